This is an optimization exercise on Yosys and OpenROAD, whose aim is small area, a short achievable clock period and few clock cycles, not a production implementation. Function was checked by simulation only, so behaviour that the tests miss may differ from the original. Order is by start time. A run may have started before the one above it ended, and the first run may already hold edits. Some runs may be left out. An edit can pass the tests and still lose a function that they never use. Power figures rest on the tool's default switching activity, not on a simulated workload.

$ cat design/flow/design.v
module cpu (input clk, input rst,
            output [31:0] imem_addr, input [31:0] imem_rdata,
            output [31:0] dmem_addr, output [31:0] dmem_wdata,
            output dmem_we, output dmem_re, input [31:0] dmem_rdata);
    reg [31:2] pc;
    reg        x_wr, x_lw, x_sw, x_beq, x_imm, x_sub, x_fa, x_fb;
    reg [4:0]  x_rd;
    reg [31:0] x_a, x_b;
    reg [15:0] x_i;
    reg [31:2] x_tgt;
    reg        m_wr, m_lw, m_sw;
    reg [4:0]  m_rd;
    reg [31:0] m_r, m_sd;
    assign dmem_addr  = m_r;
    assign dmem_wdata = m_sd;
    assign dmem_we    = m_sw;
    assign dmem_re    = m_lw;
    wire [31:0] m_res = m_lw ? dmem_rdata : m_r;
    wire [31:0] a   = x_fa ? m_res : x_a;
    wire [31:0] b   = x_fb ? m_res : x_b;
    wire [31:0] op2 = x_imm ? {{16{x_i[15]}}, x_i} : b;
    wire [31:0] alu = a + (op2 ^ {32{x_sub}}) + {31'd0, x_sub};
    wire taken = x_beq & (a == b);
    wire [31:0] inst = imem_rdata;
    wire [5:0] op = inst[31:26];
    wire [4:0] rs = inst[25:21];
    wire [4:0] rt = inst[20:16];
    wire [4:0] rdf = inst[15:11];
    wire d_R    = (op == 6'h00);
    wire d_addi = (op == 6'h08) | (op == 6'h09);
    wire d_lw   = (op == 6'h23);
    wire d_sw   = (op == 6'h2B);
    wire d_beq  = (op == 6'h04);
    wire d_j    = (op == 6'h02);
    wire d_ubeq = d_beq & (rs == rt);
    wire [4:0] d_rd = d_R ? rdf : (d_addi | d_lw) ? rt : 5'd0;
    wire d_wr = (d_R | d_addi | d_lw) & (d_rd != 5'd0);
    wire [31:2] pc4  = pc + 30'd1;
    wire [31:2] btgt = pc4 + {{14{inst[15]}}, inst[15:0]};
    wire [31:2] jtgt = {4'b0000, inst[25:0]};
    wire [31:0] rsv, rtv;
    regfile rf (.clk(clk), .rst(rst), .ra(rs), .rb(rt), .qa(rsv), .qb(rtv),
                .we(m_wr), .wa(m_rd), .wd(m_res));
    always @(posedge clk or posedge rst) begin
        if (rst) begin
            pc <= 30'd0;
            x_wr <= 1'b0; x_lw <= 1'b0; x_sw <= 1'b0; x_beq <= 1'b0;
            m_wr <= 1'b0; m_lw <= 1'b0; m_sw <= 1'b0;
        end else begin
            if (taken)             pc <= x_tgt;
            else if (d_j)          pc <= jtgt;
            else if (d_ubeq)       pc <= btgt;
            else                   pc <= pc4;
            x_wr  <= ~taken & d_wr;
            x_lw  <= ~taken & d_lw;
            x_sw  <= ~taken & d_sw;
            x_beq <= ~taken & d_beq & ~d_ubeq;
            m_wr  <= x_wr;
            m_lw  <= x_lw;
            m_sw  <= x_sw;
        end
    end
    always @(posedge clk) begin
        x_rd  <= d_rd;
        x_imm <= ~d_R;
        x_sub <= d_R & inst[1];
        x_fa  <= x_wr & (x_rd == rs);
        x_fb  <= x_wr & (x_rd == rt);
        x_a   <= rsv;
        x_b   <= rtv;
        x_i   <= inst[15:0];
        x_tgt <= btgt;
        m_rd  <= x_rd;
        m_r   <= alu;
        m_sd  <= b;
    end
    assign imem_addr = {pc, 2'b00};
endmodule
module regfile (input clk, input rst,
                input [4:0] ra, input [4:0] rb, output [31:0] qa, output [31:0] qb,
                input we, input [4:0] wa, input [31:0] wd);
    reg [31:0] r [1:31];
    reg [31:1] v;
    integer i;
    always @(posedge clk)
        for (i = 1; i < 32; i = i + 1)
            if (we && wa == i) r[i] <= wd;
    always @(posedge clk or posedge rst)
        if (rst) v <= 31'd0;
        else
            for (i = 1; i < 32; i = i + 1)
                if (we && wa == i) v[i] <= 1'b1;
    reg [31:0] oa, ob;
    always @* begin
        oa = 32'd0;
        ob = 32'd0;
        for (i = 1; i < 32; i = i + 1) begin
            oa = oa | ({32{v[i] && ra == i}} & r[i]);
            ob = ob | ({32{v[i] && rb == i}} & r[i]);
        end
    end
    wire hita = we && wa == ra;    
    wire hitb = we && wa == rb;
    assign qa = hita ? wd : oa;
    assign qb = hitb ? wd : ob;
endmodule
$ cat design/flow/run.sh
#!/bin/bash
# synth_recipe.tcl (not shown) runs the flow's synth.tcl, then flattens the netlist and writes it again
# the make line also repeats each setting of config.mk as NAME=value (left out here)
make -C /OpenROAD-flow-scripts/flow DESIGN_CONFIG=/design/flow/config.mk WORK_HOME=/design/flow/orfs CLKGATE_MAP_FILE= SYNTH_SCRIPT=/design/flow/synth_recipe.tcl finish
$ cat design/flow/config.mk
export PLATFORM = sky130hd
export DESIGN_NAME = cpu
export DESIGN_NICKNAME = cpu
export VERILOG_FILES = /design/flow/design.v
export SDC_FILE = /design/flow/constraint.sdc
export NUM_CORES = 4
export LEC_CHECK = 0
export CAP_MARGIN = 20
export CELL_PAD_IN_SITES_DETAIL_PLACEMENT = 2
export CELL_PAD_IN_SITES_GLOBAL_PLACEMENT = 2
export CORE_MARGIN = 2
export CORE_UTILIZATION = 35
export PLACE_DENSITY = 0.6
export SLEW_MARGIN = 20
$ cat design/flow/constraint.sdc
create_clock -name core_clock -period 8.0 [get_ports {clk}]
set_input_delay 1.6000 -clock core_clock [delete_from_list [all_inputs] [get_ports {clk}]]
set_output_delay 1.6000 -clock core_clock [all_outputs]
set_load 0.01 [all_outputs]
==> flow_summary.json, run 1 <==
{
  "post_layout_instance_count_excluding_filler_cells": 6464,
  "port_buffers": 161,
  "placedInstanceArea_um2": 59500,
  "synth_async_sr_flop_share": 0.0545,
  "die_width_um": 399,
  "ctsLongestPathBuffers": 3,
  "leak_nw": 22.2,
  "critical_path_class": "in -> reg",
  "cts_tree": "built",
  "grt_use_total": 0.367,
  "clkSlewWorstSetupHoldPaths_ns": 0.06,
  "cp.required_ns": 8.67,
  "post-dp-hpwl_um": 176000,
  "setup_tns_ns": 0,
  "worst_clock_skew_ns": 0.0405,
  "timing.max_cap.violations": 0,
  "vias": 46300,
  "ir_worst_vdd_mv": 0.231,
  "cts_resized": 0,
  "synth_simple_gate_area_frac": 0.0765,
  "htree_num_levels": 4,
  "tcrit_tclk_final": 0.731,
  "final_core_utilization": 0.413,
  "post_synth_instance_area_um2": 54700,
  "synth.mux.area_fraction": 0.0166,
  "critPathArrivalTime_ns": 6.52,
  "synth_compound_area_frac": 0.191,
  "die-height_um": 399,
  "outcome": "finished clean",
  "layout.cells.most_common": "sky130_fd_sc_hd__edfxtp_1",
  "hold_viol_final": 0,
  "drive_above_1_share": 0.131,
  "total_core_area_um2": 156000,
  "startpoint_type": "primary input",
  "top_library_cells_by_usage_in_the_layout_fill_and_taps_aside": "sky130_fd_sc_hd__edfxtp_1 (992), sky130_fd_sc_hd__a22oi_1 (306), sky130_fd_sc_hd__a22o_1 (300)",
  "setup_repair_after_global_routing_missed_its_margin": "no",
  "synthesis.instances": 4115,
  "achievable-frequency_ghz": 0.171,
  "crit_path_slowest_cell": "sky130_fd_sc_hd__clkinv_1",
  "timing.final.setup_violations": 0,
  "design_area_um2": 64300,
  "synth-seq-area-share": 0.645,
  "die_area_um2": 159000,
  "timing.critical_path.slowest_cell_delay_ns": 0.92,
  "synth.yosys.warnings": 3,
  "design.portCount": 164,
  "globalRouteOverflowTotal": 0,
  "first_iter_violations": 8165,
  "cts.root.buffer_cell": "sky130_fd_sc_hd__clkbuf_16",
  "combinational_family_with_the_most_area_after_synthesis": "compound AO/OA/AOI/OAI gates",
  "drtPass1Iterations": 9,
  "crit_fanout": 33,
  "final_critical_path_time_including_i_o_delays_and_setup_ns": 5.85,
  "place_inst": 6181,
  "grt_antenna_before_repair": 13,
  "fp-row-count": 145,
  "synth_cell_types": 80,
  "ctsHoldBuffers": 0,
  "wirelength_routed_um": 299000,
  "synthFlopType": "sky130_fd_sc_hd__edfxtp_1",
  "count_of_fill_cells_added_during_filler_insertion": 15400,
  "post-cts-setup-buffers": 0,
  "worstSetupEndpointType": "flip-flop",
  "first_pass_grt_wire_length_um": 399000,
  "first_global_vias": 45900,
  "post_drt_via_cell_ratio": 7.17,
  "insertion_delay_ns": 0.81,
  "cp_common_cell": "sky130_fd_sc_hd__mux2i_1",
  "start_util": 0.351,
  "power.density_nw_per_um2": 243,
  "relSlewSlack": 0.145,
  "tritoncts.num_buffers": 145,
  "synthAdderAreaFrac": 0.0145,
  "place.gp.congestion": 0.903,
  "cts.sinks": 1248,
  "final_max_slew_viol_count": 0,
  "hold_path_class": "reg -> reg",
  "routedWlPerCell_um": 46.2,
  "post_synth_xor_area_fraction": 0.0279,
  "synth_enable_flop_cells": 992,
  "slew_worst_pin_ns": 1.27,
  "postRouteAntennaNets": 0,
  "path_cells": "clkdlybuf4s50_1 -> mux2i_1 -> clkinv_1 -> mux2i_1 -> xor2_1 -> nand4_1 -> nor4b_2 -> and3_1 -> buf_4 -> nor2_1 -> a22o_1",
  "drc_errors": 0,
  "design.final.nets": 4405,
  "number_of_register_bits_inferred_by_synthesis": 1248,
  "syn_area_per_cell_um2": 13.3,
  "grt_start_max_net_pins": 63,
  "flow.area_growth_from_synthesis_pct": 17.7
}
==> cell families after synthesis <==
kind of cell / count (synthesis)
AO/OA/AOI/OAI: 1332
flip-flops: 1248
AND/OR/NAND/NOR: 810
buffers and inverters: 401
XOR/XNOR: 174
multiplexers: 87
adder cells (fa/ha/maj): 62
other: 1
==> flip-flops by register name, indices dropped and copies added (netlist names), 5 cells and up <==
name,flops
x_rd,5
x_i,16
rf.v,31
x_a,32
m_rd,5
rf.r,992
pc,30
x_b,32
m_sd,32
m_r,32
x_tgt,30
==> stage by stage <==
step                worst slack (ns)  power (mW)  hold WS (ns)
finish                          2.15        15.7         0.363
global route                    1.86        16.1         0.380
CTS                             2.52        15.7         0.372
detailed placement              1.73        9.06         0.358
global placement                1.75        9.02         0.361
floorplan                       3.32        8.41         0.331
==> where the power goes <==
group | switching, mW | total [mW] | internal, mW
clock | 2.92 | 6.72 | 3.80
sequential | 0.157 | 7.37 | 7.21
combinational | 0.922 | 1.56 | 0.641
total | 4.00 | 15.7 | 11.6
==> area by class of cell <==
class,count,area [µm²],area share
Multi-Input combinational cell,2467,18300,0.284
Clock inverter,75,783,0.0122
Inverter,70,264,0.00410
Antenna cell,7,17.5,0.000272
Tap cell,2058,2570,0.0400
Clock buffer,194,3910,0.0608
Timing Repair Buffer,345,3230,0.0502
Sequential cell,1248,35300,0.548
==> cells in the mapped netlist (all sizes together), types with 60 or more instances <==
library cell,instances,area (µm²)
clkbuf,292,1100
nor2,190,713
mux2i,65,651
a22o,300,2630
dfrtp,68,1700
and3,75,469
a222oi,64,641
a21oi,153,766
nand3,96,485
xnor2,118,1030
a22oi,306,2300
edfxtp,992,29800
nand4,131,820
a221oi,298,2610
inv,70,263
nand2,107,402
ha,60,751
dfxtp,188,3760
==> path summary, 6_finish.rpt <==
path                                start       to  slack [ns]  cells past startpoint
setup / recovery           dmem_rdata[21]   pc[13]        2.15                     11
min in group asynchronous             rst  rf.v[9]        1.16                      2
hold reg to reg                      x_lw     m_lw        0.36                      0
hold / removal                       x_lw     m_lw        0.36                      0
max in group asynchronous             rst     m_lw        5.72                      3
setup reg to reg                     m_lw   pc[13]        2.18                     11
==> worst max-delay path, delay by kind of cell <==
kind	cells	cell delay, ns
XOR/XNOR	1	0.32
AND/OR/NAND/NOR	4	1.67
buffers and inverters	3	1.66
multiplexers	2	1.06
AO/OA/AOI/OAI	1	0.20
==> routing by layer <==
layer,up-vias,part of all wire,track usage
met3,984,0.12,0.103
met2,3876,0.43,0.539
li1,17100,-,-
met1,24300,0.38,0.485
met4,10,0.066,0.209
met5,-,0.00033,0
Testbench counts, summed over its fixed seeds: cycles 46,573.
==> run 2, diff against run 1 <==
--- a/design/flow/config.mk
+++ b/design/flow/config.mk
@@ -5,10 +5,12 @@
 export SDC_FILE = /design/flow/constraint.sdc
 export NUM_CORES = 4
 export LEC_CHECK = 0
+export ABC_CLOCK_PERIOD_IN_PS = 3000
 export CAP_MARGIN = 20
 export CELL_PAD_IN_SITES_DETAIL_PLACEMENT = 2
 export CELL_PAD_IN_SITES_GLOBAL_PLACEMENT = 2
 export CORE_MARGIN = 2
 export CORE_UTILIZATION = 35
 export PLACE_DENSITY = 0.6
+export SETUP_SLACK_MARGIN = 4.8
 export SLEW_MARGIN = 20
==> flow_summary.json, run 2 <==
{
  "total_core_area_um2": 156000,
  "leak_nw": 26.5,
  "number_of_register_bits_inferred_by_synthesis": 1248,
  "timing.final.setup_violations": 0,
  "synth-seq-area-share": 0.645,
  "synthesis.instances": 4115,
  "worstSetupEndpointType": "flip-flop",
  "drc_errors": 0,
  "setup_repair_after_global_routing_missed_its_margin": "yes",
  "pre_cts_slack_ns": 2.15,
  "cts.sinks": 1248,
  "cts_tree": "built",
  "power.density_nw_per_um2": 227,
  "critPathArrivalTime_ns": 4.61,
  "final_max_slew_viol_count": 0,
  "wirelength_routed_um": 338000,
  "layout.cells.most_common": "sky130_fd_sc_hd__edfxtp_1",
  "timing.final.ws_setup_ns": 4.09,
  "final_core_utilization": 0.472,
  "grt_antenna_before_repair": 20,
  "cp.required_ns": 8.70,
  "grt_start_max_net_pins": 54,
  "die-height_um": 399,
  "most_area_consuming_cells_after_synthesis": "sky130_fd_sc_hd__edfxtp_1 (54%), sky130_fd_sc_hd__dfxtp_1 (6.9%), sky130_fd_sc_hd__a22o_1 (4.8%)",
  "design_area_um2": 73500,
  "relSlewSlack": 0.157,
  "outcome": "finished clean",
  "die_width_um": 399,
  "ctsLongestPathBuffers": 3,
  "cts.root.buffer_cell": "sky130_fd_sc_hd__clkbuf_16",
  "clkSlewWorstSetupHoldPaths_ns": 0.06,
  "placedInstanceArea_um2": 60700,
  "fp-row-count": 145,
  "synth.yosys.warnings": 3,
  "port_buffers": 161,
  "insertion_delay_ns": 0.83,
  "worst_clock_skew_ns": 0.0383,
  "routedWlPerCell_um": 48.4,
  "crit_fanout": 4,
  "sequential_cell_area_um2": 35300,
  "vias": 50000,
  "startpoint_type": "primary input",
  "first_global_vias": 49500,
  "synth.top_cells.by_count": "sky130_fd_sc_hd__edfxtp_1 (992), sky130_fd_sc_hd__a22oi_1 (306), sky130_fd_sc_hd__a22o_1 (300)",
  "tritoncts.num_buffers": 147,
  "postRouteAntennaNets": 0,
  "first_pass_grt_wire_length_um": 437000,
  "post_synth_instance_area_um2": 54700,
  "multi_input_area_um2": 22400,
  "synth_enable_flop_cells": 992,
  "design.final.nets": 4909,
  "syn_area_per_cell_um2": 13.3,
  "regMostFlops": "rf.r",
  "top_library_cells_by_usage_in_the_layout_fill_and_taps_aside": "sky130_fd_sc_hd__edfxtp_1 (992), sky130_fd_sc_hd__buf_4 (502), sky130_fd_sc_hd__a22o_1 (300)",
  "drtPass1Iterations": 9,
  "synth_cell_types": 80,
  "synth_async_sr_flop_share": 0.0545,
  "achievable-frequency_ghz": 0.256,
  "p_total_mw": 16.7,
  "tcrit_tclk_final": 0.488,
  "ir_worst_vdd_mv": 0.243,
  "setup_tns_ns": 0,
  "post-dp-hpwl_um": 184000,
  "globalRouteOverflowTotal": 0,
  "flow.area_growth_from_synthesis_pct": 34.5,
  "synth.most_common_cell": "sky130_fd_sc_hd__edfxtp_1",
  "count_of_fill_cells_added_during_filler_insertion": 14700,
  "design.portCount": 164,
  "synthFlopType": "sky130_fd_sc_hd__edfxtp_1",
  "hold_path_class": "reg -> reg",
  "place.gp.congestion": 0.913,
  "timing.max_cap.violations": 0,
  "largest_register_ff_count": 992,
  "critical_path_class": "in -> reg",
  "hold_viol_final": 0,
  "slew_worst_pin_ns": 1.27,
  "drive_above_1_share": 0.325,
  "first_iter_violations": 9556,
  "grt_use_total": 0.404,
  "post_drt_via_cell_ratio": 7.17,
  "synth_area_leader_cell": "sky130_fd_sc_hd__edfxtp_1",
  "start_util": 0.351,
  "die_area_um2": 159000,
  "synth_top_cell_area_share": 0.545,
  "final_critical_path_time_including_i_o_delays_and_setup_ns": 3.91,
  "htree_num_levels": 4
}
[run 2: cell counts after synthesis]
No cell type changed its count.
[run 2: per-stage QoR]
stage | hold WS [ns] | instances
2_1_floorplan | 0.331 | 4116
3_5_place_dp | 0.342 | 6194
6_report | 0.352 | 6975
3_3_place_gp | 0.348 | 6193
5_1_grt | 0.356 | 6964
4_1_cts | 0.355 | 6828
[run 2: layer usage]
layer / track usage / part of all wire / wire length (µm) / up-vias
met5: 0 / 0.00057 / 194 / -
met4: 0.259 / 0.079 / 26600 / 20
met3: 0.140 / 0.13 / 45000 / 1318
met2: 0.584 / 0.42 / 143000 / 4610
met1: 0.514 / 0.37 / 123000 / 25900
li1: - / - / - / 18200
[run 2: final timing paths]
check / startpoint / end / slack [ns] / depth (start not counted)
hold reg to reg: x_lw / m_lw / 0.35 / 0
max in group asynchronous: rst / m_lw / 5.58 / 3
setup reg to reg: m_lw / m_r[29] / 4.16 / 17
setup / recovery: dmem_rdata[9] / m_r[21] / 4.09 / 17
hold / removal: x_lw / m_lw / 0.35 / 0
min in group asynchronous: rst / rf.v[5] / 1.12 / 2
[run 2: worst max-delay path, cell delays in order]
cell	delay [ns]
sky130_fd_sc_hd__buf_2	0.12
sky130_fd_sc_hd__mux2i_4	0.26
sky130_fd_sc_hd__a21oi_4	0.13
sky130_fd_sc_hd__mux2i_1	0.21
sky130_fd_sc_hd__xnor2_1	0.22
sky130_fd_sc_hd__ha_2	0.37
sky130_fd_sc_hd__nand2_2	0.09
sky130_fd_sc_hd__o21ai_2	0.08
sky130_fd_sc_hd__a221oi_2	0.32
sky130_fd_sc_hd__nor2_1	0.10
sky130_fd_sc_hd__a211oi_2	0.26
sky130_fd_sc_hd__o41ai_4	0.14
sky130_fd_sc_hd__buf_6	0.17
sky130_fd_sc_hd__a31oi_4	0.24
sky130_fd_sc_hd__buf_4	0.15
sky130_fd_sc_hd__buf_6	0.08
sky130_fd_sc_hd__xnor2_2	0.05
[run 2: final cells by class]
cell class	instances	share of cell area
diodes	12	0.000408
flip-flops and latches	1248	0.480
inverters	70	0.00458
repair buffers	831	0.110
multi-input cells	2475	0.304
clock inverters	71	0.00888
clock buffers	202	0.0559
repair inverters	8	0.000749
well taps	2058	0.0350
[run 2: cell families after synthesis]
kind of cell,after synthesis,synth area share
buf+inv,401,0.0282
simple gates,810,0.0765
flops,1248,0.645
other cells,1,0.0000686
fa+ha+maj,62,0.0145
xor+xnor,174,0.0279
mux,87,0.0166
compound gates,1332,0.191
[run 2: what timing repair did]
item | in CTS | in global routing
setup buffers | 342 | 125
endpoints found under the hold margin | 0 | 0
hold buffers | 0 | 0
pin swaps | 189 | 166
cloned | 19 | 8
endpoints found under the setup margin | 238 | 212
resized for setup | 717 | 297
[run 2: power breakdown]
part	total (mW)	switching [mW]	internal, mW
combinational	2.45	1.34	1.11
sequential	7.37	0.146	7.22
clock	6.90	2.97	3.93
==> run 3, diff against run 2 <==
--- a/design/flow/design.v
+++ b/design/flow/design.v
@@ -3,10 +3,10 @@
             output [31:0] dmem_addr, output [31:0] dmem_wdata,
             output dmem_we, output dmem_re, input [31:0] dmem_rdata);
     reg [31:2] pc;
-    reg        x_wr, x_lw, x_sw, x_beq, x_imm, x_sub, x_fa, x_fb;
+    reg        x_wr, x_lw, x_sw, x_beq, x_sub;
+    reg        x_fam, x_fal, x_fbm, x_fbl, x_fom;    
     reg [4:0]  x_rd;
-    reg [31:0] x_a, x_b;
-    reg [15:0] x_i;
+    reg [31:0] x_a, x_b, x_o;
     reg [31:2] x_tgt;
     reg        m_wr, m_lw, m_sw;
     reg [4:0]  m_rd;
@@ -16,10 +16,11 @@
     assign dmem_we    = m_sw;
     assign dmem_re    = m_lw;
     wire [31:0] m_res = m_lw ? dmem_rdata : m_r;
-    wire [31:0] a   = x_fa ? m_res : x_a;
-    wire [31:0] b   = x_fb ? m_res : x_b;
-    wire [31:0] op2 = x_imm ? {{16{x_i[15]}}, x_i} : b;
-    wire [31:0] alu = a + (op2 ^ {32{x_sub}}) + {31'd0, x_sub};
+    wire [31:0] a   = x_fam ? m_r : x_fal ? dmem_rdata : x_a;
+    wire [31:0] b   = x_fbm ? m_r : x_fbl ? dmem_rdata : x_b;
+    wire [31:0] aa  = x_fam ? m_r : x_a;
+    wire [31:0] op2 = x_fom ? m_r : x_o;
+    wire [31:0] alu = aa + (op2 ^ {32{x_sub}}) + {31'd0, x_sub};
     wire taken = x_beq & (a == b);
     wire [31:0] inst = imem_rdata;
     wire [5:0] op = inst[31:26];
@@ -36,11 +37,16 @@
     wire [4:0] d_rd = d_R ? rdf : (d_addi | d_lw) ? rt : 5'd0;
     wire d_wr = (d_R | d_addi | d_lw) & (d_rd != 5'd0);
     wire [31:2] pc4  = pc + 30'd1;
-    wire [31:2] btgt = pc4 + {{14{inst[15]}}, inst[15:0]};
+    wire [31:1] btgt_c = {pc, 1'b1} + {{14{inst[15]}}, inst[15:0], 1'b1};
+    wire [31:2] btgt = btgt_c[31:2];    
     wire [31:2] jtgt = {4'b0000, inst[25:0]};
     wire [31:0] rsv, rtv;
     regfile rf (.clk(clk), .rst(rst), .ra(rs), .rb(rt), .qa(rsv), .qb(rtv),
                 .we(m_wr), .wa(m_rd), .wd(m_res));
+    wire hs = x_wr & (x_rd == rs);
+    wire ht = x_wr & (x_rd == rt);
+    wire stall = x_lw & ((hs & (d_R | d_addi | d_lw | d_sw)) | (ht & d_R));
+    wire go = ~taken & ~stall;
     always @(posedge clk or posedge rst) begin
         if (rst) begin
             pc <= 30'd0;
@@ -48,13 +54,14 @@
             m_wr <= 1'b0; m_lw <= 1'b0; m_sw <= 1'b0;
         end else begin
             if (taken)             pc <= x_tgt;
+            else if (stall)        pc <= pc;
             else if (d_j)          pc <= jtgt;
             else if (d_ubeq)       pc <= btgt;
             else                   pc <= pc4;
-            x_wr  <= ~taken & d_wr;
-            x_lw  <= ~taken & d_lw;
-            x_sw  <= ~taken & d_sw;
-            x_beq <= ~taken & d_beq & ~d_ubeq;
+            x_wr  <= go & d_wr;
+            x_lw  <= go & d_lw;
+            x_sw  <= go & d_sw;
+            x_beq <= go & d_beq & ~d_ubeq;
             m_wr  <= x_wr;
             m_lw  <= x_lw;
             m_sw  <= x_sw;
@@ -62,13 +69,15 @@
     end
     always @(posedge clk) begin
         x_rd  <= d_rd;
-        x_imm <= ~d_R;
         x_sub <= d_R & inst[1];
-        x_fa  <= x_wr & (x_rd == rs);
-        x_fb  <= x_wr & (x_rd == rt);
+        x_fam <= hs & ~x_lw;
+        x_fal <= hs & x_lw;
+        x_fbm <= ht & ~x_lw;
+        x_fbl <= ht & x_lw;
+        x_fom <= ht & ~x_lw & d_R;
         x_a   <= rsv;
         x_b   <= rtv;
-        x_i   <= inst[15:0];
+        x_o   <= d_R ? rtv : {{16{inst[15]}}, inst[15:0]};
         x_tgt <= btgt;
         m_rd  <= x_rd;
         m_r   <= alu;
--- a/design/flow/config.mk
+++ b/design/flow/config.mk
@@ -5,12 +5,13 @@
 export SDC_FILE = /design/flow/constraint.sdc
 export NUM_CORES = 4
 export LEC_CHECK = 0
-export ABC_CLOCK_PERIOD_IN_PS = 3000
 export CAP_MARGIN = 20
 export CELL_PAD_IN_SITES_DETAIL_PLACEMENT = 2
 export CELL_PAD_IN_SITES_GLOBAL_PLACEMENT = 2
 export CORE_MARGIN = 2
 export CORE_UTILIZATION = 35
+export CTS_BUF_LIST = sky130_fd_sc_hd__clkbuf_8
+export CTS_CLUSTER_SIZE = 20
 export PLACE_DENSITY = 0.6
 export SETUP_SLACK_MARGIN = 4.8
 export SLEW_MARGIN = 20
==> flow_summary.json, run 3 <==
{
  "outcome": "finished clean",
  "synthFlopType": "sky130_fd_sc_hd__edfxtp_1",
  "routedWlPerCell_um": 47.0,
  "pre_cts_slack_ns": 2.06,
  "htree_num_levels": 4,
  "place.gp.congestion": 0.917,
  "number_of_register_bits_inferred_by_synthesis": 1266,
  "cts_tree": "built",
  "worst_clock_skew_ns": 0.0766,
  "synth-seq-area-share": 0.631,
  "fp-row-count": 147,
  "design.portCount": 164,
  "hold_viol_final": 0,
  "critPathArrivalTime_ns": 4.51,
  "synth.top_cells.by_count": "sky130_fd_sc_hd__edfxtp_1 (992), sky130_fd_sc_hd__a221oi_1 (441), sky130_fd_sc_hd__a22o_1 (438)",
  "ctsLongestPathBuffers": 3,
  "die_area_um2": 164000,
  "synth_cell_types": 90,
  "cp.required_ns": 8.83,
  "timing.final.ws_setup_ns": 4.32,
  "critical_path_class": "reg -> reg",
  "cts.root.buffer_cell": "sky130_fd_sc_hd__clkbuf_8",
  "synth_async_sr_flop_share": 0.0537,
  "drc_errors": 0,
  "synth_area_leader_cell": "sky130_fd_sc_hd__edfxtp_1",
  "grt_antenna_before_repair": 21,
  "grt_use_total": 0.397,
  "postRouteAntennaNets": 0,
  "most_area_consuming_cells_after_synthesis": "sky130_fd_sc_hd__edfxtp_1 (53%), sky130_fd_sc_hd__dfxtp_1 (7.3%), sky130_fd_sc_hd__a221oi_1 (6.8%)",
  "top_library_cells_by_usage_in_the_layout_fill_and_taps_aside": "sky130_fd_sc_hd__edfxtp_1 (992), sky130_fd_sc_hd__a22o_1 (438), sky130_fd_sc_hd__buf_4 (403)",
  "synth_enable_flop_cells": 992,
  "cts.sinks": 1266,
  "count_of_fill_cells_added_during_filler_insertion": 15600,
  "insertion_delay_ns": 1.00,
  "synth.most_common_cell": "sky130_fd_sc_hd__edfxtp_1",
  "final_max_slew_viol_count": 0,
  "syn_area_per_cell_um2": 13.1,
  "first_global_vias": 49100,
  "relSlewSlack": 0.138,
  "final_critical_path_time_including_i_o_delays_and_setup_ns": 3.68,
  "post_synth_instance_area_um2": 56400,
  "die_width_um": 406,
  "drive_above_1_share": 0.301,
  "synth_top_cell_area_share": 0.528,
  "synth.yosys.warnings": 3,
  "crit_fanout": 4,
  "post_drt_via_cell_ratio": 7.07,
  "largest_register_ff_count": 992,
  "setup_repair_after_global_routing_missed_its_margin": "yes",
  "flow.area_growth_from_synthesis_pct": 26.5,
  "worstSetupEndpointType": "flip-flop",
  "slew_worst_pin_ns": 1.29,
  "layout.cells.most_common": "sky130_fd_sc_hd__edfxtp_1",
  "port_buffers": 161,
  "ir_worst_vdd_mv": 0.159,
  "power.density_nw_per_um2": 224,
  "vias": 50700,
  "timing.final.setup_violations": 0,
  "setup_tns_ns": 0,
  "drtPass1Iterations": 13,
  "tcrit_tclk_final": 0.460,
  "startpoint_type": "flip-flop",
  "hold_path_class": "reg -> reg",
  "tritoncts.num_buffers": 220,
  "globalRouteOverflowTotal": 0,
  "first_iter_violations": 8927,
  "die-height_um": 406,
  "total_core_area_um2": 160000,
  "achievable-frequency_ghz": 0.272,
  "design.final.nets": 4943,
  "post-dp-hpwl_um": 195000,
  "timing.max_cap.violations": 0,
  "wirelength_routed_um": 337000,
  "grt_start_max_net_pins": 58,
  "ctsHoldBuffers": 0,
  "synthesis.instances": 4300,
  "regMostFlops": "rf.r",
  "start_util": 0.352,
  "first_pass_grt_wire_length_um": 443000,
  "clkSlewWorstSetupHoldPaths_ns": 0.06,
  "leak_nw": 25.1
}
==> run 3: cell types whose count changed after synthesis, sizes merged, moves of 29 or more <==
cell    change
nor4       -40
buf        +29
a221oi    +144
a22oi     -283
nand2     +124
mux2i      +58
nand3      -51
a22o      +138
nor3       +29
o21ai      +80
nor2       -76
==> run 3: layout make-up <==
type | instances | area, µm² | area share
clock inverters | 162 | 996 | 0.0140
diodes | 16 | 40.0 | 0.000561
well taps | 2160 | 2700 | 0.0379
multi-input cells | 2589 | 22200 | 0.311
inverters | 94 | 377 | 0.00528
clock buffers | 250 | 3440 | 0.0482
repair buffers | 642 | 5820 | 0.0815
repair inverters | 2 | 10.0 | 0.000140
flip-flops and latches | 1266 | 35800 | 0.501
==> run 3: cell families (layout without fill, tap and decap cells) <==
logic type / count (synthesis) / after routing / synth area share
AOI/OAI and AO/OA: 1400 / 1401 / 0.199
DFF: 1266 / 1266 / 0.631
and+or+nand+nor: 815 / 819 / 0.0733
buffers and inverters: 451 / 1150 / 0.0313
xor gates and xnor gates: 167 / 167 / 0.0259
muxes: 138 / 138 / 0.0249
adders and majority gates: 62 / 62 / 0.0140
other: 1 / 18 / 0.0000665
==> run 3: critical path: stages, from the launching register on <==
cell	delay, ns
sky130_fd_sc_hd__dfxtp_4	0.38
sky130_fd_sc_hd__buf_12	0.13
sky130_fd_sc_hd__mux2_4	0.33
sky130_fd_sc_hd__nor3b_4	0.17
sky130_fd_sc_hd__nor3_2	0.23
sky130_fd_sc_hd__fa_2	0.28
sky130_fd_sc_hd__a21o_1	0.15
sky130_fd_sc_hd__and4_4	0.26
sky130_fd_sc_hd__o41ai_4	0.06
sky130_fd_sc_hd__buf_4	0.18
sky130_fd_sc_hd__a2111oi_4	0.45
sky130_fd_sc_hd__o21ai_2	0.11
sky130_fd_sc_hd__nand4_1	0.14
sky130_fd_sc_hd__a211oi_2	0.11
sky130_fd_sc_hd__o2111ai_1	0.20
sky130_fd_sc_hd__or3b_1	0.37
==> run 3: layer usage <==
metal  part of all wire  up-vias  track usage
li1                   -    18600            -
met1               0.37    26200        0.513
met2               0.42     4570        0.578
met3               0.13     1298        0.139
met4              0.067       18        0.223
met5            0.00042        -      0.00178
==> run 3: path summary, 6_finish.rpt <==
| check | depth (start not counted) | from | slack, ns | to |
|---|---|---|---|---|
| worst max-delay path | 15 | x_fom | 4.32 | m_r[30] |
| worst min-delay path | 0 | x_sw | 0.36 | m_sw |
| worst max register to register | 15 | x_fom | 4.32 | m_r[30] |
| worst min register to register | 0 | x_sw | 0.36 | m_sw |
| max in group asynchronous | 3 | rst | 5.71 | m_lw |
| min in group asynchronous | 2 | rst | 1.06 | x_sw |
==> run 3: power breakdown <==
| group | switching [mW] | leakage, nW | total (mW) | internal, mW |
|---|---|---|---|---|
| registers | 0.150 | 11.5 | 7.47 | 7.32 |
| clock network | 3.01 | 2.50 | 6.17 | 3.16 |
| logic | 1.31 | 11.1 | 2.31 | 1.00 |
| total | 4.47 | 25.1 | 16.0 | 11.5 |
==> run 3: timing repair <==
action | in CTS | in global routing
pin swaps | 73 | 117
endpoints found under the hold margin | 0 | 0
endpoints found under the setup margin | 316 | 201
gates resized for setup | 838 | 213
setup buffers | 174 | 108
gates cloned | 7 | 6
==> run 3: per-stage QoR <==
step	utilization	hold WS, ns	std cells	cell area [µm²]	power (mW)
finish	0.445	0.360	7181	71400	16.0
floorplan	-	0.331	4301	58500	8.63
detailed placement	0.389	0.341	6458	62400	9.35
global route	0.445	0.357	7166	71300	16.4
CTS	0.435	0.361	7051	69700	15.8
global placement	0.389	0.336	6458	62400	9.32
Testbench counts for the RTL of run 3, summed over its fixed seeds: cycles 47,174.
==> run 4, diff against run 3 <==
--- a/design/flow/design.v
+++ b/design/flow/design.v
@@ -20,7 +20,8 @@
     wire [31:0] b   = x_fbm ? m_r : x_fbl ? dmem_rdata : x_b;
     wire [31:0] aa  = x_fam ? m_r : x_a;
     wire [31:0] op2 = x_fom ? m_r : x_o;
-    wire [31:0] alu = aa + (op2 ^ {32{x_sub}}) + {31'd0, x_sub};
+    wire [31:0] alu;
+    sk_add #(32) alu_add (.a(aa), .b(op2 ^ {32{x_sub}}), .ci(x_sub), .s(alu));
     wire taken = x_beq & (a == b);
     wire [31:0] inst = imem_rdata;
     wire [5:0] op = inst[31:26];
@@ -36,9 +37,9 @@
     wire d_ubeq = d_beq & (rs == rt);
     wire [4:0] d_rd = d_R ? rdf : (d_addi | d_lw) ? rt : 5'd0;
     wire d_wr = (d_R | d_addi | d_lw) & (d_rd != 5'd0);
-    wire [31:2] pc4  = pc + 30'd1;
-    wire [31:1] btgt_c = {pc, 1'b1} + {{14{inst[15]}}, inst[15:0], 1'b1};
-    wire [31:2] btgt = btgt_c[31:2];    
+    wire [31:2] pc4, btgt;
+    sk_add #(30) pc_inc (.a(pc), .b(30'd0), .ci(1'b1), .s(pc4));
+    sk_add #(30) br_add (.a(pc), .b({{14{inst[15]}}, inst[15:0]}), .ci(1'b1), .s(btgt));
     wire [31:2] jtgt = {4'b0000, inst[25:0]};
     wire [31:0] rsv, rtv;
     regfile rf (.clk(clk), .rst(rst), .ra(rs), .rb(rt), .qa(rsv), .qb(rtv),
@@ -113,3 +114,27 @@
     assign qa = hita ? wd : oa;
     assign qb = hitb ? wd : ob;
 endmodule
+module sk_add #(parameter N = 32) (input [N-1:0] a, input [N-1:0] b, input ci,
+                                   output [N-1:0] s);
+    wire [N-1:0] g0 = a & b;
+    wire [N-1:0] p0 = a ^ b;
+    reg  [N-1:0] g, p, gn, pn;
+    integer i, l;
+    always @* begin
+        g = g0;
+        p = p0;
+        for (l = 0; (1 << l) < N; l = l + 1) begin
+            gn = g;
+            pn = p;
+            for (i = 0; i < N; i = i + 1)
+                if ((i >> l) & 1) begin
+                    gn[i] = g[i] | (p[i] & g[((i >> l) << l) - 1]);
+                    pn[i] = p[i] & p[((i >> l) << l) - 1];
+                end
+            g = gn;
+            p = pn;
+        end
+    end
+    wire [N-1:0] c = {g[N-2:0] | (p[N-2:0] & {(N-1){ci}}), ci};
+    assign s = p0 ^ c;
+endmodule
==> flow_summary.json, run 4 <==
{
  "cp-endpoint": "x_o[0]",
  "regMostFlops": "rf.r",
  "pre_cts_slack_ns": 2.20,
  "design.portCount": 164,
  "path_cells": "buf_4 -> nor2b_4 -> buf_4 -> buf_4 -> buf_4 -> and3_4 -> a221oi_1 -> nand4_1 -> nor3_4 -> a21oi_1 -> nand2_1 -> o21ai_1",
  "synthFlopType": "sky130_fd_sc_hd__edfxtp_1",
  "crit_path_slowest_cell": "sky130_fd_sc_hd__nor3_4",
  "seqPwrFrac": 0.488,
  "ctsLongestPathBuffers": 3,
  "first_pass_grt_wire_length_um": 445000,
  "clockPowerShare": 0.387,
  "die_width_um": 404,
  "drtPass1Iterations": 9,
  "die-height_um": 404,
  "critical_path_class": "in -> reg",
  "grt_use_total": 0.402,
  "reg2reg_path_depth": 4,
  "postRouteAntennaNets": 0,
  "final_critical_path_time_including_i_o_delays_and_setup_ns": 3.44,
  "tcrit_tclk_final": 0.430,
  "leak_nw": 25.1,
  "grt_start_max_net_pins": 49,
  "worstSetupEndpointType": "flip-flop",
  "synth_area_leader_cell": "sky130_fd_sc_hd__edfxtp_1",
  "clkSlewWorstSetupHoldPaths_ns": 0.06,
  "routedWlPerCell_um": 48.6,
  "drive_above_1_share": 0.310,
  "number_of_register_bits_inferred_by_synthesis": 1266,
  "synth.top_cells.by_count": "sky130_fd_sc_hd__edfxtp_1 (992), sky130_fd_sc_hd__a221oi_1 (448), sky130_fd_sc_hd__a22o_1 (446)",
  "crit_family": "simple AND/OR/NAND/NOR gates",
  "cts.sinks": 1266,
  "synth_async_sr_flop_share": 0.0537,
  "synth_cell_types": 93,
  "ir_worst_vdd_mv": 0.172,
  "design.final.nets": 4849,
  "slew_worst_pin_ns": 1.29,
  "syn_area_per_cell_um2": 13.4,
  "first_iter_violations": 9175,
  "drc_errors": 0,
  "worst_clock_skew_ns": 0.0740,
  "cts_tree": "built",
  "synth.most_common_cell": "sky130_fd_sc_hd__edfxtp_1",
  "top_library_cells_by_usage_in_the_layout_fill_and_taps_aside": "sky130_fd_sc_hd__edfxtp_1 (992), sky130_fd_sc_hd__a22o_1 (446), sky130_fd_sc_hd__buf_4 (381)",
  "start_util": 0.352,
  "vias": 50100,
  "power.density_nw_per_um2": 215,
  "tritoncts.num_buffers": 219,
  "final_hold_slack_ns": 0.358,
  "fp-row-count": 146,
  "timing.max_cap.violations": 0,
  "total_buffers_and_inverters_traversed_by_the_critical_path": 4,
  "hold_path_class": "reg -> reg",
  "placedInstanceArea_um2": 61600,
  "achievable-frequency_ghz": 0.291,
  "grt_antenna_before_repair": 31,
  "post_drt_via_cell_ratio": 7.16,
  "cell_internal_pwr_mw": 11.1,
  "outcome": "finished clean",
  "worst_r2r_startpoint": "m_lw",
  "die_area_um2": 163000,
  "timing.final.setup_violations": 0,
  "largest_register_ff_count": 992,
  "synthesis.instances": 4169,
  "final_max_slew_viol_count": 0,
  "post_synth_instance_area_um2": 55900,
  "timing.critical_path.slowest_cell_delay_ns": 0.46,
  "place.gp.congestion": 0.898,
  "cp.required_ns": 8.81,
  "worstSetupStartpoint": "imem_rdata[19]",
  "globalRouteOverflowTotal": 0,
  "synth-seq-area-share": 0.637,
  "crit_fanout": 10,
  "insertion_delay_ns": 1.00,
  "hold_viol_final": 0,
  "setup_repair_after_global_routing_missed_its_margin": "yes",
  "cts.root.buffer_cell": "sky130_fd_sc_hd__clkbuf_8",
  "net-switching-power_mw": 4.19,
  "switching_share": 0.274,
  "layout.cells.most_common": "sky130_fd_sc_hd__edfxtp_1",
  "startpoint_type": "primary input",
  "synth_enable_flop_cells": 992,
  "setup_tns_ns": 0,
  "design_area_um2": 71100,
  "cp_common_cell": "sky130_fd_sc_hd__buf_4",
  "most_area_consuming_cells_after_synthesis": "sky130_fd_sc_hd__edfxtp_1 (53%), sky130_fd_sc_hd__dfxtp_1 (7.4%), sky130_fd_sc_hd__a221oi_1 (7.0%)",
  "post-dp-hpwl_um": 185000,
  "first_global_vias": 48900,
  "crit-reg2reg-capture": "rf.r[2][20]",
  "relSlewSlack": 0.143,
  "total_core_area_um2": 159000,
  "critPathArrivalTime_ns": 4.25,
  "htree_num_levels": 4,
  "port_buffers": 161,
  "flow.area_growth_from_synthesis_pct": 27.2,
  "cp.depth": 12,
  "synth_top_cell_area_share": 0.533,
  "wirelength_routed_um": 340000,
  "reg2reg_setup_slack_ns": 4.63,
  "timing.final.ws_setup_ns": 4.56,
  "p_comb_frac": 0.125,
  "synth.yosys.warnings": 5
}
==> run 4: cell types whose count changed after synthesis, sizes merged, moves of 9 or more <==
| cell | change |
|---|---|
| buf | +61 |
| a22oi | -17 |
| clkbuf | -71 |
| nand3 | -16 |
| inv | -9 |
| nand2 | -15 |
| mux2i | +11 |
| a21o | -26 |
==> run 4: worst min-delay path by stage <==
stage | startpoint | endpoint | slack, ns | cells after the start
2_1_floorplan | x_sw | m_sw | 0.33 | 0
3_3_place_gp | x_sw | m_sw | 0.34 | 0
3_5_place_dp | x_sw | m_sw | 0.35 | 0
4_1_cts | x_sw | m_sw | 0.36 | 0
5_1_grt | x_sw | m_sw | 0.38 | 0
6_report | x_sw | m_sw | 0.36 | 0
==> run 4: cell type report <==
cell class	count	area (µm²)
fill	15300	87500
sequential	1266	35800
multi-input combinational	2486	21900
timing repair buffer	656	6230
clock buffer	241	3320
tap	2072	2590
clock inverter	174	912
inverter	85	347
antenna	17	42.5
timing repair inverter	3	22.5
==> run 4: metrics by stage <==
step / power (mW) / util / std cells
6_report: 15.3 / 0.448 / 7000
5_1_grt: 15.7 / 0.448 / 6988
4_1_cts: 15.2 / 0.438 / 6873
3_5_place_dp: 9.13 / 0.389 / 6220
3_3_place_gp: 9.09 / 0.388 / 6217
2_1_floorplan: 8.51 / - / 4170
==> run 4: power groups by stage <==
stage               combinational [mW]  sequential (mW)  clock [mW]
floorplan                        0.911             7.60           0
global placement                  1.44             7.66           0
detailed placement                1.47             7.66           0
CTS                               1.80             7.44        5.93
global route                      2.05             7.46        6.21
finish                            1.91             7.44        5.91
==> run 4: kinds of logic after synthesis <==
family	after synthesis	share of synthesized area
AO/OA/AOI/OAI	1333	0.193
multiplexers	144	0.0264
XOR/XNOR	159	0.0251
adder cells (fa/ha/maj)	66	0.0148
flip-flops	1266	0.637
other	1	0.0000671
buffers and inverters	432	0.0326
AND/OR/NAND/NOR	768	0.0706
==> run 4: worst reg2reg max path, stage by stage (launching register included) <==
cell and delay, ns:
sky130_fd_sc_hd__dfrtp_2 0.41, sky130_fd_sc_hd__buf_4 0.17, sky130_fd_sc_hd__buf_4 0.62, sky130_fd_sc_hd__mux2i_1 0.94, sky130_fd_sc_hd__inv_1 0.74
==> run 4: metal layers <==
layer,GRT usage,share of wire,up-vias
met5,0.00773,0.0013,-
met3,0.144,0.14,1431
met4,0.260,0.078,24
li1,-,-,18200
met1,0.504,0.37,25800
met2,0.586,0.42,4679
==> run 4: timing repair <==
item / in CTS / in global routing
gates resized for setup: 838 / 197
pin swaps: 125 / 102
setup endpoints to repair: 325 / 433
gates cloned: 13 / 9
hold buffers: 0 / 0
buffers inserted: 225 / 101
Testbench counts for the RTL of run 4, summed over its fixed seeds: cycles 47,174.
==> run 5, diff against run 4 <==
--- a/design/flow/design.v
+++ b/design/flow/design.v
@@ -4,7 +4,7 @@
             output dmem_we, output dmem_re, input [31:0] dmem_rdata);
     reg [31:2] pc;
     reg        x_wr, x_lw, x_sw, x_beq, x_sub;
-    reg        x_fam, x_fal, x_fbm, x_fbl, x_fom;    
+    reg        x_fam, x_fbm, x_fom;    
     reg [4:0]  x_rd;
     reg [31:0] x_a, x_b, x_o;
     reg [31:2] x_tgt;
@@ -16,12 +16,11 @@
     assign dmem_we    = m_sw;
     assign dmem_re    = m_lw;
     wire [31:0] m_res = m_lw ? dmem_rdata : m_r;
-    wire [31:0] a   = x_fam ? m_r : x_fal ? dmem_rdata : x_a;
-    wire [31:0] b   = x_fbm ? m_r : x_fbl ? dmem_rdata : x_b;
-    wire [31:0] aa  = x_fam ? m_r : x_a;
+    wire [31:0] a   = x_fam ? m_r : x_a;
+    wire [31:0] b   = x_fbm ? m_r : x_b;
     wire [31:0] op2 = x_fom ? m_r : x_o;
     wire [31:0] alu;
-    sk_add #(32) alu_add (.a(aa), .b(op2 ^ {32{x_sub}}), .ci(x_sub), .s(alu));
+    sk_add #(32) alu_add (.a(a), .b(op2 ^ {32{x_sub}}), .ci(x_sub), .s(alu));
     wire taken = x_beq & (a == b);
     wire [31:0] inst = imem_rdata;
     wire [5:0] op = inst[31:26];
@@ -38,15 +37,48 @@
     wire [4:0] d_rd = d_R ? rdf : (d_addi | d_lw) ? rt : 5'd0;
     wire d_wr = (d_R | d_addi | d_lw) & (d_rd != 5'd0);
     wire [31:2] pc4, btgt;
-    sk_add #(30) pc_inc (.a(pc), .b(30'd0), .ci(1'b1), .s(pc4));
+    assign pc4 = pc + 30'd1;
     sk_add #(30) br_add (.a(pc), .b({{14{inst[15]}}, inst[15:0]}), .ci(1'b1), .s(btgt));
     wire [31:2] jtgt = {4'b0000, inst[25:0]};
+    reg [31:0] rf_r [1:31];
+    reg [31:1] rf_v;
+    integer i;
+    always @(posedge clk)
+        for (i = 1; i < 32; i = i + 1)
+            if (m_wr && m_rd == i) rf_r[i] <= m_res;
+    always @(posedge clk or posedge rst)
+        if (rst) rf_v <= 31'd0;
+        else
+            for (i = 1; i < 32; i = i + 1)
+                if (m_wr && m_rd == i) rf_v[i] <= 1'b1;
+    wire [31:0] sa, sb;
+    assign sa[0] = m_wr && m_rd == rs;    
+    assign sb[0] = m_wr && m_rd == rt;
+    genvar k, n;
+    generate for (k = 1; k < 32; k = k + 1) begin : sel
+        assign sa[k] = rf_v[k] && !(m_wr && m_rd == k) && rs == k;
+        assign sb[k] = rf_v[k] && !(m_wr && m_rd == k) && rt == k;
+    end endgenerate
     wire [31:0] rsv, rtv;
-    regfile rf (.clk(clk), .rst(rst), .ra(rs), .rb(rt), .qa(rsv), .qb(rtv),
-                .we(m_wr), .wa(m_rd), .wd(m_res));
+    generate for (n = 0; n < 32; n = n + 1) begin : col
+        wire [31:0] d;
+        assign d[0] = m_res[n];
+        for (k = 1; k < 32; k = k + 1) begin : rb
+            assign d[k] = rf_r[k][n];
+        end
+        wire [3:0] pa, pb;
+        for (k = 0; k < 4; k = k + 1) begin : grp
+            ao8 ua (.s(sa[8*k+7:8*k]), .d(d[8*k+7:8*k]), .y(pa[k]));
+            ao8 ub (.s(sb[8*k+7:8*k]), .d(d[8*k+7:8*k]), .y(pb[k]));
+        end
+        assign rsv[n] = |pa;
+        assign rtv[n] = |pb;
+    end endgenerate
     wire hs = x_wr & (x_rd == rs);
     wire ht = x_wr & (x_rd == rt);
-    wire stall = x_lw & ((hs & (d_R | d_addi | d_lw | d_sw)) | (ht & d_R));
+    wire use_rs = d_R | d_addi | d_lw | d_sw | (d_beq & ~d_ubeq);
+    wire use_rt = d_R | d_sw | (d_beq & ~d_ubeq);
+    wire stall = x_lw & ((hs & use_rs) | (ht & use_rt));
     wire go = ~taken & ~stall;
     always @(posedge clk or posedge rst) begin
         if (rst) begin
@@ -71,11 +103,9 @@
     always @(posedge clk) begin
         x_rd  <= d_rd;
         x_sub <= d_R & inst[1];
-        x_fam <= hs & ~x_lw;
-        x_fal <= hs & x_lw;
-        x_fbm <= ht & ~x_lw;
-        x_fbl <= ht & x_lw;
-        x_fom <= ht & ~x_lw & d_R;
+        x_fam <= hs;
+        x_fbm <= ht;
+        x_fom <= ht & d_R;
         x_a   <= rsv;
         x_b   <= rtv;
         x_o   <= d_R ? rtv : {{16{inst[15]}}, inst[15:0]};
@@ -86,33 +116,8 @@
     end
     assign imem_addr = {pc, 2'b00};
 endmodule
-module regfile (input clk, input rst,
-                input [4:0] ra, input [4:0] rb, output [31:0] qa, output [31:0] qb,
-                input we, input [4:0] wa, input [31:0] wd);
-    reg [31:0] r [1:31];
-    reg [31:1] v;
-    integer i;
-    always @(posedge clk)
-        for (i = 1; i < 32; i = i + 1)
-            if (we && wa == i) r[i] <= wd;
-    always @(posedge clk or posedge rst)
-        if (rst) v <= 31'd0;
-        else
-            for (i = 1; i < 32; i = i + 1)
-                if (we && wa == i) v[i] <= 1'b1;
-    reg [31:0] oa, ob;
-    always @* begin
-        oa = 32'd0;
-        ob = 32'd0;
-        for (i = 1; i < 32; i = i + 1) begin
-            oa = oa | ({32{v[i] && ra == i}} & r[i]);
-            ob = ob | ({32{v[i] && rb == i}} & r[i]);
-        end
-    end
-    wire hita = we && wa == ra;    
-    wire hitb = we && wa == rb;
-    assign qa = hita ? wd : oa;
-    assign qb = hitb ? wd : ob;
+module ao8 (input [7:0] s, input [7:0] d, output y);
+    assign y = |(s & d);
 endmodule
 module sk_add #(parameter N = 32) (input [N-1:0] a, input [N-1:0] b, input ci,
                                    output [N-1:0] s);
--- a/design/flow/config.mk
+++ b/design/flow/config.mk
@@ -10,8 +10,10 @@
 export CELL_PAD_IN_SITES_GLOBAL_PLACEMENT = 2
 export CORE_MARGIN = 2
 export CORE_UTILIZATION = 35
-export CTS_BUF_LIST = sky130_fd_sc_hd__clkbuf_8
-export CTS_CLUSTER_SIZE = 20
+export CTS_CLUSTER_DIAMETER = 80
+export CTS_CLUSTER_SIZE = 18
 export PLACE_DENSITY = 0.6
 export SETUP_SLACK_MARGIN = 4.8
 export SLEW_MARGIN = 20
+export SYNTH_HIERARCHICAL = 1
+export SYNTH_MINIMUM_KEEP_SIZE = 0
==> flow_summary.json, run 5 <==
{
  "first_iter_violations": 4915,
  "cp.required_ns": 8.65,
  "post_layout_instance_count_excluding_filler_cells": 6705,
  "first_global_vias": 45400,
  "grt_antenna_before_repair": 15,
  "synthesis.instances": 3975,
  "drc_errors": 0,
  "setup_repair_after_global_routing_missed_its_margin": "yes",
  "grt_use_total": 0.344,
  "synth_enable_flop_cells": 992,
  "tritoncts.num_buffers": 92,
  "start_util": 0.353,
  "cts.sinks": 1264,
  "critPathArrivalTime_ns": 4.14,
  "design.final.nets": 4717,
  "pre_cts_slack_ns": 2.16,
  "final_critical_path_time_including_i_o_delays_and_setup_ns": 3.49,
  "place.gp.congestion": 0.846,
  "synth_cell_types": 82,
  "synth.most_common_cell": "sky130_fd_sc_hd__a22oi_1",
  "ctsLongestPathBuffers": 3,
  "timing.final.setup_violations": 0,
  "die_area_um2": 159000,
  "leak_nw": 23.8,
  "synth_top_cell_area_share": 0.546,
  "hold_viol_final": 0,
  "largest_register_ff_count": 992,
  "timing.final.ws_setup_ns": 4.51,
  "hold_path_class": "reg -> reg",
  "final_max_slew_viol_count": 0,
  "wirelength_routed_um": 280000,
  "cts.root.buffer_cell": "sky130_fd_sc_hd__clkbuf_16",
  "top_library_cells_by_usage_in_the_layout_fill_and_taps_aside": "sky130_fd_sc_hd__edfxtp_1 (992), sky130_fd_sc_hd__a22oi_1 (886), sky130_fd_sc_hd__nand4_1 (275)",
  "die-height_um": 399,
  "synthFlopType": "sky130_fd_sc_hd__edfxtp_1",
  "outcome": "finished clean",
  "slew_worst_pin_ns": 1.00,
  "startpoint_type": "primary input",
  "synth-seq-area-share": 0.652,
  "total_core_area_um2": 154000,
  "synth.yosys.warnings": 10,
  "p_total_mw": 14.5,
  "vias": 44600,
  "crit_fanout": 8,
  "routedWlPerCell_um": 41.7,
  "cts_tree": "built",
  "power.density_nw_per_um2": 206,
  "setup_tns_ns": 0,
  "timing.max_cap.violations": 0,
  "grt_start_max_net_pins": 39,
  "drtPass1Iterations": 6,
  "fp-row-count": 144,
  "synth.top_cells.by_count": "sky130_fd_sc_hd__a22oi_1 (1028), sky130_fd_sc_hd__edfxtp_1 (992), sky130_fd_sc_hd__nand4_1 (275)",
  "layout.cells.most_common": "sky130_fd_sc_hd__edfxtp_1",
  "postRouteAntennaNets": 0,
  "worst_clock_skew_ns": 0.0866,
  "critical_path_class": "in -> reg",
  "synth_async_sr_flop_share": 0.0538,
  "design.portCount": 164,
  "ctsHoldBuffers": 0,
  "relSlewSlack": 0.331,
  "syn_area_per_cell_um2": 13.7,
  "ir_worst_vdd_mv": 0.206,
  "clkSlewWorstSetupHoldPaths_ns": 0.08,
  "most_area_consuming_cells_after_synthesis": "sky130_fd_sc_hd__edfxtp_1 (55%), sky130_fd_sc_hd__a22oi_1 (14%), sky130_fd_sc_hd__dfxtp_1 (7.5%)",
  "count_of_fill_cells_added_during_filler_insertion": 14600,
  "place_inst": 6235,
  "htree_num_levels": 3,
  "post-dp-hpwl_um": 155000,
  "insertion_delay_ns": 0.77,
  "synth_area_leader_cell": "sky130_fd_sc_hd__edfxtp_1",
  "achievable-frequency_ghz": 0.286,
  "post_synth_instance_area_um2": 54500,
  "post_drt_via_cell_ratio": 6.65,
  "regMostFlops": "rf_r",
  "die_width_um": 399,
  "port_buffers": 161,
  "globalRouteOverflowTotal": 0,
  "worstSetupEndpointType": "flip-flop",
  "tcrit_tclk_final": 0.436,
  "number_of_register_bits_inferred_by_synthesis": 1264,
  "drive_above_1_share": 0.281,
  "flow.area_growth_from_synthesis_pct": 29.5,
  "first_pass_grt_wire_length_um": 380000
}
## run 5: cell count changes in the layout (fill, tap and decap cells not counted), sizes merged, moves of 118 or more
cell	delta
clkbuf	-127
buf	-130
inv	-120
a22oi	+1022
a22o	-437
nand2	-118
a221oi	-445
nand4	+133
## run 5: layout make-up
cell class                 instances  area (µm²)  share of cell area
clock buffer                     119        2430              0.0345
timing repair buffer             590        7360               0.104
antenna                            6        15.0            0.000213
tap                             2044        2560              0.0362
sequential                      1264       35700               0.506
multi-input combinational       2578       21900               0.310
inverter                          62         236             0.00335
clock inverter                    42         403             0.00571
## run 5: report_power, final
| group | total (mW) | switching (mW) | internal [mW] |
|---|---|---|---|
| combinational | 2.29 | 1.26 | 1.03 |
| sequential | 7.45 | 0.144 | 7.30 |
| clock | 4.79 | 2.55 | 2.24 |
| total | 14.5 | 3.95 | 10.6 |
## run 5: metrics by stage
stage | area, µm² | utilization | hold WS (ns)
floorplan | 56000 | - | 0.331
global placement | 60700 | 0.393 | 0.342
detailed placement | 60700 | 0.393 | 0.346
CTS | 69300 | 0.449 | 0.362
global route | 70600 | 0.457 | 0.368
finish | 70600 | 0.457 | 0.367
## run 5: worst paths after layout
path	startpoint	endpoint	slack, ns	depth (start not counted)
worst min-delay path	x_sw	m_sw	0.37	0
max in group asynchronous	rst	pc[15]	5.37	3
min in group asynchronous	rst	rf_v[9]	1.39	2
worst max-delay path	imem_rdata[16]	x_o[19]	4.51	13
worst min register to register	x_sw	m_sw	0.37	0
worst max register to register	x_fom	m_r[31]	4.60	12
## run 5: logic make-up (layout without fill, tap and decap cells)
| logic type | count (synthesis) | after routing | synth area share |
|---|---|---|---|
| xor+xnor | 161 | 161 | 0.0259 |
| compound gates | 1282 | 1282 | 0.173 |
| buf+inv | 138 | 813 | 0.0102 |
| flops | 1264 | 1264 | 0.652 |
| other cells | 2 | 10 | 0.000138 |
| mux | 156 | 156 | 0.0307 |
| simple gates | 909 | 912 | 0.0929 |
| fa+ha+maj | 63 | 63 | 0.0147 |
## run 5: worst max-delay path, stage by stage
cell and delay [ns]:
sky130_fd_sc_hd__buf_6 0.07, sky130_fd_sc_hd__buf_12 0.12, sky130_fd_sc_hd__nand2b_4 0.16, sky130_fd_sc_hd__or2_4 0.18, sky130_fd_sc_hd__buf_6 0.12, sky130_fd_sc_hd__nor3_4 0.04, sky130_fd_sc_hd__buf_12 0.16, sky130_fd_sc_hd__buf_16 0.17
sky130_fd_sc_hd__a22oi_2 0.16, sky130_fd_sc_hd__nand4_1 0.41, sky130_fd_sc_hd__or4_4 0.74, sky130_fd_sc_hd__nor2_2 0.11, sky130_fd_sc_hd__nor2_1 0.05
## run 5: metal layers
| metal | wire (µm) | vias up | global-route usage |
|---|---|---|---|
| met5 | 110 | - | 0 |
| met4 | 17200 | 12 | 0.187 |
| met3 | 21100 | 562 | 0.0546 |
| met2 | 130000 | 2303 | 0.546 |
| met1 | 112000 | 23900 | 0.452 |
| li1 | - | 17900 | - |
## run 5: modules after synthesis (local to each module, per instance), a selection
module | cell area (µm²) | flops+latches | cells | times used
cpu | 42700 | 1264 | 2374 | 1
ao8 | 36.3 | 0 | 5 | 256
## run 5: what timing repair did
item | 4_1_cts | 5_1_grt
endpoints found under the setup margin | 264 | 121
pin swaps | 260 | 169
resized for setup | 934 | 163
gates cloned | 57 | 4
setup buffers | 192 | 50
Testbench counts for the RTL of run 5, summed over its fixed seeds: cycles 47,352.
==> run 6, diff against run 5 <==
--- a/design/flow/design.v
+++ b/design/flow/design.v
@@ -3,6 +3,9 @@
             output [31:0] dmem_addr, output [31:0] dmem_wdata,
             output dmem_we, output dmem_re, input [31:0] dmem_rdata);
     reg [31:2] pc;
+    reg        d_v;
+    reg [31:0] ir;
+    reg [31:2] d_tgt;
     reg        x_wr, x_lw, x_sw, x_beq, x_sub;
     reg        x_fam, x_fbm, x_fom;    
     reg [4:0]  x_rd;
@@ -23,23 +26,24 @@
     sk_add #(32) alu_add (.a(a), .b(op2 ^ {32{x_sub}}), .ci(x_sub), .s(alu));
     wire taken = x_beq & (a == b);
     wire [31:0] inst = imem_rdata;
-    wire [5:0] op = inst[31:26];
-    wire [4:0] rs = inst[25:21];
-    wire [4:0] rt = inst[20:16];
-    wire [4:0] rdf = inst[15:11];
-    wire d_R    = (op == 6'h00);
-    wire d_addi = (op == 6'h08) | (op == 6'h09);
-    wire d_lw   = (op == 6'h23);
-    wire d_sw   = (op == 6'h2B);
-    wire d_beq  = (op == 6'h04);
-    wire d_j    = (op == 6'h02);
-    wire d_ubeq = d_beq & (rs == rt);
-    wire [4:0] d_rd = d_R ? rdf : (d_addi | d_lw) ? rt : 5'd0;
-    wire d_wr = (d_R | d_addi | d_lw) & (d_rd != 5'd0);
+    wire f_j    = (inst[31:26] == 6'h02);
+    wire f_ubeq = (inst[31:26] == 6'h04) & (inst[25:21] == inst[20:16]);
     wire [31:2] pc4, btgt;
     assign pc4 = pc + 30'd1;
     sk_add #(30) br_add (.a(pc), .b({{14{inst[15]}}, inst[15:0]}), .ci(1'b1), .s(btgt));
     wire [31:2] jtgt = {4'b0000, inst[25:0]};
+    wire [5:0] op = ir[31:26];
+    wire [4:0] rs = ir[25:21];
+    wire [4:0] rt = ir[20:16];
+    wire [4:0] rdf = ir[15:11];
+    wire d_R    = d_v & (op == 6'h00);
+    wire d_addi = d_v & ((op == 6'h08) | (op == 6'h09));
+    wire d_lw   = d_v & (op == 6'h23);
+    wire d_sw   = d_v & (op == 6'h2B);
+    wire d_beq  = d_v & (op == 6'h04);
+    wire d_ubeq = d_beq & (rs == rt);
+    wire [4:0] d_rd = d_R ? rdf : (d_addi | d_lw) ? rt : 5'd0;
+    wire d_wr = (d_R | d_addi | d_lw) & (d_rd != 5'd0);
     reg [31:0] rf_r [1:31];
     reg [31:1] rf_v;
     integer i;
@@ -83,14 +87,17 @@
     always @(posedge clk or posedge rst) begin
         if (rst) begin
             pc <= 30'd0;
+            d_v <= 1'b0;
             x_wr <= 1'b0; x_lw <= 1'b0; x_sw <= 1'b0; x_beq <= 1'b0;
             m_wr <= 1'b0; m_lw <= 1'b0; m_sw <= 1'b0;
         end else begin
             if (taken)             pc <= x_tgt;
             else if (stall)        pc <= pc;
-            else if (d_j)          pc <= jtgt;
-            else if (d_ubeq)       pc <= btgt;
+            else if (f_j)          pc <= jtgt;
+            else if (f_ubeq)       pc <= btgt;
             else                   pc <= pc4;
+            if (taken)             d_v <= 1'b0;
+            else if (!stall)       d_v <= 1'b1;
             x_wr  <= go & d_wr;
             x_lw  <= go & d_lw;
             x_sw  <= go & d_sw;
@@ -101,15 +108,19 @@
         end
     end
     always @(posedge clk) begin
+        if (!stall) begin
+            ir    <= inst;
+            d_tgt <= btgt;
+        end
         x_rd  <= d_rd;
-        x_sub <= d_R & inst[1];
+        x_sub <= d_R & ir[1];
         x_fam <= hs;
         x_fbm <= ht;
         x_fom <= ht & d_R;
         x_a   <= rsv;
         x_b   <= rtv;
-        x_o   <= d_R ? rtv : {{16{inst[15]}}, inst[15:0]};
-        x_tgt <= btgt;
+        x_o   <= d_R ? rtv : {{16{ir[15]}}, ir[15:0]};
+        x_tgt <= d_tgt;
         m_rd  <= x_rd;
         m_r   <= alu;
         m_sd  <= b;
==> flow_summary.json, run 6 <==
{
  "worstSetupEndpointType": "flip-flop",
  "grt_use_total": 0.286,
  "drive_above_1_share": 0.218,
  "die-height_um": 406,
  "crit_path_slowest_cell": "sky130_fd_sc_hd__a22o_4",
  "final_max_slew_viol_count": 0,
  "total_buffers_and_inverters_traversed_by_the_critical_path": 4,
  "htree_num_levels": 3,
  "post_synth_instance_area_um2": 56500,
  "post-dp-hpwl_um": 149000,
  "grt_start_max_net_pins": 48,
  "routedWlPerCell_um": 36.9,
  "slew_worst_pin_ns": 1.16,
  "port_buffers": 161,
  "critPathArrivalTime_ns": 4.15,
  "final_hold_slack_ns": 0.339,
  "insertion_delay_ns": 0.77,
  "fp-row-count": 147,
  "ctsLongestPathBuffers": 3,
  "hold_viol_final": 0,
  "most_area_consuming_cells_after_synthesis": "sky130_fd_sc_hd__edfxtp_1 (56%), sky130_fd_sc_hd__a22oi_1 (14%), sky130_fd_sc_hd__dfxtp_1 (7.2%)",
  "synth_cell_types": 91,
  "leak_nw": 23.2,
  "synth.yosys.warnings": 10,
  "worst_clock_skew_ns": 0.0415,
  "synth_top_cell_area_share": 0.560,
  "timing.critical_path.slowest_cell_delay_ns": 0.28,
  "setup_repair_after_global_routing_missed_its_margin": "yes",
  "largest_register_ff_count": 992,
  "tritoncts.num_buffers": 96,
  "synth-seq-area-share": 0.663,
  "die_area_um2": 165000,
  "first_pass_grt_wire_length_um": 337000,
  "pre_cts_slack_ns": 2.53,
  "postRouteAntennaNets": 0,
  "hold_path_class": "reg -> reg",
  "cp.required_ns": 8.64,
  "drc_errors": 0,
  "synthesis.instances": 3989,
  "crit_fanout": 6,
  "die_width_um": 406,
  "timing.final.setup_violations": 0,
  "synth_async_sr_flop_share": 0.0520,
  "path_cells": "buf_6 -> ha_4 -> buf_6 -> and4_4 -> nor2b_4 -> buf_4 -> a22o_4 -> nor2_8 -> buf_4 -> o21ai_4 -> a21oi_2 -> xnor2_2 -> nor2_1 -> a211oi_1 -> a221oi_1 -> o31ai_1",
  "first_global_vias": 44100,
  "start_util": 0.352,
  "tcrit_tclk_final": 0.438,
  "worst_r2r_startpoint": "x_fom",
  "relSlewSlack": 0.229,
  "grt_antenna_before_repair": 3,
  "first_iter_violations": 4212,
  "timing.max_cap.violations": 0,
  "number_of_register_bits_inferred_by_synthesis": 1327,
  "outcome": "finished clean",
  "vias": 42300,
  "synth.top_cells.by_count": "sky130_fd_sc_hd__edfxtp_1 (1054), sky130_fd_sc_hd__a22oi_1 (1027), sky130_fd_sc_hd__nand4_1 (279)",
  "cp.depth": 16,
  "synth.most_common_cell": "sky130_fd_sc_hd__edfxtp_1",
  "setup_tns_ns": 0,
  "crit-reg2reg-capture": "m_r[31]",
  "flow.area_growth_from_synthesis_pct": 22.0,
  "final_core_utilization": 0.430,
  "cts.sinks": 1327,
  "power.density_nw_per_um2": 221,
  "globalRouteOverflowTotal": 0,
  "cts_tree": "built",
  "synth_area_leader_cell": "sky130_fd_sc_hd__edfxtp_1",
  "design.final.nets": 4606,
  "startpoint_type": "primary input",
  "crit_family": "compound AO/OA/AOI/OAI gates",
  "synthFlopType": "sky130_fd_sc_hd__edfxtp_1",
  "regMostFlops": "rf_r",
  "timing.final.ws_setup_ns": 4.49,
  "critical_path_class": "in -> reg",
  "total_core_area_um2": 160000,
  "final_critical_path_time_including_i_o_delays_and_setup_ns": 3.51,
  "worstSetupStartpoint": "imem_rdata[9]",
  "reg2reg_path_depth": 16,
  "drtPass1Iterations": 8,
  "p_total_mw": 15.2,
  "clkSlewWorstSetupHoldPaths_ns": 0.08,
  "design.portCount": 164,
  "cts.root.buffer_cell": "sky130_fd_sc_hd__clkbuf_16",
  "ctsHoldBuffers": 0,
  "top_library_cells_by_usage_in_the_layout_fill_and_taps_aside": "sky130_fd_sc_hd__edfxtp_1 (1054), sky130_fd_sc_hd__a22oi_1 (1023), sky130_fd_sc_hd__nand4_1 (279)",
  "syn_area_per_cell_um2": 14.2,
  "layout.cells.most_common": "sky130_fd_sc_hd__edfxtp_1",
  "wirelength_routed_um": 248000,
  "cp-endpoint": "pc[23]",
  "ir_worst_vdd_mv": 0.172,
  "post_drt_via_cell_ratio": 6.30,
  "reg2reg_setup_slack_ns": 4.63,
  "achievable-frequency_ghz": 0.285,
  "synth_enable_flop_cells": 1054,
  "place.gp.congestion": 0.904
}
==> run 6: cell types whose count changed in the layout (fill, tap and decap cells not counted), sizes merged, moves of 14 or more <==
cell,previous run,this run
nand3,33,53
mux2,83,120
buf,433,294
o31ai,4,25
o21ai,82,42
a211oi,7,28
bufbuf,16,2
nor2,160,109
mux2i,73,52
a21oi,56,37
edfxtp,992,1054
nor4,59,29
==> run 6: how the worst min path moves through the flow <==
stage	end	from	slack (ns)	cells after the start
after global placement	x_tgt[28]	d_tgt[28]	0.32	0
after floorplan	x_tgt[10]	d_tgt[10]	0.32	0
after CTS	x_tgt[4]	d_tgt[4]	0.34	0
after global routing	x_tgt[2]	d_tgt[2]	0.35	0
after detailed placement	x_tgt[24]	d_tgt[24]	0.33	0
final	x_tgt[4]	d_tgt[4]	0.34	0
==> run 6: per-layer routing <==
layer | GRT usage | vias to the layer above | routed length, µm
li1 | - | 17700 | -
met4 | 0.128 | 2 | 14400
met2 | 0.479 | 1461 | 120000
met5 | 0 | - | 13
met1 | 0.379 | 22700 | 102000
met3 | 0.0242 | 389 | 11100
==> run 6: report_power, final <==
| part | internal (mW) | leakage [nW] | switching (mW) |
|---|---|---|---|
| clock | 2.55 | 1.54 | 2.71 |
| combinational | 0.893 | 9.53 | 1.12 |
| sequential | 7.77 | 12.1 | 0.176 |
| total | 11.2 | 23.2 | 4.00 |
==> run 6: logic make-up after synthesis <==
logic type / Yosys count / synth area share
mux: 162 / 0.0318
xor+xnor: 166 / 0.0257
buf+inv: 141 / 0.0108
compound gates: 1272 / 0.168
flops: 1327 / 0.663
fa+ha+maj: 63 / 0.0142
other cells: 2 / 0.000133
simple gates: 856 / 0.0862
==> run 6: through the flow <==
stage                     instances  cell area, µm²
after floorplan                3991           57100
after global placement         6359           62500
after detailed placement       6359           62500
after CTS                      6635           67700
after global routing           6708           69000
final                          6710           69000
==> run 6: layout make-up <==
cell class	count	area (µm²)
Sequential cell	1327	37600
Multi-Input combinational cell	2537	21000
Clock buffer	119	2590
Inverter	67	262
Fill cell	15600	91400
Timing Repair Buffer	448	4220
Tap cell	2160	2700
Antenna cell	2	5.00
Clock inverter	50	608
==> run 6: repair_timing <==
item / CTS / global route
gates resized for setup: 481 / 155
setup endpoints to repair: 328 / 115
pin swaps: 79 / 69
cloned: 9 / 10
setup buffers: 98 / 63
==> run 6: Yosys stat by module, one instance, submodules excluded, excerpt <==
| module | cells | flops+latches |
|---|---|---|
| ao8 | 5 | 0 |
| cpu | 2388 | 1327 |
==> run 6: worst reg2reg max path, cell delays in order (launching register included) <==
cell                      delay (ns)
sky130_fd_sc_hd__dfxtp_4        0.38
sky130_fd_sc_hd__buf_12         0.13
sky130_fd_sc_hd__buf_12         0.13
sky130_fd_sc_hd__buf_16         0.16
sky130_fd_sc_hd__buf_8          0.12
sky130_fd_sc_hd__buf_4          0.16
sky130_fd_sc_hd__mux2i_1        0.31
sky130_fd_sc_hd__xnor2_1        0.18
sky130_fd_sc_hd__ha_1           0.32
sky130_fd_sc_hd__a21o_1         0.20
sky130_fd_sc_hd__a21oi_1        0.30
sky130_fd_sc_hd__nor2_1         0.13
sky130_fd_sc_hd__a21oi_2        0.17
sky130_fd_sc_hd__o31ai_4        0.09
sky130_fd_sc_hd__buf_6          0.14
sky130_fd_sc_hd__o41ai_4        0.24
sky130_fd_sc_hd__xnor2_1        0.15
Testbench counts for the RTL of run 6, summed over its fixed seeds: cycles 48,361.
==> run 7, diff against run 6 <==
--- a/design/flow/design.v
+++ b/design/flow/design.v
@@ -3,13 +3,12 @@
             output [31:0] dmem_addr, output [31:0] dmem_wdata,
             output dmem_we, output dmem_re, input [31:0] dmem_rdata);
     reg [31:2] pc;
-    reg        d_v;
-    reg [31:0] ir;
-    reg [31:2] d_tgt;
     reg        x_wr, x_lw, x_sw, x_beq, x_sub;
-    reg        x_fam, x_fbm, x_fom;    
+    reg        x_fam, x_fbm;    
+    reg        x_imm;           
     reg [4:0]  x_rd;
-    reg [31:0] x_a, x_b, x_o;
+    reg [31:0] x_a, x_b;
+    reg [15:0] x_i;
     reg [31:2] x_tgt;
     reg        m_wr, m_lw, m_sw;
     reg [4:0]  m_rd;
@@ -21,29 +20,35 @@
     wire [31:0] m_res = m_lw ? dmem_rdata : m_r;
     wire [31:0] a   = x_fam ? m_r : x_a;
     wire [31:0] b   = x_fbm ? m_r : x_b;
-    wire [31:0] op2 = x_fom ? m_r : x_o;
+    wire [31:0] op2 = x_imm ? {{16{x_i[15]}}, x_i} : b;
     wire [31:0] alu;
     sk_add #(32) alu_add (.a(a), .b(op2 ^ {32{x_sub}}), .ci(x_sub), .s(alu));
     wire taken = x_beq & (a == b);
     wire [31:0] inst = imem_rdata;
-    wire f_j    = (inst[31:26] == 6'h02);
-    wire f_ubeq = (inst[31:26] == 6'h04) & (inst[25:21] == inst[20:16]);
-    wire [31:2] pc4, btgt;
-    assign pc4 = pc + 30'd1;
-    sk_add #(30) br_add (.a(pc), .b({{14{inst[15]}}, inst[15:0]}), .ci(1'b1), .s(btgt));
-    wire [31:2] jtgt = {4'b0000, inst[25:0]};
-    wire [5:0] op = ir[31:26];
-    wire [4:0] rs = ir[25:21];
-    wire [4:0] rt = ir[20:16];
-    wire [4:0] rdf = ir[15:11];
-    wire d_R    = d_v & (op == 6'h00);
-    wire d_addi = d_v & ((op == 6'h08) | (op == 6'h09));
-    wire d_lw   = d_v & (op == 6'h23);
-    wire d_sw   = d_v & (op == 6'h2B);
-    wire d_beq  = d_v & (op == 6'h04);
+    wire [5:0] op = inst[31:26];
+    wire [4:0] rs = inst[25:21];
+    wire [4:0] rt = inst[20:16];
+    wire [4:0] rdf = inst[15:11];
+    wire d_R    = (op == 6'h00);
+    wire d_addi = (op == 6'h08) | (op == 6'h09);
+    wire d_lw   = (op == 6'h23);
+    wire d_sw   = (op == 6'h2B);
+    wire d_beq  = (op == 6'h04);
+    wire d_j    = (op == 6'h02);
     wire d_ubeq = d_beq & (rs == rt);
     wire [4:0] d_rd = d_R ? rdf : (d_addi | d_lw) ? rt : 5'd0;
     wire d_wr = (d_R | d_addi | d_lw) & (d_rd != 5'd0);
+    wire [31:2] pc4, btgt;
+    assign pc4 = pc + 30'd1;
+    wire [16:0] bt_lo;
+    sk_add #(17) br_add (.a({1'b0, pc[17:2]}), .b({1'b0, inst[15:0]}), .ci(1'b1), .s(bt_lo));
+    wire [31:18] pc_hi = pc[31:18];
+    wire [31:18] pc_hi_p1 = pc_hi + 14'd1;
+    wire [31:18] pc_hi_m1 = pc_hi - 14'd1;
+    wire [31:18] bt_hi = inst[15] ? (bt_lo[16] ? pc_hi : pc_hi_m1)
+                                  : (bt_lo[16] ? pc_hi_p1 : pc_hi);
+    assign btgt = {bt_hi, bt_lo[15:0]};
+    wire [31:2] jtgt = {4'b0000, inst[25:0]};
     reg [31:0] rf_r [1:31];
     reg [31:1] rf_v;
     integer i;
@@ -84,20 +89,20 @@
     wire use_rt = d_R | d_sw | (d_beq & ~d_ubeq);
     wire stall = x_lw & ((hs & use_rs) | (ht & use_rt));
     wire go = ~taken & ~stall;
+    wire p_tgt  = taken;
+    wire p_hold = ~taken & stall;
+    wire p_j    = ~taken & ~stall & d_j;
+    wire p_b    = ~taken & ~stall & d_ubeq;
+    wire p_inc  = ~taken & ~stall & ~d_j & ~d_ubeq;
+    wire [31:2] pc_next = ({30{p_tgt}} & x_tgt) | ({30{p_hold}} & pc) | ({30{p_j}} & jtgt) |
+                          ({30{p_b}} & btgt) | ({30{p_inc}} & pc4);
     always @(posedge clk or posedge rst) begin
         if (rst) begin
             pc <= 30'd0;
-            d_v <= 1'b0;
             x_wr <= 1'b0; x_lw <= 1'b0; x_sw <= 1'b0; x_beq <= 1'b0;
             m_wr <= 1'b0; m_lw <= 1'b0; m_sw <= 1'b0;
         end else begin
-            if (taken)             pc <= x_tgt;
-            else if (stall)        pc <= pc;
-            else if (f_j)          pc <= jtgt;
-            else if (f_ubeq)       pc <= btgt;
-            else                   pc <= pc4;
-            if (taken)             d_v <= 1'b0;
-            else if (!stall)       d_v <= 1'b1;
+            pc <= pc_next;
             x_wr  <= go & d_wr;
             x_lw  <= go & d_lw;
             x_sw  <= go & d_sw;
@@ -108,19 +113,15 @@
         end
     end
     always @(posedge clk) begin
-        if (!stall) begin
-            ir    <= inst;
-            d_tgt <= btgt;
-        end
         x_rd  <= d_rd;
-        x_sub <= d_R & ir[1];
+        x_sub <= d_R & inst[1];
         x_fam <= hs;
         x_fbm <= ht;
-        x_fom <= ht & d_R;
+        x_imm <= ~d_R;
         x_a   <= rsv;
         x_b   <= rtv;
-        x_o   <= d_R ? rtv : {{16{ir[15]}}, ir[15:0]};
-        x_tgt <= d_tgt;
+        x_i   <= inst[15:0];
+        x_tgt <= btgt;
         m_rd  <= x_rd;
         m_r   <= alu;
         m_sd  <= b;
==> flow_summary.json, run 7 <==
{
  "cp.depth": 17,
  "worst_r2r_startpoint": "x_fbm",
  "synth_enable_flop_cells": 992,
  "routedWlPerCell_um": 38.3,
  "synth_top_cell_area_share": 0.554,
  "critical_path_class": "in -> reg",
  "worstSetupEndpointType": "flip-flop",
  "power.density_nw_per_um2": 213,
  "placedInstanceArea_um2": 59800,
  "startpoint_type": "primary input",
  "wirelength_routed_um": 252000,
  "port_buffers": 161,
  "cts_tree": "built",
  "flow.area_growth_from_synthesis_pct": 26.4,
  "die_width_um": 396,
  "synthesis.instances": 3871,
  "hold_viol_final": 0,
  "insertion_delay_ns": 0.75,
  "globalRouteOverflowTotal": 0,
  "synth.most_common_cell": "sky130_fd_sc_hd__a22oi_1",
  "design_area_um2": 68000,
  "tcrit_tclk_final": 0.498,
  "layout.cells.most_common": "sky130_fd_sc_hd__edfxtp_1",
  "drc_errors": 0,
  "crit_family": "compound AO/OA/AOI/OAI gates",
  "die-height_um": 396,
  "grt_start_max_net_pins": 47,
  "cp.required_ns": 8.65,
  "final_max_slew_viol_count": 0,
  "place.gp.congestion": 0.862,
  "final_critical_path_time_including_i_o_delays_and_setup_ns": 3.98,
  "die_area_um2": 157000,
  "largest_register_ff_count": 992,
  "slew_worst_pin_ns": 1.03,
  "crit_fanout": 7,
  "synthFlopType": "sky130_fd_sc_hd__edfxtp_1",
  "postRouteAntennaNets": 0,
  "total_core_area_um2": 152000,
  "critPathArrivalTime_ns": 4.63,
  "crit-reg2reg-capture": "m_r[31]",
  "first_global_vias": 43300,
  "outcome": "finished clean",
  "cp_common_cell": "sky130_fd_sc_hd__buf_6",
  "drtPass1Iterations": 6,
  "first_pass_grt_wire_length_um": 341000,
  "timing.max_cap.violations": 0,
  "achievable-frequency_ghz": 0.251,
  "worstSetupStartpoint": "imem_rdata[9]",
  "worst_clock_skew_ns": 0.0545,
  "ir_worst_vdd_mv": 0.166,
  "grt_antenna_before_repair": 25,
  "cp-endpoint": "pc[26]",
  "count_of_fill_cells_added_during_filler_insertion": 14700,
  "post_synth_instance_area_um2": 53800,
  "number_of_register_bits_inferred_by_synthesis": 1248,
  "setup_repair_after_global_routing_missed_its_margin": "yes",
  "reg2reg_setup_slack_ns": 4.44,
  "regMostFlops": "rf_r",
  "post_drt_via_cell_ratio": 6.54,
  "htree_num_levels": 3,
  "relSlewSlack": 0.313,
  "drive_above_1_share": 0.262,
  "ctsLongestPathBuffers": 3,
  "synth.top_cells.by_count": "sky130_fd_sc_hd__a22oi_1 (1039), sky130_fd_sc_hd__edfxtp_1 (992), sky130_fd_sc_hd__nand4_1 (284)",
  "timing.critical_path.slowest_cell_delay_ns": 0.38,
  "start_util": 0.353,
  "most_area_consuming_cells_after_synthesis": "sky130_fd_sc_hd__edfxtp_1 (55%), sky130_fd_sc_hd__a22oi_1 (14%), sky130_fd_sc_hd__dfxtp_1 (7.0%)",
  "crit_path_slowest_cell": "sky130_fd_sc_hd__or3_1",
  "first_iter_violations": 4914,
  "setup_tns_ns": 0,
  "leak_nw": 23.2,
  "synth.yosys.warnings": 10,
  "timing.final.setup_violations": 0,
  "clkSlewWorstSetupHoldPaths_ns": 0.08,
  "reg2reg_path_depth": 14,
  "synth_area_leader_cell": "sky130_fd_sc_hd__edfxtp_1",
  "synth_async_sr_flop_share": 0.0545,
  "top_library_cells_by_usage_in_the_layout_fill_and_taps_aside": "sky130_fd_sc_hd__edfxtp_1 (992), sky130_fd_sc_hd__a22oi_1 (987), sky130_fd_sc_hd__nand4_1 (284)",
  "cts.root.buffer_cell": "sky130_fd_sc_hd__clkbuf_16",
  "vias": 42900,
  "design.final.nets": 4576,
  "design.portCount": 164,
  "final_core_utilization": 0.447,
  "grt_use_total": 0.304,
  "tritoncts.num_buffers": 90,
  "hold_path_class": "reg -> reg",
  "fp-row-count": 143,
  "path_cells": "buf_8 -> ha_4 -> nand4_1 -> buf_4 -> buf_6 -> buf_6 -> nor2_2 -> a32oi_2 -> o211a_1 -> a211oi_4 -> buf_12 -> and3b_2 -> o2bb2a_4 -> or3_1 -> a32oi_1 -> a211o_1 -> mux2_4",
  "syn_area_per_cell_um2": 13.9,
  "synth-seq-area-share": 0.655,
  "synth_cell_types": 99,
  "cts.sinks": 1248,
  "total_buffers_and_inverters_traversed_by_the_critical_path": 5,
  "post-dp-hpwl_um": 149000
}
[run 7: cell count changes after synthesis, moves of 12 or more]
| cell | previous run | this run |
|---|---|---|
| sky130_fd_sc_hd__edfxtp_1 | 1054 | 992 |
| sky130_fd_sc_hd__mux2i_1 | 51 | 24 |
| sky130_fd_sc_hd__o21ai_0 | 34 | 73 |
| sky130_fd_sc_hd__o31ai_1 | 23 | 2 |
| sky130_fd_sc_hd__mux2_2 | 101 | 89 |
| sky130_fd_sc_hd__a221o_1 | 2 | 15 |
| sky130_fd_sc_hd__a211oi_1 | 28 | 5 |
| sky130_fd_sc_hd__dfxtp_1 | 204 | 188 |
| sky130_fd_sc_hd__clkbuf_1 | 45 | 57 |
| sky130_fd_sc_hd__xnor2_1 | 106 | 90 |
| sky130_fd_sc_hd__nor2_1 | 106 | 91 |
| sky130_fd_sc_hd__a22oi_1 | 1027 | 1039 |
| sky130_fd_sc_hd__a21oi_1 | 32 | 48 |
[run 7: worst reg2reg max path, delay by kind of cell (launching register included)]
| family | cells | cell delay (ns) |
|---|---|---|
| flops | 1 | 0.45 |
| compound gates | 5 | 0.95 |
| mux | 2 | 0.51 |
| fa+ha+maj | 1 | 0.34 |
| buf+inv | 2 | 0.33 |
| xor+xnor | 2 | 0.27 |
| simple gates | 2 | 0.63 |
[run 7: layer usage]
layer	global-route usage	routed length (µm)
met1	0.429	107000
met5	0	44
met3	0.0437	20200
met2	0.483	116000
met4	0.0908	8610
[run 7: per-stage QoR]
step                      hold slack [ns]  total power [mW]  setup slack, ns  instances
after floorplan                     0.331              8.50             3.82       3875
after global placement              0.336              9.22             2.56       6106
after detailed placement            0.350              9.26             2.57       6106
after CTS                           0.380              14.4             4.24       6472
after global routing                0.379              14.9             3.96       6554
final                               0.386              14.5             4.02       6562
[run 7: modules after synthesis (local to each module, per instance), a selection]
module,cells inside,area (µm²),times used,flip-flops and latches
ao8,5,36.3,256,0
cpu,2313,42400,1,1248
[run 7: report_power, final]
part           leakage, nW  total, mW  switching (mW)  internal [mW]
Sequential            11.3       7.44           0.202           7.24
Clock                 1.42       4.89            2.53           2.36
Combinational         10.5       2.15            1.26          0.891
[run 7: final cells by class]
cell class / count / area (µm²) / share of cell area
Antenna cell: 9 / 22.5 / 0.000331
Clock buffer: 119 / 2460 / 0.0362
Timing Repair Buffer: 575 / 6120 / 0.0900
Clock inverter: 38 / 468 / 0.00688
Multi-Input combinational cell: 2486 / 20800 / 0.306
Inverter: 57 / 218 / 0.00320
Tap cell: 2030 / 2540 / 0.0373
Sequential cell: 1248 / 35400 / 0.520
[run 7: logic make-up after synthesis]
family	after synthesis	synth area share
XOR/XNOR	145	0.0236
adder cells (fa/ha/maj)	52	0.0124
flip-flops	1248	0.655
other	2	0.000140
AO/OA/AOI/OAI	1330	0.183
multiplexers	120	0.0250
AND/OR/NAND/NOR	829	0.0882
buffers and inverters	145	0.0118
[run 7: what timing repair did]
item,CTS,global route
endpoints found under the setup margin,236,134
pin swaps,140,147
buffers inserted,186,69
gates resized for setup,706,216
hold buffers,0,0
gates cloned,23,12
[run 7: worst min path at each step]
stage | from | endpoint | slack [ns] | cells after the start
floorplan | x_sw | m_sw | 0.33 | 0
CTS | x_sw | m_sw | 0.38 | 0
detailed placement | x_sw | m_sw | 0.35 | 0
global placement | x_sw | m_sw | 0.34 | 0
global route | x_sw | m_sw | 0.38 | 0
finish | x_sw | m_sw | 0.39 | 0
Testbench counts for the RTL of run 7, summed over its fixed seeds: cycles 47,352.
==> run 8, diff against run 7 <==
--- a/design/flow/config.mk
+++ b/design/flow/config.mk
@@ -13,7 +13,7 @@
 export CTS_CLUSTER_DIAMETER = 80
 export CTS_CLUSTER_SIZE = 18
 export PLACE_DENSITY = 0.6
-export SETUP_SLACK_MARGIN = 4.8
+export SETUP_SLACK_MARGIN = 4.4
 export SLEW_MARGIN = 20
 export SYNTH_HIERARCHICAL = 1
 export SYNTH_MINIMUM_KEEP_SIZE = 0
==> flow_summary.json, run 8 <==
{
  "critical_path_class": "in -> reg",
  "clkSlewWorstSetupHoldPaths_ns": 0.07,
  "wirelength_routed_um": 238000,
  "number_of_register_bits_inferred_by_synthesis": 1248,
  "ctsHoldBuffers": 0,
  "routed-wl-met3_um": 17500,
  "wl_met1_um": 105000,
  "largest_register_ff_count": 992,
  "p_comb_frac": 0.127,
  "post_synth_instance_area_um2": 53800,
  "cts.sinks": 1248,
  "reg2reg_path_depth": 15,
  "syn_area_per_cell_um2": 13.9,
  "crit-reg2reg-capture": "m_r[30]",
  "first_iter_violations": 4475,
  "critical_hold_path_startpoint": "x_sw",
  "synth_async_sr_flop_share": 0.0545,
  "design.portCount": 164,
  "slew_worst_pin_ns": 0.933,
  "final_critical_path_time_including_i_o_delays_and_setup_ns": 3.78,
  "synth.most_common_cell": "sky130_fd_sc_hd__a22oi_1",
  "hold_path_class": "reg -> reg",
  "setup_tns_ns": 0,
  "htree_num_levels": 3,
  "design_area_um2": 65200,
  "crit_path_slowest_cell": "sky130_fd_sc_hd__or3_1",
  "synth-seq-area-share": 0.655,
  "worst_clock_skew_ns": 0.0307,
  "cts.root.buffer_cell": "sky130_fd_sc_hd__clkbuf_16",
  "grt_start_max_net_pins": 53,
  "setup_repair_after_global_routing_missed_its_margin": "yes",
  "ir_worst_vdd_mv": 0.176,
  "fp-row-count": 143,
  "top_library_cells_by_usage_in_the_layout_fill_and_taps_aside": "sky130_fd_sc_hd__a22oi_1 (1015), sky130_fd_sc_hd__edfxtp_1 (992), sky130_fd_sc_hd__nand4_1 (284)",
  "post-dp-hpwl_um": 151000,
  "final_hold_slack_ns": 0.353,
  "die-height_um": 396,
  "place.gp.congestion": 0.854,
  "flow.area_growth_from_synthesis_pct": 21.2,
  "most_area_consuming_cells_after_synthesis": "sky130_fd_sc_hd__edfxtp_1 (55%), sky130_fd_sc_hd__a22oi_1 (14%), sky130_fd_sc_hd__dfxtp_1 (7.0%)",
  "synth_enable_flop_cells": 992,
  "synth.top_cells.by_count": "sky130_fd_sc_hd__a22oi_1 (1039), sky130_fd_sc_hd__edfxtp_1 (992), sky130_fd_sc_hd__nand4_1 (284)",
  "final_max_slew_viol_count": 0,
  "grt_use_total": 0.293,
  "worstSetupEndpointType": "flip-flop",
  "total_core_area_um2": 152000,
  "cell_internal_pwr_mw": 10.3,
  "post_drt_via_cell_ratio": 6.48,
  "synth_area_leader_cell": "sky130_fd_sc_hd__edfxtp_1",
  "power.density_nw_per_um2": 218,
  "critPathArrivalTime_ns": 4.43,
  "min_delay_path_depth": 0,
  "clockPowerShare": 0.341,
  "reg2reg_setup_slack_ns": 4.34,
  "drc_errors": 0,
  "switching_share": 0.274,
  "die_width_um": 396,
  "hold_viol_final": 0,
  "relSlewSlack": 0.378,
  "drtPass1Iterations": 5,
  "crit_fanout": 6,
  "startpoint_type": "primary input",
  "worst_r2r_startpoint": "x_fbm",
  "first_pass_grt_wire_length_um": 330000,
  "path_cells": "buf_2 -> ha_4 -> nand3_1 -> or2_4 -> a21o_1 -> o211a_1 -> a211oi_4 -> buf_6 -> and3b_2 -> o2bb2a_4 -> or3_1 -> a32oi_1 -> a211o_1 -> mux2_4",
  "net-switching-power_mw": 3.89,
  "synthesis.instances": 3871,
  "tcrit_tclk_final": 0.473,
  "cts_tree": "built",
  "regMostFlops": "rf_r",
  "tritoncts.num_buffers": 93,
  "start_util": 0.353,
  "drive_above_1_share": 0.195,
  "design.final.nets": 4428,
  "die_area_um2": 157000,
  "postRouteAntennaNets": 0,
  "cp.required_ns": 8.65,
  "layout.cells.most_common": "sky130_fd_sc_hd__a22oi_1",
  "synth_top_cell_area_share": 0.554,
  "ctsLongestPathBuffers": 3,
  "placedInstanceArea_um2": 59700,
  "first_global_vias": 42600,
  "leak_nw": 21.7,
  "achievable-frequency_ghz": 0.265,
  "maxUsedRoutingLayer": "met5",
  "grt_antenna_before_repair": 28,
  "routedWlPerCell_um": 37.0,
  "synth.yosys.warnings": 10,
  "port_buffers": 161,
  "worstHoldEndpoint": "m_sw",
  "synthFlopType": "sky130_fd_sc_hd__edfxtp_1",
  "outcome": "finished clean",
  "globalRouteOverflowTotal": 0,
  "timing.final.setup_violations": 0,
  "dr_wl_met2_um": 109000,
  "timing.max_cap.violations": 0,
  "seqPwrFrac": 0.532,
  "timing.critical_path.slowest_cell_delay_ns": 0.31,
  "insertion_delay_ns": 0.74,
  "vias": 41600,
  "synth_cell_types": 99
}
run 8: how the worst max path moves through the flow:
stage,startpoint,end,cells past startpoint,slack (ns)
4_1_cts,x_fbm,m_r[31],13,4.27
3_3_place_gp,imem_rdata[24],pc[14],9,2.59
3_5_place_dp,imem_rdata[11],pc[24],14,2.55
6_report,imem_rdata[3],pc[26],14,4.22
2_1_floorplan,imem_rdata[6],pc[26],13,3.82
5_1_grt,imem_rdata[9],pc[26],14,4.17
run 8: final cells by class:
type	count	area, µm²
clock buffer	119	2460
antenna	5	12.5
fill	14900	87100
sequential	1248	35300
clock inverter	45	469
timing repair buffer	426	4260
multi-input combinational	2484	20000
inverter	57	215
tap	2030	2540
run 8: logic make-up (layout without fill, tap and decap cells):
logic type | after synthesis | after routing | share of synthesized area
buffers and inverters | 145 | 647 | 0.0118
other | 2 | 11 | 0.000140
xor gates and xnor gates | 145 | 145 | 0.0236
adders and majority gates | 52 | 52 | 0.0124
AOI/OAI and AO/OA | 1330 | 1331 | 0.183
muxes | 120 | 120 | 0.0250
and+or+nand+nor | 829 | 830 | 0.0882
DFF | 1248 | 1248 | 0.655
run 8: modules after synthesis, one instance, submodules excluded, excerpt:
module,flops+latches,cell area [µm²],copies in the design,cells
cpu,1248,42400,1,2313
ao8,0,36.3,256,5
run 8: power by group through the flow:
stage | registers, mW | logic [mW] | clock network, mW
finish | 7.55 | 1.80 | 4.84
global route | 7.58 | 1.94 | 5.16
CTS | 7.54 | 1.72 | 4.94
detailed placement | 7.68 | 1.56 | 0
global placement | 7.67 | 1.53 | 0
floorplan | 7.54 | 0.947 | 0
run 8: critical path: cells and delay by family:
| family | cells | cell delay (ns) |
|---|---|---|
| compound gates | 6 | 1.10 |
| fa+ha+maj | 1 | 0.30 |
| buf+inv | 2 | 0.32 |
| mux | 1 | 0.14 |
| simple gates | 4 | 0.95 |
run 8: what timing repair did:
action	in CTS	in global routing
endpoints found under the setup margin	147	102
setup buffers	85	38
resized for setup	361	138
gates cloned	7	4
pin swaps	101	89
run 8: through the flow:
stage	setup slack (ns)	util	power, mW	std cells
3_5_place_dp	2.55	0.392	9.24	6111
5_1_grt	4.17	0.428	14.7	6409
6_report	4.22	0.428	14.2	6414
3_3_place_gp	2.59	0.392	9.21	6109
4_1_cts	4.27	0.422	14.2	6367
2_1_floorplan	3.82	-	8.49	3875
run 8: layer usage:
layer  vias up  GRT usage
li1      17200          -
met1     22300      0.426
met2      1694      0.459
met3       341     0.0404
met4         4     0.0786
met5         -          0
==> run 9, diff against run 8 <==
--- a/design/flow/design.v
+++ b/design/flow/design.v
@@ -40,14 +40,7 @@
     wire d_wr = (d_R | d_addi | d_lw) & (d_rd != 5'd0);
     wire [31:2] pc4, btgt;
     assign pc4 = pc + 30'd1;
-    wire [16:0] bt_lo;
-    sk_add #(17) br_add (.a({1'b0, pc[17:2]}), .b({1'b0, inst[15:0]}), .ci(1'b1), .s(bt_lo));
-    wire [31:18] pc_hi = pc[31:18];
-    wire [31:18] pc_hi_p1 = pc_hi + 14'd1;
-    wire [31:18] pc_hi_m1 = pc_hi - 14'd1;
-    wire [31:18] bt_hi = inst[15] ? (bt_lo[16] ? pc_hi : pc_hi_m1)
-                                  : (bt_lo[16] ? pc_hi_p1 : pc_hi);
-    assign btgt = {bt_hi, bt_lo[15:0]};
+    sk_add #(30) br_add (.a(pc), .b({{14{inst[15]}}, inst[15:0]}), .ci(1'b1), .s(btgt));
     wire [31:2] jtgt = {4'b0000, inst[25:0]};
     reg [31:0] rf_r [1:31];
     reg [31:1] rf_v;
@@ -75,13 +68,13 @@
         for (k = 1; k < 32; k = k + 1) begin : rb
             assign d[k] = rf_r[k][n];
         end
-        wire [3:0] pa, pb;
+        wire [3:0] pa_n, pb_n;
         for (k = 0; k < 4; k = k + 1) begin : grp
-            ao8 ua (.s(sa[8*k+7:8*k]), .d(d[8*k+7:8*k]), .y(pa[k]));
-            ao8 ub (.s(sb[8*k+7:8*k]), .d(d[8*k+7:8*k]), .y(pb[k]));
+            aoi8 ua (.s(sa[8*k+7:8*k]), .d(d[8*k+7:8*k]), .y_n(pa_n[k]));
+            aoi8 ub (.s(sb[8*k+7:8*k]), .d(d[8*k+7:8*k]), .y_n(pb_n[k]));
         end
-        assign rsv[n] = |pa;
-        assign rtv[n] = |pb;
+        assign rsv[n] = ~&pa_n;
+        assign rtv[n] = ~&pb_n;
     end endgenerate
     wire hs = x_wr & (x_rd == rs);
     wire ht = x_wr & (x_rd == rt);
@@ -89,20 +82,17 @@
     wire use_rt = d_R | d_sw | (d_beq & ~d_ubeq);
     wire stall = x_lw & ((hs & use_rs) | (ht & use_rt));
     wire go = ~taken & ~stall;
-    wire p_tgt  = taken;
-    wire p_hold = ~taken & stall;
-    wire p_j    = ~taken & ~stall & d_j;
-    wire p_b    = ~taken & ~stall & d_ubeq;
-    wire p_inc  = ~taken & ~stall & ~d_j & ~d_ubeq;
-    wire [31:2] pc_next = ({30{p_tgt}} & x_tgt) | ({30{p_hold}} & pc) | ({30{p_j}} & jtgt) |
-                          ({30{p_b}} & btgt) | ({30{p_inc}} & pc4);
     always @(posedge clk or posedge rst) begin
         if (rst) begin
             pc <= 30'd0;
             x_wr <= 1'b0; x_lw <= 1'b0; x_sw <= 1'b0; x_beq <= 1'b0;
             m_wr <= 1'b0; m_lw <= 1'b0; m_sw <= 1'b0;
         end else begin
-            pc <= pc_next;
+            if (taken)             pc <= x_tgt;
+            else if (stall)        pc <= pc;
+            else if (d_j)          pc <= jtgt;
+            else if (d_ubeq)       pc <= btgt;
+            else                   pc <= pc4;
             x_wr  <= go & d_wr;
             x_lw  <= go & d_lw;
             x_sw  <= go & d_sw;
@@ -128,8 +118,8 @@
     end
     assign imem_addr = {pc, 2'b00};
 endmodule
-module ao8 (input [7:0] s, input [7:0] d, output y);
-    assign y = |(s & d);
+module aoi8 (input [7:0] s, input [7:0] d, output y_n);
+    assign y_n = ~|(s & d);
 endmodule
 module sk_add #(parameter N = 32) (input [N-1:0] a, input [N-1:0] b, input ci,
                                    output [N-1:0] s);
--- a/design/flow/config.mk
+++ b/design/flow/config.mk
@@ -13,7 +13,7 @@
 export CTS_CLUSTER_DIAMETER = 80
 export CTS_CLUSTER_SIZE = 18
 export PLACE_DENSITY = 0.6
-export SETUP_SLACK_MARGIN = 4.4
+export SETUP_SLACK_MARGIN = 4.8
 export SLEW_MARGIN = 20
 export SYNTH_HIERARCHICAL = 1
 export SYNTH_MINIMUM_KEEP_SIZE = 0
==> flow_summary.json, run 9 <==
{
  "outcome": "finished clean",
  "ir_worst_vdd_mv": 0.185,
  "first_pass_grt_wire_length_um": 331000,
  "synth.top_cells.by_count": "sky130_fd_sc_hd__a22oi_1 (1028), sky130_fd_sc_hd__edfxtp_1 (992), sky130_fd_sc_hd__and4_1 (262)",
  "clockPowerShare": 0.329,
  "path_cells": "buf_12 -> ha_4 -> a21o_1 -> a21oi_4 -> o21ai_4 -> a31o_1 -> buf_4 -> and2_4 -> o311a_1 -> nor2_1 -> xnor2_1 -> o21ai_1 -> o21ai_1 -> mux2_2 -> mux2_4",
  "tcrit_tclk_final": 0.448,
  "grt_use_total": 0.292,
  "cell_internal_pwr_mw": 10.8,
  "synth.yosys.warnings": 10,
  "ctsHoldBuffers": 0,
  "start_util": 0.353,
  "leak_nw": 21.4,
  "crit_path_slowest_cell": "sky130_fd_sc_hd__o311a_1",
  "regMostFlops": "rf_r",
  "cts_tree": "built",
  "crit_family": "compound AO/OA/AOI/OAI gates",
  "cp_common_cell": "sky130_fd_sc_hd__o21ai_1",
  "synth_area_leader_cell": "sky130_fd_sc_hd__edfxtp_1",
  "crit_fanout": 4,
  "post_drt_via_cell_ratio": 6.46,
  "cts.sinks": 1248,
  "critical_path_class": "in -> reg",
  "synth_enable_flop_cells": 992,
  "top_library_cells_by_usage_in_the_layout_fill_and_taps_aside": "sky130_fd_sc_hd__a22oi_1 (1026), sky130_fd_sc_hd__edfxtp_1 (992), sky130_fd_sc_hd__and4_1 (260)",
  "timing.final.setup_violations": 0,
  "post_synth_instance_area_um2": 54500,
  "largest_register_ff_count": 992,
  "drtPass1Iterations": 7,
  "worst_clock_skew_ns": 0.0320,
  "p_comb_frac": 0.176,
  "synth.most_common_cell": "sky130_fd_sc_hd__a22oi_1",
  "htree_num_levels": 3,
  "flow.area_growth_from_synthesis_pct": 22.6,
  "cp.required_ns": 8.62,
  "number_of_register_bits_inferred_by_synthesis": 1248,
  "die_width_um": 398,
  "design.portCount": 164,
  "vias": 41600,
  "setup_repair_after_global_routing_missed_its_margin": "yes",
  "port_buffers": 161,
  "synthesis.instances": 3829,
  "final_critical_path_time_including_i_o_delays_and_setup_ns": 3.58,
  "drc_errors": 0,
  "synth_async_sr_flop_share": 0.0545,
  "total_core_area_um2": 154000,
  "setup_tns_ns": 0,
  "synth-seq-area-share": 0.647,
  "layout.cells.most_common": "sky130_fd_sc_hd__a22oi_1",
  "synth_cell_types": 95,
  "ctsLongestPathBuffers": 3,
  "syn_area_per_cell_um2": 14.2,
  "first_iter_violations": 4288,
  "insertion_delay_ns": 0.74,
  "postRouteAntennaNets": 0,
  "startpoint_type": "primary input",
  "net-switching-power_mw": 4.13,
  "wirelength_routed_um": 240000,
  "post-dp-hpwl_um": 150000,
  "worstSetupEndpointType": "flip-flop",
  "synthFlopType": "sky130_fd_sc_hd__edfxtp_1",
  "seqPwrFrac": 0.495,
  "power.density_nw_per_um2": 224,
  "relSlewSlack": 0.319,
  "timing.max_cap.violations": 0,
  "tritoncts.num_buffers": 91,
  "hold_path_class": "reg -> reg",
  "drive_above_1_share": 0.226,
  "grt_start_max_net_pins": 52,
  "slew_worst_pin_ns": 1.01,
  "switching_share": 0.276,
  "final_max_slew_viol_count": 0,
  "routedWlPerCell_um": 37.2,
  "final_core_utilization": 0.433,
  "hold_viol_final": 0,
  "die-height_um": 398,
  "grt_antenna_before_repair": 15,
  "achievable-frequency_ghz": 0.279,
  "critPathArrivalTime_ns": 4.20,
  "fp-row-count": 144,
  "first_global_vias": 41600,
  "timing.critical_path.slowest_cell_delay_ns": 0.29,
  "die_area_um2": 159000,
  "total_buffers_and_inverters_traversed_by_the_critical_path": 2,
  "globalRouteOverflowTotal": 0,
  "synth_top_cell_area_share": 0.547,
  "clkSlewWorstSetupHoldPaths_ns": 0.08,
  "place.gp.congestion": 0.874,
  "most_area_consuming_cells_after_synthesis": "sky130_fd_sc_hd__edfxtp_1 (55%), sky130_fd_sc_hd__a22oi_1 (14%), sky130_fd_sc_hd__dfxtp_1 (6.9%)",
  "cts.root.buffer_cell": "sky130_fd_sc_hd__clkbuf_16",
  "design.final.nets": 4451
}
==> run 9: path summary, 6_finish.rpt <==
kind	end	from	cells after the start	slack, ns
worst min-delay path	m_sw	x_sw	0	0.35
max in group asynchronous	pc[23]	rst	3	5.43
worst min register to register	m_sw	x_sw	0	0.35
worst max register to register	m_r[31]	x_fbm	14	4.46
worst max-delay path	pc[13]	imem_rdata[0]	15	4.42
min in group asynchronous	rf_v[7]	rst	2	1.24
==> run 9: power by group through the flow <==
stage / logic, mW / registers, mW / clock network, mW
2_1_floorplan: 1.13 / 7.58 / 0
3_3_place_gp: 1.74 / 7.67 / 0
3_5_place_dp: 1.78 / 7.67 / 0
4_1_cts: 2.32 / 7.40 / 5.01
5_1_grt: 2.79 / 7.43 / 5.23
6_report: 2.63 / 7.41 / 4.93
==> run 9: layout make-up <==
type                            count  area, µm²
Timing Repair Buffer              458       4340
Tap cell                         2044       2560
Clock buffer                      121       2420
Sequential cell                  1248      35400
Clock inverter                     40        549
Fill cell                       15000      87500
Multi-Input combinational cell   2469      21300
Antenna cell                        3       7.51
Inverter                           54        206
==> run 9: logic make-up (layout without fill, tap and decap cells) <==
logic type	after synthesis	in the layout	synth area share
adders and majority gates	63	63	0.0148
buffers and inverters	115	673	0.00921
other	2	7	0.000138
muxes	154	154	0.0337
AOI/OAI and AO/OA	1276	1276	0.173
DFF	1248	1248	0.647
and+or+nand+nor	808	809	0.0954
xor gates and xnor gates	163	163	0.0262
==> run 9: timing repair <==
action                     4_1_cts  5_1_grt
setup endpoints to repair      242      107
resized for setup              536      166
hold endpoints to repair         0        0
cloned                           5        5
pin swaps                      117       94
setup buffers                  128       42
==> run 9: per-module statistics from Yosys, one instance, submodules excluded, a selection <==
module  flip-flops and latches  cell area, µm²
cpu                       1248           42000
aoi8                         0            38.8
==> run 9: per-layer routing <==
metal  track usage  wire (µm)  part of all wire  up-vias
met2         0.457     110000              0.46     1914
li1              -          -                 -    17100
met3        0.0350      18100             0.076      303
met4        0.0646       5980             0.025        4
met5             0         21          0.000088        -
met1         0.433     105000              0.44    22300
==> run 9: through the flow <==
stage | instance area, µm² | worst slack [ns] | total power [mW] | hold slack, ns | std cells
floorplan | 55800 | 4.10 | 8.72 | 0.331 | 3831
global placement | 60600 | 2.30 | 9.41 | 0.335 | 6093
detailed placement | 60600 | 2.13 | 9.46 | 0.337 | 6093
CTS | 65700 | 4.46 | 14.7 | 0.355 | 6387
global route | 66700 | 4.36 | 15.5 | 0.357 | 6435
finish | 66700 | 4.42 | 15.0 | 0.351 | 6437
==> run 9: worst reg2reg max path: cells and delay by family (launching register included) <==
kind                       cells  cell delay, ns
muxes                          1            0.35
adders and majority gates      1            0.40
DFF                            1            0.37
AOI/OAI and AO/OA              5            1.29
buffers and inverters          3            0.40
xor gates and xnor gates       2            0.27
and+or+nand+nor                2            0.41
Testbench counts for the RTL of run 9, summed over its fixed seeds: cycles 47,352.
==> run 10, diff against run 9 <==
--- a/design/flow/config.mk
+++ b/design/flow/config.mk
@@ -17,3 +17,4 @@
 export SLEW_MARGIN = 20
 export SYNTH_HIERARCHICAL = 1
 export SYNTH_MINIMUM_KEEP_SIZE = 0
+export TNS_END_PERCENT = 5
==> flow_summary.json, run 10 <==
{
  "grt_use_total": 0.285,
  "total_buffers_and_inverters_traversed_by_the_critical_path": 2,
  "post_synth_instance_area_um2": 54500,
  "clkSlewWorstSetupHoldPaths_ns": 0.08,
  "synthesis.instances": 3829,
  "design.portCount": 164,
  "number_of_register_bits_inferred_by_synthesis": 1248,
  "routedWlPerCell_um": 36.6,
  "crit_fanout": 6,
  "drtPass1Iterations": 5,
  "ctsLongestPathBuffers": 3,
  "total_core_area_um2": 154000,
  "p_total_mw": 14.4,
  "start_util": 0.353,
  "cts.sinks": 1248,
  "die_width_um": 398,
  "synthFlopType": "sky130_fd_sc_hd__edfxtp_1",
  "grt_antenna_before_repair": 11,
  "timing.max_cap.violations": 0,
  "drive_above_1_share": 0.180,
  "worst_clock_skew_ns": 0.0431,
  "htree_num_levels": 3,
  "crit_path_slowest_cell": "sky130_fd_sc_hd__o41ai_4",
  "final_core_utilization": 0.423,
  "ir_worst_vdd_mv": 0.156,
  "post-dp-hpwl_um": 148000,
  "leak_nw": 20.4,
  "slew_worst_pin_ns": 1.15,
  "synth_top_cell_area_share": 0.547,
  "first_iter_violations": 4096,
  "final_max_slew_viol_count": 0,
  "sequential_cell_area_um2": 35300,
  "worstSetupEndpointType": "flip-flop",
  "syn_area_per_cell_um2": 14.2,
  "most_area_consuming_cells_after_synthesis": "sky130_fd_sc_hd__edfxtp_1 (55%), sky130_fd_sc_hd__a22oi_1 (14%), sky130_fd_sc_hd__dfxtp_1 (6.9%)",
  "critical_path_class": "in -> reg",
  "regMostFlops": "rf_r",
  "cp.required_ns": 8.60,
  "setup_tns_ns": 0,
  "fp-row-count": 144,
  "place.gp.congestion": 0.831,
  "timing.final.setup_violations": 0,
  "multi_input_area_um2": 20600,
  "first_pass_grt_wire_length_um": 324000,
  "synth_area_leader_cell": "sky130_fd_sc_hd__edfxtp_1",
  "port_buffers": 161,
  "drc_errors": 0,
  "final_critical_path_time_including_i_o_delays_and_setup_ns": 3.62,
  "synth.most_common_cell": "sky130_fd_sc_hd__a22oi_1",
  "synth_enable_flop_cells": 992,
  "hold_viol_final": 0,
  "postRouteAntennaNets": 0,
  "wirelength_routed_um": 232000,
  "tcrit_tclk_final": 0.452,
  "timing.critical_path.slowest_cell_delay_ns": 0.31,
  "synth_async_sr_flop_share": 0.0545,
  "insertion_delay_ns": 0.73,
  "crit_family": "compound AO/OA/AOI/OAI gates",
  "path_cells": "clkbuf_4 -> ha_4 -> and4_4 -> nor2b_4 -> and3_4 -> a22o_4 -> nor2_8 -> buf_4 -> o41ai_4 -> a41o_1 -> a22oi_2 -> nand2_1 -> a21oi_1 -> a22o_1 -> mux2_4",
  "achievable-frequency_ghz": 0.276,
  "largest_register_ff_count": 992,
  "layout.cells.most_common": "sky130_fd_sc_hd__a22oi_1",
  "outcome": "finished clean",
  "synth.yosys.warnings": 10,
  "die-height_um": 398,
  "hold_path_class": "reg -> reg",
  "synth.top_cells.by_count": "sky130_fd_sc_hd__a22oi_1 (1028), sky130_fd_sc_hd__edfxtp_1 (992), sky130_fd_sc_hd__and4_1 (262)",
  "grt_start_max_net_pins": 51,
  "critPathArrivalTime_ns": 4.22,
  "first_global_vias": 41800,
  "vias": 40600,
  "cts.root.buffer_cell": "sky130_fd_sc_hd__clkbuf_16",
  "synth_cell_types": 95,
  "relSlewSlack": 0.230,
  "design.final.nets": 4371,
  "post_drt_via_cell_ratio": 6.40,
  "startpoint_type": "primary input",
  "die_area_um2": 159000,
  "synth-seq-area-share": 0.647,
  "cts_tree": "built",
  "count_of_fill_cells_added_during_filler_insertion": 15100,
  "globalRouteOverflowTotal": 0,
  "flow.area_growth_from_synthesis_pct": 19.7,
  "tritoncts.num_buffers": 90,
  "power.density_nw_per_um2": 220,
  "top_library_cells_by_usage_in_the_layout_fill_and_taps_aside": "sky130_fd_sc_hd__a22oi_1 (1027), sky130_fd_sc_hd__edfxtp_1 (992), sky130_fd_sc_hd__and4_1 (259)",
  "setup_repair_after_global_routing_missed_its_margin": "yes"
}
==> run 10: changes by cell type in the layout (fill, tap and decap cells not counted), moves of 9 or more <==
cell / before / now
sky130_fd_sc_hd__a21oi_1: 8 / 18
sky130_fd_sc_hd__buf_12: 23 / 11
sky130_fd_sc_hd__buf_4: 220 / 174
sky130_fd_sc_hd__buf_6: 54 / 32
sky130_fd_sc_hd__clkdlybuf4s50_1: 33 / 130
sky130_fd_sc_hd__dfrtp_1: 37 / 65
sky130_fd_sc_hd__dfrtp_2: 31 / 3
sky130_fd_sc_hd__dfxtp_1: 154 / 180
sky130_fd_sc_hd__dfxtp_4: 19 / 1
sky130_fd_sc_hd__dlygate4sd2_1: 95 / 8
sky130_fd_sc_hd__xor2_1: 51 / 60
==> run 10: cells by family (layout without fill, tap and decap cells) <==
| group | count (synthesis) | after routing | share of synthesized area |
|---|---|---|---|
| buffers and inverters | 115 | 587 | 0.00921 |
| AOI/OAI and AO/OA | 1276 | 1276 | 0.173 |
| xor gates and xnor gates | 163 | 163 | 0.0262 |
| other | 2 | 6 | 0.000138 |
| DFF | 1248 | 1248 | 0.647 |
| and+or+nand+nor | 808 | 808 | 0.0954 |
| muxes | 154 | 154 | 0.0337 |
| adders and majority gates | 63 | 63 | 0.0148 |
==> run 10: where the power goes <==
part	switching (mW)	internal, mW
clock	2.48	2.35
sequential	0.280	7.23
combinational	1.07	0.947
==> run 10: area by class of cell <==
type	count	share of cell area
clock buffer	117	0.0372
sequential	1248	0.541
tap	2044	0.0392
antenna	2	0.0000768
clock inverter	36	0.00672
timing repair buffer	380	0.0558
multi-input combinational	2468	0.317
inverter	54	0.00313
==> run 10: timing repair <==
item	in CTS	in global routing
resized for setup	276	147
hold buffers	0	0
setup buffers	49	39
gates cloned	5	2
pin swaps	62	62
setup endpoints to repair	242	217
==> run 10: per-layer routing <==
metal	vias up	wire length, µm	GRT usage
met1	21800	103000	0.407
met2	1609	106000	0.449
met5	-	0	0
met4	0	6020	0.0768
li1	16900	-	-
met3	307	17000	0.0487
==> run 10: worst paths after layout <==
kind / from / to / slack (ns) / cells after the start
min in group asynchronous: rst / rf_v[9] / 1.26 / 2
max in group asynchronous: rst / pc[2] / 5.58 / 3
min reg2reg: x_sw / m_sw / 0.38 / 0
max reg2reg: x_fbm / m_r[31] / 4.39 / 15
max: imem_rdata[8] / pc[31] / 4.38 / 15
min: x_sw / m_sw / 0.38 / 0
==> run 10: per-stage QoR <==
step	instance area (µm²)	worst slack, ns	std cells	hold WS [ns]
after global placement	60400	2.45	6099	0.334
after CTS	64400	4.38	6306	0.380
after global routing	65200	4.31	6347	0.388
after detailed placement	60400	2.37	6099	0.363
final	65200	4.38	6349	0.384
after floorplan	55500	4.10	3831	0.331
==> run 10: modules after synthesis, one instance, submodules excluded, excerpt <==
| module | times used | cells inside | area [µm²] | flops+latches |
|---|---|---|---|---|
| cpu | 1 | 2228 | 42000 | 1248 |
| aoi8 | 256 | 5 | 38.8 | 0 |
==> run 11, diff against run 10 <==
--- a/design/flow/design.v
+++ b/design/flow/design.v
@@ -82,17 +82,17 @@
     wire use_rt = d_R | d_sw | (d_beq & ~d_ubeq);
     wire stall = x_lw & ((hs & use_rs) | (ht & use_rt));
     wire go = ~taken & ~stall;
+    wire [31:2] pc_oth = taken ? x_tgt : stall ? pc : d_j ? jtgt : pc4;
+    wire sel_b = ~taken & ~stall & ~d_j & d_ubeq;
+    wire [31:2] pc_next;
+    mux2w #(30) pc_mux (.s(sel_b), .a(pc_oth), .b(btgt), .y(pc_next));
     always @(posedge clk or posedge rst) begin
         if (rst) begin
             pc <= 30'd0;
             x_wr <= 1'b0; x_lw <= 1'b0; x_sw <= 1'b0; x_beq <= 1'b0;
             m_wr <= 1'b0; m_lw <= 1'b0; m_sw <= 1'b0;
         end else begin
-            if (taken)             pc <= x_tgt;
-            else if (stall)        pc <= pc;
-            else if (d_j)          pc <= jtgt;
-            else if (d_ubeq)       pc <= btgt;
-            else                   pc <= pc4;
+            pc <= pc_next;
             x_wr  <= go & d_wr;
             x_lw  <= go & d_lw;
             x_sw  <= go & d_sw;
@@ -145,3 +145,6 @@
     wire [N-1:0] c = {g[N-2:0] | (p[N-2:0] & {(N-1){ci}}), ci};
     assign s = p0 ^ c;
 endmodule
+module mux2w #(parameter N = 32) (input s, input [N-1:0] a, input [N-1:0] b, output [N-1:0] y);
+    assign y = s ? b : a;
+endmodule
==> flow_summary.json, run 11 <==
{
  "final_max_slew_viol_count": 0,
  "relSlewSlack": 0.339,
  "place.gp.congestion": 0.853,
  "ctsLongestPathBuffers": 3,
  "tcrit_tclk_final": 0.447,
  "post_synth_instance_area_um2": 54500,
  "first_iter_violations": 4405,
  "place_inst": 6073,
  "leak_nw": 20.6,
  "worstSetupEndpointType": "flip-flop",
  "setup_repair_after_global_routing_missed_its_margin": "yes",
  "design.portCount": 164,
  "post-dp-hpwl_um": 148000,
  "die_width_um": 399,
  "synth_async_sr_flop_share": 0.0545,
  "total_core_area_um2": 154000,
  "globalRouteOverflowTotal": 0,
  "design.final.nets": 4361,
  "regMostFlops": "rf_r",
  "synthFlopType": "sky130_fd_sc_hd__edfxtp_1",
  "final_hold_slack_ns": 0.361,
  "die-height_um": 399,
  "syn_area_per_cell_um2": 14.3,
  "wirelength_routed_um": 232000,
  "first_pass_grt_wire_length_um": 323000,
  "hold_path_class": "reg -> reg",
  "grt_start_max_net_pins": 49,
  "ctsHoldBuffers": 0,
  "cts.root.buffer_cell": "sky130_fd_sc_hd__clkbuf_16",
  "htree_num_levels": 3,
  "outcome": "finished clean",
  "synth-seq-area-share": 0.647,
  "port_buffers": 161,
  "drc_errors": 0,
  "synthesis.instances": 3806,
  "grt_use_total": 0.285,
  "critPathArrivalTime_ns": 4.18,
  "ir_worst_vdd_mv": 0.171,
  "achievable-frequency_ghz": 0.280,
  "start_util": 0.353,
  "postRouteAntennaNets": 0,
  "critical_path_class": "reg -> reg",
  "drive_above_1_share": 0.181,
  "slew_worst_pin_ns": 0.992,
  "synth_top_cell_area_share": 0.547,
  "grt_antenna_before_repair": 10,
  "power.density_nw_per_um2": 218,
  "final_critical_path_time_including_i_o_delays_and_setup_ns": 3.57,
  "drtPass1Iterations": 6,
  "most_area_consuming_cells_after_synthesis": "sky130_fd_sc_hd__edfxtp_1 (55%), sky130_fd_sc_hd__a22oi_1 (14%), sky130_fd_sc_hd__dfxtp_1 (6.9%)",
  "startpoint_type": "flip-flop",
  "synth.yosys.warnings": 10,
  "routedWlPerCell_um": 36.6,
  "synth_area_leader_cell": "sky130_fd_sc_hd__edfxtp_1",
  "layout.cells.most_common": "sky130_fd_sc_hd__a22oi_1",
  "insertion_delay_ns": 0.74,
  "setup_tns_ns": 0,
  "cts_tree": "built",
  "die_area_um2": 159000,
  "synth_cell_types": 92,
  "tritoncts.num_buffers": 93,
  "clkSlewWorstSetupHoldPaths_ns": 0.08,
  "first_global_vias": 41300,
  "hold_viol_final": 0,
  "synth_enable_flop_cells": 992,
  "cp.required_ns": 8.61,
  "post_layout_instance_count_excluding_filler_cells": 6345,
  "cts.sinks": 1248,
  "timing.max_cap.violations": 0,
  "largest_register_ff_count": 992,
  "synth.most_common_cell": "sky130_fd_sc_hd__a22oi_1",
  "vias": 40600,
  "flow.area_growth_from_synthesis_pct": 20.4,
  "fp-row-count": 144,
  "top_library_cells_by_usage_in_the_layout_fill_and_taps_aside": "sky130_fd_sc_hd__a22oi_1 (1023), sky130_fd_sc_hd__edfxtp_1 (992), sky130_fd_sc_hd__and4_1 (256)",
  "synth.top_cells.by_count": "sky130_fd_sc_hd__a22oi_1 (1025), sky130_fd_sc_hd__edfxtp_1 (992), sky130_fd_sc_hd__and4_1 (260)",
  "worst_clock_skew_ns": 0.0407,
  "post_drt_via_cell_ratio": 6.40,
  "number_of_register_bits_inferred_by_synthesis": 1248,
  "timing.final.setup_violations": 0,
  "crit_fanout": 6
}
-- run 11: worst max-delay path: stages (launching register included) --
cell,delay [ns]
sky130_fd_sc_hd__dfxtp_4,0.48
sky130_fd_sc_hd__buf_16,0.17
sky130_fd_sc_hd__buf_12,0.10
sky130_fd_sc_hd__mux2_4,0.30
sky130_fd_sc_hd__mux2i_2,0.17
sky130_fd_sc_hd__xnor2_1,0.09
sky130_fd_sc_hd__ha_1,0.36
sky130_fd_sc_hd__nand4b_1,0.30
sky130_fd_sc_hd__a2111oi_2,0.44
sky130_fd_sc_hd__nand3b_4,0.25
sky130_fd_sc_hd__a32oi_4,0.15
sky130_fd_sc_hd__o31ai_4,0.32
sky130_fd_sc_hd__o41ai_4,0.13
sky130_fd_sc_hd__xnor2_1,0.14
-- run 11: layout make-up --
class,instances,area [µm²]
repair buffers,391,3960
inverters,56,219
diodes,1,2.50
flip-flops and latches,1248,35300
fillers,14800,88800
clock inverters,47,643
clock buffers,116,2530
well taps,2044,2560
multi-input cells,2442,20400
-- run 11: path summary, 6_finish.rpt --
path,slack [ns],from,cells past startpoint,end
worst max-delay path,4.43,x_fbm,13,m_r[31]
max in group asynchronous,5.64,rst,3,pc[10]
min in group asynchronous,1.19,rst,2,rf_v[24]
worst min-delay path,0.36,x_sw,0,m_sw
worst max register to register,4.43,x_fbm,13,m_r[31]
worst min register to register,0.36,x_sw,0,m_sw
-- run 11: timing repair --
action,in CTS,in global routing
endpoints found under the setup margin,247,223
cloned,9,2
buffers inserted,77,20
pin swaps,67,8
resized for setup,260,114
-- run 11: logic make-up after synthesis --
group	synth area share
DFF	0.647
xor gates and xnor gates	0.0254
AOI/OAI and AO/OA	0.174
and+or+nand+nor	0.0931
adders and majority gates	0.0147
buffers and inverters	0.0102
muxes	0.0354
other	0.000138
-- run 11: Yosys stat by module (local to each module, per instance), excerpt --
module	cells inside	flops+latches	area [µm²]
cpu	2172	1248	41500
aoi8	5	0	38.8
-- run 11: power breakdown --
group / total, mW / switching [mW] / internal, mW
Sequential: 7.45 / 0.242 / 7.21
Clock: 5.14 / 2.55 / 2.59
Combinational: 1.73 / 0.933 / 0.801
Total: 14.3 / 3.72 / 10.6
-- run 11: metrics by stage --
| stage | utilization | worst slack, ns | power [mW] | cell area, µm² |
|---|---|---|---|---|
| after floorplan | - | 4.27 | 8.50 | 55400 |
| after global placement | 0.390 | 2.41 | 9.14 | 60300 |
| after detailed placement | 0.390 | 2.32 | 9.17 | 60300 |
| after CTS | 0.421 | 4.41 | 14.4 | 65000 |
| after global routing | 0.425 | 4.30 | 14.8 | 65600 |
| final | 0.425 | 4.43 | 14.3 | 65600 |
-- run 11: layer usage --
layer / vias to the layer above / share of wire / wire [µm] / global-route usage
li1: 16900 / - / - / -
met4: 2 / 0.025 / 5890 / 0.0703
met1: 21800 / 0.45 / 105000 / 0.420
met2: 1624 / 0.45 / 106000 / 0.443
met3: 288 / 0.070 / 16300 / 0.0366
met5: - / 0.000047 / 11 / 0
Testbench counts for the RTL of run 11, summed over its fixed seeds: cycles 47,352.
==> run 12, diff against run 11 <==
--- a/design/flow/config.mk
+++ b/design/flow/config.mk
@@ -17,4 +17,4 @@
 export SLEW_MARGIN = 20
 export SYNTH_HIERARCHICAL = 1
 export SYNTH_MINIMUM_KEEP_SIZE = 0
-export TNS_END_PERCENT = 5
+export TNS_END_PERCENT = 0
==> flow_summary.json, run 12 <==
{
  "sequential_cell_area_um2": 35300,
  "outcome": "finished clean",
  "place.gp.congestion": 0.829,
  "total_buffers_and_inverters_traversed_by_the_critical_path": 2,
  "flow.area_growth_from_synthesis_pct": 18.2,
  "port_buffers": 161,
  "startpoint_type": "primary input",
  "timing.final.setup_violations": 0,
  "synth.top_cells.by_count": "sky130_fd_sc_hd__a22oi_1 (1025), sky130_fd_sc_hd__edfxtp_1 (992), sky130_fd_sc_hd__and4_1 (260)",
  "highest_utilization_routing_layer_at_the_global_route_stage": "met2",
  "crit-reg2reg-capture": "m_r[30]",
  "timing.final.ws_setup_ns": 4.38,
  "htree_num_levels": 3,
  "synth_top_cell_area_share": 0.547,
  "fp-row-count": 144,
  "synth_cell_types": 92,
  "ctsLongestPathBuffers": 3,
  "count_of_fill_cells_added_during_filler_insertion": 15000,
  "synth_simple_gate_area_frac": 0.0931,
  "ir_worst_vdd_mv": 0.167,
  "multi_input_area_um2": 20200,
  "critPathArrivalTime_ns": 4.22,
  "met2_usage": 0.449,
  "leak_nw": 20.1,
  "number_of_register_bits_inferred_by_synthesis": 1248,
  "synthAdderAreaFrac": 0.0147,
  "postRouteAntennaNets": 0,
  "tritoncts.num_buffers": 90,
  "synth_async_sr_flop_share": 0.0545,
  "tcrit_tclk_final": 0.452,
  "first_global_vias": 41200,
  "post-dp-hpwl_um": 148000,
  "grt_use_met3": 0.0459,
  "timing.critical_path.slowest_cell_delay_ns": 0.52,
  "synth_area_leader_cell": "sky130_fd_sc_hd__edfxtp_1",
  "grt_start_max_net_pins": 59,
  "top_library_cells_by_usage_in_the_layout_fill_and_taps_aside": "sky130_fd_sc_hd__a22oi_1 (1024), sky130_fd_sc_hd__edfxtp_1 (992), sky130_fd_sc_hd__and4_1 (260)",
  "final_max_slew_viol_count": 0,
  "combinational_family_with_the_most_area_after_synthesis": "compound AO/OA/AOI/OAI gates",
  "die_width_um": 399,
  "grt_antenna_before_repair": 14,
  "synth.yosys.warnings": 10,
  "pre_cts_slack_ns": 2.52,
  "routedWlPerCell_um": 36.4,
  "critical_hold_path_startpoint": "x_sw",
  "die-height_um": 399,
  "relSlewSlack": 0.354,
  "ctsHoldBuffers": 0,
  "syn_area_per_cell_um2": 14.3,
  "drtPass1Iterations": 5,
  "synth_compound_area_frac": 0.174,
  "regMostFlops": "rf_r",
  "p_total_mw": 14.0,
  "first_iter_violations": 4816,
  "total_core_area_um2": 154000,
  "globalRouteOverflowTotal": 0,
  "most_area_consuming_cells_after_synthesis": "sky130_fd_sc_hd__edfxtp_1 (55%), sky130_fd_sc_hd__a22oi_1 (14%), sky130_fd_sc_hd__dfxtp_1 (6.9%)",
  "wirelength_routed_um": 229000,
  "synth.most_common_cell": "sky130_fd_sc_hd__a22oi_1",
  "drc_errors": 0,
  "cp.depth": 8,
  "worst_clock_skew_ns": 0.0189,
  "design.portCount": 164,
  "hold_viol_final": 0,
  "cp.required_ns": 8.61,
  "path_cells": "buf_2 -> nand2b_4 -> or2_4 -> nor4_4 -> buf_4 -> a22oi_1 -> and4_1 -> nand4_1",
  "synth-seq-area-share": 0.647,
  "min_delay_path_depth": 0,
  "post_synth_instance_area_um2": 54500,
  "final_critical_path_time_including_i_o_delays_and_setup_ns": 3.62,
  "critical_path_class": "in -> reg",
  "insertion_delay_ns": 0.73,
  "setup_tns_ns": 0,
  "synthFlopType": "sky130_fd_sc_hd__edfxtp_1",
  "crit_family": "simple AND/OR/NAND/NOR gates",
  "achievable-frequency_ghz": 0.276,
  "worstHoldEndpoint": "m_sw",
  "crit_fanout": 32,
  "grt_use_total": 0.284,
  "clkSlewWorstSetupHoldPaths_ns": 0.08,
  "synth.mux.area_fraction": 0.0354,
  "post_drt_via_cell_ratio": 6.42,
  "die_area_um2": 159000,
  "final_hold_slack_ns": 0.345,
  "cts.root.buffer_cell": "sky130_fd_sc_hd__clkbuf_16",
  "grtUsageMet1": 0.411,
  "crit_path_slowest_cell": "sky130_fd_sc_hd__buf_4",
  "synthesis.instances": 3806,
  "power.density_nw_per_um2": 217,
  "worstSetupEndpointType": "flip-flop",
  "start_util": 0.353,
  "timing.max_cap.violations": 0,
  "design.final.nets": 4318,
  "slew_worst_pin_ns": 0.969,
  "worst_r2r_startpoint": "x_fbm",
  "post_synth_xor_area_fraction": 0.0254,
  "vias": 40500,
  "synth_enable_flop_cells": 992,
  "largest_register_ff_count": 992,
  "setup_repair_after_global_routing_missed_its_margin": "yes",
  "layout.cells.most_common": "sky130_fd_sc_hd__a22oi_1",
  "cts.sinks": 1248,
  "reg2reg_setup_slack_ns": 4.46,
  "cts_tree": "built",
  "hold_path_class": "reg -> reg",
  "first_pass_grt_wire_length_um": 323000,
  "reg2reg_path_depth": 14,
  "drive_above_1_share": 0.167
}
-- run 12: modules after synthesis (local to each module, per instance), excerpt --
module / area [µm²] / flip-flops and latches
aoi8: 38.8 / 0
cpu: 41500 / 1248
-- run 12: stage by stage --
| stage | area (µm²) | std cells | util |
|---|---|---|---|
| after floorplan | 55400 | 3808 | - |
| after global placement | 60300 | 6079 | 0.391 |
| after detailed placement | 60300 | 6079 | 0.391 |
| after CTS | 64300 | 6288 | 0.416 |
| after global routing | 64400 | 6297 | 0.417 |
| final | 64400 | 6299 | 0.417 |
-- run 12: cell families (layout without fill, tap and decap cells) --
logic type | Yosys count | in the layout
mux | 157 | 157
xor+xnor | 158 | 158
simple gates | 782 | 783
other cells | 2 | 6
buf+inv | 121 | 565
flops | 1248 | 1248
compound gates | 1275 | 1275
fa+ha+maj | 63 | 63
-- run 12: cell type report --
class	count	area share
sequential	1248	0.548
multi-input combinational	2440	0.314
timing repair buffer	353	0.0500
tap	2044	0.0397
clock buffer	116	0.0378
clock inverter	40	0.00734
inverter	56	0.00334
antenna	2	0.0000777
-- run 12: timing repair --
action | in CTS | in global routing
resized for setup | 232 | 14
cloned | 4 | 0
pin swaps | 39 | 20
setup buffers | 49 | 9
setup endpoints to repair | 245 | 231
-- run 12: worst max-delay path by stage --
stage	startpoint	to	slack, ns
4_1_cts	x_fbm	m_r[31]	4.48
5_1_grt	x_fbm	m_r[30]	4.33
3_3_place_gp	imem_rdata[22]	pc[11]	2.58
2_1_floorplan	imem_rdata[16]	x_b[0]	4.27
3_5_place_dp	imem_rdata[22]	pc[24]	2.52
6_report	imem_rdata[17]	x_b[16]	4.38
-- run 12: power breakdown --
group	internal (mW)	switching, mW	total [mW]
clock	2.34	2.50	4.84
sequential	7.21	0.242	7.45
combinational	0.792	0.920	1.71
-- run 12: per-layer routing --
| layer | share of wire | vias to the layer above | routed length, µm |
|---|---|---|---|
| met5 | 0.000035 | - | 8 |
| met4 | 0.021 | 2 | 4880 |
| met3 | 0.077 | 289 | 17600 |
| met2 | 0.46 | 1638 | 105000 |
| met1 | 0.44 | 21700 | 102000 |
| li1 | - | 16800 | - |
==> run 13, diff against run 12 <==
--- a/design/flow/design.v
+++ b/design/flow/design.v
@@ -11,13 +11,15 @@
     reg [15:0] x_i;
     reg [31:2] x_tgt;
     reg        m_wr, m_lw, m_sw;
+    reg        m_ld;           
     reg [4:0]  m_rd;
     reg [31:0] m_r, m_sd;
-    assign dmem_addr  = m_r;
+    reg [31:0] m_a;            
+    assign dmem_addr  = m_a;
     assign dmem_wdata = m_sd;
     assign dmem_we    = m_sw;
     assign dmem_re    = m_lw;
-    wire [31:0] m_res = m_lw ? dmem_rdata : m_r;
+    wire [31:0] m_res = m_ld ? dmem_rdata : m_r;
     wire [31:0] a   = x_fam ? m_r : x_a;
     wire [31:0] b   = x_fbm ? m_r : x_b;
     wire [31:0] op2 = x_imm ? {{16{x_i[15]}}, x_i} : b;
@@ -90,7 +92,7 @@
         if (rst) begin
             pc <= 30'd0;
             x_wr <= 1'b0; x_lw <= 1'b0; x_sw <= 1'b0; x_beq <= 1'b0;
-            m_wr <= 1'b0; m_lw <= 1'b0; m_sw <= 1'b0;
+            m_wr <= 1'b0; m_lw <= 1'b0; m_sw <= 1'b0; m_ld <= 1'b0;
         end else begin
             pc <= pc_next;
             x_wr  <= go & d_wr;
@@ -99,6 +101,7 @@
             x_beq <= go & d_beq & ~d_ubeq;
             m_wr  <= x_wr;
             m_lw  <= x_lw;
+            m_ld  <= x_lw & x_wr;
             m_sw  <= x_sw;
         end
     end
@@ -114,6 +117,7 @@
         x_tgt <= btgt;
         m_rd  <= x_rd;
         m_r   <= alu;
+        m_a   <= (x_lw | x_sw) ? alu : 32'd0;
         m_sd  <= b;
     end
     assign imem_addr = {pc, 2'b00};
--- a/design/flow/config.mk
+++ b/design/flow/config.mk
@@ -17,4 +17,4 @@
 export SLEW_MARGIN = 20
 export SYNTH_HIERARCHICAL = 1
 export SYNTH_MINIMUM_KEEP_SIZE = 0
-export TNS_END_PERCENT = 0
+export TNS_END_PERCENT = 5
==> flow_summary.json, run 13 <==
{
  "outcome": "finished clean",
  "vias": 40600,
  "drtPass1Iterations": 5,
  "total_core_area_um2": 156000,
  "leak_nw": 20.6,
  "synth_async_sr_flop_share": 0.0539,
  "path_cells": "buf_6 -> clkbuf_16 -> buf_12 -> mux2_4 -> o21ai_2 -> xnor2_1 -> ha_1 -> a21o_1 -> a21o_1 -> a221o_1 -> a32oi_4 -> buf_6 -> buf_6 -> o21ai_2 -> a211oi_2 -> nor2_2 -> nor2b_2",
  "synth_cell_types": 81,
  "grt_antenna_before_repair": 9,
  "power.density_nw_per_um2": 220,
  "count_of_fill_cells_added_during_filler_insertion": 15200,
  "post_synth_instance_area_um2": 55100,
  "first_global_vias": 41700,
  "tcrit_tclk_final": 0.465,
  "synthAdderAreaFrac": 0.0146,
  "crit_fanout": 6,
  "combinational_family_with_the_most_area_after_synthesis": "compound AO/OA/AOI/OAI gates",
  "synth_top_cell_area_share": 0.541,
  "clkSlewWorstSetupHoldPaths_ns": 0.08,
  "achievable-frequency_ghz": 0.269,
  "ctsLongestPathBuffers": 3,
  "place.gp.congestion": 0.845,
  "start_util": 0.353,
  "multi_input_area_um2": 20300,
  "hold_viol_final": 0,
  "die_width_um": 401,
  "cts.root.buffer_cell": "sky130_fd_sc_hd__clkbuf_16",
  "hold_path_class": "reg -> reg",
  "critPathArrivalTime_ns": 4.32,
  "tritoncts.num_buffers": 94,
  "sequential_cell_area_um2": 35900,
  "synth_area_leader_cell": "sky130_fd_sc_hd__edfxtp_1",
  "first_iter_violations": 3992,
  "design.portCount": 164,
  "design.final.nets": 4413,
  "htree_num_levels": 3,
  "grt_use_total": 0.278,
  "worstSetupEndpointType": "flip-flop",
  "synth.most_common_cell": "sky130_fd_sc_hd__a22oi_1",
  "synth_compound_area_frac": 0.174,
  "synth.mux.area_fraction": 0.0292,
  "routedWlPerCell_um": 35.9,
  "timing.final.setup_violations": 0,
  "timing.max_cap.violations": 0,
  "crit_path_slowest_cell": "sky130_fd_sc_hd__a221o_1",
  "wirelength_routed_um": 230000,
  "final_hold_slack_ns": 0.401,
  "regMostFlops": "rf_r",
  "ctsHoldBuffers": 0,
  "insertion_delay_ns": 0.74,
  "post-dp-hpwl_um": 148000,
  "drc_errors": 0,
  "final_critical_path_time_including_i_o_delays_and_setup_ns": 3.72,
  "cts_tree": "built",
  "top_library_cells_by_usage_in_the_layout_fill_and_taps_aside": "sky130_fd_sc_hd__a22oi_1 (1026), sky130_fd_sc_hd__edfxtp_1 (992), sky130_fd_sc_hd__and4_1 (260)",
  "synthesis.instances": 3883,
  "relSlewSlack": 0.401,
  "timing.critical_path.slowest_cell_delay_ns": 0.41,
  "largest_register_ff_count": 992,
  "slew_worst_pin_ns": 0.899,
  "die-height_um": 401,
  "synth_enable_flop_cells": 992,
  "synth-seq-area-share": 0.652,
  "die_area_um2": 161000,
  "startpoint_type": "flip-flop",
  "synth.yosys.warnings": 10,
  "setup_tns_ns": 0,
  "number_of_register_bits_inferred_by_synthesis": 1281,
  "ir_worst_vdd_mv": 0.157,
  "worst_clock_skew_ns": 0.0356,
  "synth.top_cells.by_count": "sky130_fd_sc_hd__a22oi_1 (1026), sky130_fd_sc_hd__edfxtp_1 (992), sky130_fd_sc_hd__and4_1 (261)",
  "critical_path_class": "reg -> reg",
  "synthFlopType": "sky130_fd_sc_hd__edfxtp_1",
  "port_buffers": 161,
  "syn_area_per_cell_um2": 14.2,
  "post_synth_xor_area_fraction": 0.0264,
  "design_area_um2": 65600,
  "first_pass_grt_wire_length_um": 323000,
  "layout.cells.most_common": "sky130_fd_sc_hd__a22oi_1",
  "cts.sinks": 1281,
  "setup_repair_after_global_routing_missed_its_margin": "yes",
  "synth_simple_gate_area_frac": 0.0953,
  "drive_above_1_share": 0.166,
  "final_max_slew_viol_count": 0,
  "fp-row-count": 145,
  "placedInstanceArea_um2": 60900,
  "flow.area_growth_from_synthesis_pct": 19.2,
  "postRouteAntennaNets": 0,
  "cp.required_ns": 8.60,
  "grt_start_max_net_pins": 60,
  "globalRouteOverflowTotal": 0,
  "most_area_consuming_cells_after_synthesis": "sky130_fd_sc_hd__edfxtp_1 (54%), sky130_fd_sc_hd__a22oi_1 (14%), sky130_fd_sc_hd__dfxtp_1 (8.0%)",
  "p_total_mw": 14.5,
  "cp_common_cell": "sky130_fd_sc_hd__buf_6",
  "post_drt_via_cell_ratio": 6.33
}
run 13: final timing paths:
path	cells past startpoint	startpoint	to	slack (ns)
hold reg to reg	0	x_rd[2]	m_rd[2]	0.40
setup / recovery	17	x_fbm	m_a[28]	4.28
max in group asynchronous	3	rst	m_ld	5.59
min in group asynchronous	2	rst	rf_v[1]	1.17
setup reg to reg	17	x_fbm	m_a[28]	4.28
hold / removal	0	x_rd[2]	m_rd[2]	0.40
run 13: critical path: cells and delay by family, from the launching register on:
family | cells | cell delay, ns
fa+ha+maj | 1 | 0.36
simple gates | 2 | 0.23
xor+xnor | 1 | 0.08
buf+inv | 5 | 0.70
compound gates | 7 | 1.50
mux | 1 | 0.32
flops | 1 | 0.38
run 13: through the flow:
stage / util / setup WS, ns / std cells
CTS: 0.415 / 4.24 / 6365
detailed placement: 0.390 / 2.59 / 6159
finish: 0.420 / 4.28 / 6412
floorplan: - / 4.23 / 3885
global route: 0.420 / 4.15 / 6411
global placement: 0.390 / 2.56 / 6159
run 13: layout make-up:
cell class                 instances  area share
tap                             2058      0.0392
clock buffer                     120      0.0383
sequential                      1281       0.547
inverter                          43     0.00248
timing repair buffer             369      0.0548
multi-input combinational       2495       0.309
clock inverter                    44     0.00848
antenna                            2   0.0000762
run 13: Yosys stat by module (local to each module, per instance), a selection:
module / cells inside / copies in the design / flops+latches / area, µm²
aoi8: 5 / 256 / 0 / 38.8
cpu: 2249 / 1 / 1281 / 42200
run 13: repair_timing:
| action | 4_1_cts | 5_1_grt |
|---|---|---|
| setup buffers | 31 | 44 |
| gates resized for setup | 192 | 126 |
| endpoints found under the hold margin | 0 | 0 |
| gates cloned | 11 | 1 |
| pin swaps | 19 | 31 |
| setup endpoints to repair | 266 | 245 |
run 13: kinds of logic (layout without fill, tap and decap cells):
kind of cell / Yosys count / in the layout
buffers and inverters: 113 / 576
other: 2 / 6
AOI/OAI and AO/OA: 1306 / 1306
xor gates and xnor gates: 166 / 166
DFF: 1281 / 1281
muxes: 135 / 135
adders and majority gates: 63 / 63
and+or+nand+nor: 817 / 821
run 13: routing by layer:
metal / vias up / track usage / share of wire
met4: 0 / 0.0568 / 0.020
li1: 17100 / - / -
met1: 21700 / 0.395 / 0.44
met3: 256 / 0.0376 / 0.066
met2: 1514 / 0.454 / 0.47
met5: - / 0 / 0
run 13: power breakdown:
part           internal [mW]  switching, mW  total, mW
registers               7.40          0.252       7.65
clock network           2.48           2.57       5.06
logic                  0.767          0.984       1.75
total                   10.6           3.81       14.5
Testbench counts for the RTL of run 13, summed over its fixed seeds: cycles 47,352.
==> run 14, diff against run 13 <==
--- a/design/flow/design.v
+++ b/design/flow/design.v
@@ -42,7 +42,12 @@
     wire d_wr = (d_R | d_addi | d_lw) & (d_rd != 5'd0);
     wire [31:2] pc4, btgt;
     assign pc4 = pc + 30'd1;
-    sk_add #(30) br_add (.a(pc), .b({{14{inst[15]}}, inst[15:0]}), .ci(1'b1), .s(btgt));
+    wire [16:0] bt_lo;
+    sk_add #(17) br_add (.a({1'b0, pc[17:2]}), .b({1'b0, inst[15:0]}), .ci(1'b1), .s(bt_lo));
+    wire [31:18] bt_v0, bt_v1, bt_hi;
+    hi_adj br_hi (.x(pc[31:18]), .neg(inst[15]), .c0(bt_v0), .c1(bt_v1));
+    mux2w #(14) br_sel (.s(bt_lo[16]), .a(bt_v0), .b(bt_v1), .y(bt_hi));
+    assign btgt = {bt_hi, bt_lo[15:0]};
     wire [31:2] jtgt = {4'b0000, inst[25:0]};
     reg [31:0] rf_r [1:31];
     reg [31:1] rf_v;
@@ -152,3 +157,9 @@
 module mux2w #(parameter N = 32) (input s, input [N-1:0] a, input [N-1:0] b, output [N-1:0] y);
     assign y = s ? b : a;
 endmodule
+module hi_adj (input [13:0] x, input neg, output [13:0] c0, output [13:0] c1);
+    wire [13:0] xp = x + 14'd1;
+    wire [13:0] xm = x - 14'd1;
+    assign c0 = neg ? xm : x;
+    assign c1 = neg ? x : xp;
+endmodule
==> flow_summary.json, run 14 <==
{
  "post-dp-hpwl_um": 150000,
  "achievable-frequency_ghz": 0.264,
  "top_library_cells_by_usage_in_the_layout_fill_and_taps_aside": "sky130_fd_sc_hd__a22oi_1 (1025), sky130_fd_sc_hd__edfxtp_1 (992), sky130_fd_sc_hd__and4_1 (260)",
  "postRouteAntennaNets": 0,
  "net-switching-power_mw": 3.63,
  "grt_start_max_net_pins": 49,
  "ctsLongestPathBuffers": 3,
  "switching_share": 0.257,
  "final_core_utilization": 0.421,
  "leak_nw": 21.0,
  "htree_num_levels": 3,
  "crit_fanout": 8,
  "synth_cell_types": 94,
  "regMostFlops": "rf_r",
  "power.density_nw_per_um2": 212,
  "synthesis.instances": 3923,
  "largest_register_ff_count": 992,
  "slew_worst_pin_ns": 1.09,
  "port_buffers": 161,
  "die_area_um2": 162000,
  "die-height_um": 403,
  "grt_use_total": 0.281,
  "drive_above_1_share": 0.179,
  "post_synth_instance_area_um2": 55700,
  "globalRouteOverflowTotal": 0,
  "ctsHoldBuffers": 0,
  "post_drt_via_cell_ratio": 6.39,
  "first_iter_violations": 4566,
  "cell_internal_pwr_mw": 10.5,
  "clockPowerShare": 0.345,
  "critPathArrivalTime_ns": 4.37,
  "drc_errors": 0,
  "synthFlopType": "sky130_fd_sc_hd__edfxtp_1",
  "path_cells": "buf_6 -> buf_16 -> mux2_4 -> buf_4 -> xor2_1 -> nor3_1 -> a31oi_1 -> nor3_2 -> buf_4 -> and2_4 -> buf_12 -> nor4b_4 -> buf_4 -> buf_4 -> buf_12 -> mux2_4",
  "synth_area_leader_cell": "sky130_fd_sc_hd__edfxtp_1",
  "design.final.nets": 4468,
  "flow.area_growth_from_synthesis_pct": 19.5,
  "final_critical_path_time_including_i_o_delays_and_setup_ns": 3.78,
  "tritoncts.num_buffers": 91,
  "vias": 41500,
  "total_core_area_um2": 158000,
  "start_util": 0.352,
  "place.gp.congestion": 0.843,
  "cp_common_cell": "sky130_fd_sc_hd__buf_4",
  "first_global_vias": 41800,
  "tcrit_tclk_final": 0.473,
  "crit_path_slowest_cell": "sky130_fd_sc_hd__nor3_1",
  "final_max_slew_viol_count": 0,
  "timing.max_cap.violations": 0,
  "synth.yosys.warnings": 10,
  "cts.root.buffer_cell": "sky130_fd_sc_hd__clkbuf_16",
  "worstSetupEndpointType": "flip-flop",
  "ir_worst_vdd_mv": 0.143,
  "synth_top_cell_area_share": 0.535,
  "synth_enable_flop_cells": 992,
  "seqPwrFrac": 0.540,
  "grt_antenna_before_repair": 15,
  "layout.cells.most_common": "sky130_fd_sc_hd__a22oi_1",
  "total_buffers_and_inverters_traversed_by_the_critical_path": 8,
  "clkSlewWorstSetupHoldPaths_ns": 0.08,
  "crit_family": "buffers and inverters",
  "cts_tree": "built",
  "count_of_fill_cells_added_during_filler_insertion": 15500,
  "syn_area_per_cell_um2": 14.2,
  "hold_path_class": "reg -> reg",
  "startpoint_type": "flip-flop",
  "synth-seq-area-share": 0.645,
  "synth_async_sr_flop_share": 0.0539,
  "insertion_delay_ns": 0.73,
  "first_pass_grt_wire_length_um": 328000,
  "wirelength_routed_um": 238000,
  "timing.critical_path.slowest_cell_delay_ns": 0.49,
  "number_of_register_bits_inferred_by_synthesis": 1281,
  "drtPass1Iterations": 6,
  "outcome": "finished clean",
  "hold_viol_final": 0,
  "routedWlPerCell_um": 36.7,
  "worst_clock_skew_ns": 0.0308,
  "design.portCount": 164,
  "fp-row-count": 146,
  "critical_path_class": "reg -> reg",
  "p_comb_frac": 0.115,
  "most_area_consuming_cells_after_synthesis": "sky130_fd_sc_hd__edfxtp_1 (53%), sky130_fd_sc_hd__a22oi_1 (14%), sky130_fd_sc_hd__dfxtp_1 (7.9%)",
  "p_total_mw": 14.1,
  "setup_tns_ns": 0,
  "relSlewSlack": 0.269,
  "synth.most_common_cell": "sky130_fd_sc_hd__a22oi_1",
  "cts.sinks": 1281,
  "synth.top_cells.by_count": "sky130_fd_sc_hd__a22oi_1 (1025), sky130_fd_sc_hd__edfxtp_1 (992), sky130_fd_sc_hd__and4_1 (262)",
  "cp.required_ns": 8.59,
  "setup_repair_after_global_routing_missed_its_margin": "yes",
  "timing.final.setup_violations": 0,
  "die_width_um": 403
}
==> run 14: timing repair <==
action,in CTS,in global routing
pin swaps,45,34
gates cloned,7,6
endpoints found under the setup margin,266,256
setup buffers,57,47
gates resized for setup,150,205
==> run 14: area by class of cell <==
type	count	area (µm²)	share of cell area
clock buffer	121	2480	0.0373
sequential	1281	35900	0.540
antenna	4	10.0	0.000150
multi-input combinational	2512	20800	0.312
inverter	56	211	0.00318
clock inverter	35	393	0.00590
timing repair buffer	408	4200	0.0630
tap	2072	2590	0.0389
==> run 14: worst paths after layout <==
kind	start	slack (ns)	end	cells past startpoint
worst max register to register	x_fbm	4.22	pc[25]	16
worst min-delay path	x_rd[2]	0.41	m_rd[2]	0
worst max-delay path	x_fbm	4.22	pc[25]	16
max in group asynchronous	rst	5.54	m_ld	3
worst min register to register	x_rd[2]	0.41	m_rd[2]	0
min in group asynchronous	rst	1.23	rf_v[20]	2
==> run 14: Yosys stat by module (local to each module, per instance), excerpt <==
module	area, µm²	cells inside
cpu	42500	2239
hi_adj	532	77
aoi8	38.8	5
==> run 14: per-stage QoR <==
stage	instances	worst slack (ns)	instance area (µm²)	hold slack [ns]
4_1_cts	6432	4.27	65500	0.401
5_1_grt	6485	4.11	66600	0.414
6_report	6489	4.22	66600	0.405
3_5_place_dp	6212	2.29	61500	0.388
3_3_place_gp	6212	2.39	61500	0.381
2_1_floorplan	3927	4.31	56800	0.355
==> run 14: power by group through the flow <==
stage               clock network, mW  logic (mW)  registers, mW
global placement                    0        1.47           7.76
finish                           4.87        1.62           7.63
detailed placement                  0        1.52           7.76
CTS                              4.96        1.60           7.62
floorplan                           0        1.00           7.66
global route                     5.16        1.75           7.66
==> run 14: kinds of logic (layout without fill, tap and decap cells) <==
group,Yosys count,count (layout),share of synthesized area
AOI/OAI and AO/OA,1286,1286,0.170
DFF,1281,1281,0.645
and+or+nand+nor,822,823,0.0961
muxes,181,181,0.0399
xor gates and xnor gates,164,164,0.0258
buffers and inverters,135,620,0.0118
adders and majority gates,52,52,0.0119
other,2,10,0.000135
==> run 14: routing by layer <==
layer,share of wire,track usage,up-vias,routed length (µm)
met4,0.030,0.0725,0,7120
met1,0.44,0.412,22100,105000
met3,0.073,0.0371,343,17400
li1,-,-,17200,-
met5,0,0,-,0
met2,0.46,0.438,1754,108000
==> run 14: worst register-to-register path, cell delays in order (launching register included) <==
cell and delay (ns):
sky130_fd_sc_hd__dfxtp_4 0.48, sky130_fd_sc_hd__buf_6 0.17, sky130_fd_sc_hd__buf_16 0.15, sky130_fd_sc_hd__mux2_4 0.34
sky130_fd_sc_hd__buf_4 0.15, sky130_fd_sc_hd__xor2_1 0.13, sky130_fd_sc_hd__nor3_1 0.49, sky130_fd_sc_hd__a31oi_1 0.19
sky130_fd_sc_hd__nor3_2 0.15, sky130_fd_sc_hd__buf_4 0.24, sky130_fd_sc_hd__and2_4 0.24, sky130_fd_sc_hd__buf_12 0.13
sky130_fd_sc_hd__nor4b_4 0.05, sky130_fd_sc_hd__buf_4 0.15, sky130_fd_sc_hd__buf_4 0.14, sky130_fd_sc_hd__buf_12 0.14
sky130_fd_sc_hd__mux2_4 0.30
Testbench counts for the RTL of run 14, summed over its fixed seeds: cycles 47,352.
==> run 15, diff against run 14 <==
--- a/design/flow/design.v
+++ b/design/flow/design.v
@@ -11,15 +11,13 @@
     reg [15:0] x_i;
     reg [31:2] x_tgt;
     reg        m_wr, m_lw, m_sw;
-    reg        m_ld;           
     reg [4:0]  m_rd;
     reg [31:0] m_r, m_sd;
-    reg [31:0] m_a;            
-    assign dmem_addr  = m_a;
+    assign dmem_addr  = m_r;
     assign dmem_wdata = m_sd;
     assign dmem_we    = m_sw;
     assign dmem_re    = m_lw;
-    wire [31:0] m_res = m_ld ? dmem_rdata : m_r;
+    wire [31:0] m_res = m_lw ? dmem_rdata : m_r;
     wire [31:0] a   = x_fam ? m_r : x_a;
     wire [31:0] b   = x_fbm ? m_r : x_b;
     wire [31:0] op2 = x_imm ? {{16{x_i[15]}}, x_i} : b;
@@ -42,12 +40,7 @@
     wire d_wr = (d_R | d_addi | d_lw) & (d_rd != 5'd0);
     wire [31:2] pc4, btgt;
     assign pc4 = pc + 30'd1;
-    wire [16:0] bt_lo;
-    sk_add #(17) br_add (.a({1'b0, pc[17:2]}), .b({1'b0, inst[15:0]}), .ci(1'b1), .s(bt_lo));
-    wire [31:18] bt_v0, bt_v1, bt_hi;
-    hi_adj br_hi (.x(pc[31:18]), .neg(inst[15]), .c0(bt_v0), .c1(bt_v1));
-    mux2w #(14) br_sel (.s(bt_lo[16]), .a(bt_v0), .b(bt_v1), .y(bt_hi));
-    assign btgt = {bt_hi, bt_lo[15:0]};
+    sk_add #(30) br_add (.a(pc), .b({{14{inst[15]}}, inst[15:0]}), .ci(1'b1), .s(btgt));
     wire [31:2] jtgt = {4'b0000, inst[25:0]};
     reg [31:0] rf_r [1:31];
     reg [31:1] rf_v;
@@ -97,7 +90,7 @@
         if (rst) begin
             pc <= 30'd0;
             x_wr <= 1'b0; x_lw <= 1'b0; x_sw <= 1'b0; x_beq <= 1'b0;
-            m_wr <= 1'b0; m_lw <= 1'b0; m_sw <= 1'b0; m_ld <= 1'b0;
+            m_wr <= 1'b0; m_lw <= 1'b0; m_sw <= 1'b0;
         end else begin
             pc <= pc_next;
             x_wr  <= go & d_wr;
@@ -106,7 +99,6 @@
             x_beq <= go & d_beq & ~d_ubeq;
             m_wr  <= x_wr;
             m_lw  <= x_lw;
-            m_ld  <= x_lw & x_wr;
             m_sw  <= x_sw;
         end
     end
@@ -122,7 +114,6 @@
         x_tgt <= btgt;
         m_rd  <= x_rd;
         m_r   <= alu;
-        m_a   <= (x_lw | x_sw) ? alu : 32'd0;
         m_sd  <= b;
     end
     assign imem_addr = {pc, 2'b00};
@@ -157,9 +148,3 @@
 module mux2w #(parameter N = 32) (input s, input [N-1:0] a, input [N-1:0] b, output [N-1:0] y);
     assign y = s ? b : a;
 endmodule
-module hi_adj (input [13:0] x, input neg, output [13:0] c0, output [13:0] c1);
-    wire [13:0] xp = x + 14'd1;
-    wire [13:0] xm = x - 14'd1;
-    assign c0 = neg ? xm : x;
-    assign c1 = neg ? x : xp;
-endmodule
==> design/flow/config.mk (replaced) <==
export PLATFORM = sky130hd
export DESIGN_NAME = cpu
export DESIGN_NICKNAME = cpu
export VERILOG_FILES = /design/flow/design.v
export SDC_FILE = /design/flow/constraint.sdc
export NUM_CORES = 4
export LEC_CHECK = 0
export CAP_MARGIN = 20
export CELL_PAD_IN_SITES_DETAIL_PLACEMENT = 1
export CELL_PAD_IN_SITES_GLOBAL_PLACEMENT = 1
export CORE_MARGIN = 2
export CORE_UTILIZATION = 50
export CTS_CLUSTER_DIAMETER = 80
export CTS_CLUSTER_SIZE = 18
export PLACE_DENSITY = 0.8
export SETUP_SLACK_MARGIN = 4.8
export SLEW_MARGIN = 20
export SYNTH_HIERARCHICAL = 1
export SYNTH_MINIMUM_KEEP_SIZE = 0
export TNS_END_PERCENT = 5
==> flow_summary.json, run 15 <==
{
  "cts_tree": "built",
  "globalRouteOverflowTotal": 0,
  "worst_clock_skew_ns": 0.0461,
  "startpoint_type": "primary input",
  "design.final.nets": 4324,
  "start_util": 0.503,
  "worstSetupEndpointType": "flip-flop",
  "synthFlopType": "sky130_fd_sc_hd__edfxtp_1",
  "post_drt_via_cell_ratio": 7.48,
  "synth.most_common_cell": "sky130_fd_sc_hd__a22oi_1",
  "design.portCount": 164,
  "largest_register_ff_count": 992,
  "synth.top_cells.by_count": "sky130_fd_sc_hd__a22oi_1 (1025), sky130_fd_sc_hd__edfxtp_1 (992), sky130_fd_sc_hd__and4_1 (260)",
  "worst_r2r_startpoint": "x_fbm",
  "regMostFlops": "rf_r",
  "synth-seq-area-share": 0.647,
  "grt_antenna_before_repair": 23,
  "design_area_um2": 63800,
  "crit_fanout": 6,
  "vias": 42400,
  "power.density_nw_per_um2": 213,
  "setup_repair_after_global_routing_missed_its_margin": "yes",
  "grt_use_total": 0.365,
  "setup_tns_ns": 0,
  "cts.root.buffer_cell": "sky130_fd_sc_hd__clkbuf_16",
  "flow.area_growth_from_synthesis_pct": 17.1,
  "synth_cell_types": 92,
  "slew_worst_pin_ns": 0.839,
  "drtPass1Iterations": 6,
  "postRouteAntennaNets": 0,
  "synth_async_sr_flop_share": 0.0545,
  "drc_errors": 0,
  "first_global_vias": 42900,
  "syn_area_per_cell_um2": 14.3,
  "tritoncts.num_buffers": 80,
  "hold_viol_final": 0,
  "htree_num_levels": 3,
  "wirelength_routed_um": 210000,
  "total_core_area_um2": 108000,
  "timing.max_cap.violations": 0,
  "die_width_um": 334,
  "drive_above_1_share": 0.175,
  "most_area_consuming_cells_after_synthesis": "sky130_fd_sc_hd__edfxtp_1 (55%), sky130_fd_sc_hd__a22oi_1 (14%), sky130_fd_sc_hd__dfxtp_1 (6.9%)",
  "grt_start_max_net_pins": 69,
  "placedInstanceArea_um2": 59400,
  "place.gp.congestion": 0.920,
  "ir_worst_vdd_mv": 0.153,
  "synth_area_leader_cell": "sky130_fd_sc_hd__edfxtp_1",
  "number_of_register_bits_inferred_by_synthesis": 1248,
  "final_max_slew_viol_count": 0,
  "top_library_cells_by_usage_in_the_layout_fill_and_taps_aside": "sky130_fd_sc_hd__a22oi_1 (1024), sky130_fd_sc_hd__edfxtp_1 (992), sky130_fd_sc_hd__and4_1 (259)",
  "synth.yosys.warnings": 10,
  "synth_enable_flop_cells": 992,
  "count_of_fill_cells_added_during_filler_insertion": 10100,
  "hold_path_class": "reg -> reg",
  "clkSlewWorstSetupHoldPaths_ns": 0.09,
  "cp.required_ns": 8.57,
  "relSlewSlack": 0.437,
  "routedWlPerCell_um": 37.0,
  "die-height_um": 334,
  "insertion_delay_ns": 0.71,
  "critical_hold_path_startpoint": "x_sw",
  "ctsHoldBuffers": 0,
  "critPathArrivalTime_ns": 4.09,
  "final_critical_path_time_including_i_o_delays_and_setup_ns": 3.53,
  "worstSetupStartpoint": "imem_rdata[0]",
  "die_area_um2": 112000,
  "leak_nw": 20.1,
  "synth_top_cell_area_share": 0.547,
  "ctsLongestPathBuffers": 3,
  "layout.cells.most_common": "sky130_fd_sc_hd__a22oi_1",
  "first_pass_grt_wire_length_um": 300000,
  "outcome": "finished clean",
  "critical_path_class": "in -> reg",
  "first_iter_violations": 6717,
  "post-dp-hpwl_um": 130000,
  "achievable-frequency_ghz": 0.283,
  "synthesis.instances": 3806,
  "cts.sinks": 1248,
  "fp-row-count": 121,
  "tcrit_tclk_final": 0.441,
  "post_synth_instance_area_um2": 54500,
  "port_buffers": 161,
  "timing.final.setup_violations": 0
}
## run 15: cell count changes in the layout (fill, tap and decap cells not counted), moves of 16 or more
cell,delta
sky130_fd_sc_hd__clkbuf_16,-19
sky130_fd_sc_hd__buf_4,+20
sky130_fd_sc_hd__dfrtp_1,-17
sky130_fd_sc_hd__a21oi_1,-36
sky130_fd_sc_hd__nand2_1,-18
sky130_fd_sc_hd__clkbuf_1,+22
sky130_fd_sc_hd__nor2b_1,-32
sky130_fd_sc_hd__dfxtp_1,-42
sky130_fd_sc_hd__clkinv_1,-16
sky130_fd_sc_hd__dfrtp_2,+16
sky130_fd_sc_hd__buf_6,-24
sky130_fd_sc_hd__xor2_1,-18
## run 15: worst max-delay path: stages
cell and delay, ns:
sky130_fd_sc_hd__clkdlybuf4s15_2 0.26, sky130_fd_sc_hd__ha_1 0.33, sky130_fd_sc_hd__a21o_1 0.22, sky130_fd_sc_hd__a21oi_4 0.21, sky130_fd_sc_hd__o21ai_4 0.11, sky130_fd_sc_hd__a22o_4 0.27, sky130_fd_sc_hd__nor2_8 0.20, sky130_fd_sc_hd__nor3_2 0.09
sky130_fd_sc_hd__a2111oi_4 0.38, sky130_fd_sc_hd__xnor2_2 0.14, sky130_fd_sc_hd__mux2_4 0.27
## run 15: report_power, final
group / switching [mW] / internal, mW / total, mW
combinational: 1.02 / 0.857 / 1.87
clock: 2.26 / 1.95 / 4.21
sequential: 0.266 / 7.21 / 7.48
total: 3.55 / 10.0 / 13.6
## run 15: cell type report
| type | instances | area, µm² | area share |
|---|---|---|---|
| antenna | 7 | 17.5 | 0.000275 |
| clock buffer | 128 | 2190 | 0.0344 |
| clock inverter | 10 | 180 | 0.00282 |
| inverter | 56 | 211 | 0.00331 |
| multi-input combinational | 2441 | 20600 | 0.323 |
| sequential | 1248 | 35300 | 0.553 |
| tap | 1414 | 1770 | 0.0277 |
| timing repair buffer | 368 | 3500 | 0.0548 |
## run 15: worst paths after layout
kind | to | slack [ns] | depth (start not counted)
setup / recovery | pc[24] | 4.47 | 11
hold / removal | m_sw | 0.37 | 0
setup reg to reg | m_r[31] | 4.50 | 13
hold reg to reg | m_sw | 0.37 | 0
max in group asynchronous | pc[11] | 5.97 | 4
min in group asynchronous | rf_v[15] | 1.35 | 3
## run 15: per-stage QoR
step | power, mW | cells | setup WS, ns | hold slack [ns] | utilization
floorplan | 8.50 | 3808 | 4.27 | 0.331 | -
CTS | 13.4 | 5637 | 4.59 | 0.360 | 0.582
detailed placement | 9.11 | 5431 | 2.55 | 0.340 | 0.548
global route | 13.9 | 5670 | 4.38 | 0.373 | 0.589
finish | 13.6 | 5672 | 4.47 | 0.374 | 0.589
global placement | 9.04 | 5431 | 2.43 | 0.338 | 0.548
## run 15: per-module statistics from Yosys, one instance, submodules excluded, a selection
module	copies in the design	cells inside	area [µm²]	flops+latches
cpu	1	2172	41500	1248
aoi8	256	5	38.8	0
## run 15: routing by layer
metal | GRT usage | up-vias | share of wire
met5 | 0 | - | 0.00068
met4 | 0.137 | 20 | 0.038
met3 | 0.0979 | 620 | 0.14
met2 | 0.579 | 3511 | 0.47
met1 | 0.481 | 21500 | 0.36
li1 | - | 16800 | -
## run 15: what timing repair did
item | CTS | global route
cloned | 6 | 2
setup buffers | 62 | 25
setup endpoints to repair | 220 | 198
pin swaps | 56 | 38
gates resized for setup | 302 | 108
## run 15: cell families after synthesis
kind of cell,share of synthesized area
simple gates,0.0931
xor+xnor,0.0254
other cells,0.000138
compound gates,0.174
buf+inv,0.0102
mux,0.0354
fa+ha+maj,0.0147
flops,0.647
Testbench counts for the RTL of run 15, summed over its fixed seeds: cycles 47,352.
==> run 16, diff against run 15 <==
--- a/design/flow/design.v
+++ b/design/flow/design.v
@@ -5,7 +5,7 @@
     reg [31:2] pc;
     reg        x_wr, x_lw, x_sw, x_beq, x_sub;
     reg        x_fam, x_fbm;    
-    reg        x_imm;           
+    reg        x_oi, x_om, x_ob;    
     reg [4:0]  x_rd;
     reg [31:0] x_a, x_b;
     reg [15:0] x_i;
@@ -20,10 +20,14 @@
     wire [31:0] m_res = m_lw ? dmem_rdata : m_r;
     wire [31:0] a   = x_fam ? m_r : x_a;
     wire [31:0] b   = x_fbm ? m_r : x_b;
-    wire [31:0] op2 = x_imm ? {{16{x_i[15]}}, x_i} : b;
+    wire [31:0] op2 = ({32{x_oi}} & {{16{x_i[15]}}, x_i}) | ({32{x_om}} & m_r) |
+                      ({32{x_ob}} & x_b);
     wire [31:0] alu;
     sk_add #(32) alu_add (.a(a), .b(op2 ^ {32{x_sub}}), .ci(x_sub), .s(alu));
-    wire taken = x_beq & (a == b);
+    wire eq_ab = (x_a == x_b);
+    wire eq_mb = (m_r == x_b);
+    wire eq_am = (x_a == m_r);
+    wire taken = x_beq & (x_fam ? (x_fbm | eq_mb) : (x_fbm ? eq_am : eq_ab));
     wire [31:0] inst = imem_rdata;
     wire [5:0] op = inst[31:26];
     wire [4:0] rs = inst[25:21];
@@ -53,14 +57,16 @@
         else
             for (i = 1; i < 32; i = i + 1)
                 if (m_wr && m_rd == i) rf_v[i] <= 1'b1;
-    wire [31:0] sa, sb;
-    assign sa[0] = m_wr && m_rd == rs;    
-    assign sb[0] = m_wr && m_rd == rt;
+    wire [31:1] rf_en;
     genvar k, n;
     generate for (k = 1; k < 32; k = k + 1) begin : sel
-        assign sa[k] = rf_v[k] && !(m_wr && m_rd == k) && rs == k;
-        assign sb[k] = rf_v[k] && !(m_wr && m_rd == k) && rt == k;
+        assign rf_en[k] = rf_v[k] && !(m_wr && m_rd == k);
     end endgenerate
+    wire [31:0] sa0, sa1, sb0, sb1;
+    rdec dec_a0 (.r(rs), .en(rf_en), .we(m_wr), .wa(m_rd), .sel(sa0));
+    rdec dec_a1 (.r(rs), .en(rf_en), .we(m_wr), .wa(m_rd), .sel(sa1));
+    rdec dec_b0 (.r(rt), .en(rf_en), .we(m_wr), .wa(m_rd), .sel(sb0));
+    rdec dec_b1 (.r(rt), .en(rf_en), .we(m_wr), .wa(m_rd), .sel(sb1));
     wire [31:0] rsv, rtv;
     generate for (n = 0; n < 32; n = n + 1) begin : col
         wire [31:0] d;
@@ -70,6 +76,8 @@
         end
         wire [3:0] pa_n, pb_n;
         for (k = 0; k < 4; k = k + 1) begin : grp
+            wire [31:0] sa = (n < 16) ? sa0 : sa1;
+            wire [31:0] sb = (n < 16) ? sb0 : sb1;
             aoi8 ua (.s(sa[8*k+7:8*k]), .d(d[8*k+7:8*k]), .y_n(pa_n[k]));
             aoi8 ub (.s(sb[8*k+7:8*k]), .d(d[8*k+7:8*k]), .y_n(pb_n[k]));
         end
@@ -107,7 +115,9 @@
         x_sub <= d_R & inst[1];
         x_fam <= hs;
         x_fbm <= ht;
-        x_imm <= ~d_R;
+        x_oi  <= ~d_R;
+        x_om  <= d_R & ht;
+        x_ob  <= d_R & ~ht;
         x_a   <= rsv;
         x_b   <= rtv;
         x_i   <= inst[15:0];
@@ -148,3 +158,10 @@
 module mux2w #(parameter N = 32) (input s, input [N-1:0] a, input [N-1:0] b, output [N-1:0] y);
     assign y = s ? b : a;
 endmodule
+module rdec (input [4:0] r, input [31:1] en, input we, input [4:0] wa, output [31:0] sel);
+    assign sel[0] = we && wa == r;
+    genvar k;
+    generate for (k = 1; k < 32; k = k + 1) begin : d
+        assign sel[k] = en[k] && r == k;
+    end endgenerate
+endmodule
==> design/flow/config.mk (replaced) <==
export PLATFORM = sky130hd
export DESIGN_NAME = cpu
export DESIGN_NICKNAME = cpu
export VERILOG_FILES = /design/flow/design.v
export SDC_FILE = /design/flow/constraint.sdc
export NUM_CORES = 4
export LEC_CHECK = 0
export CAP_MARGIN = 20
export CELL_PAD_IN_SITES_DETAIL_PLACEMENT = 2
export CELL_PAD_IN_SITES_GLOBAL_PLACEMENT = 2
export CORE_MARGIN = 2
export CORE_UTILIZATION = 35
export CTS_CLUSTER_DIAMETER = 80
export CTS_CLUSTER_SIZE = 18
export PLACE_DENSITY = 0.6
export SETUP_SLACK_MARGIN = 4.8
export SLEW_MARGIN = 20
export SYNTH_HIERARCHICAL = 1
export SYNTH_MINIMUM_KEEP_SIZE = 0
export TNS_END_PERCENT = 5
==> flow_summary.json, run 16 <==
{
  "grt_use_total": 0.298,
  "synth.most_common_cell": "sky130_fd_sc_hd__a22oi_1",
  "die_area_um2": 161000,
  "die_width_um": 401,
  "path_cells": "buf_12 -> a222oi_1 -> xnor2_1 -> ha_1 -> a21oi_2 -> o21ai_2 -> a221oi_2 -> nand3b_4 -> a32oi_4 -> o31ai_4 -> buf_6 -> o41ai_4 -> xnor2_1",
  "most_area_consuming_cells_after_synthesis": "sky130_fd_sc_hd__edfxtp_1 (54%), sky130_fd_sc_hd__a22oi_1 (14%), sky130_fd_sc_hd__dfxtp_1 (6.9%)",
  "total_core_area_um2": 157000,
  "synth_cell_types": 83,
  "ctsLongestPathBuffers": 3,
  "p_total_mw": 14.1,
  "power.density_nw_per_um2": 217,
  "post-dp-hpwl_um": 163000,
  "post_layout_instance_count_excluding_filler_cells": 6342,
  "clkSlewWorstSetupHoldPaths_ns": 0.09,
  "timing.critical_path.slowest_cell_delay_ns": 0.41,
  "first_iter_violations": 4232,
  "crit_fanout": 16,
  "cp.required_ns": 8.63,
  "syn_area_per_cell_um2": 14.3,
  "insertion_delay_ns": 0.73,
  "layout.cells.most_common": "sky130_fd_sc_hd__a22oi_1",
  "synth-seq-area-share": 0.639,
  "globalRouteOverflowTotal": 0,
  "outcome": "finished clean",
  "port_buffers": 161,
  "drtPass1Iterations": 5,
  "synth_async_sr_flop_share": 0.0544,
  "timing.final.setup_violations": 0,
  "setup_repair_after_global_routing_missed_its_margin": "yes",
  "num_antenna_cells": 0,
  "largest_register_ff_count": 992,
  "postRouteAntennaNets": 0,
  "die-height_um": 401,
  "total_buffers_and_inverters_traversed_by_the_critical_path": 2,
  "hold_viol_final": 0,
  "htree_num_levels": 3,
  "design.final.nets": 4342,
  "timing.final.ws_setup_ns": 4.40,
  "place_inst": 6082,
  "final_max_slew_viol_count": 0,
  "final_core_utilization": 0.416,
  "critPathArrivalTime_ns": 4.24,
  "final_critical_path_time_including_i_o_delays_and_setup_ns": 3.60,
  "ir_worst_vdd_mv": 0.188,
  "routedWlPerCell_um": 38.9,
  "cts.sinks": 1250,
  "flow.area_growth_from_synthesis_pct": 17.8,
  "number_of_register_bits_inferred_by_synthesis": 1250,
  "leak_nw": 20.4,
  "synthAdderAreaFrac": 0.0145,
  "tcrit_tclk_final": 0.450,
  "grt_start_max_net_pins": 55,
  "drc_errors": 0,
  "place.gp.congestion": 0.859,
  "design.portCount": 164,
  "post_drt_via_cell_ratio": 6.48,
  "timing.max_cap.violations": 0,
  "cts.root.buffer_cell": "sky130_fd_sc_hd__clkbuf_16",
  "top_library_cells_by_usage_in_the_layout_fill_and_taps_aside": "sky130_fd_sc_hd__a22oi_1 (1025), sky130_fd_sc_hd__edfxtp_1 (992), sky130_fd_sc_hd__and4_1 (260)",
  "synthFlopType": "sky130_fd_sc_hd__edfxtp_1",
  "synth.mux.area_fraction": 0.0352,
  "first_pass_grt_wire_length_um": 341000,
  "synth.yosys.warnings": 10,
  "grt_antenna_before_repair": 8,
  "start_util": 0.353,
  "slew_worst_pin_ns": 1.14,
  "critical_path_class": "reg -> reg",
  "crit_path_slowest_cell": "sky130_fd_sc_hd__a32oi_4",
  "pre_cts_slack_ns": 2.33,
  "crit_family": "compound AO/OA/AOI/OAI gates",
  "achievable-frequency_ghz": 0.278,
  "combinational_family_with_the_most_area_after_synthesis": "compound AO/OA/AOI/OAI gates",
  "wirelength_routed_um": 247000,
  "fp-row-count": 145,
  "drive_above_1_share": 0.176,
  "startpoint_type": "flip-flop",
  "setup_tns_ns": 0,
  "relSlewSlack": 0.239,
  "tritoncts.num_buffers": 88,
  "cp_common_cell": "sky130_fd_sc_hd__xnor2_1",
  "worst_clock_skew_ns": 0.0384,
  "regMostFlops": "rf_r",
  "synth_enable_flop_cells": 992,
  "vias": 41100,
  "post_synth_instance_area_um2": 55200,
  "synthesis.instances": 3862,
  "synth_simple_gate_area_frac": 0.107,
  "first_global_vias": 42100,
  "synth.top_cells.by_count": "sky130_fd_sc_hd__a22oi_1 (1025), sky130_fd_sc_hd__edfxtp_1 (992), sky130_fd_sc_hd__and4_1 (261)",
  "hold_path_class": "reg -> reg",
  "synth_compound_area_frac": 0.168,
  "synth_top_cell_area_share": 0.539,
  "worstSetupEndpointType": "flip-flop",
  "synth_area_leader_cell": "sky130_fd_sc_hd__edfxtp_1",
  "cts_tree": "built",
  "post_synth_xor_area_fraction": 0.0287
}
run 16: what timing repair did:
action / in CTS / in global routing
setup endpoints to repair: 239 / 224
resized for setup: 379 / 83
hold buffers: 0 / 0
hold endpoints to repair: 0 / 0
buffers inserted: 66 / 19
pin swaps: 47 / 43
cloned: 13 / 1
run 16: per-layer routing:
metal,vias up,wire length (µm),track usage
met2,1536,116000,0.486
li1,17000,-,-
met4,2,13300,0.137
met5,-,9,0
met1,22200,104000,0.397
met3,385,13000,0.0355
run 16: worst register-to-register path, cell delays in order, from the launching register on:
cell,delay [ns]
sky130_fd_sc_hd__dfxtp_4,0.38
sky130_fd_sc_hd__buf_12,0.16
sky130_fd_sc_hd__a222oi_1,0.42
sky130_fd_sc_hd__xnor2_1,0.14
sky130_fd_sc_hd__ha_1,0.37
sky130_fd_sc_hd__a21oi_2,0.17
sky130_fd_sc_hd__o21ai_2,0.10
sky130_fd_sc_hd__a221oi_2,0.33
sky130_fd_sc_hd__nand3b_4,0.23
sky130_fd_sc_hd__a32oi_4,0.42
sky130_fd_sc_hd__o31ai_4,0.09
sky130_fd_sc_hd__buf_6,0.14
sky130_fd_sc_hd__o41ai_4,0.41
sky130_fd_sc_hd__xnor2_1,0.18
run 16: layout make-up:
| cell class | count | area [µm²] |
|---|---|---|
| fillers | 15300 | 91500 |
| flip-flops and latches | 1250 | 35300 |
| multi-input cells | 2526 | 20900 |
| repair buffers | 309 | 3280 |
| well taps | 2058 | 2570 |
| clock buffers | 130 | 2410 |
| clock inverters | 31 | 397 |
| inverters | 38 | 145 |
run 16: per-stage QoR:
step,hold WS [ns],instance area [µm²]
2_1_floorplan,0.331,55400
3_3_place_gp,0.336,59800
3_5_place_dp,0.339,59800
4_1_cts,0.357,64600
5_1_grt,0.361,65100
6_report,0.356,65100
run 16: path summary, 6_finish.rpt:
| check | startpoint | to | slack (ns) | depth (start not counted) |
|---|---|---|---|---|
| min | x_sw | m_sw | 0.36 | 0 |
| max in group asynchronous | rst | m_lw | 5.52 | 3 |
| min reg2reg | x_sw | m_sw | 0.36 | 0 |
| max reg2reg | x_om | m_r[31] | 4.40 | 13 |
| min in group asynchronous | rst | pc[8] | 1.18 | 2 |
| max | x_om | m_r[31] | 4.40 | 13 |
run 16: Yosys stat by module (local to each module, per instance), excerpt:
module  area [µm²]  cells inside  flops+latches  times used
rdec           380            54              0           4
aoi8          38.8             5              0         256
cpu          40800          2012           1250           1
run 16: power breakdown:
part | internal, mW | leakage (nW) | switching (mW)
Sequential | 7.21 | 11.4 | 0.285
Combinational | 0.853 | 7.68 | 0.990
Clock | 2.33 | 1.34 | 2.45
Total | 10.4 | 20.4 | 3.73
run 16: cell families (layout without fill, tap and decap cells):
kind of cell,Yosys count,count (layout)
flip-flops,1250,1250
AO/OA/AOI/OAI,1246,1247
AND/OR/NAND/NOR,877,877
XOR/XNOR,181,181
multiplexers,154,154
buffers and inverters,89,508
adder cells (fa/ha/maj),63,63
other,2,4
Testbench counts for the RTL of run 16, summed over its fixed seeds: cycles 47,352.
==> run 17, diff against run 16 <==
--- a/design/flow/design.v
+++ b/design/flow/design.v
@@ -23,7 +23,7 @@
     wire [31:0] op2 = ({32{x_oi}} & {{16{x_i[15]}}, x_i}) | ({32{x_om}} & m_r) |
                       ({32{x_ob}} & x_b);
     wire [31:0] alu;
-    sk_add #(32) alu_add (.a(a), .b(op2 ^ {32{x_sub}}), .ci(x_sub), .s(alu));
+    cs_add alu_add (.a(a), .b(op2 ^ {32{x_sub}}), .ci(x_sub), .s(alu));
     wire eq_ab = (x_a == x_b);
     wire eq_mb = (m_r == x_b);
     wire eq_am = (x_a == m_r);
@@ -47,21 +47,18 @@
     sk_add #(30) br_add (.a(pc), .b({{14{inst[15]}}, inst[15:0]}), .ci(1'b1), .s(btgt));
     wire [31:2] jtgt = {4'b0000, inst[25:0]};
     reg [31:0] rf_r [1:31];
-    reg [31:1] rf_v;
+    reg [31:1] rf_e;
     integer i;
     always @(posedge clk)
         for (i = 1; i < 32; i = i + 1)
             if (m_wr && m_rd == i) rf_r[i] <= m_res;
     always @(posedge clk or posedge rst)
-        if (rst) rf_v <= 31'd0;
+        if (rst) rf_e <= 31'd0;
         else
             for (i = 1; i < 32; i = i + 1)
-                if (m_wr && m_rd == i) rf_v[i] <= 1'b1;
-    wire [31:1] rf_en;
+                rf_e[i] <= (rf_e[i] | (m_wr && m_rd == i)) & !(x_wr && x_rd == i);
+    wire [31:1] rf_en = rf_e;
     genvar k, n;
-    generate for (k = 1; k < 32; k = k + 1) begin : sel
-        assign rf_en[k] = rf_v[k] && !(m_wr && m_rd == k);
-    end endgenerate
     wire [31:0] sa0, sa1, sb0, sb1;
     rdec dec_a0 (.r(rs), .en(rf_en), .we(m_wr), .wa(m_rd), .sel(sa0));
     rdec dec_a1 (.r(rs), .en(rf_en), .we(m_wr), .wa(m_rd), .sel(sa1));
@@ -165,3 +162,12 @@
         assign sel[k] = en[k] && r == k;
     end endgenerate
 endmodule
+module cs_add (input [31:0] a, input [31:0] b, input ci, output [31:0] s);
+    wire [16:0] lo;
+    wire [15:0] hi0, hi1, hi;
+    sk_add #(17) add_lo (.a({1'b0, a[15:0]}), .b({1'b0, b[15:0]}), .ci(ci), .s(lo));
+    sk_add #(16) add_h0 (.a(a[31:16]), .b(b[31:16]), .ci(1'b0), .s(hi0));
+    sk_add #(16) add_h1 (.a(a[31:16]), .b(b[31:16]), .ci(1'b1), .s(hi1));
+    mux2w #(16) hi_sel (.s(lo[16]), .a(hi0), .b(hi1), .y(hi));
+    assign s = {hi, lo[15:0]};
+endmodule
==> design/flow/config.mk (replaced) <==
export PLATFORM = sky130hd
export DESIGN_NAME = cpu
export DESIGN_NICKNAME = cpu
export VERILOG_FILES = /design/flow/design.v
export SDC_FILE = /design/flow/constraint.sdc
export NUM_CORES = 4
export LEC_CHECK = 0
export CAP_MARGIN = 20
export CELL_PAD_IN_SITES_DETAIL_PLACEMENT = 1
export CELL_PAD_IN_SITES_GLOBAL_PLACEMENT = 1
export CORE_MARGIN = 2
export CORE_UTILIZATION = 50
export CTS_CLUSTER_DIAMETER = 80
export CTS_CLUSTER_SIZE = 18
export PLACE_DENSITY = 0.8
export SETUP_SLACK_MARGIN = 4.8
export SLEW_MARGIN = 20
export SYNTH_HIERARCHICAL = 1
export SYNTH_MINIMUM_KEEP_SIZE = 0
export TNS_END_PERCENT = 5
==> flow_summary.json, run 17 <==
{
  "die_area_um2": 116000,
  "total_core_area_um2": 113000,
  "synth.most_common_cell": "sky130_fd_sc_hd__a22oi_1",
  "largest_register_ff_count": 992,
  "post_synth_instance_area_um2": 56800,
  "design.final.nets": 4561,
  "pre_cts_slack_ns": 2.42,
  "synth_top_cell_area_share": 0.524,
  "routedWlPerCell_um": 38.3,
  "cts.sinks": 1250,
  "setup_repair_after_global_routing_missed_its_margin": "yes",
  "drtPass1Iterations": 9,
  "post_synth_xor_area_fraction": 0.0278,
  "hold_path_class": "reg -> reg",
  "post_drt_via_cell_ratio": 7.56,
  "design.portCount": 164,
  "critical_path_class": "in -> reg",
  "worst_clock_skew_ns": 0.0307,
  "hold_viol_final": 0,
  "multi_input_area_um2": 22200,
  "port_buffers": 161,
  "number_of_register_bits_inferred_by_synthesis": 1250,
  "synth.mux.area_fraction": 0.0395,
  "p_total_mw": 14.1,
  "cts_tree": "built",
  "ctsLongestPathBuffers": 3,
  "synth_cell_types": 96,
  "count_of_fill_cells_added_during_filler_insertion": 10700,
  "ir_worst_vdd_mv": 0.152,
  "synth_compound_area_frac": 0.176,
  "leak_nw": 20.4,
  "worstSetupEndpointType": "flip-flop",
  "synth_simple_gate_area_frac": 0.109,
  "synthFlopType": "sky130_fd_sc_hd__edfxtp_1",
  "path_cells": "buf_6 -> buf_12 -> buf_4 -> nor2b_4 -> and2_1 -> and3_2 -> a22oi_1 -> and4_1 -> nand4_1",
  "power.density_nw_per_um2": 217,
  "setup_tns_ns": 0,
  "fp-row-count": 123,
  "sequential_cell_area_um2": 35400,
  "clkSlewWorstSetupHoldPaths_ns": 0.08,
  "grt_antenna_before_repair": 20,
  "first_iter_violations": 7196,
  "tritoncts.num_buffers": 80,
  "outcome": "finished clean",
  "htree_num_levels": 3,
  "cts.root.buffer_cell": "sky130_fd_sc_hd__clkbuf_16",
  "synth.top_cells.by_count": "sky130_fd_sc_hd__a22oi_1 (1028), sky130_fd_sc_hd__edfxtp_1 (992), sky130_fd_sc_hd__and4_1 (262)",
  "vias": 45300,
  "total_buffers_and_inverters_traversed_by_the_critical_path": 3,
  "crit_path_slowest_cell": "sky130_fd_sc_hd__and3_2",
  "synth_async_sr_flop_share": 0.0544,
  "first_pass_grt_wire_length_um": 322000,
  "regMostFlops": "rf_r",
  "syn_area_per_cell_um2": 14.0,
  "synthesis.instances": 4072,
  "timing.critical_path.slowest_cell_delay_ns": 0.43,
  "final_critical_path_time_including_i_o_delays_and_setup_ns": 3.46,
  "ctsHoldBuffers": 0,
  "timing.final.setup_violations": 0,
  "drive_above_1_share": 0.172,
  "first_global_vias": 45200,
  "die-height_um": 341,
  "slew_worst_pin_ns": 1.15,
  "flow.area_growth_from_synthesis_pct": 14.5,
  "cp.required_ns": 8.41,
  "place.gp.congestion": 0.960,
  "timing.max_cap.violations": 0,
  "drc_errors": 0,
  "final_max_slew_viol_count": 0,
  "die_width_um": 341,
  "achievable-frequency_ghz": 0.289,
  "combinational_family_with_the_most_area_after_synthesis": "compound AO/OA/AOI/OAI gates",
  "relSlewSlack": 0.232,
  "synth_enable_flop_cells": 992,
  "grt_use_total": 0.381,
  "final_core_utilization": 0.578,
  "synth_area_leader_cell": "sky130_fd_sc_hd__edfxtp_1",
  "synth.yosys.warnings": 11,
  "synthAdderAreaFrac": 0.0181,
  "timing.final.ws_setup_ns": 4.54,
  "layout.cells.most_common": "sky130_fd_sc_hd__a22oi_1",
  "wirelength_routed_um": 229000,
  "top_library_cells_by_usage_in_the_layout_fill_and_taps_aside": "sky130_fd_sc_hd__a22oi_1 (1027), sky130_fd_sc_hd__edfxtp_1 (992), sky130_fd_sc_hd__and4_1 (261)",
  "crit_fanout": 16,
  "most_area_consuming_cells_after_synthesis": "sky130_fd_sc_hd__edfxtp_1 (52%), sky130_fd_sc_hd__a22oi_1 (14%), sky130_fd_sc_hd__dfxtp_1 (6.7%)",
  "tcrit_tclk_final": 0.432,
  "postRouteAntennaNets": 0,
  "start_util": 0.504,
  "insertion_delay_ns": 0.70,
  "startpoint_type": "primary input",
  "post-dp-hpwl_um": 144000,
  "crit_family": "simple AND/OR/NAND/NOR gates",
  "synth-seq-area-share": 0.621,
  "grt_start_max_net_pins": 39,
  "globalRouteOverflowTotal": 0,
  "critPathArrivalTime_ns": 3.87
}
[run 17: worst paths after layout]
| kind | startpoint | end | slack (ns) | cells past startpoint |
|---|---|---|---|---|
| worst min register to register | x_sw | m_sw | 0.38 | 0 |
| worst max register to register | x_b[9] | pc[26] | 4.66 | 10 |
| max in group asynchronous | rst | m_lw | 5.63 | 3 |
| worst max-delay path | imem_rdata[25] | x_a[20] | 4.54 | 9 |
| min in group asynchronous | rst | x_sw | 1.31 | 2 |
| worst min-delay path | x_sw | m_sw | 0.38 | 0 |
[run 17: power breakdown]
group | internal, mW | total [mW] | switching [mW] | leakage (nW)
Combinational | 1.04 | 2.33 | 1.29 | 7.98
Clock | 1.96 | 4.23 | 2.27 | 1.13
Sequential | 7.33 | 7.58 | 0.251 | 11.3
Total | 10.3 | 14.1 | 3.82 | 20.4
[run 17: cell families after synthesis]
group,Yosys count
AOI/OAI and AO/OA,1349
adders and majority gates,80
other,4
and+or+nand+nor,933
DFF,1250
xor gates and xnor gates,180
buffers and inverters,101
muxes,175
[run 17: layer usage]
layer  track usage  wire [µm]
met5       0.00123         97
met4         0.185      13700
met3         0.134      34900
met2         0.584     101000
met1         0.481      79200
[run 17: Yosys stat by module (local to each module, per instance), excerpt]
| module | times used | flip-flops and latches | cells |
|---|---|---|---|
| cpu | 1 | 1250 | 2023 |
| rdec | 4 | 0 | 54 |
| aoi8 | 256 | 0 | 5 |
| cs_add | 1 | 0 | 2 |
[run 17: per-stage QoR]
stage / area [µm²] / cells / hold WS (ns)
after floorplan: 56900 / 4078 / 0.326
final: 65100 / 5987 / 0.384
after global placement: 60800 / 5749 / 0.343
after CTS: 64400 / 5940 / 0.383
after detailed placement: 60800 / 5749 / 0.350
after global routing: 65000 / 5980 / 0.394
[run 17: final cells by class]
type / count / share of cell area
Inverter: 41 / 0.00238
Timing Repair Buffer: 313 / 0.0470
Clock inverter: 11 / 0.00208
Clock buffer: 135 / 0.0342
Multi-Input combinational cell: 2729 / 0.341
Antenna cell: 8 / 0.000308
Sequential cell: 1250 / 0.544
Tap cell: 1500 / 0.0288
[run 17: repair_timing]
action,in CTS,in global routing
buffers inserted,38,37
resized for setup,396,83
endpoints found under the setup margin,209,172
pin swaps,32,49
hold endpoints to repair,0,0
cloned,7,2
Testbench counts for the RTL of run 17, summed over its fixed seeds: cycles 47,352.
==> run 18, diff against run 17 <==
--- a/design/flow/config.mk
+++ b/design/flow/config.mk
@@ -17,4 +17,4 @@
 export SLEW_MARGIN = 20
 export SYNTH_HIERARCHICAL = 1
 export SYNTH_MINIMUM_KEEP_SIZE = 0
-export TNS_END_PERCENT = 5
+export TNS_END_PERCENT = 100
==> flow_summary.json, run 18 <==
{
  "flow.area_growth_from_synthesis_pct": 16.8,
  "critPathArrivalTime_ns": 4.11,
  "die_width_um": 341,
  "most_area_consuming_cells_after_synthesis": "sky130_fd_sc_hd__edfxtp_1 (52%), sky130_fd_sc_hd__a22oi_1 (14%), sky130_fd_sc_hd__dfxtp_1 (6.7%)",
  "timing.max_cap.violations": 0,
  "net-switching-power_mw": 3.98,
  "synth_top_cell_area_share": 0.524,
  "largest_register_ff_count": 992,
  "cts.sinks": 1250,
  "design_area_um2": 66400,
  "hold_viol_final": 0,
  "cp.required_ns": 8.57,
  "grt_start_max_net_pins": 59,
  "synth.most_common_cell": "sky130_fd_sc_hd__a22oi_1",
  "final_critical_path_time_including_i_o_delays_and_setup_ns": 3.53,
  "synth_async_sr_flop_share": 0.0544,
  "tcrit_tclk_final": 0.442,
  "port_buffers": 161,
  "ir_worst_vdd_mv": 0.149,
  "setup_repair_after_global_routing_missed_its_margin": "yes",
  "start_util": 0.504,
  "clkSlewWorstSetupHoldPaths_ns": 0.10,
  "placedInstanceArea_um2": 60900,
  "fp-row-count": 123,
  "synth_area_leader_cell": "sky130_fd_sc_hd__edfxtp_1",
  "place.gp.congestion": 0.967,
  "clockPowerShare": 0.297,
  "cts.root.buffer_cell": "sky130_fd_sc_hd__clkbuf_16",
  "postRouteAntennaNets": 0,
  "worstSetupEndpointType": "flip-flop",
  "crit_fanout": 11,
  "seqPwrFrac": 0.528,
  "tritoncts.num_buffers": 81,
  "cell_internal_pwr_mw": 10.3,
  "globalRouteOverflowTotal": 0,
  "wirelength_routed_um": 237000,
  "number_of_register_bits_inferred_by_synthesis": 1250,
  "setup_tns_ns": 0,
  "design.final.nets": 4633,
  "achievable-frequency_ghz": 0.283,
  "critical_path_class": "in -> reg",
  "top_library_cells_by_usage_in_the_layout_fill_and_taps_aside": "sky130_fd_sc_hd__a22oi_1 (1022), sky130_fd_sc_hd__edfxtp_1 (992), sky130_fd_sc_hd__and4_1 (249)",
  "count_of_fill_cells_added_during_filler_insertion": 10700,
  "first_pass_grt_wire_length_um": 329000,
  "crit-reg2reg-capture": "pc[12]",
  "grt_use_total": 0.389,
  "slew_worst_pin_ns": 1.09,
  "drc_errors": 0,
  "p_total_mw": 14.3,
  "worstSetupStartpoint": "imem_rdata[17]",
  "die_area_um2": 116000,
  "design.portCount": 164,
  "reg2reg_setup_slack_ns": 4.59,
  "power.density_nw_per_um2": 215,
  "layout.cells.most_common": "sky130_fd_sc_hd__a22oi_1",
  "synth_enable_flop_cells": 992,
  "ctsLongestPathBuffers": 3,
  "post_drt_via_cell_ratio": 7.65,
  "synthesis.instances": 4072,
  "multi_input_area_um2": 22600,
  "synthFlopType": "sky130_fd_sc_hd__edfxtp_1",
  "syn_area_per_cell_um2": 14.0,
  "leak_nw": 21.1,
  "drive_above_1_share": 0.201,
  "synth.yosys.warnings": 11,
  "reg2reg_path_depth": 12,
  "routedWlPerCell_um": 39.1,
  "synth-seq-area-share": 0.621,
  "insertion_delay_ns": 0.71,
  "hold_path_class": "reg -> reg",
  "startpoint_type": "primary input",
  "synth.top_cells.by_count": "sky130_fd_sc_hd__a22oi_1 (1028), sky130_fd_sc_hd__edfxtp_1 (992), sky130_fd_sc_hd__and4_1 (262)",
  "cts_tree": "built",
  "cp-endpoint": "pc[12]",
  "first_iter_violations": 7920,
  "first_global_vias": 45900,
  "vias": 46400,
  "die-height_um": 341,
  "regMostFlops": "rf_r",
  "post_synth_instance_area_um2": 56800,
  "outcome": "finished clean",
  "total_core_area_um2": 113000,
  "drtPass1Iterations": 7,
  "htree_num_levels": 3,
  "worst_clock_skew_ns": 0.0505,
  "grt_antenna_before_repair": 15,
  "post-dp-hpwl_um": 144000,
  "relSlewSlack": 0.275,
  "sequential_cell_area_um2": 35400,
  "worst_r2r_startpoint": "m_r[9]",
  "timing.final.setup_violations": 0,
  "final_max_slew_viol_count": 0,
  "p_comb_frac": 0.176,
  "switching_share": 0.278,
  "synth_cell_types": 96
}
-- run 18: what timing repair did --
| item | in CTS | in global routing |
|---|---|---|
| endpoints found under the setup margin | 200 | 113 |
| pin swaps | 61 | 61 |
| gates resized for setup | 523 | 161 |
| gates cloned | 15 | 4 |
| setup buffers | 97 | 45 |
| hold buffers | 0 | 0 |
-- run 18: routing by layer --
layer,vias to the layer above,global-route usage,routed length (µm)
met5,-,0.00368,447
met4,24,0.205,15000
met3,941,0.129,36000
met2,4227,0.593,105000
met1,23200,0.493,80700
li1,18000,-,-
-- run 18: metrics by stage --
stage                util  std cells  setup slack (ns)  hold WS (ns)
CTS                 0.579       6005              4.76         0.454
detailed placement  0.541       5743              2.64         0.427
finish              0.589       6059              4.47         0.476
floorplan               -       4078              4.32         0.326
global route        0.589       6056              4.44         0.481
global placement    0.541       5743              2.72         0.418
-- run 18: modules after synthesis (local to each module, per instance), a selection --
module	flip-flops and latches	cells	area, µm²
aoi8	0	5	38.8
rdec	0	54	380
cs_add	0	2	7.51
cpu	1250	2023	40900
-- run 18: power groups by stage --
stage	combinational (mW)	clock (mW)	sequential [mW]
finish	2.51	4.24	7.54
global route	2.61	4.43	7.54
CTS	2.27	4.21	7.50
detailed placement	1.88	0	7.75
global placement	1.80	0	7.74
floorplan	1.18	0	7.66
-- run 18: kinds of logic (layout without fill, tap and decap cells) --
logic type,Yosys count,in the layout,share of synthesized area
buffers and inverters,101,575,0.00894
adder cells (fa/ha/maj),80,80,0.0181
other,4,15,0.000264
flip-flops,1250,1250,0.621
XOR/XNOR,180,180,0.0278
AND/OR/NAND/NOR,933,934,0.109
multiplexers,175,175,0.0395
AO/OA/AOI/OAI,1349,1350,0.176
-- run 18: worst min path at each step --
stage               slack, ns      end  depth (start not counted)    start
detailed placement       0.43     m_lw                          0     x_lw
floorplan                0.33  m_rd[0]                          0  x_rd[0]
global route             0.48     m_lw                          0     x_lw
global placement         0.42     m_lw                          0     x_lw
finish                   0.48     m_lw                          0     x_lw
CTS                      0.45     m_lw                          0     x_lw
-- run 18: critical path, cell delays in order --
cell	delay [ns]
sky130_fd_sc_hd__clkbuf_4	0.19
sky130_fd_sc_hd__buf_12	0.18
sky130_fd_sc_hd__xor2_1	0.15
sky130_fd_sc_hd__nor2_1	0.19
sky130_fd_sc_hd__a311oi_2	0.15
sky130_fd_sc_hd__o31a_4	0.43
sky130_fd_sc_hd__buf_12	0.18
sky130_fd_sc_hd__nor4b_4	0.27
sky130_fd_sc_hd__buf_4	0.19
sky130_fd_sc_hd__buf_12	0.11
sky130_fd_sc_hd__buf_16	0.14
sky130_fd_sc_hd__mux2_4	0.31
-- run 18: final cells by class --
type	instances	share of cell area
clock inverter	15	0.00213
sequential	1250	0.534
antenna	5	0.000189
tap	1500	0.0283
multi-input combinational	2729	0.340
timing repair buffer	384	0.0587
clock buffer	135	0.0339
inverter	41	0.00238
==> run 19, diff against run 18 <==
--- a/design/flow/design.v
+++ b/design/flow/design.v
@@ -4,8 +4,10 @@
             output dmem_we, output dmem_re, input [31:0] dmem_rdata);
     reg [31:2] pc;
     reg        x_wr, x_lw, x_sw, x_beq, x_sub;
-    reg        x_fam, x_fbm;    
-    reg        x_oi, x_om, x_ob;    
+    reg        x_fam, x_fbm;              
+    reg        x_fal, x_fbl;              
+    reg        x_as, x_bs;                
+    reg        x_oi, x_om, x_ol, x_ob;    
     reg [4:0]  x_rd;
     reg [31:0] x_a, x_b;
     reg [15:0] x_i;
@@ -18,10 +20,10 @@
     assign dmem_we    = m_sw;
     assign dmem_re    = m_lw;
     wire [31:0] m_res = m_lw ? dmem_rdata : m_r;
-    wire [31:0] a   = x_fam ? m_r : x_a;
-    wire [31:0] b   = x_fbm ? m_r : x_b;
+    wire [31:0] a   = ({32{x_fam}} & m_r) | ({32{x_fal}} & dmem_rdata) | ({32{x_as}} & x_a);
+    wire [31:0] b   = ({32{x_fbm}} & m_r) | ({32{x_fbl}} & dmem_rdata) | ({32{x_bs}} & x_b);
     wire [31:0] op2 = ({32{x_oi}} & {{16{x_i[15]}}, x_i}) | ({32{x_om}} & m_r) |
-                      ({32{x_ob}} & x_b);
+                      ({32{x_ol}} & dmem_rdata) | ({32{x_ob}} & x_b);
     wire [31:0] alu;
     cs_add alu_add (.a(a), .b(op2 ^ {32{x_sub}}), .ci(x_sub), .s(alu));
     wire eq_ab = (x_a == x_b);
@@ -83,9 +85,7 @@
     end endgenerate
     wire hs = x_wr & (x_rd == rs);
     wire ht = x_wr & (x_rd == rt);
-    wire use_rs = d_R | d_addi | d_lw | d_sw | (d_beq & ~d_ubeq);
-    wire use_rt = d_R | d_sw | (d_beq & ~d_ubeq);
-    wire stall = x_lw & ((hs & use_rs) | (ht & use_rt));
+    wire stall = x_lw & d_beq & ~d_ubeq & (hs | ht);
     wire go = ~taken & ~stall;
     wire [31:2] pc_oth = taken ? x_tgt : stall ? pc : d_j ? jtgt : pc4;
     wire sel_b = ~taken & ~stall & ~d_j & d_ubeq;
@@ -110,10 +110,15 @@
     always @(posedge clk) begin
         x_rd  <= d_rd;
         x_sub <= d_R & inst[1];
-        x_fam <= hs;
-        x_fbm <= ht;
+        x_fam <= hs & ~x_lw;
+        x_fal <= hs & x_lw;
+        x_as  <= ~hs;
+        x_fbm <= ht & ~x_lw;
+        x_fbl <= ht & x_lw;
+        x_bs  <= ~ht;
         x_oi  <= ~d_R;
-        x_om  <= d_R & ht;
+        x_om  <= d_R & ht & ~x_lw;
+        x_ol  <= d_R & ht & x_lw;
         x_ob  <= d_R & ~ht;
         x_a   <= rsv;
         x_b   <= rtv;
--- a/design/flow/config.mk
+++ b/design/flow/config.mk
@@ -17,4 +17,4 @@
 export SLEW_MARGIN = 20
 export SYNTH_HIERARCHICAL = 1
 export SYNTH_MINIMUM_KEEP_SIZE = 0
-export TNS_END_PERCENT = 100
+export TNS_END_PERCENT = 5
==> flow_summary.json, run 19 <==
{
  "worstSetupStartpoint": "imem_rdata[17]",
  "post_synth_instance_area_um2": 57500,
  "fp-row-count": 124,
  "crit_path_slowest_cell": "sky130_fd_sc_hd__and3_2",
  "regMostFlops": "rf_r",
  "leak_nw": 21.1,
  "tcrit_tclk_final": 0.473,
  "largest_register_ff_count": 992,
  "first_pass_grt_wire_length_um": 328000,
  "start_util": 0.503,
  "clkSlewWorstSetupHoldPaths_ns": 0.09,
  "synth-seq-area-share": 0.616,
  "drc_errors": 0,
  "ctsLongestPathBuffers": 3,
  "hold_viol_final": 0,
  "worst_clock_skew_ns": 0.0355,
  "worstSetupEndpointType": "flip-flop",
  "worst_r2r_startpoint": "x_b[25]",
  "die-height_um": 343,
  "placedInstanceArea_um2": 61300,
  "grt_antenna_before_repair": 14,
  "final_hold_slack_ns": 0.361,
  "relSlewSlack": 0.213,
  "grt_start_max_net_pins": 64,
  "final_max_slew_viol_count": 0,
  "cts_tree": "built",
  "critical_path_class": "in -> reg",
  "design.portCount": 164,
  "synth.most_common_cell": "sky130_fd_sc_hd__a22oi_1",
  "path_cells": "buf_4 -> bufbuf_16 -> nor3_1 -> and3_2 -> a22oi_1 -> and4_1 -> nand4_1",
  "synth_top_cell_area_share": 0.518,
  "post_layout_instance_count_excluding_filler_cells": 6146,
  "cp.required_ns": 8.54,
  "synth_enable_flop_cells": 992,
  "drtPass1Iterations": 9,
  "total_core_area_um2": 114000,
  "insertion_delay_ns": 0.71,
  "drive_above_1_share": 0.160,
  "worstHoldEndpoint": "m_sw",
  "setup_tns_ns": 0,
  "synth_cell_types": 93,
  "synth.yosys.warnings": 11,
  "post_drt_via_cell_ratio": 7.60,
  "routedWlPerCell_um": 37.4,
  "slew_worst_pin_ns": 1.18,
  "vias": 46700,
  "place_inst": 5883,
  "crit_fanout": 16,
  "crit-reg2reg-capture": "pc[24]",
  "design_area_um2": 66100,
  "startpoint_type": "primary input",
  "port_buffers": 161,
  "design.final.nets": 4699,
  "cp.depth": 7,
  "final_critical_path_time_including_i_o_delays_and_setup_ns": 3.79,
  "reg2reg_path_depth": 9,
  "synth_async_sr_flop_share": 0.0542,
  "synthesis.instances": 4224,
  "tritoncts.num_buffers": 82,
  "cts.root.buffer_cell": "sky130_fd_sc_hd__clkbuf_16",
  "wirelength_routed_um": 230000,
  "die_width_um": 343,
  "setup_repair_after_global_routing_missed_its_margin": "yes",
  "synth.top_cells.by_count": "sky130_fd_sc_hd__a22oi_1 (1043), sky130_fd_sc_hd__edfxtp_1 (992), sky130_fd_sc_hd__and4_1 (262)",
  "first_iter_violations": 8017,
  "synthFlopType": "sky130_fd_sc_hd__edfxtp_1",
  "crit_family": "simple AND/OR/NAND/NOR gates",
  "achievable-frequency_ghz": 0.264,
  "min_delay_path_depth": 0,
  "grt_use_total": 0.380,
  "layout.cells.most_common": "sky130_fd_sc_hd__a22oi_1",
  "power.density_nw_per_um2": 212,
  "reg2reg_setup_slack_ns": 4.59,
  "critical_hold_path_startpoint": "x_sw",
  "critPathArrivalTime_ns": 4.33,
  "timing.final.setup_violations": 0,
  "place.gp.congestion": 0.998,
  "flow.area_growth_from_synthesis_pct": 14.9,
  "timing.max_cap.violations": 0,
  "first_global_vias": 47000,
  "cts.sinks": 1255,
  "number_of_register_bits_inferred_by_synthesis": 1255,
  "outcome": "finished clean",
  "ir_worst_vdd_mv": 0.157,
  "top_library_cells_by_usage_in_the_layout_fill_and_taps_aside": "sky130_fd_sc_hd__a22oi_1 (1041), sky130_fd_sc_hd__edfxtp_1 (992), sky130_fd_sc_hd__and4_1 (262)",
  "synth_area_leader_cell": "sky130_fd_sc_hd__edfxtp_1",
  "syn_area_per_cell_um2": 13.6,
  "globalRouteOverflowTotal": 0,
  "die_area_um2": 118000,
  "most_area_consuming_cells_after_synthesis": "sky130_fd_sc_hd__edfxtp_1 (52%), sky130_fd_sc_hd__a22oi_1 (14%), sky130_fd_sc_hd__dfxtp_1 (6.8%)",
  "hold_path_class": "reg -> reg",
  "total_buffers_and_inverters_traversed_by_the_critical_path": 2,
  "timing.critical_path.slowest_cell_delay_ns": 0.67,
  "htree_num_levels": 3,
  "postRouteAntennaNets": 0,
  "post-dp-hpwl_um": 146000
}
## run 19: cell count changes in the layout (fill, tap and decap cells not counted), moves of 23 or more
cell / before / now
sky130_fd_sc_hd__buf_4: 175 / 131
sky130_fd_sc_hd__clkdlybuf4s50_1: 59 / 100
sky130_fd_sc_hd__dlygate4sd2_1: 73 / 18
sky130_fd_sc_hd__and3_4: 51 / 4
sky130_fd_sc_hd__mux2i_1: 5 / 40
sky130_fd_sc_hd__a222oi_1: 15 / 64
sky130_fd_sc_hd__and3_1: 24 / 64
sky130_fd_sc_hd__inv_1: 38 / 110
sky130_fd_sc_hd__dfxtp_4: 24 / 1
sky130_fd_sc_hd__nand3_1: 31 / 55
sky130_fd_sc_hd__mux2_2: 91 / 36
## run 19: worst max-delay path by stage
stage                     endpoint
after floorplan            m_r[20]
after global placement      pc[24]
after detailed placement    pc[24]
after CTS                  m_r[21]
after global routing       m_r[31]
final                      x_b[14]
## run 19: repair_timing
item / in CTS / in global routing
gates resized for setup: 547 / 3
setup buffers: 82 / 5
pin swaps: 117 / 13
hold buffers: 0 / 0
endpoints found under the setup margin: 218 / 196
endpoints found under the hold margin: 0 / 0
gates cloned: 11 / 0
## run 19: kinds of logic after synthesis
| logic type | count (synthesis) | synth area share |
|---|---|---|
| AO/OA/AOI/OAI | 1419 | 0.185 |
| AND/OR/NAND/NOR | 954 | 0.108 |
| XOR/XNOR | 182 | 0.0277 |
| buffers and inverters | 185 | 0.0139 |
| multiplexers | 145 | 0.0313 |
| adder cells (fa/ha/maj) | 80 | 0.0179 |
| flip-flops | 1255 | 0.616 |
| other | 4 | 0.000261 |
## run 19: layout make-up
cell class                      instances  area, µm²
Fill cell                           11000      48100
Sequential cell                      1255      35400
Multi-Input combinational cell       2792      22700
Timing Repair Buffer                  312       3040
Clock buffer                          142       2380
Tap cell                             1512       1890
Inverter                              110        414
Clock inverter                         11        115
Antenna cell                           12       30.0
## run 19: modules after synthesis (local to each module, per instance), a selection
module,area [µm²],copies in the design,flops+latches,cells inside
aoi8,38.8,256,0,5
cpu,41600,1,1255,2175
cs_add,7.51,1,0,2
rdec,380,4,0,54
## run 19: routing by layer
| layer | vias to the layer above | part of all wire | global-route usage |
|---|---|---|---|
| met2 | 3857 | 0.44 | 0.574 |
| met5 | - | 0.00060 | 0.00481 |
| met3 | 779 | 0.14 | 0.124 |
| li1 | 18400 | - | - |
| met1 | 23700 | 0.36 | 0.493 |
| met4 | 10 | 0.056 | 0.190 |
## run 19: through the flow
| step | total power [mW] | utilization | worst slack, ns |
|---|---|---|---|
| floorplan | 8.69 | - | 4.11 |
| global placement | 9.30 | 0.537 | 2.59 |
| detailed placement | 9.39 | 0.537 | 2.51 |
| CTS | 13.9 | 0.578 | 4.57 |
| global route | 14.3 | 0.578 | 4.32 |
| finish | 14.0 | 0.578 | 4.21 |
## run 19: where the power goes
part | internal, mW | total (mW) | switching [mW]
clock network | 2.08 | 4.37 | 2.29
registers | 7.31 | 7.59 | 0.282
logic | 0.923 | 2.03 | 1.11
total | 10.3 | 14.0 | 3.68
Testbench counts for the RTL of run 19, summed over its fixed seeds: cycles 46,614.
==> run 20, diff against run 19 <==
--- a/design/flow/design.v
+++ b/design/flow/design.v
@@ -4,10 +4,8 @@
             output dmem_we, output dmem_re, input [31:0] dmem_rdata);
     reg [31:2] pc;
     reg        x_wr, x_lw, x_sw, x_beq, x_sub;
-    reg        x_fam, x_fbm;              
-    reg        x_fal, x_fbl;              
-    reg        x_as, x_bs;                
-    reg        x_oi, x_om, x_ol, x_ob;    
+    reg        x_fam, x_fbm;    
+    reg        x_oi, x_om, x_ob;    
     reg [4:0]  x_rd;
     reg [31:0] x_a, x_b;
     reg [15:0] x_i;
@@ -20,10 +18,10 @@
     assign dmem_we    = m_sw;
     assign dmem_re    = m_lw;
     wire [31:0] m_res = m_lw ? dmem_rdata : m_r;
-    wire [31:0] a   = ({32{x_fam}} & m_r) | ({32{x_fal}} & dmem_rdata) | ({32{x_as}} & x_a);
-    wire [31:0] b   = ({32{x_fbm}} & m_r) | ({32{x_fbl}} & dmem_rdata) | ({32{x_bs}} & x_b);
+    wire [31:0] a   = x_fam ? m_r : x_a;
+    wire [31:0] b   = x_fbm ? m_r : x_b;
     wire [31:0] op2 = ({32{x_oi}} & {{16{x_i[15]}}, x_i}) | ({32{x_om}} & m_r) |
-                      ({32{x_ol}} & dmem_rdata) | ({32{x_ob}} & x_b);
+                      ({32{x_ob}} & x_b);
     wire [31:0] alu;
     cs_add alu_add (.a(a), .b(op2 ^ {32{x_sub}}), .ci(x_sub), .s(alu));
     wire eq_ab = (x_a == x_b);
@@ -85,7 +83,9 @@
     end endgenerate
     wire hs = x_wr & (x_rd == rs);
     wire ht = x_wr & (x_rd == rt);
-    wire stall = x_lw & d_beq & ~d_ubeq & (hs | ht);
+    wire use_rs = d_R | d_addi | d_lw | d_sw | (d_beq & ~d_ubeq);
+    wire use_rt = d_R | d_sw | (d_beq & ~d_ubeq);
+    wire stall = x_lw & ((hs & use_rs) | (ht & use_rt));
     wire go = ~taken & ~stall;
     wire [31:2] pc_oth = taken ? x_tgt : stall ? pc : d_j ? jtgt : pc4;
     wire sel_b = ~taken & ~stall & ~d_j & d_ubeq;
@@ -110,15 +110,10 @@
     always @(posedge clk) begin
         x_rd  <= d_rd;
         x_sub <= d_R & inst[1];
-        x_fam <= hs & ~x_lw;
-        x_fal <= hs & x_lw;
-        x_as  <= ~hs;
-        x_fbm <= ht & ~x_lw;
-        x_fbl <= ht & x_lw;
-        x_bs  <= ~ht;
+        x_fam <= hs;
+        x_fbm <= ht;
         x_oi  <= ~d_R;
-        x_om  <= d_R & ht & ~x_lw;
-        x_ol  <= d_R & ht & x_lw;
+        x_om  <= d_R & ht;
         x_ob  <= d_R & ~ht;
         x_a   <= rsv;
         x_b   <= rtv;
--- a/design/flow/config.mk
+++ b/design/flow/config.mk
@@ -13,7 +13,7 @@
 export CTS_CLUSTER_DIAMETER = 80
 export CTS_CLUSTER_SIZE = 18
 export PLACE_DENSITY = 0.8
-export SETUP_SLACK_MARGIN = 4.8
+export SETUP_SLACK_MARGIN = 5.0
 export SLEW_MARGIN = 20
 export SYNTH_HIERARCHICAL = 1
 export SYNTH_MINIMUM_KEEP_SIZE = 0
==> flow_summary.json, run 20 <==
{
  "crit-reg2reg-capture": "pc[3]",
  "place.gp.congestion": 0.960,
  "drtPass1Iterations": 7,
  "hold_viol_final": 0,
  "fp-row-count": 123,
  "worst_r2r_startpoint": "x_b[9]",
  "leak_nw": 20.7,
  "design_area_um2": 65500,
  "syn_area_per_cell_um2": 14.0,
  "most_area_consuming_cells_after_synthesis": "sky130_fd_sc_hd__edfxtp_1 (52%), sky130_fd_sc_hd__a22oi_1 (14%), sky130_fd_sc_hd__dfxtp_1 (6.7%)",
  "critical_path_class": "in -> reg",
  "slew_worst_pin_ns": 1.18,
  "grt_use_total": 0.383,
  "die-height_um": 341,
  "insertion_delay_ns": 0.70,
  "wirelength_routed_um": 233000,
  "final_core_utilization": 0.581,
  "post_drt_via_cell_ratio": 7.59,
  "relSlewSlack": 0.215,
  "final_critical_path_time_including_i_o_delays_and_setup_ns": 3.54,
  "dr_wl_met2_um": 103000,
  "synth_area_leader_cell": "sky130_fd_sc_hd__edfxtp_1",
  "first_global_vias": 45600,
  "min_delay_path_depth": 0,
  "critical_hold_path_startpoint": "x_sw",
  "cts.sinks": 1250,
  "setup_tns_ns": 0,
  "synth-seq-area-share": 0.621,
  "first_pass_grt_wire_length_um": 324000,
  "maxUsedRoutingLayer": "met5",
  "worstSetupEndpointType": "flip-flop",
  "synthFlopType": "sky130_fd_sc_hd__edfxtp_1",
  "setup_repair_after_global_routing_missed_its_margin": "yes",
  "synth_top_cell_area_share": 0.524,
  "number_of_register_bits_inferred_by_synthesis": 1250,
  "drive_above_1_share": 0.180,
  "grt_antenna_before_repair": 15,
  "routedWlPerCell_um": 38.7,
  "achievable-frequency_ghz": 0.282,
  "ctsLongestPathBuffers": 3,
  "synth_enable_flop_cells": 992,
  "critPathArrivalTime_ns": 4.10,
  "worst_clock_skew_ns": 0.0277,
  "outcome": "finished clean",
  "globalRouteOverflowTotal": 0,
  "synth_cell_types": 96,
  "synth.top_cells.by_count": "sky130_fd_sc_hd__a22oi_1 (1028), sky130_fd_sc_hd__edfxtp_1 (992), sky130_fd_sc_hd__and4_1 (262)",
  "hold_path_class": "reg -> reg",
  "synthesis.instances": 4072,
  "startpoint_type": "primary input",
  "largest_register_ff_count": 992,
  "wl_met1_um": 79800,
  "clockPowerShare": 0.298,
  "ir_worst_vdd_mv": 0.151,
  "grt_start_max_net_pins": 39,
  "switching_share": 0.273,
  "synth.yosys.warnings": 11,
  "routed-wl-met3_um": 35000,
  "timing.final.setup_violations": 0,
  "flow.area_growth_from_synthesis_pct": 15.3,
  "clkSlewWorstSetupHoldPaths_ns": 0.08,
  "final_max_slew_viol_count": 0,
  "layout.cells.most_common": "sky130_fd_sc_hd__a22oi_1",
  "cts.root.buffer_cell": "sky130_fd_sc_hd__clkbuf_16",
  "placedInstanceArea_um2": 60800,
  "regMostFlops": "rf_r",
  "tcrit_tclk_final": 0.443,
  "crit_fanout": 16,
  "htree_num_levels": 3,
  "synth.most_common_cell": "sky130_fd_sc_hd__a22oi_1",
  "reg2reg_setup_slack_ns": 4.58,
  "design.final.nets": 4588,
  "start_util": 0.504,
  "tritoncts.num_buffers": 80,
  "power.density_nw_per_um2": 217,
  "drc_errors": 0,
  "synth_async_sr_flop_share": 0.0544,
  "reg2reg_path_depth": 10,
  "die_area_um2": 116000,
  "seqPwrFrac": 0.529,
  "cp.required_ns": 8.55,
  "ctsHoldBuffers": 0,
  "net-switching-power_mw": 3.88,
  "cell_internal_pwr_mw": 10.3,
  "p_total_mw": 14.2,
  "worstHoldEndpoint": "m_sw",
  "count_of_fill_cells_added_during_filler_insertion": 10700,
  "p_comb_frac": 0.173,
  "post-dp-hpwl_um": 144000,
  "first_iter_violations": 7394,
  "post_synth_instance_area_um2": 56800,
  "port_buffers": 161,
  "die_width_um": 341,
  "timing.max_cap.violations": 0,
  "cts_tree": "built",
  "vias": 45600,
  "top_library_cells_by_usage_in_the_layout_fill_and_taps_aside": "sky130_fd_sc_hd__a22oi_1 (1028), sky130_fd_sc_hd__edfxtp_1 (992), sky130_fd_sc_hd__and4_1 (261)",
  "design.portCount": 164,
  "postRouteAntennaNets": 0,
  "total_core_area_um2": 113000
}
-- run 20: through the flow --
stage | std cells | setup slack (ns) | hold slack (ns)
3_5_place_dp | 5749 | 2.42 | 0.350
2_1_floorplan | 4078 | 4.32 | 0.326
6_report | 6013 | 4.46 | 0.384
4_1_cts | 5966 | 4.70 | 0.383
5_1_grt | 6008 | 4.52 | 0.394
3_3_place_gp | 5749 | 2.43 | 0.343
-- run 20: final cells by class --
type,count,area (µm²),area share
Sequential cell,1250,35400,0.541
Multi-Input combinational cell,2729,22300,0.341
Timing Repair Buffer,340,3340,0.0510
Clock buffer,135,2230,0.0340
Tap cell,1500,1880,0.0287
Inverter,41,155,0.00237
Clock inverter,11,135,0.00206
Antenna cell,7,17.5,0.000267
-- run 20: how the worst max path moves through the flow --
stage	start	end	slack, ns	cells after the start
after floorplan	imem_rdata[24]	pc[10]	4.32	9
after global placement	imem_rdata[24]	pc[13]	2.43	10
after detailed placement	imem_rdata[24]	pc[8]	2.42	10
after CTS	x_om	m_r[31]	4.70	11
after global routing	imem_rdata[3]	pc[13]	4.52	10
final	imem_rdata[22]	x_a[16]	4.46	8
-- run 20: Yosys stat by module, one instance, submodules excluded, excerpt --
module / cells inside / flip-flops and latches / copies in the design / cell area, µm²
rdec: 54 / 0 / 4 / 380
cs_add: 2 / 0 / 1 / 7.51
cpu: 2023 / 1250 / 1 / 40900
aoi8: 5 / 0 / 256 / 38.8
-- run 20: what timing repair did --
item,4_1_cts,5_1_grt
endpoints found under the setup margin,235,221
gates cloned,7,4
pin swaps,38,53
gates resized for setup,424,101
setup buffers,64,36
-- run 20: worst max-delay path, stage by stage --
cell and delay, ns:
sky130_fd_sc_hd__buf_6 0.12, sky130_fd_sc_hd__buf_12 0.15, sky130_fd_sc_hd__buf_12 0.14, sky130_fd_sc_hd__nor3_1 0.53
sky130_fd_sc_hd__and3_2 0.66, sky130_fd_sc_hd__a22oi_1 0.18, sky130_fd_sc_hd__and4_1 0.35, sky130_fd_sc_hd__nand4_1 0.34
-- run 20: power by group through the flow --
stage / Combinational, mW / Sequential, mW / Clock [mW]
floorplan: 1.13 / 7.65 / 0
global placement: 1.74 / 7.74 / 0
detailed placement: 1.81 / 7.74 / 0
CTS: 2.21 / 7.50 / 4.23
global route: 2.56 / 7.53 / 4.44
finish: 2.45 / 7.53 / 4.24
-- run 20: cells by family after synthesis --
kind of cell	Yosys count	share of synthesized area
xor+xnor	180	0.0278
other cells	4	0.000264
buf+inv	101	0.00894
mux	175	0.0395
flops	1250	0.621
compound gates	1349	0.176
simple gates	933	0.109
fa+ha+maj	80	0.0181
-- run 20: layer usage --
layer / vias to the layer above / track usage
li1: 17900 / -
met1: 22800 / 0.482
met2: 3981 / 0.589
met3: 922 / 0.134
met4: 8 / 0.191
met5: - / 0.00613
Testbench counts for the RTL of run 20, summed over its fixed seeds: cycles 47,352.
==> run 21, diff against run 20 <==
--- a/design/flow/config.mk
+++ b/design/flow/config.mk
@@ -13,7 +13,7 @@
 export CTS_CLUSTER_DIAMETER = 80
 export CTS_CLUSTER_SIZE = 18
 export PLACE_DENSITY = 0.8
-export SETUP_SLACK_MARGIN = 5.0
+export SETUP_SLACK_MARGIN = 4.6
 export SLEW_MARGIN = 20
 export SYNTH_HIERARCHICAL = 1
 export SYNTH_MINIMUM_KEEP_SIZE = 0
==> flow_summary.json, run 21 <==
{
  "timing.final.setup_violations": 0,
  "synth_area_leader_cell": "sky130_fd_sc_hd__edfxtp_1",
  "largest_register_ff_count": 992,
  "clkSlewWorstSetupHoldPaths_ns": 0.08,
  "final_max_slew_viol_count": 0,
  "place.gp.congestion": 0.960,
  "insertion_delay_ns": 0.72,
  "ir_worst_vdd_mv": 0.154,
  "grt_antenna_before_repair": 20,
  "slew_worst_pin_ns": 1.13,
  "htree_num_levels": 3,
  "globalRouteOverflowTotal": 0,
  "first_pass_grt_wire_length_um": 318000,
  "ctsLongestPathBuffers": 3,
  "cp.required_ns": 6.40,
  "syn_area_per_cell_um2": 14.0,
  "total_buffers_and_inverters_traversed_by_the_critical_path": 1,
  "setup_tns_ns": 0,
  "achievable-frequency_ghz": 0.278,
  "synth_cell_types": 96,
  "first_global_vias": 44800,
  "wirelength_routed_um": 226000,
  "regMostFlops": "rf_r",
  "hold_path_class": "reg -> reg",
  "placedInstanceArea_um2": 60800,
  "most_area_consuming_cells_after_synthesis": "sky130_fd_sc_hd__edfxtp_1 (52%), sky130_fd_sc_hd__a22oi_1 (14%), sky130_fd_sc_hd__dfxtp_1 (6.7%)",
  "worst_clock_skew_ns": 0.0390,
  "relSlewSlack": 0.249,
  "worstSetupEndpointType": "output port",
  "drive_above_1_share": 0.141,
  "grt_start_max_net_pins": 39,
  "design_area_um2": 64300,
  "drtPass1Iterations": 9,
  "final_critical_path_time_including_i_o_delays_and_setup_ns": 3.60,
  "post_synth_instance_area_um2": 56800,
  "drc_errors": 0,
  "tcrit_tclk_final": 0.450,
  "post-dp-hpwl_um": 144000,
  "die_width_um": 341,
  "synth_async_sr_flop_share": 0.0544,
  "die-height_um": 341,
  "total_core_area_um2": 113000,
  "timing.max_cap.violations": 0,
  "synth_enable_flop_cells": 992,
  "power.density_nw_per_um2": 216,
  "die_area_um2": 116000,
  "critical_path_class": "reg -> out",
  "first_iter_violations": 6973,
  "synth.most_common_cell": "sky130_fd_sc_hd__a22oi_1",
  "post_drt_via_cell_ratio": 7.55,
  "critPathArrivalTime_ns": 2.00,
  "hold_viol_final": 0,
  "cts_tree": "built",
  "cts.sinks": 1250,
  "design.portCount": 164,
  "path_cells": "clkdlybuf4s50_1",
  "timing.critical_path.slowest_cell_delay_ns": 0.65,
  "tritoncts.num_buffers": 80,
  "layout.cells.most_common": "sky130_fd_sc_hd__a22oi_1",
  "design.final.nets": 4519,
  "synth.yosys.warnings": 11,
  "synthesis.instances": 4072,
  "routedWlPerCell_um": 38.1,
  "synth-seq-area-share": 0.621,
  "port_buffers": 161,
  "number_of_register_bits_inferred_by_synthesis": 1250,
  "vias": 44900,
  "startpoint_type": "flip-flop",
  "postRouteAntennaNets": 0,
  "grt_use_total": 0.376,
  "setup_repair_after_global_routing_missed_its_margin": "yes",
  "flow.area_growth_from_synthesis_pct": 13.1,
  "leak_nw": 20.2,
  "cts.root.buffer_cell": "sky130_fd_sc_hd__clkbuf_16",
  "crit_fanout": 6,
  "crit_family": "flip-flops",
  "start_util": 0.504,
  "outcome": "finished clean",
  "top_library_cells_by_usage_in_the_layout_fill_and_taps_aside": "sky130_fd_sc_hd__a22oi_1 (1027), sky130_fd_sc_hd__edfxtp_1 (992), sky130_fd_sc_hd__and4_1 (261)",
  "crit_path_slowest_cell": "sky130_fd_sc_hd__dfxtp_1",
  "synthFlopType": "sky130_fd_sc_hd__edfxtp_1",
  "synth.top_cells.by_count": "sky130_fd_sc_hd__a22oi_1 (1028), sky130_fd_sc_hd__edfxtp_1 (992), sky130_fd_sc_hd__and4_1 (262)",
  "synth_top_cell_area_share": 0.524,
  "fp-row-count": 123
}
-- run 21: area by class of cell --
cell class	instances	area (µm²)
Inverter	41	155
Timing Repair Buffer	273	2740
Tap cell	1500	1880
Multi-Input combinational cell	2727	21800
Antenna cell	6	15.0
Sequential cell	1250	35300
Clock inverter	11	135
Clock buffer	135	2230
Fill cell	10800	48400
-- run 21: final timing paths --
check | startpoint | endpoint | slack, ns | depth (start not counted)
min in group asynchronous | rst | x_sw | 1.30 | 2
min | x_sw | m_sw | 0.38 | 0
max | m_r[6] | dmem_addr[6] | 4.40 | 1
min reg2reg | x_sw | m_sw | 0.38 | 0
max in group asynchronous | rst | rf_e[22] | 5.63 | 3
max reg2reg | x_b[3] | pc[10] | 4.60 | 11
-- run 21: cells by family (layout without fill, tap and decap cells) --
| logic type | after synthesis | count (layout) | synth area share |
|---|---|---|---|
| XOR/XNOR | 180 | 180 | 0.0278 |
| adder cells (fa/ha/maj) | 80 | 80 | 0.0181 |
| AO/OA/AOI/OAI | 1349 | 1349 | 0.176 |
| other | 4 | 16 | 0.000264 |
| buffers and inverters | 101 | 460 | 0.00894 |
| flip-flops | 1250 | 1250 | 0.621 |
| AND/OR/NAND/NOR | 933 | 933 | 0.109 |
| multiplexers | 175 | 175 | 0.0395 |
-- run 21: per-layer routing --
layer  routed length [µm]  track usage  vias up  share of wire
met2               100000        0.578     3724           0.44
li1                     -            -    17700              -
met4                13000        0.180       18          0.058
met5                  195      0.00123        -        0.00086
met3                34000        0.135      801           0.15
met1                78500        0.475    22600           0.35
-- run 21: worst register-to-register path, stage by stage, from the launching register on --
cell                        delay (ns)
sky130_fd_sc_hd__dfxtp_1          0.67
sky130_fd_sc_hd__mux2_2           0.38
sky130_fd_sc_hd__xor2_1           0.37
sky130_fd_sc_hd__nor4_1           0.10
sky130_fd_sc_hd__nand4_1          0.13
sky130_fd_sc_hd__nor2_2           0.06
sky130_fd_sc_hd__a31oi_4          0.19
sky130_fd_sc_hd__buf_8            0.34
sky130_fd_sc_hd__nor4b_4          0.35
sky130_fd_sc_hd__buf_6            0.20
sky130_fd_sc_hd__clkbuf_16        0.20
sky130_fd_sc_hd__mux2_4           0.31
-- run 21: what timing repair did --
| item | CTS | global route |
|---|---|---|
| gates resized for setup | 233 | 72 |
| setup buffers | 15 | 19 |
| hold buffers | 0 | 0 |
| setup endpoints to repair | 174 | 103 |
| cloned | 5 | 3 |
| pin swaps | 10 | 17 |
-- run 21: modules after synthesis (local to each module, per instance), excerpt --
module	area (µm²)	cells inside	times used	flip-flops and latches
aoi8	38.8	5	256	0
cs_add	7.51	2	1	0
cpu	40900	2023	1	1250
rdec	380	54	4	0
-- run 21: power by group --
part,switching [mW],internal [mW],total [mW]
Sequential,0.307,7.31,7.62
Clock,2.27,1.96,4.23
Combinational,1.12,0.906,2.02
Total,3.70,10.2,13.9
-- run 21: metrics by stage --
step / utilization / hold WS (ns) / instances / total power [mW] / setup WS [ns]
final: 0.570 / 0.383 / 5943 / 13.9 / 4.40
after global routing: 0.570 / 0.394 / 5938 / 14.2 / 4.40
after CTS: 0.566 / 0.383 / 5915 / 13.7 / 4.43
after detailed placement: 0.540 / 0.350 / 5749 / 9.55 / 2.42
after global placement: 0.540 / 0.343 / 5749 / 9.48 / 2.43
after floorplan: - / 0.326 / 4078 / 8.78 / 4.32
==> run 22, diff against run 21 <==
--- a/design/flow/config.mk
+++ b/design/flow/config.mk
@@ -9,11 +9,11 @@
 export CELL_PAD_IN_SITES_DETAIL_PLACEMENT = 1
 export CELL_PAD_IN_SITES_GLOBAL_PLACEMENT = 1
 export CORE_MARGIN = 2
-export CORE_UTILIZATION = 50
+export CORE_UTILIZATION = 55
 export CTS_CLUSTER_DIAMETER = 80
 export CTS_CLUSTER_SIZE = 18
-export PLACE_DENSITY = 0.8
-export SETUP_SLACK_MARGIN = 4.6
+export PLACE_DENSITY = 0.85
+export SETUP_SLACK_MARGIN = 4.8
 export SLEW_MARGIN = 20
 export SYNTH_HIERARCHICAL = 1
 export SYNTH_MINIMUM_KEEP_SIZE = 0
==> flow_summary.json, run 22 <==
{
  "outcome": "finished clean",
  "die_width_um": 325,
  "relSlewSlack": 0.156,
  "top_library_cells_by_usage_in_the_layout_fill_and_taps_aside": "sky130_fd_sc_hd__a22oi_1 (1028), sky130_fd_sc_hd__edfxtp_1 (992), sky130_fd_sc_hd__and4_1 (261)",
  "final_critical_path_time_including_i_o_delays_and_setup_ns": 3.86,
  "post_layout_instance_count_excluding_filler_cells": 5830,
  "critical_path_class": "reg -> reg",
  "die-height_um": 325,
  "setup_repair_after_global_routing_missed_its_margin": "yes",
  "synth_async_sr_flop_share": 0.0544,
  "setup_tns_ns": 0,
  "timing.max_cap.violations": 0,
  "regMostFlops": "rf_r",
  "layout.cells.most_common": "sky130_fd_sc_hd__a22oi_1",
  "crit_fanout": 18,
  "synthesis.instances": 4072,
  "synth_area_leader_cell": "sky130_fd_sc_hd__edfxtp_1",
  "most_area_consuming_cells_after_synthesis": "sky130_fd_sc_hd__edfxtp_1 (52%), sky130_fd_sc_hd__a22oi_1 (14%), sky130_fd_sc_hd__dfxtp_1 (6.7%)",
  "globalRouteOverflowTotal": 0,
  "synth-seq-area-share": 0.621,
  "achievable-frequency_ghz": 0.259,
  "fp-row-count": 117,
  "worstSetupEndpointType": "flip-flop",
  "first_iter_violations": 8589,
  "design_area_um2": 64500,
  "synth.most_common_cell": "sky130_fd_sc_hd__a22oi_1",
  "drc_errors": 0,
  "pre_cts_slack_ns": 2.63,
  "ctsHoldBuffers": 0,
  "ctsLongestPathBuffers": 3,
  "synthFlopType": "sky130_fd_sc_hd__edfxtp_1",
  "htree_num_levels": 3,
  "routedWlPerCell_um": 41.8,
  "final_max_slew_viol_count": 0,
  "critPathArrivalTime_ns": 4.44,
  "cp.required_ns": 8.58,
  "hold_viol_final": 0,
  "cp_common_cell": "sky130_fd_sc_hd__buf_12",
  "crit_path_slowest_cell": "sky130_fd_sc_hd__nor4b_4",
  "count_of_fill_cells_added_during_filler_insertion": 9542,
  "total_core_area_um2": 102000,
  "synth_enable_flop_cells": 992,
  "flow.area_growth_from_synthesis_pct": 13.5,
  "path_cells": "buf_12 -> mux2_4 -> xor2_1 -> nor4_1 -> nand4_1 -> nor2_2 -> a31oi_4 -> buf_12 -> nor4b_4 -> buf_6 -> buf_12 -> buf_16 -> mux2_4",
  "die_area_um2": 106000,
  "drive_above_1_share": 0.153,
  "power.density_nw_per_um2": 222,
  "design.portCount": 164,
  "synth_cell_types": 96,
  "drtPass1Iterations": 7,
  "worst_clock_skew_ns": 0.0415,
  "synth.top_cells.by_count": "sky130_fd_sc_hd__a22oi_1 (1028), sky130_fd_sc_hd__edfxtp_1 (992), sky130_fd_sc_hd__and4_1 (262)",
  "cts.sinks": 1250,
  "first_global_vias": 46800,
  "ir_worst_vdd_mv": 0.235,
  "post_synth_instance_area_um2": 56800,
  "cts_tree": "built",
  "timing.final.setup_violations": 0,
  "first_pass_grt_wire_length_um": 333000,
  "startpoint_type": "flip-flop",
  "wirelength_routed_um": 244000,
  "place.gp.congestion": 0.984,
  "clkSlewWorstSetupHoldPaths_ns": 0.09,
  "place_inst": 5602,
  "timing.final.ws_setup_ns": 4.14,
  "synth_top_cell_area_share": 0.524,
  "design.final.nets": 4527,
  "tcrit_tclk_final": 0.483,
  "syn_area_per_cell_um2": 14.0,
  "port_buffers": 161,
  "postRouteAntennaNets": 0,
  "slew_worst_pin_ns": 1.27,
  "cts.root.buffer_cell": "sky130_fd_sc_hd__clkbuf_16",
  "hold_path_class": "reg -> reg",
  "final_core_utilization": 0.631,
  "post_drt_via_cell_ratio": 8.14,
  "tritoncts.num_buffers": 80,
  "grt_use_total": 0.429,
  "insertion_delay_ns": 0.71,
  "post-dp-hpwl_um": 150000,
  "leak_nw": 20.3,
  "largest_register_ff_count": 992,
  "vias": 47400,
  "grt_antenna_before_repair": 25,
  "placedInstanceArea_um2": 60500,
  "number_of_register_bits_inferred_by_synthesis": 1250,
  "timing.critical_path.slowest_cell_delay_ns": 0.51,
  "synth.yosys.warnings": 11,
  "grt_start_max_net_pins": 46,
  "start_util": 0.556
}
[run 22: power breakdown]
group | total [mW] | leakage [nW] | internal, mW | switching [mW]
logic | 2.36 | 7.78 | 0.963 | 1.40
clock network | 4.31 | 1.14 | 1.99 | 2.32
registers | 7.62 | 11.3 | 7.33 | 0.293
[run 22: worst max-delay path: cells and delay by family, from the launching register on]
family,cells,cell delay [ns]
mux,2,0.66
flops,1,0.44
simple gates,4,0.93
buf+inv,5,0.94
compound gates,1,0.25
xor+xnor,1,0.46
[run 22: through the flow]
| step | total power, mW | hold slack [ns] |
|---|---|---|
| 3_5_place_dp | 9.57 | 0.437 |
| 2_1_floorplan | 8.78 | 0.326 |
| 3_3_place_gp | 9.45 | 0.429 |
| 6_report | 14.3 | 0.495 |
| 4_1_cts | 13.9 | 0.461 |
| 5_1_grt | 14.5 | 0.501 |
[run 22: worst paths after layout]
kind,start,end,slack (ns),depth (start not counted)
max in group asynchronous,rst,rf_e[20],5.58,3
worst min-delay path,x_lw,m_lw,0.50,0
worst min register to register,x_lw,m_lw,0.50,0
worst max register to register,x_fbm,pc[7],4.14,13
worst max-delay path,x_fbm,pc[7],4.14,13
min in group asynchronous,rst,pc[13],1.26,2
[run 22: area by class of cell]
type	instances	area [µm²]	share of cell area
tap	1368	1710	0.0265
sequential	1250	35400	0.549
clock inverter	11	144	0.00223
multi-input combinational	2727	21900	0.340
inverter	41	155	0.00241
timing repair buffer	281	2820	0.0438
clock buffer	137	2270	0.0352
antenna	15	37.5	0.000582
[run 22: repair_timing]
| item | 4_1_cts | 5_1_grt |
|---|---|---|
| gates cloned | 8 | 3 |
| endpoints found under the setup margin | 203 | 184 |
| setup buffers | 39 | 15 |
| pin swaps | 20 | 33 |
| resized for setup | 348 | 71 |
[run 22: metal layers]
metal  track usage  up-vias  wire, µm
li1              -    17800         -
met2         0.649     4889    106000
met4         0.223       22     17200
met3         0.165     1245     40800
met1         0.535    23500     79600
met5      0.000906        -       267
[run 22: logic make-up after synthesis]
family,after synthesis,synth area share
and+or+nand+nor,933,0.109
xor gates and xnor gates,180,0.0278
buffers and inverters,101,0.00894
DFF,1250,0.621
adders and majority gates,80,0.0181
muxes,175,0.0395
other,4,0.000264
AOI/OAI and AO/OA,1349,0.176
[run 22: per-module statistics from Yosys, one instance, submodules excluded, a selection]
module	cells	flip-flops and latches	times used	cell area (µm²)
cs_add	2	0	1	7.51
aoi8	5	0	256	38.8
rdec	54	0	4	380
cpu	2023	1250	1	40900
==> run 23, diff against run 22 <==
--- a/design/flow/design.v
+++ b/design/flow/design.v
@@ -5,7 +5,8 @@
     reg [31:2] pc;
     reg        x_wr, x_lw, x_sw, x_beq, x_sub;
     reg        x_fam, x_fbm;    
-    reg        x_oi, x_om, x_ob;    
+    reg        x_fal, x_fbl;    
+    reg        x_imm;           
     reg [4:0]  x_rd;
     reg [31:0] x_a, x_b;
     reg [15:0] x_i;
@@ -18,16 +19,12 @@
     assign dmem_we    = m_sw;
     assign dmem_re    = m_lw;
     wire [31:0] m_res = m_lw ? dmem_rdata : m_r;
-    wire [31:0] a   = x_fam ? m_r : x_a;
-    wire [31:0] b   = x_fbm ? m_r : x_b;
-    wire [31:0] op2 = ({32{x_oi}} & {{16{x_i[15]}}, x_i}) | ({32{x_om}} & m_r) |
-                      ({32{x_ob}} & x_b);
+    wire [31:0] a   = x_fam ? m_r : x_fal ? dmem_rdata : x_a;
+    wire [31:0] b   = x_fbm ? m_r : x_fbl ? dmem_rdata : x_b;
+    wire [31:0] op2 = x_imm ? {{16{x_i[15]}}, x_i} : b;
     wire [31:0] alu;
-    cs_add alu_add (.a(a), .b(op2 ^ {32{x_sub}}), .ci(x_sub), .s(alu));
-    wire eq_ab = (x_a == x_b);
-    wire eq_mb = (m_r == x_b);
-    wire eq_am = (x_a == m_r);
-    wire taken = x_beq & (x_fam ? (x_fbm | eq_mb) : (x_fbm ? eq_am : eq_ab));
+    sk_add #(32) alu_add (.a(a), .b(op2 ^ {32{x_sub}}), .ci(x_sub), .s(alu));
+    wire taken = x_beq & (a == b);
     wire [31:0] inst = imem_rdata;
     wire [5:0] op = inst[31:26];
     wire [4:0] rs = inst[25:21];
@@ -47,23 +44,24 @@
     sk_add #(30) br_add (.a(pc), .b({{14{inst[15]}}, inst[15:0]}), .ci(1'b1), .s(btgt));
     wire [31:2] jtgt = {4'b0000, inst[25:0]};
     reg [31:0] rf_r [1:31];
-    reg [31:1] rf_e;
+    reg [31:1] rf_v;
     integer i;
     always @(posedge clk)
         for (i = 1; i < 32; i = i + 1)
             if (m_wr && m_rd == i) rf_r[i] <= m_res;
     always @(posedge clk or posedge rst)
-        if (rst) rf_e <= 31'd0;
+        if (rst) rf_v <= 31'd0;
         else
             for (i = 1; i < 32; i = i + 1)
-                rf_e[i] <= (rf_e[i] | (m_wr && m_rd == i)) & !(x_wr && x_rd == i);
-    wire [31:1] rf_en = rf_e;
+                if (m_wr && m_rd == i) rf_v[i] <= 1'b1;
+    wire [31:0] sa, sb;
+    assign sa[0] = m_wr && m_rd == rs;    
+    assign sb[0] = m_wr && m_rd == rt;
     genvar k, n;
-    wire [31:0] sa0, sa1, sb0, sb1;
-    rdec dec_a0 (.r(rs), .en(rf_en), .we(m_wr), .wa(m_rd), .sel(sa0));
-    rdec dec_a1 (.r(rs), .en(rf_en), .we(m_wr), .wa(m_rd), .sel(sa1));
-    rdec dec_b0 (.r(rt), .en(rf_en), .we(m_wr), .wa(m_rd), .sel(sb0));
-    rdec dec_b1 (.r(rt), .en(rf_en), .we(m_wr), .wa(m_rd), .sel(sb1));
+    generate for (k = 1; k < 32; k = k + 1) begin : sel
+        assign sa[k] = rf_v[k] && !(m_wr && m_rd == k) && rs == k;
+        assign sb[k] = rf_v[k] && !(m_wr && m_rd == k) && rt == k;
+    end endgenerate
     wire [31:0] rsv, rtv;
     generate for (n = 0; n < 32; n = n + 1) begin : col
         wire [31:0] d;
@@ -73,8 +71,6 @@
         end
         wire [3:0] pa_n, pb_n;
         for (k = 0; k < 4; k = k + 1) begin : grp
-            wire [31:0] sa = (n < 16) ? sa0 : sa1;
-            wire [31:0] sb = (n < 16) ? sb0 : sb1;
             aoi8 ua (.s(sa[8*k+7:8*k]), .d(d[8*k+7:8*k]), .y_n(pa_n[k]));
             aoi8 ub (.s(sb[8*k+7:8*k]), .d(d[8*k+7:8*k]), .y_n(pb_n[k]));
         end
@@ -83,9 +79,7 @@
     end endgenerate
     wire hs = x_wr & (x_rd == rs);
     wire ht = x_wr & (x_rd == rt);
-    wire use_rs = d_R | d_addi | d_lw | d_sw | (d_beq & ~d_ubeq);
-    wire use_rt = d_R | d_sw | (d_beq & ~d_ubeq);
-    wire stall = x_lw & ((hs & use_rs) | (ht & use_rt));
+    wire stall = x_lw & d_beq & ~d_ubeq & (hs | ht);
     wire go = ~taken & ~stall;
     wire [31:2] pc_oth = taken ? x_tgt : stall ? pc : d_j ? jtgt : pc4;
     wire sel_b = ~taken & ~stall & ~d_j & d_ubeq;
@@ -110,11 +104,11 @@
     always @(posedge clk) begin
         x_rd  <= d_rd;
         x_sub <= d_R & inst[1];
-        x_fam <= hs;
-        x_fbm <= ht;
-        x_oi  <= ~d_R;
-        x_om  <= d_R & ht;
-        x_ob  <= d_R & ~ht;
+        x_fam <= hs & ~x_lw;
+        x_fal <= hs & x_lw;
+        x_fbm <= ht & ~x_lw;
+        x_fbl <= ht & x_lw;
+        x_imm <= ~d_R;
         x_a   <= rsv;
         x_b   <= rtv;
         x_i   <= inst[15:0];
@@ -155,19 +149,3 @@
 module mux2w #(parameter N = 32) (input s, input [N-1:0] a, input [N-1:0] b, output [N-1:0] y);
     assign y = s ? b : a;
 endmodule
-module rdec (input [4:0] r, input [31:1] en, input we, input [4:0] wa, output [31:0] sel);
-    assign sel[0] = we && wa == r;
-    genvar k;
-    generate for (k = 1; k < 32; k = k + 1) begin : d
-        assign sel[k] = en[k] && r == k;
-    end endgenerate
-endmodule
-module cs_add (input [31:0] a, input [31:0] b, input ci, output [31:0] s);
-    wire [16:0] lo;
-    wire [15:0] hi0, hi1, hi;
-    sk_add #(17) add_lo (.a({1'b0, a[15:0]}), .b({1'b0, b[15:0]}), .ci(ci), .s(lo));
-    sk_add #(16) add_h0 (.a(a[31:16]), .b(b[31:16]), .ci(1'b0), .s(hi0));
-    sk_add #(16) add_h1 (.a(a[31:16]), .b(b[31:16]), .ci(1'b1), .s(hi1));
-    mux2w #(16) hi_sel (.s(lo[16]), .a(hi0), .b(hi1), .y(hi));
-    assign s = {hi, lo[15:0]};
-endmodule
--- a/design/flow/config.mk
+++ b/design/flow/config.mk
@@ -9,10 +9,10 @@
 export CELL_PAD_IN_SITES_DETAIL_PLACEMENT = 1
 export CELL_PAD_IN_SITES_GLOBAL_PLACEMENT = 1
 export CORE_MARGIN = 2
-export CORE_UTILIZATION = 55
+export CORE_UTILIZATION = 50
 export CTS_CLUSTER_DIAMETER = 80
 export CTS_CLUSTER_SIZE = 18
-export PLACE_DENSITY = 0.85
+export PLACE_DENSITY = 0.8
 export SETUP_SLACK_MARGIN = 4.8
 export SLEW_MARGIN = 20
 export SYNTH_HIERARCHICAL = 1
==> flow_summary.json, run 23 <==
{
  "outcome": "finished clean",
  "synth_enable_flop_cells": 992,
  "most_area_consuming_cells_after_synthesis": "sky130_fd_sc_hd__edfxtp_1 (55%), sky130_fd_sc_hd__a22oi_1 (14%), sky130_fd_sc_hd__dfxtp_1 (7.0%)",
  "die_area_um2": 112000,
  "die-height_um": 335,
  "critPathArrivalTime_ns": 4.53,
  "globalRouteOverflowTotal": 0,
  "synth.yosys.warnings": 10,
  "insertion_delay_ns": 0.70,
  "die_width_um": 335,
  "top_library_cells_by_usage_in_the_layout_fill_and_taps_aside": "sky130_fd_sc_hd__a22oi_1 (1017), sky130_fd_sc_hd__edfxtp_1 (992), sky130_fd_sc_hd__and4_1 (253)",
  "synthesis.instances": 3857,
  "flow.area_growth_from_synthesis_pct": 18.6,
  "timing.max_cap.violations": 0,
  "crit_family": "simple AND/OR/NAND/NOR gates",
  "timing.critical_path.slowest_cell_delay_ns": 0.49,
  "start_util": 0.503,
  "path_cells": "clkdlybuf4s50_1 -> buf_6 -> nand2b_4 -> or2_4 -> nor4_4 -> buf_4 -> a22oi_1 -> and4_1 -> nand4_1",
  "tcrit_tclk_final": 0.492,
  "synth_top_cell_area_share": 0.545,
  "post_layout_instance_count_excluding_filler_cells": 5795,
  "reg2reg_path_depth": 12,
  "postRouteAntennaNets": 0,
  "htree_num_levels": 3,
  "crit_path_slowest_cell": "sky130_fd_sc_hd__clkdlybuf4s50_1",
  "design.final.nets": 4445,
  "critical_hold_path_startpoint": "x_rd[0]",
  "first_pass_grt_wire_length_um": 295000,
  "synth_cell_types": 80,
  "achievable-frequency_ghz": 0.254,
  "syn_area_per_cell_um2": 14.2,
  "critical_path_class": "in -> reg",
  "ir_worst_vdd_mv": 0.138,
  "grt_antenna_before_repair": 25,
  "layout.cells.most_common": "sky130_fd_sc_hd__a22oi_1",
  "worstSetupEndpointType": "flip-flop",
  "vias": 42900,
  "power.density_nw_per_um2": 209,
  "first_iter_violations": 5853,
  "post-dp-hpwl_um": 128000,
  "reg2reg_setup_slack_ns": 4.18,
  "placedInstanceArea_um2": 59500,
  "place_inst": 5477,
  "synth_area_leader_cell": "sky130_fd_sc_hd__edfxtp_1",
  "cts_tree": "built",
  "final_critical_path_time_including_i_o_delays_and_setup_ns": 3.94,
  "place.gp.congestion": 0.940,
  "synth_async_sr_flop_share": 0.0544,
  "setup_repair_after_global_routing_missed_its_margin": "yes",
  "post_synth_instance_area_um2": 54600,
  "cts.root.buffer_cell": "sky130_fd_sc_hd__clkbuf_16",
  "hold_path_class": "reg -> reg",
  "worst_r2r_startpoint": "x_fbm",
  "hold_viol_final": 0,
  "setup_tns_ns": 0,
  "design.portCount": 164,
  "number_of_register_bits_inferred_by_synthesis": 1250,
  "ctsLongestPathBuffers": 3,
  "cts.sinks": 1250,
  "port_buffers": 161,
  "total_core_area_um2": 109000,
  "synthFlopType": "sky130_fd_sc_hd__edfxtp_1",
  "tritoncts.num_buffers": 80,
  "largest_register_ff_count": 992,
  "synth.most_common_cell": "sky130_fd_sc_hd__a22oi_1",
  "crit-reg2reg-capture": "m_r[31]",
  "timing.final.setup_violations": 0,
  "grt_use_total": 0.357,
  "p_total_mw": 13.5,
  "grt_start_max_net_pins": 62,
  "crit_fanout": 32,
  "routedWlPerCell_um": 37.0,
  "drc_errors": 0,
  "drive_above_1_share": 0.181,
  "final_max_slew_viol_count": 0,
  "slew_worst_pin_ns": 0.896,
  "min_delay_path_depth": 0,
  "synth-seq-area-share": 0.646,
  "final_core_utilization": 0.596,
  "relSlewSlack": 0.400,
  "total_buffers_and_inverters_traversed_by_the_critical_path": 3,
  "clkSlewWorstSetupHoldPaths_ns": 0.09,
  "post_drt_via_cell_ratio": 7.41,
  "drtPass1Iterations": 6,
  "synth.top_cells.by_count": "sky130_fd_sc_hd__a22oi_1 (1025), sky130_fd_sc_hd__edfxtp_1 (992), sky130_fd_sc_hd__and4_1 (263)",
  "worstHoldEndpoint": "m_rd[0]",
  "ctsHoldBuffers": 0,
  "first_global_vias": 42500,
  "cp.required_ns": 8.59,
  "design_area_um2": 64700,
  "leak_nw": 20.8,
  "wirelength_routed_um": 214000,
  "worst_clock_skew_ns": 0.0279,
  "startpoint_type": "primary input",
  "regMostFlops": "rf_r",
  "cp.depth": 9,
  "count_of_fill_cells_added_during_filler_insertion": 10100,
  "fp-row-count": 121
}
run 23: cell types whose count changed after synthesis, sizes merged, moves of 17 or more:
| cell | before | now |
|---|---|---|
| nor3 | 33 | 69 |
| and3 | 146 | 20 |
| or2 | 6 | 27 |
| mux2i | 5 | 84 |
| and2 | 30 | 11 |
| xnor2 | 115 | 66 |
| a21oi | 90 | 65 |
| nand2b | 11 | 32 |
| nor2b | 29 | 12 |
| mux2 | 170 | 107 |
| o21ai | 62 | 112 |
| nand2 | 77 | 131 |
| nor2 | 152 | 88 |
| a221oi | 23 | 2 |
run 23: cell type report:
| class | count | area [µm²] | area share |
|---|---|---|---|
| Clock buffer | 131 | 2210 | 0.0342 |
| Tap cell | 1414 | 1770 | 0.0273 |
| Clock inverter | 8 | 113 | 0.00174 |
| Sequential cell | 1250 | 35300 | 0.545 |
| Multi-Input combinational cell | 2488 | 20700 | 0.320 |
| Inverter | 49 | 185 | 0.00286 |
| Antenna cell | 8 | 20.0 | 0.000309 |
| Timing Repair Buffer | 447 | 4420 | 0.0683 |
run 23: timing repair:
| item | CTS | global route |
|---|---|---|
| resized for setup | 278 | 209 |
| gates cloned | 6 | 8 |
| setup endpoints to repair | 219 | 222 |
| buffers inserted | 81 | 76 |
| pin swaps | 85 | 72 |
run 23: modules after synthesis (local to each module, per instance), a selection:
module  times used  cells
aoi8           256      5
cpu              1   2223
run 23: through the flow:
step	worst slack [ns]	hold slack (ns)
6_report	4.06	0.420
3_3_place_gp	2.63	0.384
2_1_floorplan	3.81	0.331
5_1_grt	3.97	0.434
3_5_place_dp	2.63	0.389
4_1_cts	4.24	0.396
run 23: cells by family (layout without fill, tap and decap cells):
group / Yosys count / count (layout) / share of synthesized area
and+or+nand+nor: 808 / 808 / 0.0937
AOI/OAI and AO/OA: 1287 / 1289 / 0.172
other: 2 / 12 / 0.000138
adders and majority gates: 63 / 63 / 0.0147
DFF: 1250 / 1250 / 0.646
buffers and inverters: 123 / 635 / 0.0104
xor gates and xnor gates: 133 / 133 / 0.0213
muxes: 191 / 191 / 0.0419
run 23: report_power, final:
| group | internal [mW] | switching (mW) |
|---|---|---|
| Sequential | 7.25 | 0.233 |
| Combinational | 0.842 | 1.02 |
| Clock | 1.92 | 2.26 |
run 23: worst max-delay path by stage:
| stage | from | end | slack [ns] |
|---|---|---|---|
| floorplan | dmem_rdata[21] | m_r[31] | 3.81 |
| global placement | dmem_rdata[0] | m_r[31] | 2.63 |
| detailed placement | dmem_rdata[0] | m_r[31] | 2.63 |
| CTS | dmem_rdata[2] | m_r[31] | 4.24 |
| global route | dmem_rdata[26] | m_r[30] | 3.97 |
| finish | imem_rdata[21] | x_a[26] | 4.06 |
run 23: layer usage:
| metal | GRT usage | part of all wire |
|---|---|---|
| met1 | 0.464 | 0.35 |
| met2 | 0.578 | 0.46 |
| met5 | 0 | 0.00049 |
| met3 | 0.0873 | 0.13 |
| met4 | 0.141 | 0.053 |
run 23: worst register-to-register path, cell delays in order (launching register included):
cell and delay, ns:
sky130_fd_sc_hd__dfxtp_2 0.33, sky130_fd_sc_hd__buf_6 0.53, sky130_fd_sc_hd__mux2i_4 0.59, sky130_fd_sc_hd__o21ai_2 0.11
sky130_fd_sc_hd__xor2_1 0.17, sky130_fd_sc_hd__ha_1 0.37, sky130_fd_sc_hd__a21o_1 0.19, sky130_fd_sc_hd__a21o_1 0.18
sky130_fd_sc_hd__a221o_1 0.39, sky130_fd_sc_hd__a32oi_4 0.32, sky130_fd_sc_hd__o31ai_4 0.12, sky130_fd_sc_hd__o41ai_2 0.29
sky130_fd_sc_hd__xnor2_1 0.18
Testbench counts for the RTL of run 23, summed over its fixed seeds: cycles 46,614.
==> run 24, diff against run 23 <==
==> design/flow/design.v: back to that of run 17 <==
--- a/design/flow/config.mk
+++ b/design/flow/config.mk
@@ -10,8 +10,8 @@
 export CELL_PAD_IN_SITES_GLOBAL_PLACEMENT = 1
 export CORE_MARGIN = 2
 export CORE_UTILIZATION = 50
-export CTS_CLUSTER_DIAMETER = 80
-export CTS_CLUSTER_SIZE = 18
+export CTS_CLUSTER_DIAMETER = 90
+export CTS_CLUSTER_SIZE = 22
 export PLACE_DENSITY = 0.8
 export SETUP_SLACK_MARGIN = 4.8
 export SLEW_MARGIN = 20
==> flow_summary.json, run 24 <==
{
  "outcome": "finished clean",
  "synth-seq-area-share": 0.621,
  "synth_cell_types": 96,
  "insertion_delay_ns": 0.70,
  "post_synth_instance_area_um2": 56800,
  "total_core_area_um2": 113000,
  "hold_path_class": "reg -> reg",
  "tritoncts.num_buffers": 68,
  "timing.critical_path.slowest_cell_delay_ns": 0.56,
  "design.final.nets": 4559,
  "synth_area_leader_cell": "sky130_fd_sc_hd__edfxtp_1",
  "fp-row-count": 123,
  "place.gp.congestion": 0.960,
  "crit_path_slowest_cell": "sky130_fd_sc_hd__a2111oi_4",
  "drive_above_1_share": 0.177,
  "port_buffers": 161,
  "first_global_vias": 45300,
  "drc_errors": 0,
  "startpoint_type": "primary input",
  "largest_register_ff_count": 992,
  "critPathArrivalTime_ns": 4.10,
  "first_iter_violations": 7377,
  "grt_use_total": 0.381,
  "critical_path_class": "in -> reg",
  "final_hold_slack_ns": 0.386,
  "synth.yosys.warnings": 11,
  "slew_worst_pin_ns": 1.17,
  "hold_viol_final": 0,
  "routedWlPerCell_um": 39.2,
  "vias": 45800,
  "worstSetupEndpointType": "flip-flop",
  "grt_antenna_before_repair": 31,
  "leak_nw": 20.4,
  "cp.required_ns": 8.58,
  "post_drt_via_cell_ratio": 7.66,
  "syn_area_per_cell_um2": 14.0,
  "first_pass_grt_wire_length_um": 321000,
  "design.portCount": 164,
  "ir_worst_vdd_mv": 0.153,
  "synth_async_sr_flop_share": 0.0544,
  "number_of_register_bits_inferred_by_synthesis": 1250,
  "synthFlopType": "sky130_fd_sc_hd__edfxtp_1",
  "crit_fanout": 5,
  "timing.final.setup_violations": 0,
  "clkSlewWorstSetupHoldPaths_ns": 0.10,
  "count_of_fill_cells_added_during_filler_insertion": 10600,
  "timing.max_cap.violations": 0,
  "die_width_um": 341,
  "tcrit_tclk_final": 0.441,
  "worst_clock_skew_ns": 0.0394,
  "ctsLongestPathBuffers": 3,
  "most_area_consuming_cells_after_synthesis": "sky130_fd_sc_hd__edfxtp_1 (52%), sky130_fd_sc_hd__a22oi_1 (14%), sky130_fd_sc_hd__dfxtp_1 (6.7%)",
  "cts_tree": "built",
  "drtPass1Iterations": 10,
  "final_core_utilization": 0.577,
  "cts.sinks": 1250,
  "post-dp-hpwl_um": 144000,
  "die_area_um2": 116000,
  "wirelength_routed_um": 234000,
  "power.density_nw_per_um2": 216,
  "relSlewSlack": 0.219,
  "globalRouteOverflowTotal": 0,
  "synthesis.instances": 4072,
  "start_util": 0.504,
  "setup_repair_after_global_routing_missed_its_margin": "yes",
  "final_critical_path_time_including_i_o_delays_and_setup_ns": 3.53,
  "htree_num_levels": 3,
  "synth_enable_flop_cells": 992,
  "path_cells": "buf_8 -> ha_4 -> a21oi_4 -> o21ai_4 -> nor2b_4 -> or3_4 -> nor2_8 -> nor3_4 -> a2111oi_4 -> xnor2_2 -> mux2_4",
  "postRouteAntennaNets": 0,
  "grt_start_max_net_pins": 39,
  "flow.area_growth_from_synthesis_pct": 14.5,
  "final_max_slew_viol_count": 0,
  "synth_top_cell_area_share": 0.524,
  "layout.cells.most_common": "sky130_fd_sc_hd__a22oi_1",
  "die-height_um": 341,
  "regMostFlops": "rf_r",
  "cts.root.buffer_cell": "sky130_fd_sc_hd__clkbuf_16",
  "achievable-frequency_ghz": 0.283,
  "synth.most_common_cell": "sky130_fd_sc_hd__a22oi_1",
  "top_library_cells_by_usage_in_the_layout_fill_and_taps_aside": "sky130_fd_sc_hd__a22oi_1 (1026), sky130_fd_sc_hd__edfxtp_1 (992), sky130_fd_sc_hd__and4_1 (258)",
  "synth.top_cells.by_count": "sky130_fd_sc_hd__a22oi_1 (1028), sky130_fd_sc_hd__edfxtp_1 (992), sky130_fd_sc_hd__and4_1 (262)",
  "setup_tns_ns": 0
}
[run 24: cell types whose count changed in the layout (fill, tap and decap cells not counted), sizes merged, moves of 49 or more]
cell,previous run,this run
xnor2,66,115
buf,286,179
nor2,88,152
and3,20,146
nand2,131,77
mux2,107,170
mux2i,84,5
o21ai,112,62
[run 24: critical path: cells and delay by family]
family	cells	cell delay, ns
mux	1	0.28
xor+xnor	1	0.15
buf+inv	1	0.12
simple gates	4	0.84
compound gates	3	0.83
fa+ha+maj	1	0.26
[run 24: stage by stage]
step / setup slack (ns) / power [mW] / instances / instance area [µm²]
global placement: 2.43 / 9.48 / 5749 / 60800
detailed placement: 2.42 / 9.55 / 5749 / 60800
finish: 4.47 / 14.1 / 5983 / 65000
floorplan: 4.32 / 8.78 / 4078 / 56900
CTS: 4.65 / 13.6 / 5919 / 64100
global route: 4.42 / 14.3 / 5970 / 65000
[run 24: area by class of cell]
| cell class | count | area [µm²] | area share |
|---|---|---|---|
| Sequential cell | 1250 | 35400 | 0.544 |
| Multi-Input combinational cell | 2728 | 22300 | 0.342 |
| Timing Repair Buffer | 324 | 3230 | 0.0496 |
| Clock buffer | 113 | 1940 | 0.0299 |
| Tap cell | 1500 | 1880 | 0.0289 |
| Inverter | 41 | 155 | 0.00239 |
| Clock inverter | 11 | 135 | 0.00208 |
| Antenna cell | 16 | 40.0 | 0.000616 |
[run 24: layer usage]
layer	vias up	track usage	share of wire
met5	-	0	0.0011
met4	28	0.195	0.064
met3	970	0.130	0.15
met2	4004	0.584	0.44
met1	23000	0.481	0.34
li1	17800	-	-
[run 24: where the power goes]
group / internal [mW] / switching (mW) / leakage (nW)
Clock: 1.74 / 2.22 / 0.992
Combinational: 1.09 / 1.42 / 8.06
Sequential: 7.33 / 0.260 / 11.3
[run 24: logic make-up (layout without fill, tap and decap cells)]
| family | Yosys count | after routing | share of synthesized area |
|---|---|---|---|
| XOR/XNOR | 180 | 180 | 0.0278 |
| flip-flops | 1250 | 1250 | 0.621 |
| AND/OR/NAND/NOR | 933 | 933 | 0.109 |
| adder cells (fa/ha/maj) | 80 | 80 | 0.0181 |
| multiplexers | 175 | 175 | 0.0395 |
| AO/OA/AOI/OAI | 1349 | 1350 | 0.176 |
| buffers and inverters | 101 | 489 | 0.00894 |
| other | 4 | 26 | 0.000264 |
[run 24: final timing paths]
| check | startpoint | slack, ns | depth (start not counted) | to |
|---|---|---|---|---|
| max in group asynchronous | rst | 5.59 | 3 | rf_e[24] |
| min in group asynchronous | rst | 1.29 | 2 | pc[18] |
| min reg2reg | x_sw | 0.39 | 0 | m_sw |
| max | imem_rdata[9] | 4.47 | 11 | pc[24] |
| min | x_sw | 0.39 | 0 | m_sw |
| max reg2reg | pc[3] | 4.65 | 9 | pc[30] |
[run 24: what timing repair did]
item | CTS | global route
resized for setup | 391 | 146
endpoints found under the hold margin | 0 | 0
pin swaps | 26 | 60
setup endpoints to repair | 204 | 172
cloned | 9 | 3
hold buffers | 0 | 0
setup buffers | 37 | 45
[run 24: per-module statistics from Yosys (local to each module, per instance), excerpt]
module  flip-flops and latches  cells
cpu                       1250   2023
rdec                         0     54
aoi8                         0      5
cs_add                       0      2
Testbench counts for the RTL of run 24, summed over its fixed seeds: cycles 47,352.
==> run 25, diff against run 24 <==
--- a/design/flow/design.v
+++ b/design/flow/design.v
@@ -5,7 +5,7 @@
     reg [31:2] pc;
     reg        x_wr, x_lw, x_sw, x_beq, x_sub;
     reg        x_fam, x_fbm;    
-    reg        x_oi, x_om, x_ob;    
+    reg        x_imm;           
     reg [4:0]  x_rd;
     reg [31:0] x_a, x_b;
     reg [15:0] x_i;
@@ -20,14 +20,10 @@
     wire [31:0] m_res = m_lw ? dmem_rdata : m_r;
     wire [31:0] a   = x_fam ? m_r : x_a;
     wire [31:0] b   = x_fbm ? m_r : x_b;
-    wire [31:0] op2 = ({32{x_oi}} & {{16{x_i[15]}}, x_i}) | ({32{x_om}} & m_r) |
-                      ({32{x_ob}} & x_b);
+    wire [31:0] op2 = x_imm ? {{16{x_i[15]}}, x_i} : b;
     wire [31:0] alu;
-    cs_add alu_add (.a(a), .b(op2 ^ {32{x_sub}}), .ci(x_sub), .s(alu));
-    wire eq_ab = (x_a == x_b);
-    wire eq_mb = (m_r == x_b);
-    wire eq_am = (x_a == m_r);
-    wire taken = x_beq & (x_fam ? (x_fbm | eq_mb) : (x_fbm ? eq_am : eq_ab));
+    sk_add #(32) alu_add (.a(a), .b(op2 ^ {32{x_sub}}), .ci(x_sub), .s(alu));
+    wire taken = x_beq & (a == b);
     wire [31:0] inst = imem_rdata;
     wire [5:0] op = inst[31:26];
     wire [4:0] rs = inst[25:21];
@@ -57,13 +53,14 @@
         else
             for (i = 1; i < 32; i = i + 1)
                 rf_e[i] <= (rf_e[i] | (m_wr && m_rd == i)) & !(x_wr && x_rd == i);
-    wire [31:1] rf_en = rf_e;
+    wire [31:0] sa, sb;
+    assign sa[0] = m_wr && m_rd == rs;    
+    assign sb[0] = m_wr && m_rd == rt;
     genvar k, n;
-    wire [31:0] sa0, sa1, sb0, sb1;
-    rdec dec_a0 (.r(rs), .en(rf_en), .we(m_wr), .wa(m_rd), .sel(sa0));
-    rdec dec_a1 (.r(rs), .en(rf_en), .we(m_wr), .wa(m_rd), .sel(sa1));
-    rdec dec_b0 (.r(rt), .en(rf_en), .we(m_wr), .wa(m_rd), .sel(sb0));
-    rdec dec_b1 (.r(rt), .en(rf_en), .we(m_wr), .wa(m_rd), .sel(sb1));
+    generate for (k = 1; k < 32; k = k + 1) begin : sel
+        assign sa[k] = rf_e[k] && rs == k;
+        assign sb[k] = rf_e[k] && rt == k;
+    end endgenerate
     wire [31:0] rsv, rtv;
     generate for (n = 0; n < 32; n = n + 1) begin : col
         wire [31:0] d;
@@ -73,8 +70,6 @@
         end
         wire [3:0] pa_n, pb_n;
         for (k = 0; k < 4; k = k + 1) begin : grp
-            wire [31:0] sa = (n < 16) ? sa0 : sa1;
-            wire [31:0] sb = (n < 16) ? sb0 : sb1;
             aoi8 ua (.s(sa[8*k+7:8*k]), .d(d[8*k+7:8*k]), .y_n(pa_n[k]));
             aoi8 ub (.s(sb[8*k+7:8*k]), .d(d[8*k+7:8*k]), .y_n(pb_n[k]));
         end
@@ -112,9 +107,7 @@
         x_sub <= d_R & inst[1];
         x_fam <= hs;
         x_fbm <= ht;
-        x_oi  <= ~d_R;
-        x_om  <= d_R & ht;
-        x_ob  <= d_R & ~ht;
+        x_imm <= ~d_R;
         x_a   <= rsv;
         x_b   <= rtv;
         x_i   <= inst[15:0];
@@ -155,19 +148,3 @@
 module mux2w #(parameter N = 32) (input s, input [N-1:0] a, input [N-1:0] b, output [N-1:0] y);
     assign y = s ? b : a;
 endmodule
-module rdec (input [4:0] r, input [31:1] en, input we, input [4:0] wa, output [31:0] sel);
-    assign sel[0] = we && wa == r;
-    genvar k;
-    generate for (k = 1; k < 32; k = k + 1) begin : d
-        assign sel[k] = en[k] && r == k;
-    end endgenerate
-endmodule
-module cs_add (input [31:0] a, input [31:0] b, input ci, output [31:0] s);
-    wire [16:0] lo;
-    wire [15:0] hi0, hi1, hi;
-    sk_add #(17) add_lo (.a({1'b0, a[15:0]}), .b({1'b0, b[15:0]}), .ci(ci), .s(lo));
-    sk_add #(16) add_h0 (.a(a[31:16]), .b(b[31:16]), .ci(1'b0), .s(hi0));
-    sk_add #(16) add_h1 (.a(a[31:16]), .b(b[31:16]), .ci(1'b1), .s(hi1));
-    mux2w #(16) hi_sel (.s(lo[16]), .a(hi0), .b(hi1), .y(hi));
-    assign s = {hi, lo[15:0]};
-endmodule
--- a/design/flow/config.mk
+++ b/design/flow/config.mk
@@ -10,8 +10,8 @@
 export CELL_PAD_IN_SITES_GLOBAL_PLACEMENT = 1
 export CORE_MARGIN = 2
 export CORE_UTILIZATION = 50
-export CTS_CLUSTER_DIAMETER = 90
-export CTS_CLUSTER_SIZE = 22
+export CTS_CLUSTER_DIAMETER = 80
+export CTS_CLUSTER_SIZE = 18
 export PLACE_DENSITY = 0.8
 export SETUP_SLACK_MARGIN = 4.8
 export SLEW_MARGIN = 20
==> flow_summary.json, run 25 <==
{
  "achievable-frequency_ghz": 0.275,
  "synth_cell_types": 89,
  "first_pass_grt_wire_length_um": 303000,
  "tritoncts.num_buffers": 80,
  "synth.top_cells.by_count": "sky130_fd_sc_hd__a22oi_1 (1028), sky130_fd_sc_hd__edfxtp_1 (992), sky130_fd_sc_hd__and4_1 (265)",
  "hold_path_class": "reg -> reg",
  "min_delay_path_depth": 0,
  "timing.final.ws_setup_ns": 4.36,
  "top_library_cells_by_usage_in_the_layout_fill_and_taps_aside": "sky130_fd_sc_hd__a22oi_1 (1028), sky130_fd_sc_hd__edfxtp_1 (992), sky130_fd_sc_hd__and4_1 (264)",
  "die_area_um2": 112000,
  "clkSlewWorstSetupHoldPaths_ns": 0.09,
  "first_iter_violations": 7573,
  "ir_worst_vdd_mv": 0.164,
  "cts.root.buffer_cell": "sky130_fd_sc_hd__clkbuf_16",
  "post_synth_xor_area_fraction": 0.0263,
  "fp-row-count": 121,
  "flow.area_growth_from_synthesis_pct": 14.7,
  "total_core_area_um2": 109000,
  "combinational_family_with_the_most_area_after_synthesis": "compound AO/OA/AOI/OAI gates",
  "postRouteAntennaNets": 0,
  "most_area_consuming_cells_after_synthesis": "sky130_fd_sc_hd__edfxtp_1 (55%), sky130_fd_sc_hd__a22oi_1 (14%), sky130_fd_sc_hd__dfxtp_1 (6.9%)",
  "design.portCount": 164,
  "worst_clock_skew_ns": 0.0382,
  "worstHoldEndpoint": "m_sw",
  "reg2reg_path_depth": 15,
  "critical_path_class": "reg -> reg",
  "timing.max_cap.violations": 0,
  "setup_repair_after_global_routing_missed_its_margin": "yes",
  "ctsLongestPathBuffers": 3,
  "slew_worst_pin_ns": 1.03,
  "post-dp-hpwl_um": 133000,
  "worstSetupEndpointType": "flip-flop",
  "cp.required_ns": 8.59,
  "startpoint_type": "flip-flop",
  "synth.most_common_cell": "sky130_fd_sc_hd__a22oi_1",
  "synthFlopType": "sky130_fd_sc_hd__edfxtp_1",
  "worst_r2r_startpoint": "x_fbm",
  "insertion_delay_ns": 0.70,
  "final_critical_path_time_including_i_o_delays_and_setup_ns": 3.64,
  "critPathArrivalTime_ns": 4.23,
  "timing.final.setup_violations": 0,
  "start_util": 0.502,
  "cts_tree": "built",
  "drc_errors": 0,
  "htree_num_levels": 3,
  "post_drt_via_cell_ratio": 7.57,
  "post_synth_instance_area_um2": 54500,
  "design.final.nets": 4311,
  "synth_async_sr_flop_share": 0.0545,
  "synth_simple_gate_area_frac": 0.0905,
  "setup_tns_ns": 0,
  "pre_cts_slack_ns": 2.61,
  "crit_fanout": 8,
  "synth_enable_flop_cells": 992,
  "wirelength_routed_um": 213000,
  "largest_register_ff_count": 992,
  "reg2reg_setup_slack_ns": 4.36,
  "final_core_utilization": 0.576,
  "hold_viol_final": 0,
  "crit-reg2reg-capture": "m_r[28]",
  "syn_area_per_cell_um2": 14.3,
  "synthesis.instances": 3819,
  "globalRouteOverflowTotal": 0,
  "relSlewSlack": 0.316,
  "cts.sinks": 1248,
  "grt_antenna_before_repair": 13,
  "port_buffers": 161,
  "drive_above_1_share": 0.142,
  "critical_hold_path_startpoint": "x_sw",
  "regMostFlops": "rf_r",
  "first_global_vias": 42100,
  "grt_use_total": 0.371,
  "vias": 42700,
  "die_width_um": 334,
  "synth_area_leader_cell": "sky130_fd_sc_hd__edfxtp_1",
  "leak_nw": 19.5,
  "count_of_fill_cells_added_during_filler_insertion": 10300,
  "outcome": "finished clean",
  "synthAdderAreaFrac": 0.0147,
  "grt_start_max_net_pins": 64,
  "synth.mux.area_fraction": 0.0339,
  "die-height_um": 334,
  "power.density_nw_per_um2": 213,
  "synth_top_cell_area_share": 0.546,
  "final_max_slew_viol_count": 0,
  "synth_compound_area_frac": 0.179,
  "ctsHoldBuffers": 0,
  "routedWlPerCell_um": 37.7,
  "layout.cells.most_common": "sky130_fd_sc_hd__a22oi_1",
  "drtPass1Iterations": 8,
  "synth.yosys.warnings": 10,
  "tcrit_tclk_final": 0.455,
  "synth-seq-area-share": 0.646,
  "place.gp.congestion": 0.986,
  "number_of_register_bits_inferred_by_synthesis": 1248
}
## run 25: layout make-up
class,count,area (µm²),share of cell area
tap,1414,1770,0.0283
antenna,4,10.0,0.000160
timing repair buffer,349,3320,0.0532
multi-input combinational,2463,19600,0.314
clock inverter,7,100,0.00160
sequential,1248,35300,0.565
clock buffer,117,2260,0.0361
inverter,40,151,0.00242
## run 25: metrics by stage
step / instance area, µm² / power, mW / hold WS (ns) / cells
5_1_grt: 62500 / 13.6 / 0.368 / 5640
6_report: 62500 / 13.3 / 0.364 / 5642
4_1_cts: 62300 / 13.2 / 0.358 / 5626
2_1_floorplan: 54700 / 8.40 / 0.329 / 3821
3_5_place_dp: 58700 / 9.00 / 0.340 / 5437
3_3_place_gp: 58700 / 8.94 / 0.335 / 5437
## run 25: worst max-delay path by stage
stage	startpoint	endpoint	slack, ns	cells after the start
floorplan	imem_rdata[21]	pc[10]	4.18	11
CTS	x_fbm	m_r[31]	4.57	14
global placement	imem_rdata[25]	pc[5]	2.68	9
global route	x_fbm	m_r[28]	4.29	15
detailed placement	imem_rdata[25]	pc[5]	2.61	9
finish	x_fbm	m_r[28]	4.36	15
## run 25: power by group
part	total [mW]	switching, mW	leakage [nW]	internal [mW]
Combinational	1.61	0.896	7.04	0.718
Sequential	7.47	0.257	11.3	7.21
Clock	4.23	2.25	1.13	1.97
Total	13.3	3.40	19.5	9.90
## run 25: logic make-up after synthesis
group	Yosys count
AND/OR/NAND/NOR	757
other	2
multiplexers	154
AO/OA/AOI/OAI	1319
XOR/XNOR	164
adder cells (fa/ha/maj)	63
flip-flops	1248
buffers and inverters	112
## run 25: timing repair
| action | in CTS | in global routing |
|---|---|---|
| setup endpoints to repair | 220 | 199 |
| gates resized for setup | 236 | 35 |
| pin swaps | 33 | 23 |
| gates cloned | 9 | 1 |
| buffers inserted | 56 | 11 |
## run 25: routing by layer
layer | global-route usage | vias to the layer above | part of all wire
met5 | 0 | - | 0.00092
met4 | 0.124 | 12 | 0.041
met3 | 0.112 | 667 | 0.15
met2 | 0.574 | 3675 | 0.45
met1 | 0.500 | 21500 | 0.36
li1 | - | 16800 | -
## run 25: worst max-delay path, stage by stage, from the launching register on
cell and delay [ns]:
sky130_fd_sc_hd__dfxtp_4 0.46, sky130_fd_sc_hd__buf_12 0.17, sky130_fd_sc_hd__buf_12 0.12, sky130_fd_sc_hd__mux2_4 0.33
sky130_fd_sc_hd__mux2i_2 0.18, sky130_fd_sc_hd__xnor2_1 0.09, sky130_fd_sc_hd__ha_1 0.38, sky130_fd_sc_hd__a21oi_2 0.16
sky130_fd_sc_hd__o21ai_2 0.10, sky130_fd_sc_hd__a221oi_2 0.37, sky130_fd_sc_hd__nand3b_4 0.19, sky130_fd_sc_hd__a32oi_4 0.33
sky130_fd_sc_hd__buf_4 0.17, sky130_fd_sc_hd__o21ai_1 0.12, sky130_fd_sc_hd__a211oi_2 0.28, sky130_fd_sc_hd__nor2_1 0.07
## run 25: modules after synthesis, one instance, submodules excluded, a selection
module | copies in the design | cells
cpu | 1 | 2185
aoi8 | 256 | 5
Testbench counts for the RTL of run 25, summed over its fixed seeds: cycles 47,352.
==> run 26, diff against run 25 <==
--- a/design/flow/config.mk
+++ b/design/flow/config.mk
@@ -17,4 +17,4 @@
 export SLEW_MARGIN = 20
 export SYNTH_HIERARCHICAL = 1
 export SYNTH_MINIMUM_KEEP_SIZE = 0
-export TNS_END_PERCENT = 5
+export TNS_END_PERCENT = 0
==> flow_summary.json, run 26 <==
{
  "outcome": "finished clean",
  "final_critical_path_time_including_i_o_delays_and_setup_ns": 3.58,
  "postRouteAntennaNets": 0,
  "grt_use_total": 0.368,
  "fp-row-count": 121,
  "htree_num_levels": 3,
  "tcrit_tclk_final": 0.447,
  "syn_area_per_cell_um2": 14.3,
  "clkSlewWorstSetupHoldPaths_ns": 0.08,
  "design_area_um2": 62300,
  "cts.root.buffer_cell": "sky130_fd_sc_hd__clkbuf_16",
  "post_synth_instance_area_um2": 54500,
  "final_max_slew_viol_count": 0,
  "drive_above_1_share": 0.136,
  "first_iter_violations": 7354,
  "wirelength_routed_um": 211000,
  "synth_async_sr_flop_share": 0.0545,
  "synth.top_cells.by_count": "sky130_fd_sc_hd__a22oi_1 (1028), sky130_fd_sc_hd__edfxtp_1 (992), sky130_fd_sc_hd__and4_1 (265)",
  "first_pass_grt_wire_length_um": 301000,
  "start_util": 0.502,
  "drtPass1Iterations": 7,
  "crit_fanout": 32,
  "synthesis.instances": 3819,
  "startpoint_type": "primary input",
  "ctsHoldBuffers": 0,
  "ir_worst_vdd_mv": 0.155,
  "tritoncts.num_buffers": 80,
  "setup_repair_after_global_routing_missed_its_margin": "yes",
  "largest_register_ff_count": 992,
  "placedInstanceArea_um2": 58800,
  "drc_errors": 0,
  "number_of_register_bits_inferred_by_synthesis": 1248,
  "achievable-frequency_ghz": 0.279,
  "die_width_um": 334,
  "grt_antenna_before_repair": 20,
  "cts_tree": "built",
  "post-dp-hpwl_um": 132000,
  "cp.required_ns": 8.57,
  "synth.most_common_cell": "sky130_fd_sc_hd__a22oi_1",
  "hold_path_class": "reg -> reg",
  "synth_area_leader_cell": "sky130_fd_sc_hd__edfxtp_1",
  "insertion_delay_ns": 0.72,
  "most_area_consuming_cells_after_synthesis": "sky130_fd_sc_hd__edfxtp_1 (55%), sky130_fd_sc_hd__a22oi_1 (14%), sky130_fd_sc_hd__dfxtp_1 (6.9%)",
  "die-height_um": 334,
  "power.density_nw_per_um2": 212,
  "slew_worst_pin_ns": 0.995,
  "globalRouteOverflowTotal": 0,
  "multi_input_area_um2": 19700,
  "worstSetupEndpointType": "flip-flop",
  "regMostFlops": "rf_r",
  "synth_enable_flop_cells": 992,
  "relSlewSlack": 0.337,
  "post_drt_via_cell_ratio": 7.54,
  "worst_clock_skew_ns": 0.0437,
  "synth.yosys.warnings": 10,
  "design.portCount": 164,
  "first_global_vias": 42000,
  "count_of_fill_cells_added_during_filler_insertion": 10200,
  "timing.max_cap.violations": 0,
  "port_buffers": 161,
  "synth_top_cell_area_share": 0.546,
  "setup_tns_ns": 0,
  "synth_cell_types": 89,
  "ctsLongestPathBuffers": 3,
  "final_core_utilization": 0.574,
  "critical_path_class": "in -> reg",
  "synth-seq-area-share": 0.646,
  "routedWlPerCell_um": 37.5,
  "leak_nw": 19.3,
  "grt_start_max_net_pins": 63,
  "layout.cells.most_common": "sky130_fd_sc_hd__a22oi_1",
  "sequential_cell_area_um2": 35300,
  "timing.final.setup_violations": 0,
  "place.gp.congestion": 0.969,
  "critPathArrivalTime_ns": 4.15,
  "top_library_cells_by_usage_in_the_layout_fill_and_taps_aside": "sky130_fd_sc_hd__a22oi_1 (1028), sky130_fd_sc_hd__edfxtp_1 (992), sky130_fd_sc_hd__and4_1 (264)",
  "cts.sinks": 1248,
  "synthFlopType": "sky130_fd_sc_hd__edfxtp_1",
  "vias": 42300,
  "die_area_um2": 112000,
  "hold_viol_final": 0,
  "design.final.nets": 4289,
  "total_core_area_um2": 109000,
  "flow.area_growth_from_synthesis_pct": 14.3
}
[run 26: cell counts after synthesis]
Identical to the previous run, type by type.
[run 26: report_power, final]
part	leakage, nW	total (mW)	internal [mW]	switching, mW
Combinational	6.90	1.62	0.727	0.892
Clock	1.10	4.14	1.92	2.22
Sequential	11.3	7.47	7.21	0.254
[run 26: worst paths after layout]
kind                                      from        to  slack, ns  cells past startpoint
max in group asynchronous                  rst     pc[7]       5.64                      3
worst min-delay path                      x_sw      m_sw       0.36                      0
worst max register to register           x_fam    pc[24]       4.47                     12
min in group asynchronous                  rst  rf_e[17]       1.11                      2
worst max-delay path            imem_rdata[16]   x_b[29]       4.42                      8
worst min register to register            x_sw      m_sw       0.36                      0
[run 26: Yosys stat by module, one instance, submodules excluded, a selection]
module	flip-flops and latches	cells inside	times used	area (µm²)
cpu	1248	2185	1	41600
aoi8	0	5	256	38.8
[run 26: layout make-up]
| class | count | area share |
|---|---|---|
| antenna | 4 | 0.000161 |
| clock buffer | 108 | 0.0343 |
| clock inverter | 12 | 0.00235 |
| inverter | 40 | 0.00243 |
| multi-input combinational | 2461 | 0.315 |
| sequential | 1248 | 0.567 |
| tap | 1414 | 0.0284 |
| timing repair buffer | 329 | 0.0501 |
[run 26: cells by family after synthesis]
| kind of cell | after synthesis | share of synthesized area |
|---|---|---|
| AO/OA/AOI/OAI | 1319 | 0.179 |
| XOR/XNOR | 164 | 0.0263 |
| adder cells (fa/ha/maj) | 63 | 0.0147 |
| buffers and inverters | 112 | 0.00865 |
| flip-flops | 1248 | 0.646 |
| multiplexers | 154 | 0.0339 |
| other | 2 | 0.000138 |
| AND/OR/NAND/NOR | 757 | 0.0905 |
[run 26: per-layer routing]
metal / vias up / track usage / share of wire / routed length (µm)
li1: 16800 / - / - / -
met1: 21400 / 0.490 / 0.36 / 74900
met2: 3611 / 0.574 / 0.46 / 95900
met3: 576 / 0.107 / 0.15 / 30900
met4: 12 / 0.135 / 0.042 / 8880
met5: - / 0 / 0.00035 / 74
[run 26: metrics by stage]
stage                     instances  setup slack, ns  power [mW]  hold slack [ns]
after floorplan                3821             4.17        8.40            0.329
after global placement         5437             2.88        8.95            0.339
after detailed placement       5438             2.82        9.01            0.338
after CTS                      5609             4.61        13.1            0.355
after global routing           5616             4.41        13.5            0.384
final                          5616             4.42        13.2            0.356
[run 26: repair_timing]
item,4_1_cts,5_1_grt
pin swaps,41,6
setup buffers,46,3
resized for setup,258,3
setup endpoints to repair,223,203
cloned,5,0
[run 26: critical path, cell delays in order]
cell and delay [ns]:
sky130_fd_sc_hd__clkdlybuf4s15_2 0.38, sky130_fd_sc_hd__and2_1 0.34, sky130_fd_sc_hd__nor2b_1 0.41, sky130_fd_sc_hd__and3_1 0.30, sky130_fd_sc_hd__buf_8 0.34, sky130_fd_sc_hd__a22oi_1 0.17, sky130_fd_sc_hd__and4_1 0.30, sky130_fd_sc_hd__nand4_1 0.26
==> run 27, diff against run 26 <==
--- a/design/flow/config.mk
+++ b/design/flow/config.mk
@@ -13,7 +13,7 @@
 export CTS_CLUSTER_DIAMETER = 80
 export CTS_CLUSTER_SIZE = 18
 export PLACE_DENSITY = 0.8
-export SETUP_SLACK_MARGIN = 4.8
+export SETUP_SLACK_MARGIN = 5.0
 export SLEW_MARGIN = 20
 export SYNTH_HIERARCHICAL = 1
 export SYNTH_MINIMUM_KEEP_SIZE = 0
==> flow_summary.json, run 27 <==
{
  "first_iter_violations": 7354,
  "vias": 42300,
  "place.gp.congestion": 0.969,
  "die_width_um": 334,
  "postRouteAntennaNets": 0,
  "design_area_um2": 62300,
  "first_global_vias": 42000,
  "synth_cell_types": 89,
  "post_drt_via_cell_ratio": 7.54,
  "synth-seq-area-share": 0.646,
  "insertion_delay_ns": 0.72,
  "synth_async_sr_flop_share": 0.0545,
  "switching_share": 0.255,
  "cell_internal_pwr_mw": 9.86,
  "die_area_um2": 112000,
  "p_total_mw": 13.2,
  "number_of_register_bits_inferred_by_synthesis": 1248,
  "globalRouteOverflowTotal": 0,
  "min_delay_path_depth": 0,
  "count_of_fill_cells_added_during_filler_insertion": 10200,
  "setup_repair_after_global_routing_missed_its_margin": "yes",
  "outcome": "finished clean",
  "crit_family": "simple AND/OR/NAND/NOR gates",
  "p_comb_frac": 0.122,
  "wirelength_routed_um": 211000,
  "regMostFlops": "rf_r",
  "worst_r2r_startpoint": "x_fam",
  "largest_register_ff_count": 992,
  "grt_start_max_net_pins": 63,
  "synthFlopType": "sky130_fd_sc_hd__edfxtp_1",
  "final_critical_path_time_including_i_o_delays_and_setup_ns": 3.58,
  "ctsLongestPathBuffers": 3,
  "crit-reg2reg-capture": "pc[24]",
  "worst_clock_skew_ns": 0.0437,
  "start_util": 0.502,
  "achievable-frequency_ghz": 0.279,
  "flow.area_growth_from_synthesis_pct": 14.3,
  "synth.top_cells.by_count": "sky130_fd_sc_hd__a22oi_1 (1028), sky130_fd_sc_hd__edfxtp_1 (992), sky130_fd_sc_hd__and4_1 (265)",
  "crit_fanout": 32,
  "top_library_cells_by_usage_in_the_layout_fill_and_taps_aside": "sky130_fd_sc_hd__a22oi_1 (1028), sky130_fd_sc_hd__edfxtp_1 (992), sky130_fd_sc_hd__and4_1 (264)",
  "cts_tree": "built",
  "seqPwrFrac": 0.565,
  "cts.sinks": 1248,
  "layout.cells.most_common": "sky130_fd_sc_hd__a22oi_1",
  "synth_enable_flop_cells": 992,
  "power.density_nw_per_um2": 212,
  "hold_viol_final": 0,
  "reg2reg_setup_slack_ns": 4.47,
  "drive_above_1_share": 0.136,
  "relSlewSlack": 0.337,
  "timing.critical_path.slowest_cell_delay_ns": 0.41,
  "synth_top_cell_area_share": 0.546,
  "htree_num_levels": 3,
  "first_pass_grt_wire_length_um": 301000,
  "routedWlPerCell_um": 37.5,
  "post_synth_instance_area_um2": 54500,
  "timing.max_cap.violations": 0,
  "synth_area_leader_cell": "sky130_fd_sc_hd__edfxtp_1",
  "syn_area_per_cell_um2": 14.3,
  "cp.required_ns": 8.57,
  "total_buffers_and_inverters_traversed_by_the_critical_path": 2,
  "grt_antenna_before_repair": 20,
  "pre_cts_slack_ns": 2.82,
  "synthesis.instances": 3819,
  "total_core_area_um2": 109000,
  "ir_worst_vdd_mv": 0.155,
  "crit_path_slowest_cell": "sky130_fd_sc_hd__nor2b_1",
  "reg2reg_path_depth": 12,
  "synth.yosys.warnings": 10,
  "port_buffers": 161,
  "clockPowerShare": 0.313,
  "die-height_um": 334,
  "fp-row-count": 121,
  "tritoncts.num_buffers": 80,
  "drtPass1Iterations": 7,
  "tcrit_tclk_final": 0.447,
  "post-dp-hpwl_um": 132000,
  "most_area_consuming_cells_after_synthesis": "sky130_fd_sc_hd__edfxtp_1 (55%), sky130_fd_sc_hd__a22oi_1 (14%), sky130_fd_sc_hd__dfxtp_1 (6.9%)",
  "path_cells": "clkdlybuf4s15_2 -> and2_1 -> nor2b_1 -> and3_1 -> buf_8 -> a22oi_1 -> and4_1 -> nand4_1",
  "final_hold_slack_ns": 0.356,
  "critical_hold_path_startpoint": "x_sw",
  "final_core_utilization": 0.574,
  "cts.root.buffer_cell": "sky130_fd_sc_hd__clkbuf_16",
  "placedInstanceArea_um2": 58800,
  "synth.most_common_cell": "sky130_fd_sc_hd__a22oi_1",
  "final_max_slew_viol_count": 0,
  "timing.final.ws_setup_ns": 4.42,
  "grt_use_total": 0.368,
  "drc_errors": 0,
  "slew_worst_pin_ns": 0.995,
  "startpoint_type": "primary input",
  "clkSlewWorstSetupHoldPaths_ns": 0.08,
  "worstSetupEndpointType": "flip-flop",
  "timing.final.setup_violations": 0,
  "critical_path_class": "in -> reg",
  "design.final.nets": 4289,
  "critPathArrivalTime_ns": 4.15,
  "hold_path_class": "reg -> reg",
  "net-switching-power_mw": 3.37,
  "place_inst": 5438,
  "post_layout_instance_count_excluding_filler_cells": 5616,
  "leak_nw": 19.3,
  "design.portCount": 164,
  "worstHoldEndpoint": "m_sw",
  "setup_tns_ns": 0
}
==> run 27: cell counts after synthesis <==
No cell type changed its count.
==> run 27: worst max-delay path by stage <==
stage                         startpoint  endpoint  slack (ns)  depth (start not counted)
after CTS                          x_fbm   m_r[30]        4.61                         13
after floorplan           imem_rdata[21]    pc[10]        4.17                         11
after global placement    imem_rdata[15]    pc[31]        2.88                         11
after detailed placement  imem_rdata[15]    pc[31]        2.82                         11
after global routing               x_fbm   m_r[30]        4.41                         14
final                     imem_rdata[16]   x_b[29]        4.42                          8
==> run 27: cells by family (layout without fill, tap and decap cells) <==
family                     count (synthesis)  in the layout  share of synthesized area
xor gates and xnor gates                 164            164                     0.0263
buffers and inverters                    112            489                    0.00865
AOI/OAI and AO/OA                       1319           1319                      0.179
DFF                                     1248           1248                      0.646
and+or+nand+nor                          757            757                     0.0905
muxes                                    154            154                     0.0339
adders and majority gates                 63             63                     0.0147
other                                      2              8                   0.000138
==> run 27: power groups by stage <==
stage               combinational [mW]  clock, mW  sequential [mW]
finish                            1.62       4.14             7.47
detailed placement                1.44          0             7.57
CTS                               1.56       4.14             7.45
global placement                  1.38          0             7.56
global route                      1.72       4.34             7.48
floorplan                        0.897          0             7.50
==> run 27: layout make-up <==
cell class | instances | area [µm²] | area share
flip-flops and latches | 1248 | 35300 | 0.567
diodes | 4 | 10.0 | 0.000161
repair buffers | 329 | 3120 | 0.0501
multi-input cells | 2461 | 19700 | 0.315
well taps | 1414 | 1770 | 0.0284
clock inverters | 12 | 146 | 0.00235
clock buffers | 108 | 2140 | 0.0343
inverters | 40 | 151 | 0.00243
==> run 27: layer usage <==
layer,routed length [µm],GRT usage
met1,74900,0.490
met5,74,0
met3,30900,0.107
met4,8880,0.135
met2,95900,0.574
==> run 27: repair_timing <==
action                                  4_1_cts  5_1_grt
cloned                                        5        0
gates resized for setup                     258        3
pin swaps                                    41        6
buffers inserted                             46        3
endpoints found under the setup margin      245      241
hold buffers                                  0        0
==> run 27: Yosys stat by module (local to each module, per instance), a selection <==
module,cell area [µm²],flip-flops and latches,cells inside
cpu,41600,1248,2185
aoi8,38.8,0,5
==> run 28, diff against run 27 <==
==> design/flow/design.v: back to that of run 17 <==
--- a/design/flow/config.mk
+++ b/design/flow/config.mk
@@ -13,7 +13,7 @@
 export CTS_CLUSTER_DIAMETER = 80
 export CTS_CLUSTER_SIZE = 18
 export PLACE_DENSITY = 0.8
-export SETUP_SLACK_MARGIN = 5.0
+export SETUP_SLACK_MARGIN = 4.8
 export SLEW_MARGIN = 20
 export SYNTH_HIERARCHICAL = 1
 export SYNTH_MINIMUM_KEEP_SIZE = 0
==> flow_summary.json, run 28 <==
{
  "cell_internal_pwr_mw": 10.2,
  "regMostFlops": "rf_r",
  "startpoint_type": "primary input",
  "synth-seq-area-share": 0.621,
  "crit_fanout": 16,
  "combinational_family_with_the_most_area_after_synthesis": "compound AO/OA/AOI/OAI gates",
  "achievable-frequency_ghz": 0.281,
  "crit-reg2reg-capture": "pc[18]",
  "dr_wl_met2_um": 100000,
  "synth_compound_area_frac": 0.176,
  "die_area_um2": 116000,
  "path_cells": "buf_6 -> buf_12 -> buf_4 -> and2_1 -> and3_1 -> a22oi_1 -> and4_1 -> nand4_1",
  "grt_use_total": 0.379,
  "critical_path_class": "in -> reg",
  "min_delay_path_depth": 0,
  "critPathArrivalTime_ns": 3.97,
  "cts_tree": "built",
  "synth_area_leader_cell": "sky130_fd_sc_hd__edfxtp_1",
  "count_of_fill_cells_added_during_filler_insertion": 10700,
  "first_iter_violations": 7433,
  "timing.final.setup_violations": 0,
  "post_synth_xor_area_fraction": 0.0278,
  "design.final.nets": 4521,
  "ir_worst_vdd_mv": 0.153,
  "synth_simple_gate_area_frac": 0.109,
  "total_core_area_um2": 113000,
  "drc_errors": 0,
  "layout.cells.most_common": "sky130_fd_sc_hd__a22oi_1",
  "routedWlPerCell_um": 38.2,
  "number_of_register_bits_inferred_by_synthesis": 1250,
  "fp-row-count": 123,
  "routed-wl-met3_um": 33800,
  "pre_cts_slack_ns": 2.42,
  "worstSetupEndpointType": "flip-flop",
  "critical_hold_path_startpoint": "x_sw",
  "synth.yosys.warnings": 11,
  "worstHoldEndpoint": "m_sw",
  "ctsLongestPathBuffers": 3,
  "reg2reg_path_depth": 10,
  "cp.required_ns": 8.41,
  "clkSlewWorstSetupHoldPaths_ns": 0.08,
  "worst_r2r_startpoint": "x_fbm",
  "relSlewSlack": 0.229,
  "post_drt_via_cell_ratio": 7.55,
  "worstSetupStartpoint": "imem_rdata[22]",
  "setup_repair_after_global_routing_missed_its_margin": "yes",
  "seqPwrFrac": 0.544,
  "postRouteAntennaNets": 0,
  "final_hold_slack_ns": 0.384,
  "die-height_um": 341,
  "final_max_slew_viol_count": 0,
  "setup_tns_ns": 0,
  "wl_met1_um": 79300,
  "reg2reg_setup_slack_ns": 4.61,
  "tcrit_tclk_final": 0.445,
  "outcome": "finished clean",
  "synth_enable_flop_cells": 992,
  "insertion_delay_ns": 0.71,
  "synth.most_common_cell": "sky130_fd_sc_hd__a22oi_1",
  "synthAdderAreaFrac": 0.0181,
  "timing.critical_path.slowest_cell_delay_ns": 0.52,
  "htree_num_levels": 3,
  "maxUsedRoutingLayer": "met5",
  "synth_cell_types": 96,
  "tritoncts.num_buffers": 80,
  "grt_start_max_net_pins": 39,
  "timing.max_cap.violations": 0,
  "synthFlopType": "sky130_fd_sc_hd__edfxtp_1",
  "first_pass_grt_wire_length_um": 321000,
  "worst_clock_skew_ns": 0.0354,
  "post-dp-hpwl_um": 144000,
  "hold_viol_final": 0,
  "synth_async_sr_flop_share": 0.0544,
  "synth_top_cell_area_share": 0.524,
  "cts.sinks": 1250,
  "p_total_mw": 13.9,
  "most_area_consuming_cells_after_synthesis": "sky130_fd_sc_hd__edfxtp_1 (52%), sky130_fd_sc_hd__a22oi_1 (14%), sky130_fd_sc_hd__dfxtp_1 (6.7%)",
  "wirelength_routed_um": 227000,
  "port_buffers": 161,
  "start_util": 0.504,
  "die_width_um": 341,
  "switching_share": 0.267,
  "drive_above_1_share": 0.153,
  "clockPowerShare": 0.304,
  "leak_nw": 20.2,
  "design.portCount": 164,
  "top_library_cells_by_usage_in_the_layout_fill_and_taps_aside": "sky130_fd_sc_hd__a22oi_1 (1028), sky130_fd_sc_hd__edfxtp_1 (992), sky130_fd_sc_hd__and4_1 (261)",
  "flow.area_growth_from_synthesis_pct": 13.3,
  "net-switching-power_mw": 3.72,
  "slew_worst_pin_ns": 1.16,
  "synth.top_cells.by_count": "sky130_fd_sc_hd__a22oi_1 (1028), sky130_fd_sc_hd__edfxtp_1 (992), sky130_fd_sc_hd__and4_1 (262)",
  "synth.mux.area_fraction": 0.0395,
  "globalRouteOverflowTotal": 0,
  "syn_area_per_cell_um2": 14.0,
  "hold_path_class": "reg -> reg",
  "largest_register_ff_count": 992,
  "p_comb_frac": 0.152,
  "place.gp.congestion": 0.960,
  "grt_antenna_before_repair": 20,
  "timing.final.ws_setup_ns": 4.44,
  "final_critical_path_time_including_i_o_delays_and_setup_ns": 3.56,
  "cts.root.buffer_cell": "sky130_fd_sc_hd__clkbuf_16",
  "vias": 44800,
  "post_synth_instance_area_um2": 56800,
  "power.density_nw_per_um2": 216,
  "crit_path_slowest_cell": "sky130_fd_sc_hd__and3_1",
  "first_global_vias": 45100,
  "drtPass1Iterations": 8,
  "synthesis.instances": 4072
}
==> run 28: cell types whose count changed after synthesis, moves of 17 or more <==
cell                       delta
sky130_fd_sc_hd__a21oi_1     +21
sky130_fd_sc_hd__a221oi_1    +21
sky130_fd_sc_hd__and3_1      +65
sky130_fd_sc_hd__clkbuf_1    -17
sky130_fd_sc_hd__mux2_4      +34
sky130_fd_sc_hd__mux2i_1     -23
sky130_fd_sc_hd__nand2_1     +26
sky130_fd_sc_hd__nor2_1      +22
sky130_fd_sc_hd__o22ai_1     -17
==> run 28: repair_timing <==
item	in CTS	in global routing
pin swaps	22	10
gates resized for setup	353	20
setup buffers	31	6
gates cloned	7	0
hold buffers	0	0
endpoints found under the setup margin	209	180
==> run 28: per-layer routing <==
metal | GRT usage | vias up
met2 | 0.583 | 3714
met1 | 0.479 | 22600
met3 | 0.135 | 811
met4 | 0.182 | 18
li1 | - | 17800
met5 | 0.00123 | -
==> run 28: per-module statistics from Yosys, one instance, submodules excluded, a selection <==
module  cells inside  times used  cell area (µm²)
rdec              54           4              380
aoi8               5         256             38.8
cs_add             2           1             7.51
cpu             2023           1            40900
==> run 28: power groups by stage <==
stage,logic [mW],registers (mW),clock network [mW]
after floorplan,1.13,7.65,0
after global placement,1.74,7.74,0
after detailed placement,1.81,7.74,0
after CTS,2.03,7.56,4.23
after global routing,2.24,7.59,4.43
final,2.12,7.58,4.23
==> run 28: worst max path at each step <==
stage | end | slack [ns] | depth (start not counted)
3_5_place_dp | pc[8] | 2.42 | 10
2_1_floorplan | pc[10] | 4.32 | 9
6_report | x_a[16] | 4.44 | 8
3_3_place_gp | pc[13] | 2.43 | 10
4_1_cts | imem_addr[18] | 4.65 | 1
5_1_grt | pc[27] | 4.49 | 14
==> run 28: logic make-up after synthesis <==
family	after synthesis
compound gates	1349
fa+ha+maj	80
other cells	4
mux	175
simple gates	933
flops	1250
buf+inv	101
xor+xnor	180
==> run 28: stage by stage <==
stage	cells	utilization	cell area, µm²
after global routing	5940	0.571	64400
final	5943	0.571	64400
after CTS	5933	0.570	64300
after detailed placement	5749	0.540	60800
after floorplan	4078	-	56900
after global placement	5749	0.540	60800
==> run 28: layout make-up <==
cell class                      instances  area (µm²)  share of cell area
Clock buffer                          135        2230              0.0346
Tap cell                             1500        1880              0.0292
Timing Repair Buffer                  274        2710              0.0421
Sequential cell                      1250       35400               0.550
Multi-Input combinational cell       2728       21900               0.340
Inverter                               41         155             0.00241
Antenna cell                            4        10.0            0.000155
Clock inverter                         11         135             0.00210
==> run 28: worst max-delay path, delay by kind of cell <==
family                 cells  cell delay [ns]
AOI/OAI and AO/OA          1             0.35
buffers and inverters      3             0.44
and+or+nand+nor            4             1.56
Testbench counts for the RTL of run 28, summed over its fixed seeds: cycles 47,352.

[afterwards: timing with drivers on the ports]
How much do the figures lean on ideal ports? The routed layouts below were timed once more, with nothing changed but the port constraints. Step 1 assumes that a clkbuf_16 drives the clock port and a buf_2 every other input. Step 2 also shifts input and output timing later by t, the mid clock arrival at the registers, as if the neighbouring blocks saw the same clock. a / b / c = no drivers / after step 1 / after step 2; a / b = the first two.
run	t, ns	slack for setup (ns)	slew at the worst register clock pin (ns)
run 1	0.877	2.153 / 2.182 / 1.335	0.07 / 0.07
run 2	0.908	4.093 / 4.142 / 3.234	0.08 / 0.08
run 3	1.044	4.323 / 4.323 / 3.652	0.08 / 0.08
run 4	1.056	4.563 / 4.629 / 3.577	0.08 / 0.08
run 5	0.805	4.509 / 4.547 / 3.741	0.09 / 0.09
run 6	0.838	4.493 / 4.550 / 3.712	0.09 / 0.09
run 7	0.794	4.019 / 4.044 / 3.250	0.09 / 0.09
run 8	0.797	4.220 / 4.267 / 3.470	0.09 / 0.09
run 9	0.809	4.419 / 4.458 / 3.648	0.09 / 0.09
run 10	0.795	4.381 / 4.331 / 3.636	0.09 / 0.09
run 11	0.805	4.428 / 4.365 / 3.681	0.09 / 0.09
run 12	0.815	4.382 / 4.429 / 3.615	0.09 / 0.09
run 13	0.801	4.279 / 4.279 / 3.629	0.09 / 0.09
run 14	0.797	4.219 / 4.219 / 3.560	0.09 / 0.09
run 15	0.770	4.472 / 4.448 / 3.759	0.09 / 0.09
run 16	0.798	4.398 / 4.349 / 3.772	0.09 / 0.09
run 17	0.760	4.541 / 4.559 / 3.816	0.09 / 0.09
run 18	0.772	4.467 / 4.527 / 3.755	0.10 / 0.10
run 19	0.768	4.213 / 4.270 / 3.502	0.09 / 0.09
run 20	0.764	4.458 / 4.497 / 3.733	0.09 / 0.09
run 21	0.768	4.397 / 4.323 / 3.646	0.09 / 0.09
run 22	0.766	4.139 / 4.139 / 3.489	0.09 / 0.09
run 23	0.750	4.063 / 4.081 / 3.331	0.09 / 0.09
run 24	0.751	4.473 / 4.450 / 3.699	0.11 / 0.11
run 25	0.760	4.357 / 4.357 / 3.703	0.10 / 0.10
run 26	0.759	4.421 / 4.467 / 3.708	0.09 / 0.09
run 27	0.759	4.421 / 4.467 / 3.708	0.09 / 0.09
run 28	0.764	4.443 / 4.482 / 3.717	0.09 / 0.09
After both steps setup and hold are still met in every run listed. For run 4, which loses most, drivers alone change the setup slack by +0.066 ns; drivers and shift together by -0.986 ns.
